This design comes from an exercise in tuning for small area on the open sky130 flow, not from production work. At most, simulation tests tie the RTL to the original design; equivalence was not proved. Runs are listed by start time; runs that overlapped did not see each other's results, and the first one shown may already differ from the original design. The series may have gaps, and a smaller design here may also do less where the tests do not look. Only the layout flow was run in runs 1, 7 and 8; the RTL was not checked for function there.

===== flow/run.sh =====
#!/bin/bash
# synth_recipe.tcl (not shown) runs the flow's synth.tcl, then flattens the netlist and writes it again
# the make line also repeats each setting of config.mk as NAME=value (left out here)
make -C /OpenROAD-flow-scripts/flow DESIGN_CONFIG=/design/flow/config.mk WORK_HOME=/design/flow/orfs CLKGATE_MAP_FILE= SYNTH_SCRIPT=/design/flow/synth_recipe.tcl finish

===== flow/config.mk =====
export PLATFORM = sky130hd
export DESIGN_NAME = div
export DESIGN_NICKNAME = div
export VERILOG_FILES = /design/flow/design.v
export SDC_FILE = /design/flow/constraint.sdc
export NUM_CORES = 4
export LEC_CHECK = 0
export CAP_MARGIN = 20
export CORE_MARGIN = 2
export CORE_UTILIZATION = 40
export SLEW_MARGIN = 20

===== flow/constraint.sdc =====
create_clock -name core_clock -period 6.5 [get_ports {clk}]
set_input_delay 1.3000 -clock core_clock [delete_from_list [all_inputs] [get_ports {clk}]]
set_output_delay 1.3000 -clock core_clock [all_outputs]
set_load 0.01 [all_outputs]

===== flow/design.v =====
module dq #(  parameter width=8, parameter depth=2)  (clk, q, d);
  input  clk;
  input  [width-1:0] d;
  output [width-1:0] q;
  integer i;
  reg [width-1:0] delay_line [depth-1:0];
  always @(posedge clk) begin
    delay_line[0] <= {width{1'b1}} ^ d;
    for(i=1; i<depth; i=i+1) begin
      delay_line[i] <= delay_line[i-1];
    end
  end
  assign q = {width{1'b1}} ^ delay_line[depth-1];
endmodule
module dd #( parameter width = 8) (clk, d,q);
  input  clk;
  input  [width-1:0] d;
  output [width-1:0] q;
  reg [width-1:0] delay_line ;
  always @(posedge clk) begin
    delay_line <= {width{1'b1}} ^ d;
  end
  assign q = {width{1'b1}} ^ delay_line;
endmodule
module div(clk, div_a, div_b, div_z);
  input clk;
  input [31:0] div_a;
  input [31:0] div_b;
  output [31:0] div_z;
  wire [31:0] s_0;
  wire [31:0] s_1;
  wire [31:0] s_2;
  wire [0:0] s_3;
  wire [0:0] s_4;
  wire [31:0] s_5;
  wire [0:0] s_6;
  wire [31:0] s_7;
  wire [30:0] s_8;
  wire [31:0] s_9;
  wire [31:0] s_10;
  wire [31:0] s_11;
  wire [30:0] s_12;
  wire [31:0] s_13;
  wire [31:0] s_14;
  wire [31:0] s_15;
  wire [30:0] s_16;
  wire [31:0] s_17;
  wire [31:0] s_18;
  wire [8:0] s_19;
  wire [8:0] s_20;
  wire [7:0] s_21;
  wire [22:0] s_22;
  wire [23:0] s_23;
  wire [0:0] s_24;
  wire [23:0] s_25;
  wire [23:0] s_26;
  wire [23:0] s_27;
  wire [24:0] s_28;
  wire [24:0] s_29;
  wire [24:0] s_30;
  wire [24:0] s_31;
  wire [23:0] s_32;
  wire [26:0] s_33;
  wire [26:0] s_34;
  wire [26:0] s_35;
  wire [26:0] s_36;
  wire [26:0] s_37;
  wire [26:0] s_38;
  wire [26:0] s_39;
  wire [26:0] s_40;
  wire [26:0] s_41;
  wire [26:0] s_42;
  wire [26:0] s_43;
  wire [26:0] s_44;
  wire [26:0] s_45;
  wire [26:0] s_46;
  wire [26:0] s_47;
  wire [26:0] s_48;
  wire [26:0] s_49;
  wire [26:0] s_50;
  wire [26:0] s_51;
  wire [26:0] s_52;
  wire [26:0] s_53;
  wire [26:0] s_54;
  wire [26:0] s_55;
  wire [26:0] s_56;
  wire [26:0] s_57;
  wire [26:0] s_58;
  wire [26:0] s_59;
  wire [26:0] s_60;
  wire [26:0] s_61;
  wire [26:0] s_62;
  wire [26:0] s_63;
  wire [26:0] s_64;
  wire [26:0] s_65;
  wire [26:0] s_66;
  wire [26:0] s_67;
  wire [26:0] s_68;
  wire [26:0] s_69;
  wire [26:0] s_70;
  wire [26:0] s_71;
  wire [26:0] s_72;
  wire [26:0] s_73;
  wire [26:0] s_74;
  wire [26:0] s_75;
  wire [26:0] s_76;
  wire [26:0] s_77;
  wire [26:0] s_78;
  wire [26:0] s_79;
  wire [26:0] s_80;
  wire [26:0] s_81;
  wire [26:0] s_82;
  wire [26:0] s_83;
  wire [26:0] s_84;
  wire [26:0] s_85;
  wire [26:0] s_86;
  wire [26:0] s_87;
  wire [26:0] s_88;
  wire [26:0] s_89;
  wire [26:0] s_90;
  wire [26:0] s_91;
  wire [26:0] s_92;
  wire [26:0] s_93;
  wire [26:0] s_94;
  wire [26:0] s_95;
  wire [26:0] s_96;
  wire [26:0] s_97;
  wire [26:0] s_98;
  wire [26:0] s_99;
  wire [26:0] s_100;
  wire [26:0] s_101;
  wire [26:0] s_102;
  wire [26:0] s_103;
  wire [26:0] s_104;
  wire [26:0] s_105;
  wire [26:0] s_106;
  wire [26:0] s_107;
  wire [26:0] s_108;
  wire [26:0] s_109;
  wire [26:0] s_110;
  wire [26:0] s_111;
  wire [26:0] s_112;
  wire [26:0] s_113;
  wire [26:0] s_114;
  wire [26:0] s_115;
  wire [26:0] s_116;
  wire [26:0] s_117;
  wire [26:0] s_118;
  wire [26:0] s_119;
  wire [26:0] s_120;
  wire [26:0] s_121;
  wire [0:0] s_122;
  wire [26:0] s_123;
  wire [26:0] s_124;
  wire [0:0] s_125;
  wire [0:0] s_126;
  wire [27:0] s_127;
  wire [27:0] s_128;
  wire [26:0] s_129;
  wire [26:0] s_130;
  wire [23:0] s_131;
  wire [23:0] s_132;
  wire [23:0] s_133;
  wire [23:0] s_134;
  wire [0:0] s_135;
  wire [0:0] s_136;
  wire [0:0] s_137;
  wire [0:0] s_138;
  wire [7:0] s_139;
  wire [7:0] s_140;
  wire [6:0] s_141;
  wire [7:0] s_142;
  wire [22:0] s_143;
  wire [9:0] s_144;
  wire [9:0] s_145;
  wire [5:0] s_146;
  wire [5:0] s_147;
  wire [0:0] s_148;
  wire [0:0] s_149;
  wire [4:0] s_150;
  wire [0:0] s_151;
  wire [0:0] s_152;
  wire [3:0] s_153;
  wire [0:0] s_154;
  wire [0:0] s_155;
  wire [2:0] s_156;
  wire [0:0] s_157;
  wire [0:0] s_158;
  wire [1:0] s_159;
  wire [0:0] s_160;
  wire [0:0] s_161;
  wire [0:0] s_162;
  wire [1:0] s_163;
  wire [3:0] s_164;
  wire [7:0] s_165;
  wire [15:0] s_166;
  wire [31:0] s_167;
  wire [30:0] s_168;
  wire [29:0] s_169;
  wire [28:0] s_170;
  wire [27:0] s_171;
  wire [26:0] s_172;
  wire [25:0] s_173;
  wire [24:0] s_174;
  wire [0:0] s_175;
  wire [0:0] s_176;
  wire [0:0] s_177;
  wire [0:0] s_178;
  wire [0:0] s_179;
  wire [0:0] s_180;
  wire [0:0] s_181;
  wire [0:0] s_182;
  wire [0:0] s_183;
  wire [0:0] s_184;
  wire [0:0] s_185;
  wire [0:0] s_186;
  wire [0:0] s_187;
  wire [0:0] s_188;
  wire [0:0] s_189;
  wire [1:0] s_190;
  wire [0:0] s_191;
  wire [0:0] s_192;
  wire [0:0] s_193;
  wire [1:0] s_194;
  wire [0:0] s_195;
  wire [0:0] s_196;
  wire [0:0] s_197;
  wire [0:0] s_198;
  wire [0:0] s_199;
  wire [0:0] s_200;
  wire [1:0] s_201;
  wire [0:0] s_202;
  wire [0:0] s_203;
  wire [0:0] s_204;
  wire [0:0] s_205;
  wire [0:0] s_206;
  wire [0:0] s_207;
  wire [2:0] s_208;
  wire [0:0] s_209;
  wire [0:0] s_210;
  wire [1:0] s_211;
  wire [0:0] s_212;
  wire [0:0] s_213;
  wire [0:0] s_214;
  wire [1:0] s_215;
  wire [3:0] s_216;
  wire [0:0] s_217;
  wire [0:0] s_218;
  wire [0:0] s_219;
  wire [0:0] s_220;
  wire [0:0] s_221;
  wire [0:0] s_222;
  wire [0:0] s_223;
  wire [1:0] s_224;
  wire [0:0] s_225;
  wire [0:0] s_226;
  wire [0:0] s_227;
  wire [1:0] s_228;
  wire [0:0] s_229;
  wire [0:0] s_230;
  wire [0:0] s_231;
  wire [0:0] s_232;
  wire [0:0] s_233;
  wire [0:0] s_234;
  wire [1:0] s_235;
  wire [0:0] s_236;
  wire [0:0] s_237;
  wire [0:0] s_238;
  wire [0:0] s_239;
  wire [0:0] s_240;
  wire [2:0] s_241;
  wire [0:0] s_242;
  wire [0:0] s_243;
  wire [1:0] s_244;
  wire [1:0] s_245;
  wire [1:0] s_246;
  wire [0:0] s_247;
  wire [3:0] s_248;
  wire [0:0] s_249;
  wire [0:0] s_250;
  wire [2:0] s_251;
  wire [0:0] s_252;
  wire [0:0] s_253;
  wire [1:0] s_254;
  wire [0:0] s_255;
  wire [0:0] s_256;
  wire [0:0] s_257;
  wire [1:0] s_258;
  wire [3:0] s_259;
  wire [7:0] s_260;
  wire [0:0] s_261;
  wire [0:0] s_262;
  wire [0:0] s_263;
  wire [0:0] s_264;
  wire [0:0] s_265;
  wire [0:0] s_266;
  wire [0:0] s_267;
  wire [1:0] s_268;
  wire [0:0] s_269;
  wire [0:0] s_270;
  wire [0:0] s_271;
  wire [1:0] s_272;
  wire [0:0] s_273;
  wire [0:0] s_274;
  wire [0:0] s_275;
  wire [0:0] s_276;
  wire [0:0] s_277;
  wire [0:0] s_278;
  wire [1:0] s_279;
  wire [0:0] s_280;
  wire [0:0] s_281;
  wire [0:0] s_282;
  wire [0:0] s_283;
  wire [0:0] s_284;
  wire [0:0] s_285;
  wire [2:0] s_286;
  wire [0:0] s_287;
  wire [0:0] s_288;
  wire [1:0] s_289;
  wire [0:0] s_290;
  wire [0:0] s_291;
  wire [0:0] s_292;
  wire [1:0] s_293;
  wire [3:0] s_294;
  wire [0:0] s_295;
  wire [0:0] s_296;
  wire [0:0] s_297;
  wire [0:0] s_298;
  wire [0:0] s_299;
  wire [0:0] s_300;
  wire [0:0] s_301;
  wire [1:0] s_302;
  wire [0:0] s_303;
  wire [0:0] s_304;
  wire [0:0] s_305;
  wire [1:0] s_306;
  wire [0:0] s_307;
  wire [0:0] s_308;
  wire [0:0] s_309;
  wire [0:0] s_310;
  wire [0:0] s_311;
  wire [0:0] s_312;
  wire [1:0] s_313;
  wire [0:0] s_314;
  wire [0:0] s_315;
  wire [0:0] s_316;
  wire [0:0] s_317;
  wire [0:0] s_318;
  wire [2:0] s_319;
  wire [0:0] s_320;
  wire [0:0] s_321;
  wire [1:0] s_322;
  wire [1:0] s_323;
  wire [1:0] s_324;
  wire [3:0] s_325;
  wire [0:0] s_326;
  wire [0:0] s_327;
  wire [2:0] s_328;
  wire [2:0] s_329;
  wire [2:0] s_330;
  wire [0:0] s_331;
  wire [4:0] s_332;
  wire [0:0] s_333;
  wire [0:0] s_334;
  wire [3:0] s_335;
  wire [0:0] s_336;
  wire [0:0] s_337;
  wire [2:0] s_338;
  wire [0:0] s_339;
  wire [0:0] s_340;
  wire [1:0] s_341;
  wire [0:0] s_342;
  wire [0:0] s_343;
  wire [0:0] s_344;
  wire [1:0] s_345;
  wire [3:0] s_346;
  wire [7:0] s_347;
  wire [15:0] s_348;
  wire [0:0] s_349;
  wire [0:0] s_350;
  wire [0:0] s_351;
  wire [0:0] s_352;
  wire [0:0] s_353;
  wire [0:0] s_354;
  wire [0:0] s_355;
  wire [1:0] s_356;
  wire [0:0] s_357;
  wire [0:0] s_358;
  wire [0:0] s_359;
  wire [1:0] s_360;
  wire [0:0] s_361;
  wire [0:0] s_362;
  wire [0:0] s_363;
  wire [0:0] s_364;
  wire [0:0] s_365;
  wire [0:0] s_366;
  wire [1:0] s_367;
  wire [0:0] s_368;
  wire [0:0] s_369;
  wire [0:0] s_370;
  wire [0:0] s_371;
  wire [0:0] s_372;
  wire [0:0] s_373;
  wire [2:0] s_374;
  wire [0:0] s_375;
  wire [0:0] s_376;
  wire [1:0] s_377;
  wire [0:0] s_378;
  wire [0:0] s_379;
  wire [0:0] s_380;
  wire [1:0] s_381;
  wire [3:0] s_382;
  wire [0:0] s_383;
  wire [0:0] s_384;
  wire [0:0] s_385;
  wire [0:0] s_386;
  wire [0:0] s_387;
  wire [0:0] s_388;
  wire [0:0] s_389;
  wire [1:0] s_390;
  wire [0:0] s_391;
  wire [0:0] s_392;
  wire [0:0] s_393;
  wire [1:0] s_394;
  wire [0:0] s_395;
  wire [0:0] s_396;
  wire [0:0] s_397;
  wire [0:0] s_398;
  wire [0:0] s_399;
  wire [0:0] s_400;
  wire [1:0] s_401;
  wire [0:0] s_402;
  wire [0:0] s_403;
  wire [0:0] s_404;
  wire [0:0] s_405;
  wire [0:0] s_406;
  wire [2:0] s_407;
  wire [0:0] s_408;
  wire [0:0] s_409;
  wire [1:0] s_410;
  wire [1:0] s_411;
  wire [1:0] s_412;
  wire [0:0] s_413;
  wire [3:0] s_414;
  wire [0:0] s_415;
  wire [0:0] s_416;
  wire [2:0] s_417;
  wire [0:0] s_418;
  wire [0:0] s_419;
  wire [1:0] s_420;
  wire [0:0] s_421;
  wire [0:0] s_422;
  wire [0:0] s_423;
  wire [1:0] s_424;
  wire [3:0] s_425;
  wire [7:0] s_426;
  wire [0:0] s_427;
  wire [0:0] s_428;
  wire [0:0] s_429;
  wire [0:0] s_430;
  wire [0:0] s_431;
  wire [0:0] s_432;
  wire [0:0] s_433;
  wire [1:0] s_434;
  wire [0:0] s_435;
  wire [0:0] s_436;
  wire [0:0] s_437;
  wire [1:0] s_438;
  wire [0:0] s_439;
  wire [0:0] s_440;
  wire [0:0] s_441;
  wire [0:0] s_442;
  wire [0:0] s_443;
  wire [0:0] s_444;
  wire [1:0] s_445;
  wire [0:0] s_446;
  wire [0:0] s_447;
  wire [0:0] s_448;
  wire [0:0] s_449;
  wire [0:0] s_450;
  wire [0:0] s_451;
  wire [2:0] s_452;
  wire [0:0] s_453;
  wire [0:0] s_454;
  wire [1:0] s_455;
  wire [0:0] s_456;
  wire [0:0] s_457;
  wire [0:0] s_458;
  wire [1:0] s_459;
  wire [3:0] s_460;
  wire [0:0] s_461;
  wire [0:0] s_462;
  wire [0:0] s_463;
  wire [0:0] s_464;
  wire [0:0] s_465;
  wire [0:0] s_466;
  wire [0:0] s_467;
  wire [1:0] s_468;
  wire [0:0] s_469;
  wire [0:0] s_470;
  wire [0:0] s_471;
  wire [1:0] s_472;
  wire [0:0] s_473;
  wire [0:0] s_474;
  wire [0:0] s_475;
  wire [0:0] s_476;
  wire [0:0] s_477;
  wire [0:0] s_478;
  wire [1:0] s_479;
  wire [0:0] s_480;
  wire [0:0] s_481;
  wire [0:0] s_482;
  wire [0:0] s_483;
  wire [0:0] s_484;
  wire [2:0] s_485;
  wire [0:0] s_486;
  wire [0:0] s_487;
  wire [1:0] s_488;
  wire [1:0] s_489;
  wire [1:0] s_490;
  wire [3:0] s_491;
  wire [0:0] s_492;
  wire [0:0] s_493;
  wire [2:0] s_494;
  wire [2:0] s_495;
  wire [2:0] s_496;
  wire [4:0] s_497;
  wire [0:0] s_498;
  wire [0:0] s_499;
  wire [3:0] s_500;
  wire [3:0] s_501;
  wire [3:0] s_502;
  wire [9:0] s_503;
  wire [9:0] s_504;
  wire [9:0] s_505;
  wire [7:0] s_506;
  wire [7:0] s_507;
  wire [9:0] s_508;
  wire [0:0] s_509;
  wire [9:0] s_510;
  wire [9:0] s_511;
  wire [1:0] s_512;
  wire [26:0] s_513;
  wire [26:0] s_514;
  wire [23:0] s_515;
  wire [23:0] s_516;
  wire [23:0] s_517;
  wire [23:0] s_518;
  wire [0:0] s_519;
  wire [0:0] s_520;
  wire [0:0] s_521;
  wire [0:0] s_522;
  wire [7:0] s_523;
  wire [7:0] s_524;
  wire [6:0] s_525;
  wire [7:0] s_526;
  wire [22:0] s_527;
  wire [9:0] s_528;
  wire [9:0] s_529;
  wire [5:0] s_530;
  wire [5:0] s_531;
  wire [0:0] s_532;
  wire [0:0] s_533;
  wire [4:0] s_534;
  wire [0:0] s_535;
  wire [0:0] s_536;
  wire [3:0] s_537;
  wire [0:0] s_538;
  wire [0:0] s_539;
  wire [2:0] s_540;
  wire [0:0] s_541;
  wire [0:0] s_542;
  wire [1:0] s_543;
  wire [0:0] s_544;
  wire [0:0] s_545;
  wire [0:0] s_546;
  wire [1:0] s_547;
  wire [3:0] s_548;
  wire [7:0] s_549;
  wire [15:0] s_550;
  wire [31:0] s_551;
  wire [30:0] s_552;
  wire [29:0] s_553;
  wire [28:0] s_554;
  wire [27:0] s_555;
  wire [26:0] s_556;
  wire [25:0] s_557;
  wire [24:0] s_558;
  wire [0:0] s_559;
  wire [0:0] s_560;
  wire [0:0] s_561;
  wire [0:0] s_562;
  wire [0:0] s_563;
  wire [0:0] s_564;
  wire [0:0] s_565;
  wire [0:0] s_566;
  wire [0:0] s_567;
  wire [0:0] s_568;
  wire [0:0] s_569;
  wire [0:0] s_570;
  wire [0:0] s_571;
  wire [0:0] s_572;
  wire [0:0] s_573;
  wire [1:0] s_574;
  wire [0:0] s_575;
  wire [0:0] s_576;
  wire [0:0] s_577;
  wire [1:0] s_578;
  wire [0:0] s_579;
  wire [0:0] s_580;
  wire [0:0] s_581;
  wire [0:0] s_582;
  wire [0:0] s_583;
  wire [0:0] s_584;
  wire [1:0] s_585;
  wire [0:0] s_586;
  wire [0:0] s_587;
  wire [0:0] s_588;
  wire [0:0] s_589;
  wire [0:0] s_590;
  wire [0:0] s_591;
  wire [2:0] s_592;
  wire [0:0] s_593;
  wire [0:0] s_594;
  wire [1:0] s_595;
  wire [0:0] s_596;
  wire [0:0] s_597;
  wire [0:0] s_598;
  wire [1:0] s_599;
  wire [3:0] s_600;
  wire [0:0] s_601;
  wire [0:0] s_602;
  wire [0:0] s_603;
  wire [0:0] s_604;
  wire [0:0] s_605;
  wire [0:0] s_606;
  wire [0:0] s_607;
  wire [1:0] s_608;
  wire [0:0] s_609;
  wire [0:0] s_610;
  wire [0:0] s_611;
  wire [1:0] s_612;
  wire [0:0] s_613;
  wire [0:0] s_614;
  wire [0:0] s_615;
  wire [0:0] s_616;
  wire [0:0] s_617;
  wire [0:0] s_618;
  wire [1:0] s_619;
  wire [0:0] s_620;
  wire [0:0] s_621;
  wire [0:0] s_622;
  wire [0:0] s_623;
  wire [0:0] s_624;
  wire [2:0] s_625;
  wire [0:0] s_626;
  wire [0:0] s_627;
  wire [1:0] s_628;
  wire [1:0] s_629;
  wire [1:0] s_630;
  wire [0:0] s_631;
  wire [3:0] s_632;
  wire [0:0] s_633;
  wire [0:0] s_634;
  wire [2:0] s_635;
  wire [0:0] s_636;
  wire [0:0] s_637;
  wire [1:0] s_638;
  wire [0:0] s_639;
  wire [0:0] s_640;
  wire [0:0] s_641;
  wire [1:0] s_642;
  wire [3:0] s_643;
  wire [7:0] s_644;
  wire [0:0] s_645;
  wire [0:0] s_646;
  wire [0:0] s_647;
  wire [0:0] s_648;
  wire [0:0] s_649;
  wire [0:0] s_650;
  wire [0:0] s_651;
  wire [1:0] s_652;
  wire [0:0] s_653;
  wire [0:0] s_654;
  wire [0:0] s_655;
  wire [1:0] s_656;
  wire [0:0] s_657;
  wire [0:0] s_658;
  wire [0:0] s_659;
  wire [0:0] s_660;
  wire [0:0] s_661;
  wire [0:0] s_662;
  wire [1:0] s_663;
  wire [0:0] s_664;
  wire [0:0] s_665;
  wire [0:0] s_666;
  wire [0:0] s_667;
  wire [0:0] s_668;
  wire [0:0] s_669;
  wire [2:0] s_670;
  wire [0:0] s_671;
  wire [0:0] s_672;
  wire [1:0] s_673;
  wire [0:0] s_674;
  wire [0:0] s_675;
  wire [0:0] s_676;
  wire [1:0] s_677;
  wire [3:0] s_678;
  wire [0:0] s_679;
  wire [0:0] s_680;
  wire [0:0] s_681;
  wire [0:0] s_682;
  wire [0:0] s_683;
  wire [0:0] s_684;
  wire [0:0] s_685;
  wire [1:0] s_686;
  wire [0:0] s_687;
  wire [0:0] s_688;
  wire [0:0] s_689;
  wire [1:0] s_690;
  wire [0:0] s_691;
  wire [0:0] s_692;
  wire [0:0] s_693;
  wire [0:0] s_694;
  wire [0:0] s_695;
  wire [0:0] s_696;
  wire [1:0] s_697;
  wire [0:0] s_698;
  wire [0:0] s_699;
  wire [0:0] s_700;
  wire [0:0] s_701;
  wire [0:0] s_702;
  wire [2:0] s_703;
  wire [0:0] s_704;
  wire [0:0] s_705;
  wire [1:0] s_706;
  wire [1:0] s_707;
  wire [1:0] s_708;
  wire [3:0] s_709;
  wire [0:0] s_710;
  wire [0:0] s_711;
  wire [2:0] s_712;
  wire [2:0] s_713;
  wire [2:0] s_714;
  wire [0:0] s_715;
  wire [4:0] s_716;
  wire [0:0] s_717;
  wire [0:0] s_718;
  wire [3:0] s_719;
  wire [0:0] s_720;
  wire [0:0] s_721;
  wire [2:0] s_722;
  wire [0:0] s_723;
  wire [0:0] s_724;
  wire [1:0] s_725;
  wire [0:0] s_726;
  wire [0:0] s_727;
  wire [0:0] s_728;
  wire [1:0] s_729;
  wire [3:0] s_730;
  wire [7:0] s_731;
  wire [15:0] s_732;
  wire [0:0] s_733;
  wire [0:0] s_734;
  wire [0:0] s_735;
  wire [0:0] s_736;
  wire [0:0] s_737;
  wire [0:0] s_738;
  wire [0:0] s_739;
  wire [1:0] s_740;
  wire [0:0] s_741;
  wire [0:0] s_742;
  wire [0:0] s_743;
  wire [1:0] s_744;
  wire [0:0] s_745;
  wire [0:0] s_746;
  wire [0:0] s_747;
  wire [0:0] s_748;
  wire [0:0] s_749;
  wire [0:0] s_750;
  wire [1:0] s_751;
  wire [0:0] s_752;
  wire [0:0] s_753;
  wire [0:0] s_754;
  wire [0:0] s_755;
  wire [0:0] s_756;
  wire [0:0] s_757;
  wire [2:0] s_758;
  wire [0:0] s_759;
  wire [0:0] s_760;
  wire [1:0] s_761;
  wire [0:0] s_762;
  wire [0:0] s_763;
  wire [0:0] s_764;
  wire [1:0] s_765;
  wire [3:0] s_766;
  wire [0:0] s_767;
  wire [0:0] s_768;
  wire [0:0] s_769;
  wire [0:0] s_770;
  wire [0:0] s_771;
  wire [0:0] s_772;
  wire [0:0] s_773;
  wire [1:0] s_774;
  wire [0:0] s_775;
  wire [0:0] s_776;
  wire [0:0] s_777;
  wire [1:0] s_778;
  wire [0:0] s_779;
  wire [0:0] s_780;
  wire [0:0] s_781;
  wire [0:0] s_782;
  wire [0:0] s_783;
  wire [0:0] s_784;
  wire [1:0] s_785;
  wire [0:0] s_786;
  wire [0:0] s_787;
  wire [0:0] s_788;
  wire [0:0] s_789;
  wire [0:0] s_790;
  wire [2:0] s_791;
  wire [0:0] s_792;
  wire [0:0] s_793;
  wire [1:0] s_794;
  wire [1:0] s_795;
  wire [1:0] s_796;
  wire [0:0] s_797;
  wire [3:0] s_798;
  wire [0:0] s_799;
  wire [0:0] s_800;
  wire [2:0] s_801;
  wire [0:0] s_802;
  wire [0:0] s_803;
  wire [1:0] s_804;
  wire [0:0] s_805;
  wire [0:0] s_806;
  wire [0:0] s_807;
  wire [1:0] s_808;
  wire [3:0] s_809;
  wire [7:0] s_810;
  wire [0:0] s_811;
  wire [0:0] s_812;
  wire [0:0] s_813;
  wire [0:0] s_814;
  wire [0:0] s_815;
  wire [0:0] s_816;
  wire [0:0] s_817;
  wire [1:0] s_818;
  wire [0:0] s_819;
  wire [0:0] s_820;
  wire [0:0] s_821;
  wire [1:0] s_822;
  wire [0:0] s_823;
  wire [0:0] s_824;
  wire [0:0] s_825;
  wire [0:0] s_826;
  wire [0:0] s_827;
  wire [0:0] s_828;
  wire [1:0] s_829;
  wire [0:0] s_830;
  wire [0:0] s_831;
  wire [0:0] s_832;
  wire [0:0] s_833;
  wire [0:0] s_834;
  wire [0:0] s_835;
  wire [2:0] s_836;
  wire [0:0] s_837;
  wire [0:0] s_838;
  wire [1:0] s_839;
  wire [0:0] s_840;
  wire [0:0] s_841;
  wire [0:0] s_842;
  wire [1:0] s_843;
  wire [3:0] s_844;
  wire [0:0] s_845;
  wire [0:0] s_846;
  wire [0:0] s_847;
  wire [0:0] s_848;
  wire [0:0] s_849;
  wire [0:0] s_850;
  wire [0:0] s_851;
  wire [1:0] s_852;
  wire [0:0] s_853;
  wire [0:0] s_854;
  wire [0:0] s_855;
  wire [1:0] s_856;
  wire [0:0] s_857;
  wire [0:0] s_858;
  wire [0:0] s_859;
  wire [0:0] s_860;
  wire [0:0] s_861;
  wire [0:0] s_862;
  wire [1:0] s_863;
  wire [0:0] s_864;
  wire [0:0] s_865;
  wire [0:0] s_866;
  wire [0:0] s_867;
  wire [0:0] s_868;
  wire [2:0] s_869;
  wire [0:0] s_870;
  wire [0:0] s_871;
  wire [1:0] s_872;
  wire [1:0] s_873;
  wire [1:0] s_874;
  wire [3:0] s_875;
  wire [0:0] s_876;
  wire [0:0] s_877;
  wire [2:0] s_878;
  wire [2:0] s_879;
  wire [2:0] s_880;
  wire [4:0] s_881;
  wire [0:0] s_882;
  wire [0:0] s_883;
  wire [3:0] s_884;
  wire [3:0] s_885;
  wire [3:0] s_886;
  wire [9:0] s_887;
  wire [9:0] s_888;
  wire [9:0] s_889;
  wire [7:0] s_890;
  wire [7:0] s_891;
  wire [9:0] s_892;
  wire [0:0] s_893;
  wire [9:0] s_894;
  wire [9:0] s_895;
  wire [1:0] s_896;
  wire [0:0] s_897;
  wire [26:0] s_898;
  wire [0:0] s_899;
  wire [0:0] s_900;
  wire [27:0] s_901;
  wire [27:0] s_902;
  wire [27:0] s_903;
  wire [27:0] s_904;
  wire [27:0] s_905;
  wire [27:0] s_906;
  wire [0:0] s_907;
  wire [0:0] s_908;
  wire [26:0] s_909;
  wire [0:0] s_910;
  wire [26:0] s_911;
  wire [0:0] s_912;
  wire [0:0] s_913;
  wire [27:0] s_914;
  wire [27:0] s_915;
  wire [27:0] s_916;
  wire [27:0] s_917;
  wire [27:0] s_918;
  wire [27:0] s_919;
  wire [0:0] s_920;
  wire [0:0] s_921;
  wire [26:0] s_922;
  wire [0:0] s_923;
  wire [26:0] s_924;
  wire [0:0] s_925;
  wire [0:0] s_926;
  wire [27:0] s_927;
  wire [27:0] s_928;
  wire [27:0] s_929;
  wire [27:0] s_930;
  wire [27:0] s_931;
  wire [27:0] s_932;
  wire [0:0] s_933;
  wire [0:0] s_934;
  wire [26:0] s_935;
  wire [0:0] s_936;
  wire [26:0] s_937;
  wire [0:0] s_938;
  wire [0:0] s_939;
  wire [27:0] s_940;
  wire [27:0] s_941;
  wire [27:0] s_942;
  wire [27:0] s_943;
  wire [27:0] s_944;
  wire [27:0] s_945;
  wire [0:0] s_946;
  wire [0:0] s_947;
  wire [26:0] s_948;
  wire [0:0] s_949;
  wire [26:0] s_950;
  wire [0:0] s_951;
  wire [0:0] s_952;
  wire [27:0] s_953;
  wire [27:0] s_954;
  wire [27:0] s_955;
  wire [27:0] s_956;
  wire [27:0] s_957;
  wire [27:0] s_958;
  wire [0:0] s_959;
  wire [0:0] s_960;
  wire [26:0] s_961;
  wire [0:0] s_962;
  wire [26:0] s_963;
  wire [0:0] s_964;
  wire [0:0] s_965;
  wire [27:0] s_966;
  wire [27:0] s_967;
  wire [27:0] s_968;
  wire [27:0] s_969;
  wire [27:0] s_970;
  wire [27:0] s_971;
  wire [0:0] s_972;
  wire [0:0] s_973;
  wire [26:0] s_974;
  wire [0:0] s_975;
  wire [26:0] s_976;
  wire [0:0] s_977;
  wire [0:0] s_978;
  wire [27:0] s_979;
  wire [27:0] s_980;
  wire [27:0] s_981;
  wire [27:0] s_982;
  wire [27:0] s_983;
  wire [27:0] s_984;
  wire [0:0] s_985;
  wire [0:0] s_986;
  wire [26:0] s_987;
  wire [0:0] s_988;
  wire [26:0] s_989;
  wire [0:0] s_990;
  wire [0:0] s_991;
  wire [27:0] s_992;
  wire [27:0] s_993;
  wire [27:0] s_994;
  wire [27:0] s_995;
  wire [27:0] s_996;
  wire [27:0] s_997;
  wire [0:0] s_998;
  wire [0:0] s_999;
  wire [26:0] s_1000;
  wire [0:0] s_1001;
  wire [26:0] s_1002;
  wire [0:0] s_1003;
  wire [0:0] s_1004;
  wire [27:0] s_1005;
  wire [27:0] s_1006;
  wire [27:0] s_1007;
  wire [27:0] s_1008;
  wire [27:0] s_1009;
  wire [27:0] s_1010;
  wire [0:0] s_1011;
  wire [0:0] s_1012;
  wire [26:0] s_1013;
  wire [0:0] s_1014;
  wire [26:0] s_1015;
  wire [0:0] s_1016;
  wire [0:0] s_1017;
  wire [27:0] s_1018;
  wire [27:0] s_1019;
  wire [27:0] s_1020;
  wire [27:0] s_1021;
  wire [27:0] s_1022;
  wire [27:0] s_1023;
  wire [0:0] s_1024;
  wire [0:0] s_1025;
  wire [26:0] s_1026;
  wire [0:0] s_1027;
  wire [26:0] s_1028;
  wire [0:0] s_1029;
  wire [0:0] s_1030;
  wire [27:0] s_1031;
  wire [27:0] s_1032;
  wire [27:0] s_1033;
  wire [27:0] s_1034;
  wire [27:0] s_1035;
  wire [27:0] s_1036;
  wire [0:0] s_1037;
  wire [0:0] s_1038;
  wire [26:0] s_1039;
  wire [0:0] s_1040;
  wire [26:0] s_1041;
  wire [0:0] s_1042;
  wire [0:0] s_1043;
  wire [27:0] s_1044;
  wire [27:0] s_1045;
  wire [27:0] s_1046;
  wire [27:0] s_1047;
  wire [27:0] s_1048;
  wire [27:0] s_1049;
  wire [0:0] s_1050;
  wire [0:0] s_1051;
  wire [26:0] s_1052;
  wire [0:0] s_1053;
  wire [26:0] s_1054;
  wire [0:0] s_1055;
  wire [0:0] s_1056;
  wire [27:0] s_1057;
  wire [27:0] s_1058;
  wire [27:0] s_1059;
  wire [27:0] s_1060;
  wire [27:0] s_1061;
  wire [27:0] s_1062;
  wire [0:0] s_1063;
  wire [0:0] s_1064;
  wire [26:0] s_1065;
  wire [0:0] s_1066;
  wire [26:0] s_1067;
  wire [0:0] s_1068;
  wire [0:0] s_1069;
  wire [27:0] s_1070;
  wire [27:0] s_1071;
  wire [27:0] s_1072;
  wire [27:0] s_1073;
  wire [27:0] s_1074;
  wire [27:0] s_1075;
  wire [0:0] s_1076;
  wire [0:0] s_1077;
  wire [26:0] s_1078;
  wire [0:0] s_1079;
  wire [26:0] s_1080;
  wire [0:0] s_1081;
  wire [0:0] s_1082;
  wire [27:0] s_1083;
  wire [27:0] s_1084;
  wire [27:0] s_1085;
  wire [27:0] s_1086;
  wire [27:0] s_1087;
  wire [27:0] s_1088;
  wire [0:0] s_1089;
  wire [0:0] s_1090;
  wire [26:0] s_1091;
  wire [0:0] s_1092;
  wire [26:0] s_1093;
  wire [0:0] s_1094;
  wire [0:0] s_1095;
  wire [27:0] s_1096;
  wire [27:0] s_1097;
  wire [27:0] s_1098;
  wire [27:0] s_1099;
  wire [27:0] s_1100;
  wire [27:0] s_1101;
  wire [0:0] s_1102;
  wire [0:0] s_1103;
  wire [26:0] s_1104;
  wire [0:0] s_1105;
  wire [26:0] s_1106;
  wire [0:0] s_1107;
  wire [0:0] s_1108;
  wire [27:0] s_1109;
  wire [27:0] s_1110;
  wire [27:0] s_1111;
  wire [27:0] s_1112;
  wire [27:0] s_1113;
  wire [27:0] s_1114;
  wire [0:0] s_1115;
  wire [0:0] s_1116;
  wire [26:0] s_1117;
  wire [0:0] s_1118;
  wire [26:0] s_1119;
  wire [0:0] s_1120;
  wire [0:0] s_1121;
  wire [27:0] s_1122;
  wire [27:0] s_1123;
  wire [27:0] s_1124;
  wire [27:0] s_1125;
  wire [27:0] s_1126;
  wire [27:0] s_1127;
  wire [0:0] s_1128;
  wire [0:0] s_1129;
  wire [26:0] s_1130;
  wire [0:0] s_1131;
  wire [26:0] s_1132;
  wire [0:0] s_1133;
  wire [0:0] s_1134;
  wire [27:0] s_1135;
  wire [27:0] s_1136;
  wire [27:0] s_1137;
  wire [27:0] s_1138;
  wire [27:0] s_1139;
  wire [27:0] s_1140;
  wire [0:0] s_1141;
  wire [0:0] s_1142;
  wire [26:0] s_1143;
  wire [0:0] s_1144;
  wire [26:0] s_1145;
  wire [0:0] s_1146;
  wire [0:0] s_1147;
  wire [27:0] s_1148;
  wire [27:0] s_1149;
  wire [27:0] s_1150;
  wire [27:0] s_1151;
  wire [27:0] s_1152;
  wire [27:0] s_1153;
  wire [0:0] s_1154;
  wire [0:0] s_1155;
  wire [26:0] s_1156;
  wire [0:0] s_1157;
  wire [26:0] s_1158;
  wire [0:0] s_1159;
  wire [0:0] s_1160;
  wire [27:0] s_1161;
  wire [27:0] s_1162;
  wire [27:0] s_1163;
  wire [27:0] s_1164;
  wire [27:0] s_1165;
  wire [27:0] s_1166;
  wire [0:0] s_1167;
  wire [0:0] s_1168;
  wire [26:0] s_1169;
  wire [0:0] s_1170;
  wire [26:0] s_1171;
  wire [0:0] s_1172;
  wire [0:0] s_1173;
  wire [27:0] s_1174;
  wire [27:0] s_1175;
  wire [27:0] s_1176;
  wire [27:0] s_1177;
  wire [27:0] s_1178;
  wire [27:0] s_1179;
  wire [0:0] s_1180;
  wire [0:0] s_1181;
  wire [26:0] s_1182;
  wire [0:0] s_1183;
  wire [26:0] s_1184;
  wire [0:0] s_1185;
  wire [0:0] s_1186;
  wire [27:0] s_1187;
  wire [27:0] s_1188;
  wire [27:0] s_1189;
  wire [27:0] s_1190;
  wire [27:0] s_1191;
  wire [27:0] s_1192;
  wire [0:0] s_1193;
  wire [0:0] s_1194;
  wire [26:0] s_1195;
  wire [0:0] s_1196;
  wire [26:0] s_1197;
  wire [0:0] s_1198;
  wire [0:0] s_1199;
  wire [27:0] s_1200;
  wire [27:0] s_1201;
  wire [27:0] s_1202;
  wire [27:0] s_1203;
  wire [27:0] s_1204;
  wire [27:0] s_1205;
  wire [0:0] s_1206;
  wire [0:0] s_1207;
  wire [26:0] s_1208;
  wire [0:0] s_1209;
  wire [26:0] s_1210;
  wire [0:0] s_1211;
  wire [0:0] s_1212;
  wire [27:0] s_1213;
  wire [27:0] s_1214;
  wire [27:0] s_1215;
  wire [27:0] s_1216;
  wire [27:0] s_1217;
  wire [27:0] s_1218;
  wire [0:0] s_1219;
  wire [0:0] s_1220;
  wire [26:0] s_1221;
  wire [0:0] s_1222;
  wire [26:0] s_1223;
  wire [0:0] s_1224;
  wire [0:0] s_1225;
  wire [27:0] s_1226;
  wire [27:0] s_1227;
  wire [27:0] s_1228;
  wire [27:0] s_1229;
  wire [27:0] s_1230;
  wire [27:0] s_1231;
  wire [0:0] s_1232;
  wire [0:0] s_1233;
  wire [26:0] s_1234;
  wire [9:0] s_1235;
  wire [9:0] s_1236;
  wire [9:0] s_1237;
  wire [0:0] s_1238;
  wire [9:0] s_1239;
  wire [9:0] s_1240;
  wire [9:0] s_1241;
  wire [9:0] s_1242;
  wire [9:0] s_1243;
  wire [9:0] s_1244;
  wire [9:0] s_1245;
  wire [9:0] s_1246;
  wire [9:0] s_1247;
  wire [9:0] s_1248;
  wire [9:0] s_1249;
  wire [0:0] s_1250;
  wire [9:0] s_1251;
  wire [9:0] s_1252;
  wire [5:0] s_1253;
  wire [5:0] s_1254;
  wire [0:0] s_1255;
  wire [0:0] s_1256;
  wire [4:0] s_1257;
  wire [0:0] s_1258;
  wire [0:0] s_1259;
  wire [3:0] s_1260;
  wire [0:0] s_1261;
  wire [0:0] s_1262;
  wire [2:0] s_1263;
  wire [0:0] s_1264;
  wire [0:0] s_1265;
  wire [1:0] s_1266;
  wire [0:0] s_1267;
  wire [0:0] s_1268;
  wire [0:0] s_1269;
  wire [1:0] s_1270;
  wire [3:0] s_1271;
  wire [7:0] s_1272;
  wire [15:0] s_1273;
  wire [31:0] s_1274;
  wire [30:0] s_1275;
  wire [29:0] s_1276;
  wire [28:0] s_1277;
  wire [27:0] s_1278;
  wire [0:0] s_1279;
  wire [0:0] s_1280;
  wire [0:0] s_1281;
  wire [0:0] s_1282;
  wire [0:0] s_1283;
  wire [0:0] s_1284;
  wire [0:0] s_1285;
  wire [0:0] s_1286;
  wire [0:0] s_1287;
  wire [0:0] s_1288;
  wire [0:0] s_1289;
  wire [0:0] s_1290;
  wire [1:0] s_1291;
  wire [0:0] s_1292;
  wire [0:0] s_1293;
  wire [0:0] s_1294;
  wire [1:0] s_1295;
  wire [0:0] s_1296;
  wire [0:0] s_1297;
  wire [0:0] s_1298;
  wire [0:0] s_1299;
  wire [0:0] s_1300;
  wire [0:0] s_1301;
  wire [1:0] s_1302;
  wire [0:0] s_1303;
  wire [0:0] s_1304;
  wire [0:0] s_1305;
  wire [0:0] s_1306;
  wire [0:0] s_1307;
  wire [0:0] s_1308;
  wire [2:0] s_1309;
  wire [0:0] s_1310;
  wire [0:0] s_1311;
  wire [1:0] s_1312;
  wire [0:0] s_1313;
  wire [0:0] s_1314;
  wire [0:0] s_1315;
  wire [1:0] s_1316;
  wire [3:0] s_1317;
  wire [0:0] s_1318;
  wire [0:0] s_1319;
  wire [0:0] s_1320;
  wire [0:0] s_1321;
  wire [0:0] s_1322;
  wire [0:0] s_1323;
  wire [0:0] s_1324;
  wire [1:0] s_1325;
  wire [0:0] s_1326;
  wire [0:0] s_1327;
  wire [0:0] s_1328;
  wire [1:0] s_1329;
  wire [0:0] s_1330;
  wire [0:0] s_1331;
  wire [0:0] s_1332;
  wire [0:0] s_1333;
  wire [0:0] s_1334;
  wire [0:0] s_1335;
  wire [1:0] s_1336;
  wire [0:0] s_1337;
  wire [0:0] s_1338;
  wire [0:0] s_1339;
  wire [0:0] s_1340;
  wire [0:0] s_1341;
  wire [2:0] s_1342;
  wire [0:0] s_1343;
  wire [0:0] s_1344;
  wire [1:0] s_1345;
  wire [1:0] s_1346;
  wire [1:0] s_1347;
  wire [0:0] s_1348;
  wire [3:0] s_1349;
  wire [0:0] s_1350;
  wire [0:0] s_1351;
  wire [2:0] s_1352;
  wire [0:0] s_1353;
  wire [0:0] s_1354;
  wire [1:0] s_1355;
  wire [0:0] s_1356;
  wire [0:0] s_1357;
  wire [0:0] s_1358;
  wire [1:0] s_1359;
  wire [3:0] s_1360;
  wire [7:0] s_1361;
  wire [0:0] s_1362;
  wire [0:0] s_1363;
  wire [0:0] s_1364;
  wire [0:0] s_1365;
  wire [0:0] s_1366;
  wire [0:0] s_1367;
  wire [0:0] s_1368;
  wire [1:0] s_1369;
  wire [0:0] s_1370;
  wire [0:0] s_1371;
  wire [0:0] s_1372;
  wire [1:0] s_1373;
  wire [0:0] s_1374;
  wire [0:0] s_1375;
  wire [0:0] s_1376;
  wire [0:0] s_1377;
  wire [0:0] s_1378;
  wire [0:0] s_1379;
  wire [1:0] s_1380;
  wire [0:0] s_1381;
  wire [0:0] s_1382;
  wire [0:0] s_1383;
  wire [0:0] s_1384;
  wire [0:0] s_1385;
  wire [0:0] s_1386;
  wire [2:0] s_1387;
  wire [0:0] s_1388;
  wire [0:0] s_1389;
  wire [1:0] s_1390;
  wire [0:0] s_1391;
  wire [0:0] s_1392;
  wire [0:0] s_1393;
  wire [1:0] s_1394;
  wire [3:0] s_1395;
  wire [0:0] s_1396;
  wire [0:0] s_1397;
  wire [0:0] s_1398;
  wire [0:0] s_1399;
  wire [0:0] s_1400;
  wire [0:0] s_1401;
  wire [0:0] s_1402;
  wire [1:0] s_1403;
  wire [0:0] s_1404;
  wire [0:0] s_1405;
  wire [0:0] s_1406;
  wire [1:0] s_1407;
  wire [0:0] s_1408;
  wire [0:0] s_1409;
  wire [0:0] s_1410;
  wire [0:0] s_1411;
  wire [0:0] s_1412;
  wire [0:0] s_1413;
  wire [1:0] s_1414;
  wire [0:0] s_1415;
  wire [0:0] s_1416;
  wire [0:0] s_1417;
  wire [0:0] s_1418;
  wire [0:0] s_1419;
  wire [2:0] s_1420;
  wire [0:0] s_1421;
  wire [0:0] s_1422;
  wire [1:0] s_1423;
  wire [1:0] s_1424;
  wire [1:0] s_1425;
  wire [3:0] s_1426;
  wire [0:0] s_1427;
  wire [0:0] s_1428;
  wire [2:0] s_1429;
  wire [2:0] s_1430;
  wire [2:0] s_1431;
  wire [0:0] s_1432;
  wire [4:0] s_1433;
  wire [0:0] s_1434;
  wire [0:0] s_1435;
  wire [3:0] s_1436;
  wire [0:0] s_1437;
  wire [0:0] s_1438;
  wire [2:0] s_1439;
  wire [0:0] s_1440;
  wire [0:0] s_1441;
  wire [1:0] s_1442;
  wire [0:0] s_1443;
  wire [0:0] s_1444;
  wire [0:0] s_1445;
  wire [1:0] s_1446;
  wire [3:0] s_1447;
  wire [7:0] s_1448;
  wire [15:0] s_1449;
  wire [0:0] s_1450;
  wire [0:0] s_1451;
  wire [0:0] s_1452;
  wire [0:0] s_1453;
  wire [0:0] s_1454;
  wire [0:0] s_1455;
  wire [0:0] s_1456;
  wire [1:0] s_1457;
  wire [0:0] s_1458;
  wire [0:0] s_1459;
  wire [0:0] s_1460;
  wire [1:0] s_1461;
  wire [0:0] s_1462;
  wire [0:0] s_1463;
  wire [0:0] s_1464;
  wire [0:0] s_1465;
  wire [0:0] s_1466;
  wire [0:0] s_1467;
  wire [1:0] s_1468;
  wire [0:0] s_1469;
  wire [0:0] s_1470;
  wire [0:0] s_1471;
  wire [0:0] s_1472;
  wire [0:0] s_1473;
  wire [0:0] s_1474;
  wire [2:0] s_1475;
  wire [0:0] s_1476;
  wire [0:0] s_1477;
  wire [1:0] s_1478;
  wire [0:0] s_1479;
  wire [0:0] s_1480;
  wire [0:0] s_1481;
  wire [1:0] s_1482;
  wire [3:0] s_1483;
  wire [0:0] s_1484;
  wire [0:0] s_1485;
  wire [0:0] s_1486;
  wire [0:0] s_1487;
  wire [0:0] s_1488;
  wire [0:0] s_1489;
  wire [0:0] s_1490;
  wire [1:0] s_1491;
  wire [0:0] s_1492;
  wire [0:0] s_1493;
  wire [0:0] s_1494;
  wire [1:0] s_1495;
  wire [0:0] s_1496;
  wire [0:0] s_1497;
  wire [0:0] s_1498;
  wire [0:0] s_1499;
  wire [0:0] s_1500;
  wire [0:0] s_1501;
  wire [1:0] s_1502;
  wire [0:0] s_1503;
  wire [0:0] s_1504;
  wire [0:0] s_1505;
  wire [0:0] s_1506;
  wire [0:0] s_1507;
  wire [2:0] s_1508;
  wire [0:0] s_1509;
  wire [0:0] s_1510;
  wire [1:0] s_1511;
  wire [1:0] s_1512;
  wire [1:0] s_1513;
  wire [0:0] s_1514;
  wire [3:0] s_1515;
  wire [0:0] s_1516;
  wire [0:0] s_1517;
  wire [2:0] s_1518;
  wire [0:0] s_1519;
  wire [0:0] s_1520;
  wire [1:0] s_1521;
  wire [0:0] s_1522;
  wire [0:0] s_1523;
  wire [0:0] s_1524;
  wire [1:0] s_1525;
  wire [3:0] s_1526;
  wire [7:0] s_1527;
  wire [0:0] s_1528;
  wire [0:0] s_1529;
  wire [0:0] s_1530;
  wire [0:0] s_1531;
  wire [0:0] s_1532;
  wire [0:0] s_1533;
  wire [0:0] s_1534;
  wire [1:0] s_1535;
  wire [0:0] s_1536;
  wire [0:0] s_1537;
  wire [0:0] s_1538;
  wire [1:0] s_1539;
  wire [0:0] s_1540;
  wire [0:0] s_1541;
  wire [0:0] s_1542;
  wire [0:0] s_1543;
  wire [0:0] s_1544;
  wire [0:0] s_1545;
  wire [1:0] s_1546;
  wire [0:0] s_1547;
  wire [0:0] s_1548;
  wire [0:0] s_1549;
  wire [0:0] s_1550;
  wire [0:0] s_1551;
  wire [0:0] s_1552;
  wire [2:0] s_1553;
  wire [0:0] s_1554;
  wire [0:0] s_1555;
  wire [1:0] s_1556;
  wire [0:0] s_1557;
  wire [0:0] s_1558;
  wire [0:0] s_1559;
  wire [1:0] s_1560;
  wire [3:0] s_1561;
  wire [0:0] s_1562;
  wire [0:0] s_1563;
  wire [0:0] s_1564;
  wire [0:0] s_1565;
  wire [0:0] s_1566;
  wire [0:0] s_1567;
  wire [0:0] s_1568;
  wire [1:0] s_1569;
  wire [0:0] s_1570;
  wire [0:0] s_1571;
  wire [0:0] s_1572;
  wire [1:0] s_1573;
  wire [0:0] s_1574;
  wire [0:0] s_1575;
  wire [0:0] s_1576;
  wire [0:0] s_1577;
  wire [0:0] s_1578;
  wire [0:0] s_1579;
  wire [1:0] s_1580;
  wire [0:0] s_1581;
  wire [0:0] s_1582;
  wire [0:0] s_1583;
  wire [0:0] s_1584;
  wire [0:0] s_1585;
  wire [2:0] s_1586;
  wire [0:0] s_1587;
  wire [0:0] s_1588;
  wire [1:0] s_1589;
  wire [1:0] s_1590;
  wire [1:0] s_1591;
  wire [3:0] s_1592;
  wire [0:0] s_1593;
  wire [0:0] s_1594;
  wire [2:0] s_1595;
  wire [2:0] s_1596;
  wire [2:0] s_1597;
  wire [4:0] s_1598;
  wire [0:0] s_1599;
  wire [0:0] s_1600;
  wire [3:0] s_1601;
  wire [3:0] s_1602;
  wire [3:0] s_1603;
  wire [9:0] s_1604;
  wire [9:0] s_1605;
  wire [9:0] s_1606;
  wire [9:0] s_1607;
  wire [9:0] s_1608;
  wire [9:0] s_1609;
  wire [0:0] s_1610;
  wire [9:0] s_1611;
  wire [9:0] s_1612;
  wire [1:0] s_1613;
  wire [0:0] s_1614;
  wire [23:0] s_1615;
  wire [0:0] s_1616;
  wire [0:0] s_1617;
  wire [0:0] s_1618;
  wire [0:0] s_1619;
  wire [0:0] s_1620;
  wire [0:0] s_1621;
  wire [0:0] s_1622;
  wire [0:0] s_1623;
  wire [0:0] s_1624;
  wire [0:0] s_1625;
  wire [0:0] s_1626;
  wire [0:0] s_1627;
  wire [27:0] s_1628;
  wire [27:0] s_1629;
  wire [0:0] s_1630;
  wire [0:0] s_1631;
  wire [0:0] s_1632;
  wire [23:0] s_1633;
  wire [0:0] s_1634;
  wire [0:0] s_1635;
  wire [0:0] s_1636;
  wire [0:0] s_1637;
  wire [7:0] s_1638;
  wire [0:0] s_1639;
  wire [22:0] s_1640;
  wire [31:0] s_1641;
  wire [8:0] s_1642;
  wire [0:0] s_1643;
  wire [7:0] s_1644;
  wire [7:0] s_1645;
  wire [9:0] s_1646;
  wire [9:0] s_1647;
  wire [9:0] s_1648;
  wire [9:0] s_1649;
  wire [9:0] s_1650;
  wire [9:0] s_1651;
  wire [6:0] s_1652;
  wire [22:0] s_1653;
  wire [0:0] s_1654;
  wire [0:0] s_1655;
  wire [7:0] s_1656;
  wire [0:0] s_1657;
  wire [0:0] s_1658;
  wire [0:0] s_1659;
  wire [23:0] s_1660;
  wire [0:0] s_1661;
  wire [0:0] s_1662;
  wire [0:0] s_1663;
  wire [0:0] s_1664;
  wire [0:0] s_1665;
  wire [8:0] s_1666;
  wire [0:0] s_1667;
  wire [0:0] s_1668;
  wire [0:0] s_1669;
  wire [7:0] s_1670;
  wire [0:0] s_1671;
  wire [22:0] s_1672;
  wire [0:0] s_1673;
  wire [0:0] s_1674;
  wire [0:0] s_1675;
  wire [0:0] s_1676;
  wire [0:0] s_1677;
  wire [0:0] s_1678;
  wire [0:0] s_1679;
  wire [0:0] s_1680;
  wire [0:0] s_1681;
  wire [0:0] s_1682;
  wire [0:0] s_1683;
  wire [0:0] s_1684;
  wire [7:0] s_1685;
  wire [0:0] s_1686;
  wire [22:0] s_1687;
  wire [0:0] s_1688;
  wire [0:0] s_1689;
  wire [7:0] s_1690;
  wire [0:0] s_1691;
  wire [22:0] s_1692;
  wire [0:0] s_1693;
  wire [0:0] s_1694;
  wire [0:0] s_1695;
  wire [0:0] s_1696;
  wire [0:0] s_1697;
  wire [0:0] s_1698;
  assign s_0 = s_1678?s_1:s_9;
  dq #(32, 36) dq_s_1 (clk, s_1, s_2);
  assign s_2 = {s_3,s_8};
  assign s_3 = s_4 ^ s_6;
  assign s_4 = s_5[31];
  assign s_5 = div_a;
  assign s_6 = s_7[31];
  assign s_7 = div_b;
  assign s_8 = 31'd2143289344;
  assign s_9 = s_1661?s_10:s_13;
  dq #(32, 36) dq_s_10 (clk, s_10, s_11);
  assign s_11 = {s_3,s_12};
  assign s_12 = 31'd2139095040;
  assign s_13 = s_1659?s_14:s_17;
  dq #(32, 36) dq_s_14 (clk, s_14, s_15);
  assign s_15 = {s_3,s_16};
  assign s_16 = 31'd0;
  assign s_17 = s_1654?s_18:s_1641;
  assign s_18 = {s_19,s_22};
  dq #(9, 36) dq_s_19 (clk, s_19, s_20);
  assign s_20 = {s_3,s_21};
  assign s_21 = 8'd0;
  assign s_22 = s_23[22:0];
  assign s_23 = s_1635?s_24:s_25;
  assign s_24 = 1'd0;
  dq #(24, 1) dq_s_25 (clk, s_25, s_26);
  assign s_26 = s_1634?s_27:s_1633;
  assign s_27 = s_28[24:1];
  assign s_28 = s_1616?s_29:s_1615;
  dq #(25, 1) dq_s_29 (clk, s_29, s_30);
  assign s_30 = s_31 + s_1614;
  assign s_31 = s_32;
  assign s_32 = s_33[23:0];
  assign s_33 = s_34 >> s_1613;
  dq #(27, 1) dq_s_34 (clk, s_34, s_35);
  assign s_35 = s_36 << s_1251;
  dq #(27, 2) dq_s_36 (clk, s_36, s_37);
  dq #(27, 1) dq_s_37 (clk, s_37, s_38);
  assign s_38 = s_39 >> s_1235;
  dq #(27, 1) dq_s_39 (clk, s_39, s_40);
  assign s_40 = s_1225?s_41:s_1223;
  assign s_41 = s_42 << s_1222;
  dq #(27, 1) dq_s_42 (clk, s_42, s_43);
  assign s_43 = s_1212?s_44:s_1210;
  assign s_44 = s_45 << s_1209;
  dq #(27, 1) dq_s_45 (clk, s_45, s_46);
  assign s_46 = s_1199?s_47:s_1197;
  assign s_47 = s_48 << s_1196;
  dq #(27, 1) dq_s_48 (clk, s_48, s_49);
  assign s_49 = s_1186?s_50:s_1184;
  assign s_50 = s_51 << s_1183;
  dq #(27, 1) dq_s_51 (clk, s_51, s_52);
  assign s_52 = s_1173?s_53:s_1171;
  assign s_53 = s_54 << s_1170;
  dq #(27, 1) dq_s_54 (clk, s_54, s_55);
  assign s_55 = s_1160?s_56:s_1158;
  assign s_56 = s_57 << s_1157;
  dq #(27, 1) dq_s_57 (clk, s_57, s_58);
  assign s_58 = s_1147?s_59:s_1145;
  assign s_59 = s_60 << s_1144;
  dq #(27, 1) dq_s_60 (clk, s_60, s_61);
  assign s_61 = s_1134?s_62:s_1132;
  assign s_62 = s_63 << s_1131;
  dq #(27, 1) dq_s_63 (clk, s_63, s_64);
  assign s_64 = s_1121?s_65:s_1119;
  assign s_65 = s_66 << s_1118;
  dq #(27, 1) dq_s_66 (clk, s_66, s_67);
  assign s_67 = s_1108?s_68:s_1106;
  assign s_68 = s_69 << s_1105;
  dq #(27, 1) dq_s_69 (clk, s_69, s_70);
  assign s_70 = s_1095?s_71:s_1093;
  assign s_71 = s_72 << s_1092;
  dq #(27, 1) dq_s_72 (clk, s_72, s_73);
  assign s_73 = s_1082?s_74:s_1080;
  assign s_74 = s_75 << s_1079;
  dq #(27, 1) dq_s_75 (clk, s_75, s_76);
  assign s_76 = s_1069?s_77:s_1067;
  assign s_77 = s_78 << s_1066;
  dq #(27, 1) dq_s_78 (clk, s_78, s_79);
  assign s_79 = s_1056?s_80:s_1054;
  assign s_80 = s_81 << s_1053;
  dq #(27, 1) dq_s_81 (clk, s_81, s_82);
  assign s_82 = s_1043?s_83:s_1041;
  assign s_83 = s_84 << s_1040;
  dq #(27, 1) dq_s_84 (clk, s_84, s_85);
  assign s_85 = s_1030?s_86:s_1028;
  assign s_86 = s_87 << s_1027;
  dq #(27, 1) dq_s_87 (clk, s_87, s_88);
  assign s_88 = s_1017?s_89:s_1015;
  assign s_89 = s_90 << s_1014;
  dq #(27, 1) dq_s_90 (clk, s_90, s_91);
  assign s_91 = s_1004?s_92:s_1002;
  assign s_92 = s_93 << s_1001;
  dq #(27, 1) dq_s_93 (clk, s_93, s_94);
  assign s_94 = s_991?s_95:s_989;
  assign s_95 = s_96 << s_988;
  dq #(27, 1) dq_s_96 (clk, s_96, s_97);
  assign s_97 = s_978?s_98:s_976;
  assign s_98 = s_99 << s_975;
  dq #(27, 1) dq_s_99 (clk, s_99, s_100);
  assign s_100 = s_965?s_101:s_963;
  assign s_101 = s_102 << s_962;
  dq #(27, 1) dq_s_102 (clk, s_102, s_103);
  assign s_103 = s_952?s_104:s_950;
  assign s_104 = s_105 << s_949;
  dq #(27, 1) dq_s_105 (clk, s_105, s_106);
  assign s_106 = s_939?s_107:s_937;
  assign s_107 = s_108 << s_936;
  dq #(27, 1) dq_s_108 (clk, s_108, s_109);
  assign s_109 = s_926?s_110:s_924;
  assign s_110 = s_111 << s_923;
  dq #(27, 1) dq_s_111 (clk, s_111, s_112);
  assign s_112 = s_913?s_113:s_911;
  assign s_113 = s_114 << s_910;
  dq #(27, 1) dq_s_114 (clk, s_114, s_115);
  assign s_115 = s_900?s_116:s_898;
  assign s_116 = s_117 << s_897;
  dq #(27, 1) dq_s_117 (clk, s_117, s_118);
  assign s_118 = s_126?s_119:s_123;
  dq #(27, 3) dq_s_119 (clk, s_119, s_120);
  assign s_120 = s_121 << s_122;
  assign s_121 = 27'd0;
  assign s_122 = 1'd1;
  dq #(27, 3) dq_s_123 (clk, s_123, s_124);
  assign s_124 = s_120 | s_125;
  assign s_125 = 1'd1;
  assign s_126 = s_127[27];
  assign s_127 = s_128 - s_513;
  assign s_128 = s_129;
  assign s_129 = s_130 << s_512;
  assign s_130 = s_131;
  dq #(24, 1) dq_s_131 (clk, s_131, s_132);
  assign s_132 = s_133 << s_144;
  dq #(24, 2) dq_s_133 (clk, s_133, s_134);
  assign s_134 = {s_135,s_143};
  assign s_135 = s_138?s_136:s_137;
  assign s_136 = 1'd0;
  assign s_137 = 1'd1;
  assign s_138 = s_139 == s_142;
  assign s_139 = s_140 - s_141;
  assign s_140 = s_5[30:23];
  assign s_141 = 7'd127;
  assign s_142 = -8'd127;
  assign s_143 = s_5[22:0];
  dq #(10, 1) dq_s_144 (clk, s_144, s_145);
  assign s_145 = s_509?s_146:s_503;
  dq #(6, 1) dq_s_146 (clk, s_146, s_147);
  assign s_147 = {s_148,s_497};
  assign s_148 = s_149 & s_331;
  assign s_149 = s_150[4];
  assign s_150 = {s_151,s_325};
  assign s_151 = s_152 & s_247;
  assign s_152 = s_153[3];
  assign s_153 = {s_154,s_241};
  assign s_154 = s_155 & s_207;
  assign s_155 = s_156[2];
  assign s_156 = {s_157,s_201};
  assign s_157 = s_158 & s_189;
  assign s_158 = s_159[1];
  assign s_159 = {s_160,s_185};
  assign s_160 = s_161 & s_183;
  assign s_161 = ~s_162;
  assign s_162 = s_163[1];
  assign s_163 = s_164[3:2];
  assign s_164 = s_165[7:4];
  assign s_165 = s_166[15:8];
  assign s_166 = s_167[31:16];
  assign s_167 = {s_168,s_182};
  assign s_168 = {s_169,s_181};
  assign s_169 = {s_170,s_180};
  assign s_170 = {s_171,s_179};
  assign s_171 = {s_172,s_178};
  assign s_172 = {s_173,s_177};
  assign s_173 = {s_174,s_176};
  assign s_174 = {s_134,s_175};
  assign s_175 = 1'd1;
  assign s_176 = 1'd1;
  assign s_177 = 1'd1;
  assign s_178 = 1'd1;
  assign s_179 = 1'd1;
  assign s_180 = 1'd1;
  assign s_181 = 1'd1;
  assign s_182 = 1'd1;
  assign s_183 = ~s_184;
  assign s_184 = s_163[0];
  assign s_185 = s_186 & s_188;
  assign s_186 = ~s_187;
  assign s_187 = s_163[1];
  assign s_188 = s_163[0];
  assign s_189 = s_190[1];
  assign s_190 = {s_191,s_197};
  assign s_191 = s_192 & s_195;
  assign s_192 = ~s_193;
  assign s_193 = s_194[1];
  assign s_194 = s_164[1:0];
  assign s_195 = ~s_196;
  assign s_196 = s_194[0];
  assign s_197 = s_198 & s_200;
  assign s_198 = ~s_199;
  assign s_199 = s_194[1];
  assign s_200 = s_194[0];
  assign s_201 = {s_202,s_204};
  assign s_202 = s_158 & s_203;
  assign s_203 = ~s_189;
  assign s_204 = s_158?s_205:s_206;
  assign s_205 = s_190[0:0];
  assign s_206 = s_159[0:0];
  assign s_207 = s_208[2];
  assign s_208 = {s_209,s_235};
  assign s_209 = s_210 & s_223;
  assign s_210 = s_211[1];
  assign s_211 = {s_212,s_219};
  assign s_212 = s_213 & s_217;
  assign s_213 = ~s_214;
  assign s_214 = s_215[1];
  assign s_215 = s_216[3:2];
  assign s_216 = s_165[3:0];
  assign s_217 = ~s_218;
  assign s_218 = s_215[0];
  assign s_219 = s_220 & s_222;
  assign s_220 = ~s_221;
  assign s_221 = s_215[1];
  assign s_222 = s_215[0];
  assign s_223 = s_224[1];
  assign s_224 = {s_225,s_231};
  assign s_225 = s_226 & s_229;
  assign s_226 = ~s_227;
  assign s_227 = s_228[1];
  assign s_228 = s_216[1:0];
  assign s_229 = ~s_230;
  assign s_230 = s_228[0];
  assign s_231 = s_232 & s_234;
  assign s_232 = ~s_233;
  assign s_233 = s_228[1];
  assign s_234 = s_228[0];
  assign s_235 = {s_236,s_238};
  assign s_236 = s_210 & s_237;
  assign s_237 = ~s_223;
  assign s_238 = s_210?s_239:s_240;
  assign s_239 = s_224[0:0];
  assign s_240 = s_211[0:0];
  assign s_241 = {s_242,s_244};
  assign s_242 = s_155 & s_243;
  assign s_243 = ~s_207;
  assign s_244 = s_155?s_245:s_246;
  assign s_245 = s_208[1:0];
  assign s_246 = s_156[1:0];
  assign s_247 = s_248[3];
  assign s_248 = {s_249,s_319};
  assign s_249 = s_250 & s_285;
  assign s_250 = s_251[2];
  assign s_251 = {s_252,s_279};
  assign s_252 = s_253 & s_267;
  assign s_253 = s_254[1];
  assign s_254 = {s_255,s_263};
  assign s_255 = s_256 & s_261;
  assign s_256 = ~s_257;
  assign s_257 = s_258[1];
  assign s_258 = s_259[3:2];
  assign s_259 = s_260[7:4];
  assign s_260 = s_166[7:0];
  assign s_261 = ~s_262;
  assign s_262 = s_258[0];
  assign s_263 = s_264 & s_266;
  assign s_264 = ~s_265;
  assign s_265 = s_258[1];
  assign s_266 = s_258[0];
  assign s_267 = s_268[1];
  assign s_268 = {s_269,s_275};
  assign s_269 = s_270 & s_273;
  assign s_270 = ~s_271;
  assign s_271 = s_272[1];
  assign s_272 = s_259[1:0];
  assign s_273 = ~s_274;
  assign s_274 = s_272[0];
  assign s_275 = s_276 & s_278;
  assign s_276 = ~s_277;
  assign s_277 = s_272[1];
  assign s_278 = s_272[0];
  assign s_279 = {s_280,s_282};
  assign s_280 = s_253 & s_281;
  assign s_281 = ~s_267;
  assign s_282 = s_253?s_283:s_284;
  assign s_283 = s_268[0:0];
  assign s_284 = s_254[0:0];
  assign s_285 = s_286[2];
  assign s_286 = {s_287,s_313};
  assign s_287 = s_288 & s_301;
  assign s_288 = s_289[1];
  assign s_289 = {s_290,s_297};
  assign s_290 = s_291 & s_295;
  assign s_291 = ~s_292;
  assign s_292 = s_293[1];
  assign s_293 = s_294[3:2];
  assign s_294 = s_260[3:0];
  assign s_295 = ~s_296;
  assign s_296 = s_293[0];
  assign s_297 = s_298 & s_300;
  assign s_298 = ~s_299;
  assign s_299 = s_293[1];
  assign s_300 = s_293[0];
  assign s_301 = s_302[1];
  assign s_302 = {s_303,s_309};
  assign s_303 = s_304 & s_307;
  assign s_304 = ~s_305;
  assign s_305 = s_306[1];
  assign s_306 = s_294[1:0];
  assign s_307 = ~s_308;
  assign s_308 = s_306[0];
  assign s_309 = s_310 & s_312;
  assign s_310 = ~s_311;
  assign s_311 = s_306[1];
  assign s_312 = s_306[0];
  assign s_313 = {s_314,s_316};
  assign s_314 = s_288 & s_315;
  assign s_315 = ~s_301;
  assign s_316 = s_288?s_317:s_318;
  assign s_317 = s_302[0:0];
  assign s_318 = s_289[0:0];
  assign s_319 = {s_320,s_322};
  assign s_320 = s_250 & s_321;
  assign s_321 = ~s_285;
  assign s_322 = s_250?s_323:s_324;
  assign s_323 = s_286[1:0];
  assign s_324 = s_251[1:0];
  assign s_325 = {s_326,s_328};
  assign s_326 = s_152 & s_327;
  assign s_327 = ~s_247;
  assign s_328 = s_152?s_329:s_330;
  assign s_329 = s_248[2:0];
  assign s_330 = s_153[2:0];
  assign s_331 = s_332[4];
  assign s_332 = {s_333,s_491};
  assign s_333 = s_334 & s_413;
  assign s_334 = s_335[3];
  assign s_335 = {s_336,s_407};
  assign s_336 = s_337 & s_373;
  assign s_337 = s_338[2];
  assign s_338 = {s_339,s_367};
  assign s_339 = s_340 & s_355;
  assign s_340 = s_341[1];
  assign s_341 = {s_342,s_351};
  assign s_342 = s_343 & s_349;
  assign s_343 = ~s_344;
  assign s_344 = s_345[1];
  assign s_345 = s_346[3:2];
  assign s_346 = s_347[7:4];
  assign s_347 = s_348[15:8];
  assign s_348 = s_167[15:0];
  assign s_349 = ~s_350;
  assign s_350 = s_345[0];
  assign s_351 = s_352 & s_354;
  assign s_352 = ~s_353;
  assign s_353 = s_345[1];
  assign s_354 = s_345[0];
  assign s_355 = s_356[1];
  assign s_356 = {s_357,s_363};
  assign s_357 = s_358 & s_361;
  assign s_358 = ~s_359;
  assign s_359 = s_360[1];
  assign s_360 = s_346[1:0];
  assign s_361 = ~s_362;
  assign s_362 = s_360[0];
  assign s_363 = s_364 & s_366;
  assign s_364 = ~s_365;
  assign s_365 = s_360[1];
  assign s_366 = s_360[0];
  assign s_367 = {s_368,s_370};
  assign s_368 = s_340 & s_369;
  assign s_369 = ~s_355;
  assign s_370 = s_340?s_371:s_372;
  assign s_371 = s_356[0:0];
  assign s_372 = s_341[0:0];
  assign s_373 = s_374[2];
  assign s_374 = {s_375,s_401};
  assign s_375 = s_376 & s_389;
  assign s_376 = s_377[1];
  assign s_377 = {s_378,s_385};
  assign s_378 = s_379 & s_383;
  assign s_379 = ~s_380;
  assign s_380 = s_381[1];
  assign s_381 = s_382[3:2];
  assign s_382 = s_347[3:0];
  assign s_383 = ~s_384;
  assign s_384 = s_381[0];
  assign s_385 = s_386 & s_388;
  assign s_386 = ~s_387;
  assign s_387 = s_381[1];
  assign s_388 = s_381[0];
  assign s_389 = s_390[1];
  assign s_390 = {s_391,s_397};
  assign s_391 = s_392 & s_395;
  assign s_392 = ~s_393;
  assign s_393 = s_394[1];
  assign s_394 = s_382[1:0];
  assign s_395 = ~s_396;
  assign s_396 = s_394[0];
  assign s_397 = s_398 & s_400;
  assign s_398 = ~s_399;
  assign s_399 = s_394[1];
  assign s_400 = s_394[0];
  assign s_401 = {s_402,s_404};
  assign s_402 = s_376 & s_403;
  assign s_403 = ~s_389;
  assign s_404 = s_376?s_405:s_406;
  assign s_405 = s_390[0:0];
  assign s_406 = s_377[0:0];
  assign s_407 = {s_408,s_410};
  assign s_408 = s_337 & s_409;
  assign s_409 = ~s_373;
  assign s_410 = s_337?s_411:s_412;
  assign s_411 = s_374[1:0];
  assign s_412 = s_338[1:0];
  assign s_413 = s_414[3];
  assign s_414 = {s_415,s_485};
  assign s_415 = s_416 & s_451;
  assign s_416 = s_417[2];
  assign s_417 = {s_418,s_445};
  assign s_418 = s_419 & s_433;
  assign s_419 = s_420[1];
  assign s_420 = {s_421,s_429};
  assign s_421 = s_422 & s_427;
  assign s_422 = ~s_423;
  assign s_423 = s_424[1];
  assign s_424 = s_425[3:2];
  assign s_425 = s_426[7:4];
  assign s_426 = s_348[7:0];
  assign s_427 = ~s_428;
  assign s_428 = s_424[0];
  assign s_429 = s_430 & s_432;
  assign s_430 = ~s_431;
  assign s_431 = s_424[1];
  assign s_432 = s_424[0];
  assign s_433 = s_434[1];
  assign s_434 = {s_435,s_441};
  assign s_435 = s_436 & s_439;
  assign s_436 = ~s_437;
  assign s_437 = s_438[1];
  assign s_438 = s_425[1:0];
  assign s_439 = ~s_440;
  assign s_440 = s_438[0];
  assign s_441 = s_442 & s_444;
  assign s_442 = ~s_443;
  assign s_443 = s_438[1];
  assign s_444 = s_438[0];
  assign s_445 = {s_446,s_448};
  assign s_446 = s_419 & s_447;
  assign s_447 = ~s_433;
  assign s_448 = s_419?s_449:s_450;
  assign s_449 = s_434[0:0];
  assign s_450 = s_420[0:0];
  assign s_451 = s_452[2];
  assign s_452 = {s_453,s_479};
  assign s_453 = s_454 & s_467;
  assign s_454 = s_455[1];
  assign s_455 = {s_456,s_463};
  assign s_456 = s_457 & s_461;
  assign s_457 = ~s_458;
  assign s_458 = s_459[1];
  assign s_459 = s_460[3:2];
  assign s_460 = s_426[3:0];
  assign s_461 = ~s_462;
  assign s_462 = s_459[0];
  assign s_463 = s_464 & s_466;
  assign s_464 = ~s_465;
  assign s_465 = s_459[1];
  assign s_466 = s_459[0];
  assign s_467 = s_468[1];
  assign s_468 = {s_469,s_475};
  assign s_469 = s_470 & s_473;
  assign s_470 = ~s_471;
  assign s_471 = s_472[1];
  assign s_472 = s_460[1:0];
  assign s_473 = ~s_474;
  assign s_474 = s_472[0];
  assign s_475 = s_476 & s_478;
  assign s_476 = ~s_477;
  assign s_477 = s_472[1];
  assign s_478 = s_472[0];
  assign s_479 = {s_480,s_482};
  assign s_480 = s_454 & s_481;
  assign s_481 = ~s_467;
  assign s_482 = s_454?s_483:s_484;
  assign s_483 = s_468[0:0];
  assign s_484 = s_455[0:0];
  assign s_485 = {s_486,s_488};
  assign s_486 = s_416 & s_487;
  assign s_487 = ~s_451;
  assign s_488 = s_416?s_489:s_490;
  assign s_489 = s_452[1:0];
  assign s_490 = s_417[1:0];
  assign s_491 = {s_492,s_494};
  assign s_492 = s_334 & s_493;
  assign s_493 = ~s_413;
  assign s_494 = s_334?s_495:s_496;
  assign s_495 = s_414[2:0];
  assign s_496 = s_335[2:0];
  assign s_497 = {s_498,s_500};
  assign s_498 = s_149 & s_499;
  assign s_499 = ~s_331;
  assign s_500 = s_149?s_501:s_502;
  assign s_501 = s_332[3:0];
  assign s_502 = s_150[3:0];
  dq #(10, 1) dq_s_503 (clk, s_503, s_504);
  assign s_504 = s_505 - s_508;
  assign s_505 = $signed(s_506);
  assign s_506 = s_138?s_507:s_139;
  assign s_507 = -8'd126;
  assign s_508 = -10'd252;
  assign s_509 = s_510 <= s_511;
  assign s_510 = s_146;
  dq #(10, 1) dq_s_511 (clk, s_511, s_504);
  assign s_512 = 2'd3;
  assign s_513 = s_514 << s_896;
  assign s_514 = s_515;
  dq #(24, 1) dq_s_515 (clk, s_515, s_516);
  assign s_516 = s_517 << s_528;
  dq #(24, 2) dq_s_517 (clk, s_517, s_518);
  assign s_518 = {s_519,s_527};
  assign s_519 = s_522?s_520:s_521;
  assign s_520 = 1'd0;
  assign s_521 = 1'd1;
  assign s_522 = s_523 == s_526;
  assign s_523 = s_524 - s_525;
  assign s_524 = s_7[30:23];
  assign s_525 = 7'd127;
  assign s_526 = -8'd127;
  assign s_527 = s_7[22:0];
  dq #(10, 1) dq_s_528 (clk, s_528, s_529);
  assign s_529 = s_893?s_530:s_887;
  dq #(6, 1) dq_s_530 (clk, s_530, s_531);
  assign s_531 = {s_532,s_881};
  assign s_532 = s_533 & s_715;
  assign s_533 = s_534[4];
  assign s_534 = {s_535,s_709};
  assign s_535 = s_536 & s_631;
  assign s_536 = s_537[3];
  assign s_537 = {s_538,s_625};
  assign s_538 = s_539 & s_591;
  assign s_539 = s_540[2];
  assign s_540 = {s_541,s_585};
  assign s_541 = s_542 & s_573;
  assign s_542 = s_543[1];
  assign s_543 = {s_544,s_569};
  assign s_544 = s_545 & s_567;
  assign s_545 = ~s_546;
  assign s_546 = s_547[1];
  assign s_547 = s_548[3:2];
  assign s_548 = s_549[7:4];
  assign s_549 = s_550[15:8];
  assign s_550 = s_551[31:16];
  assign s_551 = {s_552,s_566};
  assign s_552 = {s_553,s_565};
  assign s_553 = {s_554,s_564};
  assign s_554 = {s_555,s_563};
  assign s_555 = {s_556,s_562};
  assign s_556 = {s_557,s_561};
  assign s_557 = {s_558,s_560};
  assign s_558 = {s_518,s_559};
  assign s_559 = 1'd1;
  assign s_560 = 1'd1;
  assign s_561 = 1'd1;
  assign s_562 = 1'd1;
  assign s_563 = 1'd1;
  assign s_564 = 1'd1;
  assign s_565 = 1'd1;
  assign s_566 = 1'd1;
  assign s_567 = ~s_568;
  assign s_568 = s_547[0];
  assign s_569 = s_570 & s_572;
  assign s_570 = ~s_571;
  assign s_571 = s_547[1];
  assign s_572 = s_547[0];
  assign s_573 = s_574[1];
  assign s_574 = {s_575,s_581};
  assign s_575 = s_576 & s_579;
  assign s_576 = ~s_577;
  assign s_577 = s_578[1];
  assign s_578 = s_548[1:0];
  assign s_579 = ~s_580;
  assign s_580 = s_578[0];
  assign s_581 = s_582 & s_584;
  assign s_582 = ~s_583;
  assign s_583 = s_578[1];
  assign s_584 = s_578[0];
  assign s_585 = {s_586,s_588};
  assign s_586 = s_542 & s_587;
  assign s_587 = ~s_573;
  assign s_588 = s_542?s_589:s_590;
  assign s_589 = s_574[0:0];
  assign s_590 = s_543[0:0];
  assign s_591 = s_592[2];
  assign s_592 = {s_593,s_619};
  assign s_593 = s_594 & s_607;
  assign s_594 = s_595[1];
  assign s_595 = {s_596,s_603};
  assign s_596 = s_597 & s_601;
  assign s_597 = ~s_598;
  assign s_598 = s_599[1];
  assign s_599 = s_600[3:2];
  assign s_600 = s_549[3:0];
  assign s_601 = ~s_602;
  assign s_602 = s_599[0];
  assign s_603 = s_604 & s_606;
  assign s_604 = ~s_605;
  assign s_605 = s_599[1];
  assign s_606 = s_599[0];
  assign s_607 = s_608[1];
  assign s_608 = {s_609,s_615};
  assign s_609 = s_610 & s_613;
  assign s_610 = ~s_611;
  assign s_611 = s_612[1];
  assign s_612 = s_600[1:0];
  assign s_613 = ~s_614;
  assign s_614 = s_612[0];
  assign s_615 = s_616 & s_618;
  assign s_616 = ~s_617;
  assign s_617 = s_612[1];
  assign s_618 = s_612[0];
  assign s_619 = {s_620,s_622};
  assign s_620 = s_594 & s_621;
  assign s_621 = ~s_607;
  assign s_622 = s_594?s_623:s_624;
  assign s_623 = s_608[0:0];
  assign s_624 = s_595[0:0];
  assign s_625 = {s_626,s_628};
  assign s_626 = s_539 & s_627;
  assign s_627 = ~s_591;
  assign s_628 = s_539?s_629:s_630;
  assign s_629 = s_592[1:0];
  assign s_630 = s_540[1:0];
  assign s_631 = s_632[3];
  assign s_632 = {s_633,s_703};
  assign s_633 = s_634 & s_669;
  assign s_634 = s_635[2];
  assign s_635 = {s_636,s_663};
  assign s_636 = s_637 & s_651;
  assign s_637 = s_638[1];
  assign s_638 = {s_639,s_647};
  assign s_639 = s_640 & s_645;
  assign s_640 = ~s_641;
  assign s_641 = s_642[1];
  assign s_642 = s_643[3:2];
  assign s_643 = s_644[7:4];
  assign s_644 = s_550[7:0];
  assign s_645 = ~s_646;
  assign s_646 = s_642[0];
  assign s_647 = s_648 & s_650;
  assign s_648 = ~s_649;
  assign s_649 = s_642[1];
  assign s_650 = s_642[0];
  assign s_651 = s_652[1];
  assign s_652 = {s_653,s_659};
  assign s_653 = s_654 & s_657;
  assign s_654 = ~s_655;
  assign s_655 = s_656[1];
  assign s_656 = s_643[1:0];
  assign s_657 = ~s_658;
  assign s_658 = s_656[0];
  assign s_659 = s_660 & s_662;
  assign s_660 = ~s_661;
  assign s_661 = s_656[1];
  assign s_662 = s_656[0];
  assign s_663 = {s_664,s_666};
  assign s_664 = s_637 & s_665;
  assign s_665 = ~s_651;
  assign s_666 = s_637?s_667:s_668;
  assign s_667 = s_652[0:0];
  assign s_668 = s_638[0:0];
  assign s_669 = s_670[2];
  assign s_670 = {s_671,s_697};
  assign s_671 = s_672 & s_685;
  assign s_672 = s_673[1];
  assign s_673 = {s_674,s_681};
  assign s_674 = s_675 & s_679;
  assign s_675 = ~s_676;
  assign s_676 = s_677[1];
  assign s_677 = s_678[3:2];
  assign s_678 = s_644[3:0];
  assign s_679 = ~s_680;
  assign s_680 = s_677[0];
  assign s_681 = s_682 & s_684;
  assign s_682 = ~s_683;
  assign s_683 = s_677[1];
  assign s_684 = s_677[0];
  assign s_685 = s_686[1];
  assign s_686 = {s_687,s_693};
  assign s_687 = s_688 & s_691;
  assign s_688 = ~s_689;
  assign s_689 = s_690[1];
  assign s_690 = s_678[1:0];
  assign s_691 = ~s_692;
  assign s_692 = s_690[0];
  assign s_693 = s_694 & s_696;
  assign s_694 = ~s_695;
  assign s_695 = s_690[1];
  assign s_696 = s_690[0];
  assign s_697 = {s_698,s_700};
  assign s_698 = s_672 & s_699;
  assign s_699 = ~s_685;
  assign s_700 = s_672?s_701:s_702;
  assign s_701 = s_686[0:0];
  assign s_702 = s_673[0:0];
  assign s_703 = {s_704,s_706};
  assign s_704 = s_634 & s_705;
  assign s_705 = ~s_669;
  assign s_706 = s_634?s_707:s_708;
  assign s_707 = s_670[1:0];
  assign s_708 = s_635[1:0];
  assign s_709 = {s_710,s_712};
  assign s_710 = s_536 & s_711;
  assign s_711 = ~s_631;
  assign s_712 = s_536?s_713:s_714;
  assign s_713 = s_632[2:0];
  assign s_714 = s_537[2:0];
  assign s_715 = s_716[4];
  assign s_716 = {s_717,s_875};
  assign s_717 = s_718 & s_797;
  assign s_718 = s_719[3];
  assign s_719 = {s_720,s_791};
  assign s_720 = s_721 & s_757;
  assign s_721 = s_722[2];
  assign s_722 = {s_723,s_751};
  assign s_723 = s_724 & s_739;
  assign s_724 = s_725[1];
  assign s_725 = {s_726,s_735};
  assign s_726 = s_727 & s_733;
  assign s_727 = ~s_728;
  assign s_728 = s_729[1];
  assign s_729 = s_730[3:2];
  assign s_730 = s_731[7:4];
  assign s_731 = s_732[15:8];
  assign s_732 = s_551[15:0];
  assign s_733 = ~s_734;
  assign s_734 = s_729[0];
  assign s_735 = s_736 & s_738;
  assign s_736 = ~s_737;
  assign s_737 = s_729[1];
  assign s_738 = s_729[0];
  assign s_739 = s_740[1];
  assign s_740 = {s_741,s_747};
  assign s_741 = s_742 & s_745;
  assign s_742 = ~s_743;
  assign s_743 = s_744[1];
  assign s_744 = s_730[1:0];
  assign s_745 = ~s_746;
  assign s_746 = s_744[0];
  assign s_747 = s_748 & s_750;
  assign s_748 = ~s_749;
  assign s_749 = s_744[1];
  assign s_750 = s_744[0];
  assign s_751 = {s_752,s_754};
  assign s_752 = s_724 & s_753;
  assign s_753 = ~s_739;
  assign s_754 = s_724?s_755:s_756;
  assign s_755 = s_740[0:0];
  assign s_756 = s_725[0:0];
  assign s_757 = s_758[2];
  assign s_758 = {s_759,s_785};
  assign s_759 = s_760 & s_773;
  assign s_760 = s_761[1];
  assign s_761 = {s_762,s_769};
  assign s_762 = s_763 & s_767;
  assign s_763 = ~s_764;
  assign s_764 = s_765[1];
  assign s_765 = s_766[3:2];
  assign s_766 = s_731[3:0];
  assign s_767 = ~s_768;
  assign s_768 = s_765[0];
  assign s_769 = s_770 & s_772;
  assign s_770 = ~s_771;
  assign s_771 = s_765[1];
  assign s_772 = s_765[0];
  assign s_773 = s_774[1];
  assign s_774 = {s_775,s_781};
  assign s_775 = s_776 & s_779;
  assign s_776 = ~s_777;
  assign s_777 = s_778[1];
  assign s_778 = s_766[1:0];
  assign s_779 = ~s_780;
  assign s_780 = s_778[0];
  assign s_781 = s_782 & s_784;
  assign s_782 = ~s_783;
  assign s_783 = s_778[1];
  assign s_784 = s_778[0];
  assign s_785 = {s_786,s_788};
  assign s_786 = s_760 & s_787;
  assign s_787 = ~s_773;
  assign s_788 = s_760?s_789:s_790;
  assign s_789 = s_774[0:0];
  assign s_790 = s_761[0:0];
  assign s_791 = {s_792,s_794};
  assign s_792 = s_721 & s_793;
  assign s_793 = ~s_757;
  assign s_794 = s_721?s_795:s_796;
  assign s_795 = s_758[1:0];
  assign s_796 = s_722[1:0];
  assign s_797 = s_798[3];
  assign s_798 = {s_799,s_869};
  assign s_799 = s_800 & s_835;
  assign s_800 = s_801[2];
  assign s_801 = {s_802,s_829};
  assign s_802 = s_803 & s_817;
  assign s_803 = s_804[1];
  assign s_804 = {s_805,s_813};
  assign s_805 = s_806 & s_811;
  assign s_806 = ~s_807;
  assign s_807 = s_808[1];
  assign s_808 = s_809[3:2];
  assign s_809 = s_810[7:4];
  assign s_810 = s_732[7:0];
  assign s_811 = ~s_812;
  assign s_812 = s_808[0];
  assign s_813 = s_814 & s_816;
  assign s_814 = ~s_815;
  assign s_815 = s_808[1];
  assign s_816 = s_808[0];
  assign s_817 = s_818[1];
  assign s_818 = {s_819,s_825};
  assign s_819 = s_820 & s_823;
  assign s_820 = ~s_821;
  assign s_821 = s_822[1];
  assign s_822 = s_809[1:0];
  assign s_823 = ~s_824;
  assign s_824 = s_822[0];
  assign s_825 = s_826 & s_828;
  assign s_826 = ~s_827;
  assign s_827 = s_822[1];
  assign s_828 = s_822[0];
  assign s_829 = {s_830,s_832};
  assign s_830 = s_803 & s_831;
  assign s_831 = ~s_817;
  assign s_832 = s_803?s_833:s_834;
  assign s_833 = s_818[0:0];
  assign s_834 = s_804[0:0];
  assign s_835 = s_836[2];
  assign s_836 = {s_837,s_863};
  assign s_837 = s_838 & s_851;
  assign s_838 = s_839[1];
  assign s_839 = {s_840,s_847};
  assign s_840 = s_841 & s_845;
  assign s_841 = ~s_842;
  assign s_842 = s_843[1];
  assign s_843 = s_844[3:2];
  assign s_844 = s_810[3:0];
  assign s_845 = ~s_846;
  assign s_846 = s_843[0];
  assign s_847 = s_848 & s_850;
  assign s_848 = ~s_849;
  assign s_849 = s_843[1];
  assign s_850 = s_843[0];
  assign s_851 = s_852[1];
  assign s_852 = {s_853,s_859};
  assign s_853 = s_854 & s_857;
  assign s_854 = ~s_855;
  assign s_855 = s_856[1];
  assign s_856 = s_844[1:0];
  assign s_857 = ~s_858;
  assign s_858 = s_856[0];
  assign s_859 = s_860 & s_862;
  assign s_860 = ~s_861;
  assign s_861 = s_856[1];
  assign s_862 = s_856[0];
  assign s_863 = {s_864,s_866};
  assign s_864 = s_838 & s_865;
  assign s_865 = ~s_851;
  assign s_866 = s_838?s_867:s_868;
  assign s_867 = s_852[0:0];
  assign s_868 = s_839[0:0];
  assign s_869 = {s_870,s_872};
  assign s_870 = s_800 & s_871;
  assign s_871 = ~s_835;
  assign s_872 = s_800?s_873:s_874;
  assign s_873 = s_836[1:0];
  assign s_874 = s_801[1:0];
  assign s_875 = {s_876,s_878};
  assign s_876 = s_718 & s_877;
  assign s_877 = ~s_797;
  assign s_878 = s_718?s_879:s_880;
  assign s_879 = s_798[2:0];
  assign s_880 = s_719[2:0];
  assign s_881 = {s_882,s_884};
  assign s_882 = s_533 & s_883;
  assign s_883 = ~s_715;
  assign s_884 = s_533?s_885:s_886;
  assign s_885 = s_716[3:0];
  assign s_886 = s_534[3:0];
  dq #(10, 1) dq_s_887 (clk, s_887, s_888);
  assign s_888 = s_889 - s_892;
  assign s_889 = $signed(s_890);
  assign s_890 = s_522?s_891:s_523;
  assign s_891 = -8'd126;
  assign s_892 = -10'd252;
  assign s_893 = s_894 <= s_895;
  assign s_894 = s_530;
  dq #(10, 1) dq_s_895 (clk, s_895, s_888);
  assign s_896 = 2'd3;
  assign s_897 = 1'd1;
  assign s_898 = s_116 | s_899;
  assign s_899 = 1'd1;
  assign s_900 = s_901[27];
  assign s_901 = s_902 - s_909;
  assign s_902 = s_903;
  assign s_903 = s_904 | s_908;
  assign s_904 = s_905 << s_907;
  dq #(28, 1) dq_s_905 (clk, s_905, s_906);
  assign s_906 = s_126?s_129:s_127;
  assign s_907 = 1'd1;
  assign s_908 = 1'd0;
  dq #(27, 1) dq_s_909 (clk, s_909, s_513);
  assign s_910 = 1'd1;
  assign s_911 = s_113 | s_912;
  assign s_912 = 1'd1;
  assign s_913 = s_914[27];
  assign s_914 = s_915 - s_922;
  assign s_915 = s_916;
  assign s_916 = s_917 | s_921;
  assign s_917 = s_918 << s_920;
  dq #(28, 1) dq_s_918 (clk, s_918, s_919);
  assign s_919 = s_900?s_903:s_901;
  assign s_920 = 1'd1;
  assign s_921 = 1'd0;
  dq #(27, 2) dq_s_922 (clk, s_922, s_513);
  assign s_923 = 1'd1;
  assign s_924 = s_110 | s_925;
  assign s_925 = 1'd1;
  assign s_926 = s_927[27];
  assign s_927 = s_928 - s_935;
  assign s_928 = s_929;
  assign s_929 = s_930 | s_934;
  assign s_930 = s_931 << s_933;
  dq #(28, 1) dq_s_931 (clk, s_931, s_932);
  assign s_932 = s_913?s_916:s_914;
  assign s_933 = 1'd1;
  assign s_934 = 1'd0;
  dq #(27, 3) dq_s_935 (clk, s_935, s_513);
  assign s_936 = 1'd1;
  assign s_937 = s_107 | s_938;
  assign s_938 = 1'd1;
  assign s_939 = s_940[27];
  assign s_940 = s_941 - s_948;
  assign s_941 = s_942;
  assign s_942 = s_943 | s_947;
  assign s_943 = s_944 << s_946;
  dq #(28, 1) dq_s_944 (clk, s_944, s_945);
  assign s_945 = s_926?s_929:s_927;
  assign s_946 = 1'd1;
  assign s_947 = 1'd0;
  dq #(27, 4) dq_s_948 (clk, s_948, s_513);
  assign s_949 = 1'd1;
  assign s_950 = s_104 | s_951;
  assign s_951 = 1'd1;
  assign s_952 = s_953[27];
  assign s_953 = s_954 - s_961;
  assign s_954 = s_955;
  assign s_955 = s_956 | s_960;
  assign s_956 = s_957 << s_959;
  dq #(28, 1) dq_s_957 (clk, s_957, s_958);
  assign s_958 = s_939?s_942:s_940;
  assign s_959 = 1'd1;
  assign s_960 = 1'd0;
  dq #(27, 5) dq_s_961 (clk, s_961, s_513);
  assign s_962 = 1'd1;
  assign s_963 = s_101 | s_964;
  assign s_964 = 1'd1;
  assign s_965 = s_966[27];
  assign s_966 = s_967 - s_974;
  assign s_967 = s_968;
  assign s_968 = s_969 | s_973;
  assign s_969 = s_970 << s_972;
  dq #(28, 1) dq_s_970 (clk, s_970, s_971);
  assign s_971 = s_952?s_955:s_953;
  assign s_972 = 1'd1;
  assign s_973 = 1'd0;
  dq #(27, 6) dq_s_974 (clk, s_974, s_513);
  assign s_975 = 1'd1;
  assign s_976 = s_98 | s_977;
  assign s_977 = 1'd1;
  assign s_978 = s_979[27];
  assign s_979 = s_980 - s_987;
  assign s_980 = s_981;
  assign s_981 = s_982 | s_986;
  assign s_982 = s_983 << s_985;
  dq #(28, 1) dq_s_983 (clk, s_983, s_984);
  assign s_984 = s_965?s_968:s_966;
  assign s_985 = 1'd1;
  assign s_986 = 1'd0;
  dq #(27, 7) dq_s_987 (clk, s_987, s_513);
  assign s_988 = 1'd1;
  assign s_989 = s_95 | s_990;
  assign s_990 = 1'd1;
  assign s_991 = s_992[27];
  assign s_992 = s_993 - s_1000;
  assign s_993 = s_994;
  assign s_994 = s_995 | s_999;
  assign s_995 = s_996 << s_998;
  dq #(28, 1) dq_s_996 (clk, s_996, s_997);
  assign s_997 = s_978?s_981:s_979;
  assign s_998 = 1'd1;
  assign s_999 = 1'd0;
  dq #(27, 8) dq_s_1000 (clk, s_1000, s_513);
  assign s_1001 = 1'd1;
  assign s_1002 = s_92 | s_1003;
  assign s_1003 = 1'd1;
  assign s_1004 = s_1005[27];
  assign s_1005 = s_1006 - s_1013;
  assign s_1006 = s_1007;
  assign s_1007 = s_1008 | s_1012;
  assign s_1008 = s_1009 << s_1011;
  dq #(28, 1) dq_s_1009 (clk, s_1009, s_1010);
  assign s_1010 = s_991?s_994:s_992;
  assign s_1011 = 1'd1;
  assign s_1012 = 1'd0;
  dq #(27, 9) dq_s_1013 (clk, s_1013, s_513);
  assign s_1014 = 1'd1;
  assign s_1015 = s_89 | s_1016;
  assign s_1016 = 1'd1;
  assign s_1017 = s_1018[27];
  assign s_1018 = s_1019 - s_1026;
  assign s_1019 = s_1020;
  assign s_1020 = s_1021 | s_1025;
  assign s_1021 = s_1022 << s_1024;
  dq #(28, 1) dq_s_1022 (clk, s_1022, s_1023);
  assign s_1023 = s_1004?s_1007:s_1005;
  assign s_1024 = 1'd1;
  assign s_1025 = 1'd0;
  dq #(27, 10) dq_s_1026 (clk, s_1026, s_513);
  assign s_1027 = 1'd1;
  assign s_1028 = s_86 | s_1029;
  assign s_1029 = 1'd1;
  assign s_1030 = s_1031[27];
  assign s_1031 = s_1032 - s_1039;
  assign s_1032 = s_1033;
  assign s_1033 = s_1034 | s_1038;
  assign s_1034 = s_1035 << s_1037;
  dq #(28, 1) dq_s_1035 (clk, s_1035, s_1036);
  assign s_1036 = s_1017?s_1020:s_1018;
  assign s_1037 = 1'd1;
  assign s_1038 = 1'd0;
  dq #(27, 11) dq_s_1039 (clk, s_1039, s_513);
  assign s_1040 = 1'd1;
  assign s_1041 = s_83 | s_1042;
  assign s_1042 = 1'd1;
  assign s_1043 = s_1044[27];
  assign s_1044 = s_1045 - s_1052;
  assign s_1045 = s_1046;
  assign s_1046 = s_1047 | s_1051;
  assign s_1047 = s_1048 << s_1050;
  dq #(28, 1) dq_s_1048 (clk, s_1048, s_1049);
  assign s_1049 = s_1030?s_1033:s_1031;
  assign s_1050 = 1'd1;
  assign s_1051 = 1'd0;
  dq #(27, 12) dq_s_1052 (clk, s_1052, s_513);
  assign s_1053 = 1'd1;
  assign s_1054 = s_80 | s_1055;
  assign s_1055 = 1'd1;
  assign s_1056 = s_1057[27];
  assign s_1057 = s_1058 - s_1065;
  assign s_1058 = s_1059;
  assign s_1059 = s_1060 | s_1064;
  assign s_1060 = s_1061 << s_1063;
  dq #(28, 1) dq_s_1061 (clk, s_1061, s_1062);
  assign s_1062 = s_1043?s_1046:s_1044;
  assign s_1063 = 1'd1;
  assign s_1064 = 1'd0;
  dq #(27, 13) dq_s_1065 (clk, s_1065, s_513);
  assign s_1066 = 1'd1;
  assign s_1067 = s_77 | s_1068;
  assign s_1068 = 1'd1;
  assign s_1069 = s_1070[27];
  assign s_1070 = s_1071 - s_1078;
  assign s_1071 = s_1072;
  assign s_1072 = s_1073 | s_1077;
  assign s_1073 = s_1074 << s_1076;
  dq #(28, 1) dq_s_1074 (clk, s_1074, s_1075);
  assign s_1075 = s_1056?s_1059:s_1057;
  assign s_1076 = 1'd1;
  assign s_1077 = 1'd0;
  dq #(27, 14) dq_s_1078 (clk, s_1078, s_513);
  assign s_1079 = 1'd1;
  assign s_1080 = s_74 | s_1081;
  assign s_1081 = 1'd1;
  assign s_1082 = s_1083[27];
  assign s_1083 = s_1084 - s_1091;
  assign s_1084 = s_1085;
  assign s_1085 = s_1086 | s_1090;
  assign s_1086 = s_1087 << s_1089;
  dq #(28, 1) dq_s_1087 (clk, s_1087, s_1088);
  assign s_1088 = s_1069?s_1072:s_1070;
  assign s_1089 = 1'd1;
  assign s_1090 = 1'd0;
  dq #(27, 15) dq_s_1091 (clk, s_1091, s_513);
  assign s_1092 = 1'd1;
  assign s_1093 = s_71 | s_1094;
  assign s_1094 = 1'd1;
  assign s_1095 = s_1096[27];
  assign s_1096 = s_1097 - s_1104;
  assign s_1097 = s_1098;
  assign s_1098 = s_1099 | s_1103;
  assign s_1099 = s_1100 << s_1102;
  dq #(28, 1) dq_s_1100 (clk, s_1100, s_1101);
  assign s_1101 = s_1082?s_1085:s_1083;
  assign s_1102 = 1'd1;
  assign s_1103 = 1'd0;
  dq #(27, 16) dq_s_1104 (clk, s_1104, s_513);
  assign s_1105 = 1'd1;
  assign s_1106 = s_68 | s_1107;
  assign s_1107 = 1'd1;
  assign s_1108 = s_1109[27];
  assign s_1109 = s_1110 - s_1117;
  assign s_1110 = s_1111;
  assign s_1111 = s_1112 | s_1116;
  assign s_1112 = s_1113 << s_1115;
  dq #(28, 1) dq_s_1113 (clk, s_1113, s_1114);
  assign s_1114 = s_1095?s_1098:s_1096;
  assign s_1115 = 1'd1;
  assign s_1116 = 1'd0;
  dq #(27, 17) dq_s_1117 (clk, s_1117, s_513);
  assign s_1118 = 1'd1;
  assign s_1119 = s_65 | s_1120;
  assign s_1120 = 1'd1;
  assign s_1121 = s_1122[27];
  assign s_1122 = s_1123 - s_1130;
  assign s_1123 = s_1124;
  assign s_1124 = s_1125 | s_1129;
  assign s_1125 = s_1126 << s_1128;
  dq #(28, 1) dq_s_1126 (clk, s_1126, s_1127);
  assign s_1127 = s_1108?s_1111:s_1109;
  assign s_1128 = 1'd1;
  assign s_1129 = 1'd0;
  dq #(27, 18) dq_s_1130 (clk, s_1130, s_513);
  assign s_1131 = 1'd1;
  assign s_1132 = s_62 | s_1133;
  assign s_1133 = 1'd1;
  assign s_1134 = s_1135[27];
  assign s_1135 = s_1136 - s_1143;
  assign s_1136 = s_1137;
  assign s_1137 = s_1138 | s_1142;
  assign s_1138 = s_1139 << s_1141;
  dq #(28, 1) dq_s_1139 (clk, s_1139, s_1140);
  assign s_1140 = s_1121?s_1124:s_1122;
  assign s_1141 = 1'd1;
  assign s_1142 = 1'd0;
  dq #(27, 19) dq_s_1143 (clk, s_1143, s_513);
  assign s_1144 = 1'd1;
  assign s_1145 = s_59 | s_1146;
  assign s_1146 = 1'd1;
  assign s_1147 = s_1148[27];
  assign s_1148 = s_1149 - s_1156;
  assign s_1149 = s_1150;
  assign s_1150 = s_1151 | s_1155;
  assign s_1151 = s_1152 << s_1154;
  dq #(28, 1) dq_s_1152 (clk, s_1152, s_1153);
  assign s_1153 = s_1134?s_1137:s_1135;
  assign s_1154 = 1'd1;
  assign s_1155 = 1'd0;
  dq #(27, 20) dq_s_1156 (clk, s_1156, s_513);
  assign s_1157 = 1'd1;
  assign s_1158 = s_56 | s_1159;
  assign s_1159 = 1'd1;
  assign s_1160 = s_1161[27];
  assign s_1161 = s_1162 - s_1169;
  assign s_1162 = s_1163;
  assign s_1163 = s_1164 | s_1168;
  assign s_1164 = s_1165 << s_1167;
  dq #(28, 1) dq_s_1165 (clk, s_1165, s_1166);
  assign s_1166 = s_1147?s_1150:s_1148;
  assign s_1167 = 1'd1;
  assign s_1168 = 1'd0;
  dq #(27, 21) dq_s_1169 (clk, s_1169, s_513);
  assign s_1170 = 1'd1;
  assign s_1171 = s_53 | s_1172;
  assign s_1172 = 1'd1;
  assign s_1173 = s_1174[27];
  assign s_1174 = s_1175 - s_1182;
  assign s_1175 = s_1176;
  assign s_1176 = s_1177 | s_1181;
  assign s_1177 = s_1178 << s_1180;
  dq #(28, 1) dq_s_1178 (clk, s_1178, s_1179);
  assign s_1179 = s_1160?s_1163:s_1161;
  assign s_1180 = 1'd1;
  assign s_1181 = 1'd0;
  dq #(27, 22) dq_s_1182 (clk, s_1182, s_513);
  assign s_1183 = 1'd1;
  assign s_1184 = s_50 | s_1185;
  assign s_1185 = 1'd1;
  assign s_1186 = s_1187[27];
  assign s_1187 = s_1188 - s_1195;
  assign s_1188 = s_1189;
  assign s_1189 = s_1190 | s_1194;
  assign s_1190 = s_1191 << s_1193;
  dq #(28, 1) dq_s_1191 (clk, s_1191, s_1192);
  assign s_1192 = s_1173?s_1176:s_1174;
  assign s_1193 = 1'd1;
  assign s_1194 = 1'd0;
  dq #(27, 23) dq_s_1195 (clk, s_1195, s_513);
  assign s_1196 = 1'd1;
  assign s_1197 = s_47 | s_1198;
  assign s_1198 = 1'd1;
  assign s_1199 = s_1200[27];
  assign s_1200 = s_1201 - s_1208;
  assign s_1201 = s_1202;
  assign s_1202 = s_1203 | s_1207;
  assign s_1203 = s_1204 << s_1206;
  dq #(28, 1) dq_s_1204 (clk, s_1204, s_1205);
  assign s_1205 = s_1186?s_1189:s_1187;
  assign s_1206 = 1'd1;
  assign s_1207 = 1'd0;
  dq #(27, 24) dq_s_1208 (clk, s_1208, s_513);
  assign s_1209 = 1'd1;
  assign s_1210 = s_44 | s_1211;
  assign s_1211 = 1'd1;
  assign s_1212 = s_1213[27];
  assign s_1213 = s_1214 - s_1221;
  assign s_1214 = s_1215;
  assign s_1215 = s_1216 | s_1220;
  assign s_1216 = s_1217 << s_1219;
  dq #(28, 1) dq_s_1217 (clk, s_1217, s_1218);
  assign s_1218 = s_1199?s_1202:s_1200;
  assign s_1219 = 1'd1;
  assign s_1220 = 1'd0;
  dq #(27, 25) dq_s_1221 (clk, s_1221, s_513);
  assign s_1222 = 1'd1;
  assign s_1223 = s_41 | s_1224;
  assign s_1224 = 1'd1;
  assign s_1225 = s_1226[27];
  assign s_1226 = s_1227 - s_1234;
  assign s_1227 = s_1228;
  assign s_1228 = s_1229 | s_1233;
  assign s_1229 = s_1230 << s_1232;
  dq #(28, 1) dq_s_1230 (clk, s_1230, s_1231);
  assign s_1231 = s_1212?s_1215:s_1213;
  assign s_1232 = 1'd1;
  assign s_1233 = 1'd0;
  dq #(27, 26) dq_s_1234 (clk, s_1234, s_513);
  dq #(10, 24) dq_s_1235 (clk, s_1235, s_1236);
  dq #(10, 1) dq_s_1236 (clk, s_1236, s_1237);
  assign s_1237 = s_1250?s_1238:s_1239;
  assign s_1238 = 1'd0;
  dq #(10, 1) dq_s_1239 (clk, s_1239, s_1240);
  assign s_1240 = s_1241 - s_1242;
  assign s_1241 = -10'd126;
  dq #(10, 1) dq_s_1242 (clk, s_1242, s_1243);
  assign s_1243 = s_1244 - s_1247;
  dq #(10, 1) dq_s_1244 (clk, s_1244, s_1245);
  assign s_1245 = s_1246 - s_144;
  dq #(10, 2) dq_s_1246 (clk, s_1246, s_505);
  dq #(10, 1) dq_s_1247 (clk, s_1247, s_1248);
  assign s_1248 = s_1249 - s_528;
  dq #(10, 2) dq_s_1249 (clk, s_1249, s_889);
  assign s_1250 = s_1239[9];
  dq #(10, 1) dq_s_1251 (clk, s_1251, s_1252);
  assign s_1252 = s_1610?s_1253:s_1604;
  dq #(6, 1) dq_s_1253 (clk, s_1253, s_1254);
  assign s_1254 = {s_1255,s_1598};
  assign s_1255 = s_1256 & s_1432;
  assign s_1256 = s_1257[4];
  assign s_1257 = {s_1258,s_1426};
  assign s_1258 = s_1259 & s_1348;
  assign s_1259 = s_1260[3];
  assign s_1260 = {s_1261,s_1342};
  assign s_1261 = s_1262 & s_1308;
  assign s_1262 = s_1263[2];
  assign s_1263 = {s_1264,s_1302};
  assign s_1264 = s_1265 & s_1290;
  assign s_1265 = s_1266[1];
  assign s_1266 = {s_1267,s_1286};
  assign s_1267 = s_1268 & s_1284;
  assign s_1268 = ~s_1269;
  assign s_1269 = s_1270[1];
  assign s_1270 = s_1271[3:2];
  assign s_1271 = s_1272[7:4];
  assign s_1272 = s_1273[15:8];
  assign s_1273 = s_1274[31:16];
  assign s_1274 = {s_1275,s_1283};
  assign s_1275 = {s_1276,s_1282};
  assign s_1276 = {s_1277,s_1281};
  assign s_1277 = {s_1278,s_1280};
  assign s_1278 = {s_37,s_1279};
  assign s_1279 = 1'd1;
  assign s_1280 = 1'd1;
  assign s_1281 = 1'd1;
  assign s_1282 = 1'd1;
  assign s_1283 = 1'd1;
  assign s_1284 = ~s_1285;
  assign s_1285 = s_1270[0];
  assign s_1286 = s_1287 & s_1289;
  assign s_1287 = ~s_1288;
  assign s_1288 = s_1270[1];
  assign s_1289 = s_1270[0];
  assign s_1290 = s_1291[1];
  assign s_1291 = {s_1292,s_1298};
  assign s_1292 = s_1293 & s_1296;
  assign s_1293 = ~s_1294;
  assign s_1294 = s_1295[1];
  assign s_1295 = s_1271[1:0];
  assign s_1296 = ~s_1297;
  assign s_1297 = s_1295[0];
  assign s_1298 = s_1299 & s_1301;
  assign s_1299 = ~s_1300;
  assign s_1300 = s_1295[1];
  assign s_1301 = s_1295[0];
  assign s_1302 = {s_1303,s_1305};
  assign s_1303 = s_1265 & s_1304;
  assign s_1304 = ~s_1290;
  assign s_1305 = s_1265?s_1306:s_1307;
  assign s_1306 = s_1291[0:0];
  assign s_1307 = s_1266[0:0];
  assign s_1308 = s_1309[2];
  assign s_1309 = {s_1310,s_1336};
  assign s_1310 = s_1311 & s_1324;
  assign s_1311 = s_1312[1];
  assign s_1312 = {s_1313,s_1320};
  assign s_1313 = s_1314 & s_1318;
  assign s_1314 = ~s_1315;
  assign s_1315 = s_1316[1];
  assign s_1316 = s_1317[3:2];
  assign s_1317 = s_1272[3:0];
  assign s_1318 = ~s_1319;
  assign s_1319 = s_1316[0];
  assign s_1320 = s_1321 & s_1323;
  assign s_1321 = ~s_1322;
  assign s_1322 = s_1316[1];
  assign s_1323 = s_1316[0];
  assign s_1324 = s_1325[1];
  assign s_1325 = {s_1326,s_1332};
  assign s_1326 = s_1327 & s_1330;
  assign s_1327 = ~s_1328;
  assign s_1328 = s_1329[1];
  assign s_1329 = s_1317[1:0];
  assign s_1330 = ~s_1331;
  assign s_1331 = s_1329[0];
  assign s_1332 = s_1333 & s_1335;
  assign s_1333 = ~s_1334;
  assign s_1334 = s_1329[1];
  assign s_1335 = s_1329[0];
  assign s_1336 = {s_1337,s_1339};
  assign s_1337 = s_1311 & s_1338;
  assign s_1338 = ~s_1324;
  assign s_1339 = s_1311?s_1340:s_1341;
  assign s_1340 = s_1325[0:0];
  assign s_1341 = s_1312[0:0];
  assign s_1342 = {s_1343,s_1345};
  assign s_1343 = s_1262 & s_1344;
  assign s_1344 = ~s_1308;
  assign s_1345 = s_1262?s_1346:s_1347;
  assign s_1346 = s_1309[1:0];
  assign s_1347 = s_1263[1:0];
  assign s_1348 = s_1349[3];
  assign s_1349 = {s_1350,s_1420};
  assign s_1350 = s_1351 & s_1386;
  assign s_1351 = s_1352[2];
  assign s_1352 = {s_1353,s_1380};
  assign s_1353 = s_1354 & s_1368;
  assign s_1354 = s_1355[1];
  assign s_1355 = {s_1356,s_1364};
  assign s_1356 = s_1357 & s_1362;
  assign s_1357 = ~s_1358;
  assign s_1358 = s_1359[1];
  assign s_1359 = s_1360[3:2];
  assign s_1360 = s_1361[7:4];
  assign s_1361 = s_1273[7:0];
  assign s_1362 = ~s_1363;
  assign s_1363 = s_1359[0];
  assign s_1364 = s_1365 & s_1367;
  assign s_1365 = ~s_1366;
  assign s_1366 = s_1359[1];
  assign s_1367 = s_1359[0];
  assign s_1368 = s_1369[1];
  assign s_1369 = {s_1370,s_1376};
  assign s_1370 = s_1371 & s_1374;
  assign s_1371 = ~s_1372;
  assign s_1372 = s_1373[1];
  assign s_1373 = s_1360[1:0];
  assign s_1374 = ~s_1375;
  assign s_1375 = s_1373[0];
  assign s_1376 = s_1377 & s_1379;
  assign s_1377 = ~s_1378;
  assign s_1378 = s_1373[1];
  assign s_1379 = s_1373[0];
  assign s_1380 = {s_1381,s_1383};
  assign s_1381 = s_1354 & s_1382;
  assign s_1382 = ~s_1368;
  assign s_1383 = s_1354?s_1384:s_1385;
  assign s_1384 = s_1369[0:0];
  assign s_1385 = s_1355[0:0];
  assign s_1386 = s_1387[2];
  assign s_1387 = {s_1388,s_1414};
  assign s_1388 = s_1389 & s_1402;
  assign s_1389 = s_1390[1];
  assign s_1390 = {s_1391,s_1398};
  assign s_1391 = s_1392 & s_1396;
  assign s_1392 = ~s_1393;
  assign s_1393 = s_1394[1];
  assign s_1394 = s_1395[3:2];
  assign s_1395 = s_1361[3:0];
  assign s_1396 = ~s_1397;
  assign s_1397 = s_1394[0];
  assign s_1398 = s_1399 & s_1401;
  assign s_1399 = ~s_1400;
  assign s_1400 = s_1394[1];
  assign s_1401 = s_1394[0];
  assign s_1402 = s_1403[1];
  assign s_1403 = {s_1404,s_1410};
  assign s_1404 = s_1405 & s_1408;
  assign s_1405 = ~s_1406;
  assign s_1406 = s_1407[1];
  assign s_1407 = s_1395[1:0];
  assign s_1408 = ~s_1409;
  assign s_1409 = s_1407[0];
  assign s_1410 = s_1411 & s_1413;
  assign s_1411 = ~s_1412;
  assign s_1412 = s_1407[1];
  assign s_1413 = s_1407[0];
  assign s_1414 = {s_1415,s_1417};
  assign s_1415 = s_1389 & s_1416;
  assign s_1416 = ~s_1402;
  assign s_1417 = s_1389?s_1418:s_1419;
  assign s_1418 = s_1403[0:0];
  assign s_1419 = s_1390[0:0];
  assign s_1420 = {s_1421,s_1423};
  assign s_1421 = s_1351 & s_1422;
  assign s_1422 = ~s_1386;
  assign s_1423 = s_1351?s_1424:s_1425;
  assign s_1424 = s_1387[1:0];
  assign s_1425 = s_1352[1:0];
  assign s_1426 = {s_1427,s_1429};
  assign s_1427 = s_1259 & s_1428;
  assign s_1428 = ~s_1348;
  assign s_1429 = s_1259?s_1430:s_1431;
  assign s_1430 = s_1349[2:0];
  assign s_1431 = s_1260[2:0];
  assign s_1432 = s_1433[4];
  assign s_1433 = {s_1434,s_1592};
  assign s_1434 = s_1435 & s_1514;
  assign s_1435 = s_1436[3];
  assign s_1436 = {s_1437,s_1508};
  assign s_1437 = s_1438 & s_1474;
  assign s_1438 = s_1439[2];
  assign s_1439 = {s_1440,s_1468};
  assign s_1440 = s_1441 & s_1456;
  assign s_1441 = s_1442[1];
  assign s_1442 = {s_1443,s_1452};
  assign s_1443 = s_1444 & s_1450;
  assign s_1444 = ~s_1445;
  assign s_1445 = s_1446[1];
  assign s_1446 = s_1447[3:2];
  assign s_1447 = s_1448[7:4];
  assign s_1448 = s_1449[15:8];
  assign s_1449 = s_1274[15:0];
  assign s_1450 = ~s_1451;
  assign s_1451 = s_1446[0];
  assign s_1452 = s_1453 & s_1455;
  assign s_1453 = ~s_1454;
  assign s_1454 = s_1446[1];
  assign s_1455 = s_1446[0];
  assign s_1456 = s_1457[1];
  assign s_1457 = {s_1458,s_1464};
  assign s_1458 = s_1459 & s_1462;
  assign s_1459 = ~s_1460;
  assign s_1460 = s_1461[1];
  assign s_1461 = s_1447[1:0];
  assign s_1462 = ~s_1463;
  assign s_1463 = s_1461[0];
  assign s_1464 = s_1465 & s_1467;
  assign s_1465 = ~s_1466;
  assign s_1466 = s_1461[1];
  assign s_1467 = s_1461[0];
  assign s_1468 = {s_1469,s_1471};
  assign s_1469 = s_1441 & s_1470;
  assign s_1470 = ~s_1456;
  assign s_1471 = s_1441?s_1472:s_1473;
  assign s_1472 = s_1457[0:0];
  assign s_1473 = s_1442[0:0];
  assign s_1474 = s_1475[2];
  assign s_1475 = {s_1476,s_1502};
  assign s_1476 = s_1477 & s_1490;
  assign s_1477 = s_1478[1];
  assign s_1478 = {s_1479,s_1486};
  assign s_1479 = s_1480 & s_1484;
  assign s_1480 = ~s_1481;
  assign s_1481 = s_1482[1];
  assign s_1482 = s_1483[3:2];
  assign s_1483 = s_1448[3:0];
  assign s_1484 = ~s_1485;
  assign s_1485 = s_1482[0];
  assign s_1486 = s_1487 & s_1489;
  assign s_1487 = ~s_1488;
  assign s_1488 = s_1482[1];
  assign s_1489 = s_1482[0];
  assign s_1490 = s_1491[1];
  assign s_1491 = {s_1492,s_1498};
  assign s_1492 = s_1493 & s_1496;
  assign s_1493 = ~s_1494;
  assign s_1494 = s_1495[1];
  assign s_1495 = s_1483[1:0];
  assign s_1496 = ~s_1497;
  assign s_1497 = s_1495[0];
  assign s_1498 = s_1499 & s_1501;
  assign s_1499 = ~s_1500;
  assign s_1500 = s_1495[1];
  assign s_1501 = s_1495[0];
  assign s_1502 = {s_1503,s_1505};
  assign s_1503 = s_1477 & s_1504;
  assign s_1504 = ~s_1490;
  assign s_1505 = s_1477?s_1506:s_1507;
  assign s_1506 = s_1491[0:0];
  assign s_1507 = s_1478[0:0];
  assign s_1508 = {s_1509,s_1511};
  assign s_1509 = s_1438 & s_1510;
  assign s_1510 = ~s_1474;
  assign s_1511 = s_1438?s_1512:s_1513;
  assign s_1512 = s_1475[1:0];
  assign s_1513 = s_1439[1:0];
  assign s_1514 = s_1515[3];
  assign s_1515 = {s_1516,s_1586};
  assign s_1516 = s_1517 & s_1552;
  assign s_1517 = s_1518[2];
  assign s_1518 = {s_1519,s_1546};
  assign s_1519 = s_1520 & s_1534;
  assign s_1520 = s_1521[1];
  assign s_1521 = {s_1522,s_1530};
  assign s_1522 = s_1523 & s_1528;
  assign s_1523 = ~s_1524;
  assign s_1524 = s_1525[1];
  assign s_1525 = s_1526[3:2];
  assign s_1526 = s_1527[7:4];
  assign s_1527 = s_1449[7:0];
  assign s_1528 = ~s_1529;
  assign s_1529 = s_1525[0];
  assign s_1530 = s_1531 & s_1533;
  assign s_1531 = ~s_1532;
  assign s_1532 = s_1525[1];
  assign s_1533 = s_1525[0];
  assign s_1534 = s_1535[1];
  assign s_1535 = {s_1536,s_1542};
  assign s_1536 = s_1537 & s_1540;
  assign s_1537 = ~s_1538;
  assign s_1538 = s_1539[1];
  assign s_1539 = s_1526[1:0];
  assign s_1540 = ~s_1541;
  assign s_1541 = s_1539[0];
  assign s_1542 = s_1543 & s_1545;
  assign s_1543 = ~s_1544;
  assign s_1544 = s_1539[1];
  assign s_1545 = s_1539[0];
  assign s_1546 = {s_1547,s_1549};
  assign s_1547 = s_1520 & s_1548;
  assign s_1548 = ~s_1534;
  assign s_1549 = s_1520?s_1550:s_1551;
  assign s_1550 = s_1535[0:0];
  assign s_1551 = s_1521[0:0];
  assign s_1552 = s_1553[2];
  assign s_1553 = {s_1554,s_1580};
  assign s_1554 = s_1555 & s_1568;
  assign s_1555 = s_1556[1];
  assign s_1556 = {s_1557,s_1564};
  assign s_1557 = s_1558 & s_1562;
  assign s_1558 = ~s_1559;
  assign s_1559 = s_1560[1];
  assign s_1560 = s_1561[3:2];
  assign s_1561 = s_1527[3:0];
  assign s_1562 = ~s_1563;
  assign s_1563 = s_1560[0];
  assign s_1564 = s_1565 & s_1567;
  assign s_1565 = ~s_1566;
  assign s_1566 = s_1560[1];
  assign s_1567 = s_1560[0];
  assign s_1568 = s_1569[1];
  assign s_1569 = {s_1570,s_1576};
  assign s_1570 = s_1571 & s_1574;
  assign s_1571 = ~s_1572;
  assign s_1572 = s_1573[1];
  assign s_1573 = s_1561[1:0];
  assign s_1574 = ~s_1575;
  assign s_1575 = s_1573[0];
  assign s_1576 = s_1577 & s_1579;
  assign s_1577 = ~s_1578;
  assign s_1578 = s_1573[1];
  assign s_1579 = s_1573[0];
  assign s_1580 = {s_1581,s_1583};
  assign s_1581 = s_1555 & s_1582;
  assign s_1582 = ~s_1568;
  assign s_1583 = s_1555?s_1584:s_1585;
  assign s_1584 = s_1569[0:0];
  assign s_1585 = s_1556[0:0];
  assign s_1586 = {s_1587,s_1589};
  assign s_1587 = s_1517 & s_1588;
  assign s_1588 = ~s_1552;
  assign s_1589 = s_1517?s_1590:s_1591;
  assign s_1590 = s_1553[1:0];
  assign s_1591 = s_1518[1:0];
  assign s_1592 = {s_1593,s_1595};
  assign s_1593 = s_1435 & s_1594;
  assign s_1594 = ~s_1514;
  assign s_1595 = s_1435?s_1596:s_1597;
  assign s_1596 = s_1515[2:0];
  assign s_1597 = s_1436[2:0];
  assign s_1598 = {s_1599,s_1601};
  assign s_1599 = s_1256 & s_1600;
  assign s_1600 = ~s_1432;
  assign s_1601 = s_1256?s_1602:s_1603;
  assign s_1602 = s_1433[3:0];
  assign s_1603 = s_1257[3:0];
  dq #(10, 25) dq_s_1604 (clk, s_1604, s_1605);
  assign s_1605 = s_1606 - s_1609;
  dq #(10, 1) dq_s_1606 (clk, s_1606, s_1607);
  assign s_1607 = s_1608 + s_1236;
  dq #(10, 2) dq_s_1608 (clk, s_1608, s_1242);
  assign s_1609 = -10'd126;
  assign s_1610 = s_1611 <= s_1612;
  assign s_1611 = s_1253;
  dq #(10, 25) dq_s_1612 (clk, s_1612, s_1605);
  assign s_1613 = 2'd3;
  assign s_1614 = 1'd1;
  dq #(24, 1) dq_s_1615 (clk, s_1615, s_32);
  assign s_1616 = s_1617 & s_1619;
  dq #(1, 1) dq_s_1617 (clk, s_1617, s_1618);
  assign s_1618 = s_34[2];
  assign s_1619 = s_1620 | s_1631;
  assign s_1620 = s_1621 | s_1623;
  dq #(1, 1) dq_s_1621 (clk, s_1621, s_1622);
  assign s_1622 = s_34[1];
  dq #(1, 1) dq_s_1623 (clk, s_1623, s_1624);
  assign s_1624 = s_1625 | s_1626;
  assign s_1625 = s_34[0];
  dq #(1, 4) dq_s_1626 (clk, s_1626, s_1627);
  assign s_1627 = s_1628 != s_1630;
  dq #(28, 1) dq_s_1628 (clk, s_1628, s_1629);
  assign s_1629 = s_1225?s_1228:s_1226;
  assign s_1630 = 1'd0;
  dq #(1, 1) dq_s_1631 (clk, s_1631, s_1632);
  assign s_1632 = s_32[0];
  assign s_1633 = s_28[23:0];
  assign s_1634 = s_28[24];
  dq #(1, 36) dq_s_1635 (clk, s_1635, s_1636);
  assign s_1636 = s_1637 & s_1639;
  assign s_1637 = s_523 == s_1638;
  assign s_1638 = 8'd128;
  assign s_1639 = s_527 == s_1640;
  assign s_1640 = 23'd0;
  assign s_1641 = {s_1642,s_1653};
  assign s_1642 = {s_1643,s_1644};
  dq #(1, 36) dq_s_1643 (clk, s_1643, s_3);
  assign s_1644 = s_1645 + s_1652;
  assign s_1645 = s_1646[7:0];
  dq #(10, 1) dq_s_1646 (clk, s_1646, s_1647);
  assign s_1647 = s_1648 + s_1634;
  dq #(10, 1) dq_s_1648 (clk, s_1648, s_1649);
  dq #(10, 1) dq_s_1649 (clk, s_1649, s_1650);
  assign s_1650 = s_1651 - s_1251;
  dq #(10, 26) dq_s_1651 (clk, s_1651, s_1606);
  assign s_1652 = 7'd127;
  assign s_1653 = s_23[22:0];
  assign s_1654 = s_1655 & s_1657;
  assign s_1655 = s_1645 == s_1656;
  assign s_1656 = -8'd126;
  assign s_1657 = ~s_1658;
  assign s_1658 = s_23[23];
  assign s_1659 = s_23 == s_1660;
  assign s_1660 = 24'd0;
  assign s_1661 = s_1677?s_1662:s_1663;
  assign s_1662 = 1'd0;
  assign s_1663 = s_1664 | s_1673;
  assign s_1664 = s_1665 | s_1667;
  assign s_1665 = $signed(s_1646) > $signed(s_1666);
  assign s_1666 = 9'd127;
  dq #(1, 36) dq_s_1667 (clk, s_1667, s_1668);
  assign s_1668 = s_1669 & s_1671;
  assign s_1669 = s_139 == s_1670;
  assign s_1670 = 8'd128;
  assign s_1671 = s_143 == s_1672;
  assign s_1672 = 23'd0;
  dq #(1, 32) dq_s_1673 (clk, s_1673, s_1674);
  dq #(1, 1) dq_s_1674 (clk, s_1674, s_1675);
  assign s_1675 = s_513 == s_1676;
  assign s_1676 = 1'd0;
  dq #(1, 36) dq_s_1677 (clk, s_1677, s_1636);
  dq #(1, 33) dq_s_1678 (clk, s_1678, s_1679);
  assign s_1679 = s_1680 | s_1694;
  dq #(1, 3) dq_s_1680 (clk, s_1680, s_1681);
  assign s_1681 = s_1682 | s_1693;
  assign s_1682 = s_1683 | s_1688;
  assign s_1683 = s_1684 & s_1686;
  assign s_1684 = s_139 == s_1685;
  assign s_1685 = 8'd128;
  assign s_1686 = s_143 != s_1687;
  assign s_1687 = 23'd0;
  assign s_1688 = s_1689 & s_1691;
  assign s_1689 = s_523 == s_1690;
  assign s_1690 = 8'd128;
  assign s_1691 = s_527 != s_1692;
  assign s_1692 = 23'd0;
  assign s_1693 = s_1668 & s_1636;
  assign s_1694 = s_1695 & s_1697;
  assign s_1695 = s_129 == s_1696;
  assign s_1696 = 1'd0;
  assign s_1697 = s_513 == s_1698;
  assign s_1698 = 1'd0;
  assign div_z = s_0;
endmodule

==> results of run 1 <==
==> cell families after synthesis <==
kind of cell,after synthesis,share of synthesized area
flops,3058,0.557
compound gates,2035,0.118
simple gates,1952,0.0855
buf+inv,1083,0.0377
fa+ha+maj,730,0.0853
mux,671,0.0665
xor+xnor,623,0.0499
other cells,1,0.0000341
==> area by class of cell <==
cell class,count,area [µm²],share of cell area
multi-input combinational,6024,44800,0.357
sequential,3058,61200,0.488
timing repair buffer,145,1370,0.0109
clock buffer,441,9010,0.0718
clock inverter,105,1250,0.00993
antenna,3,7.51,0.0000598
tap,3589,4490,0.0358
inverter,892,3350,0.0267
==> stage by stage <==
step / hold slack [ps] / instance area (µm²) / instances
finish: 293 / 125000 / 14300
floorplan: 310 / 110000 / 10200
global placement: 310 / 115000 / 13700
detailed placement: 312 / 115000 / 13700
CTS: 287 / 125000 / 14300
global route: 286 / 125000 / 14300
==> worst max-delay path: stages, from the launching register on <==
cell	delay (ps)
dfxtp_1	360
nand2_1	70
nand2_1	60
nand3_1	130
a21boi_1	610
nand3_1	690
nor2_1	270
clkdlybuf4s50_1	570
==> cells in the final DEF (no fill, tap or decap), types with 107 or more instances in the layout <==
master and n:
a21o_1 233, a21oi_1 643, clkbuf_16 316, dfxtp_1 3058, ha_1 698, inv_1 887
mux2i_1 556, nand2_1 505, nand2b_1 107, nand3_1 188, nor2_1 512, nor3_1 139
o21a_1 144, o21ai_0 402, xnor2_1 420, xor2_1 180
==> state kept, by name, summed over array words and instances, names as in the netlist, 54 cells and up <==
signal / count
dq_s_1169.delay_line: 72
dq_s_1130.delay_line: 72
dq_s_1604.delay_line: 225
dq_s_1208.delay_line: 72
dq_s_1156.delay_line: 72
dq_s_1651.delay_line: 260
dq_s_1234.delay_line: 120
dq_s_1117.delay_line: 72
dq_s_1235.delay_line: 216
dq_s_1143.delay_line: 96
dq_s_36.delay_line: 54
==> final timing paths <==
| check | endpoint | slack, ps |
|---|---|---|
| setup / recovery | div_z[9] | 1600 |
| hold / removal | dq_s_1235.delay_line[2][8] | 290 |
| hold reg to reg | dq_s_1235.delay_line[2][8] | 290 |
| setup reg to reg | dq_s_1628.delay_line[0][13] | 1660 |
==> routing by layer <==
metal	vias up	track usage	routed length [µm]
met5	-	0	0
met4	0	0.0677	9130
met3	612	0.0217	6300
met2	1176	0.285	109000
met1	32200	0.145	80800
li1	35500	-	-
==> summary.md, run 1 <==
| Metric | Value |
|---|---|
| Netlist cell types | between 80 and 90 |
| Vias in the first global route | 71,700 |
| Reg2Reg Depth | 15 |
| CTS buffer count | 313 |
| Clock Sinks | approximately 3,100 |
| Max-cap violations | 0 |
| Root Buffer | clkbuf_16 |
| Starting Density | 0.402 |
| Yosys reg bits | just over 3,000 |
| Hold depth | 0 |
| Post-layout net count | about 11,000 |
| Most used DFF post-synth | dfxtp_1 |
| Worst path arrival time | between 3000 and 4000 ps |
| Post-synth EDFFs | 0 |
| Avg Vias per Cell | around 4.9 |
| # DRC | 0 |
| CTS max path bufs | 4 |
| Area delta synth->final | 14.2% |
| Hold path start | dq_s_1235.delay_line[1][8] |
| WP data required | approximately 5200 ps |
| CTS tree | yes |
| Port bufs | 96 |
| Post-DP HPWL | approximately 160,000 µm |
| Synth area leader | dfxtp_1 |
| CTS Hold Buffers Added | 0 |
| Die Width | between 500 and 600 µm |
| Via count | roughly 69,000 |
| Mapped Cells | around 10,000 |
| Setup Skew | 68.2 ps |
| Most instantiated library cell after synthesis | dfxtp_1 |
| First drt pass iteration count | 8 |
| Htree depth | 5 |
| Share of cells above drive strength 1 | 0.0716 |
| Core footprint | roughly 0.27 mm² |
| Final worst setup slack | 1600 ps |
| Drt initial violations | about 2,600 |
| Place WS | approximately 1700 ps |
| Critical path peak fanout | 21 |
| Crit path from | dq_s_1646.delay_line[0][7] |
| Setup bufs post-CTS | 0 |
| Slew Limit Headroom | 0.332 |
| Count of final max-slew check failures | 0 |
| Fmax | between 200 and 250 MHz |
| Final period util | 0.754 |
| Post-CTS sizing | 0 |
| Post-route ant nets | 0 |
| Final hold violation count | 0 |
| IO Pins | 97 |
| First-pass GRT wire length | 340,000 µm |
| Total Wirelength | between 200,000 and 250,000 µm |
| Fin crit period | 4900 ps |
| Setup violators final | 0 |
| Initial antenna violation count | 3 |
| Worst reg2reg startpoint | dq_s_1230.delay_line[0][3] |
| Mapped Area | 0.110 mm² |
| Seq/Total Area, Yosys | 0.557 |
| Yosys top cell area share | 0.557 |
| Top cells by count, synth | dfxtp_1, inv_1, ha_1, a21oi_1, mux2i_1 |
| Clk slew on worst S/H paths | about 60 ps |
| Tot GR Track Use | 0.144 |
| Syn Area/Cell | between 10 and 15 µm² |
| GP Congestion | ~0.87 |
| Worst skew pair latency | 850 ps |
| Dominant cells by area after synthesis | dfxtp_1, ha_1, mux2i_1 |
| CP Capture Type | output pin |
| Slew @ Worst Pin | slightly below 1000 ps |
| RSZ-0062 raised after global routing | no |
| Avg WL per Cell | roughly 14 µm |
| Number of fill cells | approximately 25,000 |
| Setup crit start kind | register |
| Rows | roughly 190 |
| Pin count of the biggest net entering global routing | 50 |
| Synth async-reset ratio | 0 |
| Die Y | between 500 and 600 µm |
| Die ar. | approximately 0.28 mm² |
| Yosys warning total | 88 |
| Type of the worst min-delay path | register to register |
| Final core occ | 0.459 |
| Sum Neg Setup Slack | 0 ps |
| Kind of critical path | register to output pin |
| Outcome | complete, no violations |
| GR Overflow Total | 0 |
Power of run 1 is not shown: the default activity estimate is doubtful for this run.
==> run 2, diff against run 1 <==
==> flow/design.v (replaced) <==
module clz24(x, n);
  input [23:0] x;
  output reg [4:0] n;
  integer i;
  always @(*) begin
    n = 5'd0;
    for (i = 0; i < 24; i = i + 1)
      if (x[i]) n = 5'd23 - i;
  end
endmodule
module div(clk, div_a, div_b, div_z);
  input clk;
  input [31:0] div_a;
  input [31:0] div_b;
  output [31:0] div_z;
  wire [0:0] sign_1 = div_a[31] ^ div_b[31];
  wire a_e0 = div_a[30:23] == 8'd0, a_e1 = div_a[30:23] == 8'hff, a_f0 = div_a[22:0] == 23'd0;
  wire b_e0 = div_b[30:23] == 8'd0, b_e1 = div_b[30:23] == 8'hff, b_f0 = div_b[22:0] == 23'd0;
  wire a_nan = a_e1 & ~a_f0, a_inf = a_e1 & a_f0, a_zero = a_e0 & a_f0;
  wire b_nan = b_e1 & ~b_f0, b_inf = b_e1 & b_f0, b_zero = b_e0 & b_f0;
  wire nan_o = a_nan | b_nan | (a_inf & b_inf) | (a_zero & b_zero);
  wire inf_o = ~nan_o & ~b_inf & (a_inf | b_zero);
  wire zero_o = ~nan_o & ~inf_o & (b_inf | a_zero);
  wire [1:0] code_2 = {inf_o | zero_o, nan_o | zero_o};
  wire [4:0] clz_a, clz_b;
  clz24 u_clz_a (.x({~a_e0, div_a[22:0]}), .n(clz_a));
  clz24 u_clz_b (.x({~b_e0, div_b[22:0]}), .n(clz_b));
  wire [23:0] xa = {~a_e0, div_a[22:0]} << clz_a;
  wire [23:0] xb = {~b_e0, div_b[22:0]} << clz_b;
  wire [22:0] x_3 = xa[22:0];
  wire [22:0] d_4 = xb[22:0];
  wire [9:0] e_5 = ({2'b00, div_a[30:24], div_a[23] | a_e0} - {5'd0, clz_a}) - ({2'b00, div_b[30:24], div_b[23] | b_e0} - {5'd0, clz_b});
  reg [0:0] s1_sign;
  always @(posedge clk) s1_sign <= sign_1;
  reg [1:0] s1_code;
  always @(posedge clk) s1_code <= code_2;
  reg [22:0] s1_x;
  always @(posedge clk) s1_x <= x_3;
  reg [22:0] s1_d;
  always @(posedge clk) s1_d <= d_4;
  reg [9:0] s1_e;
  always @(posedge clk) s1_e <= e_5;
  wire [26:0] ws_6 = {4'b1111, s1_x ~^ s1_d};
  wire [26:0] wc_7 = {3'b000, s1_x & ~s1_d, 1'b1};
  wire [3:0] t_8 = ws_6[25:22] + wc_7[25:22];
  wire pos_9 = ~t_8[3];
  wire neg_10 = t_8[3] & ~(&t_8);
  wire [26:0] A_11 = ({4'b0001, s1_d} ^ {27{pos_9}}) & {27{pos_9 | neg_10}};
  wire [26:0] ps_12 = {ws_6[25:0], 1'b0};
  wire [26:0] pc_13 = {wc_7[25:0], 1'b0};
  wire [26:0] ws_14 = ps_12 ^ pc_13 ^ A_11;
  wire [26:0] mj_15 = (ps_12 & pc_13) | (ps_12 & A_11) | (pc_13 & A_11);
  wire [26:0] wc_16 = {mj_15[25:0], pos_9};
  wire [0:0] qp_17 = pos_9;
  wire [0:0] qn_18 = neg_10;
  wire [3:0] t_19 = ws_14[25:22] + wc_16[25:22];
  wire pos_20 = ~t_19[3];
  wire neg_21 = t_19[3] & ~(&t_19);
  wire [26:0] A_22 = ({4'b0001, s1_d} ^ {27{pos_20}}) & {27{pos_20 | neg_21}};
  wire [26:0] ps_23 = {ws_14[25:0], 1'b0};
  wire [26:0] pc_24 = {wc_16[25:0], 1'b0};
  wire [26:0] ws_25 = ps_23 ^ pc_24 ^ A_22;
  wire [26:0] mj_26 = (ps_23 & pc_24) | (ps_23 & A_22) | (pc_24 & A_22);
  wire [26:0] wc_27 = {mj_26[25:0], pos_20};
  wire [1:0] qp_28 = {qp_17, pos_20};
  wire [1:0] qn_29 = {qn_18, neg_21};
  reg [0:0] s2_sign;
  always @(posedge clk) s2_sign <= s1_sign;
  reg [1:0] s2_code;
  always @(posedge clk) s2_code <= s1_code;
  reg [22:0] s2_d;
  always @(posedge clk) s2_d <= s1_d;
  reg [9:0] s2_e;
  always @(posedge clk) s2_e <= s1_e;
  reg [26:0] s2_ws;
  always @(posedge clk) s2_ws <= ws_25;
  reg [26:0] s2_wc;
  always @(posedge clk) s2_wc <= wc_27;
  reg [1:0] s2_qp;
  always @(posedge clk) s2_qp <= qp_28;
  reg [1:0] s2_qn;
  always @(posedge clk) s2_qn <= qn_29;
  wire [3:0] t_30 = s2_ws[25:22] + s2_wc[25:22];
  wire pos_31 = ~t_30[3];
  wire neg_32 = t_30[3] & ~(&t_30);
  wire [26:0] A_33 = ({4'b0001, s2_d} ^ {27{pos_31}}) & {27{pos_31 | neg_32}};
  wire [26:0] ps_34 = {s2_ws[25:0], 1'b0};
  wire [26:0] pc_35 = {s2_wc[25:0], 1'b0};
  wire [26:0] ws_36 = ps_34 ^ pc_35 ^ A_33;
  wire [26:0] mj_37 = (ps_34 & pc_35) | (ps_34 & A_33) | (pc_35 & A_33);
  wire [26:0] wc_38 = {mj_37[25:0], pos_31};
  wire [2:0] qp_39 = {s2_qp, pos_31};
  wire [2:0] qn_40 = {s2_qn, neg_32};
  wire [3:0] t_41 = ws_36[25:22] + wc_38[25:22];
  wire pos_42 = ~t_41[3];
  wire neg_43 = t_41[3] & ~(&t_41);
  wire [26:0] A_44 = ({4'b0001, s2_d} ^ {27{pos_42}}) & {27{pos_42 | neg_43}};
  wire [26:0] ps_45 = {ws_36[25:0], 1'b0};
  wire [26:0] pc_46 = {wc_38[25:0], 1'b0};
  wire [26:0] ws_47 = ps_45 ^ pc_46 ^ A_44;
  wire [26:0] mj_48 = (ps_45 & pc_46) | (ps_45 & A_44) | (pc_46 & A_44);
  wire [26:0] wc_49 = {mj_48[25:0], pos_42};
  wire [3:0] qp_50 = {qp_39, pos_42};
  wire [3:0] qn_51 = {qn_40, neg_43};
  reg [0:0] s3_sign;
  always @(posedge clk) s3_sign <= s2_sign;
  reg [1:0] s3_code;
  always @(posedge clk) s3_code <= s2_code;
  reg [22:0] s3_d;
  always @(posedge clk) s3_d <= s2_d;
  reg [9:0] s3_e;
  always @(posedge clk) s3_e <= s2_e;
  reg [26:0] s3_ws;
  always @(posedge clk) s3_ws <= ws_47;
  reg [26:0] s3_wc;
  always @(posedge clk) s3_wc <= wc_49;
  reg [3:0] s3_qp;
  always @(posedge clk) s3_qp <= qp_50;
  reg [3:0] s3_qn;
  always @(posedge clk) s3_qn <= qn_51;
  wire [3:0] t_52 = s3_ws[25:22] + s3_wc[25:22];
  wire pos_53 = ~t_52[3];
  wire neg_54 = t_52[3] & ~(&t_52);
  wire [26:0] A_55 = ({4'b0001, s3_d} ^ {27{pos_53}}) & {27{pos_53 | neg_54}};
  wire [26:0] ps_56 = {s3_ws[25:0], 1'b0};
  wire [26:0] pc_57 = {s3_wc[25:0], 1'b0};
  wire [26:0] ws_58 = ps_56 ^ pc_57 ^ A_55;
  wire [26:0] mj_59 = (ps_56 & pc_57) | (ps_56 & A_55) | (pc_57 & A_55);
  wire [26:0] wc_60 = {mj_59[25:0], pos_53};
  wire [4:0] qp_61 = {s3_qp, pos_53};
  wire [4:0] qn_62 = {s3_qn, neg_54};
  wire [3:0] t_63 = ws_58[25:22] + wc_60[25:22];
  wire pos_64 = ~t_63[3];
  wire neg_65 = t_63[3] & ~(&t_63);
  wire [26:0] A_66 = ({4'b0001, s3_d} ^ {27{pos_64}}) & {27{pos_64 | neg_65}};
  wire [26:0] ps_67 = {ws_58[25:0], 1'b0};
  wire [26:0] pc_68 = {wc_60[25:0], 1'b0};
  wire [26:0] ws_69 = ps_67 ^ pc_68 ^ A_66;
  wire [26:0] mj_70 = (ps_67 & pc_68) | (ps_67 & A_66) | (pc_68 & A_66);
  wire [26:0] wc_71 = {mj_70[25:0], pos_64};
  wire [5:0] qp_72 = {qp_61, pos_64};
  wire [5:0] qn_73 = {qn_62, neg_65};
  reg [0:0] s4_sign;
  always @(posedge clk) s4_sign <= s3_sign;
  reg [1:0] s4_code;
  always @(posedge clk) s4_code <= s3_code;
  reg [22:0] s4_d;
  always @(posedge clk) s4_d <= s3_d;
  reg [9:0] s4_e;
  always @(posedge clk) s4_e <= s3_e;
  reg [26:0] s4_ws;
  always @(posedge clk) s4_ws <= ws_69;
  reg [26:0] s4_wc;
  always @(posedge clk) s4_wc <= wc_71;
  reg [5:0] s4_qp;
  always @(posedge clk) s4_qp <= qp_72;
  reg [5:0] s4_qn;
  always @(posedge clk) s4_qn <= qn_73;
  wire [3:0] t_74 = s4_ws[25:22] + s4_wc[25:22];
  wire pos_75 = ~t_74[3];
  wire neg_76 = t_74[3] & ~(&t_74);
  wire [26:0] A_77 = ({4'b0001, s4_d} ^ {27{pos_75}}) & {27{pos_75 | neg_76}};
  wire [26:0] ps_78 = {s4_ws[25:0], 1'b0};
  wire [26:0] pc_79 = {s4_wc[25:0], 1'b0};
  wire [26:0] ws_80 = ps_78 ^ pc_79 ^ A_77;
  wire [26:0] mj_81 = (ps_78 & pc_79) | (ps_78 & A_77) | (pc_79 & A_77);
  wire [26:0] wc_82 = {mj_81[25:0], pos_75};
  wire [6:0] qp_83 = {s4_qp, pos_75};
  wire [6:0] qn_84 = {s4_qn, neg_76};
  wire [3:0] t_85 = ws_80[25:22] + wc_82[25:22];
  wire pos_86 = ~t_85[3];
  wire neg_87 = t_85[3] & ~(&t_85);
  wire [26:0] A_88 = ({4'b0001, s4_d} ^ {27{pos_86}}) & {27{pos_86 | neg_87}};
  wire [26:0] ps_89 = {ws_80[25:0], 1'b0};
  wire [26:0] pc_90 = {wc_82[25:0], 1'b0};
  wire [26:0] ws_91 = ps_89 ^ pc_90 ^ A_88;
  wire [26:0] mj_92 = (ps_89 & pc_90) | (ps_89 & A_88) | (pc_90 & A_88);
  wire [26:0] wc_93 = {mj_92[25:0], pos_86};
  wire [7:0] qp_94 = {qp_83, pos_86};
  wire [7:0] qn_95 = {qn_84, neg_87};
  reg [0:0] s5_sign;
  always @(posedge clk) s5_sign <= s4_sign;
  reg [1:0] s5_code;
  always @(posedge clk) s5_code <= s4_code;
  reg [22:0] s5_d;
  always @(posedge clk) s5_d <= s4_d;
  reg [9:0] s5_e;
  always @(posedge clk) s5_e <= s4_e;
  reg [26:0] s5_ws;
  always @(posedge clk) s5_ws <= ws_91;
  reg [26:0] s5_wc;
  always @(posedge clk) s5_wc <= wc_93;
  reg [7:0] s5_qp;
  always @(posedge clk) s5_qp <= qp_94;
  reg [7:0] s5_qn;
  always @(posedge clk) s5_qn <= qn_95;
  wire [3:0] t_96 = s5_ws[25:22] + s5_wc[25:22];
  wire pos_97 = ~t_96[3];
  wire neg_98 = t_96[3] & ~(&t_96);
  wire [26:0] A_99 = ({4'b0001, s5_d} ^ {27{pos_97}}) & {27{pos_97 | neg_98}};
  wire [26:0] ps_100 = {s5_ws[25:0], 1'b0};
  wire [26:0] pc_101 = {s5_wc[25:0], 1'b0};
  wire [26:0] ws_102 = ps_100 ^ pc_101 ^ A_99;
  wire [26:0] mj_103 = (ps_100 & pc_101) | (ps_100 & A_99) | (pc_101 & A_99);
  wire [26:0] wc_104 = {mj_103[25:0], pos_97};
  wire [8:0] qp_105 = {s5_qp, pos_97};
  wire [8:0] qn_106 = {s5_qn, neg_98};
  wire [3:0] t_107 = ws_102[25:22] + wc_104[25:22];
  wire pos_108 = ~t_107[3];
  wire neg_109 = t_107[3] & ~(&t_107);
  wire [26:0] A_110 = ({4'b0001, s5_d} ^ {27{pos_108}}) & {27{pos_108 | neg_109}};
  wire [26:0] ps_111 = {ws_102[25:0], 1'b0};
  wire [26:0] pc_112 = {wc_104[25:0], 1'b0};
  wire [26:0] ws_113 = ps_111 ^ pc_112 ^ A_110;
  wire [26:0] mj_114 = (ps_111 & pc_112) | (ps_111 & A_110) | (pc_112 & A_110);
  wire [26:0] wc_115 = {mj_114[25:0], pos_108};
  wire [9:0] qp_116 = {qp_105, pos_108};
  wire [9:0] qn_117 = {qn_106, neg_109};
  reg [0:0] s6_sign;
  always @(posedge clk) s6_sign <= s5_sign;
  reg [1:0] s6_code;
  always @(posedge clk) s6_code <= s5_code;
  reg [22:0] s6_d;
  always @(posedge clk) s6_d <= s5_d;
  reg [9:0] s6_e;
  always @(posedge clk) s6_e <= s5_e;
  reg [26:0] s6_ws;
  always @(posedge clk) s6_ws <= ws_113;
  reg [26:0] s6_wc;
  always @(posedge clk) s6_wc <= wc_115;
  reg [9:0] s6_qp;
  always @(posedge clk) s6_qp <= qp_116;
  reg [9:0] s6_qn;
  always @(posedge clk) s6_qn <= qn_117;
  wire [3:0] t_118 = s6_ws[25:22] + s6_wc[25:22];
  wire pos_119 = ~t_118[3];
  wire neg_120 = t_118[3] & ~(&t_118);
  wire [26:0] A_121 = ({4'b0001, s6_d} ^ {27{pos_119}}) & {27{pos_119 | neg_120}};
  wire [26:0] ps_122 = {s6_ws[25:0], 1'b0};
  wire [26:0] pc_123 = {s6_wc[25:0], 1'b0};
  wire [26:0] ws_124 = ps_122 ^ pc_123 ^ A_121;
  wire [26:0] mj_125 = (ps_122 & pc_123) | (ps_122 & A_121) | (pc_123 & A_121);
  wire [26:0] wc_126 = {mj_125[25:0], pos_119};
  wire [10:0] qp_127 = {s6_qp, pos_119};
  wire [10:0] qn_128 = {s6_qn, neg_120};
  wire [3:0] t_129 = ws_124[25:22] + wc_126[25:22];
  wire pos_130 = ~t_129[3];
  wire neg_131 = t_129[3] & ~(&t_129);
  wire [26:0] A_132 = ({4'b0001, s6_d} ^ {27{pos_130}}) & {27{pos_130 | neg_131}};
  wire [26:0] ps_133 = {ws_124[25:0], 1'b0};
  wire [26:0] pc_134 = {wc_126[25:0], 1'b0};
  wire [26:0] ws_135 = ps_133 ^ pc_134 ^ A_132;
  wire [26:0] mj_136 = (ps_133 & pc_134) | (ps_133 & A_132) | (pc_134 & A_132);
  wire [26:0] wc_137 = {mj_136[25:0], pos_130};
  wire [11:0] qp_138 = {qp_127, pos_130};
  wire [11:0] qn_139 = {qn_128, neg_131};
  reg [0:0] s7_sign;
  always @(posedge clk) s7_sign <= s6_sign;
  reg [1:0] s7_code;
  always @(posedge clk) s7_code <= s6_code;
  reg [22:0] s7_d;
  always @(posedge clk) s7_d <= s6_d;
  reg [9:0] s7_e;
  always @(posedge clk) s7_e <= s6_e;
  reg [26:0] s7_ws;
  always @(posedge clk) s7_ws <= ws_135;
  reg [26:0] s7_wc;
  always @(posedge clk) s7_wc <= wc_137;
  reg [11:0] s7_qp;
  always @(posedge clk) s7_qp <= qp_138;
  reg [11:0] s7_qn;
  always @(posedge clk) s7_qn <= qn_139;
  wire [3:0] t_140 = s7_ws[25:22] + s7_wc[25:22];
  wire pos_141 = ~t_140[3];
  wire neg_142 = t_140[3] & ~(&t_140);
  wire [26:0] A_143 = ({4'b0001, s7_d} ^ {27{pos_141}}) & {27{pos_141 | neg_142}};
  wire [26:0] ps_144 = {s7_ws[25:0], 1'b0};
  wire [26:0] pc_145 = {s7_wc[25:0], 1'b0};
  wire [26:0] ws_146 = ps_144 ^ pc_145 ^ A_143;
  wire [26:0] mj_147 = (ps_144 & pc_145) | (ps_144 & A_143) | (pc_145 & A_143);
  wire [26:0] wc_148 = {mj_147[25:0], pos_141};
  wire [12:0] qp_149 = {s7_qp, pos_141};
  wire [12:0] qn_150 = {s7_qn, neg_142};
  wire [3:0] t_151 = ws_146[25:22] + wc_148[25:22];
  wire pos_152 = ~t_151[3];
  wire neg_153 = t_151[3] & ~(&t_151);
  wire [26:0] A_154 = ({4'b0001, s7_d} ^ {27{pos_152}}) & {27{pos_152 | neg_153}};
  wire [26:0] ps_155 = {ws_146[25:0], 1'b0};
  wire [26:0] pc_156 = {wc_148[25:0], 1'b0};
  wire [26:0] ws_157 = ps_155 ^ pc_156 ^ A_154;
  wire [26:0] mj_158 = (ps_155 & pc_156) | (ps_155 & A_154) | (pc_156 & A_154);
  wire [26:0] wc_159 = {mj_158[25:0], pos_152};
  wire [13:0] qp_160 = {qp_149, pos_152};
  wire [13:0] qn_161 = {qn_150, neg_153};
  reg [0:0] s8_sign;
  always @(posedge clk) s8_sign <= s7_sign;
  reg [1:0] s8_code;
  always @(posedge clk) s8_code <= s7_code;
  reg [22:0] s8_d;
  always @(posedge clk) s8_d <= s7_d;
  reg [9:0] s8_e;
  always @(posedge clk) s8_e <= s7_e;
  reg [26:0] s8_ws;
  always @(posedge clk) s8_ws <= ws_157;
  reg [26:0] s8_wc;
  always @(posedge clk) s8_wc <= wc_159;
  reg [13:0] s8_qp;
  always @(posedge clk) s8_qp <= qp_160;
  reg [13:0] s8_qn;
  always @(posedge clk) s8_qn <= qn_161;
  wire [3:0] t_162 = s8_ws[25:22] + s8_wc[25:22];
  wire pos_163 = ~t_162[3];
  wire neg_164 = t_162[3] & ~(&t_162);
  wire [26:0] A_165 = ({4'b0001, s8_d} ^ {27{pos_163}}) & {27{pos_163 | neg_164}};
  wire [26:0] ps_166 = {s8_ws[25:0], 1'b0};
  wire [26:0] pc_167 = {s8_wc[25:0], 1'b0};
  wire [26:0] ws_168 = ps_166 ^ pc_167 ^ A_165;
  wire [26:0] mj_169 = (ps_166 & pc_167) | (ps_166 & A_165) | (pc_167 & A_165);
  wire [26:0] wc_170 = {mj_169[25:0], pos_163};
  wire [14:0] qp_171 = {s8_qp, pos_163};
  wire [14:0] qn_172 = {s8_qn, neg_164};
  wire [3:0] t_173 = ws_168[25:22] + wc_170[25:22];
  wire pos_174 = ~t_173[3];
  wire neg_175 = t_173[3] & ~(&t_173);
  wire [26:0] A_176 = ({4'b0001, s8_d} ^ {27{pos_174}}) & {27{pos_174 | neg_175}};
  wire [26:0] ps_177 = {ws_168[25:0], 1'b0};
  wire [26:0] pc_178 = {wc_170[25:0], 1'b0};
  wire [26:0] ws_179 = ps_177 ^ pc_178 ^ A_176;
  wire [26:0] mj_180 = (ps_177 & pc_178) | (ps_177 & A_176) | (pc_178 & A_176);
  wire [26:0] wc_181 = {mj_180[25:0], pos_174};
  wire [15:0] qp_182 = {qp_171, pos_174};
  wire [15:0] qn_183 = {qn_172, neg_175};
  reg [0:0] s9_sign;
  always @(posedge clk) s9_sign <= s8_sign;
  reg [1:0] s9_code;
  always @(posedge clk) s9_code <= s8_code;
  reg [22:0] s9_d;
  always @(posedge clk) s9_d <= s8_d;
  reg [9:0] s9_e;
  always @(posedge clk) s9_e <= s8_e;
  reg [26:0] s9_ws;
  always @(posedge clk) s9_ws <= ws_179;
  reg [26:0] s9_wc;
  always @(posedge clk) s9_wc <= wc_181;
  reg [15:0] s9_qp;
  always @(posedge clk) s9_qp <= qp_182;
  reg [15:0] s9_qn;
  always @(posedge clk) s9_qn <= qn_183;
  wire [3:0] t_184 = s9_ws[25:22] + s9_wc[25:22];
  wire pos_185 = ~t_184[3];
  wire neg_186 = t_184[3] & ~(&t_184);
  wire [26:0] A_187 = ({4'b0001, s9_d} ^ {27{pos_185}}) & {27{pos_185 | neg_186}};
  wire [26:0] ps_188 = {s9_ws[25:0], 1'b0};
  wire [26:0] pc_189 = {s9_wc[25:0], 1'b0};
  wire [26:0] ws_190 = ps_188 ^ pc_189 ^ A_187;
  wire [26:0] mj_191 = (ps_188 & pc_189) | (ps_188 & A_187) | (pc_189 & A_187);
  wire [26:0] wc_192 = {mj_191[25:0], pos_185};
  wire [16:0] qp_193 = {s9_qp, pos_185};
  wire [16:0] qn_194 = {s9_qn, neg_186};
  wire [3:0] t_195 = ws_190[25:22] + wc_192[25:22];
  wire pos_196 = ~t_195[3];
  wire neg_197 = t_195[3] & ~(&t_195);
  wire [26:0] A_198 = ({4'b0001, s9_d} ^ {27{pos_196}}) & {27{pos_196 | neg_197}};
  wire [26:0] ps_199 = {ws_190[25:0], 1'b0};
  wire [26:0] pc_200 = {wc_192[25:0], 1'b0};
  wire [26:0] ws_201 = ps_199 ^ pc_200 ^ A_198;
  wire [26:0] mj_202 = (ps_199 & pc_200) | (ps_199 & A_198) | (pc_200 & A_198);
  wire [26:0] wc_203 = {mj_202[25:0], pos_196};
  wire [17:0] qp_204 = {qp_193, pos_196};
  wire [17:0] qn_205 = {qn_194, neg_197};
  reg [0:0] s10_sign;
  always @(posedge clk) s10_sign <= s9_sign;
  reg [1:0] s10_code;
  always @(posedge clk) s10_code <= s9_code;
  reg [22:0] s10_d;
  always @(posedge clk) s10_d <= s9_d;
  reg [9:0] s10_e;
  always @(posedge clk) s10_e <= s9_e;
  reg [26:0] s10_ws;
  always @(posedge clk) s10_ws <= ws_201;
  reg [26:0] s10_wc;
  always @(posedge clk) s10_wc <= wc_203;
  reg [17:0] s10_qp;
  always @(posedge clk) s10_qp <= qp_204;
  reg [17:0] s10_qn;
  always @(posedge clk) s10_qn <= qn_205;
  wire [3:0] t_206 = s10_ws[25:22] + s10_wc[25:22];
  wire pos_207 = ~t_206[3];
  wire neg_208 = t_206[3] & ~(&t_206);
  wire [26:0] A_209 = ({4'b0001, s10_d} ^ {27{pos_207}}) & {27{pos_207 | neg_208}};
  wire [26:0] ps_210 = {s10_ws[25:0], 1'b0};
  wire [26:0] pc_211 = {s10_wc[25:0], 1'b0};
  wire [26:0] ws_212 = ps_210 ^ pc_211 ^ A_209;
  wire [26:0] mj_213 = (ps_210 & pc_211) | (ps_210 & A_209) | (pc_211 & A_209);
  wire [26:0] wc_214 = {mj_213[25:0], pos_207};
  wire [18:0] qp_215 = {s10_qp, pos_207};
  wire [18:0] qn_216 = {s10_qn, neg_208};
  wire [3:0] t_217 = ws_212[25:22] + wc_214[25:22];
  wire pos_218 = ~t_217[3];
  wire neg_219 = t_217[3] & ~(&t_217);
  wire [26:0] A_220 = ({4'b0001, s10_d} ^ {27{pos_218}}) & {27{pos_218 | neg_219}};
  wire [26:0] ps_221 = {ws_212[25:0], 1'b0};
  wire [26:0] pc_222 = {wc_214[25:0], 1'b0};
  wire [26:0] ws_223 = ps_221 ^ pc_222 ^ A_220;
  wire [26:0] mj_224 = (ps_221 & pc_222) | (ps_221 & A_220) | (pc_222 & A_220);
  wire [26:0] wc_225 = {mj_224[25:0], pos_218};
  wire [19:0] qp_226 = {qp_215, pos_218};
  wire [19:0] qn_227 = {qn_216, neg_219};
  reg [0:0] s11_sign;
  always @(posedge clk) s11_sign <= s10_sign;
  reg [1:0] s11_code;
  always @(posedge clk) s11_code <= s10_code;
  reg [22:0] s11_d;
  always @(posedge clk) s11_d <= s10_d;
  reg [9:0] s11_e;
  always @(posedge clk) s11_e <= s10_e;
  reg [26:0] s11_ws;
  always @(posedge clk) s11_ws <= ws_223;
  reg [26:0] s11_wc;
  always @(posedge clk) s11_wc <= wc_225;
  reg [19:0] s11_qp;
  always @(posedge clk) s11_qp <= qp_226;
  reg [19:0] s11_qn;
  always @(posedge clk) s11_qn <= qn_227;
  wire [3:0] t_228 = s11_ws[25:22] + s11_wc[25:22];
  wire pos_229 = ~t_228[3];
  wire neg_230 = t_228[3] & ~(&t_228);
  wire [26:0] A_231 = ({4'b0001, s11_d} ^ {27{pos_229}}) & {27{pos_229 | neg_230}};
  wire [26:0] ps_232 = {s11_ws[25:0], 1'b0};
  wire [26:0] pc_233 = {s11_wc[25:0], 1'b0};
  wire [26:0] ws_234 = ps_232 ^ pc_233 ^ A_231;
  wire [26:0] mj_235 = (ps_232 & pc_233) | (ps_232 & A_231) | (pc_233 & A_231);
  wire [26:0] wc_236 = {mj_235[25:0], pos_229};
  wire [20:0] qp_237 = {s11_qp, pos_229};
  wire [20:0] qn_238 = {s11_qn, neg_230};
  wire [3:0] t_239 = ws_234[25:22] + wc_236[25:22];
  wire pos_240 = ~t_239[3];
  wire neg_241 = t_239[3] & ~(&t_239);
  wire [26:0] A_242 = ({4'b0001, s11_d} ^ {27{pos_240}}) & {27{pos_240 | neg_241}};
  wire [26:0] ps_243 = {ws_234[25:0], 1'b0};
  wire [26:0] pc_244 = {wc_236[25:0], 1'b0};
  wire [26:0] ws_245 = ps_243 ^ pc_244 ^ A_242;
  wire [26:0] mj_246 = (ps_243 & pc_244) | (ps_243 & A_242) | (pc_244 & A_242);
  wire [26:0] wc_247 = {mj_246[25:0], pos_240};
  wire [21:0] qp_248 = {qp_237, pos_240};
  wire [21:0] qn_249 = {qn_238, neg_241};
  reg [0:0] s12_sign;
  always @(posedge clk) s12_sign <= s11_sign;
  reg [1:0] s12_code;
  always @(posedge clk) s12_code <= s11_code;
  reg [22:0] s12_d;
  always @(posedge clk) s12_d <= s11_d;
  reg [9:0] s12_e;
  always @(posedge clk) s12_e <= s11_e;
  reg [26:0] s12_ws;
  always @(posedge clk) s12_ws <= ws_245;
  reg [26:0] s12_wc;
  always @(posedge clk) s12_wc <= wc_247;
  reg [21:0] s12_qp;
  always @(posedge clk) s12_qp <= qp_248;
  reg [21:0] s12_qn;
  always @(posedge clk) s12_qn <= qn_249;
  wire [3:0] t_250 = s12_ws[25:22] + s12_wc[25:22];
  wire pos_251 = ~t_250[3];
  wire neg_252 = t_250[3] & ~(&t_250);
  wire [26:0] A_253 = ({4'b0001, s12_d} ^ {27{pos_251}}) & {27{pos_251 | neg_252}};
  wire [26:0] ps_254 = {s12_ws[25:0], 1'b0};
  wire [26:0] pc_255 = {s12_wc[25:0], 1'b0};
  wire [26:0] ws_256 = ps_254 ^ pc_255 ^ A_253;
  wire [26:0] mj_257 = (ps_254 & pc_255) | (ps_254 & A_253) | (pc_255 & A_253);
  wire [26:0] wc_258 = {mj_257[25:0], pos_251};
  wire [22:0] qp_259 = {s12_qp, pos_251};
  wire [22:0] qn_260 = {s12_qn, neg_252};
  wire [3:0] t_261 = ws_256[25:22] + wc_258[25:22];
  wire pos_262 = ~t_261[3];
  wire neg_263 = t_261[3] & ~(&t_261);
  wire [26:0] A_264 = ({4'b0001, s12_d} ^ {27{pos_262}}) & {27{pos_262 | neg_263}};
  wire [26:0] ps_265 = {ws_256[25:0], 1'b0};
  wire [26:0] pc_266 = {wc_258[25:0], 1'b0};
  wire [26:0] ws_267 = ps_265 ^ pc_266 ^ A_264;
  wire [26:0] mj_268 = (ps_265 & pc_266) | (ps_265 & A_264) | (pc_266 & A_264);
  wire [26:0] wc_269 = {mj_268[25:0], pos_262};
  wire [23:0] qp_270 = {qp_259, pos_262};
  wire [23:0] qn_271 = {qn_260, neg_263};
  reg [0:0] s13_sign;
  always @(posedge clk) s13_sign <= s12_sign;
  reg [1:0] s13_code;
  always @(posedge clk) s13_code <= s12_code;
  reg [22:0] s13_d;
  always @(posedge clk) s13_d <= s12_d;
  reg [9:0] s13_e;
  always @(posedge clk) s13_e <= s12_e;
  reg [26:0] s13_ws;
  always @(posedge clk) s13_ws <= ws_267;
  reg [26:0] s13_wc;
  always @(posedge clk) s13_wc <= wc_269;
  reg [23:0] s13_qp;
  always @(posedge clk) s13_qp <= qp_270;
  reg [23:0] s13_qn;
  always @(posedge clk) s13_qn <= qn_271;
  wire [3:0] t_272 = s13_ws[25:22] + s13_wc[25:22];
  wire pos_273 = ~t_272[3];
  wire neg_274 = t_272[3] & ~(&t_272);
  wire [26:0] A_275 = ({4'b0001, s13_d} ^ {27{pos_273}}) & {27{pos_273 | neg_274}};
  wire [26:0] ps_276 = {s13_ws[25:0], 1'b0};
  wire [26:0] pc_277 = {s13_wc[25:0], 1'b0};
  wire [26:0] ws_278 = ps_276 ^ pc_277 ^ A_275;
  wire [26:0] mj_279 = (ps_276 & pc_277) | (ps_276 & A_275) | (pc_277 & A_275);
  wire [26:0] wc_280 = {mj_279[25:0], pos_273};
  wire [24:0] qp_281 = {s13_qp, pos_273};
  wire [24:0] qn_282 = {s13_qn, neg_274};
  wire [3:0] t_283 = ws_278[25:22] + wc_280[25:22];
  wire pos_284 = ~t_283[3];
  wire neg_285 = t_283[3] & ~(&t_283);
  wire [26:0] A_286 = ({4'b0001, s13_d} ^ {27{pos_284}}) & {27{pos_284 | neg_285}};
  wire [26:0] ps_287 = {ws_278[25:0], 1'b0};
  wire [26:0] pc_288 = {wc_280[25:0], 1'b0};
  wire [26:0] ws_289 = ps_287 ^ pc_288 ^ A_286;
  wire [26:0] mj_290 = (ps_287 & pc_288) | (ps_287 & A_286) | (pc_288 & A_286);
  wire [26:0] wc_291 = {mj_290[25:0], pos_284};
  wire [25:0] qp_292 = {qp_281, pos_284};
  wire [25:0] qn_293 = {qn_282, neg_285};
  reg [0:0] s14_sign;
  always @(posedge clk) s14_sign <= s13_sign;
  reg [1:0] s14_code;
  always @(posedge clk) s14_code <= s13_code;
  reg [22:0] s14_d;
  always @(posedge clk) s14_d <= s13_d;
  reg [9:0] s14_e;
  always @(posedge clk) s14_e <= s13_e;
  reg [26:0] s14_ws;
  always @(posedge clk) s14_ws <= ws_289;
  reg [26:0] s14_wc;
  always @(posedge clk) s14_wc <= wc_291;
  reg [25:0] s14_qp;
  always @(posedge clk) s14_qp <= qp_292;
  reg [25:0] s14_qn;
  always @(posedge clk) s14_qn <= qn_293;
  wire [26:0] rem_294 = s14_ws + s14_wc;
  wire [26:0] remd_295 = rem_294 + {4'b0001, s14_d};
  wire [0:0] nz_296 = rem_294[26] ? (|remd_295) : (|rem_294);
  wire [26:0] q_297 = {1'b1, s14_qp} + {1'b1, ~s14_qn} + {26'd0, ~rem_294[26]};
  reg [0:0] s15_sign;
  always @(posedge clk) s15_sign <= s14_sign;
  reg [1:0] s15_code;
  always @(posedge clk) s15_code <= s14_code;
  reg [9:0] s15_e;
  always @(posedge clk) s15_e <= s14_e;
  reg [0:0] s15_nz;
  always @(posedge clk) s15_nz <= nz_296;
  reg [26:0] s15_q;
  always @(posedge clk) s15_q <= q_297;
  wire under = $signed(s15_e) < -10'sd126;
  wire [9:0] sh = -10'sd126 - s15_e;
  wire [4:0] sha = (sh[9:5] != 5'd0) ? 5'd31 : sh[4:0];
  wire norm = ~under & ~s15_q[26] & (s15_e != -10'sd126);
  wire [26:0] q2 = under ? (s15_q >> sha) : norm ? {s15_q[25:0], 1'b0} : s15_q;
  wire [9:0] e1 = under ? -10'sd126 : norm ? s15_e - 10'd1 : s15_e;
  wire up = q2[2] & (q2[1] | q2[0] | s15_nz | q2[3]);
  wire [24:0] mr = {1'b0, q2[26:3]} + {24'd0, up};
  wire [9:0] field = mr[24] ? e1 + 10'd128 : mr[23] ? e1 + 10'd127 : 10'd0;
  wire ovf = ~field[9] & (field[8] | (&field[7:0]));
  wire [31:0] z_298 = (s15_code == 2'b01) ? {s15_sign, 31'h7fc00000} : ((s15_code == 2'b10) | ((s15_code == 2'b00) & ovf)) ? {s15_sign, 31'h7f800000} : (s15_code == 2'b11) ? {s15_sign, 31'd0} : {s15_sign, field[7:0], mr[22:0]};
  reg [31:0] s16_z;
  always @(posedge clk) s16_z <= z_298;
  reg [31:0] zd1;
  always @(posedge clk) zd1 <= s16_z;
  reg [31:0] zd2;
  always @(posedge clk) zd2 <= zd1;
  reg [31:0] zd3;
  always @(posedge clk) zd3 <= zd2;
  reg [31:0] zd4;
  always @(posedge clk) zd4 <= zd3;
  reg [31:0] zd5;
  always @(posedge clk) zd5 <= zd4;
  reg [31:0] zd6;
  always @(posedge clk) zd6 <= zd5;
  reg [31:0] zd7;
  always @(posedge clk) zd7 <= zd6;
  reg [31:0] zd8;
  always @(posedge clk) zd8 <= zd7;
  reg [31:0] zd9;
  always @(posedge clk) zd9 <= zd8;
  reg [31:0] zd10;
  always @(posedge clk) zd10 <= zd9;
  reg [31:0] zd11;
  always @(posedge clk) zd11 <= zd10;
  reg [31:0] zd12;
  always @(posedge clk) zd12 <= zd11;
  reg [31:0] zd13;
  always @(posedge clk) zd13 <= zd12;
  reg [31:0] zd14;
  always @(posedge clk) zd14 <= zd13;
  reg [31:0] zd15;
  always @(posedge clk) zd15 <= zd14;
  reg [31:0] zd16;
  always @(posedge clk) zd16 <= zd15;
  reg [31:0] zd17;
  always @(posedge clk) zd17 <= zd16;
  reg [31:0] zd18;
  always @(posedge clk) zd18 <= zd17;
  reg [31:0] zd19;
  always @(posedge clk) zd19 <= zd18;
  reg [31:0] zd20;
  always @(posedge clk) zd20 <= zd19;
  assign div_z = zd20;
endmodule
==> summary.md, run 2 <==
| Metric | Value |
|---|---|
| Outcome | complete, no violations |
| Mapped Area | 0.0814 mm² (-26%) |
| Synth Area in XOR/XNOR | 0.0228 (-0.0271) |
| Number of fill cells | 18,400 (-26%) |
| Slew @ Worst Pin | 1130 ps (+155 ps) |
| Setup Skew | 65.7 ps (-2.46 ps) |
| CP bufs+invs | 4 (+3) |
| Count of final max-slew check failures | 0 (unchanged) |
| Yosys top cell area share | 0.555 (-0.00235) |
| Area delta synth->final | 15.4% |
| Post-route ant nets | 0 (unchanged) |
| # DRC | 0 (unchanged) |
| Final hold violation count | 0 (unchanged) |
| Largest delay contributor family on the critical path | compound AO/OA/AOI/OAI gates |
| Most instantiated library cell after synthesis | dfxtp_1 |
| Type of the worst min-delay path | register to register |
| CTS Hold Buffers Added | 0 (unchanged) |
| Slew Limit Headroom | 0.240 (-0.0918) |
| Avg Vias per Cell | 4.56 (-6.3%) |
| Final period util | 0.924 (+0.170) |
| Initial antenna violation count | 3 (unchanged) |
| CTS tree | yes |
| GP Congestion | 0.846 (-3.0%) |
| Setup violators final | 0 (unchanged) |
| Slowest library cell on the worst path | nor4_4 |
| Clock Sinks | 2,256 (-26%) |
| Worst skew pair latency | 850 ps (about the same) |
| Fmax | 167 MHz (-18%) |
| Htree depth | 4 (-1) |
| Hold path start | s13_qp[1] |
| Critical path peak fanout | 24 (+14%) |
| Clk slew on worst S/H paths | 60 ps (about the same) |
| CTS max path bufs | 3 (-1) |
| Worst reg2reg startpoint | s15_e[0] |
| Synth Area in Adders | 0.188 (+0.103) |
| Pin count of the biggest net entering global routing | 43 (-14%) |
| Most used DFF post-synth | dfxtp_1 |
| Via count | 47,500 (-32%) |
| RSZ-0062 raised after global routing | no |
| Synth area leader | dfxtp_1 |
| First-pass GRT wire length | 261,000 µm (-23%) |
| Post-synth EDFFs | 0 (unchanged) |
| Post-synthesis compound-gate area fraction | 0.0852 (-0.0326) |
| CP Capture Type | register |
| CTS buffer count | 216 (-31%) |
| Die Width | 455 µm (-14%) |
| Worst path arrival time | 6770 ps (+3170 ps) |
| Post-layout net count | 8,478 (-24%) |
| Kind of critical path | register to register |
| Root Buffer | clkbuf_16 |
| Critical path cell sequence | buf_4 -> a2111o_1 -> mux2_4 -> nor4_4 -> o21ai_0 -> o22ai_1 -> o32a_1 -> o21ai_1 -> nor2_1 -> ha_1 -> inv_1 -> a31oi_1 -> nand2_1 -> nor4_4 -> inv_1 -> or3_1 -> o21a_1 -> o41ai_4 -> buf_4 -> o2bb2ai_1 |
| Setup bufs post-CTS | 0 (unchanged) |
| Yosys reg bits | 2,256 (-26%) |
| Yosys warning total | 2 (-98%) |
| Critical path's largest stage delay | 1000 ps (+310 ps) |
| Avg WL per Cell | 15.1 µm (+5.1%) |
| Fin crit period | 6010 ps (+1110 ps) |
| Total Wirelength | 158,000 µm (-23%) |
| Antenna diodes | 0 (-3) |
| Syn Area/Cell | 11.2 µm² (+3.3%) |
| Dominant cells by area after synthesis | dfxtp_1, fa_1, inv_1 |
| Max-cap violations | 0 (unchanged) |
| Die Y | 455 µm (-14%) |
| GR Overflow Total | 0 (unchanged) |
| Mapped Cells | 7,284 (-28%) |
| Synth async-reset ratio | 0 (unchanged) |
| Top cells by count, synth | dfxtp_1, inv_1, nor2_1, a21oi_1, fa_1 |
| Crit path from | s15_e[0] |
| Share of cells above drive strength 1 | 0.0747 (+0.00308) |
| Tot GR Track Use | 0.156 (+0.0121) |
| Highest-count cells in the layout ignoring fill and taps | dfxtp_1, inv_1, nor2_1, a21oi_1, fa_1 |
| Vias in the first global route | 49,500 (-31%) |
| Seq/Total Area, Yosys | 0.555 (-0.00235) |
| Hold WS | 299 ps (+5.32 ps) |
| Post-Synth Simple-Gate Area | 0.0709 (-0.0146) |
| Combinational family with the most area after synthesis | adder cells |
| Leading cell type in the layout, fill and taps excluded | dfxtp_1 |
| Core footprint | 0.202 mm² (-26%) |
| Die ar. | 0.207 mm² (-26%) |
| IO Pins | 97 (unchanged) |
| Starting Density | 0.403 (+0.000843) |
| First drt pass iteration count | 5 (-3) |
| Setup crit start kind | register |
| Drt initial violations | 1,906 (-26%) |
| Post-DP HPWL | 121,000 µm (-22%) |
| WP data required | 7270 ps (+2070 ps) |
| Port bufs | 96 (unchanged) |
| Netlist cell types | 85 (-3.4%) |
| Rows | 165 (-14%) |
| Multiplexer area fraction after synthesis | 0.0149 (-0.0516) |
-- run 2: cell types whose count changed in the layout (fill, tap and decap cells not counted), moves of 288 or more --
cell,previous run,this run
dfxtp_1,3058,2256
fa_1,32,616
ha_1,698,236
mux2i_1,556,99
xnor2_1,420,104
inv_1,887,1175
-- run 2: through the flow --
| stage | area [µm²] | setup TNS, ps | worst slack (ps) | instances | utilization |
|---|---|---|---|---|---|
| finish | 93900 | 0 | 495 | 10400 | 0.464 |
| global route | 93900 | 0 | 12.8 | 10400 | 0.464 |
| CTS | 93800 | 0 | 33.7 | 10400 | 0.464 |
| detailed placement | 86300 | -532 | -195 | 10000 | 0.427 |
| global placement | 86300 | -1050 | -381 | 10000 | 0.427 |
| floorplan | 81400 | 0 | 790 | 7284 | - |
-- run 2: worst paths after layout --
path         slack (ps)  depth (start not counted)         to
max                 490                         20  s16_z[29]
min                 300                          0  s14_qp[3]
max reg2reg         490                         20  s16_z[29]
min reg2reg         300                          0  s14_qp[3]
-- run 2: layout make-up --
cell class                 count  area (µm²)  area share
timing repair buffer         234        2040      0.0217
clock buffer                 309        6240      0.0664
inverter                    1181        4430      0.0472
tap                         2672        3340      0.0356
sequential                  2256       45200       0.481
multi-input combinational   3671       31300       0.334
clock inverter                98        1310      0.0139
-- run 2: kinds of logic after synthesis --
| logic type | Yosys count |
|---|---|
| flops | 2256 |
| buf+inv | 1357 |
| simple gates | 1296 |
| compound gates | 1190 |
| fa+ha+maj | 853 |
| xor+xnor | 212 |
| mux | 118 |
| other cells | 2 |
-- run 2: metal layers --
metal / part of all wire / global-route usage / wire length [µm]
met1: 0.42 / 0.180 / 66100
met2: 0.51 / 0.286 / 80900
met5: 0.000082 / 0 / 13
met3: 0.033 / 0.0249 / 5230
met4: 0.036 / 0.0632 / 5720
-- run 2: timing repair --
action	4_1_cts	5_1_grt
gates resized for setup	2	9
cloned	0	0
endpoints found under the setup margin	3	5
pin swaps	1	2
Power of run 2 is not shown: default switching activity piles up to over one toggle a cycle in this logic, so the estimate is an artifact.
==> run 3, diff against run 2 <==
--- a/flow/config.mk
+++ b/flow/config.mk
@@ -9,3 +9,4 @@
 export CORE_MARGIN = 2
-export CORE_UTILIZATION = 40
+export CORE_UTILIZATION = 60
+export CTS_BUF_LIST = sky130_fd_sc_hd__clkbuf_2 sky130_fd_sc_hd__clkbuf_4 sky130_fd_sc_hd__clkbuf_8
 export SLEW_MARGIN = 20
==> summary.md, run 3 <==
| Metric | Value |
|---|---|
| Post-synth EDFFs | 0 (unchanged) |
| Fin crit period | 6030 ps (+28.5 ps) |
| Share of cells above drive strength 1 | 0.0996 (+0.0249) |
| Slowest library cell on the worst path | fa_1 |
| Die Y | 372 µm (-18%) |
| Post-route ant nets | 0 (unchanged) |
| Type of the worst min-delay path | register to register |
| Post-Synth Simple-Gate Area | 0.0709 (unchanged) |
| Kind of critical path | register to register |
| Avg WL per Cell | 16.7 µm (+10%) |
| CTS tree | yes |
| Clock Sinks | 2,256 (unchanged) |
| First-pass GRT wire length | 261,000 µm (about the same) |
| CP Capture Type | register |
| Avg Vias per Cell | 5.01 (+9.8%) |
| Via count | 48,600 (+2.2%) |
| Dominant cells by area after synthesis | dfxtp_1, fa_1, inv_1 |
| Most used DFF post-synth | dfxtp_1 |
| Yosys top cell area share | 0.555 (unchanged) |
| Outcome | complete, no violations |
| Worst path arrival time | 6890 ps (+120 ps) |
| Yosys warning total | 2 (unchanged) |
| Htree depth | 5 (+1) |
| CTS max path bufs | 4 (+1) |
| Die Width | 372 µm (-18%) |
| Mapped Area | 0.0814 mm² (unchanged) |
| Grt met2 use | 0.430 (+0.144) |
| RSZ-0062 raised after global routing | no |
| Most instantiated library cell after synthesis | dfxtp_1 |
| Synth Area in XOR/XNOR | 0.0228 (unchanged) |
| Drt initial violations | 2,234 (+17%) |
| Root Buffer | clkbuf_8 |
| GRT busiest layer | met2 |
| # DRC | 0 (unchanged) |
| Setup Skew | 110 ps (+44.7 ps) |
| Worst skew pair latency | 1020 ps (+170 ps) |
| WP data required | 7360 ps (+90 ps) |
| Critical path peak fanout | 3 (-88%) |
| Synth area leader | dfxtp_1 |
| GP Congestion | 0.905 (+6.9%) |
| Post-layout net count | 8,589 (+1.3%) |
| Pin count of the biggest net entering global routing | 44 (+2.3%) |
| Yosys reg bits | 2,256 (unchanged) |
| Largest delay contributor family on the critical path | compound AO/OA/AOI/OAI gates |
| CP most frequent cell | buf_4 |
| Slew @ Worst Pin | 1050 ps (-78.3 ps) |
| Mapped Cells | 7,284 (unchanged) |
| CTS buffer count | 351 (+63%) |
| Tot GR Track Use | 0.238 (+0.0822) |
| Starting Density | 0.603 (+0.200) |
| Met1 Resource Use GR | 0.276 (+0.0956) |
| Leading cell type in the layout, fill and taps excluded | dfxtp_1 |
| Combinational family with the most area after synthesis | adder cells |
| CP bufs+invs | 4 (unchanged) |
| Post-DP HPWL | 121,000 µm (-0.29%) |
| Netlist cell types | 85 (unchanged) |
| CTS Hold Buffers Added | 0 (unchanged) |
| Vias in the first global route | 50,500 (+2.1%) |
| GR Overflow Total | 0 (unchanged) |
| Final hold violation count | 0 (unchanged) |
| First drt pass iteration count | 7 (+2) |
| Synth async-reset ratio | 0 (unchanged) |
| Sum Neg Setup Slack | 0 ps (unchanged) |
| Rows | 135 (-18%) |
| IO Pins | 97 (unchanged) |
| Multiplexer area fraction after synthesis | 0.0149 (unchanged) |
| Synth Area in Adders | 0.188 (unchanged) |
| Setup crit start kind | register |
| Count of final max-slew check failures | 0 (unchanged) |
| Met3 usage | 0.0352 (+0.0103) |
| Setup violators final | 0 (unchanged) |
| Max-cap violations | 0 (unchanged) |
| Design Area, Final | 0.0925 mm² (-1.4%) |
| Area delta synth->final | 13.7% |
| Critical path's largest stage delay | 390 ps (-610 ps) |
| Fmax | 166 MHz (-0.47%) |
| Port bufs | 96 (unchanged) |
| Clk slew on worst S/H paths | 60 ps (about the same) |
| Top cells by count, synth | dfxtp_1, inv_1, nor2_1, a21oi_1, fa_1 |
| Core footprint | 0.135 mm² (-33%) |
| Post-synthesis compound-gate area fraction | 0.0852 (unchanged) |
| Slew Limit Headroom | 0.290 (+0.0504) |
| Syn Area/Cell | 11.2 µm² (unchanged) |
| Final period util | 0.928 (+0.00438) |
| Total Wirelength | 162,000 µm (+2.5%) |
| Initial antenna violation count | 2 (-1) |
| Seq/Total Area, Yosys | 0.555 (unchanged) |
| Placed instance area | 0.0850 mm² (-1.5%) |
| Highest-count cells in the layout ignoring fill and taps | dfxtp_1, inv_1, nor2_1, a21oi_1, fa_1 |
| Die ar. | 0.139 mm² (-33%) |
run 3: cell counts after synthesis:
Identical to the previous run, type by type.
run 3: per-stage QoR:
stage / worst slack [ps] / instances / utilization / hold WS [ps]
5_1_grt: 20.1 / 9697 / 0.685 / 227
3_3_place_gp: 172 / 9097 / 0.630 / 309
2_1_floorplan: 790 / 7284 / - / 310
6_report: 466 / 9697 / 0.685 / 252
3_5_place_dp: 46.2 / 9097 / 0.630 / 312
4_1_cts: 11.9 / 9692 / 0.685 / 236
run 3: layout make-up:
| type | count | area, µm² |
|---|---|---|
| well taps | 1781 | 2230 |
| clock buffers | 532 | 6750 |
| clock inverters | 63 | 711 |
| flip-flops and latches | 2256 | 45200 |
| repair buffers | 210 | 1890 |
| fillers | 9936 | 42400 |
| inverters | 1181 | 4430 |
| diodes | 3 | 7.51 |
| multi-input cells | 3671 | 31300 |
run 3: cell families (layout without fill, tap and decap cells):
| kind of cell | count (synthesis) | in the layout |
|---|---|---|
| flops | 2256 | 2256 |
| buf+inv | 1357 | 1986 |
| simple gates | 1296 | 1296 |
| compound gates | 1190 | 1190 |
| fa+ha+maj | 853 | 853 |
| xor+xnor | 212 | 212 |
| mux | 118 | 118 |
| other cells | 2 | 5 |
run 3: worst paths after layout:
kind | from | end | slack [ps] | cells past startpoint
worst max-delay path | s14_qp[0] | s15_q[24] | 470 | 30
worst min-delay path | zd2[30] | zd3[30] | 250 | 0
worst max register to register | s14_qp[0] | s15_q[24] | 470 | 30
worst min register to register | zd2[30] | zd3[30] | 250 | 0
run 3: worst reg2reg max path, delay by kind of cell, from the launching register on:
kind,cells,cell delay (ps)
flip-flops,1,310
buffers and inverters,4,610
adder cells (fa/ha/maj),4,1080
XOR/XNOR,2,340
AND/OR/NAND/NOR,5,650
AO/OA/AOI/OAI,15,2920
run 3: timing repair:
| action | CTS | global route |
|---|---|---|
| setup endpoints to repair | 2 | 4 |
| setup buffers | 0 | 1 |
| resized for setup | 1 | 9 |
| pin swaps | 0 | 3 |
run 3: routing by layer:
layer / wire length, µm / vias to the layer above / part of all wire
met5: 0 / - / 0
met4: 7120 / 0 / 0.044
met3: 5320 / 407 / 0.033
met2: 82900 / 949 / 0.51
met1: 66500 / 23300 / 0.41
li1: - / 23900 / -
Power of run 3 is left out for the same reason.
==> run 4, diff against run 3 <==
--- a/flow/config.mk
+++ b/flow/config.mk
@@ -9,4 +9,4 @@
 export CORE_MARGIN = 2
-export CORE_UTILIZATION = 60
-export CTS_BUF_LIST = sky130_fd_sc_hd__clkbuf_2 sky130_fd_sc_hd__clkbuf_4 sky130_fd_sc_hd__clkbuf_8
+export CORE_UTILIZATION = 40
+export CTS_BUF_LIST = sky130_fd_sc_hd__clkbuf_4
 export SLEW_MARGIN = 20
==> summary.md, run 4 <==
| Metric | Value |
|---|---|
| Outcome | complete, no violations |
| Yosys reg bits | 2,256 (unchanged) |
| Mapped Area | 0.0814 mm² (unchanged) |
| First drt pass iteration count | 7 (unchanged) |
| CTS Hold Buffers Added | 0 (unchanged) |
| Dominant cells by area after synthesis | dfxtp_1, fa_1, inv_1 |
| Yosys top cell area share | 0.555 (unchanged) |
| CP Capture Type | register |
| Via count | 49,800 (+2.4%) |
| Synth area leader | dfxtp_1 |
| Setup Skew | 93.4 ps (-17.0 ps) |
| Starting Density | 0.403 (-0.200) |
| Setup bufs post-CTS | 0 (unchanged) |
| Placed instance area | 0.0863 mm² (+1.5%) |
| IO Pins | 97 (unchanged) |
| Slowest library cell on the worst path | nor4_4 |
| Post-DP HPWL | 121,000 µm (+0.29%) |
| Slew Limit Headroom | 0.243 (-0.0471) |
| Area delta synth->final | 14.9% |
| Die Width | 455 µm (+22%) |
| CTS max path bufs | 4 (unchanged) |
| CTS tree | yes |
| Vias in the first global route | 52,600 (+4.2%) |
| Worst path arrival time | 7230 ps (+340 ps) |
| Kind of critical path | register to register |
| Sum Neg Setup Slack | 0 ps (unchanged) |
| First-pass GRT wire length | 266,000 µm (+2.2%) |
| Avg Vias per Cell | 4.53 (-9.5%) |
| WP data required | 7680 ps (+320 ps) |
| Clock Sinks | 2,256 (unchanged) |
| Final core occ | 0.462 (-0.223) |
| Tot GR Track Use | 0.159 (-0.0792) |
| Die Y | 455 µm (+22%) |
| Type of the worst min-delay path | register to register |
| Fin cells | 11,000 (+13%) |
| Core footprint | 0.202 mm² (+50%) |
| Total Wirelength | 160,000 µm (-0.96%) |
| RSZ-0062 raised after global routing | no |
| Final period util | 0.932 (+0.00344) |
| Syn Area/Cell | 11.2 µm² (unchanged) |
| Inst Count DP | 10,000 (+10%) |
| # DRC | 0 (unchanged) |
| GR Overflow Total | 0 (unchanged) |
| Htree depth | 6 (+1) |
| Most used DFF post-synth | dfxtp_1 |
| Highest-count cells in the layout ignoring fill and taps | dfxtp_1, inv_1, clkbuf_4, nor2_1, a21oi_1 |
| Final hold violation count | 0 (unchanged) |
| Port bufs | 96 (unchanged) |
| Initial antenna violation count | 9 (+7) |
| Share of cells above drive strength 1 | 0.131 (+0.0317) |
| Worst skew pair latency | 1310 ps (+290 ps) |
| Max-cap violations | 0 (unchanged) |
| Rows | 165 (+22%) |
| CTS buffer count | 572 (+63%) |
| Slew @ Worst Pin | 1130 ps (+73.2 ps) |
| Top cells by count, synth | dfxtp_1, inv_1, nor2_1, a21oi_1, fa_1 |
| Mapped Cells | 7,284 (unchanged) |
| Leading cell type in the layout, fill and taps excluded | dfxtp_1 |
| Most instantiated library cell after synthesis | dfxtp_1 |
| Seq/Total Area, Yosys | 0.555 (unchanged) |
| Root Buffer | clkbuf_4 |
| Fmax | 165 MHz (-0.37%) |
| Count of final max-slew check failures | 0 (unchanged) |
| Clk slew on worst S/H paths | 60 ps (about the same) |
| Design Area, Final | 0.0935 mm² (+1.0%) |
| Avg WL per Cell | 14.6 µm (-12%) |
| Drt initial violations | 1,969 (-12%) |
| Setup crit start kind | register |
| Post-synth EDFFs | 0 (unchanged) |
| Critical path's largest stage delay | 1000 ps (+610 ps) |
| Fin crit period | 6060 ps (+22.4 ps) |
| GP Congestion | 0.846 (-6.4%) |
| Setup violators final | 0 (unchanged) |
| Pin count of the biggest net entering global routing | 43 (-2.3%) |
| Post-route ant nets | 0 (unchanged) |
| Critical path cell sequence | buf_4 -> a2111o_1 -> mux2_4 -> nor4_4 -> o21ai_0 -> o22ai_1 -> o32a_1 -> o21ai_1 -> nor2_1 -> ha_1 -> inv_1 -> a31oi_1 -> nand2_1 -> nor4_4 -> inv_1 -> or3_1 -> o21a_1 -> o41ai_4 -> buf_4 -> o2bb2ai_1 |
| Yosys warning total | 2 (unchanged) |
| Post-layout net count | 8,834 (+2.9%) |
| Netlist cell types | 85 (unchanged) |
| Die ar. | 0.207 mm² (+49%) |
| Critical path peak fanout | 24 (+21) |
| Synth async-reset ratio | 0 (unchanged) |
-- run 4: area by class of cell --
class | instances | area (µm²)
sequential | 2256 | 45200
timing repair buffer | 234 | 2040
multi-input combinational | 3671 | 31300
inverter | 1181 | 4430
clock buffer | 826 | 6200
antenna | 8 | 20.0
tap | 2672 | 3340
clock inverter | 127 | 926
fill | 18700 | 109000
-- run 4: metrics by stage --
stage | hold slack [ps] | setup WS (ps)
finish | 278 | 444
global route | 231 | 4.04
CTS | 243 | 29.6
detailed placement | 312 | -195
global placement | 309 | -381
floorplan | 310 | 790
-- run 4: repair_timing --
action                                  4_1_cts  5_1_grt
gates resized for setup                       2        9
endpoints found under the setup margin        3        5
pin swaps                                     1        2
-- run 4: logic make-up after synthesis --
group,after synthesis,synth area share
flops,2256,0.555
buf+inv,1357,0.0631
simple gates,1296,0.0709
compound gates,1190,0.0852
fa+ha+maj,853,0.188
xor+xnor,212,0.0228
mux,118,0.0149
other cells,2,0.0000923
-- run 4: worst paths after layout --
kind	from	to	slack (ps)	cells past startpoint
setup / recovery	s15_e[0]	s16_z[26]	440	20
hold / removal	s11_qn[1]	s12_qn[3]	280	0
setup reg to reg	s15_e[0]	s16_z[26]	440	20
hold reg to reg	s11_qn[1]	s12_qn[3]	280	0
-- run 4: layer usage --
layer | track usage | wire length [µm] | vias to the layer above
met5 | 0 | 61 | -
met4 | 0.0738 | 5540 | 8
met3 | 0.0377 | 6710 | 362
met2 | 0.289 | 82700 | 955
met1 | 0.174 | 65300 | 23600
li1 | - | - | 24800
-- run 4: critical path, delay by kind of cell (launching register included) --
family	cells	cell delay, ps
adder cells (fa/ha/maj)	1	170
multiplexers	1	460
buffers and inverters	4	650
AO/OA/AOI/OAI	9	2210
AND/OR/NAND/NOR	5	2050
flip-flops	1	380
Power of run 4 is left out for the same reason.
==> run 5, diff against run 4 <==
==> flow/design.v (replaced) <==
module clz24(x, n);
  input [23:0] x;
  output reg [4:0] n;
  integer i;
  always @(*) begin
    n = 5'd0;
    for (i = 0; i < 24; i = i + 1)
      if (x[i]) n = 5'd23 - i;
  end
endmodule
module add7(a, b, s);
  input [6:0] a, b;
  output [6:0] s;
  wire [6:0] g0 = a & b, p0 = a | b, x = a ^ b;
  wire [6:0] g1 = g0 | (p0 & {g0[5:0], 1'b0}), p1 = p0 & {p0[5:0], 1'b0};
  wire [6:0] g2 = g1 | (p1 & {g1[4:0], 2'b00}), p2 = p1 & {p1[4:0], 2'b00};
  wire [6:0] g3 = g2 | (p2 & {g2[2:0], 4'b0000});
  assign s = x ^ {g3[5:0], 1'b0};
endmodule
module qsel4(y, d, q);
  input [6:0] y;
  input [2:0] d;
  output [3:0] q;
  wire signed [6:0] ys = y;
  reg ge2, gem1;
  always @(*) begin
    case (d)
      3'd0: begin ge2 = ys >= 7'sd12; gem1 = ys >= -7'sd13; end
      3'd1: begin ge2 = ys >= 7'sd14; gem1 = ys >= -7'sd15; end
      3'd2: begin ge2 = ys >= 7'sd15; gem1 = ys >= -7'sd16; end
      3'd3: begin ge2 = ys >= 7'sd16; gem1 = ys >= -7'sd17; end
      3'd4, 3'd5: begin ge2 = ys >= 7'sd19; gem1 = ys >= -7'sd20; end
      default: begin ge2 = ys >= 7'sd22; gem1 = ys >= -7'sd23; end
    endcase
  end
  wire ge1 = d[2] ? (ys >= 7'sd6) : (ys >= 7'sd4);
  wire ge0 = d[2] ? (ys >= -7'sd7) : (ys >= -7'sd5);
  assign q[3] = ge2;
  assign q[2] = ge1 & ~ge2;
  assign q[1] = gem1 & ~ge0;
  assign q[0] = ~gem1;
endmodule
module div(clk, div_a, div_b, div_z);
  input clk;
  input [31:0] div_a;
  input [31:0] div_b;
  output [31:0] div_z;
  wire [0:0] sign_1 = div_a[31] ^ div_b[31];
  wire a_e0 = div_a[30:23] == 8'd0, a_e1 = div_a[30:23] == 8'hff, a_f0 = div_a[22:0] == 23'd0;
  wire b_e0 = div_b[30:23] == 8'd0, b_e1 = div_b[30:23] == 8'hff, b_f0 = div_b[22:0] == 23'd0;
  wire a_nan = a_e1 & ~a_f0, a_inf = a_e1 & a_f0, a_zero = a_e0 & a_f0;
  wire b_nan = b_e1 & ~b_f0, b_inf = b_e1 & b_f0, b_zero = b_e0 & b_f0;
  wire nan_o = a_nan | b_nan | (a_inf & b_inf) | (a_zero & b_zero);
  wire inf_o = ~nan_o & ~b_inf & (a_inf | b_zero);
  wire zero_o = ~nan_o & ~inf_o & (b_inf | a_zero);
  wire [1:0] code_2 = {inf_o | zero_o, nan_o | zero_o};
  wire [4:0] clz_a, clz_b;
  clz24 u_clz_a (.x({~a_e0, div_a[22:0]}), .n(clz_a));
  clz24 u_clz_b (.x({~b_e0, div_b[22:0]}), .n(clz_b));
  wire [23:0] xa = {~a_e0, div_a[22:0]} << clz_a;
  wire [23:0] xb = {~b_e0, div_b[22:0]} << clz_b;
  wire [22:0] x_3 = xa[22:0];
  wire [22:0] d_4 = xb[22:0];
  wire [9:0] e_5 = ({2'b00, div_a[30:24], div_a[23] | a_e0} - {5'd0, clz_a}) - ({2'b00, div_b[30:24], div_b[23] | b_e0} - {5'd0, clz_b});
  reg [0:0] s1_sign;
  always @(posedge clk) s1_sign <= sign_1;
  reg [1:0] s1_code;
  always @(posedge clk) s1_code <= code_2;
  reg [22:0] s1_x;
  always @(posedge clk) s1_x <= x_3;
  reg [22:0] s1_d;
  always @(posedge clk) s1_d <= d_4;
  reg [9:0] s1_e;
  always @(posedge clk) s1_e <= e_5;
  wire [6:0] y_6 = {4'b0001, s1_x[22:20]};
  wire [3:0] qsel_7;   
  qsel4 u_qsel_7 (.y(y_6), .d(s1_d[22:20]), .q(qsel_7));
  wire pos_8 = qsel_7[3] | qsel_7[2];
  wire [26:0] dn_9 = {4'b0001, s1_d};
  wire [26:0] mag_10 = ({27{qsel_7[3] | qsel_7[0]}} & {dn_9[25:0], 1'b0}) | ({27{qsel_7[2] | qsel_7[1]}} & dn_9);
  wire [26:0] A_11 = mag_10 ^ {27{pos_8}};
  wire [26:0] ps_12 = {4'b0001, s1_x};
  wire [26:0] ws_13 = ~(ps_12 ^ A_11);
  wire [26:0] wc_14 = ~{ps_12[25:0] & A_11[25:0], pos_8};
  wire [2:0] qd_15 = {qsel_7[1] | qsel_7[0], qsel_7[3] | qsel_7[0], qsel_7[2] | qsel_7[1]};
  wire [6:0] y_16;
  add7 u_y_16 (.a(~ws_13[24:18]), .b(~wc_14[24:18]), .s(y_16));
  wire [3:0] qsel_17;   
  qsel4 u_qsel_17 (.y(y_16), .d(s1_d[22:20]), .q(qsel_17));
  reg [0:0] s2_sign;
  always @(posedge clk) s2_sign <= s1_sign;
  reg [1:0] s2_code;
  always @(posedge clk) s2_code <= s1_code;
  reg [22:0] s2_d;
  always @(posedge clk) s2_d <= s1_d;
  reg [9:0] s2_e;
  always @(posedge clk) s2_e <= s1_e;
  reg [26:0] s2_ws;
  always @(posedge clk) s2_ws <= ws_13;
  reg [26:0] s2_wc;
  always @(posedge clk) s2_wc <= wc_14;
  reg [2:0] s2_qd;
  always @(posedge clk) s2_qd <= qd_15;
  reg [3:0] s2_qs;
  always @(posedge clk) s2_qs <= qsel_17;
  wire pos_18 = s2_qs[3] | s2_qs[2];
  wire [26:0] dn_19 = {4'b0001, s2_d};
  wire [26:0] mag_20 = ({27{s2_qs[3] | s2_qs[0]}} & {dn_19[25:0], 1'b0}) | ({27{s2_qs[2] | s2_qs[1]}} & dn_19);
  wire [26:0] A_21 = mag_20 ^ {27{pos_18}};
  wire [26:0] ps_22 = ~{s2_ws[24:0], 2'b11};
  wire [26:0] pc_23 = ~{s2_wc[24:0], 2'b11};
  wire [26:0] ws_24 = ~(ps_22 ^ pc_23 ^ A_21);
  wire [26:0] mj_25 = (ps_22 & pc_23) | (ps_22 & A_21) | (pc_23 & A_21);
  wire [26:0] wc_26 = ~{mj_25[25:0], pos_18};
  wire [5:0] qd_27 = {s2_qd, {s2_qs[1] | s2_qs[0], s2_qs[3] | s2_qs[0], s2_qs[2] | s2_qs[1]}};
  wire [6:0] y_28;
  add7 u_y_28 (.a(~ws_24[24:18]), .b(~wc_26[24:18]), .s(y_28));
  wire [3:0] qsel_29;   
  qsel4 u_qsel_29 (.y(y_28), .d(s2_d[22:20]), .q(qsel_29));
  wire pos_30 = qsel_29[3] | qsel_29[2];
  wire [26:0] dn_31 = {4'b0001, s2_d};
  wire [26:0] mag_32 = ({27{qsel_29[3] | qsel_29[0]}} & {dn_31[25:0], 1'b0}) | ({27{qsel_29[2] | qsel_29[1]}} & dn_31);
  wire [26:0] A_33 = mag_32 ^ {27{pos_30}};
  wire [26:0] ps_34 = ~{ws_24[24:0], 2'b11};
  wire [26:0] pc_35 = ~{wc_26[24:0], 2'b11};
  wire [26:0] ws_36 = ~(ps_34 ^ pc_35 ^ A_33);
  wire [26:0] mj_37 = (ps_34 & pc_35) | (ps_34 & A_33) | (pc_35 & A_33);
  wire [26:0] wc_38 = ~{mj_37[25:0], pos_30};
  wire [8:0] qd_39 = {qd_27, {qsel_29[1] | qsel_29[0], qsel_29[3] | qsel_29[0], qsel_29[2] | qsel_29[1]}};
  reg [0:0] s3_sign;
  always @(posedge clk) s3_sign <= s2_sign;
  reg [1:0] s3_code;
  always @(posedge clk) s3_code <= s2_code;
  reg [22:0] s3_d;
  always @(posedge clk) s3_d <= s2_d;
  reg [9:0] s3_e;
  always @(posedge clk) s3_e <= s2_e;
  reg [26:0] s3_ws;
  always @(posedge clk) s3_ws <= ws_36;
  reg [26:0] s3_wc;
  always @(posedge clk) s3_wc <= wc_38;
  reg [8:0] s3_qd;
  always @(posedge clk) s3_qd <= qd_39;
  wire [6:0] y_40;
  add7 u_y_40 (.a(~s3_ws[24:18]), .b(~s3_wc[24:18]), .s(y_40));
  wire [3:0] qsel_41;   
  qsel4 u_qsel_41 (.y(y_40), .d(s3_d[22:20]), .q(qsel_41));
  wire pos_42 = qsel_41[3] | qsel_41[2];
  wire [26:0] dn_43 = {4'b0001, s3_d};
  wire [26:0] mag_44 = ({27{qsel_41[3] | qsel_41[0]}} & {dn_43[25:0], 1'b0}) | ({27{qsel_41[2] | qsel_41[1]}} & dn_43);
  wire [26:0] A_45 = mag_44 ^ {27{pos_42}};
  wire [26:0] ps_46 = ~{s3_ws[24:0], 2'b11};
  wire [26:0] pc_47 = ~{s3_wc[24:0], 2'b11};
  wire [26:0] ws_48 = ~(ps_46 ^ pc_47 ^ A_45);
  wire [26:0] mj_49 = (ps_46 & pc_47) | (ps_46 & A_45) | (pc_47 & A_45);
  wire [26:0] wc_50 = ~{mj_49[25:0], pos_42};
  wire [11:0] qd_51 = {s3_qd, {qsel_41[1] | qsel_41[0], qsel_41[3] | qsel_41[0], qsel_41[2] | qsel_41[1]}};
  wire [6:0] y_52;
  add7 u_y_52 (.a(~ws_48[24:18]), .b(~wc_50[24:18]), .s(y_52));
  reg [0:0] s4_sign;
  always @(posedge clk) s4_sign <= s3_sign;
  reg [1:0] s4_code;
  always @(posedge clk) s4_code <= s3_code;
  reg [22:0] s4_d;
  always @(posedge clk) s4_d <= s3_d;
  reg [9:0] s4_e;
  always @(posedge clk) s4_e <= s3_e;
  reg [26:0] s4_ws;
  always @(posedge clk) s4_ws <= ws_48;
  reg [26:0] s4_wc;
  always @(posedge clk) s4_wc <= wc_50;
  reg [11:0] s4_qd;
  always @(posedge clk) s4_qd <= qd_51;
  reg [6:0] s4_y;
  always @(posedge clk) s4_y <= y_52;
  wire [3:0] qsel_53;   
  qsel4 u_qsel_53 (.y(s4_y), .d(s4_d[22:20]), .q(qsel_53));
  wire pos_54 = qsel_53[3] | qsel_53[2];
  wire [26:0] dn_55 = {4'b0001, s4_d};
  wire [26:0] mag_56 = ({27{qsel_53[3] | qsel_53[0]}} & {dn_55[25:0], 1'b0}) | ({27{qsel_53[2] | qsel_53[1]}} & dn_55);
  wire [26:0] A_57 = mag_56 ^ {27{pos_54}};
  wire [26:0] ps_58 = ~{s4_ws[24:0], 2'b11};
  wire [26:0] pc_59 = ~{s4_wc[24:0], 2'b11};
  wire [26:0] ws_60 = ~(ps_58 ^ pc_59 ^ A_57);
  wire [26:0] mj_61 = (ps_58 & pc_59) | (ps_58 & A_57) | (pc_59 & A_57);
  wire [26:0] wc_62 = ~{mj_61[25:0], pos_54};
  wire [14:0] qd_63 = {s4_qd, {qsel_53[1] | qsel_53[0], qsel_53[3] | qsel_53[0], qsel_53[2] | qsel_53[1]}};
  wire [6:0] y_64;
  add7 u_y_64 (.a(~ws_60[24:18]), .b(~wc_62[24:18]), .s(y_64));
  wire [3:0] qsel_65;   
  qsel4 u_qsel_65 (.y(y_64), .d(s4_d[22:20]), .q(qsel_65));
  reg [0:0] s5_sign;
  always @(posedge clk) s5_sign <= s4_sign;
  reg [1:0] s5_code;
  always @(posedge clk) s5_code <= s4_code;
  reg [22:0] s5_d;
  always @(posedge clk) s5_d <= s4_d;
  reg [9:0] s5_e;
  always @(posedge clk) s5_e <= s4_e;
  reg [26:0] s5_ws;
  always @(posedge clk) s5_ws <= ws_60;
  reg [26:0] s5_wc;
  always @(posedge clk) s5_wc <= wc_62;
  reg [14:0] s5_qd;
  always @(posedge clk) s5_qd <= qd_63;
  reg [3:0] s5_qs;
  always @(posedge clk) s5_qs <= qsel_65;
  wire pos_66 = s5_qs[3] | s5_qs[2];
  wire [26:0] dn_67 = {4'b0001, s5_d};
  wire [26:0] mag_68 = ({27{s5_qs[3] | s5_qs[0]}} & {dn_67[25:0], 1'b0}) | ({27{s5_qs[2] | s5_qs[1]}} & dn_67);
  wire [26:0] A_69 = mag_68 ^ {27{pos_66}};
  wire [26:0] ps_70 = ~{s5_ws[24:0], 2'b11};
  wire [26:0] pc_71 = ~{s5_wc[24:0], 2'b11};
  wire [26:0] ws_72 = ~(ps_70 ^ pc_71 ^ A_69);
  wire [26:0] mj_73 = (ps_70 & pc_71) | (ps_70 & A_69) | (pc_71 & A_69);
  wire [26:0] wc_74 = ~{mj_73[25:0], pos_66};
  wire [17:0] qd_75 = {s5_qd, {s5_qs[1] | s5_qs[0], s5_qs[3] | s5_qs[0], s5_qs[2] | s5_qs[1]}};
  wire [6:0] y_76;
  add7 u_y_76 (.a(~ws_72[24:18]), .b(~wc_74[24:18]), .s(y_76));
  wire [3:0] qsel_77;   
  qsel4 u_qsel_77 (.y(y_76), .d(s5_d[22:20]), .q(qsel_77));
  wire pos_78 = qsel_77[3] | qsel_77[2];
  wire [26:0] dn_79 = {4'b0001, s5_d};
  wire [26:0] mag_80 = ({27{qsel_77[3] | qsel_77[0]}} & {dn_79[25:0], 1'b0}) | ({27{qsel_77[2] | qsel_77[1]}} & dn_79);
  wire [26:0] A_81 = mag_80 ^ {27{pos_78}};
  wire [26:0] ps_82 = ~{ws_72[24:0], 2'b11};
  wire [26:0] pc_83 = ~{wc_74[24:0], 2'b11};
  wire [26:0] ws_84 = ~(ps_82 ^ pc_83 ^ A_81);
  wire [26:0] mj_85 = (ps_82 & pc_83) | (ps_82 & A_81) | (pc_83 & A_81);
  wire [26:0] wc_86 = ~{mj_85[25:0], pos_78};
  wire [20:0] qd_87 = {qd_75, {qsel_77[1] | qsel_77[0], qsel_77[3] | qsel_77[0], qsel_77[2] | qsel_77[1]}};
  reg [0:0] s6_sign;
  always @(posedge clk) s6_sign <= s5_sign;
  reg [1:0] s6_code;
  always @(posedge clk) s6_code <= s5_code;
  reg [22:0] s6_d;
  always @(posedge clk) s6_d <= s5_d;
  reg [9:0] s6_e;
  always @(posedge clk) s6_e <= s5_e;
  reg [26:0] s6_ws;
  always @(posedge clk) s6_ws <= ws_84;
  reg [26:0] s6_wc;
  always @(posedge clk) s6_wc <= wc_86;
  reg [20:0] s6_qd;
  always @(posedge clk) s6_qd <= qd_87;
  wire [6:0] y_88;
  add7 u_y_88 (.a(~s6_ws[24:18]), .b(~s6_wc[24:18]), .s(y_88));
  wire [3:0] qsel_89;   
  qsel4 u_qsel_89 (.y(y_88), .d(s6_d[22:20]), .q(qsel_89));
  wire pos_90 = qsel_89[3] | qsel_89[2];
  wire [26:0] dn_91 = {4'b0001, s6_d};
  wire [26:0] mag_92 = ({27{qsel_89[3] | qsel_89[0]}} & {dn_91[25:0], 1'b0}) | ({27{qsel_89[2] | qsel_89[1]}} & dn_91);
  wire [26:0] A_93 = mag_92 ^ {27{pos_90}};
  wire [26:0] ps_94 = ~{s6_ws[24:0], 2'b11};
  wire [26:0] pc_95 = ~{s6_wc[24:0], 2'b11};
  wire [26:0] ws_96 = ~(ps_94 ^ pc_95 ^ A_93);
  wire [26:0] mj_97 = (ps_94 & pc_95) | (ps_94 & A_93) | (pc_95 & A_93);
  wire [26:0] wc_98 = ~{mj_97[25:0], pos_90};
  wire [23:0] qd_99 = {s6_qd, {qsel_89[1] | qsel_89[0], qsel_89[3] | qsel_89[0], qsel_89[2] | qsel_89[1]}};
  wire [6:0] y_100;
  add7 u_y_100 (.a(~ws_96[24:18]), .b(~wc_98[24:18]), .s(y_100));
  reg [0:0] s7_sign;
  always @(posedge clk) s7_sign <= s6_sign;
  reg [1:0] s7_code;
  always @(posedge clk) s7_code <= s6_code;
  reg [22:0] s7_d;
  always @(posedge clk) s7_d <= s6_d;
  reg [9:0] s7_e;
  always @(posedge clk) s7_e <= s6_e;
  reg [26:0] s7_ws;
  always @(posedge clk) s7_ws <= ws_96;
  reg [26:0] s7_wc;
  always @(posedge clk) s7_wc <= wc_98;
  reg [23:0] s7_qd;
  always @(posedge clk) s7_qd <= qd_99;
  reg [6:0] s7_y;
  always @(posedge clk) s7_y <= y_100;
  wire [3:0] qsel_101;   
  qsel4 u_qsel_101 (.y(s7_y), .d(s7_d[22:20]), .q(qsel_101));
  wire pos_102 = qsel_101[3] | qsel_101[2];
  wire [26:0] dn_103 = {4'b0001, s7_d};
  wire [26:0] mag_104 = ({27{qsel_101[3] | qsel_101[0]}} & {dn_103[25:0], 1'b0}) | ({27{qsel_101[2] | qsel_101[1]}} & dn_103);
  wire [26:0] A_105 = mag_104 ^ {27{pos_102}};
  wire [26:0] ps_106 = ~{s7_ws[24:0], 2'b11};
  wire [26:0] pc_107 = ~{s7_wc[24:0], 2'b11};
  wire [26:0] ws_108 = ~(ps_106 ^ pc_107 ^ A_105);
  wire [26:0] mj_109 = (ps_106 & pc_107) | (ps_106 & A_105) | (pc_107 & A_105);
  wire [26:0] wc_110 = ~{mj_109[25:0], pos_102};
  wire [26:0] qd_111 = {s7_qd, {qsel_101[1] | qsel_101[0], qsel_101[3] | qsel_101[0], qsel_101[2] | qsel_101[1]}};
  wire [6:0] y_112;
  add7 u_y_112 (.a(~ws_108[24:18]), .b(~wc_110[24:18]), .s(y_112));
  wire [3:0] qsel_113;   
  qsel4 u_qsel_113 (.y(y_112), .d(s7_d[22:20]), .q(qsel_113));
  reg [0:0] s8_sign;
  always @(posedge clk) s8_sign <= s7_sign;
  reg [1:0] s8_code;
  always @(posedge clk) s8_code <= s7_code;
  reg [22:0] s8_d;
  always @(posedge clk) s8_d <= s7_d;
  reg [9:0] s8_e;
  always @(posedge clk) s8_e <= s7_e;
  reg [26:0] s8_ws;
  always @(posedge clk) s8_ws <= ws_108;
  reg [26:0] s8_wc;
  always @(posedge clk) s8_wc <= wc_110;
  reg [26:0] s8_qd;
  always @(posedge clk) s8_qd <= qd_111;
  reg [3:0] s8_qs;
  always @(posedge clk) s8_qs <= qsel_113;
  wire pos_114 = s8_qs[3] | s8_qs[2];
  wire [26:0] dn_115 = {4'b0001, s8_d};
  wire [26:0] mag_116 = ({27{s8_qs[3] | s8_qs[0]}} & {dn_115[25:0], 1'b0}) | ({27{s8_qs[2] | s8_qs[1]}} & dn_115);
  wire [26:0] A_117 = mag_116 ^ {27{pos_114}};
  wire [26:0] ps_118 = ~{s8_ws[24:0], 2'b11};
  wire [26:0] pc_119 = ~{s8_wc[24:0], 2'b11};
  wire [26:0] ws_120 = ~(ps_118 ^ pc_119 ^ A_117);
  wire [26:0] mj_121 = (ps_118 & pc_119) | (ps_118 & A_117) | (pc_119 & A_117);
  wire [26:0] wc_122 = ~{mj_121[25:0], pos_114};
  wire [29:0] qd_123 = {s8_qd, {s8_qs[1] | s8_qs[0], s8_qs[3] | s8_qs[0], s8_qs[2] | s8_qs[1]}};
  wire [6:0] y_124;
  add7 u_y_124 (.a(~ws_120[24:18]), .b(~wc_122[24:18]), .s(y_124));
  wire [3:0] qsel_125;   
  qsel4 u_qsel_125 (.y(y_124), .d(s8_d[22:20]), .q(qsel_125));
  wire pos_126 = qsel_125[3] | qsel_125[2];
  wire [26:0] dn_127 = {4'b0001, s8_d};
  wire [26:0] mag_128 = ({27{qsel_125[3] | qsel_125[0]}} & {dn_127[25:0], 1'b0}) | ({27{qsel_125[2] | qsel_125[1]}} & dn_127);
  wire [26:0] A_129 = mag_128 ^ {27{pos_126}};
  wire [26:0] ps_130 = ~{ws_120[24:0], 2'b11};
  wire [26:0] pc_131 = ~{wc_122[24:0], 2'b11};
  wire [26:0] ws_132 = ~(ps_130 ^ pc_131 ^ A_129);
  wire [26:0] mj_133 = (ps_130 & pc_131) | (ps_130 & A_129) | (pc_131 & A_129);
  wire [26:0] wc_134 = ~{mj_133[25:0], pos_126};
  wire [32:0] qd_135 = {qd_123, {qsel_125[1] | qsel_125[0], qsel_125[3] | qsel_125[0], qsel_125[2] | qsel_125[1]}};
  reg [0:0] s9_sign;
  always @(posedge clk) s9_sign <= s8_sign;
  reg [1:0] s9_code;
  always @(posedge clk) s9_code <= s8_code;
  reg [22:0] s9_d;
  always @(posedge clk) s9_d <= s8_d;
  reg [9:0] s9_e;
  always @(posedge clk) s9_e <= s8_e;
  reg [26:0] s9_ws;
  always @(posedge clk) s9_ws <= ws_132;
  reg [26:0] s9_wc;
  always @(posedge clk) s9_wc <= wc_134;
  reg [32:0] s9_qd;
  always @(posedge clk) s9_qd <= qd_135;
  wire [6:0] y_136;
  add7 u_y_136 (.a(~s9_ws[24:18]), .b(~s9_wc[24:18]), .s(y_136));
  wire [3:0] qsel_137;   
  qsel4 u_qsel_137 (.y(y_136), .d(s9_d[22:20]), .q(qsel_137));
  wire pos_138 = qsel_137[3] | qsel_137[2];
  wire [26:0] dn_139 = {4'b0001, s9_d};
  wire [26:0] mag_140 = ({27{qsel_137[3] | qsel_137[0]}} & {dn_139[25:0], 1'b0}) | ({27{qsel_137[2] | qsel_137[1]}} & dn_139);
  wire [26:0] A_141 = mag_140 ^ {27{pos_138}};
  wire [26:0] ps_142 = ~{s9_ws[24:0], 2'b11};
  wire [26:0] pc_143 = ~{s9_wc[24:0], 2'b11};
  wire [26:0] ws_144 = ~(ps_142 ^ pc_143 ^ A_141);
  wire [26:0] mj_145 = (ps_142 & pc_143) | (ps_142 & A_141) | (pc_143 & A_141);
  wire [26:0] wc_146 = ~{mj_145[25:0], pos_138};
  wire [35:0] qd_147 = {s9_qd, {qsel_137[1] | qsel_137[0], qsel_137[3] | qsel_137[0], qsel_137[2] | qsel_137[1]}};
  wire [6:0] y_148;
  add7 u_y_148 (.a(~ws_144[24:18]), .b(~wc_146[24:18]), .s(y_148));
  reg [0:0] s10_sign;
  always @(posedge clk) s10_sign <= s9_sign;
  reg [1:0] s10_code;
  always @(posedge clk) s10_code <= s9_code;
  reg [22:0] s10_d;
  always @(posedge clk) s10_d <= s9_d;
  reg [9:0] s10_e;
  always @(posedge clk) s10_e <= s9_e;
  reg [26:0] s10_ws;
  always @(posedge clk) s10_ws <= ws_144;
  reg [26:0] s10_wc;
  always @(posedge clk) s10_wc <= wc_146;
  reg [35:0] s10_qd;
  always @(posedge clk) s10_qd <= qd_147;
  reg [6:0] s10_y;
  always @(posedge clk) s10_y <= y_148;
  wire [3:0] qsel_149;   
  qsel4 u_qsel_149 (.y(s10_y), .d(s10_d[22:20]), .q(qsel_149));
  wire pos_150 = qsel_149[3] | qsel_149[2];
  wire [26:0] dn_151 = {4'b0001, s10_d};
  wire [26:0] mag_152 = ({27{qsel_149[3] | qsel_149[0]}} & {dn_151[25:0], 1'b0}) | ({27{qsel_149[2] | qsel_149[1]}} & dn_151);
  wire [26:0] A_153 = mag_152 ^ {27{pos_150}};
  wire [26:0] ps_154 = ~{s10_ws[24:0], 2'b11};
  wire [26:0] pc_155 = ~{s10_wc[24:0], 2'b11};
  wire [26:0] ws_156 = ~(ps_154 ^ pc_155 ^ A_153);
  wire [26:0] mj_157 = (ps_154 & pc_155) | (ps_154 & A_153) | (pc_155 & A_153);
  wire [26:0] wc_158 = ~{mj_157[25:0], pos_150};
  wire [38:0] qd_159 = {s10_qd, {qsel_149[1] | qsel_149[0], qsel_149[3] | qsel_149[0], qsel_149[2] | qsel_149[1]}};
  wire [6:0] y_160;
  add7 u_y_160 (.a(~ws_156[24:18]), .b(~wc_158[24:18]), .s(y_160));
  wire [3:0] qsel_161;   
  qsel4 u_qsel_161 (.y(y_160), .d(s10_d[22:20]), .q(qsel_161));
  reg [0:0] s11_sign;
  always @(posedge clk) s11_sign <= s10_sign;
  reg [1:0] s11_code;
  always @(posedge clk) s11_code <= s10_code;
  reg [22:0] s11_d;
  always @(posedge clk) s11_d <= s10_d;
  reg [9:0] s11_e;
  always @(posedge clk) s11_e <= s10_e;
  reg [26:0] s11_ws;
  always @(posedge clk) s11_ws <= ws_156;
  reg [26:0] s11_wc;
  always @(posedge clk) s11_wc <= wc_158;
  reg [38:0] s11_qd;
  always @(posedge clk) s11_qd <= qd_159;
  reg [3:0] s11_qs;
  always @(posedge clk) s11_qs <= qsel_161;
  wire pos_162 = s11_qs[3] | s11_qs[2];
  wire [26:0] dn_163 = {4'b0001, s11_d};
  wire [26:0] mag_164 = ({27{s11_qs[3] | s11_qs[0]}} & {dn_163[25:0], 1'b0}) | ({27{s11_qs[2] | s11_qs[1]}} & dn_163);
  wire [26:0] A_165 = mag_164 ^ {27{pos_162}};
  wire [26:0] ps_166 = ~{s11_ws[24:0], 2'b11};
  wire [26:0] pc_167 = ~{s11_wc[24:0], 2'b11};
  wire [26:0] ws_168 = ~(ps_166 ^ pc_167 ^ A_165);
  wire [26:0] mj_169 = (ps_166 & pc_167) | (ps_166 & A_165) | (pc_167 & A_165);
  wire [26:0] wc_170 = ~{mj_169[25:0], pos_162};
  wire [41:0] qd_171 = {s11_qd, {s11_qs[1] | s11_qs[0], s11_qs[3] | s11_qs[0], s11_qs[2] | s11_qs[1]}};
  wire [26:0] ra_172 = ~ws_168;
  wire [26:0] rb_173 = ~wc_170;
  wire [26:0] rem_174 = ra_172 + rb_173;
  wire [0:0] nz_175 = (ra_172 ^ rb_173) != {ra_172[25:0] | rb_173[25:0], 1'b0};
  wire [27:0] qp_176 = {qd_171[40:39] & {2{~qd_171[41]}}, qd_171[37:36] & {2{~qd_171[38]}}, qd_171[34:33] & {2{~qd_171[35]}}, qd_171[31:30] & {2{~qd_171[32]}}, qd_171[28:27] & {2{~qd_171[29]}}, qd_171[25:24] & {2{~qd_171[26]}}, qd_171[22:21] & {2{~qd_171[23]}}, qd_171[19:18] & {2{~qd_171[20]}}, qd_171[16:15] & {2{~qd_171[17]}}, qd_171[13:12] & {2{~qd_171[14]}}, qd_171[10:9] & {2{~qd_171[11]}}, qd_171[7:6] & {2{~qd_171[8]}}, qd_171[4:3] & {2{~qd_171[5]}}, qd_171[1:0] & {2{~qd_171[2]}}};
  wire [27:0] qn_177 = {qd_171[40:39] & {2{qd_171[41]}}, qd_171[37:36] & {2{qd_171[38]}}, qd_171[34:33] & {2{qd_171[35]}}, qd_171[31:30] & {2{qd_171[32]}}, qd_171[28:27] & {2{qd_171[29]}}, qd_171[25:24] & {2{qd_171[26]}}, qd_171[22:21] & {2{qd_171[23]}}, qd_171[19:18] & {2{qd_171[20]}}, qd_171[16:15] & {2{qd_171[17]}}, qd_171[13:12] & {2{qd_171[14]}}, qd_171[10:9] & {2{qd_171[11]}}, qd_171[7:6] & {2{qd_171[8]}}, qd_171[4:3] & {2{qd_171[5]}}, qd_171[1:0] & {2{qd_171[2]}}};
  wire [26:0] q_178 = qp_176[26:0] - qn_177[26:0];
  wire [0:0] qneg_179 = rem_174[26];
  reg [0:0] s12_sign;
  always @(posedge clk) s12_sign <= s11_sign;
  reg [1:0] s12_code;
  always @(posedge clk) s12_code <= s11_code;
  reg [9:0] s12_e;
  always @(posedge clk) s12_e <= s11_e;
  reg [0:0] s12_nz;
  always @(posedge clk) s12_nz <= nz_175;
  reg [26:0] s12_q;
  always @(posedge clk) s12_q <= q_178;
  reg [0:0] s12_qneg;
  always @(posedge clk) s12_qneg <= qneg_179;
  wire [26:0] qc_180 = s12_q - {26'd0, s12_qneg};
  wire under = $signed(s12_e) < -10'sd126;
  wire [9:0] sh = -10'sd126 - s12_e;
  wire [4:0] sha = (sh[9:5] != 5'd0) ? 5'd31 : sh[4:0];
  wire norm = ~under & ~qc_180[26] & (s12_e != -10'sd126);
  wire [26:0] q2 = under ? (qc_180 >> sha) : norm ? {qc_180[25:0], 1'b0} : qc_180;
  wire [9:0] e1 = under ? -10'sd126 : norm ? s12_e - 10'd1 : s12_e;
  wire up = q2[2] & (q2[1] | q2[0] | s12_nz | q2[3]);
  wire [24:0] mr = {1'b0, q2[26:3]} + {24'd0, up};
  wire [9:0] field = mr[24] ? e1 + 10'd128 : mr[23] ? e1 + 10'd127 : 10'd0;
  wire ovf = ~field[9] & (field[8] | (&field[7:0]));
  wire [31:0] z_181 = (s12_code == 2'b01) ? {s12_sign, 31'h7fc00000} : ((s12_code == 2'b10) | ((s12_code == 2'b00) & ovf)) ? {s12_sign, 31'h7f800000} : (s12_code == 2'b11) ? {s12_sign, 31'd0} : {s12_sign, field[7:0], mr[22:0]};
  reg [31:0] s13_z;
  always @(posedge clk) s13_z <= z_181;
  reg [31:0] zd1;
  always @(posedge clk) zd1 <= s13_z;
  reg [31:0] zd2;
  always @(posedge clk) zd2 <= zd1;
  reg [31:0] zd3;
  always @(posedge clk) zd3 <= zd2;
  reg [31:0] zd4;
  always @(posedge clk) zd4 <= zd3;
  reg [31:0] zd5;
  always @(posedge clk) zd5 <= zd4;
  reg [31:0] zd6;
  always @(posedge clk) zd6 <= zd5;
  reg [31:0] zd7;
  always @(posedge clk) zd7 <= zd6;
  reg [31:0] zd8;
  always @(posedge clk) zd8 <= zd7;
  reg [31:0] zd9;
  always @(posedge clk) zd9 <= zd8;
  reg [31:0] zd10;
  always @(posedge clk) zd10 <= zd9;
  reg [31:0] zd11;
  always @(posedge clk) zd11 <= zd10;
  reg [31:0] zd12;
  always @(posedge clk) zd12 <= zd11;
  reg [31:0] zd13;
  always @(posedge clk) zd13 <= zd12;
  reg [31:0] zd14;
  always @(posedge clk) zd14 <= zd13;
  reg [31:0] zd15;
  always @(posedge clk) zd15 <= zd14;
  reg [31:0] zd16;
  always @(posedge clk) zd16 <= zd15;
  reg [31:0] zd17;
  always @(posedge clk) zd17 <= zd16;
  reg [31:0] zd18;
  always @(posedge clk) zd18 <= zd17;
  reg [31:0] zd19;
  always @(posedge clk) zd19 <= zd18;
  reg [31:0] zd20;
  always @(posedge clk) zd20 <= zd19;
  reg [31:0] zd21;
  always @(posedge clk) zd21 <= zd20;
  reg [31:0] zd22;
  always @(posedge clk) zd22 <= zd21;
  reg [31:0] zd23;
  always @(posedge clk) zd23 <= zd22;
  assign div_z = zd23;
endmodule
--- a/flow/config.mk
+++ b/flow/config.mk
@@ -7,2 +7,3 @@
 export LEC_CHECK = 0
+export ABC_AREA = 1
 export CAP_MARGIN = 20
@@ -10,3 +11,5 @@
 export CORE_UTILIZATION = 40
-export CTS_BUF_LIST = sky130_fd_sc_hd__clkbuf_4
+export CTS_BUF_LIST = sky130_fd_sc_hd__clkbuf_8
+export CTS_CLUSTER_DIAMETER = 80
+export CTS_CLUSTER_SIZE = 18
 export SLEW_MARGIN = 20
==> summary.md, run 5 <==
| Metric | Value |
|---|---|
| Outcome | complete, no violations |
| Sum Neg Setup Slack | 0 ps (unchanged) |
| Post-synth EDFFs | 0 (unchanged) |
| Largest Register | s11_qd |
| Fmax | 171 MHz (+3.4%) |
| Number of fill cells | 16,500 (-12%) |
| Dominant cells by area after synthesis | dfxtp_1, fa_1, inv_1 |
| Highest-count cells in the layout ignoring fill and taps | dfxtp_1, inv_1, nand2_1, xor2_1, nor2_1 |
| CTS max path bufs | 3 (-1) |
| Worst R2R End | s9_ws[14] |
| CTS tree | yes |
| CP most frequent cell | nand2_1 |
| Worst path arrival time | 6660 ps (-570 ps) |
| Port bufs | 96 (unchanged) |
| CTS buffer count | 132 (-77%) |
| First drt pass iteration count | 6 (-1) |
| Setup crit start kind | register |
| Initial antenna violation count | 3 (-6) |
| Synth area leader | dfxtp_1 |
| Type of the worst min-delay path | register to register |
| Final hold violation count | 0 (unchanged) |
| Reg2Reg Setup Slack | 640 ps (+200 ps) |
| Root Buffer | clkbuf_8 |
| Top cells by count, synth | dfxtp_1, inv_1, nand2_1, xor2_1, nor2_1 |
| Avg WL per Cell | 15.2 µm (+4.2%) |
| Mapped Cells | 6,824 (-6.3%) |
| WP data required | 7300 ps (-380 ps) |
| Avg Vias per Cell | 4.62 (+2.0%) |
| Vias in the first global route | 42,600 (-19%) |
| Setup Skew | 40.5 ps (-53.0 ps) |
| Setup bufs post-CTS | 0 (unchanged) |
| Core footprint | 0.172 mm² (-15%) |
| Max-cap violations | 0 (unchanged) |
| Worst reg2reg startpoint | s8_qs[1] |
| CTS Hold Buffers Added | 0 (unchanged) |
| Kind of critical path | register to register |
| Critical path's largest stage delay | 500 ps (-500 ps) |
| Total Wirelength | 142,000 µm (-11%) |
| Hold path start | zd21[18] |
| Setup violators final | 0 (unchanged) |
| Worst skew pair latency | 920 ps (-390 ps) |
| RSZ-0062 raised after global routing | no |
| Tot GR Track Use | 0.161 (+0.00165) |
| Via count | 43,200 (-13%) |
| Pin count of the biggest net entering global routing | 44 (+2.3%) |
| GR Overflow Total | 0 (unchanged) |
| Post-layout net count | 7,594 (-14%) |
| Post-DP HPWL | 112,000 µm (-7.9%) |
| Netlist cell types | 69 (-19%) |
| Largest register FFs | 37 |
| Hold depth | 0 (unchanged) |
| Yosys warning total | 3 (+1) |
| Yosys top cell area share | 0.554 (about the same) |
| Clock Sinks | 1,922 (-15%) |
| Slew @ Worst Pin | 976 ps (-150 ps) |
| Die Y | 421 µm (-7.6%) |
| Placed instance area | 0.0733 mm² (-15%) |
| Syn Area/Cell | 10.2 µm² (-9.0%) |
| Design Area, Final | 0.0756 mm² (-19%) |
| Seq/Total Area, Yosys | 0.554 (about the same) |
| Count of final max-slew check failures | 0 (unchanged) |
| Rows | 152 (-7.9%) |
| Inst Count DP | 9,166 (-8.5%) |
| CP Capture Type | register |
| Die Width | 421 µm (-7.6%) |
| First-pass GRT wire length | 227,000 µm (-15%) |
| Area delta synth->final | 8.88% |
| Drt initial violations | 2,623 (+33%) |
| Slowest library cell on the worst path | fa_1 |
| Regs by FF count | s11_qd x37, s10_qd x34 |
| Fin crit period | 5860 ps (-199 ps) |
| IO Pins | 97 (unchanged) |
| # DRC | 0 (unchanged) |
| GP Congestion | 0.887 (+4.8%) |
| Clk slew on worst S/H paths | 110 ps (+50 ps) |
| Hold EP | zd22[18] |
| Fin cells | 9,337 (-15%) |
| Slew Limit Headroom | 0.347 (+0.103) |
| Die ar. | 0.177 mm² (-15%) |
| Final period util | 0.901 (-0.0306) |
| Critical path peak fanout | 18 (-25%) |
| Synth async-reset ratio | 0 (unchanged) |
| Post-CTS sizing | 0 (-2) |
| Most used DFF post-synth | dfxtp_1 |
| Mapped Area | 0.0694 mm² (-15%) |
| Most instantiated library cell after synthesis | dfxtp_1 |
| Post-route ant nets | 0 (unchanged) |
| Leading cell type in the layout, fill and taps excluded | dfxtp_1 |
| Htree depth | 4 (-2) |
| Share of cells above drive strength 1 | 0.0524 (-0.0789) |
| Starting Density | 0.404 (+0.00102) |
| Yosys reg bits | 1,922 (-15%) |
| Reg2Reg Depth | 25 (+25%) |
[run 5: changes by cell type after synthesis, sizes merged, moves of 315 or more]
cell and change:
a21oi -510, xor2 +337, dfxtp -334, nor2 -315, nand2 +624, fa -341
[run 5: final cells by class]
| type | instances | area, µm² | share of cell area |
|---|---|---|---|
| sequential | 1922 | 38500 | 0.509 |
| multi-input combinational | 3697 | 26300 | 0.348 |
| antenna | 3 | 7.51 | 0.0000993 |
| timing repair buffer | 180 | 1600 | 0.0212 |
| tap | 2310 | 2890 | 0.0382 |
| clock buffer | 134 | 1840 | 0.0244 |
| inverter | 1057 | 3970 | 0.0525 |
| clock inverter | 34 | 454 | 0.00601 |
[run 5: worst max-delay path by stage]
stage / start / to / slack [ps] / cells past startpoint
2_1_floorplan: s8_qs[3] / s9_ws[22] / 1070 / 28
3_3_place_gp: s8_qs[1] / s9_ws[12] / 730 / 25
3_5_place_dp: s8_qs[1] / s9_ws[14] / 660 / 25
4_1_cts: s8_qs[1] / s9_ws[14] / 630 / 25
5_1_grt: s8_qs[2] / s9_ws[14] / 120 / 26
6_report: s8_qs[1] / s9_ws[14] / 640 / 25
[run 5: cell families (layout without fill, tap and decap cells)]
kind of cell             after synthesis  in the layout  share of synthesized area
other                                  1              5                  0.0000540
adder cells (fa/ha/maj)              539            539                      0.127
AO/OA/AOI/OAI                        895            895                     0.0775
XOR/XNOR                             477            477                     0.0602
multiplexers                          28             28                    0.00404
flip-flops                          1922           1922                      0.554
AND/OR/NAND/NOR                     1756           1756                      0.110
buffers and inverters               1206           1405                     0.0666
[run 5: layer usage]
| layer | track usage | vias up | part of all wire |
|---|---|---|---|
| met3 | 0.0247 | 222 | 0.038 |
| met1 | 0.212 | 20200 | 0.47 |
| met4 | 0.0567 | 0 | 0.032 |
| met5 | 0 | - | 0 |
| met2 | 0.267 | 878 | 0.46 |
| li1 | - | 21900 | - |
[run 5: critical path: cells and delay by family (launching register included)]
kind,cells,cell delay (ps)
AOI/OAI and AO/OA,6,860
xor gates and xnor gates,3,810
adders and majority gates,4,1640
buffers and inverters,2,530
DFF,1,330
and+or+nand+nor,10,1560
[run 5: stage by stage]
step           setup slack [ps]  hold WS, ps  utilization
6_report                    643          314        0.440
5_1_grt                     123          311        0.440
4_1_cts                     631          303        0.439
3_5_place_dp                661          312        0.426
3_3_place_gp                735          310        0.426
2_1_floorplan              1070          310            -
Power of run 5 is left out for the same reason.
==> run 6, diff against run 5 <==
--- a/flow/config.mk
+++ b/flow/config.mk
@@ -11,5 +11,5 @@
 export CORE_UTILIZATION = 40
-export CTS_BUF_LIST = sky130_fd_sc_hd__clkbuf_8
-export CTS_CLUSTER_DIAMETER = 80
-export CTS_CLUSTER_SIZE = 18
+export CTS_BUF_LIST = sky130_fd_sc_hd__clkbuf_16
+export CTS_CLUSTER_DIAMETER = 120
+export CTS_CLUSTER_SIZE = 28
 export SLEW_MARGIN = 20
==> summary.md, run 6 <==
| Metric | Value |
|---|---|
| Outcome | complete, no violations |
| Slew @ Worst Pin | 1010 ps (+30.0 ps) |
| Final hold violation count | 0 (unchanged) |
| Synth Area in Adders | 0.127 (unchanged) |
| Top cells by count, synth | dfxtp_1, inv_1, nand2_1, xor2_1, nor2_1 |
| Leading cell type in the layout, fill and taps excluded | dfxtp_1 |
| Slew Limit Headroom | 0.327 (-0.0201) |
| Fin crit period | 5880 ps (+26.6 ps) |
| # DRC | 0 (unchanged) |
| Rows | 152 (unchanged) |
| Post-route ant nets | 0 (unchanged) |
| Critical path peak fanout | 18 (unchanged) |
| Die ar. | 0.177 mm² (unchanged) |
| CTS buffer count | 82 (-38%) |
| Drt initial violations | 2,773 (+5.7%) |
| Htree depth | 3 (-1) |
| Critical path's largest stage delay | 500 ps (about the same) |
| Max-cap violations | 0 (unchanged) |
| Worst skew pair latency | 730 ps (-190 ps) |
| CP bufs+invs | 2 (unchanged) |
| Setup violators final | 0 (unchanged) |
| Sum Neg Setup Slack | 0 ps (unchanged) |
| Inst Count DP | 9,166 (unchanged) |
| Most instantiated library cell after synthesis | dfxtp_1 |
| Die Width | 421 µm (unchanged) |
| RSZ-0062 raised after global routing | no |
| CTS max path bufs | 3 (unchanged) |
| Starting Density | 0.404 (unchanged) |
| CTS Hold Buffers Added | 0 (unchanged) |
| Post-synthesis compound-gate area fraction | 0.0775 (unchanged) |
| Yosys warning total | 3 (unchanged) |
| Synth area leader | dfxtp_1 |
| Setup Skew | 38.2 ps (-2.24 ps) |
| Final core occ | 0.440 (+0.000604) |
| Highest-count cells in the layout ignoring fill and taps | dfxtp_1, inv_1, nand2_1, xor2_1, nor2_1 |
| Final period util | 0.905 (+0.00408) |
| Post-DP HPWL | 112,000 µm (unchanged) |
| Largest delay contributor family on the critical path | adder cells |
| Vias in the first global route | 42,200 (-0.92%) |
| CP Capture Type | register |
| Via count | 42,900 (-0.73%) |
| First-pass GRT wire length | 226,000 µm (-0.68%) |
| Slowest library cell on the worst path | fa_1 |
| Avg Vias per Cell | 4.62 (about the same) |
| Synth Area in XOR/XNOR | 0.0602 (unchanged) |
| Dominant cells by area after synthesis | dfxtp_1, fa_1, inv_1 |
| Netlist cell types | 69 (unchanged) |
| Mapped Area | 0.0694 mm² (unchanged) |
| Avg WL per Cell | 15.2 µm (+0.15%) |
| Count of final max-slew check failures | 0 (unchanged) |
| Initial antenna violation count | 2 (-1) |
| Clock Sinks | 1,922 (unchanged) |
| Worst path arrival time | 6500 ps (-160 ps) |
| Post-CTS sizing | 0 (unchanged) |
| Post-synth EDFFs | 0 (unchanged) |
| Multiplexer area fraction after synthesis | 0.00404 (unchanged) |
| Post-Synth Simple-Gate Area | 0.110 (unchanged) |
| Area delta synth->final | 9.03% |
| Regs by FF count | s11_qd x37, s10_qd x34 |
| Kind of critical path | register to register |
| Seq/Total Area, Yosys | 0.554 (unchanged) |
| Combinational family with the most area after synthesis | adder cells |
| GR Overflow Total | 0 (unchanged) |
| Syn Area/Cell | 10.2 µm² (unchanged) |
| Port bufs | 96 (unchanged) |
| Yosys reg bits | 1,922 (unchanged) |
| Most used DFF post-synth | dfxtp_1 |
| Die Y | 421 µm (unchanged) |
| First drt pass iteration count | 6 (unchanged) |
| Yosys top cell area share | 0.554 (unchanged) |
| Clk slew on worst S/H paths | 110 ps (about the same) |
| Synth async-reset ratio | 0 (unchanged) |
| Fmax | 170 MHz (-0.45%) |
| GP Congestion | 0.887 (unchanged) |
| Pin count of the biggest net entering global routing | 44 (unchanged) |
| CTS tree | yes |
| WP data required | 7120 ps (-180 ps) |
| Largest Register | s11_qd |
| IO Pins | 97 (unchanged) |
| Mapped Cells | 6,824 (unchanged) |
| Total Wirelength | 141,000 µm (-0.59%) |
| Tot GR Track Use | 0.159 (-0.00193) |
| Setup bufs post-CTS | 0 (unchanged) |
| Root Buffer | clkbuf_16 |
| Setup crit start kind | register |
| Fin cells | 9,268 (-0.74%) |
| Share of cells above drive strength 1 | 0.0436 (-0.00884) |
| Largest register FFs | 37 (unchanged) |
| Core footprint | 0.172 mm² (unchanged) |
| Post-layout net count | 7,544 (-0.66%) |
| Type of the worst min-delay path | register to register |
| CP most frequent cell | nand2_1 |
run 6: worst paths after layout:
kind	from	depth (start not counted)	slack (ps)	end
setup / recovery	s8_qs[1]	25	620	s9_ws[14]
hold reg to reg	s10_e[4]	0	310	s11_e[4]
hold / removal	s10_e[4]	0	310	s11_e[4]
setup reg to reg	s8_qs[1]	25	620	s9_ws[14]
run 6: layout make-up:
type	instances	area (µm²)
Antenna cell	1	2.50
Clock buffer	82	2050
Clock inverter	19	355
Fill cell	16500	96300
Inverter	1057	3970
Multi-Input combinational cell	3697	26300
Sequential cell	1922	38500
Tap cell	2310	2890
Timing Repair Buffer	180	1600
run 6: kinds of logic after synthesis:
| family | after synthesis |
|---|---|
| AO/OA/AOI/OAI | 895 |
| multiplexers | 28 |
| other | 1 |
| XOR/XNOR | 477 |
| buffers and inverters | 1206 |
| flip-flops | 1922 |
| AND/OR/NAND/NOR | 1756 |
| adder cells (fa/ha/maj) | 539 |
run 6: metrics by stage:
step / worst slack, ps / area, µm² / hold slack, ps
after floorplan: 1070 / 69400 / 310
after global placement: 735 / 73300 / 310
after detailed placement: 661 / 73300 / 312
after CTS: 630 / 75700 / 311
after global routing: 110 / 75700 / 319
final: 616 / 75700 / 311
run 6: worst register-to-register path, stage by stage (launching register included):
cell and delay, ps:
dfxtp_1 330, nor2_1 440, o22ai_1 170, xor2_1 190, fa_1 500, ha_1 260
fa_1 420, nand3_1 100, nand2_1 90, a21oi_1 140, o21bai_1 90, xor2_1 410
inv_1 200, nor3_1 220, nand2_1 70, a21oi_1 130, nor2_1 50, nand2_1 50
nor3b_1 50, a31oi_1 260, nand2_1 470, buf_4 350, nand2_1 60, o21ai_0 90
xor2_1 210, fa_1 460
run 6: layer usage:
layer / vias to the layer above / global-route usage / wire length, µm / share of wire
li1: 21800 / - / - / -
met5: - / 0 / 0 / 0
met1: 20000 / 0.211 / 66500 / 0.47
met2: 860 / 0.268 / 65300 / 0.46
met4: 0 / 0.0550 / 4410 / 0.031
met3: 191 / 0.0178 / 5000 / 0.035
Power of run 6 is left out for the same reason.
==> run 7, diff against run 6 <==
==> flow/design.v (replaced) <==
module clz24(x, n);
  input [23:0] x;
  output reg [4:0] n;
  integer i;
  always @(*) begin
    n = 5'd0;
    for (i = 0; i < 24; i = i + 1)
      if (x[i]) n = 5'd23 - i;
  end
endmodule
module add7(a, b, s);
  input [6:0] a, b;
  output [6:0] s;
  wire [6:0] g0 = a & b, p0 = a | b, x = a ^ b;
  wire [6:0] g1 = g0 | (p0 & {g0[5:0], 1'b0}), p1 = p0 & {p0[5:0], 1'b0};
  wire [6:0] g2 = g1 | (p1 & {g1[4:0], 2'b00}), p2 = p1 & {p1[4:0], 2'b00};
  wire [6:0] g3 = g2 | (p2 & {g2[2:0], 4'b0000});
  assign s = x ^ {g3[5:0], 1'b0};
endmodule
module qsel4(y, d, q);
  input [6:0] y;
  input [2:0] d;
  output [2:0] q;
  wire signed [6:0] ys = y;
  reg ge2, gem1;
  always @(*) begin
    case (d)
      3'd0: begin ge2 = ys >= 7'sd12; gem1 = ys >= -7'sd13; end
      3'd1: begin ge2 = ys >= 7'sd14; gem1 = ys >= -7'sd15; end
      3'd2: begin ge2 = ys >= 7'sd15; gem1 = ys >= -7'sd16; end
      3'd3: begin ge2 = ys >= 7'sd16; gem1 = ys >= -7'sd17; end
      3'd4, 3'd5: begin ge2 = ys >= 7'sd19; gem1 = ys >= -7'sd20; end
      default: begin ge2 = ys >= 7'sd22; gem1 = ys >= -7'sd23; end
    endcase
  end
  wire ge1 = d[2] ? (ys >= 7'sd6) : (ys >= 7'sd4);
  wire ge0 = d[2] ? (ys >= -7'sd7) : (ys >= -7'sd5);
  assign q[2] = ge1;
  assign q[1] = ge2 | ~gem1;
  assign q[0] = (ge1 & ~ge2) | (gem1 & ~ge0);
endmodule
module div(clk, div_a, div_b, div_z);
  input clk;
  input [31:0] div_a;
  input [31:0] div_b;
  output [31:0] div_z;
  wire [0:0] sign_1 = div_a[31] ^ div_b[31];
  wire a_e0 = div_a[30:23] == 8'd0, a_e1 = div_a[30:23] == 8'hff, a_f0 = div_a[22:0] == 23'd0;
  wire b_e0 = div_b[30:23] == 8'd0, b_e1 = div_b[30:23] == 8'hff, b_f0 = div_b[22:0] == 23'd0;
  wire a_nan = a_e1 & ~a_f0, a_inf = a_e1 & a_f0, a_zero = a_e0 & a_f0;
  wire b_nan = b_e1 & ~b_f0, b_inf = b_e1 & b_f0, b_zero = b_e0 & b_f0;
  wire nan_o = a_nan | b_nan | (a_inf & b_inf) | (a_zero & b_zero);
  wire inf_o = ~nan_o & ~b_inf & (a_inf | b_zero);
  wire zero_o = ~nan_o & ~inf_o & (b_inf | a_zero);
  wire [1:0] code = {inf_o | zero_o, nan_o | zero_o};
  wire [4:0] clz_a, clz_b;
  clz24 u_clz_a (.x({~a_e0, div_a[22:0]}), .n(clz_a));
  clz24 u_clz_b (.x({~b_e0, div_b[22:0]}), .n(clz_b));
  wire [23:0] xa = {~a_e0, div_a[22:0]} << clz_a;
  wire [23:0] xb = {~b_e0, div_b[22:0]} << clz_b;
  wire [22:0] x_2 = xa[22:0];
  wire [22:0] d_3 = xb[22:0];
  wire [9:0] ediff = ({2'b00, div_a[30:24], div_a[23] | a_e0} - {5'd0, clz_a}) - ({2'b00, div_b[30:24], div_b[23] | b_e0} - {5'd0, clz_b});
  wire [9:0] e_4 = (code == 2'b00) ? ediff : {8'b01111100, code};
  reg [0:0] s1_sign;
  always @(posedge clk) s1_sign <= sign_1;
  reg [22:0] s1_x;
  always @(posedge clk) s1_x <= x_2;
  reg [22:0] s1_d;
  always @(posedge clk) s1_d <= d_3;
  reg [9:0] s1_e;
  always @(posedge clk) s1_e <= e_4;
  wire [6:0] y_5 = {4'b0001, s1_x[22:20]};
  wire [2:0] qsel_6;   
  qsel4 u_qsel_6 (.y(y_5), .d(s1_d[22:20]), .q(qsel_6));
  wire pos_7 = qsel_6[2];
  wire [26:0] dn_8 = {4'b0001, s1_d};
  wire [26:0] mag_9 = ({27{qsel_6[1]}} & {dn_8[25:0], 1'b0}) | ({27{qsel_6[0]}} & dn_8);
  wire [26:0] A_10 = mag_9 ^ {27{pos_7}};
  wire [26:0] ps_11 = {4'b0001, s1_x};
  wire [26:0] ws_12 = ~(ps_11 ^ A_10);
  wire [26:0] wc_13 = ~{ps_11[25:0] & A_10[25:0], pos_7};
  wire [0:0] qd_14 = qsel_6[1];
  wire [6:0] y_15;
  add7 u_y_15 (.a(~ws_12[24:18]), .b(~wc_13[24:18]), .s(y_15));
  wire [2:0] qsel_16;   
  qsel4 u_qsel_16 (.y(y_15), .d(s1_d[22:20]), .q(qsel_16));
  reg [0:0] s2_sign;
  always @(posedge clk) s2_sign <= s1_sign;
  reg [22:0] s2_d;
  always @(posedge clk) s2_d <= s1_d;
  reg [9:0] s2_e;
  always @(posedge clk) s2_e <= s1_e;
  reg [26:0] s2_ws;
  always @(posedge clk) s2_ws <= ws_12;
  reg [26:0] s2_wc;
  always @(posedge clk) s2_wc <= wc_13;
  reg [0:0] s2_qd;
  always @(posedge clk) s2_qd <= qd_14;
  reg [2:0] s2_qs;
  always @(posedge clk) s2_qs <= qsel_16;
  wire pos_17 = s2_qs[2];
  wire [26:0] dn_18 = {4'b0001, s2_d};
  wire [26:0] mag_19 = ({27{s2_qs[1]}} & {dn_18[25:0], 1'b0}) | ({27{s2_qs[0]}} & dn_18);
  wire [26:0] A_20 = mag_19 ^ {27{pos_17}};
  wire [26:0] ps_21 = ~{s2_ws[24:0], 2'b11};
  wire [26:0] pc_22 = ~{s2_wc[24:0], 2'b11};
  wire [26:0] ws_23 = ~(ps_21 ^ pc_22 ^ A_20);
  wire [26:0] mj_24 = (ps_21 & pc_22) | (ps_21 & A_20) | (pc_22 & A_20);
  wire [26:0] wc_25 = ~{mj_24[25:0], pos_17};
  wire [3:0] qd_26 = {s2_qd, {~s2_qs[2], s2_qs[1], s2_qs[0]}};
  wire [6:0] y_27;
  add7 u_y_27 (.a(~ws_23[24:18]), .b(~wc_25[24:18]), .s(y_27));
  wire [2:0] qsel_28;   
  qsel4 u_qsel_28 (.y(y_27), .d(s2_d[22:20]), .q(qsel_28));
  wire pos_29 = qsel_28[2];
  wire [26:0] dn_30 = {4'b0001, s2_d};
  wire [26:0] mag_31 = ({27{qsel_28[1]}} & {dn_30[25:0], 1'b0}) | ({27{qsel_28[0]}} & dn_30);
  wire [26:0] A_32 = mag_31 ^ {27{pos_29}};
  wire [26:0] ps_33 = ~{ws_23[24:0], 2'b11};
  wire [26:0] pc_34 = ~{wc_25[24:0], 2'b11};
  wire [26:0] ws_35 = ~(ps_33 ^ pc_34 ^ A_32);
  wire [26:0] mj_36 = (ps_33 & pc_34) | (ps_33 & A_32) | (pc_34 & A_32);
  wire [26:0] wc_37 = ~{mj_36[25:0], pos_29};
  wire [6:0] qd_38 = {qd_26, {~qsel_28[2], qsel_28[1], qsel_28[0]}};
  reg [0:0] s3_sign;
  always @(posedge clk) s3_sign <= s2_sign;
  reg [22:0] s3_d;
  always @(posedge clk) s3_d <= s2_d;
  reg [9:0] s3_e;
  always @(posedge clk) s3_e <= s2_e;
  reg [26:0] s3_ws;
  always @(posedge clk) s3_ws <= ws_35;
  reg [26:0] s3_wc;
  always @(posedge clk) s3_wc <= wc_37;
  reg [6:0] s3_qd;
  always @(posedge clk) s3_qd <= qd_38;
  wire [6:0] y_39;
  add7 u_y_39 (.a(~s3_ws[24:18]), .b(~s3_wc[24:18]), .s(y_39));
  wire [2:0] qsel_40;   
  qsel4 u_qsel_40 (.y(y_39), .d(s3_d[22:20]), .q(qsel_40));
  wire pos_41 = qsel_40[2];
  wire [26:0] dn_42 = {4'b0001, s3_d};
  wire [26:0] mag_43 = ({27{qsel_40[1]}} & {dn_42[25:0], 1'b0}) | ({27{qsel_40[0]}} & dn_42);
  wire [26:0] A_44 = mag_43 ^ {27{pos_41}};
  wire [26:0] ps_45 = ~{s3_ws[24:0], 2'b11};
  wire [26:0] pc_46 = ~{s3_wc[24:0], 2'b11};
  wire [26:0] ws_47 = ~(ps_45 ^ pc_46 ^ A_44);
  wire [26:0] mj_48 = (ps_45 & pc_46) | (ps_45 & A_44) | (pc_46 & A_44);
  wire [26:0] wc_49 = ~{mj_48[25:0], pos_41};
  wire [9:0] qd_50 = {s3_qd, {~qsel_40[2], qsel_40[1], qsel_40[0]}};
  wire [6:0] y_51;
  add7 u_y_51 (.a(~ws_47[24:18]), .b(~wc_49[24:18]), .s(y_51));
  reg [0:0] s4_sign;
  always @(posedge clk) s4_sign <= s3_sign;
  reg [22:0] s4_d;
  always @(posedge clk) s4_d <= s3_d;
  reg [9:0] s4_e;
  always @(posedge clk) s4_e <= s3_e;
  reg [26:0] s4_ws;
  always @(posedge clk) s4_ws <= ws_47;
  reg [26:0] s4_wc;
  always @(posedge clk) s4_wc <= wc_49;
  reg [9:0] s4_qd;
  always @(posedge clk) s4_qd <= qd_50;
  reg [6:0] s4_y;
  always @(posedge clk) s4_y <= y_51;
  wire [2:0] qsel_52;   
  qsel4 u_qsel_52 (.y(s4_y), .d(s4_d[22:20]), .q(qsel_52));
  wire pos_53 = qsel_52[2];
  wire [26:0] dn_54 = {4'b0001, s4_d};
  wire [26:0] mag_55 = ({27{qsel_52[1]}} & {dn_54[25:0], 1'b0}) | ({27{qsel_52[0]}} & dn_54);
  wire [26:0] A_56 = mag_55 ^ {27{pos_53}};
  wire [26:0] ps_57 = ~{s4_ws[24:0], 2'b11};
  wire [26:0] pc_58 = ~{s4_wc[24:0], 2'b11};
  wire [26:0] ws_59 = ~(ps_57 ^ pc_58 ^ A_56);
  wire [26:0] mj_60 = (ps_57 & pc_58) | (ps_57 & A_56) | (pc_58 & A_56);
  wire [26:0] wc_61 = ~{mj_60[25:0], pos_53};
  wire [12:0] qd_62 = {s4_qd, {~qsel_52[2], qsel_52[1], qsel_52[0]}};
  wire [6:0] y_63;
  add7 u_y_63 (.a(~ws_59[24:18]), .b(~wc_61[24:18]), .s(y_63));
  wire [2:0] qsel_64;   
  qsel4 u_qsel_64 (.y(y_63), .d(s4_d[22:20]), .q(qsel_64));
  reg [0:0] s5_sign;
  always @(posedge clk) s5_sign <= s4_sign;
  reg [22:0] s5_d;
  always @(posedge clk) s5_d <= s4_d;
  reg [9:0] s5_e;
  always @(posedge clk) s5_e <= s4_e;
  reg [26:0] s5_ws;
  always @(posedge clk) s5_ws <= ws_59;
  reg [26:0] s5_wc;
  always @(posedge clk) s5_wc <= wc_61;
  reg [12:0] s5_qd;
  always @(posedge clk) s5_qd <= qd_62;
  reg [2:0] s5_qs;
  always @(posedge clk) s5_qs <= qsel_64;
  wire pos_65 = s5_qs[2];
  wire [26:0] dn_66 = {4'b0001, s5_d};
  wire [26:0] mag_67 = ({27{s5_qs[1]}} & {dn_66[25:0], 1'b0}) | ({27{s5_qs[0]}} & dn_66);
  wire [26:0] A_68 = mag_67 ^ {27{pos_65}};
  wire [26:0] ps_69 = ~{s5_ws[24:0], 2'b11};
  wire [26:0] pc_70 = ~{s5_wc[24:0], 2'b11};
  wire [26:0] ws_71 = ~(ps_69 ^ pc_70 ^ A_68);
  wire [26:0] mj_72 = (ps_69 & pc_70) | (ps_69 & A_68) | (pc_70 & A_68);
  wire [26:0] wc_73 = ~{mj_72[25:0], pos_65};
  wire [15:0] qd_74 = {s5_qd, {~s5_qs[2], s5_qs[1], s5_qs[0]}};
  wire [6:0] y_75;
  add7 u_y_75 (.a(~ws_71[24:18]), .b(~wc_73[24:18]), .s(y_75));
  wire [2:0] qsel_76;   
  qsel4 u_qsel_76 (.y(y_75), .d(s5_d[22:20]), .q(qsel_76));
  wire pos_77 = qsel_76[2];
  wire [26:0] dn_78 = {4'b0001, s5_d};
  wire [26:0] mag_79 = ({27{qsel_76[1]}} & {dn_78[25:0], 1'b0}) | ({27{qsel_76[0]}} & dn_78);
  wire [26:0] A_80 = mag_79 ^ {27{pos_77}};
  wire [26:0] ps_81 = ~{ws_71[24:0], 2'b11};
  wire [26:0] pc_82 = ~{wc_73[24:0], 2'b11};
  wire [26:0] ws_83 = ~(ps_81 ^ pc_82 ^ A_80);
  wire [26:0] mj_84 = (ps_81 & pc_82) | (ps_81 & A_80) | (pc_82 & A_80);
  wire [26:0] wc_85 = ~{mj_84[25:0], pos_77};
  wire [18:0] qd_86 = {qd_74, {~qsel_76[2], qsel_76[1], qsel_76[0]}};
  reg [0:0] s6_sign;
  always @(posedge clk) s6_sign <= s5_sign;
  reg [22:0] s6_d;
  always @(posedge clk) s6_d <= s5_d;
  reg [9:0] s6_e;
  always @(posedge clk) s6_e <= s5_e;
  reg [26:0] s6_ws;
  always @(posedge clk) s6_ws <= ws_83;
  reg [26:0] s6_wc;
  always @(posedge clk) s6_wc <= wc_85;
  reg [18:0] s6_qd;
  always @(posedge clk) s6_qd <= qd_86;
  wire [6:0] y_87;
  add7 u_y_87 (.a(~s6_ws[24:18]), .b(~s6_wc[24:18]), .s(y_87));
  wire [2:0] qsel_88;   
  qsel4 u_qsel_88 (.y(y_87), .d(s6_d[22:20]), .q(qsel_88));
  wire pos_89 = qsel_88[2];
  wire [26:0] dn_90 = {4'b0001, s6_d};
  wire [26:0] mag_91 = ({27{qsel_88[1]}} & {dn_90[25:0], 1'b0}) | ({27{qsel_88[0]}} & dn_90);
  wire [26:0] A_92 = mag_91 ^ {27{pos_89}};
  wire [26:0] ps_93 = ~{s6_ws[24:0], 2'b11};
  wire [26:0] pc_94 = ~{s6_wc[24:0], 2'b11};
  wire [26:0] ws_95 = ~(ps_93 ^ pc_94 ^ A_92);
  wire [26:0] mj_96 = (ps_93 & pc_94) | (ps_93 & A_92) | (pc_94 & A_92);
  wire [26:0] wc_97 = ~{mj_96[25:0], pos_89};
  wire [21:0] qd_98 = {s6_qd, {~qsel_88[2], qsel_88[1], qsel_88[0]}};
  wire [6:0] y_99;
  add7 u_y_99 (.a(~ws_95[24:18]), .b(~wc_97[24:18]), .s(y_99));
  reg [0:0] s7_sign;
  always @(posedge clk) s7_sign <= s6_sign;
  reg [22:0] s7_d;
  always @(posedge clk) s7_d <= s6_d;
  reg [9:0] s7_e;
  always @(posedge clk) s7_e <= s6_e;
  reg [26:0] s7_ws;
  always @(posedge clk) s7_ws <= ws_95;
  reg [26:0] s7_wc;
  always @(posedge clk) s7_wc <= wc_97;
  reg [21:0] s7_qd;
  always @(posedge clk) s7_qd <= qd_98;
  reg [6:0] s7_y;
  always @(posedge clk) s7_y <= y_99;
  wire [2:0] qsel_100;   
  qsel4 u_qsel_100 (.y(s7_y), .d(s7_d[22:20]), .q(qsel_100));
  wire pos_101 = qsel_100[2];
  wire [26:0] dn_102 = {4'b0001, s7_d};
  wire [26:0] mag_103 = ({27{qsel_100[1]}} & {dn_102[25:0], 1'b0}) | ({27{qsel_100[0]}} & dn_102);
  wire [26:0] A_104 = mag_103 ^ {27{pos_101}};
  wire [26:0] ps_105 = ~{s7_ws[24:0], 2'b11};
  wire [26:0] pc_106 = ~{s7_wc[24:0], 2'b11};
  wire [26:0] ws_107 = ~(ps_105 ^ pc_106 ^ A_104);
  wire [26:0] mj_108 = (ps_105 & pc_106) | (ps_105 & A_104) | (pc_106 & A_104);
  wire [26:0] wc_109 = ~{mj_108[25:0], pos_101};
  wire [24:0] qd_110 = {s7_qd, {~qsel_100[2], qsel_100[1], qsel_100[0]}};
  wire [6:0] y_111;
  add7 u_y_111 (.a(~ws_107[24:18]), .b(~wc_109[24:18]), .s(y_111));
  wire [2:0] qsel_112;   
  qsel4 u_qsel_112 (.y(y_111), .d(s7_d[22:20]), .q(qsel_112));
  reg [0:0] s8_sign;
  always @(posedge clk) s8_sign <= s7_sign;
  reg [22:0] s8_d;
  always @(posedge clk) s8_d <= s7_d;
  reg [9:0] s8_e;
  always @(posedge clk) s8_e <= s7_e;
  reg [26:0] s8_ws;
  always @(posedge clk) s8_ws <= ws_107;
  reg [26:0] s8_wc;
  always @(posedge clk) s8_wc <= wc_109;
  reg [24:0] s8_qd;
  always @(posedge clk) s8_qd <= qd_110;
  reg [2:0] s8_qs;
  always @(posedge clk) s8_qs <= qsel_112;
  wire pos_113 = s8_qs[2];
  wire [26:0] dn_114 = {4'b0001, s8_d};
  wire [26:0] mag_115 = ({27{s8_qs[1]}} & {dn_114[25:0], 1'b0}) | ({27{s8_qs[0]}} & dn_114);
  wire [26:0] A_116 = mag_115 ^ {27{pos_113}};
  wire [26:0] ps_117 = ~{s8_ws[24:0], 2'b11};
  wire [26:0] pc_118 = ~{s8_wc[24:0], 2'b11};
  wire [26:0] ws_119 = ~(ps_117 ^ pc_118 ^ A_116);
  wire [26:0] mj_120 = (ps_117 & pc_118) | (ps_117 & A_116) | (pc_118 & A_116);
  wire [26:0] wc_121 = ~{mj_120[25:0], pos_113};
  wire [27:0] qd_122 = {s8_qd, {~s8_qs[2], s8_qs[1], s8_qs[0]}};
  wire [6:0] y_123;
  add7 u_y_123 (.a(~ws_119[24:18]), .b(~wc_121[24:18]), .s(y_123));
  wire [2:0] qsel_124;   
  qsel4 u_qsel_124 (.y(y_123), .d(s8_d[22:20]), .q(qsel_124));
  wire pos_125 = qsel_124[2];
  wire [26:0] dn_126 = {4'b0001, s8_d};
  wire [26:0] mag_127 = ({27{qsel_124[1]}} & {dn_126[25:0], 1'b0}) | ({27{qsel_124[0]}} & dn_126);
  wire [26:0] A_128 = mag_127 ^ {27{pos_125}};
  wire [26:0] ps_129 = ~{ws_119[24:0], 2'b11};
  wire [26:0] pc_130 = ~{wc_121[24:0], 2'b11};
  wire [26:0] ws_131 = ~(ps_129 ^ pc_130 ^ A_128);
  wire [26:0] mj_132 = (ps_129 & pc_130) | (ps_129 & A_128) | (pc_130 & A_128);
  wire [26:0] wc_133 = ~{mj_132[25:0], pos_125};
  wire [30:0] qd_134 = {qd_122, {~qsel_124[2], qsel_124[1], qsel_124[0]}};
  reg [0:0] s9_sign;
  always @(posedge clk) s9_sign <= s8_sign;
  reg [22:0] s9_d;
  always @(posedge clk) s9_d <= s8_d;
  reg [9:0] s9_e;
  always @(posedge clk) s9_e <= s8_e;
  reg [26:0] s9_ws;
  always @(posedge clk) s9_ws <= ws_131;
  reg [26:0] s9_wc;
  always @(posedge clk) s9_wc <= wc_133;
  reg [30:0] s9_qd;
  always @(posedge clk) s9_qd <= qd_134;
  wire [6:0] y_135;
  add7 u_y_135 (.a(~s9_ws[24:18]), .b(~s9_wc[24:18]), .s(y_135));
  wire [2:0] qsel_136;   
  qsel4 u_qsel_136 (.y(y_135), .d(s9_d[22:20]), .q(qsel_136));
  wire pos_137 = qsel_136[2];
  wire [26:0] dn_138 = {4'b0001, s9_d};
  wire [26:0] mag_139 = ({27{qsel_136[1]}} & {dn_138[25:0], 1'b0}) | ({27{qsel_136[0]}} & dn_138);
  wire [26:0] A_140 = mag_139 ^ {27{pos_137}};
  wire [26:0] ps_141 = ~{s9_ws[24:0], 2'b11};
  wire [26:0] pc_142 = ~{s9_wc[24:0], 2'b11};
  wire [26:0] ws_143 = ~(ps_141 ^ pc_142 ^ A_140);
  wire [26:0] mj_144 = (ps_141 & pc_142) | (ps_141 & A_140) | (pc_142 & A_140);
  wire [26:0] wc_145 = ~{mj_144[25:0], pos_137};
  wire [33:0] qd_146 = {s9_qd, {~qsel_136[2], qsel_136[1], qsel_136[0]}};
  wire [6:0] y_147;
  add7 u_y_147 (.a(~ws_143[24:18]), .b(~wc_145[24:18]), .s(y_147));
  reg [0:0] s10_sign;
  always @(posedge clk) s10_sign <= s9_sign;
  reg [22:0] s10_d;
  always @(posedge clk) s10_d <= s9_d;
  reg [9:0] s10_e;
  always @(posedge clk) s10_e <= s9_e;
  reg [26:0] s10_ws;
  always @(posedge clk) s10_ws <= ws_143;
  reg [26:0] s10_wc;
  always @(posedge clk) s10_wc <= wc_145;
  reg [33:0] s10_qd;
  always @(posedge clk) s10_qd <= qd_146;
  reg [6:0] s10_y;
  always @(posedge clk) s10_y <= y_147;
  wire [2:0] qsel_148;   
  qsel4 u_qsel_148 (.y(s10_y), .d(s10_d[22:20]), .q(qsel_148));
  wire pos_149 = qsel_148[2];
  wire [26:0] dn_150 = {4'b0001, s10_d};
  wire [26:0] mag_151 = ({27{qsel_148[1]}} & {dn_150[25:0], 1'b0}) | ({27{qsel_148[0]}} & dn_150);
  wire [26:0] A_152 = mag_151 ^ {27{pos_149}};
  wire [26:0] ps_153 = ~{s10_ws[24:0], 2'b11};
  wire [26:0] pc_154 = ~{s10_wc[24:0], 2'b11};
  wire [26:0] ws_155 = ~(ps_153 ^ pc_154 ^ A_152);
  wire [26:0] mj_156 = (ps_153 & pc_154) | (ps_153 & A_152) | (pc_154 & A_152);
  wire [26:0] wc_157 = ~{mj_156[25:0], pos_149};
  wire [36:0] qd_158 = {s10_qd, {~qsel_148[2], qsel_148[1], qsel_148[0]}};
  wire [6:0] y_159;
  add7 u_y_159 (.a(~ws_155[24:18]), .b(~wc_157[24:18]), .s(y_159));
  wire [2:0] qsel_160;   
  qsel4 u_qsel_160 (.y(y_159), .d(s10_d[22:20]), .q(qsel_160));
  reg [0:0] s11_sign;
  always @(posedge clk) s11_sign <= s10_sign;
  reg [22:0] s11_d;
  always @(posedge clk) s11_d <= s10_d;
  reg [9:0] s11_e;
  always @(posedge clk) s11_e <= s10_e;
  reg [26:0] s11_ws;
  always @(posedge clk) s11_ws <= ws_155;
  reg [26:0] s11_wc;
  always @(posedge clk) s11_wc <= wc_157;
  reg [36:0] s11_qd;
  always @(posedge clk) s11_qd <= qd_158;
  reg [2:0] s11_qs;
  always @(posedge clk) s11_qs <= qsel_160;
  wire pos_161 = s11_qs[2];
  wire [26:0] dn_162 = {4'b0001, s11_d};
  wire [26:0] mag_163 = ({27{s11_qs[1]}} & {dn_162[25:0], 1'b0}) | ({27{s11_qs[0]}} & dn_162);
  wire [26:0] A_164 = mag_163 ^ {27{pos_161}};
  wire [26:0] ps_165 = ~{s11_ws[24:0], 2'b11};
  wire [26:0] pc_166 = ~{s11_wc[24:0], 2'b11};
  wire [26:0] ws_167 = ~(ps_165 ^ pc_166 ^ A_164);
  wire [26:0] mj_168 = (ps_165 & pc_166) | (ps_165 & A_164) | (pc_166 & A_164);
  wire [26:0] wc_169 = ~{mj_168[25:0], pos_161};
  wire [39:0] qd_170 = {s11_qd, {~s11_qs[2], s11_qs[1], s11_qs[0]}};
  wire [26:0] ra_171 = ~ws_167;
  wire [26:0] rb_172 = ~wc_169;
  wire [26:0] rem_173 = ra_171 + rb_172;
  wire [0:0] nz_174 = (ra_171 ^ rb_172) != {ra_171[25:0] | rb_172[25:0], 1'b0};
  wire [27:0] qp_175 = {qd_170[39], ~qd_170[39], qd_170[37:36] & {2{~qd_170[38]}}, qd_170[34:33] & {2{~qd_170[35]}}, qd_170[31:30] & {2{~qd_170[32]}}, qd_170[28:27] & {2{~qd_170[29]}}, qd_170[25:24] & {2{~qd_170[26]}}, qd_170[22:21] & {2{~qd_170[23]}}, qd_170[19:18] & {2{~qd_170[20]}}, qd_170[16:15] & {2{~qd_170[17]}}, qd_170[13:12] & {2{~qd_170[14]}}, qd_170[10:9] & {2{~qd_170[11]}}, qd_170[7:6] & {2{~qd_170[8]}}, qd_170[4:3] & {2{~qd_170[5]}}, qd_170[1:0] & {2{~qd_170[2]}}};
  wire [27:0] qn_176 = {2'b00, qd_170[37:36] & {2{qd_170[38]}}, qd_170[34:33] & {2{qd_170[35]}}, qd_170[31:30] & {2{qd_170[32]}}, qd_170[28:27] & {2{qd_170[29]}}, qd_170[25:24] & {2{qd_170[26]}}, qd_170[22:21] & {2{qd_170[23]}}, qd_170[19:18] & {2{qd_170[20]}}, qd_170[16:15] & {2{qd_170[17]}}, qd_170[13:12] & {2{qd_170[14]}}, qd_170[10:9] & {2{qd_170[11]}}, qd_170[7:6] & {2{qd_170[8]}}, qd_170[4:3] & {2{qd_170[5]}}, qd_170[1:0] & {2{qd_170[2]}}};
  wire [26:0] q_177 = qp_175[26:0] - qn_176[26:0];
  wire [0:0] qneg_178 = rem_173[26];
  reg [0:0] s12_sign;
  always @(posedge clk) s12_sign <= s11_sign;
  reg [9:0] s12_e;
  always @(posedge clk) s12_e <= s11_e;
  reg [0:0] s12_nz;
  always @(posedge clk) s12_nz <= nz_174;
  reg [26:0] s12_q;
  always @(posedge clk) s12_q <= q_177;
  reg [0:0] s12_qneg;
  always @(posedge clk) s12_qneg <= qneg_178;
  wire [26:0] qc_179 = s12_q - {26'd0, s12_qneg};
  wire under = $signed(s12_e) < -10'sd126;
  wire [9:0] sh = -10'sd126 - s12_e;
  wire [4:0] sha = (sh[9:5] != 5'd0) ? 5'd31 : sh[4:0];
  wire norm = ~under & ~qc_179[26] & (s12_e != -10'sd126);
  wire [26:0] q2 = under ? (qc_179 >> sha) : norm ? {qc_179[25:0], 1'b0} : qc_179;
  wire [9:0] e1 = under ? -10'sd126 : norm ? s12_e - 10'd1 : s12_e;
  wire up = q2[2] & (q2[1] | q2[0] | s12_nz | q2[3]);
  wire [24:0] mr = {1'b0, q2[26:3]} + {24'd0, up};
  wire [9:0] field = mr[24] ? e1 + 10'd128 : mr[23] ? e1 + 10'd127 : 10'd0;
  wire ovf = ~field[9] & (field[8] | (&field[7:0]));
  wire [1:0] code_180 = (s12_e[9:4] == 6'b011111) ? s12_e[1:0] : 2'b00;
  wire [31:0] z_181 = (code_180 == 2'b01) ? {s12_sign, 31'h7fc00000} : ((code_180 == 2'b10) | ((code_180 == 2'b00) & ovf)) ? {s12_sign, 31'h7f800000} : (code_180 == 2'b11) ? {s12_sign, 31'd0} : {s12_sign, field[7:0], mr[22:0]};
  reg [31:0] s13_z;
  always @(posedge clk) s13_z <= z_181;
  reg [31:0] zd1;
  always @(posedge clk) zd1 <= s13_z;
  reg [31:0] zd2;
  always @(posedge clk) zd2 <= zd1;
  reg [31:0] zd3;
  always @(posedge clk) zd3 <= zd2;
  reg [31:0] zd4;
  always @(posedge clk) zd4 <= zd3;
  reg [31:0] zd5;
  always @(posedge clk) zd5 <= zd4;
  reg [31:0] zd6;
  always @(posedge clk) zd6 <= zd5;
  reg [31:0] zd7;
  always @(posedge clk) zd7 <= zd6;
  reg [31:0] zd8;
  always @(posedge clk) zd8 <= zd7;
  reg [31:0] zd9;
  always @(posedge clk) zd9 <= zd8;
  reg [31:0] zd10;
  always @(posedge clk) zd10 <= zd9;
  reg [31:0] zd11;
  always @(posedge clk) zd11 <= zd10;
  reg [31:0] zd12;
  always @(posedge clk) zd12 <= zd11;
  reg [31:0] zd13;
  always @(posedge clk) zd13 <= zd12;
  reg [31:0] zd14;
  always @(posedge clk) zd14 <= zd13;
  reg [31:0] zd15;
  always @(posedge clk) zd15 <= zd14;
  reg [31:0] zd16;
  always @(posedge clk) zd16 <= zd15;
  reg [31:0] zd17;
  always @(posedge clk) zd17 <= zd16;
  reg [31:0] zd18;
  always @(posedge clk) zd18 <= zd17;
  reg [31:0] zd19;
  always @(posedge clk) zd19 <= zd18;
  reg [31:0] zd20;
  always @(posedge clk) zd20 <= zd19;
  reg [31:0] zd21;
  always @(posedge clk) zd21 <= zd20;
  reg [31:0] zd22;
  always @(posedge clk) zd22 <= zd21;
  reg [31:0] zd23;
  always @(posedge clk) zd23 <= zd22;
  assign div_z = zd23;
endmodule
--- a/flow/config.mk
+++ b/flow/config.mk
@@ -11,5 +11,5 @@
 export CORE_UTILIZATION = 40
-export CTS_BUF_LIST = sky130_fd_sc_hd__clkbuf_16
-export CTS_CLUSTER_DIAMETER = 120
-export CTS_CLUSTER_SIZE = 28
+export CTS_BUF_LIST = sky130_fd_sc_hd__clkbuf_8
+export CTS_CLUSTER_DIAMETER = 80
+export CTS_CLUSTER_SIZE = 18
 export SLEW_MARGIN = 20
==> summary.md, run 7 <==
| Metric | Value |
|---|---|
| Clk slew on worst S/H paths | 110 ps (about the same) |
| Clock Sinks | 1,885 (-1.9%) |
| Max-cap violations | 0 (unchanged) |
| Seq/Total Area, Yosys | 0.550 (-0.00448) |
| Setup bufs post-CTS | 0 (unchanged) |
| Highest-count cells in the layout ignoring fill and taps | dfxtp_1, inv_1, nand2_1, xor2_1, nor2_1 |
| Post-CTS sizing | 0 (unchanged) |
| CP Capture Type | register |
| Drt initial violations | 2,708 (-2.3%) |
| Critical path's largest stage delay | 520 ps (+20 ps) |
| Final hold violation count | 0 (unchanged) |
| IO Pins | 97 (unchanged) |
| Worst reg2reg startpoint | s6_ws[19] |
| Worst skew pair latency | 880 ps (+150 ps) |
| CTS buffer count | 121 (+48%) |
| Count of final max-slew check failures | 0 (unchanged) |
| Type of the worst min-delay path | register to register |
| Vias in the first global route | 41,900 (-0.70%) |
| Critical path peak fanout | 17 (-1) |
| Dominant cells by area after synthesis | dfxtp_1, fa_1, xor2_1 |
| Post-layout net count | 7,509 (-0.46%) |
| Post-synth EDFFs | 0 (unchanged) |
| WP data required | 7310 ps (+190 ps) |
| Pin count of the biggest net entering global routing | 37 (-16%) |
| Tot GR Track Use | 0.158 (-0.000745) |
| Fmax | 170 MHz (about the same) |
| Die ar. | 0.175 mm² (-1.1%) |
| Most instantiated library cell after synthesis | dfxtp_1 |
| Largest Register | s11_qd |
| Starting Density | 0.401 (-0.00233) |
| Setup violators final | 0 (unchanged) |
| Worst path arrival time | 6690 ps (+190 ps) |
| Fin crit period | 5890 ps (+1.88 ps) |
| Yosys warning total | 3 (unchanged) |
| Slew Limit Headroom | 0.448 (+0.122) |
| CP most frequent cell | nor2_1 |
| Share of cells above drive strength 1 | 0.0497 (+0.00615) |
| Synth async-reset ratio | 0 (unchanged) |
| Yosys reg bits | 1,885 (-1.9%) |
| Mapped Cells | 6,733 (-1.3%) |
| CTS tree | yes |
| Top cells by count, synth | dfxtp_1, inv_1, nand2_1, xor2_1, nor2_1 |
| Initial antenna violation count | 3 (+1) |
| RSZ-0062 raised after global routing | no |
| Syn Area/Cell | 10.2 µm² (+0.21%) |
| GR Overflow Total | 0 (unchanged) |
| CTS max path bufs | 3 (unchanged) |
| Slew @ Worst Pin | 826 ps (-181 ps) |
| Core footprint | 0.171 mm² (-0.55%) |
| Setup Skew | 66.0 ps (+27.7 ps) |
| Kind of critical path | register to register |
| Leading cell type in the layout, fill and taps excluded | dfxtp_1 |
| Synth area leader | dfxtp_1 |
| Die Width | 418 µm (-0.56%) |
| Avg Vias per Cell | 4.64 (+0.33%) |
| Port bufs | 96 (unchanged) |
| Sum Neg Setup Slack | 0 ps (unchanged) |
| Hold path start | s10_qd[19] |
| Mapped Area | 0.0686 mm² (-1.1%) |
| Post-route ant nets | 0 (unchanged) |
| Via count | 42,500 (-0.85%) |
| Rows | 152 (unchanged) |
| GP Congestion | 0.894 (+0.82%) |
| First-pass GRT wire length | 223,000 µm (-1.0%) |
| Die Y | 418 µm (-0.56%) |
| Area delta synth->final | 8.59% |
| Total Wirelength | 139,000 µm (-1.4%) |
| Outcome | complete, no violations |
| Hold depth | 0 (unchanged) |
| Most used DFF post-synth | dfxtp_1 |
| Yosys top cell area share | 0.550 (-0.00448) |
| Root Buffer | clkbuf_8 |
| Regs by FF count | s11_qd x37, s10_qd x34 |
| Post-DP HPWL | 110,000 µm (-1.3%) |
| Reg2Reg Depth | 33 (+32%) |
| # DRC | 0 (unchanged) |
| Slowest library cell on the worst path | fa_1 |
| Largest register FFs | 37 (unchanged) |
| Final period util | 0.905 (about the same) |
| Htree depth | 3 (unchanged) |
| Crit path from | s6_ws[19] |
| Avg WL per Cell | 15.2 µm (-0.18%) |
| CTS Hold Buffers Added | 0 (unchanged) |
| Setup crit start kind | register |
| First drt pass iteration count | 6 (unchanged) |
| Netlist cell types | 71 (+2.9%) |
[run 7: cell families after synthesis]
kind of cell / Yosys count / share of synthesized area
flip-flops: 1885 / 0.550
AND/OR/NAND/NOR: 1744 / 0.110
buffers and inverters: 1145 / 0.0644
AO/OA/AOI/OAI: 887 / 0.0780
adder cells (fa/ha/maj): 551 / 0.131
XOR/XNOR: 494 / 0.0631
multiplexers: 26 / 0.00379
other: 1 / 0.0000547
[run 7: final cells by class]
type,instances,area [µm²]
Timing Repair Buffer,188,1650
Inverter,993,3730
Sequential cell,1885,37700
Fill cell,16300,96500
Antenna cell,5,12.5
Tap cell,2233,2790
Clock buffer,122,1680
Clock inverter,29,413
Multi-Input combinational cell,3704,26500
[run 7: per-stage QoR]
| stage | area, µm² | util | std cells | hold WS [ps] | setup WS, ps |
|---|---|---|---|---|---|
| 6_report | 74500 | 0.436 | 9159 | 275 | 614 |
| 5_1_grt | 74500 | 0.436 | 9155 | 293 | 33.7 |
| 4_1_cts | 74500 | 0.436 | 9154 | 275 | 507 |
| 3_5_place_dp | 72400 | 0.423 | 9003 | 312 | 541 |
| 3_3_place_gp | 72400 | 0.423 | 9003 | 310 | 629 |
| 2_1_floorplan | 68600 | - | 6734 | 310 | 849 |
[run 7: per-layer routing]
layer	global-route usage	up-vias	routed length, µm
met2	0.267	901	64700
met3	0.0210	204	5660
li1	-	21600	-
met5	0	-	0
met1	0.208	19700	65000
met4	0.0521	0	3950
[run 7: final timing paths]
path / end / slack (ps)
min reg2reg: s11_qd[22] / 270
max: s7_y[6] / 610
max reg2reg: s7_y[6] / 610
min: s11_qd[22] / 270
[run 7: worst max-delay path, delay by kind of cell (launching register included)]
family                   cells  cell delay [ps]
AND/OR/NAND/NOR             10             1060
flip-flops                   1              400
XOR/XNOR                     5             1000
adder cells (fa/ha/maj)      5             1570
buffers and inverters        4              510
AO/OA/AOI/OAI                9             1310
Power of run 7 is left out for the same reason.
==> run 8, diff against run 7 <==
--- a/flow/design.v
+++ b/flow/design.v
@@ -10,10 +10,6 @@
 endmodule
-module add7(a, b, s);
+module add7n(a, b, s);
   input [6:0] a, b;
   output [6:0] s;
-  wire [6:0] g0 = a & b, p0 = a | b, x = a ^ b;
-  wire [6:0] g1 = g0 | (p0 & {g0[5:0], 1'b0}), p1 = p0 & {p0[5:0], 1'b0};
-  wire [6:0] g2 = g1 | (p1 & {g1[4:0], 2'b00}), p2 = p1 & {p1[4:0], 2'b00};
-  wire [6:0] g3 = g2 | (p2 & {g2[2:0], 4'b0000});
-  assign s = x ^ {g3[5:0], 1'b0};
+  assign s = ~(a + b + 7'd1);
 endmodule
@@ -61,3 +57,3 @@
   wire [22:0] x_2 = xa[22:0];
-  wire [22:0] d_3 = xb[22:0];
+  wire [22:0] d_3 = ~xb[22:0];
   wire [9:0] ediff = ({2'b00, div_a[30:24], div_a[23] | a_e0} - {5'd0, clz_a}) - ({2'b00, div_b[30:24], div_b[23] | b_e0} - {5'd0, clz_b});
@@ -74,5 +70,5 @@
   wire [2:0] qsel_6;   
-  qsel4 u_qsel_6 (.y(y_5), .d(s1_d[22:20]), .q(qsel_6));
+  qsel4 u_qsel_6 (.y(y_5), .d(~s1_d[22:20]), .q(qsel_6));
   wire pos_7 = qsel_6[2];
-  wire [26:0] dn_8 = {4'b0001, s1_d};
+  wire [26:0] dn_8 = {4'b0001, ~s1_d};
   wire [26:0] mag_9 = ({27{qsel_6[1]}} & {dn_8[25:0], 1'b0}) | ({27{qsel_6[0]}} & dn_8);
@@ -84,5 +80,5 @@
   wire [6:0] y_15;
-  add7 u_y_15 (.a(~ws_12[24:18]), .b(~wc_13[24:18]), .s(y_15));
+  add7n u_y_15 (.a(ws_12[24:18]), .b(wc_13[24:18]), .s(y_15));
   wire [2:0] qsel_16;   
-  qsel4 u_qsel_16 (.y(y_15), .d(s1_d[22:20]), .q(qsel_16));
+  qsel4 u_qsel_16 (.y(y_15), .d(~s1_d[22:20]), .q(qsel_16));
   reg [0:0] s2_sign;
@@ -102,3 +98,3 @@
   wire pos_17 = s2_qs[2];
-  wire [26:0] dn_18 = {4'b0001, s2_d};
+  wire [26:0] dn_18 = {4'b0001, ~s2_d};
   wire [26:0] mag_19 = ({27{s2_qs[1]}} & {dn_18[25:0], 1'b0}) | ({27{s2_qs[0]}} & dn_18);
@@ -112,7 +108,7 @@
   wire [6:0] y_27;
-  add7 u_y_27 (.a(~ws_23[24:18]), .b(~wc_25[24:18]), .s(y_27));
+  add7n u_y_27 (.a(ws_23[24:18]), .b(wc_25[24:18]), .s(y_27));
   wire [2:0] qsel_28;   
-  qsel4 u_qsel_28 (.y(y_27), .d(s2_d[22:20]), .q(qsel_28));
+  qsel4 u_qsel_28 (.y(y_27), .d(~s2_d[22:20]), .q(qsel_28));
   wire pos_29 = qsel_28[2];
-  wire [26:0] dn_30 = {4'b0001, s2_d};
+  wire [26:0] dn_30 = {4'b0001, ~s2_d};
   wire [26:0] mag_31 = ({27{qsel_28[1]}} & {dn_30[25:0], 1'b0}) | ({27{qsel_28[0]}} & dn_30);
@@ -138,7 +134,7 @@
   wire [6:0] y_39;
-  add7 u_y_39 (.a(~s3_ws[24:18]), .b(~s3_wc[24:18]), .s(y_39));
+  add7n u_y_39 (.a(s3_ws[24:18]), .b(s3_wc[24:18]), .s(y_39));
   wire [2:0] qsel_40;   
-  qsel4 u_qsel_40 (.y(y_39), .d(s3_d[22:20]), .q(qsel_40));
+  qsel4 u_qsel_40 (.y(y_39), .d(~s3_d[22:20]), .q(qsel_40));
   wire pos_41 = qsel_40[2];
-  wire [26:0] dn_42 = {4'b0001, s3_d};
+  wire [26:0] dn_42 = {4'b0001, ~s3_d};
   wire [26:0] mag_43 = ({27{qsel_40[1]}} & {dn_42[25:0], 1'b0}) | ({27{qsel_40[0]}} & dn_42);
@@ -152,3 +148,3 @@
   wire [6:0] y_51;
-  add7 u_y_51 (.a(~ws_47[24:18]), .b(~wc_49[24:18]), .s(y_51));
+  add7n u_y_51 (.a(ws_47[24:18]), .b(wc_49[24:18]), .s(y_51));
   reg [0:0] s4_sign;
@@ -168,5 +164,5 @@
   wire [2:0] qsel_52;   
-  qsel4 u_qsel_52 (.y(s4_y), .d(s4_d[22:20]), .q(qsel_52));
+  qsel4 u_qsel_52 (.y(s4_y), .d(~s4_d[22:20]), .q(qsel_52));
   wire pos_53 = qsel_52[2];
-  wire [26:0] dn_54 = {4'b0001, s4_d};
+  wire [26:0] dn_54 = {4'b0001, ~s4_d};
   wire [26:0] mag_55 = ({27{qsel_52[1]}} & {dn_54[25:0], 1'b0}) | ({27{qsel_52[0]}} & dn_54);
@@ -180,5 +176,5 @@
   wire [6:0] y_63;
-  add7 u_y_63 (.a(~ws_59[24:18]), .b(~wc_61[24:18]), .s(y_63));
+  add7n u_y_63 (.a(ws_59[24:18]), .b(wc_61[24:18]), .s(y_63));
   wire [2:0] qsel_64;   
-  qsel4 u_qsel_64 (.y(y_63), .d(s4_d[22:20]), .q(qsel_64));
+  qsel4 u_qsel_64 (.y(y_63), .d(~s4_d[22:20]), .q(qsel_64));
   reg [0:0] s5_sign;
@@ -198,3 +194,3 @@
   wire pos_65 = s5_qs[2];
-  wire [26:0] dn_66 = {4'b0001, s5_d};
+  wire [26:0] dn_66 = {4'b0001, ~s5_d};
   wire [26:0] mag_67 = ({27{s5_qs[1]}} & {dn_66[25:0], 1'b0}) | ({27{s5_qs[0]}} & dn_66);
@@ -208,7 +204,7 @@
   wire [6:0] y_75;
-  add7 u_y_75 (.a(~ws_71[24:18]), .b(~wc_73[24:18]), .s(y_75));
+  add7n u_y_75 (.a(ws_71[24:18]), .b(wc_73[24:18]), .s(y_75));
   wire [2:0] qsel_76;   
-  qsel4 u_qsel_76 (.y(y_75), .d(s5_d[22:20]), .q(qsel_76));
+  qsel4 u_qsel_76 (.y(y_75), .d(~s5_d[22:20]), .q(qsel_76));
   wire pos_77 = qsel_76[2];
-  wire [26:0] dn_78 = {4'b0001, s5_d};
+  wire [26:0] dn_78 = {4'b0001, ~s5_d};
   wire [26:0] mag_79 = ({27{qsel_76[1]}} & {dn_78[25:0], 1'b0}) | ({27{qsel_76[0]}} & dn_78);
@@ -234,7 +230,7 @@
   wire [6:0] y_87;
-  add7 u_y_87 (.a(~s6_ws[24:18]), .b(~s6_wc[24:18]), .s(y_87));
+  add7n u_y_87 (.a(s6_ws[24:18]), .b(s6_wc[24:18]), .s(y_87));
   wire [2:0] qsel_88;   
-  qsel4 u_qsel_88 (.y(y_87), .d(s6_d[22:20]), .q(qsel_88));
+  qsel4 u_qsel_88 (.y(y_87), .d(~s6_d[22:20]), .q(qsel_88));
   wire pos_89 = qsel_88[2];
-  wire [26:0] dn_90 = {4'b0001, s6_d};
+  wire [26:0] dn_90 = {4'b0001, ~s6_d};
   wire [26:0] mag_91 = ({27{qsel_88[1]}} & {dn_90[25:0], 1'b0}) | ({27{qsel_88[0]}} & dn_90);
@@ -248,3 +244,3 @@
   wire [6:0] y_99;
-  add7 u_y_99 (.a(~ws_95[24:18]), .b(~wc_97[24:18]), .s(y_99));
+  add7n u_y_99 (.a(ws_95[24:18]), .b(wc_97[24:18]), .s(y_99));
   reg [0:0] s7_sign;
@@ -264,5 +260,5 @@
   wire [2:0] qsel_100;   
-  qsel4 u_qsel_100 (.y(s7_y), .d(s7_d[22:20]), .q(qsel_100));
+  qsel4 u_qsel_100 (.y(s7_y), .d(~s7_d[22:20]), .q(qsel_100));
   wire pos_101 = qsel_100[2];
-  wire [26:0] dn_102 = {4'b0001, s7_d};
+  wire [26:0] dn_102 = {4'b0001, ~s7_d};
   wire [26:0] mag_103 = ({27{qsel_100[1]}} & {dn_102[25:0], 1'b0}) | ({27{qsel_100[0]}} & dn_102);
@@ -276,5 +272,5 @@
   wire [6:0] y_111;
-  add7 u_y_111 (.a(~ws_107[24:18]), .b(~wc_109[24:18]), .s(y_111));
+  add7n u_y_111 (.a(ws_107[24:18]), .b(wc_109[24:18]), .s(y_111));
   wire [2:0] qsel_112;   
-  qsel4 u_qsel_112 (.y(y_111), .d(s7_d[22:20]), .q(qsel_112));
+  qsel4 u_qsel_112 (.y(y_111), .d(~s7_d[22:20]), .q(qsel_112));
   reg [0:0] s8_sign;
@@ -294,3 +290,3 @@
   wire pos_113 = s8_qs[2];
-  wire [26:0] dn_114 = {4'b0001, s8_d};
+  wire [26:0] dn_114 = {4'b0001, ~s8_d};
   wire [26:0] mag_115 = ({27{s8_qs[1]}} & {dn_114[25:0], 1'b0}) | ({27{s8_qs[0]}} & dn_114);
@@ -304,7 +300,7 @@
   wire [6:0] y_123;
-  add7 u_y_123 (.a(~ws_119[24:18]), .b(~wc_121[24:18]), .s(y_123));
+  add7n u_y_123 (.a(ws_119[24:18]), .b(wc_121[24:18]), .s(y_123));
   wire [2:0] qsel_124;   
-  qsel4 u_qsel_124 (.y(y_123), .d(s8_d[22:20]), .q(qsel_124));
+  qsel4 u_qsel_124 (.y(y_123), .d(~s8_d[22:20]), .q(qsel_124));
   wire pos_125 = qsel_124[2];
-  wire [26:0] dn_126 = {4'b0001, s8_d};
+  wire [26:0] dn_126 = {4'b0001, ~s8_d};
   wire [26:0] mag_127 = ({27{qsel_124[1]}} & {dn_126[25:0], 1'b0}) | ({27{qsel_124[0]}} & dn_126);
@@ -330,7 +326,7 @@
   wire [6:0] y_135;
-  add7 u_y_135 (.a(~s9_ws[24:18]), .b(~s9_wc[24:18]), .s(y_135));
+  add7n u_y_135 (.a(s9_ws[24:18]), .b(s9_wc[24:18]), .s(y_135));
   wire [2:0] qsel_136;   
-  qsel4 u_qsel_136 (.y(y_135), .d(s9_d[22:20]), .q(qsel_136));
+  qsel4 u_qsel_136 (.y(y_135), .d(~s9_d[22:20]), .q(qsel_136));
   wire pos_137 = qsel_136[2];
-  wire [26:0] dn_138 = {4'b0001, s9_d};
+  wire [26:0] dn_138 = {4'b0001, ~s9_d};
   wire [26:0] mag_139 = ({27{qsel_136[1]}} & {dn_138[25:0], 1'b0}) | ({27{qsel_136[0]}} & dn_138);
@@ -344,3 +340,3 @@
   wire [6:0] y_147;
-  add7 u_y_147 (.a(~ws_143[24:18]), .b(~wc_145[24:18]), .s(y_147));
+  add7n u_y_147 (.a(ws_143[24:18]), .b(wc_145[24:18]), .s(y_147));
   reg [0:0] s10_sign;
@@ -360,5 +356,5 @@
   wire [2:0] qsel_148;   
-  qsel4 u_qsel_148 (.y(s10_y), .d(s10_d[22:20]), .q(qsel_148));
+  qsel4 u_qsel_148 (.y(s10_y), .d(~s10_d[22:20]), .q(qsel_148));
   wire pos_149 = qsel_148[2];
-  wire [26:0] dn_150 = {4'b0001, s10_d};
+  wire [26:0] dn_150 = {4'b0001, ~s10_d};
   wire [26:0] mag_151 = ({27{qsel_148[1]}} & {dn_150[25:0], 1'b0}) | ({27{qsel_148[0]}} & dn_150);
@@ -372,5 +368,5 @@
   wire [6:0] y_159;
-  add7 u_y_159 (.a(~ws_155[24:18]), .b(~wc_157[24:18]), .s(y_159));
+  add7n u_y_159 (.a(ws_155[24:18]), .b(wc_157[24:18]), .s(y_159));
   wire [2:0] qsel_160;   
-  qsel4 u_qsel_160 (.y(y_159), .d(s10_d[22:20]), .q(qsel_160));
+  qsel4 u_qsel_160 (.y(y_159), .d(~s10_d[22:20]), .q(qsel_160));
   reg [0:0] s11_sign;
@@ -390,3 +386,3 @@
   wire pos_161 = s11_qs[2];
-  wire [26:0] dn_162 = {4'b0001, s11_d};
+  wire [26:0] dn_162 = {4'b0001, ~s11_d};
   wire [26:0] mag_163 = ({27{s11_qs[1]}} & {dn_162[25:0], 1'b0}) | ({27{s11_qs[0]}} & dn_162);
--- a/flow/config.mk
+++ b/flow/config.mk
@@ -10,3 +10,3 @@
 export CORE_MARGIN = 2
-export CORE_UTILIZATION = 40
+export CORE_UTILIZATION = 55
 export CTS_BUF_LIST = sky130_fd_sc_hd__clkbuf_8
@@ -14,2 +14,3 @@
 export CTS_CLUSTER_SIZE = 18
+export PLACE_DENSITY = 0.7
 export SLEW_MARGIN = 20
==> summary.md, run 8 <==
| Metric | Value |
|---|---|
| Area of the multi-input gates | 0.0260 mm² (-1.8%) |
| Mapped Area | 0.0671 mm² (-2.1%) |
| Kind of critical path | register to register |
| Area delta synth->final | 7.43% |
| CTS tree | yes |
| Rows | 128 (-16%) |
| Synth async-reset ratio | 0 (unchanged) |
| Starting Density | 0.553 (+0.152) |
| Outcome | complete, no violations |
| Leading cell type in the layout, fill and taps excluded | dfxtp_1 |
| Critical path's largest stage delay | 420 ps (-100 ps) |
| Die Width | 353 µm (-15%) |
| Worst reg2reg startpoint | s3_ws[19] |
| Final hold violation count | 0 (unchanged) |
| First-pass GRT wire length | 214,000 µm (-4.2%) |
| Top cells by count, synth | dfxtp_1, nand2_1, inv_1, xor2_1, nor2_1 |
| Critical path peak fanout | 17 (unchanged) |
| WP data required | 7310 ps (about the same) |
| Die Y | 353 µm (-15%) |
| Type of the worst min-delay path | register to register |
| Highest-count cells in the layout ignoring fill and taps | dfxtp_1, nand2_1, inv_1, xor2_1, nor2_1 |
| Worst path arrival time | 6720 ps (+30 ps) |
| # DRC | 0 (unchanged) |
| Final period util | 0.910 (+0.00448) |
| Slowest library cell on the worst path | a221oi_1 |
| Clock Sinks | 1,885 (unchanged) |
| Avg WL per Cell | 16.0 µm (+5.0%) |
| Core footprint | 0.121 mm² (-29%) |
| CTS Hold Buffers Added | 0 (unchanged) |
| Reg2Reg Setup Slack | 590 ps (-30 ps) |
| Slew Limit Headroom | 0.435 (-0.0134) |
| Htree depth | 3 (unchanged) |
| First drt pass iteration count | 5 (-1) |
| Worst skew pair latency | 880 ps (about the same) |
| Count of final max-slew check failures | 0 (unchanged) |
| Synth area leader | dfxtp_1 |
| Drt initial violations | 2,554 (-5.7%) |
| Fmax | 169 MHz (-0.49%) |
| Setup crit start kind | register |
| IO Pins | 97 (unchanged) |
| Yosys reg bits | 1,885 (unchanged) |
| Setup bufs post-CTS | 0 (unchanged) |
| Hold EP | s9_qd[10] |
| Post-DP HPWL | 103,000 µm (-6.4%) |
| Die ar. | 0.125 mm² (-29%) |
| Register area | 0.0377 mm² (about the same) |
| Port bufs | 96 (unchanged) |
| Post-layout net count | 7,203 (-4.1%) |
| Largest Register | s11_qd |
| Seq/Total Area, Yosys | 0.562 (+0.0120) |
| Netlist cell types | 69 (-2.8%) |
| CTS max path bufs | 3 (unchanged) |
| Mapped Cells | 6,487 (-3.7%) |
| Most instantiated library cell after synthesis | dfxtp_1 |
| Initial antenna violation count | 1 (-2) |
| Clk slew on worst S/H paths | 110 ps (about the same) |
| Reg2Reg Depth | 29 (-12%) |
| Dominant cells by area after synthesis | dfxtp_1, fa_1, xor2_1 |
| Worst R2R End | s4_y[6] |
| GR Overflow Total | 0 (unchanged) |
| Setup Skew | 60.1 ps (-5.82 ps) |
| Hold path start | s8_qd[4] |
| Number of fill cells | 10,300 (-37%) |
| Fin crit period | 5910 ps (+29.1 ps) |
| GP Congestion | 0.925 (+3.4%) |
| CP Capture Type | register |
| Share of cells above drive strength 1 | 0.0447 (-0.00500) |
| Setup violators final | 0 (unchanged) |
| Largest register FFs | 37 (unchanged) |
| Most used DFF post-synth | dfxtp_1 |
| Regs by FF count | s11_qd x37, s10_qd x34 |
| Max-cap violations | 0 (unchanged) |
| Syn Area/Cell | 10.4 µm² (+1.6%) |
| Total Wirelength | 132,000 µm (-5.2%) |
| Slew @ Worst Pin | 845 ps (+19.0 ps) |
| CTS buffer count | 118 (-2.5%) |
| Yosys top cell area share | 0.562 (+0.0120) |
| Tot GR Track Use | 0.210 (+0.0523) |
| Post-synth EDFFs | 0 (unchanged) |
| Hold depth | 0 (unchanged) |
| Avg Vias per Cell | 5.10 (+9.9%) |
| Root Buffer | clkbuf_8 |
| Pin count of the biggest net entering global routing | 47 (+27%) |
| Yosys warning total | 3 (unchanged) |
| Vias in the first global route | 41,600 (-0.75%) |
| CP most frequent cell | nand2_1 |
| RSZ-0062 raised after global routing | no |
| Via count | 42,200 (-0.80%) |
| Sum Neg Setup Slack | 0 ps (unchanged) |
| Post-route ant nets | 0 (unchanged) |
## run 8: changes by cell type after synthesis, moves of 10 or more
cell,change
o21ai_0,+56
nand2_1,+28
mux2i_1,-18
o21bai_1,-14
ha_1,-40
a31oi_1,+14
nor2_2,-10
nand3_1,-27
buf_1,+10
inv_1,-261
a21o_1,+10
## run 8: layout make-up
class,instances,share of cell area
Sequential cell,1885,0.523
Multi-Input combinational cell,3707,0.361
Inverter,733,0.0381
Tap cell,1625,0.0282
Clock buffer,118,0.0225
Timing Repair Buffer,182,0.0224
Clock inverter,18,0.00493
Antenna cell,2,0.0000694
## run 8: worst max path at each step
stage              start  endpoint  slack (ps)
3_3_place_gp    s7_d[22]  s8_qs[1]         500
3_5_place_dp   s3_ws[19]   s4_y[6]         470
2_1_floorplan  s6_ws[18]   s7_y[6]         650
5_1_grt        s3_ws[19]   s4_y[6]           7
4_1_cts        s3_ws[19]   s4_y[6]         440
6_report       s3_ws[19]   s4_y[6]         590
## run 8: logic make-up after synthesis
group | share of synthesized area
buf+inv | 0.0509
other cells | 0.0000558
compound gates | 0.0867
mux | 0.00119
xor+xnor | 0.0634
simple gates | 0.110
flops | 0.562
fa+ha+maj | 0.126
## run 8: worst max-delay path, delay by kind of cell (launching register included)
family	cells	cell delay (ps)
AOI/OAI and AO/OA	8	1630
buffers and inverters	4	650
adders and majority gates	5	1460
and+or+nand+nor	7	740
DFF	1	400
xor gates and xnor gates	5	980
## run 8: stage by stage
| step | area, µm² | hold slack [ps] | util | instances | worst slack [ps] |
|---|---|---|---|---|---|
| after floorplan | 67100 | 310 | - | 6487 | 650 |
| after global placement | 70100 | 309 | 0.578 | 8132 | 499 |
| final | 72100 | 291 | 0.594 | 8270 | 585 |
| after detailed placement | 70100 | 312 | 0.578 | 8132 | 471 |
| after CTS | 72100 | 299 | 0.594 | 8268 | 438 |
| after global routing | 72100 | 284 | 0.594 | 8270 | 6.96 |
## run 8: metal layers
| layer | GRT usage | share of wire | up-vias |
|---|---|---|---|
| met4 | 0.0921 | 0.040 | 0 |
| li1 | - | - | 21200 |
| met1 | 0.257 | 0.43 | 19800 |
| met2 | 0.374 | 0.49 | 919 |
| met3 | 0.0250 | 0.037 | 252 |
| met5 | 0 | 0 | - |
## run 8: timing repair
action,in CTS,in global routing
endpoints found under the hold margin,0,0
gates resized for setup,0,3
endpoints found under the setup margin,0,3
Power of run 8 is left out for the same reason.
==> run 9, diff against run 8 <==
==> flow/design.v (replaced) <==
module clz24(x, n);
  input [23:0] x;
  output reg [4:0] n;
  integer i;
  always @(*) begin
    n = 5'd0;
    for (i = 0; i < 24; i = i + 1)
      if (x[i]) n = 5'd23 - i;
  end
endmodule
module add7n(a, b, s);
  input [6:0] a, b;
  output [6:0] s;
  assign s = ~(a + b + 7'd1);
endmodule
module qsel4(y, d, q);
  input [6:0] y;
  input [2:0] d;
  output [2:0] q;
  wire signed [6:0] ys = y;
  reg ge2, gem1;
  always @(*) begin
    case (d)
      3'd0: begin ge2 = ys >= 7'sd12; gem1 = ys >= -7'sd13; end
      3'd1: begin ge2 = ys >= 7'sd14; gem1 = ys >= -7'sd15; end
      3'd2: begin ge2 = ys >= 7'sd15; gem1 = ys >= -7'sd16; end
      3'd3: begin ge2 = ys >= 7'sd16; gem1 = ys >= -7'sd17; end
      3'd4, 3'd5: begin ge2 = ys >= 7'sd19; gem1 = ys >= -7'sd20; end
      default: begin ge2 = ys >= 7'sd22; gem1 = ys >= -7'sd23; end
    endcase
  end
  wire ge1 = d[2] ? (ys >= 7'sd6) : (ys >= 7'sd4);
  wire ge0 = d[2] ? (ys >= -7'sd7) : (ys >= -7'sd5);
  assign q[2] = ge1;
  assign q[1] = ge2 | ~gem1;
  assign q[0] = (ge1 & ~ge2) | (gem1 & ~ge0);
endmodule
module qself(na, nb, d, q);
  input [6:0] na, nb;
  input [2:0] d;
  output [2:0] q;
  reg [6:0] c2, cm1;
  always @(*) begin
    case (d)
      3'd0: begin c2 = -7'sd12; cm1 = 7'sd13; end
      3'd1: begin c2 = -7'sd14; cm1 = 7'sd15; end
      3'd2: begin c2 = -7'sd15; cm1 = 7'sd16; end
      3'd3: begin c2 = -7'sd16; cm1 = 7'sd17; end
      3'd4, 3'd5: begin c2 = -7'sd19; cm1 = 7'sd20; end
      default: begin c2 = -7'sd22; cm1 = 7'sd23; end
    endcase
  end
  wire [6:0] c1 = d[2] ? -7'sd6 : -7'sd4;
  wire [6:0] c0 = d[2] ? 7'sd7 : 7'sd5;
  wire ge2, ge1, ge0, gem1;
  sgn3 u2 (.a(~na), .b(~nb), .c(c2), .ge(ge2));
  sgn3 u1 (.a(~na), .b(~nb), .c(c1), .ge(ge1));
  sgn3 u0 (.a(~na), .b(~nb), .c(c0), .ge(ge0));
  sgn3 um (.a(~na), .b(~nb), .c(cm1), .ge(gem1));
  assign q[2] = ge1;
  assign q[1] = ge2 | ~gem1;
  assign q[0] = (ge1 & ~ge2) | (gem1 & ~ge0);
endmodule
module sgn3(a, b, c, ge);
  input [6:0] a, b, c;
  output ge;
  wire [6:0] s = a ^ b ^ c;
  wire [6:0] k = (a & b) | (a & c) | (b & c);
  wire [6:0] t = {k[5:0], 1'b0};
  wire [5:0] g = s[5:0] & t[5:0], p = s[5:0] | t[5:0];
  wire c6 = g[5] | (p[5] & g[4]) | (p[5] & p[4] & g[3]) | (p[5] & p[4] & p[3] & g[2]) | (p[5] & p[4] & p[3] & p[2] & g[1]);
  assign ge = ~(s[6] ^ t[6] ^ c6);
endmodule
module div(clk, div_a, div_b, div_z);
  input clk;
  input [31:0] div_a;
  input [31:0] div_b;
  output [31:0] div_z;
  wire [0:0] sign_1 = div_a[31] ^ div_b[31];
  wire a_e0 = div_a[30:23] == 8'd0, a_e1 = div_a[30:23] == 8'hff, a_f0 = div_a[22:0] == 23'd0;
  wire b_e0 = div_b[30:23] == 8'd0, b_e1 = div_b[30:23] == 8'hff, b_f0 = div_b[22:0] == 23'd0;
  wire a_nan = a_e1 & ~a_f0, a_inf = a_e1 & a_f0, a_zero = a_e0 & a_f0;
  wire b_nan = b_e1 & ~b_f0, b_inf = b_e1 & b_f0, b_zero = b_e0 & b_f0;
  wire nan_o = a_nan | b_nan | (a_inf & b_inf) | (a_zero & b_zero);
  wire inf_o = ~nan_o & ~b_inf & (a_inf | b_zero);
  wire zero_o = ~nan_o & ~inf_o & (b_inf | a_zero);
  wire [1:0] code = {inf_o | zero_o, nan_o | zero_o};
  wire [4:0] clz_a, clz_b;
  clz24 u_clz_a (.x({~a_e0, div_a[22:0]}), .n(clz_a));
  clz24 u_clz_b (.x({~b_e0, div_b[22:0]}), .n(clz_b));
  wire [23:0] xa = {~a_e0, div_a[22:0]} << clz_a;
  wire [23:0] xb = {~b_e0, div_b[22:0]} << clz_b;
  wire [22:0] x_2 = xa[22:0];
  wire [22:0] d_3 = ~xb[22:0];
  wire [9:0] ediff = ({2'b00, div_a[30:24], div_a[23] | a_e0} - {5'd0, clz_a}) - ({2'b00, div_b[30:24], div_b[23] | b_e0} - {5'd0, clz_b});
  wire [9:0] e_4 = (code == 2'b00) ? ediff : {8'b01111100, code};
  reg [0:0] s1_sign;
  always @(posedge clk) s1_sign <= sign_1;
  reg [22:0] s1_x;
  always @(posedge clk) s1_x <= x_2;
  reg [22:0] s1_d;
  always @(posedge clk) s1_d <= d_3;
  reg [9:0] s1_e;
  always @(posedge clk) s1_e <= e_4;
  wire [6:0] y_5 = {4'b0001, s1_x[22:20]};
  wire [2:0] qsel_6;   
  qsel4 u_qsel_6 (.y(y_5), .d(~s1_d[22:20]), .q(qsel_6));
  wire pos_7 = qsel_6[2];
  wire [26:0] dn_8 = {4'b0001, ~s1_d};
  wire [26:0] mag_9 = ({27{qsel_6[1]}} & {dn_8[25:0], 1'b0}) | ({27{qsel_6[0]}} & dn_8);
  wire [26:0] A_10 = mag_9 ^ {27{pos_7}};
  wire [26:0] ps_11 = {4'b0001, s1_x};
  wire [26:0] ws_12 = ~(ps_11 ^ A_10);
  wire [26:0] wc_13 = ~{ps_11[25:0] & A_10[25:0], pos_7};
  wire [0:0] qd_14 = qsel_6[1];
  wire [2:0] qsel_15;   
  qself u_qsel_15 (.na(ws_12[24:18]), .nb(wc_13[24:18]), .d(~s1_d[22:20]), .q(qsel_15));
  reg [0:0] s2_sign;
  always @(posedge clk) s2_sign <= s1_sign;
  reg [22:0] s2_d;
  always @(posedge clk) s2_d <= s1_d;
  reg [9:0] s2_e;
  always @(posedge clk) s2_e <= s1_e;
  reg [26:0] s2_ws;
  always @(posedge clk) s2_ws <= ws_12;
  reg [26:0] s2_wc;
  always @(posedge clk) s2_wc <= wc_13;
  reg [0:0] s2_qd;
  always @(posedge clk) s2_qd <= qd_14;
  reg [2:0] s2_qs;
  always @(posedge clk) s2_qs <= qsel_15;
  wire pos_16 = s2_qs[2];
  wire [26:0] dn_17 = {4'b0001, ~s2_d};
  wire [26:0] mag_18 = ({27{s2_qs[1]}} & {dn_17[25:0], 1'b0}) | ({27{s2_qs[0]}} & dn_17);
  wire [26:0] A_19 = mag_18 ^ {27{pos_16}};
  wire [26:0] ps_20 = ~{s2_ws[24:0], 2'b11};
  wire [26:0] pc_21 = ~{s2_wc[24:0], 2'b11};
  wire [26:0] ws_22 = ~(ps_20 ^ pc_21 ^ A_19);
  wire [26:0] mj_23 = (ps_20 & pc_21) | (ps_20 & A_19) | (pc_21 & A_19);
  wire [26:0] wc_24 = ~{mj_23[25:0], pos_16};
  wire [3:0] qd_25 = {s2_qd, {~s2_qs[2], s2_qs[1], s2_qs[0]}};
  wire [2:0] qsel_26;   
  qself u_qsel_26 (.na(ws_22[24:18]), .nb(wc_24[24:18]), .d(~s2_d[22:20]), .q(qsel_26));
  wire pos_27 = qsel_26[2];
  wire [26:0] dn_28 = {4'b0001, ~s2_d};
  wire [26:0] mag_29 = ({27{qsel_26[1]}} & {dn_28[25:0], 1'b0}) | ({27{qsel_26[0]}} & dn_28);
  wire [26:0] A_30 = mag_29 ^ {27{pos_27}};
  wire [26:0] ps_31 = ~{ws_22[24:0], 2'b11};
  wire [26:0] pc_32 = ~{wc_24[24:0], 2'b11};
  wire [26:0] ws_33 = ~(ps_31 ^ pc_32 ^ A_30);
  wire [26:0] mj_34 = (ps_31 & pc_32) | (ps_31 & A_30) | (pc_32 & A_30);
  wire [26:0] wc_35 = ~{mj_34[25:0], pos_27};
  wire [6:0] qd_36 = {qd_25, {~qsel_26[2], qsel_26[1], qsel_26[0]}};
  wire [2:0] qsel_37;   
  qself u_qsel_37 (.na(ws_33[24:18]), .nb(wc_35[24:18]), .d(~s2_d[22:20]), .q(qsel_37));
  reg [0:0] s3_sign;
  always @(posedge clk) s3_sign <= s2_sign;
  reg [22:0] s3_d;
  always @(posedge clk) s3_d <= s2_d;
  reg [9:0] s3_e;
  always @(posedge clk) s3_e <= s2_e;
  reg [26:0] s3_ws;
  always @(posedge clk) s3_ws <= ws_33;
  reg [26:0] s3_wc;
  always @(posedge clk) s3_wc <= wc_35;
  reg [6:0] s3_qd;
  always @(posedge clk) s3_qd <= qd_36;
  reg [2:0] s3_qs;
  always @(posedge clk) s3_qs <= qsel_37;
  wire pos_38 = s3_qs[2];
  wire [26:0] dn_39 = {4'b0001, ~s3_d};
  wire [26:0] mag_40 = ({27{s3_qs[1]}} & {dn_39[25:0], 1'b0}) | ({27{s3_qs[0]}} & dn_39);
  wire [26:0] A_41 = mag_40 ^ {27{pos_38}};
  wire [26:0] ps_42 = ~{s3_ws[24:0], 2'b11};
  wire [26:0] pc_43 = ~{s3_wc[24:0], 2'b11};
  wire [26:0] ws_44 = ~(ps_42 ^ pc_43 ^ A_41);
  wire [26:0] mj_45 = (ps_42 & pc_43) | (ps_42 & A_41) | (pc_43 & A_41);
  wire [26:0] wc_46 = ~{mj_45[25:0], pos_38};
  wire [9:0] qd_47 = {s3_qd, {~s3_qs[2], s3_qs[1], s3_qs[0]}};
  wire [2:0] qsel_48;   
  qself u_qsel_48 (.na(ws_44[24:18]), .nb(wc_46[24:18]), .d(~s3_d[22:20]), .q(qsel_48));
  wire pos_49 = qsel_48[2];
  wire [26:0] dn_50 = {4'b0001, ~s3_d};
  wire [26:0] mag_51 = ({27{qsel_48[1]}} & {dn_50[25:0], 1'b0}) | ({27{qsel_48[0]}} & dn_50);
  wire [26:0] A_52 = mag_51 ^ {27{pos_49}};
  wire [26:0] ps_53 = ~{ws_44[24:0], 2'b11};
  wire [26:0] pc_54 = ~{wc_46[24:0], 2'b11};
  wire [26:0] ws_55 = ~(ps_53 ^ pc_54 ^ A_52);
  wire [26:0] mj_56 = (ps_53 & pc_54) | (ps_53 & A_52) | (pc_54 & A_52);
  wire [26:0] wc_57 = ~{mj_56[25:0], pos_49};
  wire [12:0] qd_58 = {qd_47, {~qsel_48[2], qsel_48[1], qsel_48[0]}};
  wire [2:0] qsel_59;   
  qself u_qsel_59 (.na(ws_55[24:18]), .nb(wc_57[24:18]), .d(~s3_d[22:20]), .q(qsel_59));
  reg [0:0] s4_sign;
  always @(posedge clk) s4_sign <= s3_sign;
  reg [22:0] s4_d;
  always @(posedge clk) s4_d <= s3_d;
  reg [9:0] s4_e;
  always @(posedge clk) s4_e <= s3_e;
  reg [26:0] s4_ws;
  always @(posedge clk) s4_ws <= ws_55;
  reg [26:0] s4_wc;
  always @(posedge clk) s4_wc <= wc_57;
  reg [12:0] s4_qd;
  always @(posedge clk) s4_qd <= qd_58;
  reg [2:0] s4_qs;
  always @(posedge clk) s4_qs <= qsel_59;
  wire pos_60 = s4_qs[2];
  wire [26:0] dn_61 = {4'b0001, ~s4_d};
  wire [26:0] mag_62 = ({27{s4_qs[1]}} & {dn_61[25:0], 1'b0}) | ({27{s4_qs[0]}} & dn_61);
  wire [26:0] A_63 = mag_62 ^ {27{pos_60}};
  wire [26:0] ps_64 = ~{s4_ws[24:0], 2'b11};
  wire [26:0] pc_65 = ~{s4_wc[24:0], 2'b11};
  wire [26:0] ws_66 = ~(ps_64 ^ pc_65 ^ A_63);
  wire [26:0] mj_67 = (ps_64 & pc_65) | (ps_64 & A_63) | (pc_65 & A_63);
  wire [26:0] wc_68 = ~{mj_67[25:0], pos_60};
  wire [15:0] qd_69 = {s4_qd, {~s4_qs[2], s4_qs[1], s4_qs[0]}};
  wire [2:0] qsel_70;   
  qself u_qsel_70 (.na(ws_66[24:18]), .nb(wc_68[24:18]), .d(~s4_d[22:20]), .q(qsel_70));
  wire pos_71 = qsel_70[2];
  wire [26:0] dn_72 = {4'b0001, ~s4_d};
  wire [26:0] mag_73 = ({27{qsel_70[1]}} & {dn_72[25:0], 1'b0}) | ({27{qsel_70[0]}} & dn_72);
  wire [26:0] A_74 = mag_73 ^ {27{pos_71}};
  wire [26:0] ps_75 = ~{ws_66[24:0], 2'b11};
  wire [26:0] pc_76 = ~{wc_68[24:0], 2'b11};
  wire [26:0] ws_77 = ~(ps_75 ^ pc_76 ^ A_74);
  wire [26:0] mj_78 = (ps_75 & pc_76) | (ps_75 & A_74) | (pc_76 & A_74);
  wire [26:0] wc_79 = ~{mj_78[25:0], pos_71};
  wire [18:0] qd_80 = {qd_69, {~qsel_70[2], qsel_70[1], qsel_70[0]}};
  wire [2:0] qsel_81;   
  qself u_qsel_81 (.na(ws_77[24:18]), .nb(wc_79[24:18]), .d(~s4_d[22:20]), .q(qsel_81));
  reg [0:0] s5_sign;
  always @(posedge clk) s5_sign <= s4_sign;
  reg [22:0] s5_d;
  always @(posedge clk) s5_d <= s4_d;
  reg [9:0] s5_e;
  always @(posedge clk) s5_e <= s4_e;
  reg [26:0] s5_ws;
  always @(posedge clk) s5_ws <= ws_77;
  reg [26:0] s5_wc;
  always @(posedge clk) s5_wc <= wc_79;
  reg [18:0] s5_qd;
  always @(posedge clk) s5_qd <= qd_80;
  reg [2:0] s5_qs;
  always @(posedge clk) s5_qs <= qsel_81;
  wire pos_82 = s5_qs[2];
  wire [26:0] dn_83 = {4'b0001, ~s5_d};
  wire [26:0] mag_84 = ({27{s5_qs[1]}} & {dn_83[25:0], 1'b0}) | ({27{s5_qs[0]}} & dn_83);
  wire [26:0] A_85 = mag_84 ^ {27{pos_82}};
  wire [26:0] ps_86 = ~{s5_ws[24:0], 2'b11};
  wire [26:0] pc_87 = ~{s5_wc[24:0], 2'b11};
  wire [26:0] ws_88 = ~(ps_86 ^ pc_87 ^ A_85);
  wire [26:0] mj_89 = (ps_86 & pc_87) | (ps_86 & A_85) | (pc_87 & A_85);
  wire [26:0] wc_90 = ~{mj_89[25:0], pos_82};
  wire [21:0] qd_91 = {s5_qd, {~s5_qs[2], s5_qs[1], s5_qs[0]}};
  wire [2:0] qsel_92;   
  qself u_qsel_92 (.na(ws_88[24:18]), .nb(wc_90[24:18]), .d(~s5_d[22:20]), .q(qsel_92));
  wire pos_93 = qsel_92[2];
  wire [26:0] dn_94 = {4'b0001, ~s5_d};
  wire [26:0] mag_95 = ({27{qsel_92[1]}} & {dn_94[25:0], 1'b0}) | ({27{qsel_92[0]}} & dn_94);
  wire [26:0] A_96 = mag_95 ^ {27{pos_93}};
  wire [26:0] ps_97 = ~{ws_88[24:0], 2'b11};
  wire [26:0] pc_98 = ~{wc_90[24:0], 2'b11};
  wire [26:0] ws_99 = ~(ps_97 ^ pc_98 ^ A_96);
  wire [26:0] mj_100 = (ps_97 & pc_98) | (ps_97 & A_96) | (pc_98 & A_96);
  wire [26:0] wc_101 = ~{mj_100[25:0], pos_93};
  wire [24:0] qd_102 = {qd_91, {~qsel_92[2], qsel_92[1], qsel_92[0]}};
  wire [2:0] qsel_103;   
  qself u_qsel_103 (.na(ws_99[24:18]), .nb(wc_101[24:18]), .d(~s5_d[22:20]), .q(qsel_103));
  reg [0:0] s6_sign;
  always @(posedge clk) s6_sign <= s5_sign;
  reg [22:0] s6_d;
  always @(posedge clk) s6_d <= s5_d;
  reg [9:0] s6_e;
  always @(posedge clk) s6_e <= s5_e;
  reg [26:0] s6_ws;
  always @(posedge clk) s6_ws <= ws_99;
  reg [26:0] s6_wc;
  always @(posedge clk) s6_wc <= wc_101;
  reg [24:0] s6_qd;
  always @(posedge clk) s6_qd <= qd_102;
  reg [2:0] s6_qs;
  always @(posedge clk) s6_qs <= qsel_103;
  wire pos_104 = s6_qs[2];
  wire [26:0] dn_105 = {4'b0001, ~s6_d};
  wire [26:0] mag_106 = ({27{s6_qs[1]}} & {dn_105[25:0], 1'b0}) | ({27{s6_qs[0]}} & dn_105);
  wire [26:0] A_107 = mag_106 ^ {27{pos_104}};
  wire [26:0] ps_108 = ~{s6_ws[24:0], 2'b11};
  wire [26:0] pc_109 = ~{s6_wc[24:0], 2'b11};
  wire [26:0] ws_110 = ~(ps_108 ^ pc_109 ^ A_107);
  wire [26:0] mj_111 = (ps_108 & pc_109) | (ps_108 & A_107) | (pc_109 & A_107);
  wire [26:0] wc_112 = ~{mj_111[25:0], pos_104};
  wire [27:0] qd_113 = {s6_qd, {~s6_qs[2], s6_qs[1], s6_qs[0]}};
  wire [2:0] qsel_114;   
  qself u_qsel_114 (.na(ws_110[24:18]), .nb(wc_112[24:18]), .d(~s6_d[22:20]), .q(qsel_114));
  wire pos_115 = qsel_114[2];
  wire [26:0] dn_116 = {4'b0001, ~s6_d};
  wire [26:0] mag_117 = ({27{qsel_114[1]}} & {dn_116[25:0], 1'b0}) | ({27{qsel_114[0]}} & dn_116);
  wire [26:0] A_118 = mag_117 ^ {27{pos_115}};
  wire [26:0] ps_119 = ~{ws_110[24:0], 2'b11};
  wire [26:0] pc_120 = ~{wc_112[24:0], 2'b11};
  wire [26:0] ws_121 = ~(ps_119 ^ pc_120 ^ A_118);
  wire [26:0] mj_122 = (ps_119 & pc_120) | (ps_119 & A_118) | (pc_120 & A_118);
  wire [26:0] wc_123 = ~{mj_122[25:0], pos_115};
  wire [30:0] qd_124 = {qd_113, {~qsel_114[2], qsel_114[1], qsel_114[0]}};
  wire [2:0] qsel_125;   
  qself u_qsel_125 (.na(ws_121[24:18]), .nb(wc_123[24:18]), .d(~s6_d[22:20]), .q(qsel_125));
  reg [0:0] s7_sign;
  always @(posedge clk) s7_sign <= s6_sign;
  reg [22:0] s7_d;
  always @(posedge clk) s7_d <= s6_d;
  reg [9:0] s7_e;
  always @(posedge clk) s7_e <= s6_e;
  reg [26:0] s7_ws;
  always @(posedge clk) s7_ws <= ws_121;
  reg [26:0] s7_wc;
  always @(posedge clk) s7_wc <= wc_123;
  reg [30:0] s7_qd;
  always @(posedge clk) s7_qd <= qd_124;
  reg [2:0] s7_qs;
  always @(posedge clk) s7_qs <= qsel_125;
  wire pos_126 = s7_qs[2];
  wire [26:0] dn_127 = {4'b0001, ~s7_d};
  wire [26:0] mag_128 = ({27{s7_qs[1]}} & {dn_127[25:0], 1'b0}) | ({27{s7_qs[0]}} & dn_127);
  wire [26:0] A_129 = mag_128 ^ {27{pos_126}};
  wire [26:0] ps_130 = ~{s7_ws[24:0], 2'b11};
  wire [26:0] pc_131 = ~{s7_wc[24:0], 2'b11};
  wire [26:0] ws_132 = ~(ps_130 ^ pc_131 ^ A_129);
  wire [26:0] mj_133 = (ps_130 & pc_131) | (ps_130 & A_129) | (pc_131 & A_129);
  wire [26:0] wc_134 = ~{mj_133[25:0], pos_126};
  wire [33:0] qd_135 = {s7_qd, {~s7_qs[2], s7_qs[1], s7_qs[0]}};
  wire [2:0] qsel_136;   
  qself u_qsel_136 (.na(ws_132[24:18]), .nb(wc_134[24:18]), .d(~s7_d[22:20]), .q(qsel_136));
  wire pos_137 = qsel_136[2];
  wire [26:0] dn_138 = {4'b0001, ~s7_d};
  wire [26:0] mag_139 = ({27{qsel_136[1]}} & {dn_138[25:0], 1'b0}) | ({27{qsel_136[0]}} & dn_138);
  wire [26:0] A_140 = mag_139 ^ {27{pos_137}};
  wire [26:0] ps_141 = ~{ws_132[24:0], 2'b11};
  wire [26:0] pc_142 = ~{wc_134[24:0], 2'b11};
  wire [26:0] ws_143 = ~(ps_141 ^ pc_142 ^ A_140);
  wire [26:0] mj_144 = (ps_141 & pc_142) | (ps_141 & A_140) | (pc_142 & A_140);
  wire [26:0] wc_145 = ~{mj_144[25:0], pos_137};
  wire [36:0] qd_146 = {qd_135, {~qsel_136[2], qsel_136[1], qsel_136[0]}};
  wire [2:0] qsel_147;   
  qself u_qsel_147 (.na(ws_143[24:18]), .nb(wc_145[24:18]), .d(~s7_d[22:20]), .q(qsel_147));
  reg [0:0] s8_sign;
  always @(posedge clk) s8_sign <= s7_sign;
  reg [22:0] s8_d;
  always @(posedge clk) s8_d <= s7_d;
  reg [9:0] s8_e;
  always @(posedge clk) s8_e <= s7_e;
  reg [26:0] s8_ws;
  always @(posedge clk) s8_ws <= ws_143;
  reg [26:0] s8_wc;
  always @(posedge clk) s8_wc <= wc_145;
  reg [36:0] s8_qd;
  always @(posedge clk) s8_qd <= qd_146;
  reg [2:0] s8_qs;
  always @(posedge clk) s8_qs <= qsel_147;
  wire pos_148 = s8_qs[2];
  wire [26:0] dn_149 = {4'b0001, ~s8_d};
  wire [26:0] mag_150 = ({27{s8_qs[1]}} & {dn_149[25:0], 1'b0}) | ({27{s8_qs[0]}} & dn_149);
  wire [26:0] A_151 = mag_150 ^ {27{pos_148}};
  wire [26:0] ps_152 = ~{s8_ws[24:0], 2'b11};
  wire [26:0] pc_153 = ~{s8_wc[24:0], 2'b11};
  wire [26:0] ws_154 = ~(ps_152 ^ pc_153 ^ A_151);
  wire [26:0] mj_155 = (ps_152 & pc_153) | (ps_152 & A_151) | (pc_153 & A_151);
  wire [26:0] wc_156 = ~{mj_155[25:0], pos_148};
  wire [39:0] qd_157 = {s8_qd, {~s8_qs[2], s8_qs[1], s8_qs[0]}};
  wire [26:0] ra_158 = ~ws_154;
  wire [26:0] rb_159 = ~wc_156;
  wire [26:0] rem_160 = ra_158 + rb_159;
  wire [0:0] nz_161 = (ra_158 ^ rb_159) != {ra_158[25:0] | rb_159[25:0], 1'b0};
  wire [27:0] qp_162 = {qd_157[39], ~qd_157[39], qd_157[37:36] & {2{~qd_157[38]}}, qd_157[34:33] & {2{~qd_157[35]}}, qd_157[31:30] & {2{~qd_157[32]}}, qd_157[28:27] & {2{~qd_157[29]}}, qd_157[25:24] & {2{~qd_157[26]}}, qd_157[22:21] & {2{~qd_157[23]}}, qd_157[19:18] & {2{~qd_157[20]}}, qd_157[16:15] & {2{~qd_157[17]}}, qd_157[13:12] & {2{~qd_157[14]}}, qd_157[10:9] & {2{~qd_157[11]}}, qd_157[7:6] & {2{~qd_157[8]}}, qd_157[4:3] & {2{~qd_157[5]}}, qd_157[1:0] & {2{~qd_157[2]}}};
  wire [27:0] qn_163 = {2'b00, qd_157[37:36] & {2{qd_157[38]}}, qd_157[34:33] & {2{qd_157[35]}}, qd_157[31:30] & {2{qd_157[32]}}, qd_157[28:27] & {2{qd_157[29]}}, qd_157[25:24] & {2{qd_157[26]}}, qd_157[22:21] & {2{qd_157[23]}}, qd_157[19:18] & {2{qd_157[20]}}, qd_157[16:15] & {2{qd_157[17]}}, qd_157[13:12] & {2{qd_157[14]}}, qd_157[10:9] & {2{qd_157[11]}}, qd_157[7:6] & {2{qd_157[8]}}, qd_157[4:3] & {2{qd_157[5]}}, qd_157[1:0] & {2{qd_157[2]}}};
  wire [26:0] q_164 = qp_162[26:0] - qn_163[26:0];
  wire [0:0] qneg_165 = rem_160[26];
  reg [0:0] s9_sign;
  always @(posedge clk) s9_sign <= s8_sign;
  reg [9:0] s9_e;
  always @(posedge clk) s9_e <= s8_e;
  reg [0:0] s9_nz;
  always @(posedge clk) s9_nz <= nz_161;
  reg [26:0] s9_q;
  always @(posedge clk) s9_q <= q_164;
  reg [0:0] s9_qneg;
  always @(posedge clk) s9_qneg <= qneg_165;
  wire [26:0] qc_166 = s9_q - {26'd0, s9_qneg};
  wire under = $signed(s9_e) < -10'sd126;
  wire [9:0] sh = -10'sd126 - s9_e;
  wire [4:0] sha = (sh[9:5] != 5'd0) ? 5'd31 : sh[4:0];
  wire norm = ~under & ~qc_166[26] & (s9_e != -10'sd126);
  wire [26:0] q2 = under ? (qc_166 >> sha) : norm ? {qc_166[25:0], 1'b0} : qc_166;
  wire [9:0] e1 = under ? -10'sd126 : norm ? s9_e - 10'd1 : s9_e;
  wire up = q2[2] & (q2[1] | q2[0] | s9_nz | q2[3]);
  wire [24:0] mr = {1'b0, q2[26:3]} + {24'd0, up};
  wire [9:0] field = mr[24] ? e1 + 10'd128 : mr[23] ? e1 + 10'd127 : 10'd0;
  wire ovf = ~field[9] & (field[8] | (&field[7:0]));
  wire [1:0] code_167 = (s9_e[9:4] == 6'b011111) ? s9_e[1:0] : 2'b00;
  wire [31:0] z_168 = (code_167 == 2'b01) ? {s9_sign, 31'h7fc00000} : ((code_167 == 2'b10) | ((code_167 == 2'b00) & ovf)) ? {s9_sign, 31'h7f800000} : (code_167 == 2'b11) ? {s9_sign, 31'd0} : {s9_sign, field[7:0], mr[22:0]};
  reg [31:0] s10_z;
  always @(posedge clk) s10_z <= z_168;
  reg [31:0] zd1;
  always @(posedge clk) zd1 <= s10_z;
  reg [31:0] zd2;
  always @(posedge clk) zd2 <= zd1;
  reg [31:0] zd3;
  always @(posedge clk) zd3 <= zd2;
  reg [31:0] zd4;
  always @(posedge clk) zd4 <= zd3;
  reg [31:0] zd5;
  always @(posedge clk) zd5 <= zd4;
  reg [31:0] zd6;
  always @(posedge clk) zd6 <= zd5;
  reg [31:0] zd7;
  always @(posedge clk) zd7 <= zd6;
  reg [31:0] zd8;
  always @(posedge clk) zd8 <= zd7;
  reg [31:0] zd9;
  always @(posedge clk) zd9 <= zd8;
  reg [31:0] zd10;
  always @(posedge clk) zd10 <= zd9;
  reg [31:0] zd11;
  always @(posedge clk) zd11 <= zd10;
  reg [31:0] zd12;
  always @(posedge clk) zd12 <= zd11;
  reg [31:0] zd13;
  always @(posedge clk) zd13 <= zd12;
  reg [31:0] zd14;
  always @(posedge clk) zd14 <= zd13;
  reg [31:0] zd15;
  always @(posedge clk) zd15 <= zd14;
  reg [31:0] zd16;
  always @(posedge clk) zd16 <= zd15;
  reg [31:0] zd17;
  always @(posedge clk) zd17 <= zd16;
  reg [31:0] zd18;
  always @(posedge clk) zd18 <= zd17;
  reg [31:0] zd19;
  always @(posedge clk) zd19 <= zd18;
  reg [31:0] zd20;
  always @(posedge clk) zd20 <= zd19;
  reg [31:0] zd21;
  always @(posedge clk) zd21 <= zd20;
  reg [31:0] zd22;
  always @(posedge clk) zd22 <= zd21;
  reg [31:0] zd23;
  always @(posedge clk) zd23 <= zd22;
  reg [31:0] zd24;
  always @(posedge clk) zd24 <= zd23;
  reg [31:0] zd25;
  always @(posedge clk) zd25 <= zd24;
  reg [31:0] zd26;
  always @(posedge clk) zd26 <= zd25;
  assign div_z = zd26;
endmodule
--- a/flow/config.mk
+++ b/flow/config.mk
@@ -10,3 +10,3 @@
 export CORE_MARGIN = 2
-export CORE_UTILIZATION = 55
+export CORE_UTILIZATION = 40
 export CTS_BUF_LIST = sky130_fd_sc_hd__clkbuf_8
@@ -14,3 +14,2 @@
 export CTS_CLUSTER_SIZE = 18
-export PLACE_DENSITY = 0.7
 export SLEW_MARGIN = 20
==> summary.md, run 9 <==
| Metric | Value |
|---|---|
| Final hold violation count | 0 (unchanged) |
| Die ar. | 0.164 mm² (+31%) |
| Fmax | 166 MHz (-1.8%) |
| Area delta synth->final | 9.02% |
| CTS tree | yes |
| GR Overflow Total | 0 (unchanged) |
| RSZ-0062 raised after global routing | yes |
| Die Y | 405 µm (+15%) |
| Dominant cells by area after synthesis | dfxtp_1, fa_1, xor2_1 |
| Largest register FFs | 37 (unchanged) |
| Critical path peak fanout | 18 (+1) |
| Yosys warning total | 4 (+1) |
| # DRC | 0 (unchanged) |
| Setup Skew | 61.1 ps (+0.926 ps) |
| Mapped Area | 0.0643 mm² (-4.2%) |
| First drt pass iteration count | 8 (+3) |
| Count of final max-slew check failures | 0 (unchanged) |
| Sum Neg Setup Slack | 0 ps (unchanged) |
| Setup crit start kind | register |
| Design Area, Final | 0.0701 mm² (-2.8%) |
| Post-layout net count | 7,091 (-1.6%) |
| Final period util | 0.927 (+0.0166) |
| Post-synth EDFFs | 0 (unchanged) |
| Most used DFF post-synth | dfxtp_1 |
| Largest delay contributor family on the critical path | adder cells |
| Critical path's largest stage delay | 570 ps (+150 ps) |
| Area of the multi-input gates | 0.0274 mm² (+5.3%) |
| Avg WL per Cell | 15.5 µm (-2.8%) |
| Yosys top cell area share | 0.517 (-0.0455) |
| Htree depth | 3 (unchanged) |
| Clk slew on worst S/H paths | 100 ps (about the same) |
| CTS buffer count | 111 (-5.9%) |
| Outcome | complete, no violations |
| Slowest library cell on the worst path | fa_1 |
| Die Width | 405 µm (+15%) |
| Seq/Total Area, Yosys | 0.517 (-0.0455) |
| Worst skew pair latency | 870 ps (about the same) |
| Kind of critical path | register to register |
| Max-cap violations | 0 (unchanged) |
| Largest Register | s8_qd |
| Slew Limit Headroom | 0.399 (-0.0362) |
| Final worst setup slack | 477 ps (-108 ps) |
| Type of the worst min-delay path | register to register |
| WP data required | 7250 ps (-60 ps) |
| Slew @ Worst Pin | 899 ps (+54.0 ps) |
| Clock Sinks | 1,660 (-12%) |
| Mapped Cells | 6,253 (-3.6%) |
| Met3 wire len | 5630 µm (+15%) |
| Register area | 0.0332 mm² (-12%) |
| Placed instance area | 0.0681 mm² (-2.9%) |
| Starting Density | 0.402 (-0.152) |
| Number of fill cells | 15,200 (+47%) |
| GP Congestion | 0.880 (-4.9%) |
| Syn Area/Cell | 10.3 µm² (-0.60%) |
| Yosys reg bits | 1,660 (-12%) |
| Core footprint | 0.160 mm² (+32%) |
| Drt initial violations | 2,591 (+1.4%) |
| Metal-1 WL | 63,400 µm (+12%) |
| Avg Vias per Cell | 4.68 (-8.2%) |
| Post-DP HPWL | 105,000 µm (+2.0%) |
| Highest-count cells in the layout ignoring fill and taps | dfxtp_1, inv_1, nand2_1, xor2_1, fa_1 |
| Met2 Routed Length | 61,800 µm (-5.1%) |
| Share of cells above drive strength 1 | 0.0548 (+0.0101) |
| CP most frequent cell | fa_1 |
| Root Buffer | clkbuf_8 |
| Via count | 40,200 (-4.6%) |
| Fin crit period | 6020 ps (+108 ps) |
| Tot GR Track Use | 0.163 (-0.0471) |
| Worst path arrival time | 6770 ps (+50 ps) |
| Top sig layer | met4 |
| Netlist cell types | 68 (-1.4%) |
| Pin count of the biggest net entering global routing | 44 (-6.4%) |
| Top cells by count, synth | dfxtp_1, inv_1, nand2_1, xor2_1, fa_1 |
| CP bufs+invs | 4 (unchanged) |
| Port bufs | 96 (unchanged) |
| Synth async-reset ratio | 0 (unchanged) |
| IO Pins | 97 (unchanged) |
| Vias in the first global route | 39,900 (-4.1%) |
| CTS max path bufs | 3 (unchanged) |
| First-pass GRT wire length | 215,000 µm (+0.65%) |
| Rows | 147 (+15%) |
| Leading cell type in the layout, fill and taps excluded | dfxtp_1 |
| Post-route ant nets | 0 (unchanged) |
| Place WS | 437 ps (-34.0 ps) |
| Synth area leader | dfxtp_1 |
| Total Wirelength | 133,000 µm (+1.0%) |
| CP Capture Type | register |
| Setup violators final | 0 (unchanged) |
| Initial antenna violation count | 1 (unchanged) |
| Most instantiated library cell after synthesis | dfxtp_1 |
## run 9: worst reg2reg max path, cell delays in order (launching register included)
cell,delay [ps]
dfxtp_1,340
inv_1,160
buf_4,250
o22ai_1,120
xor2_1,160
fa_1,470
fa_1,570
a21oi_1,50
a221oi_1,280
nor2_1,70
a2bb2oi_1,140
or2_2,280
mux2_2,260
nand2_1,100
inv_1,130
o22ai_1,170
xor2_1,220
fa_1,460
fa_1,510
and2_1,150
o21ai_0,80
o21ai_0,80
a21oi_1,80
o22ai_1,110
a21o_1,100
inv_1,60
or2_2,300
a32o_1,220
## run 9: repair_timing
action | in CTS | in global routing
resized for setup | 0 | 9
buffers inserted | 0 | 3
endpoints found under the setup margin | 0 | 7
hold buffers | 0 | 0
## run 9: area by class of cell
cell class | count | area share
Tap cell | 2160 | 0.0385
Sequential cell | 1660 | 0.474
Timing Repair Buffer | 205 | 0.0257
Inverter | 805 | 0.0431
Clock inverter | 30 | 0.00617
Multi-Input combinational cell | 3624 | 0.391
Clock buffer | 112 | 0.0220
Antenna cell | 1 | 0.0000357
## run 9: final timing paths
check / cells past startpoint / slack [ps] / endpoint / start
worst min-delay path: 0 / 300 / zd16[5] / zd15[5]
worst min register to register: 0 / 300 / zd16[5] / zd15[5]
worst max register to register: 27 / 480 / s6_qs[0] / s5_qs[1]
worst max-delay path: 27 / 480 / s6_qs[0] / s5_qs[1]
## run 9: cell families (layout without fill, tap and decap cells)
logic type | after synthesis | count (layout) | share of synthesized area
adder cells (fa/ha/maj) | 620 | 620 | 0.165
AO/OA/AOI/OAI | 964 | 964 | 0.0896
flip-flops | 1660 | 1660 | 0.517
other | 1 | 2 | 0.0000583
multiplexers | 9 | 9 | 0.00146
XOR/XNOR | 502 | 502 | 0.0687
AND/OR/NAND/NOR | 1528 | 1528 | 0.101
buffers and inverters | 969 | 1152 | 0.0578
## run 9: per-layer routing
| layer | track usage | vias up |
|---|---|---|
| met5 | 0 | - |
| met4 | 0.0423 | 0 |
| met3 | 0.0220 | 138 |
| met2 | 0.272 | 768 |
| met1 | 0.223 | 19000 |
| li1 | - | 20300 |
## run 9: stage by stage
stage / hold slack (ps) / utilization / cells
after detailed placement: 312 / 0.425 / 8450
final: 296 / 0.438 / 8597
after CTS: 284 / 0.437 / 8592
after global placement: 310 / 0.425 / 8450
after floorplan: 310 / - / 6253
after global routing: 303 / 0.438 / 8597
Power of run 9 is left out for the same reason.
==> run 10, diff against run 9 <==
==> flow/design.v (replaced) <==
module clz24(x, n);
  input [23:0] x;
  output reg [4:0] n;
  integer i;
  always @(*) begin
    n = 5'd0;
    for (i = 0; i < 24; i = i + 1)
      if (x[i]) n = 5'd23 - i;
  end
endmodule
module add7n(a, b, s);
  input [6:0] a, b;
  output [6:0] s;
  assign s = ~(a + b + 7'd1);
endmodule
module qsel4(y, d, q);
  input [6:0] y;
  input [2:0] d;
  output [2:0] q;
  wire signed [6:0] ys = y;
  reg ge2, gem1;
  always @(*) begin
    case (d)
      3'd0: begin ge2 = ys >= 7'sd12; gem1 = ys >= -7'sd13; end
      3'd1: begin ge2 = ys >= 7'sd14; gem1 = ys >= -7'sd15; end
      3'd2: begin ge2 = ys >= 7'sd15; gem1 = ys >= -7'sd16; end
      3'd3: begin ge2 = ys >= 7'sd16; gem1 = ys >= -7'sd17; end
      3'd4, 3'd5: begin ge2 = ys >= 7'sd19; gem1 = ys >= -7'sd20; end
      default: begin ge2 = ys >= 7'sd22; gem1 = ys >= -7'sd23; end
    endcase
  end
  wire ge1 = d[2] ? (ys >= 7'sd6) : (ys >= 7'sd4);
  wire ge0 = d[2] ? (ys >= -7'sd7) : (ys >= -7'sd5);
  assign q[2] = ge1;
  assign q[1] = ge2 | ~gem1;
  assign q[0] = (ge1 & ~ge2) | (gem1 & ~ge0);
endmodule
module qself(na, nb, d, q);
  input [6:0] na, nb;
  input [2:0] d;
  output [2:0] q;
  reg [6:0] c2, cm1;
  always @(*) begin
    case (d)
      3'd0: begin c2 = -7'sd12; cm1 = 7'sd13; end
      3'd1: begin c2 = -7'sd14; cm1 = 7'sd15; end
      3'd2: begin c2 = -7'sd15; cm1 = 7'sd16; end
      3'd3: begin c2 = -7'sd16; cm1 = 7'sd17; end
      3'd4, 3'd5: begin c2 = -7'sd19; cm1 = 7'sd20; end
      default: begin c2 = -7'sd22; cm1 = 7'sd23; end
    endcase
  end
  wire [6:0] c1 = d[2] ? -7'sd6 : -7'sd4;
  wire [6:0] c0 = d[2] ? 7'sd7 : 7'sd5;
  wire ge2, ge1, ge0, gem1;
  sgn3 u2 (.a(~na), .b(~nb), .c(c2), .ge(ge2));
  sgn3 u1 (.a(~na), .b(~nb), .c(c1), .ge(ge1));
  sgn3 u0 (.a(~na), .b(~nb), .c(c0), .ge(ge0));
  sgn3 um (.a(~na), .b(~nb), .c(cm1), .ge(gem1));
  assign q[2] = ge1;
  assign q[1] = ge2 | ~gem1;
  assign q[0] = (ge1 & ~ge2) | (gem1 & ~ge0);
endmodule
module sgn3(a, b, c, ge);
  input [6:0] a, b, c;
  output ge;
  wire [6:0] s = a ^ b ^ c;
  wire [6:0] k = (a & b) | (a & c) | (b & c);
  wire [6:0] t = {k[5:0], 1'b0};
  wire [5:0] g = s[5:0] & t[5:0], p = s[5:0] | t[5:0];
  wire c6 = g[5] | (p[5] & g[4]) | (p[5] & p[4] & g[3]) | (p[5] & p[4] & p[3] & g[2]) | (p[5] & p[4] & p[3] & p[2] & g[1]);
  assign ge = ~(s[6] ^ t[6] ^ c6);
endmodule
module div(clk, div_a, div_b, div_z);
  input clk;
  input [31:0] div_a;
  input [31:0] div_b;
  output [31:0] div_z;
  wire [0:0] sign_1 = div_a[31] ^ div_b[31];
  wire a_e0 = div_a[30:23] == 8'd0, a_e1 = div_a[30:23] == 8'hff, a_f0 = div_a[22:0] == 23'd0;
  wire b_e0 = div_b[30:23] == 8'd0, b_e1 = div_b[30:23] == 8'hff, b_f0 = div_b[22:0] == 23'd0;
  wire a_nan = a_e1 & ~a_f0, a_inf = a_e1 & a_f0, a_zero = a_e0 & a_f0;
  wire b_nan = b_e1 & ~b_f0, b_inf = b_e1 & b_f0, b_zero = b_e0 & b_f0;
  wire nan_o = a_nan | b_nan | (a_inf & b_inf) | (a_zero & b_zero);
  wire inf_o = ~nan_o & ~b_inf & (a_inf | b_zero);
  wire zero_o = ~nan_o & ~inf_o & (b_inf | a_zero);
  wire [1:0] code = {inf_o | zero_o, nan_o | zero_o};
  wire [4:0] clz_a, clz_b;
  clz24 u_clz_a (.x({~a_e0, div_a[22:0]}), .n(clz_a));
  clz24 u_clz_b (.x({~b_e0, div_b[22:0]}), .n(clz_b));
  wire [23:0] xa = {~a_e0, div_a[22:0]} << clz_a;
  wire [23:0] xb = {~b_e0, div_b[22:0]} << clz_b;
  wire [22:0] x_2 = xa[22:0];
  wire [22:0] d_3 = ~xb[22:0];
  wire [9:0] ediff = ({2'b00, div_a[30:24], div_a[23] | a_e0} - {5'd0, clz_a}) - ({2'b00, div_b[30:24], div_b[23] | b_e0} - {5'd0, clz_b});
  wire [9:0] e_4 = (code == 2'b00) ? ediff : {8'b01111100, code};
  wire [6:0] y_5 = {4'b0001, x_2[22:20]};
  wire [2:0] qsel_6;   
  qsel4 u_qsel_6 (.y(y_5), .d(~d_3[22:20]), .q(qsel_6));
  reg [0:0] s1_sign;
  always @(posedge clk) s1_sign <= sign_1;
  reg [22:0] s1_x;
  always @(posedge clk) s1_x <= x_2;
  reg [22:0] s1_d;
  always @(posedge clk) s1_d <= d_3;
  reg [9:0] s1_e;
  always @(posedge clk) s1_e <= e_4;
  reg [2:0] s1_qs;
  always @(posedge clk) s1_qs <= qsel_6;
  wire pos_7 = s1_qs[2];
  wire [26:0] dn_8 = {4'b0001, ~s1_d};
  wire [26:0] mag_9 = ({27{s1_qs[1]}} & {dn_8[25:0], 1'b0}) | ({27{s1_qs[0]}} & dn_8);
  wire [26:0] A_10 = mag_9 ^ {27{pos_7}};
  wire [26:0] ps_11 = {4'b0001, s1_x};
  wire [26:0] ws_12 = ~(ps_11 ^ A_10);
  wire [26:0] wc_13 = ~{ps_11[25:0] & A_10[25:0], pos_7};
  wire [0:0] qd_14 = s1_qs[1];
  wire [2:0] qsel_15;   
  qself u_qsel_15 (.na(ws_12[24:18]), .nb(wc_13[24:18]), .d(~s1_d[22:20]), .q(qsel_15));
  wire pos_16 = qsel_15[2];
  wire [26:0] dn_17 = {4'b0001, ~s1_d};
  wire [26:0] mag_18 = ({27{qsel_15[1]}} & {dn_17[25:0], 1'b0}) | ({27{qsel_15[0]}} & dn_17);
  wire [26:0] A_19 = mag_18 ^ {27{pos_16}};
  wire [26:0] ps_20 = ~{ws_12[24:0], 2'b11};
  wire [26:0] pc_21 = ~{wc_13[24:0], 2'b11};
  wire [26:0] ws_22 = ~(ps_20 ^ pc_21 ^ A_19);
  wire [26:0] mj_23 = (ps_20 & pc_21) | (ps_20 & A_19) | (pc_21 & A_19);
  wire [26:0] wc_24 = ~{mj_23[25:0], pos_16};
  wire [3:0] qd_25 = {qd_14, {~qsel_15[2], qsel_15[1], qsel_15[0]}};
  wire [2:0] qsel_26;   
  qself u_qsel_26 (.na(ws_22[24:18]), .nb(wc_24[24:18]), .d(~s1_d[22:20]), .q(qsel_26));
  reg [0:0] s2_sign;
  always @(posedge clk) s2_sign <= s1_sign;
  reg [22:0] s2_d;
  always @(posedge clk) s2_d <= s1_d;
  reg [9:0] s2_e;
  always @(posedge clk) s2_e <= s1_e;
  reg [26:0] s2_ws;
  always @(posedge clk) s2_ws <= ws_22;
  reg [26:0] s2_wc;
  always @(posedge clk) s2_wc <= wc_24;
  reg [3:0] s2_qd;
  always @(posedge clk) s2_qd <= qd_25;
  reg [2:0] s2_qs;
  always @(posedge clk) s2_qs <= qsel_26;
  wire pos_27 = s2_qs[2];
  wire [26:0] dn_28 = {4'b0001, ~s2_d};
  wire [26:0] mag_29 = ({27{s2_qs[1]}} & {dn_28[25:0], 1'b0}) | ({27{s2_qs[0]}} & dn_28);
  wire [26:0] A_30 = mag_29 ^ {27{pos_27}};
  wire [26:0] ps_31 = ~{s2_ws[24:0], 2'b11};
  wire [26:0] pc_32 = ~{s2_wc[24:0], 2'b11};
  wire [26:0] ws_33 = ~(ps_31 ^ pc_32 ^ A_30);
  wire [26:0] mj_34 = (ps_31 & pc_32) | (ps_31 & A_30) | (pc_32 & A_30);
  wire [26:0] wc_35 = ~{mj_34[25:0], pos_27};
  wire [6:0] qd_36 = {s2_qd, {~s2_qs[2], s2_qs[1], s2_qs[0]}};
  wire [2:0] qsel_37;   
  qself u_qsel_37 (.na(ws_33[24:18]), .nb(wc_35[24:18]), .d(~s2_d[22:20]), .q(qsel_37));
  wire pos_38 = qsel_37[2];
  wire [26:0] dn_39 = {4'b0001, ~s2_d};
  wire [26:0] mag_40 = ({27{qsel_37[1]}} & {dn_39[25:0], 1'b0}) | ({27{qsel_37[0]}} & dn_39);
  wire [26:0] A_41 = mag_40 ^ {27{pos_38}};
  wire [26:0] ps_42 = ~{ws_33[24:0], 2'b11};
  wire [26:0] pc_43 = ~{wc_35[24:0], 2'b11};
  wire [26:0] ws_44 = ~(ps_42 ^ pc_43 ^ A_41);
  wire [26:0] mj_45 = (ps_42 & pc_43) | (ps_42 & A_41) | (pc_43 & A_41);
  wire [26:0] wc_46 = ~{mj_45[25:0], pos_38};
  wire [9:0] qd_47 = {qd_36, {~qsel_37[2], qsel_37[1], qsel_37[0]}};
  wire [2:0] qsel_48;   
  qself u_qsel_48 (.na(ws_44[24:18]), .nb(wc_46[24:18]), .d(~s2_d[22:20]), .q(qsel_48));
  reg [0:0] s3_sign;
  always @(posedge clk) s3_sign <= s2_sign;
  reg [22:0] s3_d;
  always @(posedge clk) s3_d <= s2_d;
  reg [9:0] s3_e;
  always @(posedge clk) s3_e <= s2_e;
  reg [26:0] s3_ws;
  always @(posedge clk) s3_ws <= ws_44;
  reg [26:0] s3_wc;
  always @(posedge clk) s3_wc <= wc_46;
  reg [9:0] s3_qd;
  always @(posedge clk) s3_qd <= qd_47;
  reg [2:0] s3_qs;
  always @(posedge clk) s3_qs <= qsel_48;
  wire pos_49 = s3_qs[2];
  wire [26:0] dn_50 = {4'b0001, ~s3_d};
  wire [26:0] mag_51 = ({27{s3_qs[1]}} & {dn_50[25:0], 1'b0}) | ({27{s3_qs[0]}} & dn_50);
  wire [26:0] A_52 = mag_51 ^ {27{pos_49}};
  wire [26:0] ps_53 = ~{s3_ws[24:0], 2'b11};
  wire [26:0] pc_54 = ~{s3_wc[24:0], 2'b11};
  wire [26:0] ws_55 = ~(ps_53 ^ pc_54 ^ A_52);
  wire [26:0] mj_56 = (ps_53 & pc_54) | (ps_53 & A_52) | (pc_54 & A_52);
  wire [26:0] wc_57 = ~{mj_56[25:0], pos_49};
  wire [12:0] qd_58 = {s3_qd, {~s3_qs[2], s3_qs[1], s3_qs[0]}};
  wire [2:0] qsel_59;   
  qself u_qsel_59 (.na(ws_55[24:18]), .nb(wc_57[24:18]), .d(~s3_d[22:20]), .q(qsel_59));
  wire pos_60 = qsel_59[2];
  wire [26:0] dn_61 = {4'b0001, ~s3_d};
  wire [26:0] mag_62 = ({27{qsel_59[1]}} & {dn_61[25:0], 1'b0}) | ({27{qsel_59[0]}} & dn_61);
  wire [26:0] A_63 = mag_62 ^ {27{pos_60}};
  wire [26:0] ps_64 = ~{ws_55[24:0], 2'b11};
  wire [26:0] pc_65 = ~{wc_57[24:0], 2'b11};
  wire [26:0] ws_66 = ~(ps_64 ^ pc_65 ^ A_63);
  wire [26:0] mj_67 = (ps_64 & pc_65) | (ps_64 & A_63) | (pc_65 & A_63);
  wire [26:0] wc_68 = ~{mj_67[25:0], pos_60};
  wire [15:0] qd_69 = {qd_58, {~qsel_59[2], qsel_59[1], qsel_59[0]}};
  wire [2:0] qsel_70;   
  qself u_qsel_70 (.na(ws_66[24:18]), .nb(wc_68[24:18]), .d(~s3_d[22:20]), .q(qsel_70));
  reg [0:0] s4_sign;
  always @(posedge clk) s4_sign <= s3_sign;
  reg [22:0] s4_d;
  always @(posedge clk) s4_d <= s3_d;
  reg [9:0] s4_e;
  always @(posedge clk) s4_e <= s3_e;
  reg [26:0] s4_ws;
  always @(posedge clk) s4_ws <= ws_66;
  reg [26:0] s4_wc;
  always @(posedge clk) s4_wc <= wc_68;
  reg [15:0] s4_qd;
  always @(posedge clk) s4_qd <= qd_69;
  reg [2:0] s4_qs;
  always @(posedge clk) s4_qs <= qsel_70;
  wire pos_71 = s4_qs[2];
  wire [26:0] dn_72 = {4'b0001, ~s4_d};
  wire [26:0] mag_73 = ({27{s4_qs[1]}} & {dn_72[25:0], 1'b0}) | ({27{s4_qs[0]}} & dn_72);
  wire [26:0] A_74 = mag_73 ^ {27{pos_71}};
  wire [26:0] ps_75 = ~{s4_ws[24:0], 2'b11};
  wire [26:0] pc_76 = ~{s4_wc[24:0], 2'b11};
  wire [26:0] ws_77 = ~(ps_75 ^ pc_76 ^ A_74);
  wire [26:0] mj_78 = (ps_75 & pc_76) | (ps_75 & A_74) | (pc_76 & A_74);
  wire [26:0] wc_79 = ~{mj_78[25:0], pos_71};
  wire [18:0] qd_80 = {s4_qd, {~s4_qs[2], s4_qs[1], s4_qs[0]}};
  wire [2:0] qsel_81;   
  qself u_qsel_81 (.na(ws_77[24:18]), .nb(wc_79[24:18]), .d(~s4_d[22:20]), .q(qsel_81));
  wire pos_82 = qsel_81[2];
  wire [26:0] dn_83 = {4'b0001, ~s4_d};
  wire [26:0] mag_84 = ({27{qsel_81[1]}} & {dn_83[25:0], 1'b0}) | ({27{qsel_81[0]}} & dn_83);
  wire [26:0] A_85 = mag_84 ^ {27{pos_82}};
  wire [26:0] ps_86 = ~{ws_77[24:0], 2'b11};
  wire [26:0] pc_87 = ~{wc_79[24:0], 2'b11};
  wire [26:0] ws_88 = ~(ps_86 ^ pc_87 ^ A_85);
  wire [26:0] mj_89 = (ps_86 & pc_87) | (ps_86 & A_85) | (pc_87 & A_85);
  wire [26:0] wc_90 = ~{mj_89[25:0], pos_82};
  wire [21:0] qd_91 = {qd_80, {~qsel_81[2], qsel_81[1], qsel_81[0]}};
  wire [2:0] qsel_92;   
  qself u_qsel_92 (.na(ws_88[24:18]), .nb(wc_90[24:18]), .d(~s4_d[22:20]), .q(qsel_92));
  reg [0:0] s5_sign;
  always @(posedge clk) s5_sign <= s4_sign;
  reg [22:0] s5_d;
  always @(posedge clk) s5_d <= s4_d;
  reg [9:0] s5_e;
  always @(posedge clk) s5_e <= s4_e;
  reg [26:0] s5_ws;
  always @(posedge clk) s5_ws <= ws_88;
  reg [26:0] s5_wc;
  always @(posedge clk) s5_wc <= wc_90;
  reg [21:0] s5_qd;
  always @(posedge clk) s5_qd <= qd_91;
  reg [2:0] s5_qs;
  always @(posedge clk) s5_qs <= qsel_92;
  wire pos_93 = s5_qs[2];
  wire [26:0] dn_94 = {4'b0001, ~s5_d};
  wire [26:0] mag_95 = ({27{s5_qs[1]}} & {dn_94[25:0], 1'b0}) | ({27{s5_qs[0]}} & dn_94);
  wire [26:0] A_96 = mag_95 ^ {27{pos_93}};
  wire [26:0] ps_97 = ~{s5_ws[24:0], 2'b11};
  wire [26:0] pc_98 = ~{s5_wc[24:0], 2'b11};
  wire [26:0] ws_99 = ~(ps_97 ^ pc_98 ^ A_96);
  wire [26:0] mj_100 = (ps_97 & pc_98) | (ps_97 & A_96) | (pc_98 & A_96);
  wire [26:0] wc_101 = ~{mj_100[25:0], pos_93};
  wire [24:0] qd_102 = {s5_qd, {~s5_qs[2], s5_qs[1], s5_qs[0]}};
  wire [2:0] qsel_103;   
  qself u_qsel_103 (.na(ws_99[24:18]), .nb(wc_101[24:18]), .d(~s5_d[22:20]), .q(qsel_103));
  wire pos_104 = qsel_103[2];
  wire [26:0] dn_105 = {4'b0001, ~s5_d};
  wire [26:0] mag_106 = ({27{qsel_103[1]}} & {dn_105[25:0], 1'b0}) | ({27{qsel_103[0]}} & dn_105);
  wire [26:0] A_107 = mag_106 ^ {27{pos_104}};
  wire [26:0] ps_108 = ~{ws_99[24:0], 2'b11};
  wire [26:0] pc_109 = ~{wc_101[24:0], 2'b11};
  wire [26:0] ws_110 = ~(ps_108 ^ pc_109 ^ A_107);
  wire [26:0] mj_111 = (ps_108 & pc_109) | (ps_108 & A_107) | (pc_109 & A_107);
  wire [26:0] wc_112 = ~{mj_111[25:0], pos_104};
  wire [27:0] qd_113 = {qd_102, {~qsel_103[2], qsel_103[1], qsel_103[0]}};
  wire [2:0] qsel_114;   
  qself u_qsel_114 (.na(ws_110[24:18]), .nb(wc_112[24:18]), .d(~s5_d[22:20]), .q(qsel_114));
  reg [0:0] s6_sign;
  always @(posedge clk) s6_sign <= s5_sign;
  reg [22:0] s6_d;
  always @(posedge clk) s6_d <= s5_d;
  reg [9:0] s6_e;
  always @(posedge clk) s6_e <= s5_e;
  reg [26:0] s6_ws;
  always @(posedge clk) s6_ws <= ws_110;
  reg [26:0] s6_wc;
  always @(posedge clk) s6_wc <= wc_112;
  reg [27:0] s6_qd;
  always @(posedge clk) s6_qd <= qd_113;
  reg [2:0] s6_qs;
  always @(posedge clk) s6_qs <= qsel_114;
  wire pos_115 = s6_qs[2];
  wire [26:0] dn_116 = {4'b0001, ~s6_d};
  wire [26:0] mag_117 = ({27{s6_qs[1]}} & {dn_116[25:0], 1'b0}) | ({27{s6_qs[0]}} & dn_116);
  wire [26:0] A_118 = mag_117 ^ {27{pos_115}};
  wire [26:0] ps_119 = ~{s6_ws[24:0], 2'b11};
  wire [26:0] pc_120 = ~{s6_wc[24:0], 2'b11};
  wire [26:0] ws_121 = ~(ps_119 ^ pc_120 ^ A_118);
  wire [26:0] mj_122 = (ps_119 & pc_120) | (ps_119 & A_118) | (pc_120 & A_118);
  wire [26:0] wc_123 = ~{mj_122[25:0], pos_115};
  wire [30:0] qd_124 = {s6_qd, {~s6_qs[2], s6_qs[1], s6_qs[0]}};
  wire [2:0] qsel_125;   
  qself u_qsel_125 (.na(ws_121[24:18]), .nb(wc_123[24:18]), .d(~s6_d[22:20]), .q(qsel_125));
  wire pos_126 = qsel_125[2];
  wire [26:0] dn_127 = {4'b0001, ~s6_d};
  wire [26:0] mag_128 = ({27{qsel_125[1]}} & {dn_127[25:0], 1'b0}) | ({27{qsel_125[0]}} & dn_127);
  wire [26:0] A_129 = mag_128 ^ {27{pos_126}};
  wire [26:0] ps_130 = ~{ws_121[24:0], 2'b11};
  wire [26:0] pc_131 = ~{wc_123[24:0], 2'b11};
  wire [26:0] ws_132 = ~(ps_130 ^ pc_131 ^ A_129);
  wire [26:0] mj_133 = (ps_130 & pc_131) | (ps_130 & A_129) | (pc_131 & A_129);
  wire [26:0] wc_134 = ~{mj_133[25:0], pos_126};
  wire [33:0] qd_135 = {qd_124, {~qsel_125[2], qsel_125[1], qsel_125[0]}};
  wire [2:0] qsel_136;   
  qself u_qsel_136 (.na(ws_132[24:18]), .nb(wc_134[24:18]), .d(~s6_d[22:20]), .q(qsel_136));
  reg [0:0] s7_sign;
  always @(posedge clk) s7_sign <= s6_sign;
  reg [22:0] s7_d;
  always @(posedge clk) s7_d <= s6_d;
  reg [9:0] s7_e;
  always @(posedge clk) s7_e <= s6_e;
  reg [26:0] s7_ws;
  always @(posedge clk) s7_ws <= ws_132;
  reg [26:0] s7_wc;
  always @(posedge clk) s7_wc <= wc_134;
  reg [33:0] s7_qd;
  always @(posedge clk) s7_qd <= qd_135;
  reg [2:0] s7_qs;
  always @(posedge clk) s7_qs <= qsel_136;
  wire pos_137 = s7_qs[2];
  wire [26:0] dn_138 = {4'b0001, ~s7_d};
  wire [26:0] mag_139 = ({27{s7_qs[1]}} & {dn_138[25:0], 1'b0}) | ({27{s7_qs[0]}} & dn_138);
  wire [26:0] A_140 = mag_139 ^ {27{pos_137}};
  wire [26:0] ps_141 = ~{s7_ws[24:0], 2'b11};
  wire [26:0] pc_142 = ~{s7_wc[24:0], 2'b11};
  wire [26:0] ws_143 = ~(ps_141 ^ pc_142 ^ A_140);
  wire [26:0] mj_144 = (ps_141 & pc_142) | (ps_141 & A_140) | (pc_142 & A_140);
  wire [26:0] wc_145 = ~{mj_144[25:0], pos_137};
  wire [36:0] qd_146 = {s7_qd, {~s7_qs[2], s7_qs[1], s7_qs[0]}};
  wire [2:0] qsel_147;   
  qself u_qsel_147 (.na(ws_143[24:18]), .nb(wc_145[24:18]), .d(~s7_d[22:20]), .q(qsel_147));
  wire pos_148 = qsel_147[2];
  wire [26:0] dn_149 = {4'b0001, ~s7_d};
  wire [26:0] mag_150 = ({27{qsel_147[1]}} & {dn_149[25:0], 1'b0}) | ({27{qsel_147[0]}} & dn_149);
  wire [26:0] A_151 = mag_150 ^ {27{pos_148}};
  wire [26:0] ps_152 = ~{ws_143[24:0], 2'b11};
  wire [26:0] pc_153 = ~{wc_145[24:0], 2'b11};
  wire [26:0] ws_154 = ~(ps_152 ^ pc_153 ^ A_151);
  wire [26:0] mj_155 = (ps_152 & pc_153) | (ps_152 & A_151) | (pc_153 & A_151);
  wire [26:0] wc_156 = ~{mj_155[25:0], pos_148};
  wire [39:0] qd_157 = {qd_146, {~qsel_147[2], qsel_147[1], qsel_147[0]}};
  wire [26:0] ra_158 = ~ws_154;
  wire [26:0] rb_159 = ~wc_156;
  wire [26:0] rem_160 = ra_158 + rb_159;
  wire [0:0] nz_161 = (ra_158 ^ rb_159) != {ra_158[25:0] | rb_159[25:0], 1'b0};
  wire [27:0] qp_162 = {qd_157[39], ~qd_157[39], qd_157[37:36] & {2{~qd_157[38]}}, qd_157[34:33] & {2{~qd_157[35]}}, qd_157[31:30] & {2{~qd_157[32]}}, qd_157[28:27] & {2{~qd_157[29]}}, qd_157[25:24] & {2{~qd_157[26]}}, qd_157[22:21] & {2{~qd_157[23]}}, qd_157[19:18] & {2{~qd_157[20]}}, qd_157[16:15] & {2{~qd_157[17]}}, qd_157[13:12] & {2{~qd_157[14]}}, qd_157[10:9] & {2{~qd_157[11]}}, qd_157[7:6] & {2{~qd_157[8]}}, qd_157[4:3] & {2{~qd_157[5]}}, qd_157[1:0] & {2{~qd_157[2]}}};
  wire [27:0] qn_163 = {2'b00, qd_157[37:36] & {2{qd_157[38]}}, qd_157[34:33] & {2{qd_157[35]}}, qd_157[31:30] & {2{qd_157[32]}}, qd_157[28:27] & {2{qd_157[29]}}, qd_157[25:24] & {2{qd_157[26]}}, qd_157[22:21] & {2{qd_157[23]}}, qd_157[19:18] & {2{qd_157[20]}}, qd_157[16:15] & {2{qd_157[17]}}, qd_157[13:12] & {2{qd_157[14]}}, qd_157[10:9] & {2{qd_157[11]}}, qd_157[7:6] & {2{qd_157[8]}}, qd_157[4:3] & {2{qd_157[5]}}, qd_157[1:0] & {2{qd_157[2]}}};
  wire [26:0] q_164 = qp_162[26:0] - qn_163[26:0];
  wire [0:0] qneg_165 = rem_160[26];
  reg [0:0] s8_sign;
  always @(posedge clk) s8_sign <= s7_sign;
  reg [9:0] s8_e;
  always @(posedge clk) s8_e <= s7_e;
  reg [0:0] s8_nz;
  always @(posedge clk) s8_nz <= nz_161;
  reg [26:0] s8_q;
  always @(posedge clk) s8_q <= q_164;
  reg [0:0] s8_qneg;
  always @(posedge clk) s8_qneg <= qneg_165;
  wire [26:0] qc_166 = s8_q - {26'd0, s8_qneg};
  wire under = $signed(s8_e) < -10'sd126;
  wire [9:0] sh = -10'sd126 - s8_e;
  wire [4:0] sha = (sh[9:5] != 5'd0) ? 5'd31 : sh[4:0];
  wire norm = ~under & ~qc_166[26] & (s8_e != -10'sd126);
  wire [26:0] q2 = under ? (qc_166 >> sha) : norm ? {qc_166[25:0], 1'b0} : qc_166;
  wire [9:0] e1 = under ? -10'sd126 : norm ? s8_e - 10'd1 : s8_e;
  wire up = q2[2] & (q2[1] | q2[0] | s8_nz | q2[3]);
  wire [24:0] mr = {1'b0, q2[26:3]} + {24'd0, up};
  wire [9:0] field = mr[24] ? e1 + 10'd128 : mr[23] ? e1 + 10'd127 : 10'd0;
  wire ovf = ~field[9] & (field[8] | (&field[7:0]));
  wire [1:0] code_167 = (s8_e[9:4] == 6'b011111) ? s8_e[1:0] : 2'b00;
  wire [31:0] z_168 = (code_167 == 2'b01) ? {s8_sign, 31'h7fc00000} : ((code_167 == 2'b10) | ((code_167 == 2'b00) & ovf)) ? {s8_sign, 31'h7f800000} : (code_167 == 2'b11) ? {s8_sign, 31'd0} : {s8_sign, field[7:0], mr[22:0]};
  reg [31:0] s9_z;
  always @(posedge clk) s9_z <= z_168;
  reg [31:0] zd1;
  always @(posedge clk) zd1 <= s9_z;
  reg [31:0] zd2;
  always @(posedge clk) zd2 <= zd1;
  reg [31:0] zd3;
  always @(posedge clk) zd3 <= zd2;
  reg [31:0] zd4;
  always @(posedge clk) zd4 <= zd3;
  reg [31:0] zd5;
  always @(posedge clk) zd5 <= zd4;
  reg [31:0] zd6;
  always @(posedge clk) zd6 <= zd5;
  reg [31:0] zd7;
  always @(posedge clk) zd7 <= zd6;
  reg [31:0] zd8;
  always @(posedge clk) zd8 <= zd7;
  reg [31:0] zd9;
  always @(posedge clk) zd9 <= zd8;
  reg [31:0] zd10;
  always @(posedge clk) zd10 <= zd9;
  reg [31:0] zd11;
  always @(posedge clk) zd11 <= zd10;
  reg [31:0] zd12;
  always @(posedge clk) zd12 <= zd11;
  reg [31:0] zd13;
  always @(posedge clk) zd13 <= zd12;
  reg [31:0] zd14;
  always @(posedge clk) zd14 <= zd13;
  reg [31:0] zd15;
  always @(posedge clk) zd15 <= zd14;
  reg [31:0] zd16;
  always @(posedge clk) zd16 <= zd15;
  reg [31:0] zd17;
  always @(posedge clk) zd17 <= zd16;
  reg [31:0] zd18;
  always @(posedge clk) zd18 <= zd17;
  reg [31:0] zd19;
  always @(posedge clk) zd19 <= zd18;
  reg [31:0] zd20;
  always @(posedge clk) zd20 <= zd19;
  reg [31:0] zd21;
  always @(posedge clk) zd21 <= zd20;
  reg [31:0] zd22;
  always @(posedge clk) zd22 <= zd21;
  reg [31:0] zd23;
  always @(posedge clk) zd23 <= zd22;
  reg [31:0] zd24;
  always @(posedge clk) zd24 <= zd23;
  reg [31:0] zd25;
  always @(posedge clk) zd25 <= zd24;
  reg [31:0] zd26;
  always @(posedge clk) zd26 <= zd25;
  reg [31:0] zd27;
  always @(posedge clk) zd27 <= zd26;
  assign div_z = zd27;
endmodule
==> summary.md, run 10 <==
| Metric | Value |
|---|---|
| Slew Limit Headroom | 0.344 (-0.0547) |
| Highest-count cells in the layout ignoring fill and taps | dfxtp_1, inv_1, nand2_1, xor2_1, fa_1 |
| Vias in the first global route | 40,800 (+2.5%) |
| Synth async-reset ratio | 0 (unchanged) |
| Seq/Total Area, Yosys | 0.501 (-0.0152) |
| Top cells by count, synth | dfxtp_1, inv_1, nand2_1, xor2_1, fa_1 |
| Leading cell type in the layout, fill and taps excluded | dfxtp_1 |
| Outcome | complete, no violations |
| Largest delay contributor family on the critical path | adder cells |
| Syn Area/Cell | 10.1 µm² (-1.7%) |
| Count of final max-slew check failures | 0 (unchanged) |
| WP data required | 7260 ps (about the same) |
| Total Wirelength | 134,000 µm (about the same) |
| First drt pass iteration count | 5 (-3) |
| Worst skew pair latency | 890 ps (+20 ps) |
| Setup Skew | 68.0 ps (+6.90 ps) |
| Synth area leader | dfxtp_1 |
| Slowest library cell on the worst path | fa_2 |
| Initial antenna violation count | 3 (+2) |
| Yosys reg bits | 1,589 (-4.3%) |
| Critical path peak fanout | 20 (+2) |
| Kind of critical path | register to register |
| Sum Neg Setup Slack | 0 ps (unchanged) |
| Yosys top cell area share | 0.501 (-0.0152) |
| GP Congestion | 0.879 (-0.10%) |
| Worst path arrival time | 6900 ps (+130 ps) |
| Via count | 40,800 (+1.5%) |
| Core footprint | 0.158 mm² (-1.4%) |
| Fmax | 163 MHz (-1.8%) |
| Critical path's largest stage delay | 540 ps (-30 ps) |
| CTS buffer count | 105 (-5.4%) |
| Clk slew on worst S/H paths | 110 ps (about the same) |
| CP bufs+invs | 6 (+2) |
| Most instantiated library cell after synthesis | dfxtp_1 |
| Area delta synth->final | 8.97% (about the same) |
| Most used DFF post-synth | dfxtp_1 |
| Post-route ant nets | 0 (unchanged) |
| Dominant cells by area after synthesis | dfxtp_1, fa_1, xor2_1 |
| Drt initial violations | 2,293 (-12%) |
| Largest register FFs | 34 (-8.1%) |
| Port bufs | 96 (unchanged) |
| Post-DP HPWL | 106,000 µm (+0.46%) |
| Mapped Cells | 6,275 (+0.35%) |
| GR Overflow Total | 0 (unchanged) |
| Post-synth EDFFs | 0 (unchanged) |
| CTS max path bufs | 3 (unchanged) |
| Final hold violation count | 0 (unchanged) |
| Slew @ Worst Pin | 976 ps (+77.9 ps) |
| First-pass GRT wire length | 218,000 µm (+1.1%) |
| Number of fill cells | 15,100 (-0.54%) |
| Setup crit start kind | register |
| Pin count of the biggest net entering global routing | 35 (-20%) |
| # DRC | 0 (unchanged) |
| Setup violators final | 0 (unchanged) |
| IO Pins | 97 (unchanged) |
| Fin crit period | 6140 ps (+112 ps) |
| Die Y | 402 µm (-0.68%) |
| Htree depth | 3 (unchanged) |
| Mapped Area | 0.0635 mm² (-1.4%) |
| Post-layout net count | 7,119 (+0.39%) |
| Type of the worst min-delay path | register to register |
| CTS tree | yes |
| Max-cap violations | 0 (unchanged) |
| Die ar. | 0.162 mm² (-1.4%) |
| CP Capture Type | register |
| Avg Vias per Cell | 4.79 (+2.3%) |
| Rows | 146 (-0.68%) |
| Netlist cell types | 70 (+2.9%) |
| Final period util | 0.944 (+0.0173) |
| Die Width | 402 µm (-0.68%) |
| Yosys warning total | 4 (unchanged) |
| Tot GR Track Use | 0.165 (+0.00202) |
| Share of cells above drive strength 1 | 0.0613 (+0.00648) |
| Starting Density | 0.402 (about the same) |
| Largest Register | s7_qd |
| Clock Sinks | 1,589 (-4.3%) |
| CP most frequent cell | o22ai_1 |
| Root Buffer | clkbuf_8 |
| Avg WL per Cell | 15.7 µm (+0.83%) |
[run 10: changes by cell type after synthesis, moves of 13 or more]
cell / before / now
a31oi_1: 22 / 35
nand3_1: 268 / 322
nand2_1: 762 / 778
xor2_1: 434 / 420
o22ai_1: 333 / 356
dfxtp_1: 1660 / 1589
inv_1: 786 / 851
o21ai_0: 312 / 216
[run 10: stage by stage]
step	utilization	cell area [µm²]	setup slack [ps]	std cells	hold WS [ps]
global route	0.438	69100	-4.63	8532	274
detailed placement	0.425	67200	109	8396	312
finish	0.438	69100	365	8534	280
CTS	0.437	69000	78.3	8527	263
global placement	0.425	67200	205	8396	310
floorplan	-	63500	-2.83	6275	310
[run 10: routing by layer]
metal / global-route usage / routed length [µm] / vias up
met2: 0.284 / 63700 / 874
met1: 0.218 / 61300 / 19400
li1: - / - / 20400
met4: 0.0497 / 3420 / 0
met5: 0 / 0 / -
met3: 0.0201 / 5230 / 202
[run 10: kinds of logic after synthesis]
kind of cell               after synthesis  share of synthesized area
AOI/OAI and AO/OA                      909                     0.0876
xor gates and xnor gates               498                     0.0696
adders and majority gates              621                      0.167
buffers and inverters                 1031                     0.0628
DFF                                   1589                      0.501
muxes                                    5                   0.000848
other                                    1                  0.0000591
and+or+nand+nor                       1621                      0.111
[run 10: path summary, 6_finish.rpt]
path              startpoint       end  slack (ps)  depth (start not counted)
setup reg to reg    s4_qs[1]  s5_qs[0]         360                         28
hold / removal      zd12[20]  zd13[20]         280                          0
setup / recovery    s4_qs[1]  s5_qs[0]         360                         28
hold reg to reg     zd12[20]  zd13[20]         280                          0
[run 10: cell type report]
| class | count | area, µm² | area share |
|---|---|---|---|
| Sequential cell | 1589 | 31800 | 0.460 |
| Antenna cell | 5 | 12.5 | 0.000181 |
| Timing Repair Buffer | 208 | 1860 | 0.0270 |
| Inverter | 874 | 3280 | 0.0474 |
| Clock buffer | 109 | 1500 | 0.0217 |
| Multi-Input combinational cell | 3655 | 27700 | 0.401 |
| Clock inverter | 22 | 332 | 0.00480 |
| Tap cell | 2072 | 2590 | 0.0375 |
[run 10: repair_timing]
action	in CTS	in global routing
hold buffers	0	0
gates resized for setup	0	49
endpoints found under the setup margin	0	11
buffers inserted	0	2
Power of run 10 is left out for the same reason.
==> run 11, diff against run 10 <==
--- a/flow/config.mk
+++ b/flow/config.mk
@@ -10,3 +10,3 @@
 export CORE_MARGIN = 2
-export CORE_UTILIZATION = 40
+export CORE_UTILIZATION = 55
 export CTS_BUF_LIST = sky130_fd_sc_hd__clkbuf_8
@@ -14,2 +14,3 @@
 export CTS_CLUSTER_SIZE = 18
+export PLACE_DENSITY = 0.7
 export SLEW_MARGIN = 20
==> summary.md, run 11 <==
| Metric | Value |
|---|---|
| Outcome | complete, no violations |
| Core footprint | 0.114 mm² (-28%) |
| Synth Area in Adders | 0.167 (unchanged) |
| Placed instance area | 0.0665 mm² (-1.1%) |
| Netlist cell types | 70 (unchanged) |
| Largest register FFs | 34 (unchanged) |
| Area delta synth->final | 7.81% |
| Highest-count cells in the layout ignoring fill and taps | dfxtp_1, inv_1, nand2_1, xor2_1, fa_1 |
| Critical path's largest stage delay | 590 ps (+50 ps) |
| Die Width | 344 µm (-15%) |
| Slew @ Worst Pin | 986 ps (+9.90 ps) |
| Setup Skew | 87.7 ps (+19.7 ps) |
| Yosys reg bits | 1,589 (unchanged) |
| Design Area, Final | 0.0684 mm² (-1.1%) |
| Htree depth | 3 (unchanged) |
| CTS buffer count | 106 (+0.95%) |
| Combinational family with the most area after synthesis | adder cells |
| Synth Area in XOR/XNOR | 0.0696 (unchanged) |
| Avg Vias per Cell | 5.19 (+8.4%) |
| Most instantiated library cell after synthesis | dfxtp_1 |
| Seq/Total Area, Yosys | 0.501 (unchanged) |
| Worst path arrival time | 6930 ps (+30 ps) |
| Synth area leader | dfxtp_1 |
| CTS tree | yes |
| WP data required | 7260 ps (about the same) |
| Die ar. | 0.118 mm² (-27%) |
| GP Congestion | 0.941 (+7.0%) |
| Yosys warning total | 4 (unchanged) |
| CP Capture Type | register |
| Starting Density | 0.555 (+0.153) |
| Root Buffer | clkbuf_8 |
| First drt pass iteration count | 5 (unchanged) |
| Syn Area/Cell | 10.1 µm² (unchanged) |
| Dominant cells by area after synthesis | dfxtp_1, fa_1, xor2_1 |
| Tot GR Track Use | 0.220 (+0.0544) |
| Final period util | 0.950 (+0.00578) |
| Multiplexer area fraction after synthesis | 0.000848 (unchanged) |
| Slowest library cell on the worst path | fa_1 |
| Yosys top cell area share | 0.501 (unchanged) |
| Rows | 124 (-15%) |
| Post-synth EDFFs | 0 (unchanged) |
| Setup crit start kind | register |
| Leading cell type in the layout, fill and taps excluded | dfxtp_1 |
| Pin count of the biggest net entering global routing | 35 (unchanged) |
| Share of cells above drive strength 1 | 0.0618 (+0.000474) |
| Via count | 41,300 (+1.2%) |
| RSZ-0062 raised after global routing | no |
| Kind of critical path | register to register |
| Port bufs | 96 (unchanged) |
| Clk slew on worst S/H paths | 120 ps (about the same) |
| GR Overflow Total | 0 (unchanged) |
| # DRC | 0 (unchanged) |
| IO Pins | 97 (unchanged) |
| Post-route ant nets | 0 (unchanged) |
| CTS Hold Buffers Added | 0 (unchanged) |
| Post-synthesis compound-gate area fraction | 0.0875 (unchanged) |
| Die Y | 344 µm (-15%) |
| Total Wirelength | 130,000 µm (-2.6%) |
| Top cells by count, synth | dfxtp_1, inv_1, nand2_1, xor2_1, fa_1 |
| Critical path peak fanout | 19 (-5.0%) |
| Initial antenna violation count | 1 (-2) |
| Worst skew pair latency | 840 ps (-50 ps) |
| Fmax | 162 MHz (-0.61%) |
| Mapped Cells | 6,275 (unchanged) |
| Number of fill cells | 9,567 (-37%) |
| Largest Register | s7_qd |
| Count of final max-slew check failures | 0 (unchanged) |
| Max-cap violations | 0 (unchanged) |
| First-pass GRT wire length | 210,000 µm (-3.7%) |
| Post-Synth Simple-Gate Area | 0.111 (unchanged) |
| Vias in the first global route | 40,200 (-1.6%) |
| Type of the worst min-delay path | register to register |
| Fin crit period | 6170 ps (+37.5 ps) |
| Final hold violation count | 0 (unchanged) |
| Setup violators final | 0 (unchanged) |
| Synth async-reset ratio | 0 (unchanged) |
| Avg WL per Cell | 16.3 µm (+4.3%) |
| Clock Sinks | 1,589 (unchanged) |
| CTS max path bufs | 3 (unchanged) |
| Mapped Area | 0.0635 mm² (unchanged) |
| Drt initial violations | 2,647 (+15%) |
| Slew Limit Headroom | 0.337 (-0.00665) |
| Post-layout net count | 7,120 (+0.014%) |
| Most used DFF post-synth | dfxtp_1 |
| Post-DP HPWL | 103,000 µm (-2.8%) |
run 11: per-stage QoR:
step,worst slack (ps),std cells,hold slack [ps],utilization,setup TNS [ps]
global route,12.1,7969,279,0.598,0
global placement,308,7834,309,0.581,0
finish,327,7969,276,0.598,0
CTS,205,7964,252,0.597,0
detailed placement,236,7834,312,0.581,0
floorplan,-2.83,6275,310,-,-2.83
run 11: kinds of logic (layout without fill, tap and decap cells):
group | count (synthesis) | count (layout)
other cells | 1 | 2
xor+xnor | 498 | 498
simple gates | 1621 | 1621
fa+ha+maj | 621 | 621
buf+inv | 1031 | 1212
flops | 1589 | 1589
compound gates | 909 | 909
mux | 5 | 5
run 11: worst paths after layout:
path         startpoint       end  slack (ps)  depth (start not counted)
min reg2reg    zd12[25]  zd13[25]         280                          0
min            zd12[25]  zd13[25]         280                          0
max            s4_qs[0]  s5_qs[0]         330                         29
max reg2reg    s4_qs[0]  s5_qs[0]         330                         29
run 11: area by class of cell:
class                      instances  area, µm²  area share
timing repair buffer             208       1870      0.0273
tap                             1512       1890      0.0277
antenna                            1       2.50   0.0000366
multi-input combinational       3655      27700       0.405
sequential                      1589      31800       0.465
clock inverter                    23        345     0.00505
clock buffer                     107       1470      0.0215
inverter                         874       3290      0.0481
run 11: worst max-delay path, delay by kind of cell, from the launching register on:
kind            cells  cell delay (ps)
simple gates        7             1150
fa+ha+maj           3             1650
mux                 1              270
buf+inv             6             1010
compound gates     10             1350
flops               1              330
xor+xnor            2              300
run 11: metal layers:
| metal | up-vias | wire length [µm] | share of wire | GRT usage |
|---|---|---|---|---|
| met4 | 0 | 3300 | 0.025 | 0.0639 |
| li1 | 20400 | - | - | - |
| met3 | 202 | 6430 | 0.049 | 0.0292 |
| met1 | 19700 | 57900 | 0.44 | 0.287 |
| met2 | 1022 | 62500 | 0.48 | 0.381 |
| met5 | - | 0 | 0 | 0 |
run 11: repair_timing:
item / 4_1_cts / 5_1_grt
endpoints found under the setup margin: 0 / 13
buffers inserted: 0 / 4
resized for setup: 0 / 51
Power of run 11 is left out for the same reason.
==> run 12, diff against run 11 <==
==> flow/flow/run.sh (new file) <==
#!/bin/bash
set -e
export BUFFER_PORTS_ARGS="-buffer_cell sky130_fd_sc_hd__buf_1"
ls -la > ls_before.log 2>&1
bash standard.sh > standard.log 2>&1
==> flow/standard.sh (new file) <==
#!/bin/bash
# synth_recipe.tcl (not shown) runs the flow's synth.tcl, then flattens the netlist and writes it again
# the make line also repeats each setting of config.mk as NAME=value (left out here)
make -C /OpenROAD-flow-scripts/flow DESIGN_CONFIG=/design/flow/config.mk WORK_HOME=/design/flow/orfs CLKGATE_MAP_FILE= SYNTH_SCRIPT=/design/flow/synth_recipe.tcl "${@:-finish}"
--- a/flow/config.mk
+++ b/flow/config.mk
@@ -10,3 +10,3 @@
 export CORE_MARGIN = 2
-export CORE_UTILIZATION = 55
+export CORE_UTILIZATION = 40
 export CTS_BUF_LIST = sky130_fd_sc_hd__clkbuf_8
@@ -14,3 +14,2 @@
 export CTS_CLUSTER_SIZE = 18
-export PLACE_DENSITY = 0.7
 export SLEW_MARGIN = 20
removed: flow/run.sh
==> summary.md, run 12 <==
| Metric | Value |
|---|---|
| Pin count of the biggest net entering global routing | 35 (unchanged) |
| Seq/Total Area, Yosys | 0.501 (unchanged) |
| Reg2Reg Depth | 28 (-3.4%) |
| Starting Density | 0.402 (-0.153) |
| WP data required | 7280 ps (+20 ps) |
| Slew Limit Headroom | 0.386 (+0.0490) |
| GP Congestion | 0.890 (-5.5%) |
| Yosys reg bits | 1,589 (unchanged) |
| Met3 usage | 0.0191 (-0.0101) |
| Htree depth | 3 (unchanged) |
| Most instantiated library cell after synthesis | dfxtp_1 |
| Area of the multi-input gates | 0.0278 mm² (+0.11%) |
| Largest Register | s7_qd |
| GRT busiest layer | met2 |
| Leading cell type in the layout, fill and taps excluded | dfxtp_1 |
| Top cells by count, synth | dfxtp_1, inv_1, nand2_1, xor2_1, fa_1 |
| Mapped Area | 0.0635 mm² (unchanged) |
| Avg Vias per Cell | 4.77 (-8.0%) |
| Met1 Resource Use GR | 0.211 (-0.0764) |
| Worst R2R End | s5_qs[0] |
| Slew @ Worst Pin | 913 ps (-72.9 ps) |
| Kind of critical path | register to register |
| Slowest library cell on the worst path | fa_2 |
| Post-synth EDFFs | 0 (unchanged) |
| Clock Sinks | 1,589 (unchanged) |
| Hold path start | zd17[27] |
| # DRC | 0 (unchanged) |
| Via count | 40,800 (-1.3%) |
| Grt met2 use | 0.283 (-0.0977) |
| Type of the worst min-delay path | register to register |
| Root Buffer | clkbuf_8 |
| Place WS | 177 ps (-59.7 ps) |
| Die Width | 402 µm (+17%) |
| Dominant cells by area after synthesis | dfxtp_1, fa_1, xor2_1 |
| Vias in the first global route | 40,200 (-0.12%) |
| Max-cap violations | 0 (unchanged) |
| Hold EP | zd18[27] |
| Tot GR Track Use | 0.162 (-0.0574) |
| Synth area leader | dfxtp_1 |
| Final period util | 0.938 (-0.0119) |
| Avg WL per Cell | 15.5 µm (-5.0%) |
| CTS max path bufs | 3 (unchanged) |
| Final hold violation count | 0 (unchanged) |
| Worst skew pair latency | 880 ps (+40 ps) |
| Post-route ant nets | 0 (unchanged) |
| Worst path arrival time | 6880 ps (-50 ps) |
| CTS buffer count | 107 (+0.94%) |
| Netlist cell types | 70 (unchanged) |
| Initial antenna violation count | 3 (+2) |
| Setup violators final | 0 (unchanged) |
| Number of fill cells | 15,100 (+58%) |
| Worst reg2reg startpoint | s4_qs[1] |
| Total Wirelength | 133,000 µm (+2.0%) |
| Die ar. | 0.162 mm² (+37%) |
| Area delta synth->final | 8.28% |
| Reg2Reg Setup Slack | 400 ps (+80 ps) |
| Count of final max-slew check failures | 0 (unchanged) |
| IO Pins | 97 (unchanged) |
| Critical path peak fanout | 19 (unchanged) |
| Die Y | 402 µm (+17%) |
| Yosys top cell area share | 0.501 (unchanged) |
| First-pass GRT wire length | 214,000 µm (+2.1%) |
| Outcome | complete, no violations |
| First drt pass iteration count | 6 (+1) |
| Fin crit period | 6100 ps (-77.2 ps) |
| Syn Area/Cell | 10.1 µm² (unchanged) |
| GR Overflow Total | 0 (unchanged) |
| Largest register FFs | 34 (unchanged) |
| Rows | 146 (+18%) |
| Port bufs | 96 (unchanged) |
| CTS tree | yes |
| Core footprint | 0.158 mm² (+38%) |
| Fmax | 164 MHz (+1.3%) |
| Synth async-reset ratio | 0 (unchanged) |
| Yosys warning total | 4 (unchanged) |
| Setup Skew | 68.5 ps (-19.2 ps) |
| Share of cells above drive strength 1 | 0.0646 (+0.00275) |
| Final worst setup slack | 404 ps (+77.2 ps) |
| Most used DFF post-synth | dfxtp_1 |
| Drt initial violations | 2,366 (-11%) |
| Post-DP HPWL | 106,000 µm (+2.7%) |
| Mapped Cells | 6,275 (unchanged) |
| Critical path's largest stage delay | 520 ps (-70 ps) |
| Highest-count cells in the layout ignoring fill and taps | dfxtp_1, inv_1, nand2_1, xor2_1, fa_1 |
| Post-layout net count | 7,132 (+0.17%) |
| Setup crit start kind | register |
| Register area | 0.0318 mm² (about the same) |
| Clk slew on worst S/H paths | 110 ps (about the same) |
| Hold depth | 0 (unchanged) |
| CP Capture Type | register |
-- run 12: logic make-up after synthesis --
family	after synthesis	synth area share
muxes	5	0.000848
adders and majority gates	621	0.167
AOI/OAI and AO/OA	909	0.0876
DFF	1589	0.501
other	1	0.0000591
buffers and inverters	1031	0.0628
and+or+nand+nor	1621	0.111
xor gates and xnor gates	498	0.0696
-- run 12: worst max-delay path, delay by kind of cell, from the launching register on --
family,cells,cell delay [ps]
compound gates,10,1540
buf+inv,6,670
flops,1,370
xor+xnor,3,620
fa+ha+maj,4,1920
simple gates,5,940
-- run 12: how the worst max path moves through the flow --
stage                   from  endpoint  depth (start not counted)
global route        s4_qs[1]  s5_qs[0]                         29
detailed placement  s6_d[21]  s7_qs[0]                         25
CTS                 s6_d[21]  s7_qs[0]                         25
global placement    s4_qs[1]  s5_qs[0]                         28
finish              s4_qs[1]  s5_qs[0]                         28
floorplan           s4_qs[0]  s5_qs[0]                         28
-- run 12: area by class of cell --
class	instances	area share
Multi-Input combinational cell	3655	0.404
Clock buffer	111	0.0222
Antenna cell	3	0.000109
Tap cell	2072	0.0377
Timing Repair Buffer	219	0.0196
Sequential cell	1589	0.463
Clock inverter	27	0.00543
Inverter	874	0.0478
-- run 12: routing by layer --
metal | wire length [µm] | part of all wire
met1 | 60900 | 0.46
met2 | 63700 | 0.48
met3 | 5020 | 0.038
met4 | 3090 | 0.023
met5 | 0 | 0
-- run 12: repair_timing --
item	CTS	global route
hold buffers	0	0
endpoints found under the setup margin	0	10
gates resized for setup	0	53
setup buffers	0	4
-- run 12: stage by stage --
step / hold WS [ps] / setup TNS [ps] / utilization / std cells / cell area [µm²]
after floorplan: 310 / -2.83 / - / 6275 / 63500
after global placement: 310 / 0 / 0.422 / 8405 / 66600
after detailed placement: 312 / 0 / 0.422 / 8405 / 66600
after CTS: 271 / 0 / 0.434 / 8543 / 68500
after global routing: 279 / -0.901 / 0.435 / 8549 / 68700
final: 280 / 0 / 0.435 / 8550 / 68700
Power of run 12 is left out for the same reason.
==> run 13, diff against run 12 <==
==> flow/run.sh (new file) <==
#!/bin/bash
# synth_recipe.tcl (not shown) runs the flow's synth.tcl, then flattens the netlist and writes it again
# the make line also repeats each setting of config.mk as NAME=value (left out here)
make -C /OpenROAD-flow-scripts/flow DESIGN_CONFIG=/design/flow/config.mk WORK_HOME=/design/flow/orfs CLKGATE_MAP_FILE= SYNTH_SCRIPT=/design/flow/synth_recipe.tcl finish
--- a/flow/config.mk
+++ b/flow/config.mk
@@ -11,5 +11,5 @@
 export CORE_UTILIZATION = 40
-export CTS_BUF_LIST = sky130_fd_sc_hd__clkbuf_8
-export CTS_CLUSTER_DIAMETER = 80
-export CTS_CLUSTER_SIZE = 18
+export CTS_BUF_LIST = sky130_fd_sc_hd__clkbuf_4
+export CTS_CLUSTER_DIAMETER = 50
+export CTS_CLUSTER_SIZE = 10
 export SLEW_MARGIN = 20
removed: flow/flow/run.sh
removed: flow/standard.sh
==> summary.md, run 13 <==
| Metric | Value |
|---|---|
| # DRC | 0 (unchanged) |
| Mapped Area | 0.0635 mm² (unchanged) |
| Seq/Total Area, Yosys | 0.501 (unchanged) |
| Htree depth | 4 (+1) |
| Count of final max-slew check failures | 0 (unchanged) |
| Outcome | complete, no violations |
| Core footprint | 0.158 mm² (unchanged) |
| Die ar. | 0.162 mm² (unchanged) |
| Setup crit start kind | register |
| Starting Density | 0.402 (unchanged) |
| Setup violators final | 0 (unchanged) |
| RSZ-0062 raised after global routing | no |
| Port bufs | 96 (unchanged) |
| Critical path peak fanout | 20 (+1) |
| First-pass GRT wire length | 220,000 µm (+2.6%) |
| Avg Vias per Cell | 4.78 (about the same) |
| Final period util | 0.942 (+0.00432) |
| CP endpoint | s5_qs[0] |
| Fin crit period | 6120 ps (+28.1 ps) |
| Initial antenna violation count | 4 (+1) |
| Kind of critical path | register to register |
| Drt initial violations | 2,280 (-3.6%) |
| Leading cell type in the layout, fill and taps excluded | dfxtp_1 |
| Slew Limit Headroom | 0.348 (-0.0383) |
| Top cells by count, synth | dfxtp_1, inv_1, nand2_1, xor2_1, fa_1 |
| CTS tree | yes |
| Design Area, Final | 0.0695 mm² (+1.2%) |
| Total Wirelength | 134,000 µm (+1.1%) |
| Type of the worst min-delay path | register to register |
| Worst skew pair latency | 1230 ps (+350 ps) |
| GR Overflow Total | 0 (unchanged) |
| Rows | 146 (unchanged) |
| Clock Sinks | 1,589 (unchanged) |
| Root Buffer | clkbuf_4 |
| Yosys top cell area share | 0.501 (unchanged) |
| Clk slew on worst S/H paths | 100 ps (about the same) |
| Post-synth EDFFs | 0 (unchanged) |
| WP data required | 7580 ps (+300 ps) |
| Netlist cell types | 70 (unchanged) |
| Die Y | 402 µm (unchanged) |
| Setup Skew | 111 ps (+43.0 ps) |
| Slew @ Worst Pin | 970 ps (+57.0 ps) |
| Crit path from | s4_qs[1] |
| Critical path's largest stage delay | 540 ps (+20 ps) |
| Yosys warning total | 4 (unchanged) |
| Most instantiated library cell after synthesis | dfxtp_1 |
| Reg2Reg Depth | 28 (unchanged) |
| Slowest library cell on the worst path | fa_2 |
| Via count | 41,400 (+1.4%) |
| Avg WL per Cell | 15.5 µm (-0.24%) |
| Max-cap violations | 0 (unchanged) |
| Fmax | 163 MHz (-0.46%) |
| Largest register FFs | 34 (unchanged) |
| Number of fill cells | 15,100 (+0.36%) |
| Share of cells above drive strength 1 | 0.0792 (+0.0147) |
| First drt pass iteration count | 5 (-1) |
| Mapped Cells | 6,275 (unchanged) |
| GP Congestion | 0.879 (-1.2%) |
| Syn Area/Cell | 10.1 µm² (unchanged) |
| Tot GR Track Use | 0.167 (+0.00471) |
| Vias in the first global route | 41,700 (+3.9%) |
| CTS Hold Buffers Added | 0 (unchanged) |
| Placed instance area | 0.0672 mm² (+0.80%) |
| Post-DP HPWL | 106,000 µm (+0.17%) |
| Worst path arrival time | 7200 ps (+320 ps) |
| Most used DFF post-synth | dfxtp_1 |
| IO Pins | 97 (unchanged) |
| Area delta synth->final | 9.58% |
| Pin count of the biggest net entering global routing | 35 (unchanged) |
| Dominant cells by area after synthesis | dfxtp_1, fa_1, xor2_1 |
| Synth async-reset ratio | 0 (unchanged) |
| Highest-count cells in the layout ignoring fill and taps | dfxtp_1, inv_1, nand2_1, xor2_1, fa_1 |
| Synth area leader | dfxtp_1 |
| Largest Register | s7_qd |
| CP Capture Type | register |
| Reg2Reg Setup Slack | 380 ps (-30 ps) |
| CTS buffer count | 196 (+83%) |
| CTS max path bufs | 3 (unchanged) |
| Die Width | 402 µm (unchanged) |
| Yosys reg bits | 1,589 (unchanged) |
| Final hold violation count | 0 (unchanged) |
| Post-layout net count | 7,210 (+1.1%) |
| Post-route ant nets | 0 (unchanged) |
| Worst reg2reg startpoint | s4_qs[1] |
| Worst R2R End | s5_qs[0] |
run 13: cell counts after synthesis:
Identical to the previous run, type by type.
run 13: cell families (layout without fill, tap and decap cells):
family / Yosys count / after routing / share of synthesized area
other: 1 / 6 / 0.0000591
XOR/XNOR: 498 / 498 / 0.0696
AO/OA/AOI/OAI: 909 / 909 / 0.0876
flip-flops: 1589 / 1589 / 0.501
AND/OR/NAND/NOR: 1621 / 1621 / 0.111
adder cells (fa/ha/maj): 621 / 621 / 0.167
buffers and inverters: 1031 / 1343 / 0.0628
multiplexers: 5 / 5 / 0.000848
run 13: area by class of cell:
class                      count  area [µm²]  area share
sequential                  1589       31800       0.458
tap                         2072        2590      0.0373
timing repair buffer         208        1870      0.0269
inverter                     874        3280      0.0472
multi-input combinational   3655       27800       0.399
clock buffer                 203        1520      0.0219
clock inverter                58         673     0.00968
antenna                        5        12.5    0.000180
run 13: worst min-delay path by stage:
stage,startpoint,endpoint,slack [ps],cells after the start
after floorplan,s1_e[0],s2_e[0],310,0
after global placement,zd26[8],zd27[8],310,0
after detailed placement,s1_e[5],s2_e[5],310,0
after CTS,zd16[15],zd17[15],240,0
after global routing,zd8[5],zd9[5],260,0
final,zd8[14],zd9[14],260,0
run 13: worst max-delay path, delay by kind of cell, from the launching register on:
| family | cells | cell delay (ps) |
|---|---|---|
| compound gates | 10 | 1390 |
| xor+xnor | 3 | 690 |
| flops | 1 | 360 |
| fa+ha+maj | 4 | 2000 |
| simple gates | 5 | 940 |
| buf+inv | 6 | 560 |
run 13: timing repair:
| item | 4_1_cts | 5_1_grt |
|---|---|---|
| setup buffers | 0 | 2 |
| setup endpoints to repair | 0 | 10 |
| resized for setup | 0 | 54 |
| endpoints found under the hold margin | 0 | 0 |
run 13: per-stage QoR:
stage / std cells / utilization / setup WS (ps) / setup TNS (ps) / hold WS [ps]
6_report: 8664 / 0.440 / 376 / 0 / 261
5_1_grt: 8663 / 0.440 / 3.23 / 0 / 264
4_1_cts: 8657 / 0.439 / 74.6 / 0 / 243
3_5_place_dp: 8396 / 0.425 / 109 / 0 / 312
3_3_place_gp: 8396 / 0.425 / 205 / 0 / 310
2_1_floorplan: 6275 / - / -2.83 / -2.83 / 310
run 13: per-layer routing:
metal	vias to the layer above	wire length, µm	global-route usage
met3	219	5510	0.0260
met5	-	0	0
li1	20700	-	-
met4	0	3360	0.0532
met1	19600	61100	0.216
met2	883	64200	0.286
Power of run 13 is left out for the same reason.
==> run 14, diff against run 13 <==
--- a/flow/config.mk
+++ b/flow/config.mk
@@ -11,5 +11,5 @@
 export CORE_UTILIZATION = 40
-export CTS_BUF_LIST = sky130_fd_sc_hd__clkbuf_4
-export CTS_CLUSTER_DIAMETER = 50
-export CTS_CLUSTER_SIZE = 10
+export CTS_BUF_LIST = sky130_fd_sc_hd__clkbuf_8
+export CTS_CLUSTER_DIAMETER = 60
+export CTS_CLUSTER_SIZE = 22
 export SLEW_MARGIN = 20
==> summary.md, run 14 <==
| Metric | Value |
|---|---|
| Outcome | complete, no violations |
| Fin crit period | 6130 ps (+8.75 ps) |
| Largest Register | s7_qd |
| Post-Synth Simple-Gate Area | 0.111 (unchanged) |
| First-pass GRT wire length | 218,000 µm (-0.80%) |
| Clock Sinks | 1,589 (unchanged) |
| Setup crit start kind | register |
| Slowest library cell on the worst path | fa_1 |
| Most instantiated library cell after synthesis | dfxtp_1 |
| Share of cells above drive strength 1 | 0.0669 (-0.0124) |
| Avg WL per Cell | 15.6 µm (+0.67%) |
| Kind of critical path | register to register |
| Seq/Total Area, Yosys | 0.501 (unchanged) |
| Die Y | 402 µm (unchanged) |
| Slew Limit Headroom | 0.360 (+0.0116) |
| Mapped Cells | 6,275 (unchanged) |
| Post-route ant nets | 0 (unchanged) |
| Avg Vias per Cell | 4.77 (-0.12%) |
| Die ar. | 0.162 mm² (unchanged) |
| Highest-count cells in the layout ignoring fill and taps | dfxtp_1, inv_1, nand2_1, xor2_1, fa_1 |
| Root Buffer | clkbuf_8 |
| Dominant cells by area after synthesis | dfxtp_1, fa_1, xor2_1 |
| Met1 Resource Use GR | 0.217 (+0.00138) |
| Most used DFF post-synth | dfxtp_1 |
| Clk slew on worst S/H paths | 110 ps (about the same) |
| Post-synth EDFFs | 0 (unchanged) |
| Hold path start | s3_e[5] |
| Htree depth | 3 (-1) |
| Max-cap violations | 0 (unchanged) |
| Final core occ | 0.441 (+0.00111) |
| GR Overflow Total | 0 (unchanged) |
| Initial antenna violation count | 1 (-3) |
| Area delta synth->final | 9.85% |
| Worst skew pair latency | 860 ps (-370 ps) |
| Vias in the first global route | 40,900 (-1.9%) |
| Met3 usage | 0.0192 (-0.00684) |
| Critical path's largest stage delay | 640 ps (+100 ps) |
| Post-layout net count | 7,126 (-1.2%) |
| Final hold violation count | 0 (unchanged) |
| Synth Area in XOR/XNOR | 0.0696 (unchanged) |
| Tot GR Track Use | 0.165 (-0.00190) |
| GRT busiest layer | met2 |
| Syn Area/Cell | 10.1 µm² (unchanged) |
| CTS max path bufs | 3 (unchanged) |
| Yosys warning total | 4 (unchanged) |
| Worst R2R End | s6_qs[0] |
| First drt pass iteration count | 6 (+1) |
| Setup violators final | 0 (unchanged) |
| CTS buffer count | 112 (-43%) |
| Pin count of the biggest net entering global routing | 35 (unchanged) |
| Reg2Reg Depth | 29 (+3.6%) |
| Multiplexer area fraction after synthesis | 0.000848 (unchanged) |
| WP data required | 7250 ps (-330 ps) |
| Via count | 40,900 (-1.1%) |
| CTS Hold Buffers Added | 0 (unchanged) |
| # DRC | 0 (unchanged) |
| CP Capture Type | register |
| Rows | 146 (unchanged) |
| Hold depth | 0 (unchanged) |
| Core footprint | 0.158 mm² (unchanged) |
| Mapped Area | 0.0635 mm² (unchanged) |
| Critical path peak fanout | 6 (-70%) |
| Yosys top cell area share | 0.501 (unchanged) |
| Top cells by count, synth | dfxtp_1, inv_1, nand2_1, xor2_1, fa_1 |
| Synth Area in Adders | 0.167 (unchanged) |
| Post-synthesis compound-gate area fraction | 0.0875 (unchanged) |
| Netlist cell types | 70 (unchanged) |
| Largest register FFs | 34 (unchanged) |
| Setup Skew | 52.4 ps (-59.1 ps) |
| Yosys reg bits | 1,589 (unchanged) |
| Total Wirelength | 134,000 µm (-0.34%) |
| Worst reg2reg startpoint | s5_qs[0] |
| Number of fill cells | 15,100 (-0.61%) |
| Synth async-reset ratio | 0 (unchanged) |
| Grt met2 use | 0.284 (-0.00175) |
| Fmax | 163 MHz (-0.14%) |
| Sum Neg Setup Slack | 0 ps (unchanged) |
| Starting Density | 0.402 (unchanged) |
| CTS tree | yes |
| Crit path from | s5_qs[0] |
| Reg2Reg Setup Slack | 370 ps (about the same) |
| Worst path arrival time | 6890 ps (-310 ps) |
| GP Congestion | 0.879 (unchanged) |
| Die Width | 402 µm (unchanged) |
| Slew @ Worst Pin | 953 ps (-17.2 ps) |
| Post-DP HPWL | 106,000 µm (unchanged) |
| Type of the worst min-delay path | register to register |
| Port bufs | 96 (unchanged) |
| Combinational family with the most area after synthesis | adder cells |
| Count of final max-slew check failures | 0 (unchanged) |
| Hold EP | s4_e[5] |
| RSZ-0062 raised after global routing | no |
| Drt initial violations | 2,314 (+1.5%) |
| IO Pins | 97 (unchanged) |
| Leading cell type in the layout, fill and taps excluded | dfxtp_1 |
| Final period util | 0.943 (+0.00135) |
| Synth area leader | dfxtp_1 |
==> run 14: cell counts after synthesis <==
No cell type changed its count.
==> run 14: layout make-up <==
| cell class | count | area (µm²) | share of cell area |
|---|---|---|---|
| Clock inverter | 62 | 815 | 0.0117 |
| Tap cell | 2072 | 2590 | 0.0372 |
| Sequential cell | 1589 | 31800 | 0.456 |
| Timing Repair Buffer | 208 | 1860 | 0.0267 |
| Inverter | 874 | 3280 | 0.0471 |
| Multi-Input combinational cell | 3655 | 27700 | 0.398 |
| Antenna cell | 1 | 2.50 | 0.0000359 |
| Clock buffer | 116 | 1600 | 0.0229 |
==> run 14: worst max path at each step <==
stage | endpoint | slack (ps) | depth (start not counted)
finish | s6_qs[0] | 370 | 29
floorplan | s5_qs[0] | -3 | 28
CTS | s7_qs[0] | 90 | 25
global placement | s5_qs[0] | 210 | 29
detailed placement | s7_qs[0] | 110 | 25
global route | s3_qs[0] | 1 | 29
==> run 14: cells by family after synthesis <==
logic type | count (synthesis)
AND/OR/NAND/NOR | 1621
buffers and inverters | 1031
AO/OA/AOI/OAI | 909
XOR/XNOR | 498
adder cells (fa/ha/maj) | 621
multiplexers | 5
flip-flops | 1589
other | 1
==> run 14: worst max-delay path: cells and delay by family, from the launching register on <==
| family | cells | cell delay (ps) |
|---|---|---|
| adder cells (fa/ha/maj) | 4 | 2270 |
| AO/OA/AOI/OAI | 9 | 1340 |
| buffers and inverters | 5 | 720 |
| flip-flops | 1 | 330 |
| AND/OR/NAND/NOR | 8 | 860 |
| XOR/XNOR | 3 | 510 |
==> run 14: repair_timing <==
item | CTS | global route
buffers inserted | 0 | 2
gates resized for setup | 0 | 42
setup endpoints to repair | 0 | 10
==> run 14: metal layers <==
layer  wire, µm  vias up
met3       5130      194
met2      63700      839
met1      61500    19400
met5          0        -
met4       3390        0
li1           -    20500
==> run 14: metrics by stage <==
stage	setup WS (ps)	cell area [µm²]	std cells	hold slack [ps]
after floorplan	-2.83	63500	6275	310
after global placement	205	67200	8396	310
after detailed placement	109	67200	8396	312
after CTS	89.8	69600	8574	323
after global routing	0.981	69700	8577	317
final	368	69700	8577	326
Power of run 14 is left out for the same reason.
==> run 15, diff against run 14 <==
==> flow/flow/run.sh (new file) <==
#!/bin/bash
# The standard layout (standard.sh, unchanged synthesis and steps), with
# one difference: the port buffers that buffer_ports puts on every input and
# output are sky130_fd_sc_hd__buf_1 instead of the tool's default choice.
# The make output goes to standard.log; each ORFS step keeps its own log
# under orfs/logs.
set -e
export BUFFER_PORTS_ARGS="-buffer_cell sky130_fd_sc_hd__buf_1"
bash standard.sh > standard.log 2>&1
==> flow/standard.sh (new file) <==
#!/bin/bash
# synth_recipe.tcl (not shown) runs the flow's synth.tcl, then flattens the netlist and writes it again
# the make line also repeats each setting of config.mk as NAME=value (left out here)
make -C /OpenROAD-flow-scripts/flow DESIGN_CONFIG=/design/flow/config.mk WORK_HOME=/design/flow/orfs CLKGATE_MAP_FILE= SYNTH_SCRIPT=/design/flow/synth_recipe.tcl "${@:-finish}"
--- a/flow/config.mk
+++ b/flow/config.mk
@@ -12,4 +12,4 @@
 export CTS_BUF_LIST = sky130_fd_sc_hd__clkbuf_8
-export CTS_CLUSTER_DIAMETER = 60
-export CTS_CLUSTER_SIZE = 22
+export CTS_CLUSTER_DIAMETER = 80
+export CTS_CLUSTER_SIZE = 18
 export SLEW_MARGIN = 20
removed: flow/run.sh
==> summary.md, run 15 <==
| Metric | Value |
|---|---|
| Post-route ant nets | 0 (unchanged) |
| Share of cells above drive strength 1 | 0.0646 (-0.00233) |
| Initial antenna violation count | 3 (+2) |
| Fmax | 164 MHz (+0.60%) |
| Final hold violation count | 0 (unchanged) |
| Met3 usage | 0.0191 (-0.0000795) |
| Die ar. | 0.162 mm² (unchanged) |
| Critical path's largest stage delay | 520 ps (-120 ps) |
| Met1 Resource Use GR | 0.211 (-0.00585) |
| Die Y | 402 µm (unchanged) |
| Syn Area/Cell | 10.1 µm² (unchanged) |
| Hold WS | 280 ps (-45.2 ps) |
| Dominant cells by area after synthesis | dfxtp_1, fa_1, xor2_1 |
| Yosys reg bits | 1,589 (unchanged) |
| Largest register FFs | 34 (unchanged) |
| Drt initial violations | 2,366 (+2.2%) |
| Starting Density | 0.402 (unchanged) |
| Grt met2 use | 0.283 (-0.00136) |
| Outcome | complete, no violations |
| Synth area leader | dfxtp_1 |
| Yosys warning total | 4 (unchanged) |
| CP bufs+invs | 6 (+1) |
| Post-layout net count | 7,132 (+0.084%) |
| Port bufs | 96 (unchanged) |
| Slew Limit Headroom | 0.386 (+0.0268) |
| GR Overflow Total | 0 (unchanged) |
| Avg Vias per Cell | 4.77 (about the same) |
| Tot GR Track Use | 0.162 (-0.00281) |
| IO Pins | 97 (unchanged) |
| CP Capture Type | register |
| Total Wirelength | 133,000 µm (-0.74%) |
| Final core occ | 0.435 (-0.00633) |
| Slew @ Worst Pin | 913 ps (-39.8 ps) |
| Final period util | 0.938 (-0.00567) |
| Seq/Total Area, Yosys | 0.501 (unchanged) |
| First drt pass iteration count | 6 (unchanged) |
| Htree depth | 3 (unchanged) |
| CTS tree | yes |
| CTS Hold Buffers Added | 0 (unchanged) |
| Synth async-reset ratio | 0 (unchanged) |
| GP Congestion | 0.890 (+1.2%) |
| First-pass GRT wire length | 214,000 µm (-1.8%) |
| Top cells by count, synth | dfxtp_1, inv_1, nand2_1, xor2_1, fa_1 |
| Die Width | 402 µm (unchanged) |
| Setup Skew | 68.5 ps (+16.0 ps) |
| Post-synth EDFFs | 0 (unchanged) |
| WP data required | 7280 ps (+30 ps) |
| Setup crit start kind | register |
| Mapped Cells | 6,275 (unchanged) |
| CTS buffer count | 107 (-4.5%) |
| Sum Neg Setup Slack | 0 ps (unchanged) |
| GRT busiest layer | met2 |
| Clk slew on worst S/H paths | 110 ps (about the same) |
| Max-cap violations | 0 (unchanged) |
| Type of the worst min-delay path | register to register |
| Largest Register | s7_qd |
| Setup violators final | 0 (unchanged) |
| CTS max path bufs | 3 (unchanged) |
| Mapped Area | 0.0635 mm² (unchanged) |
| Avg WL per Cell | 15.5 µm (-0.43%) |
| Slowest library cell on the worst path | fa_2 |
| Kind of critical path | register to register |
| Leading cell type in the layout, fill and taps excluded | dfxtp_1 |
| Netlist cell types | 70 (unchanged) |
| Worst path arrival time | 6880 ps (about the same) |
| Count of final max-slew check failures | 0 (unchanged) |
| Via count | 40,800 (-0.28%) |
| Vias in the first global route | 40,200 (-1.9%) |
| Worst skew pair latency | 880 ps (+20 ps) |
| Core footprint | 0.158 mm² (unchanged) |
| Clock Sinks | 1,589 (unchanged) |
| Pin count of the biggest net entering global routing | 35 (unchanged) |
| Area delta synth->final | 8.28% |
| Yosys top cell area share | 0.501 (unchanged) |
| Highest-count cells in the layout ignoring fill and taps | dfxtp_1, inv_1, nand2_1, xor2_1, fa_1 |
| Fin crit period | 6100 ps (-36.9 ps) |
| Root Buffer | clkbuf_8 |
| # DRC | 0 (unchanged) |
| Most used DFF post-synth | dfxtp_1 |
| Largest delay contributor family on the critical path | adder cells |
| Critical path peak fanout | 19 (+13) |
| Rows | 146 (unchanged) |
| Most instantiated library cell after synthesis | dfxtp_1 |
| Post-DP HPWL | 106,000 µm (-0.17%) |
run 15: cell counts after synthesis:
Identical to the previous run, type by type.
run 15: final timing paths:
kind	start	endpoint	slack, ps	depth (start not counted)
hold / removal	zd17[27]	zd18[27]	280	0
hold reg to reg	zd17[27]	zd18[27]	280	0
setup reg to reg	s4_qs[1]	s5_qs[0]	400	28
setup / recovery	s4_qs[1]	s5_qs[0]	400	28
run 15: kinds of logic (layout without fill, tap and decap cells):
group                    after synthesis  count (layout)  synth area share
other                                  1               4         0.0000591
flip-flops                          1589            1589             0.501
AO/OA/AOI/OAI                        909             909            0.0876
AND/OR/NAND/NOR                     1621            1621             0.111
XOR/XNOR                             498             498            0.0696
multiplexers                           5               5          0.000848
adder cells (fa/ha/maj)              621             621             0.167
buffers and inverters               1031            1231            0.0628
run 15: routing by layer:
metal	vias up	part of all wire
met5	-	0
met4	0	0.023
met3	174	0.038
met2	828	0.48
met1	19300	0.46
li1	20500	-
run 15: per-stage QoR:
stage	std cells	area, µm²	worst slack [ps]
6_report	8550	68700	404
5_1_grt	8549	68700	-0.901
4_1_cts	8543	68500	122
3_5_place_dp	8405	66600	177
3_3_place_gp	8405	66600	150
2_1_floorplan	6275	63500	-2.83
run 15: final cells by class:
type	instances	area, µm²
fill	15100	89300
sequential	1589	31800
multi-input combinational	3655	27800
inverter	874	3280
tap	2072	2590
clock buffer	111	1530
timing repair buffer	219	1350
clock inverter	27	373
antenna	3	7.51
run 15: timing repair:
action                     CTS  global route
setup buffers                0             4
setup endpoints to repair    0            10
resized for setup            0            53
run 15: worst register-to-register path: cells and delay by family, from the launching register on:
kind	cells	cell delay, ps
adders and majority gates	4	1920
AOI/OAI and AO/OA	10	1540
and+or+nand+nor	5	940
buffers and inverters	6	670
xor gates and xnor gates	3	620
DFF	1	370
Power of run 15 is left out for the same reason.

==> port drivers added, routing unchanged <==
How much do the figures lean on ideal ports? The routed layouts below were timed once more, with nothing changed but the port constraints.
Step 1 sets driving cells, clkbuf_16 on the clock port and buf_2 on the other inputs (assumed; they add their load-dependent delay and slew).
Step 2 adds t to the input delays and takes it off the output delays; t is the mean of the earliest and latest rising clock arrival at the registers after step 1. Input paths then give back, and output paths get back, about the clock's delay inside the block.
Three values: ideal ports, drivers, drivers and shift; two values: the first two.
| run | shift t [ns] | setup WS [ns] | latest minus earliest clock arrival (ns) | slew at the worst register clock pin (ns) |
|---|---|---|---|---|
| run 1 | 0.922 | 1.601 / 1.509 / 1.657 | 0.104 / 0.105 | 0.07 / 0.07 |
| run 2 | 0.895 | 0.495 / 0.495 / 0.495 | 0.067 / 0.067 | 0.07 / 0.07 |
| run 3 | 1.041 | 0.466 / 0.466 / 0.466 | 0.114 / 0.114 | 0.09 / 0.09 |
| run 4 | 1.342 | 0.444 / 0.444 / 0.444 | 0.098 / 0.099 | 0.07 / 0.07 |
| run 5 | 0.968 | 0.643 / 0.643 / 0.643 | 0.048 / 0.047 | 0.11 / 0.11 |
| run 6 | 0.788 | 0.616 / 0.616 / 0.616 | 0.043 / 0.043 | 0.11 / 0.11 |
| run 7 | 0.929 | 0.614 / 0.614 / 0.614 | 0.066 / 0.066 | 0.11 / 0.11 |
| run 8 | 0.933 | 0.585 / 0.585 / 0.585 | 0.072 / 0.073 | 0.11 / 0.11 |
| run 9 | 0.915 | 0.477 / 0.477 / 0.477 | 0.072 / 0.072 | 0.12 / 0.12 |
| run 10 | 0.918 | 0.365 / 0.365 / 0.365 | 0.086 / 0.085 | 0.12 / 0.12 |
| run 11 | 0.868 | 0.327 / 0.327 / 0.327 | 0.096 / 0.096 | 0.12 / 0.12 |
| run 12 | 0.908 | 0.404 / 0.404 / 0.404 | 0.091 / 0.091 | 0.12 / 0.12 |
| run 13 | 1.241 | 0.376 / 0.376 / 0.376 | 0.115 / 0.115 | 0.12 / 0.12 |
| run 14 | 0.910 | 0.368 / 0.368 / 0.368 | 0.058 / 0.058 | 0.12 / 0.12 |
| run 15 | 0.908 | 0.404 / 0.404 / 0.404 | 0.091 / 0.091 | 0.12 / 0.12 |
After both steps setup and hold are still met in every run listed.
